This design comes from an exercise in tuning for small area, a short achievable clock period and few clock cycles per item on the open sky130 flow, not from production work. Where RTL was checked, it was by simulation tests only, not by an equivalence proof against the original. Order is by start time. A run may have started before the one above it ended, and the first run may already hold edits. Not every run is shown, and edits may drop behaviour that the tests do not exercise. No functional check of the RTL was part of runs 8, 10, 30 to 33, 40, 54 to 56, 60 to 62 and 74 to 77. The clock cells of runs 36 to 79 come from the design's own scripts or RTL, not from TritonCTS. The clock input has no modelled driver; a real chip could not lean on it and would need a root buffer or a full tree. Power figures rest on the tool's default switching activity, not on a simulated workload.

## flow/design.v

```verilog
module Log2(
  input clk,
  input reset,
  input h,
  output reg flag,
  input [7:0] in,
  output reg [7:0] out  
);
  reg [2:0] parteI;
  reg [3:0] estado;
  reg [4:0] z;
  reg [15:0] mantissa, aux;
  parameter idle = 0;
  parameter estado1 = 1;
  parameter estado2 = 2;
  parameter estado3 = 3;
  parameter estado4 = 4;
  parameter estado5 = 5;
  parameter estado6 = 6;
  parameter estado7 = 7;
  parameter estado8 = 8;
  parameter estado9 = 9;
  parameter estado10 = 10;
  parameter estado11 = 11;
	always_comb begin  
if (in[7])
  parteI <= 3'd7;
else if (in[6])
  parteI <= 3'd6;
else if (in[5])
  parteI <= 3'd5;
else if (in[4])
  parteI <= 3'd4;
else if (in[3])
  parteI <= 3'd3;
else if (in[2])
  parteI <= 3'd2;
else if (in[1])
  parteI <= 3'd1;
else if (in[0])
  parteI <= 3'd0;
      else parteI <= 3'd0;
    end
  always@(posedge clk or posedge reset) begin  
    if(reset)
      begin
        z <= 0;
        estado <= idle;
        flag <=0;
        out <= 0;
        mantissa <=0;
      end
    else begin
      if(estado == idle) begin  
        mantissa <= in;
        z <= 0;
        if (h) begin
          flag <=0;
          estado = estado1;
        end
      end
      else if (estado == estado1) begin
        {mantissa,aux} <= {mantissa << (3'd7 - parteI), 8'd0}*{mantissa << (3'd7 - parteI), 8'd0}; 
         estado <= estado2;
       end
      else if (estado == estado2) begin
        if(mantissa[15]) begin
          z++;
        end else  mantissa <= mantissa << 1;
         estado <= estado3;
      end
        else if(estado == estado3) begin
          {mantissa,aux} <= mantissa *mantissa;
          z = z << 1;
          estado <= estado4;
        end
      else if(estado == estado4) begin
  			if(mantissa[15]) begin
          z++;
        end else mantissa <= mantissa << 1; 
          estado <= estado5;
        end
      else if(estado == estado5) begin
  			{mantissa,aux} <= mantissa *mantissa;
          z = z << 1;  
          estado <= estado6;
        end
      else if(estado == estado6) begin
  			if(mantissa[15]) begin
          z++;  
        end else mantissa <= mantissa << 1; 
          estado <= estado7;
        end
      else if(estado == estado7) begin
  			{mantissa,aux} <= mantissa *mantissa;
          z = z << 1;  
          estado <= estado8;
        end
      else if(estado == estado8) begin
  			if(mantissa[15]) begin
          z++;  
        end else mantissa <= mantissa << 1; 
          estado <= estado9;
        end
      else if(estado == estado9) begin
  			{mantissa,aux} <= mantissa *mantissa;
          z = z << 1;  
          estado <= estado10;
        end
      else if(estado == estado10) begin
  			if(mantissa[15]) begin
          z++;  
        end else mantissa <= mantissa << 1; 
          estado <= estado11;
        end
      else if(estado == estado11) begin
        out <= {parteI,z};
        flag <= 1;  
        estado = idle;
        end
      end
    end
endmodule
```

## flow/run.sh

```bash
#!/bin/bash
# synth_recipe.tcl (not shown) runs the flow's synth.tcl, then flattens the netlist and writes it again
# the make line also repeats each setting of config.mk as NAME=value (left out here)
make -C /OpenROAD-flow-scripts/flow DESIGN_CONFIG=/design/flow/config.mk WORK_HOME=/design/flow/orfs CLKGATE_MAP_FILE= SYNTH_SCRIPT=/design/flow/synth_recipe.tcl finish
```

## flow/config.mk

```make
export PLATFORM = sky130hd
export DESIGN_NAME = Log2
export DESIGN_NICKNAME = Log2
export VERILOG_FILES = /design/flow/design.v
export SDC_FILE = /design/flow/constraint.sdc
export NUM_CORES = 4
export LEC_CHECK = 0
export CAP_MARGIN = 20
export CORE_MARGIN = 2
export CORE_UTILIZATION = 40
export SLEW_MARGIN = 20
```

## flow/constraint.sdc

```tcl
create_clock -name core_clock -period 10.0 [get_ports {clk}]
set_input_delay 2.0000 -clock core_clock [delete_from_list [all_inputs] [get_ports {clk}]]
set_output_delay 2.0000 -clock core_clock [all_outputs]
set_load 0.01 [all_outputs]
```

==> results of run 1 <==
## cells by family (layout without fill, tap and decap cells)
group | after synthesis | after routing | synth area share
AO/OA/AOI/OAI | 186 | 186 | 0.09994
other | 0 | 1 | 0
XOR/XNOR | 46 | 46 | 0.03241
AND/OR/NAND/NOR | 358 | 358 | 0.1321
multiplexers | 24 | 24 | 0.02335
flip-flops | 34 | 34 | 0.06844
buffers and inverters | 427 | 412 | 0.1304
adder cells (fa/ha/maj) | 372 | 372 | 0.5133
## worst paths after layout
check                      depth (start not counted)                  endpoint
max                                               26  mantissa[14]$_DFFE_PP0P_
min                                                2        out[7]$_DFFE_PP0P_
max reg2reg                                       22  mantissa[12]$_DFFE_PP0P_
min reg2reg                                        2        out[7]$_DFFE_PP0P_
max in group asynchronous                          3   mantissa[3]$_DFFE_PP0P_
min in group asynchronous                          3        out[7]$_DFFE_PP0P_
## cell type report
cell class	count	area [um2]	share of cell area
antenna	1	2.502	0.0001902
clock buffer	6	138.9	0.01055
inverter	371	1393	0.1058
multi-input combinational	986	9968	0.7575
sequential	34	850.8	0.06466
tap	396	495.5	0.03765
timing repair buffer	35	310.3	0.02358
## cell usage after synthesis, types with 3 or more instances
| cell type | number | area [um2] |
|---|---|---|
| nand2_1 | 154 | 578.1 |
| o211ai_1 | 5 | 37.54 |
| a211oi_1 | 9 | 67.56 |
| inv_1 | 367 | 1378 |
| a21oi_1 | 51 | 255.2 |
| a31o_2 | 4 | 35.03 |
| o22ai_1 | 4 | 25.02 |
| a21boi_0 | 3 | 22.52 |
| nor2b_1 | 8 | 50.05 |
| and2_1 | 42 | 262.8 |
| fa_1 | 230 | 4604 |
| nand4_1 | 6 | 37.54 |
| and3_1 | 8 | 50.05 |
| xnor2_1 | 31 | 271.5 |
| nor3_1 | 13 | 65.06 |
| mux2i_1 | 11 | 110.1 |
| o31ai_1 | 4 | 30.03 |
| or2_2 | 3 | 18.77 |
| a21o_1 | 14 | 105.1 |
| xor2_1 | 15 | 131.4 |
| a31oi_1 | 11 | 68.82 |
| or3_1 | 4 | 25.02 |
| a311oi_1 | 3 | 26.28 |
| a211o_1 | 3 | 26.28 |
| dfrtp_1 | 34 | 850.8 |
| nand3_1 | 18 | 90.09 |
| clkinv_1 | 4 | 15.01 |
| o21a_1 | 3 | 22.52 |
| ha_1 | 142 | 1777 |
| o21ai_0 | 38 | 190.2 |
| o21ai_1 | 9 | 45.04 |
| mux4_2 | 3 | 67.56 |
| nand2b_1 | 7 | 43.79 |
| nor2_1 | 85 | 319.1 |
| clkbuf_1 | 47 | 176.4 |
| mux2_2 | 10 | 112.6 |
| buf_2 | 6 | 30.03 |
## registers in the layout (all words and copies together), names as in the netlist
register / cells
z: 5
mantissa: 16
out: 8
estado: 4
flag: 1
## worst min-delay path, cell delays in order, from the launching register on
cell	delay, ps
dfrtp_1	350
nand2_1	50
o21ai_0	60
## cell usage in the layout (no fill, tap or decap), drive strengths merged, types with 13 or more instances in the layout
cell | synthesis | layout
a21o | 15 | 15
a21oi | 51 | 51
and2 | 42 | 42
buf | 9 | 16
clkdlybuf4s50 | 0 | 19
dfrtp | 34 | 34
fa | 230 | 230
ha | 142 | 142
inv | 367 | 367
nand2 | 154 | 154
nand3 | 18 | 18
nor2 | 85 | 85
nor3 | 13 | 13
o21ai | 48 | 48
xnor2 | 31 | 31
xor2 | 15 | 15
## stage by stage
stage | cell area [um2] | worst slack [ps] | instances | utilization | hold slack (ps)
final | 13160 | 772.2 | 1829 | 0.4302 | 489.3
after global routing | 13160 | 248.7 | 1828 | 0.4301 | 527.7
after CTS | 13160 | 834.2 | 1828 | 0.4301 | 492.2
after detailed placement | 13020 | 583.9 | 1822 | 0.4256 | 475.4
after global placement | 13020 | 667.8 | 1822 | 0.4256 | 476.4
after floorplan | 12430 | 1889 | 1447 | - | 489.1
## layer usage
layer | wire [um] | vias up | global-route usage
met5 | 0 | - | 0
met4 | 414 | 0 | 0.03032
met3 | 1133 | 29 | 0.01455
met2 | 14750 | 195 | 0.3356
met1 | 13150 | 4625 | 0.2637
li1 | - | 4419 | -
==> run summary, run 1 <==
TritonRoute pass-1 iters = 7
Setup TNS = 0 ps
Hold Violations, Final = 0
slowest stage delay, CP = 600 ps
final layout net count = 1816
Slew Limit Fails = 0
skew final = 5.411 ps
initial antenna violation count = 1
average size of a mapped cell = 8.592 um2
routability congestion estimate = 0.9200
status = complete, no violations
Max-Cap Viols = 0
minimum clock period = 9228 ps
Die ar. = 32510 um2
Die Wd = 180.3 um
Worst Path Required = 10150 ps
# DRC = 0
HPWL after DPL = 24290 um
worst slew pin tran = 1071 ps
Fmax = 108.4 MHz
Tot GR Track Use = 0.1913
RSZ-0062 raised after global routing = no
largest net degree at the start of global routing = 35
CTS Buf Count = 5
period utilization = 0.9228
Die H = 180.3 um
Post-Synthesis Cells = 1447
Core Rows = 64
CTS tree = built
total grt overflow = 0
Max clock buf depth = 2
PostCTS Resize Cnt = 0
worst hold start = out[7]$_DFFE_PP0P_
CTS sink cnt = 34
DR vias/cell = 5.067
Worst slew margin = 0.2863
ys async rst share = 1.000
r2r startpoint = mantissa[12]$_DFFE_PP0P_
syn_nets = 1830
critical path data arrival time = 9380 ps
CTS clock-pin slew for the worst setup and hold paths = 50 ps
CP Capture Type = flip-flop
Post-synth top flop = dfrtp_1
first-pass GRT wire length = 50920 um
number of global-route vias before repair = 9919
Final setup viols = 0
Core Area = 30590 um2
Post-CTS Hold Buffers = 0
worst-path cell with the longest stage delay = or4_1
crit path launch = in[2]
total wire length = 29450 um
synth unique cells = 70
Worst Hold Class = flip-flop to flip-flop
share of layout cells above drive strength 1 = 0.04050
area grow syn2layout = 5.848%
Starting Density = 0.4064
Clk Latency, worst-skew pair = 280 ps
Critical Path Start Type = input pin
Vias = 9268
setup slack, reg-to-reg = 2700 ps
most used cell along the critical path = fa_1
# IOs = 20
wire per inst = 16.10 um
Root Driver = clkbuf_16
CP delay by family, top = adder cells
Final ANT Viol Nets = 0
post-synthesis sequential area ratio = 0.06844
EDFF count, synth = 0
Fill cells = 3089
CP Max Fanout = 11
IO Port Bufs = 19
H-tree depth = 2
Syn Std Cell Area = 12430 um2
Post-CTS Setup Repair Bufs = 0
Iteration-0 DRC Markers = 631
CP Class = input pin to flip-flop
worst path buffer plus inverter count = 6
Ys Warns = 1
Seq cells post-synth = 34
Testbench counts, summed over its fixed seeds: cycles 49,152, conversions 4,096.
Power of run 1 is not shown: default switching activity piles up to over one toggle a cycle in this logic, so the estimate is an artifact.
==> run 2: changes to the inputs <==
==> flow/design.v (replaced) <==
module Log2(
  input clk,
  input reset,
  input h,
  output reg flag,
  input [7:0] in,
  output reg [7:0] out
);
  reg busy;
  wire [7:0] lut;
  always @(posedge clk or posedge reset) begin
    if (reset) begin
      busy <= 1'b0;
      flag <= 1'b0;
    end else begin
      busy <= h;
      flag <= busy | (flag & ~h);
    end
  end
  always @(posedge clk) begin
    if (h)
      out <= in;
    else if (busy)
      out <= lut;
  end
  wire new_n17, new_n18, new_n19, new_n20, new_n21, new_n22, new_n23,     new_n24, new_n25, new_n26, new_n27, new_n28, new_n29, new_n30, new_n31,     new_n32, new_n33, new_n34, new_n35, new_n36, new_n37, new_n38, new_n39,     new_n40, new_n41, new_n43, new_n44, new_n45, new_n46, new_n47, new_n48,     new_n49, new_n50, new_n51, new_n52, new_n53, new_n55, new_n56, new_n57,     new_n58, new_n59, new_n60, new_n61, new_n62, new_n63, new_n64, new_n65,     new_n66, new_n67, new_n68, new_n69, new_n70, new_n71, new_n72, new_n73,     new_n74, new_n75, new_n76, new_n77, new_n78, new_n79, new_n80, new_n81,     new_n82, new_n83, new_n84, new_n85, new_n86, new_n87, new_n88, new_n89,     new_n90, new_n91, new_n92, new_n93, new_n94, new_n95, new_n96, new_n97,     new_n98, new_n99, new_n100, new_n101, new_n102, new_n103, new_n104,     new_n105, new_n106, new_n107, new_n108, new_n109, new_n110, new_n111,     new_n112, new_n113, new_n114, new_n115, new_n116, new_n117, new_n119,     new_n120, new_n121, new_n122, new_n123, new_n124, new_n125, new_n126,     new_n127, new_n128, new_n129, new_n130, new_n132, new_n133, new_n134,     new_n135, new_n136, new_n138, new_n139;
  assign new_n17 = ~out[5] & ~out[7];
  assign new_n18 = out[1] & ~out[4];
  assign new_n19 = ~out[3] & ~new_n18;
  assign new_n20 = ~out[6] & ~new_n19;
  assign new_n21 = new_n17 & ~new_n20;
  assign new_n22 = out[4] & ~out[7];
  assign new_n23 = ~out[6] & ~new_n22;
  assign new_n24 = out[0] & ~out[3];
  assign new_n25 = ~out[2] & ~new_n24;
  assign new_n26 = new_n17 & ~new_n25;
  assign new_n27 = new_n23 & ~new_n26;
  assign new_n28 = ~new_n21 & ~new_n27;
  assign new_n29 = out[6] & ~out[7];
  assign new_n30 = ~new_n17 & ~new_n29;
  assign new_n31 = ~out[6] & ~out[7];
  assign new_n32 = out[0] & new_n31;
  assign new_n33 = out[2] & ~new_n31;
  assign new_n34 = ~new_n32 & ~new_n33;
  assign new_n35 = new_n30 & ~new_n34;
  assign new_n36 = out[1] & ~out[7];
  assign new_n37 = out[6] & new_n36;
  assign new_n38 = ~new_n35 & ~new_n37;
  assign new_n39 = ~out[2] & ~out[3];
  assign new_n40 = ~out[4] & ~out[5];
  assign new_n41 = ~new_n39 & new_n40;
  assign lut[6] = ~new_n31 | new_n41;
  assign new_n43 = out[3] & lut[6];
  assign new_n44 = out[1] & ~lut[6];
  assign new_n45 = ~new_n43 & ~new_n44;
  assign new_n46 = ~new_n30 & new_n45;
  assign new_n47 = ~new_n23 & ~new_n30;
  assign new_n48 = ~out[2] & ~lut[6];
  assign new_n49 = ~out[4] & ~new_n32;
  assign new_n50 = lut[6] & new_n49;
  assign new_n51 = ~new_n48 & ~new_n50;
  assign new_n52 = ~new_n47 & ~new_n51;
  assign new_n53 = ~new_n46 & ~new_n52;
  assign lut[5] = ~new_n46 & ~new_n47;
  assign new_n55 = ~new_n51 & ~lut[5];
  assign new_n56 = ~out[3] & ~out[7];
  assign new_n57 = ~out[5] & ~new_n36;
  assign new_n58 = ~new_n56 & ~new_n57;
  assign new_n59 = lut[5] & ~new_n58;
  assign new_n60 = ~new_n55 & ~new_n59;
  assign new_n61 = new_n30 & ~new_n45;
  assign new_n62 = ~new_n34 & new_n47;
  assign new_n63 = ~new_n61 & ~new_n62;
  assign new_n64 = out[0] & out[7];
  assign new_n65 = new_n63 & new_n64;
  assign new_n66 = ~new_n60 & ~new_n65;
  assign new_n67 = ~new_n63 & ~new_n64;
  assign new_n68 = ~new_n66 & ~new_n67;
  assign new_n69 = new_n53 & ~new_n68;
  assign new_n70 = out[1] & out[7];
  assign new_n71 = out[0] & new_n29;
  assign new_n72 = ~new_n70 & ~new_n71;
  assign new_n73 = ~new_n60 & new_n72;
  assign new_n74 = ~new_n69 & ~new_n73;
  assign new_n75 = new_n38 & ~new_n74;
  assign new_n76 = ~new_n38 & ~new_n72;
  assign new_n77 = new_n63 & ~new_n76;
  assign new_n78 = new_n60 & ~new_n77;
  assign new_n79 = new_n53 & new_n78;
  assign new_n80 = ~new_n38 & ~new_n63;
  assign new_n81 = new_n38 & ~new_n72;
  assign new_n82 = ~new_n80 & ~new_n81;
  assign new_n83 = new_n79 & new_n82;
  assign new_n84 = ~new_n75 & ~new_n83;
  assign new_n85 = new_n28 & ~new_n84;
  assign new_n86 = ~new_n38 & new_n72;
  assign new_n87 = new_n64 & ~new_n86;
  assign new_n88 = ~new_n63 & new_n87;
  assign new_n89 = ~new_n81 & ~new_n86;
  assign new_n90 = ~new_n80 & ~new_n89;
  assign new_n91 = ~new_n88 & ~new_n90;
  assign new_n92 = new_n53 & ~new_n91;
  assign new_n93 = ~new_n28 & ~new_n60;
  assign new_n94 = ~new_n92 & new_n93;
  assign new_n95 = new_n38 & new_n60;
  assign new_n96 = ~new_n91 & new_n95;
  assign new_n97 = ~new_n94 & ~new_n96;
  assign new_n98 = new_n38 & ~new_n65;
  assign new_n99 = new_n63 & new_n98;
  assign new_n100 = new_n90 & ~new_n99;
  assign new_n101 = ~out[5] & new_n88;
  assign new_n102 = ~new_n53 & ~new_n101;
  assign new_n103 = ~new_n100 & new_n102;
  assign new_n104 = ~new_n97 & ~new_n103;
  assign new_n105 = ~new_n66 & new_n86;
  assign new_n106 = ~new_n28 & ~new_n105;
  assign new_n107 = ~new_n104 & new_n106;
  assign new_n108 = new_n60 & ~new_n98;
  assign new_n109 = new_n38 & ~new_n60;
  assign new_n110 = ~new_n67 & ~new_n72;
  assign new_n111 = ~new_n109 & new_n110;
  assign new_n112 = ~new_n108 & ~new_n111;
  assign new_n113 = new_n63 & new_n78;
  assign new_n114 = new_n28 & ~new_n53;
  assign new_n115 = ~new_n113 & new_n114;
  assign new_n116 = ~new_n112 & new_n115;
  assign new_n117 = ~new_n107 & ~new_n116;
  assign lut[0] = ~new_n85 & new_n117;
  assign new_n119 = ~new_n94 & ~new_n116;
  assign new_n120 = ~new_n28 & new_n80;
  assign new_n121 = ~new_n63 & new_n76;
  assign new_n122 = ~new_n28 & ~new_n77;
  assign new_n123 = ~new_n121 & new_n122;
  assign new_n124 = ~new_n60 & new_n63;
  assign new_n125 = new_n28 & ~new_n78;
  assign new_n126 = ~new_n124 & new_n125;
  assign new_n127 = ~new_n123 & ~new_n126;
  assign new_n128 = ~new_n120 & ~new_n127;
  assign new_n129 = ~new_n119 & ~new_n128;
  assign new_n130 = new_n119 & ~new_n127;
  assign lut[1] = ~new_n129 & ~new_n130;
  assign new_n132 = ~new_n77 & ~lut[1];
  assign new_n133 = ~new_n120 & ~new_n132;
  assign new_n134 = new_n53 & ~new_n133;
  assign new_n135 = ~new_n53 & ~new_n80;
  assign new_n136 = ~new_n132 & new_n135;
  assign lut[2] = ~new_n134 & ~new_n136;
  assign new_n138 = ~new_n60 & new_n134;
  assign new_n139 = new_n60 & ~new_n134;
  assign lut[3] = new_n138 | new_n139;
  assign lut[4] = new_n28 | new_n79;
  assign lut[7] = ~new_n31 | ~new_n40;
endmodule
==> run 2 against run 1 <==
Against the previous run:
- still clean
- worst setup slack better by 5600 ps
- fmax rose to 2.5 times the previous value
- global-route usage up 1.9 points
- final cell count down 88%
- synthesized cell count down 89%
- clock skew down 1.0 ps
- wire length down 88%
- sequential cell count down 24
==> run summary, run 2 <==
critical path data arrival time = 1640 ps
Clk Latency, worst-skew pair = 270 ps
average size of a mapped cell = 7.942 um2
Top reg by flops = out
Ys Warns = 1
final layout net count = 189
worst-path cell with the longest stage delay = edfxtp_1
Slew Limit Fails = 0
Die ar. = 3665 um2
busiest grt layer = met2
Synth top cells by count = nand2_1 (19), inv_1 (11), nor2_1 (10), o21ai_0 (10), a21oi_1 (9)
Fill cells = 327
Worst slew margin = 0.5184
Die H = 60.54 um
Max clock buf depth = 2
first-pass GRT wire length = 5878 um
Die Wd = 60.54 um
Final ANT Viol Nets = 0
Yosys top cell area share = 0.1879
# DRC = 0
DR vias/cell = 5.922
Root Driver = clkbuf_4
most frequent cell after synthesis = nand2_1
post-synthesis sequential area ratio = 0.2270
crit path launch = out[7]$_DFFE_PP_
Core Rows = 20
slowest stage delay, CP = 730 ps
leading area contributor after synthesis = edfxtp_1
commonest cells after routing, fill and taps aside = nand2_1 (19), clkdlybuf4s50_1 (19), inv_1 (11)
H-tree depth = 1
CTS sink cnt = 10
Vias = 1297
Worst Hold Class = flip-flop to flip-flop
Placed Cells incl. Taps = 215
worst path buffer plus inverter count = 1
number of global-route vias before repair = 1227
status = complete, no violations
Post-Synthesis Cells = 161
TritonRoute pass-1 iters = 4
Top Layer Used = met4
total wire length = 3455 um
PostCTS Resize Cnt = 0
Worst Path Required = 8000 ps
Fmax = 274.8 MHz
# IOs = 20
CP Class = flip-flop to output pin
ys async rst share = 0.2000
CP delay by family, top = flip-flops
IO Port Bufs = 19
met3 WL post-DR = 189 um
worst slew pin tran = 722.4 ps
Max-Cap Viols = 0
minimum clock period = 3639 ps
final instance area = 1489 um2
period utilization = 0.3639
Non-Filler Instances = 219
antenna cells = 0
Finished Core Util = 0.4877
Place WS = 6185 ps
Area contributors post-synth = edfxtp_1 (19%), nand2_1 (5.6%), dfrtp_1 (3.9%)
CP Capture Type = output pin
Starting Density = 0.4189
GR Util met1 = 0.2977
Setup TNS = 0 ps
number of flip-flops in the largest register = 8
area grow syn2layout = 16.44%
total grt overflow = 0
CP Max Fanout = 18
Cell Area, Placed = 1463 um2
Hold Violations, Final = 0
setup slack, reg-to-reg = 6600 ps
## run 2: changes by cell type after synthesis, moves of 14 or more
cell      before  now
nor2_1        85   10
inv_1        367   11
and2_1        42    0
clkbuf_1      47    1
a21oi_1       51    9
o21ai_0       38   10
xnor2_1       31    0
ha_1         142    2
dfrtp_1       34    2
nand2_1      154   19
nand3_1       18    4
fa_1         230    0
xor2_1        15    0
## run 2: power breakdown
part	internal, uW	total (uW)	switching, uW
combinational	69.2	166	96.7
clock	15.4	30.0	14.6
sequential	54.2	71.3	17.1
total	139	267	128
## run 2: cell type report
class / count / area, um2 / share of cell area
repair buffers: 19 / 190.2 / 0.1277
well taps: 44 / 55.05 / 0.03697
clock buffers: 4 / 26.28 / 0.01765
inverters: 11 / 41.29 / 0.02773
multi-input cells: 131 / 885.9 / 0.5950
flip-flops and latches: 10 / 290.3 / 0.1950
## run 2: cell families after synthesis
group                      Yosys count  share of synthesized area
DFF                                 10                     0.2270
muxes                                3                    0.03033
buffers and inverters               20                    0.08023
AOI/OAI and AO/OA                   61                     0.3611
adders and majority gates            2                    0.01957
and+or+nand+nor                     65                     0.2818
## run 2: path summary, 6_finish.rpt
check	endpoint	cells past startpoint
max	out[7]	1
min	flag$_DFF_PP0_	1
max reg2reg	out[3]$_DFFE_PP_	11
min reg2reg	flag$_DFF_PP0_	1
max in group asynchronous	flag$_DFF_PP0_	2
min in group asynchronous	busy$_DFF_PP0_	2
Testbench counts for the RTL of run 2, summed over its fixed seeds: cycles 8,192, conversions 4,096.
==> run 3: changes to the inputs <==
==> flow/flow/run.sh (new file) <==
#!/bin/bash
# Standard ORFS layout with two changes:
#  - synthesis maps the logic with an area-oriented ABC script (flow/abc_area.script);
#  - port buffers are sky130_fd_sc_hd__buf_2 instead of the default delay buffer.
set -euo pipefail
rm -rf myscripts
cp -r "$FLOW_HOME/scripts" myscripts
cp flow/abc_area.script myscripts/abc_area.script
bash standard.sh synth ABC_AREA=1 SCRIPTS_DIR="$PWD/myscripts" > synth.log 2>&1
bash standard.sh finish "BUFFER_PORTS_ARGS=-buffer_cell sky130_fd_sc_hd__buf_2" > layout.log 2>&1
==> flow/flow/abc_area.script (new file) <==
strash
dch
amap
topo
==> flow/standard.sh (new file) <==
#!/bin/bash
# synth_recipe.tcl (not shown) runs the flow's synth.tcl, then flattens the netlist and writes it again
# the make line also repeats each setting of config.mk as NAME=value (left out here)
make -C /OpenROAD-flow-scripts/flow DESIGN_CONFIG=/design/flow/config.mk WORK_HOME=/design/flow/orfs CLKGATE_MAP_FILE= SYNTH_SCRIPT=/design/flow/synth_recipe.tcl "${@:-finish}"
removed: flow/run.sh
==> run 3 against run 2 <==
Against the previous run:
- hold slack lost 2.5 ps
- wire length shrank 39%
- critical endpoint is now out[3]$_DFFE_PP_
- largest power group unchanged
- final cell count shrank 25%
- combinational power shrank 38%
- register-to-register slack lost 870 ps
- sequential cell count is the same
- fmax shrank 15%
- critical path depth grew 14
- still clean on timing, DRC and antenna
- synthesized cell count shrank 29%
==> run summary, run 3 <==
total wire length = 2092 um
Slew Limit Fails = 0
DR vias/cell = 5.585
wire per inst = 12.76 um
routability congestion estimate = 0.9715
Post-Synthesis Cells = 114
number of flip-flops in the largest register = 8
average size of a mapped cell = 7.266 um2
period utilization = 0.4272
CTS sink cnt = 10
Die ar. = 2451 um2
antenna cells = 0
Cell Area, Placed = 957.2 um2
Worst slew margin = 0.5402
commonest cells after routing, fill and taps aside = nor2_1 (22), clkinv_1 (19), buf_2 (19)
final instance area = 993.5 um2
setup slack, reg-to-reg = 5730 ps
Finished Core Util = 0.5064
Yosys top cell area share = 0.2900
Final setup viols = 0
CP Capture Type = flip-flop
HPWL after DPL = 1675 um
EDFF count, synth = 8
minimum clock period = 4272 ps
most frequent cell after synthesis = nor2_1
Root Driver = clkbuf_4
Core Rows = 16
# IOs = 20
hold path endpoint = flag$_DFF_PP0_
Post-CTS Setup Repair Bufs = 0
Die H = 49.51 um
Syn Std Cell Area = 828.3 um2
Max-Cap Viols = 0
worst-path cell with the longest stage delay = a32oi_1
CP Capture Point = out[3]$_DFFE_PP_
post-synthesis sequential area ratio = 0.3505
Ys Warns = 1
CP Class = flip-flop to flip-flop
CTS clock-pin slew for the worst setup and hold paths = 70 ps
Area contributors post-synth = edfxtp_1 (29%), nor2_1 (10%), clkinv_1 (8.6%)
slowest stage delay, CP = 610 ps
CP Max Fanout = 8
worst slew pin tran = 689.6 ps
CP delay by family, top = compound AO/OA/AOI/OAI gates
share of layout cells above drive strength 1 = 0.1679
RSZ-0062 raised after global routing = no
skew final = 5.437 ps
Multi-input gate area = 466.7 um2
ys async rst share = 0.2000
status = complete, no violations
largest net degree at the start of global routing = 17
Worst Path Required = 10000 ps
reg-to-reg endpoint = out[3]$_DFFE_PP_
most used cell along the critical path = o21ai_0
initial antenna violation count = 0
Placed Cells incl. Taps = 160
CTS tree = built
worst path buffer plus inverter count = 2
register area = 290.3 um2
Iteration-0 DRC Markers = 44
crit path launch = out[5]$_DFFE_PP_
worst hold start = busy$_DFF_PP0_
Worst R2R Path Depth = 15
IO Port Bufs = 19
Post-CTS Hold Buffers = 0
Critical Path Start Type = flip-flop
synth unique cells = 23
Setup TNS = 0 ps
Post-synth top flop = edfxtp_1
final layout net count = 151
commonest non-fill, non-tap cell in the layout = nor2_1
-- run 3: changes by cell type in the layout (fill, tap and decap cells not counted), moves of 4 or more --
cell / change
inv_1: -11
nor3_1: -5
clkdlybuf4s50_1: -19
o32a_1: +4
or2_2: -4
buf_2: +19
nand3_1: -4
clkinv_1: +19
nor2_1: +12
nand2_1: -7
-- run 3: metrics by stage --
stage | hold slack (ps) | power, uW
final | 447.4 | 200.9
after global routing | 471.1 | 216.7
after CTS | 453.9 | 200.2
after detailed placement | 438.8 | 162.8
after global placement | 427.5 | 162.3
after floorplan | 420.5 | 136.0
-- run 3: layer usage --
metal / up-vias / share of wire / track usage / wire (um)
li1: 461 / - / - / -
met1: 416 / 0.48 / 0.2438 / 1008
met2: 39 / 0.45 / 0.2995 / 951
met3: 0 / 0.063 / 0.05455 / 131
met4: 0 / 0 / 0.04167 / 0
met5: - / 0 / 0 / 0
-- run 3: power by group --
part	leakage [uW]	internal, uW	switching (uW)
registers	0.000102	53.8	7.39
clock network	0.0000210	22.1	14.3
logic	0.000272	37.8	65.5
total	0.000395	114	87.2
-- run 3: cell type report --
cell class	count	share of cell area
sequential	10	0.2922
timing repair buffer	19	0.09572
tap	27	0.03401
clock buffer	4	0.03652
inverter	19	0.07179
multi-input combinational	85	0.4698
-- run 3: cells by family after synthesis --
family          synth area share
simple gates              0.2100
fa+ha+maj                0.03021
compound gates            0.3233
flops                     0.3505
buf+inv                  0.08610
==> run 4: changes to the inputs <==
--- a/flow/flow/run.sh
+++ b/flow/flow/run.sh
@@ -8,3 +8,3 @@
 cp flow/abc_area.script myscripts/abc_area.script
 bash standard.sh synth ABC_AREA=1 SCRIPTS_DIR="$PWD/myscripts" > synth.log 2>&1
-bash standard.sh finish "BUFFER_PORTS_ARGS=-buffer_cell sky130_fd_sc_hd__buf_2" > layout.log 2>&1
+bash standard.sh finish SETUP_SLACK_MARGIN=7.3 "BUFFER_PORTS_ARGS=-buffer_cell sky130_fd_sc_hd__buf_2" > layout.log 2>&1
==> run 4 against run 3 <==
Against the previous run:
- critical path depth rose by 3
- design area increased by 51%
- final cell count up 21%
- register-to-register slack gained 1000 ps
- sequential share of layout area shrank 9.9 points
- clock power is 1% higher
- wire length up 48%
- die area did not move
- synthesized cell count is the same
- worst setup slack improved by 1000 ps
- area after synthesis unchanged
- hold slack better by 12 ps
- critical path type unchanged
- critical endpoint is now out[0]$_DFFE_PP_
==> run summary, run 4 <==
share of layout cells above drive strength 1 = 0.5731
comb pwr = 225 uW
Root Driver = clkbuf_4
skew final = 2.892 ps
mux share of post-synthesis cell area = 0
Max clock buf depth = 2
CTS Buf Count = 3
Worst R2R Path Depth = 18
CP Capture Type = flip-flop
CP Max Fanout = 3
Tot GR Track Use = 0.2521
Vias = 1078
Iteration-0 DRC Markers = 38
Worst Setup Slack, final = 6724 ps
met3 WL post-DR = 157 um
Finished Core Util = 0.7640
Yosys top cell area share = 0.2900
Critical Path Start Type = flip-flop
critical path data arrival time = 3290 ps
routability congestion estimate = 1.035
H-tree depth = 1
Post-CTS Hold Buffers = 0
CP Class = flip-flop to flip-flop
antenna cells = 0
CTS clock-pin slew for the worst setup and hold paths = 70 ps
routed length on met2 = 1576 um
largest net degree at the start of global routing = 17
most frequent cell after synthesis = nor2_1
Seq. pwr = 58.7 uW
Syn Std Cell Area = 828.3 um2
CTS sink cnt = 10
TritonRoute pass-1 iters = 4
Largest regs = out: 8 flops, busy: 1 flops, flag: 1 flops
EDFF count, synth = 8
average size of a mapped cell = 7.266 um2
commonest non-fill, non-tap cell in the layout = buf_4
Seq cells post-synth = 10
Clock buf/inv share = 0.02421
Placed Cells incl. Taps = 160
Die Wd = 49.51 um
seq_cells = 10
Worst Hold Class = flip-flop to flip-flop
Synth Area in Compound Gates = 0.3233
final instance area = 1499 um2
Place WS = 6252 ps
post-synthesis sequential area ratio = 0.3505
Top reg by flops = out
Die H = 49.51 um
Setup TNS = 0 ps
status = complete, no violations
post-synthesis adder-cell area fraction = 0.03021
Max-Cap Viols = 0
Fmax = 305.2 MHz
Die ar. = 2451 um2
Worst slew margin = 0.7537
Clk. pwr = 36.9 uW
r2r startpoint = out[5]$_DFFE_PP_
minimum clock period = 3276 ps
Final ANT Viol Nets = 0
Post-Synthesis Cells = 114
ys async rst share = 0.2000
top cell category = multi-input gates
wire per inst = 15.59 um
final layout net count = 185
Starting Density = 0.4222
Post-synth top flop = edfxtp_1
Synth top cells by count = nor2_1 (22), clkinv_1 (19), nand2_1 (12)
Tap Count = 27
worst hold margin = 459.8 ps
CTS tree = built
clock network power share = 0.115
## run 4: how the worst min path moves through the flow
stage | from | end | slack [ps] | depth (start not counted)
floorplan | busy$_DFF_PP0_ | flag$_DFF_PP0_ | 420 | 1
global placement | busy$_DFF_PP0_ | flag$_DFF_PP0_ | 430 | 1
detailed placement | busy$_DFF_PP0_ | flag$_DFF_PP0_ | 450 | 1
CTS | busy$_DFF_PP0_ | flag$_DFF_PP0_ | 470 | 1
global route | busy$_DFF_PP0_ | flag$_DFF_PP0_ | 490 | 1
finish | busy$_DFF_PP0_ | flag$_DFF_PP0_ | 460 | 1
## run 4: worst max-delay path: stages (launching register included)
cell and delay (ps):
edfxtp_1 390, buf_4 160, or2_4 260, nand2_2 100
nor2_1 70, a21oi_2 150, clkinv_2 80, ha_1 300
nor2b_2 220, a21oi_2 70, nor2_2 120, nor2_2 50
buf_4 120, buf_4 120, buf_4 120, buf_4 120
o32a_1 180, a211oi_2 260, o41ai_2 130
## run 4: layer usage
| layer | up-vias | global-route usage |
|---|---|---|
| li1 | 522 | - |
| met1 | 510 | 0.3136 |
| met2 | 42 | 0.4572 |
| met3 | 4 | 0.04848 |
| met4 | 0 | 0.04167 |
| met5 | - | 0 |
## run 4: what timing repair did
item	4_1_cts	5_1_grt
setup buffers	30	4
hold endpoints to repair	0	0
setup endpoints to repair	21	23
resized for setup	26	24
pin swaps	16	10
==> run 5: changes to the inputs <==
==> flow/flow/abc_area.script (replaced) <==
strash
dch
map -D 2000
topo
buffer -p
upsize -D 2000
dnsize -D 2000
==> run 5 against run 4 <==
Against the previous run:
- largest cell class unchanged
- still clean on timing, DRC and antenna
- critical path type is now flip-flop to output pin
- largest power group unchanged
- critical endpoint is now out[1]
- hold slack gained 32 ps
- non-clock buffer count decreased by 4
- sequential share of layout area about the same
- via count is 4.4% higher
- highest routed layer unchanged
- sequential cell count unchanged
==> run summary, run 5 <==
status = complete, no violations
Worst slew margin = 0.7314
Iteration-0 DRC Markers = 19
commonest cells after routing, fill and taps aside = buf_4 (23), nand2_1 (21), buf_2 (18)
initial antenna violation count = 0
Root Driver = clkbuf_4
Setup TNS = 0 ps
Final setup viols = 0
Sw Ratio = 0.4395
area grow syn2layout = 62.42%
share of layout cells above drive strength 1 = 0.5249
Critical Path Start Type = flip-flop
CP Class = flip-flop to output pin
Post-CTS Setup Repair Bufs = 23
number of flip-flops in the largest register = 8
H-tree depth = 1
EDFF count, synth = 8
Clk. pwr = 28.5 uW
GRT met3 Usage = 0.05172
IO Port Bufs = 19
Fill cells = 184
total wire length = 2910 um
Post-synth top flop = edfxtp_1
Final ANT Viol Nets = 0
CTS Buf Count = 3
final layout net count = 195
Die H = 52.02 um
CP delay by family, top = flip-flops
slowest stage delay, CP = 430 ps
synth unique cells = 32
CTS tree = built
Tot GR Track Use = 0.2290
largest power group = combinational cells
Worst Setup Slack, final = 7051 ps
Synth Area in Compound Gates = 0.3107
Synth Area in XOR/XNOR = 0.009498
PostCTS Resize Cnt = 23
Max clock buf depth = 2
mux share of post-synthesis cell area = 0
Seq. pwr = 58.9 uW
ys async rst share = 0.2000
average size of a mapped cell = 7.148 um2
Post-CTS Hold Buffers = 0
Largest regs = out: 8 flops, busy: 1 flops, flag: 1 flops
busiest grt layer = met2
CP Capture Type = output pin
combinational share of power = 0.652
worst slew pin tran = 398.7 ps
Slew Limit Fails = 0
Place WS = 7014 ps
Syn Std Cell Area = 922.1 um2
minimum clock period = 2949 ps
period utilization = 0.2949
first-pass GRT wire length = 4636 um
leading area contributor after synthesis = edfxtp_1
routability congestion estimate = 0.8242
Post-Synthesis Cells = 129
Metal-1 WL = 1219 um
Synth Area in Simple Gates = 0.2483
HPWL after DPL = 1748 um
reg-to-reg endpoint = out[3]$_DFFE_PP_
worst hold margin = 492.0 ps
Worst R2R Path Depth = 18
TritonRoute pass-1 iters = 5
clock network power share = 0.114
skew final = 4.823 ps
DR vias/cell = 5.383
Vias = 1125
Cell Int Power = 140.7 uW
post-synthesis adder-cell area fraction = 0.02714
comb pwr = 164 uW
-- run 5: cell types whose count changed after synthesis, sizes merged, moves of 2 or more --
cell / before / now
a211oi: 3 / 0
nor2: 22 / 16
o211ai: 0 / 3
o31ai: 2 / 0
o32a: 4 / 0
nand2: 12 / 27
inv: 0 / 20
o21ai: 8 / 19
nand3: 0 / 4
nor3: 3 / 1
clkinv: 19 / 1
a21o: 2 / 0
-- run 5: stage by stage --
stage          power, uW  cells    util  cell area [um2]
2_1_floorplan      139.0    129       -            949.7
3_3_place_gp       162.0    175  0.4894             1072
3_5_place_dp       163.7    175  0.4894             1072
4_1_cts            231.7    202  0.6305             1381
5_1_grt            271.6    209  0.6836             1498
6_report           251.0    209  0.6836             1498
-- run 5: worst register-to-register path: cells and delay by family (launching register included) --
family                    cells  cell delay (ps)
AOI/OAI and AO/OA            10             1250
and+or+nand+nor               5              600
DFF                           1              380
buffers and inverters         2              270
xor gates and xnor gates      1              160
-- run 5: cell type report --
cell class | instances | area (um2) | area share
Tap cell | 28 | 35.03 | 0.02339
Multi-Input combinational cell | 97 | 698.2 | 0.4662
Inverter | 21 | 86.33 | 0.05764
Sequential cell | 10 | 290.3 | 0.1938
Clock inverter | 1 | 3.754 | 0.002506
Timing Repair Buffer | 49 | 361.6 | 0.2414
Clock buffer | 3 | 22.52 | 0.01504
==> run 6: changes to the inputs <==
--- a/flow/flow/run.sh
+++ b/flow/flow/run.sh
@@ -8,3 +8,3 @@
 cp flow/abc_area.script myscripts/abc_area.script
 bash standard.sh synth ABC_AREA=1 SCRIPTS_DIR="$PWD/myscripts" > synth.log 2>&1
-bash standard.sh finish SETUP_SLACK_MARGIN=7.3 "BUFFER_PORTS_ARGS=-buffer_cell sky130_fd_sc_hd__buf_2" > layout.log 2>&1
+bash standard.sh finish SETUP_SLACK_MARGIN=6.8 "BUFFER_PORTS_ARGS=-buffer_cell sky130_fd_sc_hd__buf_2" > layout.log 2>&1
==> flow/flow/abc_area.script (replaced) <==
strash
dch
amap
topo
==> run 6 against run 5 <==
Against the previous run:
- still clean
- design area down 10%
- utilization increased by 0.20 points
- sequential power increased by 6.5%
- total power rose by 8.1%
- hold slack worse by 42 ps
- critical endpoint is now out[3]$_DFFE_PP_
- largest cell class unchanged
==> run summary, run 6 <==
Root Driver = clkbuf_4
first-pass GRT wire length = 4312 um
HPWL after DPL = 1701 um
busiest grt layer = met2
routed length on met2 = 1564 um
Fmax = 300.6 MHz
Iteration-0 DRC Markers = 31
post-synthesis sequential area ratio = 0.3505
commonest cells after routing, fill and taps aside = buf_4 (22), buf_2 (19), nor2_1 (15)
slowest stage delay, CP = 470 ps
setup slack, reg-to-reg = 6670 ps
worst path buffer plus inverter count = 4
CP delay by family, top = compound AO/OA/AOI/OAI gates
Max-Cap Viols = 0
TritonRoute pass-1 iters = 5
EDFF count, synth = 8
worst hold start = busy$_DFF_PP0_
average size of a mapped cell = 7.266 um2
largest net degree at the start of global routing = 17
Worst Path Required = 10010 ps
Finished Core Util = 0.6856
Die H = 49.51 um
Core Rows = 16
H-tree depth = 1
number of flip-flops in the largest register = 8
Placed Cells incl. Taps = 160
number of global-route vias before repair = 963
Vias = 1080
CTS clock-pin slew for the worst setup and hold paths = 70 ps
Ys Warns = 1
# DRC = 0
status = complete, no violations
commonest non-fill, non-tap cell in the layout = buf_4
CP Class = flip-flop to flip-flop
Post-synth top flop = edfxtp_1
area grow syn2layout = 62.39%
total grt overflow = 0
synth unique cells = 23
Post-Synthesis Cells = 114
reg-to-reg endpoint = out[3]$_DFFE_PP_
total wire length = 2969 um
period utilization = 0.3327
critical path depth = 18
Top reg by flops = out
share of layout cells above drive strength 1 = 0.4875
Core Area = 1962 um2
Place WS = 6320 ps
Worst Setup Slack, final = 6673 ps
ys async rst share = 0.2000
Syn Std Cell Area = 828.3 um2
most frequent cell after synthesis = nor2_1
Die Wd = 49.51 um
Cell Area, Placed = 1022 um2
Synth top cells by count = nor2_1 (22), clkinv_1 (19), nand2_1 (12)
Setup TNS = 0 ps
Non-Filler Instances = 187
Max clock buf depth = 2
Yosys top cell area share = 0.2900
CP Capture Type = flip-flop
wire per inst = 15.88 um
antenna cells = 0
minimum clock period = 3327 ps
Area contributors post-synth = edfxtp_1 (29%), nor2_1 (10%), clkinv_1 (8.6%)
Top Layer Used = met4
syn_nets = 127
CTS tree = built
worst hold margin = 449.8 ps
Final setup viols = 0
hold path endpoint = flag$_DFF_PP0_
r2r startpoint = out[7]$_DFFE_PP_
Tot GR Track Use = 0.2336
## run 6: cell types whose count changed after synthesis, moves of 3 or more
cell | previous run | this run
inv_2 | 3 | 0
a211oi_1 | 0 | 3
o32a_1 | 0 | 4
inv_1 | 17 | 0
clkinv_1 | 1 | 19
nand3_1 | 4 | 0
nand2_2 | 4 | 0
o21ai_1 | 4 | 0
o21ai_2 | 5 | 0
nor2_1 | 12 | 22
nand2_1 | 23 | 12
or2_0 | 0 | 3
## run 6: cell families (layout without fill, tap and decap cells)
logic type	Yosys count	in the layout	share of synthesized area
and+or+nand+nor	42	42	0.2100
AOI/OAI and AO/OA	41	41	0.3233
buffers and inverters	19	65	0.08610
DFF	10	10	0.3505
adders and majority gates	2	2	0.03021
## run 6: power by group
group	total, uW	switching (uW)	leakage (uW)	internal (uW)
Sequential	62.7	8.85	0.000102	53.9
Combinational	180	101	0.000430	78.6
Clock	28.8	13.4	0.0000150	15.4
## run 6: repair_timing
item | CTS | global route
hold buffers | 0 | 0
endpoints found under the setup margin | 2 | 3
resized for setup | 17 | 17
pin swaps | 9 | 12
gates cloned | 0 | 0
setup buffers | 16 | 7
## run 6: final cells by class
| class | count | area (um2) |
|---|---|---|
| clock buffers | 4 | 26.28 |
| fillers | 169 | 616.8 |
| inverters | 19 | 81.33 |
| multi-input cells | 85 | 641.9 |
| flip-flops and latches | 10 | 290.3 |
| well taps | 27 | 33.78 |
| repair buffers | 42 | 271.5 |
==> run 7: changes to the inputs <==
--- a/flow/flow/run.sh
+++ b/flow/flow/run.sh
@@ -8,3 +8,3 @@
 cp flow/abc_area.script myscripts/abc_area.script
 bash standard.sh synth ABC_AREA=1 SCRIPTS_DIR="$PWD/myscripts" > synth.log 2>&1
-bash standard.sh finish SETUP_SLACK_MARGIN=6.8 "BUFFER_PORTS_ARGS=-buffer_cell sky130_fd_sc_hd__buf_2" > layout.log 2>&1
+bash standard.sh finish "BUFFER_PORTS_ARGS=-buffer_cell sky130_fd_sc_hd__buf_2" > layout.log 2>&1
==> flow/flow/abc_area.script (replaced) <==
strash
dch
map -D 2000
topo
buffer -p
upsize -D 2000
dnsize -D 2000
==> run 7 against run 6 <==
Against the previous run:
- first-iteration DRC count fell by 32%
- synthesized cell count rose by 13%
- critical path depth fell by 3
- clock power fell by 2%
- largest cell class unchanged
- still clean
- critical path type unchanged
==> run summary, run 7 <==
Post-CTS Setup Repair Bufs = 0
post-synthesis adder-cell area fraction = 0.02714
routability congestion estimate = 0.7645
post-synthesis sequential area ratio = 0.3148
share of layout cells above drive strength 1 = 0.2848
Iteration-0 DRC Markers = 21
PostCTS Resize Cnt = 0
largest net degree at the start of global routing = 11
wire per inst = 12.94 um
Syn Std Cell Area = 922.1 um2
synth unique cells = 32
Sw Ratio = 0.4496
largest power group = combinational cells
Area contributors post-synth = edfxtp_1 (26%), nand2_1 (9.4%), inv_1 (6.9%)
EDFF count, synth = 8
CP Class = flip-flop to flip-flop
Post-CTS Hold Buffers = 0
clock network power share = 0.149
Final setup viols = 0
Worst Hold Class = flip-flop to flip-flop
worst path buffer plus inverter count = 2
DR vias/cell = 5.453
number of global-route vias before repair = 1000
Fill cells = 239
antenna cells = 0
worst hold margin = 465.1 ps
H-tree depth = 1
ys async rst share = 0.2000
Seq. pwr = 61.0 uW
Top reg by flops = out
comb pwr = 100 uW
Tot GR Track Use = 0.2078
M2 GR Usage = 0.3797
Slew Limit Fails = 0
Worst slew margin = 0.6206
status = complete, no violations
Critical Path Start Type = flip-flop
crit path cell chain = nor2_4 -> nand2_2 -> o21ai_0 -> inv_1 -> o21ai_2 -> inv_2 -> a21oi_1 -> o2111ai_1 -> o21ai_2 -> o21ai_2 -> o21ai_2 -> nand2_2 -> a21oi_2 -> xor2_1 -> o21ai_1
leading area contributor after synthesis = edfxtp_1
Clk Latency, worst-skew pair = 260 ps
Post-Synthesis Cells = 129
first-pass GRT wire length = 4236 um
Seq cells post-synth = 10
commonest cells after routing, fill and taps aside = nand2_1 (23), buf_2 (19), inv_1 (17)
initial antenna violation count = 0
skew final = 4.721 ps
Starting Density = 0.4209
Setup TNS = 0 ps
mux share of post-synthesis cell area = 0
number of flip-flops in the largest register = 8
CP delay by family, top = compound AO/OA/AOI/OAI gates
total grt overflow = 0
most used cell along the critical path = o21ai_2
Synth Area in Simple Gates = 0.2483
# DRC = 0
period utilization = 0.3103
Worst Setup Slack, final = 6897 ps
register area = 290.3 um2
Vias = 976
Yosys top cell area share = 0.2605
P_sw = 85.31 uW
combinational share of power = 0.529
Max-Cap Viols = 0
average size of a mapped cell = 7.148 um2
Fmax = 322.3 MHz
total power = 189.7 uW
Die H = 52.02 um
CP Max Fanout = 9
final layout net count = 165
Synth Area in XOR/XNOR = 0.009498
Core Rows = 17
[run 7: path summary, 6_finish.rpt]
check / startpoint / to / slack (ps) / cells after the start
max: out[7]$_DFFE_PP_ / out[3]$_DFFE_PP_ / 6900 / 15
min: busy$_DFF_PP0_ / flag$_DFF_PP0_ / 470 / 2
max reg2reg: out[7]$_DFFE_PP_ / out[3]$_DFFE_PP_ / 6900 / 15
min reg2reg: busy$_DFF_PP0_ / flag$_DFF_PP0_ / 470 / 2
max in group asynchronous: reset / busy$_DFF_PP0_ / 8310 / 2
min in group asynchronous: reset / flag$_DFF_PP0_ / 1580 / 2
[run 7: tightest hold or removal path, cell delays in order (launching register included)]
cell and delay [ps]:
dfrtp_1 330, inv_1 50, nand2_1 60
[run 7: layer usage]
layer | vias to the layer above | share of wire
li1 | 494 | -
met1 | 457 | 0.45
met2 | 23 | 0.50
met3 | 2 | 0.037
met4 | 0 | 0.0082
met5 | - | 0
[run 7: metrics by stage]
step	instances	util	area [um2]
2_1_floorplan	129	-	922.1
5_1_grt	179	0.4906	1075
3_5_place_dp	175	0.4786	1049
4_1_cts	179	0.4906	1075
3_3_place_gp	175	0.4786	1049
6_report	179	0.4906	1075
[run 7: final cells by class]
type	count	share of cell area
Multi-Input combinational cell	97	0.5111
Sequential cell	10	0.2701
Timing Repair Buffer	19	0.08848
Inverter	21	0.07334
Tap cell	28	0.03260
Clock buffer	4	0.02445
==> run 8: changes to the inputs <==
==> flow/design.v (replaced) <==
module Log2(
  input clk,
  input reset,
  input h,
  output reg flag,
  input [7:0] in,
  output reg [7:0] out  
);
  reg busy;
  always @(posedge clk or posedge reset) begin
    if (reset) begin
      busy <= 1'b0;
      flag <= 1'b0;
    end else begin
      busy <= h;
      flag <= busy | (flag & ~h);
    end
  end
  wire [2:0] p;
  assign p[2] = |out[7:4];
  wire [7:0] s1 = p[2] ? out : {out[3:0], 4'b0};
  assign p[1] = |s1[7:6];
  wire [7:0] s2 = p[1] ? s1 : {s1[5:0], 2'b0};
  assign p[0] = s2[7];
  wire [6:0] n = p[0] ? s2[6:0] : {s2[5:0], 1'b0};
  localparam [127:0] DTAB = 128'h0124456788899aaaabaaaaa997765321;
  wire [3:0] d = DTAB[{n[6:2], 2'b00} +: 4];
  wire [7:0] sum = {1'b0, n} + {4'b0, d};
  wire [7:0] lg = {p, sum[6:2]};
  always @(posedge clk) begin
    if (h)
      out <= in;
    else if (busy)
      out <= lg;
  end
endmodule
==> flow/flow/run.sh (replaced) <==
#!/bin/bash
# Standard ORFS layout with these changes:
#  - synthesis maps the logic with the ABC script in flow/abc_area.script;
#  - port buffers are sky130_fd_sc_hd__buf_2 instead of the default delay buffer;
#  - extra make settings: SETUP_SLACK_MARGIN=7.1 SETUP_MOVE_SEQUENCE=sizeup,swap
set -euo pipefail
rm -rf myscripts
cp -r "$FLOW_HOME/scripts" myscripts
cp flow/abc_area.script myscripts/abc_area.script
bash standard.sh synth ABC_AREA=1 SCRIPTS_DIR="$PWD/myscripts" > synth.log 2>&1
bash standard.sh finish SETUP_SLACK_MARGIN=7.1 SETUP_MOVE_SEQUENCE=sizeup,swap "BUFFER_PORTS_ARGS=-buffer_cell sky130_fd_sc_hd__buf_2" > layout.log 2>&1
==> flow/flow/abc_area.script (replaced) <==
strash
dch
map -D 2000
topo
==> run 8 against run 7 <==
Against the previous run:
- non-clock buffer count stayed put
- synthesized cell count grew 3.9%
- utilization increased by 7.5 points
- still clean on timing, DRC and antenna
- critical path type unchanged
- sequential cell count unchanged
- combinational power up 47%
- highest routed layer unchanged
- first-iteration DRC count is 38% lower
==> run summary, run 8 <==
status = complete, no violations
IO Port Bufs = 19
Cell Area, Placed = 1122 um2
Place WS = 5925 ps
Worst slew margin = 0.6366
Worst Setup Slack, final = 6053 ps
CP Max Fanout = 9
Max-Cap Viols = 0
Core Rows = 17
slowest stage delay, CP = 530 ps
Root Driver = clkbuf_4
DR vias/cell = 5.281
Syn Std Cell Area = 917.1 um2
EDFF count, synth = 8
TritonRoute pass-1 iters = 4
Synth Area in Simple Gates = 0.2674
area grow syn2layout = 35.20%
CP delay by family, top = simple AND/OR/NAND/NOR gates
post-synthesis sequential area ratio = 0.3165
Synth top cells by count = nand2_1 (37), o21ai_0 (20), clkinv_1 (18)
post-synthesis adder-cell area fraction = 0.1228
Die ar. = 2692 um2
GR Util met1 = 0.2270
Max clock buf depth = 2
Top reg by flops = out
Slew Limit Fails = 0
Fill cells = 201
Synth Area in Compound Gates = 0.2196
Worst R2R Path Depth = 19
Die Wd = 51.89 um
Top Layer Used = met4
Post-Synthesis Cells = 134
H-tree depth = 1
routability congestion estimate = 0.8508
Fmax = 253.3 MHz
CTS sink cnt = 10
total wire length = 2218 um
hold depth = 2
Final ANT Viol Nets = 0
reg-to-reg endpoint = out[4]$_DFFE_PP_
wire per inst = 11.99 um
Post-synth top flop = edfxtp_1
Die H = 51.89 um
r2r startpoint = out[5]$_DFFE_PP_
worst path buffer plus inverter count = 2
met3 WL post-DR = 90 um
# DRC = 0
Critical Path Start Type = flip-flop
average size of a mapped cell = 6.844 um2
CP Capture Point = out[4]$_DFFE_PP_
Clk Latency, worst-skew pair = 260 ps
largest family of logic cells by synthesized area = simple AND/OR/NAND/NOR gates
crit path launch = out[5]$_DFFE_PP_
M2 GR Usage = 0.3312
largest net degree at the start of global routing = 13
Worst Path Required = 10020 ps
CTS clock-pin slew for the worst setup and hold paths = 70 ps
critical path depth = 19
Ys Warns = 1
final layout net count = 178
Post-CTS Hold Buffers = 0
total grt overflow = 0
crit path cell chain = nor4_4 -> a21oi_2 -> o21ai_4 -> clkinv_4 -> or2_4 -> o21ai_4 -> ha_4 -> o21ai_1 -> nor2_1 -> nor3_1 -> a211oi_1 -> ha_1 -> a31o_4 -> nand3_2 -> and2_4 -> nor2_4 -> inv_4 -> o21ai_1 -> a31oi_1
Final setup viols = 0
Area contributors post-synth = edfxtp_1 (26%), nand2_1 (15%), ha_1 (12%)
most frequent cell after synthesis = nand2_1
number of flip-flops in the largest register = 8
commonest non-fill, non-tap cell in the layout = nand2_1
worst hold start = flag$_DFF_PP0_
worst slew pin tran = 539.4 ps
Tot GR Track Use = 0.1846
[run 8: cell count changes after synthesis, sizes merged, moves of 2 or more]
cell	delta
o21a	-2
ha	+7
nand2	+10
a21oi	-3
inv	-20
o22ai	-4
clkinv	+17
o211ai	-3
[run 8: stage by stage]
stage,util,std cells,hold WS [ps],power [uW]
2_1_floorplan,-,134,457.2,162.1
3_3_place_gp,0.5123,181,451.7,191.1
3_5_place_dp,0.5123,181,456.2,191.6
4_1_cts,0.5425,185,471.7,225.7
5_1_grt,0.5660,185,508.9,258.2
6_report,0.5660,185,464.4,237.5
[run 8: layout make-up]
cell class | count | share of cell area
clock buffers | 4 | 0.02119
inverters | 18 | 0.06458
multi-input cells | 106 | 0.5752
flip-flops and latches | 10 | 0.2341
well taps | 28 | 0.02825
repair buffers | 19 | 0.07669
[run 8: kinds of logic after synthesis]
kind of cell	after synthesis
AO/OA/AOI/OAI	36
adder cells (fa/ha/maj)	9
buffers and inverters	18
flip-flops	10
AND/OR/NAND/NOR	61
[run 8: timing repair]
action,CTS,global route
pin swaps,1,10
setup endpoints to repair,8,18
gates cloned,0,0
gates resized for setup,9,11
[run 8: worst min-delay path, delay by kind of cell, from the launching register on]
family / cells / cell delay, ps
flip-flops: 1 / 330
AND/OR/NAND/NOR: 2 / 100
[run 8: report_power, final]
group / internal, uW / switching, uW
clock network: 15.4 / 13.4
registers: 54.6 / 7.22
logic: 57.4 / 89.4
==> run 9: changes to the inputs <==
==> flow/design.v: back to that of run 2 <==
==> flow/flow/abc_area.script (replaced) <==
strash
dch
map -D 2000
topo
buffer -p
upsize -D 2000
dnsize -D 2000
==> run 9 against run 8 <==
Against the previous run:
- via count is 0.31% lower
- clock-buffer cell count unchanged
- final cell count down 3.2%
- area after synthesis increased by 0.55%
- sequential cell count is the same
- register-to-register slack better by 960 ps
- global-route usage increased by 0.20 points
- wire length increased by 8.9%
- first-iteration DRC count is 140% higher
- critical path depth shrank 18
- non-clock buffer count stayed put
- die area rose by 0.50%
- critical path type is now flip-flop to output pin
- highest routed layer unchanged
==> run summary, run 9 <==
Multi-input gate area = 645.6 um2
Worst Hold Class = flip-flop to flip-flop
Top reg by flops = out
EDFF count, synth = 8
top cell category = multi-input gates
Core Rows = 17
setup slack, reg-to-reg = 7010 ps
number of global-route vias before repair = 852
Signal buf overhead = 0.08042
slowest stage delay, CP = 600 ps
Die Wd = 52.02 um
Max clock buf depth = 2
Core Area = 2191 um2
Final ANT Viol Nets = 0
Max-Cap Viols = 0
Non-clk invs = 21
Worst Path Required = 8000 ps
Post-CTS Hold Buffers = 0
Top Layer Used = met4
Vias = 974
CTS sink cnt = 10
most frequent cell after synthesis = nand2_1
commonest non-fill, non-tap cell in the layout = nand2_1
RSZ-0062 raised after global routing = yes
Yosys top cell area share = 0.2605
CTS clock-pin slew for the worst setup and hold paths = 70 ps
Fmax = 324.9 MHz
fraction of area in registers = 0.2455
status = complete, no violations
final layout net count = 165
worst path buffer plus inverter count = 1
register area = 290.3 um2
IO Port Bufs = 19
Largest regs = out: 8 flops, busy: 1 flops, flag: 1 flops
Buffers excl. clock = 19
HPWL after DPL = 1786 um
final instance area = 1182 um2
total wire length = 2416 um
worst hold start = busy$_DFF_PP0_
r2r startpoint = out[7]$_DFFE_PP_
first-pass GRT wire length = 3691 um
TritonRoute pass-1 iters = 4
Post-CTS Setup Repair Bufs = 0
hold path endpoint = flag$_DFF_PP0_
Clock buf/inv share = 0.03069
area grow syn2layout = 28.22%
total grt overflow = 0
Starting Density = 0.4209
Tot GR Track Use = 0.1866
skew final = 3.710 ps
fraction of area in multi-input gates = 0.5460
Fill cells = 210
share of layout cells above drive strength 1 = 0.3907
crit path cell chain = buf_2
Die ar. = 2706 um2
CP Max Fanout = 9
Clk Latency, worst-skew pair = 270 ps
Multi-In Gates = 97
CP delay by family, top = flip-flops
worst slew pin tran = 497.1 ps
number of flip-flops in the largest register = 8
CP Capture Type = output pin
Die H = 52.02 um
H-tree depth = 1
Area contributors post-synth = edfxtp_1 (26%), nand2_1 (9.4%), inv_1 (6.9%)
Placed Cells incl. Taps = 175
worst hold margin = 464.9 ps
critical path data arrival time = 1080 ps
Slew Limit Fails = 0
DR vias/cell = 5.441
reg-to-reg endpoint = out[3]$_DFFE_PP_
## run 9: how the worst max path moves through the flow
stage | start | end | slack (ps) | depth (start not counted)
after floorplan | h | out[0]$_DFFE_PP_ | 7110 | 3
after global routing | out[7]$_DFFE_PP_ | out[3]$_DFFE_PP_ | 6810 | 15
final | out[7]$_DFFE_PP_ | out[7] | 6920 | 1
after global placement | out[7]$_DFFE_PP_ | out[3]$_DFFE_PP_ | 7040 | 15
after CTS | out[7]$_DFFE_PP_ | out[7] | 6970 | 1
after detailed placement | out[7]$_DFFE_PP_ | out[3]$_DFFE_PP_ | 6990 | 15
## run 9: kinds of logic after synthesis
family,count (synthesis),synth area share
fa+ha+maj,2,0.02713
compound gates,44,0.3107
xor+xnor,1,0.009500
simple gates,50,0.2483
flops,10,0.3148
buf+inv,22,0.08954
## run 9: power breakdown
group	internal, uW	switching, uW	leakage, uW
combinational	42.7	72.4	0.000381
sequential	53.2	8.68	0.000103
clock	22.1	15.0	0.0000210
total	118	96.0	0.000504
## run 9: tightest hold or removal path: stages (launching register included)
cell and delay [ps]:
dfrtp_1 330, inv_1 50, nand2_1 60
## run 9: timing repair
action	CTS	global route
resized for setup	1	17
pin swaps	0	8
endpoints found under the hold margin	0	0
setup endpoints to repair	7	7
## run 9: per-layer routing
layer  GRT usage  up-vias
met4     0.05263        0
met2      0.3101       32
met3     0.04310        2
met1      0.2397      451
li1            -      489
met5           0        -
Testbench counts for the RTL of run 9, summed over its fixed seeds: cycles 8,192, conversions 4,096.
==> run 10: changes to the inputs <==
==> flow/design.v (replaced) <==
module Log2(
  input clk,
  input reset,
  input h,
  output reg flag,
  input [7:0] in,
  output reg [7:0] out  
);
  reg busy;
  always @(posedge clk or posedge reset) begin
    if (reset) begin
      busy <= 1'b0;
      flag <= 1'b0;
    end else begin
      busy <= h;
      flag <= busy | (flag & ~h);
    end
  end
  wire [2:0] p;
  assign p[2] = |out[7:4];
  wire [7:0] s1 = p[2] ? out : {out[3:0], 4'b0};
  assign p[1] = |s1[7:6];
  wire [7:0] s2 = p[1] ? s1 : {s1[5:0], 2'b0};
  assign p[0] = s2[7];
  wire [6:0] n = p[0] ? s2[6:0] : {s2[5:0], 1'b0};
  localparam [127:0] DTAB = 128'h0124456788899aaaabaaaaa997765321;
  wire [3:0] d = DTAB[{n[6:2], 2'b00} +: 4];
  wire [7:0] sum = {1'b0, n} + {4'b0, d};
  wire [7:0] lg = {p, sum[6:2]};
  always @(posedge clk) begin
    if (h)
      out <= in;
    else if (busy)
      out <= lg;
  end
endmodule
==> flow/flow/run.sh (replaced) <==
#!/bin/bash
# Standard ORFS layout with these changes:
#  - synthesis maps the logic with the ABC script in flow/abc_area.script
#    (same synthesis script otherwise, so registers keep their names and types);
#  - port buffers are sky130_fd_sc_hd__buf_2 instead of the default delay buffer;
#  - extra make settings: 
set -euo pipefail
rm -rf myscripts
cp -r "$FLOW_HOME/scripts" myscripts
cp flow/abc_area.script myscripts/abc_area.script
bash standard.sh synth ABC_AREA=1 SCRIPTS_DIR="$PWD/myscripts" > synth.log 2>&1
bash standard.sh finish  "BUFFER_PORTS_ARGS=-buffer_cell sky130_fd_sc_hd__buf_2" > layout.log 2>&1
==> flow/flow/abc_area.script (replaced) <==
strash
dch
map -D 2000
topo
upsize -D 2000
dnsize -D 2000
==> run 10 against run 9 <==
Against the previous run:
- global-route usage down 2.1 points
- sequential share of layout area up 0.37 points
- utilization down 6.1 points
- area after synthesis up 9.1%
- synthesized cell count up 3.9%
- die area up 8.4%
- clock-buffer cell count down 1
- non-clock buffer count unchanged
==> run summary, run 10 <==
Max-Cap Viols = 0
met3 WL post-DR = 114 um
area grow syn2layout = 15.80%
Fill cells = 251
Core Rows = 18
Yosys top cell area share = 0.2388
# IOs = 20
commonest cells after routing, fill and taps aside = nand2_1 (35), buf_2 (19), nor2_1 (14), o21ai_0 (14), clkinv_1 (12)
Die H = 54.15 um
Setup TNS = 0 ps
skew final = 4.177 ps
Vias = 957
Post-Synthesis Cells = 134
GR Util met1 = 0.2177
# DRC = 0
setup slack, reg-to-reg = 5610 ps
worst-path cell with the longest stage delay = o21ai_0
Post-synth top flop = edfxtp_1
CP Capture Point = out[4]$_DFFE_PP_
Die ar. = 2932 um2
antenna cells = 0
Placed Cells incl. Taps = 183
RSZ-0062 raised after global routing = no
Place WS = 5562 ps
busiest grt layer = met2
CP delay by family, top = compound AO/OA/AOI/OAI gates
Die Wd = 54.15 um
period utilization = 0.4391
CTS sink cnt = 10
CTS clock-pin slew for the worst setup and hold paths = 60 ps
Root Driver = clkbuf_4
worst path buffer plus inverter count = 3
critical path depth = 19
number of flip-flops in the largest register = 8
M2 GR Usage = 0.2751
wire per inst = 11.23 um
final layout net count = 178
Max clock buf depth = 2
Post-CTS Setup Repair Bufs = 0
Final ANT Viol Nets = 0
routed length on met2 = 1000 um
average size of a mapped cell = 7.507 um2
DR vias/cell = 5.118
Worst Hold Class = flip-flop to flip-flop
Clk Latency, worst-skew pair = 260 ps
total wire length = 2100 um
CP Capture Type = flip-flop
total power = 219.3 uW
post-synthesis sequential area ratio = 0.2886
Worst Setup Slack, final = 5609 ps
crit path launch = out[4]$_DFFE_PP_
PostCTS Resize Cnt = 0
GRT met3 Usage = 0.03333
Starting Density = 0.4136
Finished Core Util = 0.4789
reg-to-reg endpoint = out[4]$_DFFE_PP_
hold path endpoint = flag$_DFF_PP0_
Core Area = 2432 um2
Metal-1 WL = 975 um
Top Layer Used = met4
Worst R2R Path Depth = 19
Worst Path Required = 10010 ps
Hold Violations, Final = 0
largest net degree at the start of global routing = 13
worst hold start = flag$_DFF_PP0_
status = complete, no violations
slowest stage delay, CP = 530 ps
leading area contributor after synthesis = edfxtp_1
Ys Warns = 1
worst hold margin = 475.7 ps
Cell Area, Placed = 1139 um2
## run 10: cell types whose count changed in the layout (fill, tap and decap cells not counted), moves of 3 or more
cell,delta
nor2_2,-4
ha_1,+9
clkinv_1,+12
nand2_2,-6
nor2_4,-3
o21ai_0,+4
inv_1,-14
a21oi_1,-4
nor2_1,+5
nand2_1,+14
## run 10: logic make-up after synthesis
| logic type | after synthesis | share of synthesized area |
|---|---|---|
| DFF | 10 | 0.2886 |
| adders and majority gates | 9 | 0.1119 |
| and+or+nand+nor | 61 | 0.2960 |
| AOI/OAI and AO/OA | 36 | 0.2314 |
| buffers and inverters | 18 | 0.07214 |
## run 10: tightest hold or removal path: cells and delay by family, from the launching register on
family | cells | cell delay, ps
flip-flops | 1 | 350
AND/OR/NAND/NOR | 2 | 100
## run 10: layout make-up
type,count,area [um2],share of cell area
tap,30,37.54,0.03222
clock inverter,1,3.754,0.003222
sequential,10,290.3,0.2492
multi-input combinational,106,643.1,0.5521
timing repair buffer,19,95.09,0.08163
clock buffer,3,22.52,0.01933
inverter,18,72.57,0.06230
## run 10: where the power goes
group | switching, uW | internal [uW]
logic | 80.6 | 49.5
clock network | 12.9 | 14.4
registers | 7.21 | 54.7
total | 101 | 119
==> run 11: changes to the inputs <==
==> flow/design.v: back to that of run 2 <==
==> run 11 against run 10 <==
Against the previous run:
- clock power grew 2%
- synthesized cell count decreased by 4.5%
- highest routed layer is now met3
- critical path type unchanged
- worst setup slack improved by 1200 ps
- via count up 0.84%
- die area fell by 7.4%
- fmax rose by 40%
- global-route usage rose by 2.0 points
- hold slack got worse by 2.4 ps
- design area shrank 7.1%
- sequential share of layout area increased by 1.9 points
- still clean on timing, DRC and antenna
- critical endpoint is now out[3]$_DFFE_PP_
- largest power group unchanged
- sequential power decreased by 2%
- wire length grew 4.6%
==> run summary, run 11 <==
status = complete, no violations
r2r startpoint = out[7]$_DFFE_PP_
Synth Area in Compound Gates = 0.3095
Place WS = 6889 ps
Slew Limit Fails = 0
Top reg by flops = out
Ys Warns = 1
CTS tree = built
commonest non-fill, non-tap cell in the layout = nand2_1
Post-Synthesis Cells = 128
critical path depth = 15
skew final = 7.518 ps
number of global-route vias before repair = 910
Yosys top cell area share = 0.2595
Iteration-0 DRC Markers = 20
Core Area = 2191 um2
worst slew pin tran = 609.7 ps
RSZ-0062 raised after global routing = no
largest power group = combinational cells
post-synthesis sequential area ratio = 0.3135
Clk. pwr = 27.9 uW
CTS clock-pin slew for the worst setup and hold paths = 70 ps
Worst Path Required = 10010 ps
Seq cells post-synth = 10
worst-path cell with the longest stage delay = edfxtp_1
commonest cells after routing, fill and taps aside = nand2_1 (23), buf_2 (19), clkinv_1 (15)
comb pwr = 102 uW
Finished Core Util = 0.4940
M2 GR Usage = 0.3312
Max-Cap Viols = 0
CTS sink cnt = 10
hold path endpoint = flag$_DFF_PP0_
first-pass GRT wire length = 3753 um
Vias = 965
post-synthesis adder-cell area fraction = 0.02703
Post-CTS Setup Repair Bufs = 0
worst hold margin = 473.2 ps
most used cell along the critical path = clkinv_1
final instance area = 1082 um2
ys async rst share = 0.2000
critical path data arrival time = 3160 ps
GR Util met1 = 0.2254
Final setup viols = 0
Synth Area in XOR/XNOR = 0.009459
share of layout cells above drive strength 1 = 0.2848
Die ar. = 2715 um2
average size of a mapped cell = 7.234 um2
PostCTS Resize Cnt = 0
P_sw = 87.06 uW
[run 11: cell types whose count changed after synthesis, sizes merged, moves of 2 or more]
| cell | previous run | this run |
|---|---|---|
| o21a | 0 | 2 |
| ha | 9 | 2 |
| o211ai | 0 | 3 |
| nand2 | 37 | 27 |
| o22ai | 0 | 4 |
| a21oi | 8 | 11 |
| clkinv | 11 | 14 |
[run 11: logic make-up after synthesis]
| group | count (synthesis) |
|---|---|
| flops | 10 |
| xor+xnor | 1 |
| fa+ha+maj | 2 |
| buf+inv | 21 |
| simple gates | 50 |
| compound gates | 44 |
[run 11: worst max path at each step]
stage,end,slack (ps)
floorplan,out[3]$_DFFE_PP_,7260
global placement,out[0]$_DFFE_PP_,6930
detailed placement,out[1]$_DFFE_PP_,6890
CTS,out[3]$_DFFE_PP_,6900
global route,out[3]$_DFFE_PP_,6630
finish,out[3]$_DFFE_PP_,6850
[run 11: cell type report]
type | count | area (um2)
Fill cell | 236 | 1109
Clock buffer | 3 | 22.52
Inverter | 21 | 81.33
Multi-Input combinational cell | 97 | 554.3
Clock inverter | 1 | 3.754
Timing Repair Buffer | 19 | 95.09
Tap cell | 28 | 35.03
Sequential cell | 10 | 290.3
[run 11: metal layers]
metal / up-vias / share of wire
li1: 492 / -
met1: 447 / 0.47
met2: 26 / 0.49
met3: 0 / 0.043
met4: 0 / 0
met5: - / 0
Testbench counts for the RTL of run 11, summed over its fixed seeds: cycles 8,192, conversions 4,096.
==> run 12: changes to the inputs <==
--- a/flow/design.v
+++ b/flow/design.v
@@ -19,8 +19,8 @@
   end
   always @(posedge clk) begin
-    if (h)
+    if (busy)
+      out <= lut;
+    else if (h | ~flag)
       out <= in;
-    else if (busy)
-      out <= lut;
   end
   wire new_n17, new_n18, new_n19, new_n20, new_n21, new_n22, new_n23,     new_n24, new_n25, new_n26, new_n27, new_n28, new_n29, new_n30, new_n31,     new_n32, new_n33, new_n34, new_n35, new_n36, new_n37, new_n38, new_n39,     new_n40, new_n41, new_n43, new_n44, new_n45, new_n46, new_n47, new_n48,     new_n49, new_n50, new_n51, new_n52, new_n53, new_n55, new_n56, new_n57,     new_n58, new_n59, new_n60, new_n61, new_n62, new_n63, new_n64, new_n65,     new_n66, new_n67, new_n68, new_n69, new_n70, new_n71, new_n72, new_n73,     new_n74, new_n75, new_n76, new_n77, new_n78, new_n79, new_n80, new_n81,     new_n82, new_n83, new_n84, new_n85, new_n86, new_n87, new_n88, new_n89,     new_n90, new_n91, new_n92, new_n93, new_n94, new_n95, new_n96, new_n97,     new_n98, new_n99, new_n100, new_n101, new_n102, new_n103, new_n104,     new_n105, new_n106, new_n107, new_n108, new_n109, new_n110, new_n111,     new_n112, new_n113, new_n114, new_n115, new_n116, new_n117, new_n119,     new_n120, new_n121, new_n122, new_n123, new_n124, new_n125, new_n126,     new_n127, new_n128, new_n129, new_n130, new_n132, new_n133, new_n134,     new_n135, new_n136, new_n138, new_n139;
==> flow/flow/abc_area.script (replaced) <==
strash
dch
map -D 1600
topo
buffer -p
upsize -D 1600
dnsize -D 1600
==> run 12 against run 11 <==
Against the previous run:
- still clean on timing, DRC and antenna
- combinational power grew about 20%
- utilization shrank 1.6 points
- first-iteration DRC count shrank 10%
- sequential power grew 3.6%
- critical path type is now flip-flop to output pin
- largest power group unchanged
==> run summary, run 12 <==
# IOs = 20
Worst slew margin = 0.6853
Vias = 986
final layout net count = 173
Place WS = 7112 ps
share of layout cells above drive strength 1 = 0.3019
antenna cells = 0
Die Wd = 53.90 um
Placed Cells incl. Taps = 185
Core Rows = 18
Post-CTS Setup Repair Bufs = 0
# DRC = 0
Cell Int Power = 112.4 uW
leading area contributor after synthesis = edfxtp_1
combinational share of power = 0.574
initial antenna violation count = 0
setup slack, reg-to-reg = 7080 ps
commonest non-fill, non-tap cell in the layout = nand2_1
Non-Filler Instances = 189
total grt overflow = 0
CTS sink cnt = 10
worst slew pin tran = 467.2 ps
Yosys top cell area share = 0.2412
worst-path cell with the longest stage delay = edfxtp_1
CP Capture Type = output pin
crit path launch = out[7]$_DFFE_PP_
Root Driver = clkbuf_4
Post-synth top flop = edfxtp_1
average size of a mapped cell = 7.270 um2
skew final = 2.655 ps
Cell Area, Placed = 1125 um2
CP Capture Point = out[7]
worst hold start = flag$_DFF_PP0_
Largest regs = out: 8 flops, busy: 1 flops, flag: 1 flops
worst path buffer plus inverter count = 1
Max clock buf depth = 2
status = complete, no violations
post-synthesis sequential area ratio = 0.2915
Die ar. = 2905 um2
DR vias/cell = 5.217
Worst R2R Path Depth = 17
HPWL after DPL = 1907 um
Setup TNS = 0 ps
P_sw = 100.8 uW
RSZ-0062 raised after global routing = no
Worst Setup Slack, final = 7043 ps
most frequent cell after synthesis = nand2_1
Clk Latency, worst-skew pair = 260 ps
PostCTS Resize Cnt = 0
Final setup viols = 0
Area contributors post-synth = edfxtp_1 (24%), nand2_1 (9.0%), nor2_1 (6.4%)
Critical Path Start Type = flip-flop
IO Port Bufs = 19
Iteration-0 DRC Markers = 18
Seq cells post-synth = 10
syn_nets = 150
Post-CTS Hold Buffers = 0
Max-Cap Viols = 0
H-tree depth = 1
wire per inst = 12.37 um
ys async rst share = 0.2000
minimum clock period = 2957 ps
CP delay by family, top = flip-flops
hold path endpoint = flag$_DFF_PP0_
clock network power share = 0.131
Fmax = 338.1 MHz
area grow syn2layout = 15.58%
CTS clock-pin slew for the worst setup and hold paths = 60 ps
Synth top cells by count = nand2_1 (24), nor2_1 (17), inv_1 (16)
period utilization = 0.2957
r2r startpoint = out[7]$_DFFE_PP_
[run 12: through the flow]
| stage | hold WS [ps] | power, uW |
|---|---|---|
| 2_1_floorplan | 540.4 | 155.7 |
| 3_3_place_gp | 537.1 | 184.0 |
| 3_5_place_dp | 546.2 | 184.6 |
| 4_1_cts | 558.1 | 213.5 |
| 5_1_grt | 587.2 | 234.8 |
| 6_report | 550.0 | 213.3 |
[run 12: layer usage]
layer | share of wire | up-vias | global-route usage
li1 | - | 515 | -
met1 | 0.48 | 453 | 0.2547
met2 | 0.49 | 18 | 0.3171
met3 | 0.030 | 0 | 0.01667
met4 | 0 | 0 | 0.02564
met5 | 0 | - | 0
[run 12: layout make-up]
class                   instances  area (um2)
clock buffers                   4       26.28
fillers                       253        1259
inverters                      19       71.32
multi-input cells             107       630.6
flip-flops and latches         10       290.3
well taps                      30       37.54
repair buffers                 19       95.09
[run 12: cells by family (layout without fill, tap and decap cells)]
family                     after synthesis  count (layout)  synth area share
adders and majority gates                2               2           0.02512
AOI/OAI and AO/OA                       43              43            0.3141
DFF                                     10              10            0.2915
and+or+nand+nor                         62              62            0.2940
buffers and inverters                   20              42           0.07537
[run 12: power by group through the flow]
stage                     clock [uW]  sequential [uW]  combinational (uW)
final                           28.0             63.0                 122
after floorplan                    0             64.5                91.2
after CTS                       29.0             63.1                 121
after global routing            32.1             64.4                 138
after global placement             0             63.9                 120
after detailed placement           0             64.0                 121
Testbench counts for the RTL of run 12, summed over its fixed seeds: cycles 8,192, conversions 4,096.
==> run 13: changes to the inputs <==
==> flow/flow/run.sh (replaced) <==
#!/bin/bash
# Standard ORFS layout with these changes:
#  - synthesis maps the logic with the ABC script in flow/abc_area.script
#    (same synthesis script otherwise, so registers keep their names and types);
#  - port buffers are sky130_fd_sc_hd__buf_1 instead of the default delay buffer;
#  - extra make settings: 
set -euo pipefail
rm -rf myscripts
cp -r "$FLOW_HOME/scripts" myscripts
cp flow/abc_area.script myscripts/abc_area.script
bash standard.sh synth ABC_AREA=1 SCRIPTS_DIR="$PWD/myscripts" > synth.log 2>&1
bash standard.sh finish  "BUFFER_PORTS_ARGS=-buffer_cell sky130_fd_sc_hd__buf_1" > layout.log 2>&1
==> flow/flow/abc_area.script (replaced) <==
strash
dch
map -D 2000
topo
buffer -p
upsize -D 2000
dnsize -D 2000
==> run 13 against run 12 <==
Against the previous run:
- via count fell by 2.1%
- global-route usage rose by 0.23 points
- largest cell class unchanged
- largest power group unchanged
- register-to-register slack got worse by 130 ps
- utilization rose by 1.2 points
- sequential cell count stayed put
- fmax down 3.0%
- non-clock buffer count stayed put
- clock skew barely moved
==> run summary, run 13 <==
antenna cells = 0
Max clock buf depth = 2
Setup TNS = 0 ps
Ys Warns = 1
Root Driver = clkbuf_4
PostCTS Resize Cnt = 0
r2r startpoint = out[7]$_DFFE_PP_
Syn Std Cell Area = 944.7 um2
Slew Limit Fails = 0
Seq cells post-synth = 10
Placed Cells incl. Taps = 175
clock network power share = 0.169
# DRC = 0
total wire length = 2205 um
first-pass GRT wire length = 3781 um
synth unique cells = 33
Core Rows = 17
EDFF count, synth = 8
Place WS = 6955 ps
hold path endpoint = flag$_DFF_PP0_
worst slew pin tran = 650.0 ps
status = complete, no violations
minimum clock period = 3050 ps
worst hold margin = 552.9 ps
Fmax = 327.9 MHz
skew final = 2.205 ps
wire per inst = 12.32 um
slowest stage delay, CP = 560 ps
most used cell along the critical path = o21ai_2
HPWL after DPL = 1757 um
total grt overflow = 0
Worst R2R Path Depth = 14
Iteration-0 DRC Markers = 19
commonest non-fill, non-tap cell in the layout = nand2_1
Tot GR Track Use = 0.1866
IO Port Bufs = 19
Hold Violations, Final = 0
Synth top cells by count = nand2_1 (21), inv_1 (17), nor2_1 (11), o21ai_0 (11), a21oi_1 (10)
P_sw = 99.42 uW
Worst Hold Class = flip-flop to flip-flop
final layout net count = 165
Worst slew margin = 0.5667
worst-path cell with the longest stage delay = edfxtp_1
largest power group = combinational cells
CTS sink cnt = 10
Vias = 965
register area = 290.3 um2
crit path cell chain = nor2_4 -> nand2_4 -> o21ai_0 -> o21ai_0 -> o22ai_1 -> a21oi_1 -> or2_1 -> o21ai_2 -> o21ai_2 -> o21ai_2 -> nand2_2 -> a21oi_2 -> xor2_1 -> o21ai_1
post-synthesis sequential area ratio = 0.3073
syn_nets = 142
setup slack, reg-to-reg = 6950 ps
Core Area = 2212 um2
largest net degree at the start of global routing = 11
CTS clock-pin slew for the worst setup and hold paths = 70 ps
Worst Setup Slack, final = 6950 ps
CTS tree = built
final instance area = 1084 um2
Worst Path Required = 10020 ps
Largest regs = out: 8 flops, busy: 1 flops, flag: 1 flops
ys async rst share = 0.2000
CP Max Fanout = 9
DR vias/cell = 5.391
total power = 216.3 uW
Die ar. = 2766 um2
CP Capture Type = flip-flop
commonest cells after routing, fill and taps aside = nand2_1 (21), buf_1 (19), inv_1 (17)
leading area contributor after synthesis = edfxtp_1
combinational share of power = 0.532
Post-synth top flop = edfxtp_1
routability congestion estimate = 0.7833
Clk Latency, worst-skew pair = 270 ps
==> run 13: cell count changes in the layout (fill, tap and decap cells not counted), sizes merged, moves of 2 or more <==
cell,change
a21oi,+3
a22oi,-2
a31oi,-4
nand2,-7
nor2,-6
o21a,+2
o21ai,+2
o22ai,+3
o31ai,-2
or2,+2
==> run 13: cells by family after synthesis <==
logic type	share of synthesized area
flip-flops	0.3073
XOR/XNOR	0.009273
AND/OR/NAND/NOR	0.2543
buffers and inverters	0.08741
adder cells (fa/ha/maj)	0.02649
AO/OA/AOI/OAI	0.3152
==> run 13: critical path: cells and delay by family, from the launching register on <==
| kind | cells | cell delay [ps] |
|---|---|---|
| flip-flops | 1 | 560 |
| AND/OR/NAND/NOR | 4 | 700 |
| AO/OA/AOI/OAI | 9 | 1370 |
| XOR/XNOR | 1 | 170 |
==> run 13: metal layers <==
metal,vias up,GRT usage,share of wire
met4,0,0.05556,0.010
met1,434,0.2261,0.47
met3,4,0.05143,0.059
li1,494,-,-
met2,33,0.3188,0.46
met5,-,0,0
==> run 13: area by class of cell <==
type / instances / share of cell area
flip-flops and latches: 10 / 0.2679
repair buffers: 19 / 0.06582
clock buffers: 4 / 0.03349
multi-input cells: 97 / 0.5277
well taps: 28 / 0.03233
inverters: 21 / 0.07275
==> run 14: changes to the inputs <==
==> flow/flow/run.sh (replaced) <==
#!/bin/bash
# Standard ORFS layout with these changes:
#  - synthesis maps the logic with the ABC script in flow/abc_area.script
#    (same synthesis script otherwise, so registers keep their names and types);
#  - port buffers are sky130_fd_sc_hd__buf_2 instead of the default delay buffer;
#  - extra make settings: 
set -euo pipefail
rm -rf myscripts
cp -r "$FLOW_HOME/scripts" myscripts
cp flow/abc_area.script myscripts/abc_area.script
bash standard.sh synth ABC_AREA=1 SCRIPTS_DIR="$PWD/myscripts" > synth.log 2>&1
bash standard.sh finish  "BUFFER_PORTS_ARGS=-buffer_cell sky130_fd_sc_hd__buf_2" > layout.log 2>&1
==> flow/flow/abc_area.script (replaced) <==
strash
dch
map -D 1600
topo
==> run 14 against run 13 <==
Against the previous run:
- clock power about the same
- global-route usage up 0.65 points
- sequential power down 3.7%
- total power down 5.9%
- area after synthesis down 6.6%
- clock skew up 1.8 ps
- via count up 6.0%
- first-iteration DRC count up 16%
- critical path type unchanged
- critical endpoint unchanged
- largest power group unchanged
==> run summary, run 14 <==
status = complete, no violations
share of layout cells above drive strength 1 = 0.1509
TritonRoute pass-1 iters = 4
Tot GR Track Use = 0.1931
Multi-input gate area = 520.5 um2
Area contributors post-synth = edfxtp_1 (27%), nand2_1 (14%), o21ai_0 (10%)
Synth top cells by count = nand2_1 (32), nor2_1 (23), clkinv_1 (19)
DR vias/cell = 5.471
HPWL after DPL = 1788 um
area grow syn2layout = 18.87%
Die ar. = 2597 um2
antenna cells = 0
average size of a mapped cell = 6.486 um2
reg-to-reg endpoint = out[3]$_DFFE_PP_
number of global-route vias before repair = 882
Die Wd = 50.96 um
CTS tree = built
slowest stage delay, CP = 620 ps
CP Capture Point = out[3]$_DFFE_PP_
critical path data arrival time = 3330 ps
Fill cells = 238
Syn Std Cell Area = 882.1 um2
ys async rst share = 0.2000
hold depth = 2
Largest regs = out: 8 flops, busy: 1 flops, flag: 1 flops
Worst R2R Path Depth = 14
synth unique cells = 20
commonest cells after routing, fill and taps aside = nand2_1 (32), nor2_1 (23), clkinv_1 (19), buf_2 (19), o21ai_0 (18)
syn_nets = 149
PostCTS Resize Cnt = 0
Fmax = 300.5 MHz
Worst slew margin = 0.5062
total grt overflow = 0
first-pass GRT wire length = 3801 um
commonest non-fill, non-tap cell in the layout = nand2_1
Die H = 50.96 um
# DRC = 0
Core Area = 2148 um2
largest net degree at the start of global routing = 14
total wire length = 2295 um
final layout net count = 173
setup slack, reg-to-reg = 6670 ps
Post-CTS Setup Repair Bufs = 0
Finished Core Util = 0.4881
worst-path cell with the longest stage delay = o21ai_0
routability congestion estimate = 0.8548
Clk Latency, worst-skew pair = 270 ps
IO Port Bufs = 19
CP Capture Type = flip-flop
crit path cell chain = nor2_1 -> nand2_1 -> nand2_1 -> o21ai_0 -> nor2_1 -> nor2_1 -> o21ai_0 -> nand2_1 -> a32oi_1 -> o211ai_1 -> a31oi_1 -> nor2_1 -> nand2_1 -> a31oi_1
Worst Setup Slack, final = 6672 ps
H-tree depth = 1
CP Max Fanout = 6
wire per inst = 12.27 um
Post-synth top flop = edfxtp_1
Worst Hold Class = flip-flop to flip-flop
minimum clock period = 3328 ps
Worst Path Required = 10010 ps
Core Rows = 17
Ys Warns = 1
CTS clock-pin slew for the worst setup and hold paths = 70 ps
Post-CTS Hold Buffers = 0
Seq cells post-synth = 10
initial antenna violation count = 0
CP delay by family, top = compound AO/OA/AOI/OAI gates
CTS Buf Count = 3
Max-Cap Viols = 0
post-synthesis sequential area ratio = 0.3291
RSZ-0062 raised after global routing = no
leading area contributor after synthesis = edfxtp_1
hold path endpoint = flag$_DFF_PP0_
==> run 14: area by class of cell <==
class | instances | area share
repair buffers | 19 | 0.09069
flip-flops and latches | 10 | 0.2768
multi-input cells | 107 | 0.4964
well taps | 28 | 0.03341
inverters | 19 | 0.06802
clock buffers | 4 | 0.03461
==> run 14: stage by stage <==
step | cell area [um2] | cells | hold slack, ps
floorplan | 882.1 | 136 | 560.9
global placement | 1012 | 183 | 517.9
detailed placement | 1012 | 183 | 528.8
CTS | 1049 | 187 | 539.9
global route | 1049 | 187 | 592.9
finish | 1049 | 187 | 534.6
==> run 14: worst register-to-register path: cells and delay by family, from the launching register on <==
kind	cells	cell delay, ps
DFF	1	460
and+or+nand+nor	8	1100
AOI/OAI and AO/OA	6	1510
==> run 14: report_power, final <==
group          internal (uW)  leakage [uW]  switching, uW
sequential              54.0      0.000103           8.21
clock                   22.1     0.0000210           14.6
combinational           35.7      0.000308           69.0
==> run 14: metal layers <==
layer	GRT usage	vias to the layer above	share of wire
li1	-	518	-
met1	0.2573	460	0.47
met2	0.3074	39	0.45
met3	0.04386	6	0.061
met4	0.06306	0	0.016
met5	0	-	0
==> run 14: logic make-up after synthesis <==
family	Yosys count	synth area share
compound gates	43	0.2865
fa+ha+maj	2	0.02836
buf+inv	19	0.08085
flops	10	0.3291
simple gates	62	0.2752
==> run 15: changes to the inputs <==
==> flow/flow/run.sh (replaced) <==
#!/bin/bash
# Standard ORFS layout with these changes:
#  - synthesis maps the logic with the ABC script in flow/abc_area.script
#    (same synthesis script otherwise, so registers keep their names and types);
#  - port buffers are sky130_fd_sc_hd__buf_1 instead of the default delay buffer;
#  - extra make settings: 
set -euo pipefail
rm -rf myscripts
cp -r "$FLOW_HOME/scripts" myscripts
cp flow/abc_area.script myscripts/abc_area.script
bash standard.sh synth ABC_AREA=1 SCRIPTS_DIR="$PWD/myscripts" > synth.log 2>&1
bash standard.sh finish  "BUFFER_PORTS_ARGS=-buffer_cell sky130_fd_sc_hd__buf_1" > layout.log 2>&1
==> run 15 against run 14 <==
Against the previous run:
- via count shrank 5.8%
- critical endpoint unchanged
- utilization decreased by 1.1 points
- wire length decreased by 3.0%
- first-iteration DRC count is 9.1% higher
- final cell count stayed put
- largest power group unchanged
- sequential cell count is the same
- fmax decreased by 0.35%
- critical path depth unchanged
- worst setup slack got worse by 12 ps
==> run summary, run 15 <==
# DRC = 0
Worst Hold Class = flip-flop to flip-flop
Top reg by flops = out
leading area contributor after synthesis = edfxtp_1
CTS Buf Count = 3
Post-CTS Setup Repair Bufs = 0
ys async rst share = 0.2000
worst path buffer plus inverter count = 0
CTS sink cnt = 10
Area contributors post-synth = edfxtp_1 (27%), nand2_1 (14%), o21ai_0 (10%)
Die ar. = 2597 um2
Tot GR Track Use = 0.1874
PostCTS Resize Cnt = 0
Hold Violations, Final = 0
wire per inst = 11.90 um
Die H = 50.96 um
clock network power share = 0.179
Cell Int Power = 109.6 uW
Vias = 964
Max clock buf depth = 2
status = complete, no violations
Worst slew margin = 0.4912
Finished Core Util = 0.4770
syn_nets = 149
commonest cells after routing, fill and taps aside = nand2_1 (32), nor2_1 (23), clkinv_1 (19), buf_1 (19), o21ai_0 (18)
Post-Synthesis Cells = 136
period utilization = 0.3339
worst-path cell with the longest stage delay = o21ai_0
TritonRoute pass-1 iters = 4
GRT met3 Usage = 0.02632
total grt overflow = 0
post-synthesis sequential area ratio = 0.3291
Fill cells = 229
antenna cells = 0
routability congestion estimate = 0.8651
Place WS = 6738 ps
Seq. pwr = 61.8 uW
CP Max Fanout = 6
Root Driver = clkbuf_4
most frequent cell after synthesis = nand2_1
Starting Density = 0.4106
Clk Latency, worst-skew pair = 260 ps
final layout net count = 173
CP Capture Type = flip-flop
total wire length = 2226 um
Seq cells post-synth = 10
Synth top cells by count = nand2_1 (32), nor2_1 (23), clkinv_1 (19)
Core Area = 2148 um2
# IOs = 20
largest power group = combinational cells
Critical Path Start Type = flip-flop
Sequential Power Share = 0.310
Fmax = 299.5 MHz
CP delay by family, top = compound AO/OA/AOI/OAI gates
P_sw = 89.90 uW
critical path data arrival time = 3340 ps
number of flip-flops in the largest register = 8
busiest grt layer = met2
average size of a mapped cell = 6.486 um2
total power = 199.5 uW
area grow syn2layout = 16.17%
Setup TNS = 0 ps
CP Class = flip-flop to flip-flop
HPWL after DPL = 1804 um
M2 GR Usage = 0.3117
Slew Limit Fails = 0
Post-CTS Hold Buffers = 0
final instance area = 1025 um2
combinational share of power = 0.511
commonest non-fill, non-tap cell in the layout = nand2_1
Post-synth top flop = edfxtp_1
[run 15: worst paths after layout]
path                                  start               end  slack (ps)  depth (start not counted)
max                        out[7]$_DFFE_PP_  out[3]$_DFFE_PP_        6660                         14
min                          flag$_DFF_PP0_    flag$_DFF_PP0_         550                          2
max reg2reg                out[7]$_DFFE_PP_  out[3]$_DFFE_PP_        6660                         14
min reg2reg                  flag$_DFF_PP0_    flag$_DFF_PP0_         550                          2
max in group asynchronous             reset    busy$_DFF_PP0_        8370                          2
min in group asynchronous             reset    flag$_DFF_PP0_        1540                          2
[run 15: logic make-up after synthesis]
| group | after synthesis | share of synthesized area |
|---|---|---|
| buffers and inverters | 19 | 0.08085 |
| adder cells (fa/ha/maj) | 2 | 0.02836 |
| flip-flops | 10 | 0.3291 |
| AND/OR/NAND/NOR | 62 | 0.2752 |
| AO/OA/AOI/OAI | 43 | 0.2865 |
[run 15: final cells by class]
type / instances / area, um2 / share of cell area
Clock buffer: 4 / 36.28 / 0.03541
Inverter: 19 / 71.32 / 0.06960
Multi-Input combinational cell: 107 / 520.5 / 0.5079
Sequential cell: 10 / 290.3 / 0.2833
Tap cell: 28 / 35.03 / 0.03419
Timing Repair Buffer: 19 / 71.32 / 0.06960
[run 15: metal layers]
layer / vias to the layer above / share of wire
met3: 0 / 0.063
li1: 516 / -
met5: - / 0
met1: 416 / 0.49
met2: 32 / 0.45
met4: 0 / 0
==> run 16: changes to the inputs <==
==> flow/flow/run.sh (replaced) <==
#!/bin/bash
# Standard ORFS layout with these changes:
#  - synthesis maps the logic with the ABC script in flow/abc_area.script
#    (same synthesis script otherwise, so registers keep their names and types);
#  - port buffers are sky130_fd_sc_hd__buf_1 instead of the default delay buffer;
#  - extra make settings: SETUP_SLACK_MARGIN=7.0 SETUP_MOVE_SEQUENCE=sizeup,swap
set -euo pipefail
rm -rf myscripts
cp -r "$FLOW_HOME/scripts" myscripts
cp flow/abc_area.script myscripts/abc_area.script
bash standard.sh synth ABC_AREA=1 SCRIPTS_DIR="$PWD/myscripts" > synth.log 2>&1
bash standard.sh finish SETUP_SLACK_MARGIN=7.0 SETUP_MOVE_SEQUENCE=sizeup,swap "BUFFER_PORTS_ARGS=-buffer_cell sky130_fd_sc_hd__buf_1" > layout.log 2>&1
--- a/flow/config.mk
+++ b/flow/config.mk
@@ -7,5 +7,5 @@
 export LEC_CHECK = 0
 export CAP_MARGIN = 20
-export CORE_MARGIN = 2
-export CORE_UTILIZATION = 40
+export CORE_AREA = 2.5 2.5 61.5 61.5
+export DIE_AREA = 0 0 64 64
 export SLEW_MARGIN = 20
==> run 16 against run 15 <==
Against the previous run:
- synthesized cell count did not move
- total power rose by 16%
- sequential power rose by 2%
- utilization fell by 12 points
- register-to-register slack improved by 510 ps
- design area rose by 17%
- critical path depth fell by 13
- sequential share of layout area fell by 4.1 points
- fmax rose by 12%
- clock-buffer cell count did not move
- combinational power rose by about 30%
- critical endpoint is now out[7]
==> run summary, run 16 <==
status = complete, no violations
total power = 231.9 uW
post-synthesis sequential area ratio = 0.3291
CTS Buf Count = 3
Worst R2R Path Depth = 13
CTS tree = built
total grt overflow = 0
reg-to-reg endpoint = out[2]$_DFFE_PP_
worst slew pin tran = 390.2 ps
number of flip-flops in the largest register = 8
syn_nets = 149
minimum clock period = 2973 ps
DR vias/cell = 5.049
Slew Limit Fails = 0
Core Area = 3337 um2
EDFF count, synth = 8
Worst Hold Class = flip-flop to flip-flop
Root Driver = clkbuf_4
CTS sink cnt = 10
Post-synth top flop = edfxtp_1
crit path launch = out[7]$_DFFE_PP_
Tot GR Track Use = 0.1191
Worst slew margin = 0.7399
antenna cells = 0
Place WS = 6778 ps
leading area contributor after synthesis = edfxtp_1
Placed Cells incl. Taps = 201
Cell Area, Placed = 1011 um2
Final ANT Viol Nets = 0
crit path cell chain = clkbuf_2
slowest stage delay, CP = 510 ps
IO Port Bufs = 19
period utilization = 0.2973
Setup TNS = 0 ps
HPWL after DPL = 1800 um
final instance area = 1196 um2
first-pass GRT wire length = 3891 um
share of layout cells above drive strength 1 = 0.1950
Iteration-0 DRC Markers = 14
Worst Path Required = 8000 ps
Top reg by flops = out
hold path endpoint = flag$_DFF_PP0_
critical path depth = 1
# DRC = 0
CP Capture Type = output pin
most frequent cell after synthesis = nand2_1
final layout net count = 173
routability congestion estimate = 0.9092
Die Wd = 64 um
worst-path cell with the longest stage delay = edfxtp_1
critical path data arrival time = 970 ps
synth unique cells = 20
wire per inst = 12.59 um
Post-Synthesis Cells = 136
worst hold margin = 533.9 ps
# IOs = 20
initial antenna violation count = 0
Starting Density = 0.2643
CP Capture Point = out[7]
Die H = 64 um
ys async rst share = 0.2000
Finished Core Util = 0.3585
CTS clock-pin slew for the worst setup and hold paths = 70 ps
largest net degree at the start of global routing = 14
TritonRoute pass-1 iters = 4
Hold Violations, Final = 0
area grow syn2layout = 35.60%
setup slack, reg-to-reg = 7170 ps
Syn Std Cell Area = 882.1 um2
Die ar. = 4096 um2
worst path buffer plus inverter count = 1
==> run 16: timing repair <==
action	CTS	global route
pin swaps	0	7
setup buffers	0	0
gates resized for setup	5	36
hold buffers	0	0
endpoints found under the setup margin	2	4
==> run 16: logic make-up after synthesis <==
family / count (synthesis) / synth area share
compound gates: 43 / 0.2865
fa+ha+maj: 2 / 0.02836
buf+inv: 19 / 0.08085
flops: 10 / 0.3291
simple gates: 62 / 0.2752
==> run 16: layout make-up <==
type,instances,area [um2],area share
sequential,10,290.3,0.2427
timing repair buffer,19,72.57,0.06067
tap,46,57.56,0.04812
multi-input combinational,107,665.6,0.5565
clock buffer,4,36.28,0.03033
inverter,19,73.82,0.06172
==> run 16: power by group <==
group,internal (uW),switching [uW]
Combinational,45.4,87.2
Sequential,54.0,8.88
Clock,22.1,14.3
Total,122,110
==> run 16: metal layers <==
metal  up-vias  track usage  wire, um
met3         4      0.02289       158
met1       467       0.1707      1160
li1        527            -         -
met4         0      0.05163        26
met2        37       0.1719      1235
met5         -            0         0
==> run 17: changes to the inputs <==
==> flow/flow/run.sh (replaced) <==
#!/bin/bash
# Standard ORFS layout with these changes:
#  - synthesis maps the logic with the ABC script in flow/abc_area.script
#    (same synthesis script otherwise, so registers keep their names and types);
#  - port buffers are sky130_fd_sc_hd__buf_1 instead of the default delay buffer;
#  - extra make settings: 
set -euo pipefail
rm -rf myscripts
cp -r "$FLOW_HOME/scripts" myscripts
cp flow/abc_area.script myscripts/abc_area.script
bash standard.sh synth ABC_AREA=1 SCRIPTS_DIR="$PWD/myscripts" > synth.log 2>&1
bash standard.sh finish  "BUFFER_PORTS_ARGS=-buffer_cell sky130_fd_sc_hd__buf_1" > layout.log 2>&1
==> flow/flow/abc_area.script (replaced) <==
strash
dch
map -D 2000
topo
buffer -p
upsize -D 2000
dnsize -D 2000
==> run 17 against run 16 <==
Against the previous run:
- still clean on timing, DRC and antenna
- design area decreased by 7.5%
- sequential share of layout area increased by 2.0 points
- wire length decreased by 17%
- global-route usage decreased by 0.88 points
- final cell count decreased by 3.9%
- clock-buffer cell count unchanged
- utilization decreased by 2.7 points
- fmax decreased by 2.7%
==> run summary, run 17 <==
Post-CTS Hold Buffers = 0
first-pass GRT wire length = 3663 um
CP delay by family, top = compound AO/OA/AOI/OAI gates
Post-CTS Setup Repair Bufs = 0
crit path cell chain = nor2_4 -> nand2_1 -> o21ai_1 -> o22ai_2 -> ha_1 -> nand2_1 -> a21oi_1 -> or2_1 -> o21ai_2 -> o21ai_2 -> o21ai_2 -> nand2_2 -> a21oi_2 -> xor2_1 -> o21ai_1
Sw Ratio = 0.4575
register area = 290.3 um2
GR Util met1 = 0.1569
CTS sink cnt = 10
setup slack, reg-to-reg = 6940 ps
status = complete, no violations
worst-path cell with the longest stage delay = edfxtp_1
commonest cells after routing, fill and taps aside = nand2_1 (21), buf_1 (19), inv_1 (17)
wire per inst = 10.84 um
Root Driver = clkbuf_4
DR vias/cell = 4.787
Final setup viols = 0
Vias = 943
antenna cells = 0
area grow syn2layout = 17.09%
Worst R2R Path Depth = 15
Post-Synthesis Cells = 129
Hold Violations, Final = 0
Yosys top cell area share = 0.2543
most used cell along the critical path = o21ai_2
period utilization = 0.3056
GRT met3 Usage = 0.02641
Critical Path Start Type = flip-flop
average size of a mapped cell = 7.323 um2
CTS Buf Count = 3
leading area contributor after synthesis = edfxtp_1
slowest stage delay, CP = 560 ps
Top reg by flops = out
Ys Warns = 1
Clk. pwr = 35.2 uW
M2 GR Usage = 0.1680
Cell Int Power = 116.8 uW
Tot GR Track Use = 0.1102
Fill cells = 370
largest family of logic cells by synthesized area = compound AO/OA/AOI/OAI gates
# DRC = 0
Core Area = 3337 um2
most frequent cell after synthesis = nand2_1
number of flip-flops in the largest register = 8
TritonRoute pass-1 iters = 4
Top Layer Used = met4
Setup TNS = 0 ps
RSZ-0062 raised after global routing = no
Max-Cap Viols = 0
total grt overflow = 0
crit path launch = out[7]$_DFFE_PP_
Die ar. = 4096 um2
Core Rows = 21
Worst Setup Slack, final = 6944 ps
syn_nets = 142
busiest grt layer = met2
Synth Area in Compound Gates = 0.3152
initial antenna violation count = 0
number of global-route vias before repair = 817
worst slew pin tran = 605.0 ps
reg-to-reg endpoint = out[3]$_DFFE_PP_
CP Max Fanout = 9
largest net degree at the start of global routing = 11
largest power group = combinational cells
Area contributors post-synth = edfxtp_1 (25%), nand2_1 (8.3%), inv_1 (6.8%)
Multi-input gate area = 571.8 um2
Synth Area in Simple Gates = 0.2543
Syn Std Cell Area = 944.7 um2
r2r startpoint = out[7]$_DFFE_PP_
CP Capture Point = out[3]$_DFFE_PP_
Synth Area in XOR/XNOR = 0.009272
[run 17: cell types whose count changed after synthesis, sizes merged, moves of 3 or more]
cell,before,now
o22ai,1,4
clkinv,19,1
a31oi,6,2
nand2,32,25
nor2,23,17
a21oi,8,11
inv,0,20
[run 17: worst min path at each step]
| stage | start | end | cells after the start |
|---|---|---|---|
| 2_1_floorplan | flag$_DFF_PP0_ | flag$_DFF_PP0_ | 2 |
| 3_5_place_dp | flag$_DFF_PP0_ | flag$_DFF_PP0_ | 2 |
| 5_1_grt | flag$_DFF_PP0_ | flag$_DFF_PP0_ | 2 |
| 6_report | flag$_DFF_PP0_ | flag$_DFF_PP0_ | 2 |
| 4_1_cts | flag$_DFF_PP0_ | flag$_DFF_PP0_ | 2 |
| 3_3_place_gp | flag$_DFF_PP0_ | flag$_DFF_PP0_ | 2 |
[run 17: layout make-up]
type	count	share of cell area
Timing Repair Buffer	19	0.06448
Clock buffer	4	0.03281
Multi-Input combinational cell	97	0.5170
Sequential cell	10	0.2624
Inverter	21	0.07127
Tap cell	46	0.05204
[run 17: stage by stage]
step	instances	util	hold WS [ps]	total power [uW]	instance area, um2
2_1_floorplan	129	-	571.1	153.4	944.7
3_3_place_gp	193	0.3206	537.3	180.8	1070
3_5_place_dp	193	0.3206	536.3	179.3	1070
5_1_grt	197	0.3315	628.8	235.7	1106
6_report	197	0.3315	538.7	215.3	1106
4_1_cts	197	0.3315	547.1	214.7	1106
==> run 18: changes to the inputs <==
==> flow/design.v (replaced) <==
module Log2(
  input clk,
  input reset,
  input h,
  output reg flag,
  input [7:0] in,
  output reg [7:0] out
);
  reg busy;
  wire [7:0] lut;
  always @(posedge clk or posedge reset) begin
    if (reset) begin
      busy <= 1'b0;
      flag <= 1'b0;
    end else begin
      busy <= h;
      flag <= busy | (flag & ~h);
    end
  end
  always @(posedge clk) begin
    if (busy)
      out <= lut;
    else if (h | ~flag)
      out <= in;
  end
  log2_lut u_lut (.x(out), .y(lut));
endmodule
module log2_lut(input [7:0] x, output [7:0] y);
  wire new_n17, new_n18, new_n19, new_n20, new_n21, new_n22, new_n23,
    new_n24, new_n25, new_n26, new_n27, new_n28, new_n29, new_n30, new_n31,
    new_n32, new_n33, new_n34, new_n35, new_n36, new_n37, new_n38, new_n39,
    new_n40, new_n41, new_n43, new_n44, new_n45, new_n46, new_n47, new_n48,
    new_n49, new_n50, new_n51, new_n52, new_n53, new_n55, new_n56, new_n57,
    new_n58, new_n59, new_n60, new_n61, new_n62, new_n63, new_n64, new_n65,
    new_n66, new_n67, new_n68, new_n69, new_n70, new_n71, new_n72, new_n73,
    new_n74, new_n75, new_n76, new_n77, new_n78, new_n79, new_n80, new_n81,
    new_n82, new_n83, new_n84, new_n85, new_n86, new_n87, new_n88, new_n89,
    new_n90, new_n91, new_n92, new_n93, new_n94, new_n95, new_n96, new_n97,
    new_n98, new_n99, new_n100, new_n101, new_n102, new_n103, new_n104,
    new_n105, new_n106, new_n107, new_n108, new_n109, new_n110, new_n111,
    new_n112, new_n113, new_n114, new_n115, new_n116, new_n117, new_n119,
    new_n120, new_n121, new_n122, new_n123, new_n124, new_n125, new_n126,
    new_n127, new_n128, new_n129, new_n130, new_n132, new_n133, new_n134,
    new_n135, new_n136, new_n138, new_n139;
  assign new_n17 = ~x[5] & ~x[7];
  assign new_n18 = x[1] & ~x[4];
  assign new_n19 = ~x[3] & ~new_n18;
  assign new_n20 = ~x[6] & ~new_n19;
  assign new_n21 = new_n17 & ~new_n20;
  assign new_n22 = x[4] & ~x[7];
  assign new_n23 = ~x[6] & ~new_n22;
  assign new_n24 = x[0] & ~x[3];
  assign new_n25 = ~x[2] & ~new_n24;
  assign new_n26 = new_n17 & ~new_n25;
  assign new_n27 = new_n23 & ~new_n26;
  assign new_n28 = ~new_n21 & ~new_n27;
  assign new_n29 = x[6] & ~x[7];
  assign new_n30 = ~new_n17 & ~new_n29;
  assign new_n31 = ~x[6] & ~x[7];
  assign new_n32 = x[0] & new_n31;
  assign new_n33 = x[2] & ~new_n31;
  assign new_n34 = ~new_n32 & ~new_n33;
  assign new_n35 = new_n30 & ~new_n34;
  assign new_n36 = x[1] & ~x[7];
  assign new_n37 = x[6] & new_n36;
  assign new_n38 = ~new_n35 & ~new_n37;
  assign new_n39 = ~x[2] & ~x[3];
  assign new_n40 = ~x[4] & ~x[5];
  assign new_n41 = ~new_n39 & new_n40;
  assign y[6] = ~new_n31 | new_n41;
  assign new_n43 = x[3] & y[6];
  assign new_n44 = x[1] & ~y[6];
  assign new_n45 = ~new_n43 & ~new_n44;
  assign new_n46 = ~new_n30 & new_n45;
  assign new_n47 = ~new_n23 & ~new_n30;
  assign new_n48 = ~x[2] & ~y[6];
  assign new_n49 = ~x[4] & ~new_n32;
  assign new_n50 = y[6] & new_n49;
  assign new_n51 = ~new_n48 & ~new_n50;
  assign new_n52 = ~new_n47 & ~new_n51;
  assign new_n53 = ~new_n46 & ~new_n52;
  assign y[5] = ~new_n46 & ~new_n47;
  assign new_n55 = ~new_n51 & ~y[5];
  assign new_n56 = ~x[3] & ~x[7];
  assign new_n57 = ~x[5] & ~new_n36;
  assign new_n58 = ~new_n56 & ~new_n57;
  assign new_n59 = y[5] & ~new_n58;
  assign new_n60 = ~new_n55 & ~new_n59;
  assign new_n61 = new_n30 & ~new_n45;
  assign new_n62 = ~new_n34 & new_n47;
  assign new_n63 = ~new_n61 & ~new_n62;
  assign new_n64 = x[0] & x[7];
  assign new_n65 = new_n63 & new_n64;
  assign new_n66 = ~new_n60 & ~new_n65;
  assign new_n67 = ~new_n63 & ~new_n64;
  assign new_n68 = ~new_n66 & ~new_n67;
  assign new_n69 = new_n53 & ~new_n68;
  assign new_n70 = x[1] & x[7];
  assign new_n71 = x[0] & new_n29;
  assign new_n72 = ~new_n70 & ~new_n71;
  assign new_n73 = ~new_n60 & new_n72;
  assign new_n74 = ~new_n69 & ~new_n73;
  assign new_n75 = new_n38 & ~new_n74;
  assign new_n76 = ~new_n38 & ~new_n72;
  assign new_n77 = new_n63 & ~new_n76;
  assign new_n78 = new_n60 & ~new_n77;
  assign new_n79 = new_n53 & new_n78;
  assign new_n80 = ~new_n38 & ~new_n63;
  assign new_n81 = new_n38 & ~new_n72;
  assign new_n82 = ~new_n80 & ~new_n81;
  assign new_n83 = new_n79 & new_n82;
  assign new_n84 = ~new_n75 & ~new_n83;
  assign new_n85 = new_n28 & ~new_n84;
  assign new_n86 = ~new_n38 & new_n72;
  assign new_n87 = new_n64 & ~new_n86;
  assign new_n88 = ~new_n63 & new_n87;
  assign new_n89 = ~new_n81 & ~new_n86;
  assign new_n90 = ~new_n80 & ~new_n89;
  assign new_n91 = ~new_n88 & ~new_n90;
  assign new_n92 = new_n53 & ~new_n91;
  assign new_n93 = ~new_n28 & ~new_n60;
  assign new_n94 = ~new_n92 & new_n93;
  assign new_n95 = new_n38 & new_n60;
  assign new_n96 = ~new_n91 & new_n95;
  assign new_n97 = ~new_n94 & ~new_n96;
  assign new_n98 = new_n38 & ~new_n65;
  assign new_n99 = new_n63 & new_n98;
  assign new_n100 = new_n90 & ~new_n99;
  assign new_n101 = ~x[5] & new_n88;
  assign new_n102 = ~new_n53 & ~new_n101;
  assign new_n103 = ~new_n100 & new_n102;
  assign new_n104 = ~new_n97 & ~new_n103;
  assign new_n105 = ~new_n66 & new_n86;
  assign new_n106 = ~new_n28 & ~new_n105;
  assign new_n107 = ~new_n104 & new_n106;
  assign new_n108 = new_n60 & ~new_n98;
  assign new_n109 = new_n38 & ~new_n60;
  assign new_n110 = ~new_n67 & ~new_n72;
  assign new_n111 = ~new_n109 & new_n110;
  assign new_n112 = ~new_n108 & ~new_n111;
  assign new_n113 = new_n63 & new_n78;
  assign new_n114 = new_n28 & ~new_n53;
  assign new_n115 = ~new_n113 & new_n114;
  assign new_n116 = ~new_n112 & new_n115;
  assign new_n117 = ~new_n107 & ~new_n116;
  assign y[0] = ~new_n85 & new_n117;
  assign new_n119 = ~new_n94 & ~new_n116;
  assign new_n120 = ~new_n28 & new_n80;
  assign new_n121 = ~new_n63 & new_n76;
  assign new_n122 = ~new_n28 & ~new_n77;
  assign new_n123 = ~new_n121 & new_n122;
  assign new_n124 = ~new_n60 & new_n63;
  assign new_n125 = new_n28 & ~new_n78;
  assign new_n126 = ~new_n124 & new_n125;
  assign new_n127 = ~new_n123 & ~new_n126;
  assign new_n128 = ~new_n120 & ~new_n127;
  assign new_n129 = ~new_n119 & ~new_n128;
  assign new_n130 = new_n119 & ~new_n127;
  assign y[1] = ~new_n129 & ~new_n130;
  assign new_n132 = ~new_n77 & ~y[1];
  assign new_n133 = ~new_n120 & ~new_n132;
  assign new_n134 = new_n53 & ~new_n133;
  assign new_n135 = ~new_n53 & ~new_n80;
  assign new_n136 = ~new_n132 & new_n135;
  assign y[2] = ~new_n134 & ~new_n136;
  assign new_n138 = ~new_n60 & new_n134;
  assign new_n139 = new_n60 & ~new_n134;
  assign y[3] = new_n138 | new_n139;
  assign y[4] = new_n28 | new_n79;
  assign y[7] = ~new_n31 | ~new_n40;
endmodule
==> flow/flow/abc_area.script (replaced) <==
strash
dch
map -D 1800
topo
buffer -p
upsize -D 1800
dnsize -D 1800
==> run 18 against run 17 <==
Against the previous run:
- still clean on timing, DRC and antenna
- clock-buffer cell count unchanged
- combinational power shrank 12%
- wire length up 11%
- final cell count grew 1.5%
- hold slack improved by 27 ps
- first-iteration DRC count decreased by 16%
==> run summary, run 18 <==
status = complete, no violations
Critical Path Start Type = flip-flop
DR vias/cell = 4.735
total wire length = 2364 um
Core Rows = 21
Die Wd = 64 um
crit path cell chain = buf_1
Starting Density = 0.2778
skew final = 5.880 ps
setup slack, reg-to-reg = 7050 ps
H-tree depth = 1
largest net degree at the start of global routing = 14
syn_nets = 145
ys async rst share = 0.2000
Max-Cap Viols = 0
area grow syn2layout = 17.41%
IO Port Bufs = 19
Area contributors post-synth = edfxtp_1 (26%), nand2_1 (8.9%), inv_1 (8.5%)
Iteration-0 DRC Markers = 57
first-pass GRT wire length = 4105 um
CTS tree = built
Final setup viols = 0
Non-Filler Instances = 200
most frequent cell after synthesis = nand2_1
final instance area = 1089 um2
critical path data arrival time = 990 ps
# IOs = 20
Post-synth top flop = edfxtp_1
RSZ-0062 raised after global routing = no
Tot GR Track Use = 0.1274
antenna cells = 0
Clk Latency, worst-skew pair = 260 ps
Cell Area, Placed = 1052 um2
# DRC = 0
share of layout cells above drive strength 1 = 0.1234
period utilization = 0.2995
Syn Std Cell Area = 927.1 um2
Worst Path Required = 8000 ps
CP Max Fanout = 9
minimum clock period = 2995 ps
routability congestion estimate = 0.8926
worst hold start = flag$_DFF_PP0_
leading area contributor after synthesis = edfxtp_1
slowest stage delay, CP = 540 ps
commonest non-fill, non-tap cell in the layout = nand2_1
crit path launch = out[7]$_DFFE_PP_
Synth top cells by count = nand2_1 (22), inv_1 (21), nor2_1 (16)
worst path buffer plus inverter count = 1
CP Capture Type = output pin
total power = 199.5 uW
worst-path cell with the longest stage delay = edfxtp_1
Worst R2R Path Depth = 14
Max clock buf depth = 2
synth unique cells = 29
average size of a mapped cell = 7.024 um2
Hold Violations, Final = 0
worst slew pin tran = 643.4 ps
number of global-route vias before repair = 953
TritonRoute pass-1 iters = 4
r2r startpoint = out[7]$_DFFE_PP_
Place WS = 7099 ps
Top reg by flops = out
worst hold margin = 566.1 ps
hold depth = 2
critical path depth = 1
CP Capture Point = out[7]
Vias = 947
reg-to-reg endpoint = out[3]$_DFFE_PP_
Post-CTS Setup Repair Bufs = 0
Post-CTS Hold Buffers = 0
Seq cells post-synth = 10
run 18: cell count changes after synthesis, moves of 2 or more:
cell      previous run  this run
inv_1               17        21
nor2_4               3         1
o21ai_0             11        13
nor2_2               3         0
o211ai_1             2         5
inv_2                3         1
o21ai_1              4         2
nor2_1              11        16
a31oi_1              2         4
run 18: tightest hold or removal path, stage by stage (launching register included):
cell and delay, ps:
dfrtp_1 390, inv_1 70, o21ai_0 70
run 18: cells by family after synthesis:
logic type | synth area share
flops | 0.3131
fa+ha+maj | 0.02699
buf+inv | 0.09987
simple gates | 0.2429
compound gates | 0.3171
run 18: area by class of cell:
type,count,area (um2)
clock buffers,4,36.28
inverters,23,88.84
repair buffers,19,71.32
well taps,46,57.56
flip-flops and latches,10,290.3
fillers,386,2248
multi-input cells,98,544.3
run 18: routing by layer:
| layer | part of all wire | vias to the layer above | global-route usage |
|---|---|---|---|
| li1 | - | 503 | - |
| met1 | 0.49 | 417 | 0.1605 |
| met2 | 0.45 | 23 | 0.2083 |
| met3 | 0.044 | 4 | 0.02641 |
| met4 | 0.013 | 0 | 0.05707 |
| met5 | 0 | - | 0 |
run 18: report_power, final:
part,switching (uW),leakage [uW],internal (uW)
registers,9.21,0.000103,53.6
clock network,13.7,0.0000210,22.1
logic,66.9,0.000324,33.9
total,89.8,0.000448,110
Testbench counts for the RTL of run 18, summed over its fixed seeds: cycles 8,192, conversions 4,096.
==> run 19: changes to the inputs <==
==> flow/flow/abc_area.script (replaced) <==
strash
dch
map -D 1800
topo
upsize -D 1800
dnsize -D 1800
==> run 19 against run 18 <==
Against the previous run:
- clock skew increased by 2.1 ps
- total power decreased by 5.3%
- fmax decreased by 0.33%
- clock power decreased by 23%
- global-route usage decreased by 0.83 points
- sequential cell count unchanged
- worst setup slack got worse by 9.8 ps
- register-to-register slack got worse by 50 ps
- hold slack got worse by 34 ps
- still clean on timing, DRC and antenna
- die area unchanged
- first-iteration DRC count increased by 60%
- area after synthesis decreased by 2.6%
==> run summary, run 19 <==
status = complete, no violations
critical path depth = 1
Final ANT Viol Nets = 0
hold depth = 2
routability congestion estimate = 0.9252
worst hold margin = 532.5 ps
DR vias/cell = 4.870
Iteration-0 DRC Markers = 91
CP Class = flip-flop to output pin
ys async rst share = 0.2000
HPWL after DPL = 1838 um
Fill cells = 372
Top reg by flops = out
Core Area = 3337 um2
worst hold start = flag$_DFF_PP0_
hold path endpoint = flag$_DFF_PP0_
slowest stage delay, CP = 550 ps
Slew Limit Fails = 0
CTS sink cnt = 10
final layout net count = 168
Yosys top cell area share = 0.2659
first-pass GRT wire length = 3884 um
Hold Violations, Final = 0
Post-CTS Setup Repair Bufs = 0
register area = 290.3 um2
Ys Warns = 1
largest net degree at the start of global routing = 14
r2r startpoint = out[7]$_DFFE_PP_
TritonRoute pass-1 iters = 4
CTS Buf Count = 3
Non-Filler Instances = 200
Clk Latency, worst-skew pair = 260 ps
Worst R2R Path Depth = 15
Critical Path Start Type = flip-flop
busiest grt layer = met2
M2 GR Usage = 0.1979
Starting Density = 0.2707
total power = 188.9 uW
H-tree depth = 1
Post-synth top flop = edfxtp_1
Multi-input gate area = 526.8 um2
reg-to-reg endpoint = out[3]$_DFFE_PP_
total wire length = 2263 um
Area contributors post-synth = edfxtp_1 (27%), nand2_1 (10%), clkinv_1 (7.5%)
leading area contributor after synthesis = edfxtp_1
CTS tree = built
Worst slew margin = 0.5121
IO Port Bufs = 19
crit path launch = out[7]$_DFFE_PP_
Place WS = 7031 ps
crit path cell chain = buf_1
Seq cells post-synth = 10
synth unique cells = 26
Tot GR Track Use = 0.1191
Finished Core Util = 0.3172
final instance area = 1059 um2
Setup TNS = 0 ps
Syn Std Cell Area = 903.4 um2
Root Driver = clkbuf_4
setup slack, reg-to-reg = 7000 ps
GR Util met1 = 0.1513
post-synthesis sequential area ratio = 0.3213
number of global-route vias before repair = 946
period utilization = 0.3005
worst path buffer plus inverter count = 1
worst slew pin tran = 724.2 ps
PostCTS Resize Cnt = 0
Placed Cells incl. Taps = 196
EDFF count, synth = 8
Post-Synthesis Cells = 131
total grt overflow = 0
-- run 19: cell types whose count changed in the layout (fill, tap and decap cells not counted), moves of 2 or more --
cell | previous run | this run
clkinv_1 | 0 | 18
inv_1 | 21 | 2
inv_2 | 1 | 3
nand2_1 | 22 | 25
nand2_2 | 3 | 1
o21ai_0 | 13 | 11
o21ai_1 | 2 | 4
-- run 19: report_power, final --
group          switching (uW)  total [uW]  internal (uW)
Clock                    12.3        27.6           15.3
Sequential               9.91        63.6           53.7
Combinational            64.6        97.7           33.1
Total                    86.7         189            102
-- run 19: cell type report --
class / count / share of cell area
well taps: 46 / 0.05437
multi-input cells: 98 / 0.4976
flip-flops and latches: 10 / 0.2742
clock buffers: 4 / 0.02482
repair buffers: 19 / 0.06738
inverters: 23 / 0.08156
-- run 19: kinds of logic (layout without fill, tap and decap cells) --
| kind of cell | count (synthesis) | in the layout | synth area share |
|---|---|---|---|
| simple gates | 50 | 50 | 0.2299 |
| flops | 10 | 10 | 0.3213 |
| compound gates | 46 | 46 | 0.3255 |
| fa+ha+maj | 2 | 2 | 0.02770 |
| buf+inv | 23 | 46 | 0.09556 |
-- run 19: per-layer routing --
layer | up-vias | routed length (um)
li1 | 503 | -
met5 | - | 0
met1 | 434 | 1057
met2 | 37 | 1045
met4 | 0 | 0
met3 | 0 | 160
==> run 20: changes to the inputs <==
==> flow/design.v (replaced) <==
module Log2(
  input clk,
  input reset,
  input h,
  output reg flag,
  input [7:0] in,
  output reg [7:0] out
);
  reg busy;
  wire [7:0] lut;
  always @(posedge clk or posedge reset) begin
    if (reset) begin
      busy <= 1'b0;
      flag <= 1'b0;
    end else begin
      busy <= h;
      flag <= busy | (flag & ~h);
    end
  end
  always @(posedge clk) begin
    if (busy)
      out <= lut;
    else if (h | ~flag)
      out <= in;
  end
  log2_lut u_lut (.x(out), .y(lut));
endmodule
module log2_lut(input [7:0] x, output [7:0] y);
  wire new_n17, new_n18, new_n19, new_n20, new_n21, new_n22, new_n23,
    new_n24, new_n25, new_n26, new_n28, new_n29, new_n30, new_n31, new_n32,
    new_n33, new_n35, new_n36, new_n37, new_n38, new_n39, new_n40, new_n41,
    new_n42, new_n43, new_n44, new_n46, new_n47, new_n48, new_n49, new_n50,
    new_n51, new_n52, new_n53, new_n54, new_n55, new_n56, new_n57, new_n58,
    new_n59, new_n60, new_n61, new_n62, new_n63, new_n64, new_n65, new_n66,
    new_n67, new_n68, new_n69, new_n70, new_n71, new_n72, new_n73, new_n74,
    new_n75, new_n76, new_n77, new_n78, new_n79, new_n80, new_n81, new_n82,
    new_n83, new_n84, new_n85, new_n86, new_n87, new_n88, new_n89, new_n90,
    new_n91, new_n92, new_n93, new_n94, new_n95, new_n96, new_n97, new_n98,
    new_n99, new_n100, new_n101, new_n102, new_n103, new_n104, new_n105,
    new_n106, new_n107, new_n108, new_n109, new_n110, new_n111, new_n112,
    new_n113, new_n115, new_n116, new_n117, new_n118, new_n119, new_n120,
    new_n121, new_n122, new_n123, new_n125, new_n126, new_n127, new_n129,
    new_n130;
  assign new_n17 = x[0] & ~x[3];
  assign new_n18 = ~x[2] & ~new_n17;
  assign new_n19 = ~x[5] & ~new_n18;
  assign new_n20 = ~x[4] & ~new_n19;
  assign new_n21 = ~x[7] & ~new_n20;
  assign new_n22 = ~x[6] & ~new_n21;
  assign new_n23 = x[3] & ~x[6];
  assign new_n24 = ~x[7] & ~new_n23;
  assign new_n25 = ~x[6] & ~x[7];
  assign new_n26 = ~x[4] & ~x[5];
  assign y[7] = ~new_n25 | ~new_n26;
  assign new_n28 = x[1] & ~y[7];
  assign new_n29 = ~x[5] & ~new_n28;
  assign new_n30 = new_n24 & new_n29;
  assign new_n31 = ~new_n22 & ~new_n30;
  assign new_n32 = ~x[2] & ~x[3];
  assign new_n33 = new_n26 & ~new_n32;
  assign y[6] = ~new_n25 | new_n33;
  assign new_n35 = ~x[2] & ~y[6];
  assign new_n36 = ~x[0] & ~x[5];
  assign new_n37 = new_n25 & ~new_n36;
  assign new_n38 = ~x[4] & ~new_n37;
  assign new_n39 = ~new_n35 & ~new_n38;
  assign new_n40 = x[1] & ~x[2];
  assign new_n41 = ~x[3] & ~new_n40;
  assign new_n42 = ~x[4] & ~new_n41;
  assign new_n43 = ~x[5] & ~new_n42;
  assign new_n44 = ~x[6] & ~new_n43;
  assign y[5] = x[7] | new_n44;
  assign new_n46 = new_n39 & ~y[5];
  assign new_n47 = ~new_n24 & ~new_n29;
  assign new_n48 = ~new_n46 & ~new_n47;
  assign new_n49 = new_n31 & ~new_n48;
  assign new_n50 = ~x[0] & new_n25;
  assign new_n51 = ~x[2] & ~new_n25;
  assign new_n52 = y[7] & ~new_n51;
  assign new_n53 = ~new_n50 & new_n52;
  assign new_n54 = y[5] & new_n53;
  assign new_n55 = x[1] & x[6];
  assign new_n56 = ~y[5] & new_n55;
  assign new_n57 = ~new_n54 & ~new_n56;
  assign new_n58 = x[1] & x[7];
  assign new_n59 = x[0] & new_n58;
  assign new_n60 = new_n57 & ~new_n59;
  assign new_n61 = x[3] & ~new_n25;
  assign new_n62 = x[1] & new_n25;
  assign new_n63 = ~new_n26 & new_n62;
  assign new_n64 = ~new_n61 & ~new_n63;
  assign new_n65 = y[5] & ~new_n64;
  assign new_n66 = ~y[5] & new_n53;
  assign new_n67 = ~new_n65 & ~new_n66;
  assign new_n68 = x[0] & ~new_n25;
  assign new_n69 = ~new_n58 & ~new_n68;
  assign new_n70 = new_n67 & ~new_n69;
  assign new_n71 = ~new_n31 & new_n69;
  assign new_n72 = ~new_n70 & ~new_n71;
  assign new_n73 = new_n60 & new_n72;
  assign new_n74 = x[1] & ~new_n57;
  assign new_n75 = new_n70 & new_n74;
  assign new_n76 = ~y[5] & ~new_n64;
  assign new_n77 = new_n39 & y[5];
  assign new_n78 = ~new_n76 & ~new_n77;
  assign new_n79 = ~new_n75 & new_n78;
  assign new_n80 = ~new_n73 & new_n79;
  assign new_n81 = new_n49 & ~new_n80;
  assign new_n82 = ~new_n59 & ~new_n67;
  assign new_n83 = new_n57 & ~new_n82;
  assign new_n84 = ~new_n57 & ~new_n67;
  assign new_n85 = ~new_n78 & ~new_n84;
  assign new_n86 = ~new_n83 & new_n85;
  assign new_n87 = new_n81 & ~new_n86;
  assign new_n88 = ~x[1] & x[7];
  assign new_n89 = ~new_n86 & new_n88;
  assign new_n90 = ~new_n69 & ~new_n89;
  assign new_n91 = new_n57 & ~new_n90;
  assign new_n92 = ~new_n78 & ~new_n91;
  assign new_n93 = ~new_n70 & ~new_n82;
  assign new_n94 = ~new_n57 & ~new_n93;
  assign new_n95 = ~new_n31 & new_n48;
  assign new_n96 = ~new_n94 & new_n95;
  assign new_n97 = ~new_n92 & new_n96;
  assign new_n98 = new_n78 & ~new_n82;
  assign new_n99 = new_n48 & ~new_n98;
  assign new_n100 = ~new_n69 & new_n74;
  assign new_n101 = ~new_n99 & new_n100;
  assign new_n102 = ~new_n96 & ~new_n101;
  assign new_n103 = ~new_n91 & new_n102;
  assign new_n104 = ~new_n97 & ~new_n103;
  assign new_n105 = ~new_n17 & new_n31;
  assign new_n106 = new_n57 & new_n105;
  assign new_n107 = ~new_n78 & new_n106;
  assign new_n108 = ~new_n60 & ~new_n99;
  assign new_n109 = ~new_n31 & ~new_n108;
  assign new_n110 = ~new_n49 & ~new_n109;
  assign new_n111 = new_n80 & ~new_n110;
  assign new_n112 = ~new_n107 & ~new_n111;
  assign new_n113 = ~new_n104 & new_n112;
  assign y[0] = new_n87 | new_n113;
  assign new_n115 = ~new_n49 & new_n84;
  assign new_n116 = new_n104 & new_n115;
  assign new_n117 = ~new_n92 & new_n95;
  assign new_n118 = ~new_n81 & ~new_n117;
  assign new_n119 = new_n67 & ~new_n101;
  assign new_n120 = new_n118 & ~new_n119;
  assign new_n121 = ~new_n116 & new_n120;
  assign new_n122 = ~new_n115 & ~new_n119;
  assign new_n123 = ~new_n118 & ~new_n122;
  assign y[1] = ~new_n121 & ~new_n123;
  assign new_n125 = ~new_n115 & ~new_n120;
  assign new_n126 = ~new_n78 & ~new_n125;
  assign new_n127 = new_n78 & new_n125;
  assign y[2] = ~new_n126 & ~new_n127;
  assign new_n129 = ~new_n48 & new_n126;
  assign new_n130 = new_n48 & ~new_n126;
  assign y[3] = ~new_n129 & ~new_n130;
  assign y[4] = new_n31 | new_n129;
endmodule
==> flow/flow/abc_area.script (replaced) <==
strash
dch
map -D 1400
topo
buffer -p
upsize -D 1400
dnsize -D 1400
==> run 20 against run 19 <==
Against the previous run:
- register-to-register slack gained 70 ps
- non-clock buffer count stayed put
- area after synthesis grew 2.6%
- die area unchanged
- critical path depth is the same
- hold slack improved by 26 ps
- global-route usage fell by 0.71 points
- utilization up 0.79 points
- final cell count shrank 1.0%
==> run summary, run 20 <==
crit path cell chain = buf_1
worst hold start = flag$_DFF_PP0_
Die H = 64 um
area grow syn2layout = 17.00%
EDFF count, synth = 8
CP Class = flip-flop to output pin
CP Capture Type = output pin
average size of a mapped cell = 7.132 um2
Starting Density = 0.2778
CTS sink cnt = 10
worst hold margin = 558.8 ps
initial antenna violation count = 0
post-synthesis sequential area ratio = 0.3131
# DRC = 0
Cell Area, Placed = 1049 um2
Yosys top cell area share = 0.2591
CP delay by family, top = flip-flops
Non-Filler Instances = 198
period utilization = 0.2996
IO Port Bufs = 19
Worst slew margin = 0.6957
CTS clock-pin slew for the worst setup and hold paths = 70 ps
Multi-input gate area = 550.5 um2
Area contributors post-synth = edfxtp_1 (26%), nand2_1 (11%), a21oi_1 (8.1%)
Worst Setup Slack, final = 7004 ps
ys async rst share = 0.2000
Final ANT Viol Nets = 0
register area = 290.3 um2
Slew Limit Fails = 0
H-tree depth = 1
Post-CTS Setup Repair Bufs = 0
Core Area = 3337 um2
wire per inst = 10.71 um
worst slew pin tran = 456.5 ps
routability congestion estimate = 0.7970
Post-synth top flop = edfxtp_1
CTS tree = built
Max clock buf depth = 2
critical path data arrival time = 1000 ps
share of layout cells above drive strength 1 = 0.1250
r2r startpoint = out[7]$_DFFE_PP_
hold path endpoint = flag$_DFF_PP0_
Core Rows = 21
RSZ-0062 raised after global routing = no
total grt overflow = 0
final instance area = 1085 um2
Vias = 956
Seq cells post-synth = 10
skew final = 1.264 ps
status = complete, no violations
Post-CTS Hold Buffers = 0
Syn Std Cell Area = 927.1 um2
Iteration-0 DRC Markers = 47
Ys Warns = 1
first-pass GRT wire length = 3726 um
syn_nets = 143
number of flip-flops in the largest register = 8
CTS Buf Count = 3
number of global-route vias before repair = 857
CP Max Fanout = 7
most frequent cell after synthesis = nand2_1
Final setup viols = 0
Root Driver = clkbuf_4
hold depth = 2
Largest regs = out: 8 flops, busy: 1 flops, flag: 1 flops
Setup TNS = 0 ps
Tot GR Track Use = 0.1120
HPWL after DPL = 1747 um
total wire length = 2120 um
Die ar. = 4096 um2
# IOs = 20
[run 20: cell count changes after synthesis, sizes merged, moves of 2 or more]
cell and change:
o21ai -3, clkinv -17, a21oi +6, o22ai +2, o31ai +2, nor2 -2
inv +15, a31oi -3, o211ai -4
[run 20: report_power, final]
group	switching, uW	internal (uW)	total [uW]	leakage, uW
sequential	9.98	54.4	64.4	0.000103
clock	14.5	22.1	36.6	0.0000210
combinational	68.7	39.4	108	0.000334
[run 20: kinds of logic after synthesis]
logic type                 Yosys count  synth area share
DFF                                 10            0.3131
AOI/OAI and AO/OA                   47            0.3360
and+or+nand+nor                     49            0.2308
buffers and inverters               22           0.09311
adders and majority gates            2           0.02699
[run 20: area by class of cell]
class	instances	area share
multi-input combinational	98	0.5075
sequential	10	0.2676
inverter	21	0.07266
timing repair buffer	19	0.06574
tap	46	0.05306
clock buffer	4	0.03345
[run 20: per-layer routing]
layer	wire, um	vias up	part of all wire	track usage
met5	0	-	0	0
met4	25	0	0.012	0.04891
met3	100	4	0.047	0.005282
met2	976	34	0.46	0.1875
met1	1017	426	0.48	0.1488
li1	-	492	-	-
Testbench counts for the RTL of run 20, summed over its fixed seeds: cycles 8,192, conversions 4,096.
==> run 21: changes to the inputs <==
==> flow/flow/abc_area.script (replaced) <==
strash
dch
map -D 1600
topo
upsize -D 1600
dnsize -D 1600
==> run 21 against run 20 <==
Against the previous run:
- still clean on timing, DRC and antenna
- total power fell by 5.1%
- critical path depth rose by 15
- sequential share of layout area rose by 1.8 points
- sequential cell count did not move
- register-to-register slack got worse by 280 ps
- utilization fell by 2.1 points
- synthesized cell count fell by 11%
- wire length fell by 5.0%
- die area did not move
- final cell count fell by 6.6%
- hold slack got worse by 15 ps
- critical path type is now flip-flop to flip-flop
- critical endpoint is now out[4]$_DFFE_PP_
- largest cell class unchanged
- highest routed layer unchanged
==> run summary, run 21 <==
CP Class = flip-flop to flip-flop
final instance area = 1016 um2
RSZ-0062 raised after global routing = no
# IOs = 20
Signal buf overhead = 0.07020
Post-CTS Hold Buffers = 0
initial antenna violation count = 0
wire per inst = 10.89 um
Top reg by flops = out
total grt overflow = 0
Yosys top cell area share = 0.2824
seq_cells = 10
minimum clock period = 3212 ps
PostCTS Resize Cnt = 0
DR vias/cell = 4.735
synth unique cells = 27
Cell Area, Placed = 979.7 um2
Worst R2R Path Depth = 16
r2r startpoint = out[7]$_DFFE_PP_
Setup TNS = 0 ps
Synth Area in Compound Gates = 0.3103
Worst Hold Class = flip-flop to flip-flop
TritonRoute pass-1 iters = 4
CP Capture Point = out[4]$_DFFE_PP_
Largest regs = out: 8 flops, busy: 1 flops, flag: 1 flops
crit path cell chain = nor2_4 -> o21ai_2 -> o22ai_1 -> nand2_1 -> o21ai_1 -> nand2_1 -> o211ai_2 -> a31oi_1 -> o21ai_0 -> a21oi_1 -> o21ai_1 -> o21ai_0 -> ha_1 -> ha_1 -> nor2_1 -> a21oi_1
Seq cells post-synth = 10
crit path launch = out[7]$_DFFE_PP_
average size of a mapped cell = 7.335 um2
reg-to-reg endpoint = out[4]$_DFFE_PP_
CTS clock-pin slew for the worst setup and hold paths = 60 ps
Max-Cap Viols = 0
total wire length = 2014 um
status = complete, no violations
Multi-input gate area = 504.2 um2
largest net degree at the start of global routing = 12
period utilization = 0.3212
critical path depth = 16
syn_nets = 129
Multi-In Gates = 91
CTS sink cnt = 10
Die ar. = 4096 um2
mux share of post-synthesis cell area = 0.02647
first-pass GRT wire length = 3484 um
CP Capture Type = flip-flop
Tap Count = 46
routability congestion estimate = 0.8882
Worst slew margin = 0.6581
post-synthesis adder-cell area fraction = 0.02941
## run 21: changes by cell type after synthesis, sizes merged, moves of 5 or more
cell    change
nor2        +6
o21ai       +5
clkinv     +11
nand2       -6
a21oi       -6
inv        -17
nand3       -5
## run 21: where the power goes
part / leakage, uW / internal, uW / switching, uW
clock: 0.0000210 / 22.1 / 14.1
combinational: 0.000237 / 36.2 / 60.9
sequential: 0.000103 / 54.6 / 10.5
## run 21: metal layers
metal / track usage / share of wire / up-vias
met1: 0.1261 / 0.46 / 388
met5: 0 / 0 / -
li1: - / - / 450
met3: 0.01937 / 0.048 / 2
met2: 0.1875 / 0.48 / 36
met4: 0.03533 / 0.0094 / 0
## run 21: worst min-delay path by stage
| stage | start | to | cells after the start |
|---|---|---|---|
| CTS | flag$_DFF_PP0_ | flag$_DFF_PP0_ | 2 |
| global route | flag$_DFF_PP0_ | flag$_DFF_PP0_ | 2 |
| floorplan | flag$_DFF_PP0_ | flag$_DFF_PP0_ | 2 |
| detailed placement | flag$_DFF_PP0_ | flag$_DFF_PP0_ | 2 |
| global placement | flag$_DFF_PP0_ | flag$_DFF_PP0_ | 2 |
| finish | flag$_DFF_PP0_ | flag$_DFF_PP0_ | 2 |
## run 21: stage by stage
stage               power (uW)  hold slack [ps]
floorplan                137.9            560.9
global placement         163.7            527.8
detailed placement       161.9            541.4
CTS                      198.6            549.8
global route             214.5            592.6
finish                   198.4            543.5
==> run 22: changes to the inputs <==
==> flow/design.v: back to that of run 18 <==
--- a/flow/flow/run.sh
+++ b/flow/flow/run.sh
@@ -10,3 +10,3 @@
 cp flow/abc_area.script myscripts/abc_area.script
 bash standard.sh synth ABC_AREA=1 SCRIPTS_DIR="$PWD/myscripts" > synth.log 2>&1
-bash standard.sh finish  "BUFFER_PORTS_ARGS=-buffer_cell sky130_fd_sc_hd__buf_1" > layout.log 2>&1
+bash standard.sh finish "CTS_ARGS=-root_buf sky130_fd_sc_hd__clkbuf_8 -buf_list sky130_fd_sc_hd__clkbuf_8 -dont_use_dummy_load -repair_clock_nets"  "BUFFER_PORTS_ARGS=-buffer_cell sky130_fd_sc_hd__buf_1" > layout.log 2>&1
==> flow/flow/abc_area.script (replaced) <==
strash
dch
map -D 1800
topo
upsize -D 1800
dnsize -D 1800
==> run 22 against run 21 <==
Against the previous run:
- still clean
- die area stayed put
- sequential power is 2% lower
- via count is 12% higher
- clock-buffer cell count is 1 lower
- first-iteration DRC count grew to 2.8 times the previous value
- register-to-register slack better by 210 ps
- final cell count is 7.6% higher
- worst setup slack better by 210 ps
- critical path type unchanged
- largest cell class unchanged
==> run summary, run 22 <==
r2r startpoint = out[7]$_DFFE_PP_
Slew Limit Fails = 0
CTS tree = built
worst hold margin = 529.2 ps
final layout net count = 168
reg-to-reg endpoint = out[3]$_DFFE_PP_
CP Max Fanout = 9
M2 GR Usage = 0.1979
critical path data arrival time = 2960 ps
status = complete, no violations
CTS Buf Count = 3
Post-Synthesis Cells = 131
leading area contributor after synthesis = edfxtp_1
Final ANT Viol Nets = 0
area grow syn2layout = 18.84%
HPWL after DPL = 1838 um
Hold Violations, Final = 0
CTS clock-pin slew for the worst setup and hold paths = 40 ps
Top Layer Used = met4
clock network power share = 0.198
# IOs = 20
Area contributors post-synth = edfxtp_1 (27%), nand2_1 (10%), clkinv_1 (7.5%)
first-pass GRT wire length = 3919 um
Final setup viols = 0
average size of a mapped cell = 6.896 um2
Die H = 64 um
GRT met3 Usage = 0.03345
largest net degree at the start of global routing = 14
final instance area = 1074 um2
H-tree depth = 1
# DRC = 0
most used cell along the critical path = o21ai_2
IO Port Bufs = 19
Seq cells post-synth = 10
RSZ-0062 raised after global routing = no
initial antenna violation count = 0
met3 WL post-DR = 155 um
Max clock buf depth = 2
commonest cells after routing, fill and taps aside = nand2_1 (25), buf_1 (19), clkinv_1 (18)
wire per inst = 11.57 um
total wire length = 2302 um
Iteration-0 DRC Markers = 86
routed length on met2 = 1042 um
minimum clock period = 3002 ps
CP Class = flip-flop to flip-flop
skew final = 3.057 ps
EDFF count, synth = 8
Sw Ratio = 0.4381
Starting Density = 0.2707
P_sw = 88.24 uW
setup slack, reg-to-reg = 7000 ps
Worst Path Required = 9960 ps
CP Capture Type = flip-flop
hold depth = 2
crit path launch = out[7]$_DFFE_PP_
busiest grt layer = met2
worst hold start = flag$_DFF_PP0_
TritonRoute pass-1 iters = 4
Critical Path Start Type = flip-flop
Metal-1 WL = 1085 um
Vias = 985
slowest stage delay, CP = 530 ps
Die Wd = 64 um
combinational share of power = 0.485
Top reg by flops = out
Core Rows = 21
Synth top cells by count = nand2_1 (25), clkinv_1 (18), nor2_1 (16)
worst slew pin tran = 725.3 ps
Root Driver = clkbuf_8
Worst R2R Path Depth = 15
Clk Latency, worst-skew pair = 230 ps
run 22: worst reg2reg max path, stage by stage, from the launching register on:
cell and delay, ps:
edfxtp_1 530, nor2_4 230, nand2_2 100, nand2_1 80
o21ai_2 80, o21ai_2 200, o221ai_1 160, o21ai_2 170
inv_2 130, nor2_1 120, o2111ai_1 210, o211ai_1 190
nand3_1 120, a21oi_1 210, or2_1 130, a31oi_1 60
run 22: area by class of cell:
type / count / area [um2]
Sequential cell: 10 / 290.3
Inverter: 23 / 86.33
Timing Repair Buffer: 19 / 71.32
Tap cell: 46 / 57.56
Fill cell: 372 / 2263
Clock buffer: 3 / 41.29
Multi-Input combinational cell: 98 / 526.8
run 22: power by group through the flow:
stage / Clock, uW / Sequential [uW] / Combinational, uW
final: 39.9 / 63.8 / 97.8
after floorplan: 0 / 64.4 / 72.2
after detailed placement: 0 / 64.4 / 96.8
after global routing: 44.0 / 64.9 / 111
after CTS: 40.3 / 63.8 / 97.4
after global placement: 0 / 64.4 / 98.1
run 22: cells by family after synthesis:
kind of cell	after synthesis	share of synthesized area
fa+ha+maj	2	0.02770
buf+inv	23	0.09556
compound gates	46	0.3255
simple gates	50	0.2299
flops	10	0.3213
run 22: stage by stage:
step	setup slack, ps	util	instances
after floorplan	7372	-	131
after global placement	7047	0.3093	196
after global routing	6683	0.3217	199
after CTS	7009	0.3217	199
final	6998	0.3217	199
after detailed placement	7031	0.3093	196
Testbench counts for the RTL of run 22, summed over its fixed seeds: cycles 8,192, conversions 4,096.
==> run 23: changes to the inputs <==
--- a/flow/flow/run.sh
+++ b/flow/flow/run.sh
@@ -10,3 +10,3 @@
 cp flow/abc_area.script myscripts/abc_area.script
 bash standard.sh synth ABC_AREA=1 SCRIPTS_DIR="$PWD/myscripts" > synth.log 2>&1
-bash standard.sh finish "CTS_ARGS=-root_buf sky130_fd_sc_hd__clkbuf_8 -buf_list sky130_fd_sc_hd__clkbuf_8 -dont_use_dummy_load -repair_clock_nets"  "BUFFER_PORTS_ARGS=-buffer_cell sky130_fd_sc_hd__buf_1" > layout.log 2>&1
+bash standard.sh finish "CTS_ARGS=-sink_clustering_enable -sink_clustering_size 20 -sink_clustering_max_diameter 200 -dont_use_dummy_load -repair_clock_nets"  "BUFFER_PORTS_ARGS=-buffer_cell sky130_fd_sc_hd__buf_1" > layout.log 2>&1
==> run 23 against run 22 <==
Against the previous run:
- utilization decreased by 0.56 points
- total power fell by 7.2%
- die area stayed put
- first-iteration DRC count grew 1.2%
- combinational power hardly changed
- via count down 0.51%
- critical endpoint unchanged
- critical path type unchanged
- synthesized cell count unchanged
- clock-buffer cell count is the same
- area after synthesis unchanged
- register-to-register slack hardly changed
==> run summary, run 23 <==
CP delay by family, top = compound AO/OA/AOI/OAI gates
Clk Latency, worst-skew pair = 260 ps
Seq cells post-synth = 10
worst-path cell with the longest stage delay = o21ai_0
P_sw = 86.31 uW
register area = 290.3 um2
number of flip-flops in the largest register = 8
largest family of logic cells by synthesized area = compound AO/OA/AOI/OAI gates
commonest cells after routing, fill and taps aside = nand2_1 (25), buf_1 (19), clkinv_1 (18)
Core Rows = 21
mux share of post-synthesis cell area = 0
# IOs = 20
Worst Hold Class = flip-flop to flip-flop
Tap Count = 46
Placed Cells incl. Taps = 196
most used cell along the critical path = o21ai_0
Post-synth top flop = edfxtp_1
ys async rst share = 0.2000
Area contributors post-synth = edfxtp_1 (27%), nand2_1 (10%), clkinv_1 (7.5%)
worst path buffer plus inverter count = 0
Core Area = 3337 um2
worst slew pin tran = 731.9 ps
Synth Area in XOR/XNOR = 0
Sequential Power Share = 0.340
synth unique cells = 26
DR vias/cell = 4.925
Starting Density = 0.2707
routability congestion estimate = 0.9252
share of layout cells above drive strength 1 = 0.09804
worst hold margin = 532.5 ps
largest net degree at the start of global routing = 14
leading area contributor after synthesis = edfxtp_1
status = complete, no violations
IO Port Bufs = 19
CP Capture Type = flip-flop
post-synthesis adder-cell area fraction = 0.02770
area grow syn2layout = 16.76%
Die H = 64 um
Syn Std Cell Area = 903.4 um2
skew final = 3.924 ps
Die Wd = 64 um
Tot GR Track Use = 0.1191
clock network power share = 0.137
Cell Area, Placed = 1032 um2
HPWL after DPL = 1838 um
total power = 186.9 uW
Fill cells = 374
Synth Area in Simple Gates = 0.2299
Fmax = 333.8 MHz
initial antenna violation count = 0
combinational share of power = 0.523
Largest regs = out: 8 flops, busy: 1 flops, flag: 1 flops
commonest non-fill, non-tap cell in the layout = nand2_1
total grt overflow = 0
Root Driver = clkbuf_4
final layout net count = 168
Non-Filler Instances = 199
Vias = 980
CP Max Fanout = 9
CLK BUF = 3
Post-CTS Hold Buffers = 0
Final ANT Viol Nets = 0
Synth top cells by count = nand2_1 (25), clkinv_1 (18), nor2_1 (16)
TritonRoute pass-1 iters = 4
seq_cells = 10
top cell category = multi-input gates
CTS tree = built
fraction of area in registers = 0.2752
Multi-input gate area = 526.8 um2
number of global-route vias before repair = 946
final instance area = 1055 um2
-- run 23: changes by cell type in the layout (fill, tap and decap cells not counted) --
cell	before	now
clkbuf_4	0	3
clkbuf_8	3	0
-- run 23: power groups by stage --
stage               Combinational [uW]  Clock (uW)  Sequential (uW)
floorplan                         72.2           0             64.4
global placement                  98.1           0             64.4
detailed placement                96.8           0             64.4
CTS                               97.4        25.9             63.6
global route                       111        29.6             64.8
finish                            97.8        25.6             63.6
-- run 23: final timing paths --
check	start	slack [ps]	to	depth (start not counted)
max	out[7]$_DFFE_PP_	7000	out[3]$_DFFE_PP_	11
min	flag$_DFF_PP0_	530	flag$_DFF_PP0_	2
max reg2reg	out[7]$_DFFE_PP_	7000	out[3]$_DFFE_PP_	11
min reg2reg	flag$_DFF_PP0_	530	flag$_DFF_PP0_	2
max in group asynchronous	reset	8360	busy$_DFF_PP0_	2
min in group asynchronous	reset	1550	flag$_DFF_PP0_	2
-- run 23: worst min-delay path: stages, from the launching register on --
cell and delay, ps:
dfrtp_1 380, clkinv_1 50, o21ai_0 60
-- run 23: per-layer routing --
metal	track usage	routed length, um	vias to the layer above
met5	0	0	-
met4	0.02989	0	0
met3	0.03345	163	0
met2	0.1979	1034	42
met1	0.1513	1063	435
li1	-	-	503
==> run 24: changes to the inputs <==
--- a/flow/config.mk
+++ b/flow/config.mk
@@ -9,3 +9,3 @@
 export CORE_AREA = 2.5 2.5 61.5 61.5
 export DIE_AREA = 0 0 64 64
-export SLEW_MARGIN = 20
+export SLEW_MARGIN = 80
==> run 24 against run 23 <==
Against the previous run:
- worst setup slack got worse by 180 ps
- first-iteration DRC count fell by 31%
- fmax fell by 5.7%
- non-clock buffer count is 1 higher
- still clean
- largest cell class unchanged
- final cell count rose by 0.50%
==> run summary, run 24 <==
status = complete, no violations
antenna cells = 0
Worst Path Required = 8000 ps
first-pass GRT wire length = 4188 um
commonest cells after routing, fill and taps aside = nand2_1 (24), buf_1 (19), clkinv_1 (18)
wire per inst = 11.81 um
Post-Synthesis Cells = 131
Worst Setup Slack, final = 6824 ps
commonest non-fill, non-tap cell in the layout = nand2_1
Largest regs = out: 8 flops, busy: 1 flops, flag: 1 flops
clock network power share = 0.130
post-synthesis sequential area ratio = 0.3213
TritonRoute pass-1 iters = 4
Vias = 997
CP Class = flip-flop to output pin
worst slew pin tran = 268.6 ps
Yosys top cell area share = 0.2659
routability congestion estimate = 0.9252
Sw Ratio = 0.4681
Ys Warns = 1
CP Capture Point = out[7]
total grt overflow = 0
Post-CTS Setup Repair Bufs = 0
CTS tree = built
Syn Std Cell Area = 903.4 um2
CTS sink cnt = 10
DR vias/cell = 4.985
crit path cell chain = clkdlybuf4s15_2 -> buf_1
Fill cells = 379
final layout net count = 169
comb pwr = 110 uW
Clk. pwr = 25.9 uW
Area contributors post-synth = edfxtp_1 (27%), nand2_1 (10%), clkinv_1 (7.5%)
Cell Area, Placed = 1092 um2
Hold Violations, Final = 0
HPWL after DPL = 1917 um
# IOs = 20
Max-Cap Viols = 0
Core Area = 3337 um2
P_sw = 93.21 uW
Worst R2R Path Depth = 15
leading area contributor after synthesis = edfxtp_1
Tot GR Track Use = 0.1272
Non-Filler Instances = 200
area grow syn2layout = 25.76%
worst-path cell with the longest stage delay = edfxtp_1
CP Max Fanout = 7
most frequent cell after synthesis = nand2_1
ys async rst share = 0.2000
Worst Hold Class = flip-flop to flip-flop
Slew Limit Fails = 0
CTS clock-pin slew for the worst setup and hold paths = 60 ps
Top Layer Used = met4
total power = 199.1 uW
total wire length = 2362 um
Metal-1 WL = 1156 um
Sequential Power Share = 0.318
EDFF count, synth = 8
average size of a mapped cell = 6.896 um2
Final setup viols = 0
crit path launch = out[7]$_DFFE_PP_
skew final = 10.41 ps
Fmax = 314.9 MHz
share of layout cells above drive strength 1 = 0.1688
Post-CTS Hold Buffers = 0
critical path depth = 2
RSZ-0062 raised after global routing = no
minimum clock period = 3176 ps
syn_nets = 144
r2r startpoint = out[7]$_DFFE_PP_
Cell Int Power = 105.9 uW
-- run 24: cell count changes in the layout (fill, tap and decap cells not counted), sizes merged --
cell / previous run / this run
clkdlybuf4s15: 0 / 1
-- run 24: worst min path at each step --
stage,start,cells past startpoint,endpoint,slack (ps)
2_1_floorplan,flag$_DFF_PP0_,2,flag$_DFF_PP0_,560
3_3_place_gp,flag$_DFF_PP0_,2,flag$_DFF_PP0_,520
3_5_place_dp,flag$_DFF_PP0_,2,flag$_DFF_PP0_,530
4_1_cts,flag$_DFF_PP0_,2,flag$_DFF_PP0_,540
5_1_grt,flag$_DFF_PP0_,2,flag$_DFF_PP0_,600
6_report,flag$_DFF_PP0_,2,flag$_DFF_PP0_,530
-- run 24: final cells by class --
cell class	instances	area, um2	area share
multi-input combinational	98	595.6	0.5242
sequential	10	291.5	0.2566
inverter	23	86.33	0.07599
timing repair buffer	20	82.58	0.07269
tap	46	57.56	0.05066
clock buffer	3	22.52	0.01982
-- run 24: cell families after synthesis --
| group | share of synthesized area |
|---|---|
| compound gates | 0.3255 |
| fa+ha+maj | 0.02770 |
| buf+inv | 0.09556 |
| flops | 0.3213 |
| simple gates | 0.2299 |
-- run 24: routing by layer --
layer  up-vias  global-route usage
li1        510                   -
met5         -                   0
met4         0             0.03261
met3         2             0.03169
met1       456              0.1640
met2        29              0.2109
==> run 25: changes to the inputs <==
--- a/flow/flow/run.sh
+++ b/flow/flow/run.sh
@@ -10,3 +10,3 @@
 cp flow/abc_area.script myscripts/abc_area.script
 bash standard.sh synth ABC_AREA=1 SCRIPTS_DIR="$PWD/myscripts" > synth.log 2>&1
-bash standard.sh finish "CTS_ARGS=-sink_clustering_enable -sink_clustering_size 20 -sink_clustering_max_diameter 200 -dont_use_dummy_load -repair_clock_nets"  "BUFFER_PORTS_ARGS=-buffer_cell sky130_fd_sc_hd__buf_1" > layout.log 2>&1
+bash standard.sh finish SETUP_SLACK_MARGIN=6.95 SETUP_MOVE_SEQUENCE=sizeup,swap "CTS_ARGS=-sink_clustering_enable -sink_clustering_size 20 -sink_clustering_max_diameter 200 -dont_use_dummy_load -repair_clock_nets"  "BUFFER_PORTS_ARGS=-buffer_cell sky130_fd_sc_hd__buf_1" > layout.log 2>&1
--- a/flow/config.mk
+++ b/flow/config.mk
@@ -9,3 +9,3 @@
 export CORE_AREA = 2.5 2.5 61.5 61.5
 export DIE_AREA = 0 0 64 64
-export SLEW_MARGIN = 80
+export SLEW_MARGIN = 20
==> run 25 against run 24 <==
Against the previous run:
- sequential share of layout area is 0.20 points higher
- highest routed layer is now met3
- wire length is 3.0% higher
- synthesized cell count stayed put
- critical path depth is 1 lower
- register-to-register slack better by 120 ps
- first-iteration DRC count is 20% higher
- global-route usage is 0.81 points lower
- clock skew is 4.1 ps lower
- area after synthesis stayed put
- sequential cell count stayed put
- clock power is 2% lower
==> run summary, run 25 <==
Clk. pwr = 25.3 uW
critical path depth = 1
average size of a mapped cell = 6.896 um2
crit path launch = out[7]$_DFFE_PP_
leading area contributor after synthesis = edfxtp_1
# IOs = 20
critical path data arrival time = 1060 ps
Worst R2R Path Depth = 15
Root Driver = clkbuf_4
HPWL after DPL = 1838 um
worst-path cell with the longest stage delay = edfxtp_1
EDFF count, synth = 8
Vias = 992
CP Capture Type = output pin
Seq cells post-synth = 10
Hold Violations, Final = 0
total wire length = 2433 um
Finished Core Util = 0.3363
worst path buffer plus inverter count = 1
Core Rows = 21
largest power group = combinational cells
synth unique cells = 26
total grt overflow = 0
slowest stage delay, CP = 590 ps
Placed Cells incl. Taps = 196
CTS Buf Count = 3
commonest non-fill, non-tap cell in the layout = nand2_1
Worst slew margin = 0.6364
first-pass GRT wire length = 3884 um
period utilization = 0.3059
routability congestion estimate = 0.9252
routed length on met2 = 1180 um
skew final = 6.272 ps
comb pwr = 110 uW
# DRC = 0
r2r startpoint = out[7]$_DFFE_PP_
Non-Filler Instances = 199
largest net degree at the start of global routing = 14
worst slew pin tran = 541.8 ps
Die H = 64 um
Metal-1 WL = 1121 um
most frequent cell after synthesis = nand2_1
initial antenna violation count = 0
Tot GR Track Use = 0.1191
share of layout cells above drive strength 1 = 0.1569
CTS tree = built
Sequential Power Share = 0.321
Ys Warns = 1
CTS clock-pin slew for the worst setup and hold paths = 60 ps
reg-to-reg endpoint = out[3]$_DFFE_PP_
status = complete, no violations
minimum clock period = 3059 ps
worst hold margin = 531.8 ps
Syn Std Cell Area = 903.4 um2
Die Wd = 64 um
setup slack, reg-to-reg = 7030 ps
total power = 199.0 uW
TritonRoute pass-1 iters = 4
Worst Setup Slack, final = 6941 ps
final layout net count = 168
Yosys top cell area share = 0.2659
H-tree depth = 1
IO Port Bufs = 19
Starting Density = 0.2707
Slew Limit Fails = 0
commonest cells after routing, fill and taps aside = nand2_1 (24), clkinv_1 (18), buf_1 (18)
Post-CTS Setup Repair Bufs = 0
Post-synth top flop = edfxtp_1
Max clock buf depth = 2
Fmax = 327.0 MHz
Top reg by flops = out
-- run 25: cell type report --
class	count	area [um2]
Fill cell	372	2215
Multi-Input combinational cell	98	590.6
Sequential cell	10	290.3
Inverter	23	88.84
Timing Repair Buffer	19	72.57
Tap cell	46	57.56
Clock buffer	3	22.52
-- run 25: how the worst min path moves through the flow --
stage	startpoint	endpoint	slack, ps	cells past startpoint
after floorplan	flag$_DFF_PP0_	flag$_DFF_PP0_	560	2
after global placement	flag$_DFF_PP0_	flag$_DFF_PP0_	520	2
after detailed placement	flag$_DFF_PP0_	flag$_DFF_PP0_	530	2
after CTS	flag$_DFF_PP0_	flag$_DFF_PP0_	540	2
after global routing	flag$_DFF_PP0_	flag$_DFF_PP0_	600	2
final	flag$_DFF_PP0_	flag$_DFF_PP0_	530	2
-- run 25: logic make-up (layout without fill, tap and decap cells) --
kind of cell | after synthesis | after routing | share of synthesized area
AND/OR/NAND/NOR | 50 | 50 | 0.2299
AO/OA/AOI/OAI | 46 | 46 | 0.3255
buffers and inverters | 23 | 45 | 0.09556
flip-flops | 10 | 10 | 0.3213
adder cells (fa/ha/maj) | 2 | 2 | 0.02770
-- run 25: routing by layer --
metal | up-vias | track usage
li1 | 501 | -
met1 | 457 | 0.1513
met2 | 34 | 0.1979
met3 | 0 | 0.03345
met4 | 0 | 0.02989
met5 | - | 0
==> run 26: changes to the inputs <==
--- a/flow/flow/run.sh
+++ b/flow/flow/run.sh
@@ -10,3 +10,3 @@
 cp flow/abc_area.script myscripts/abc_area.script
 bash standard.sh synth ABC_AREA=1 SCRIPTS_DIR="$PWD/myscripts" > synth.log 2>&1
-bash standard.sh finish SETUP_SLACK_MARGIN=6.95 SETUP_MOVE_SEQUENCE=sizeup,swap "CTS_ARGS=-sink_clustering_enable -sink_clustering_size 20 -sink_clustering_max_diameter 200 -dont_use_dummy_load -repair_clock_nets"  "BUFFER_PORTS_ARGS=-buffer_cell sky130_fd_sc_hd__buf_1" > layout.log 2>&1
+bash standard.sh finish "CTS_ARGS=-sink_clustering_enable -sink_clustering_size 20 -sink_clustering_max_diameter 200 -dont_use_dummy_load -repair_clock_nets"  "BUFFER_PORTS_ARGS=-buffer_cell sky130_fd_sc_hd__buf_1" > layout.log 2>&1
==> flow/flow/abc_area.script (replaced) <==
strash
dch
map -D 1700
topo
upsize -D 1700
dnsize -D 1700
==> run 26 against run 25 <==
Against the previous run:
- still clean
- wire length decreased by 6.2%
- register-to-register slack got worse by 60 ps
- clock-buffer cell count unchanged
- hold slack improved by 5.7 ps
- utilization decreased by 1.8 points
- critical endpoint is now out[3]$_DFFE_PP_
- highest routed layer is now met4
==> run summary, run 26 <==
Area contributors post-synth = edfxtp_1 (26%), nand2_1 (9.5%), clkinv_1 (7.4%)
worst-path cell with the longest stage delay = edfxtp_1
Worst Hold Class = flip-flop to flip-flop
status = complete, no violations
RSZ-0062 raised after global routing = no
CLK BUF = 3
Worst slew margin = 0.6106
Synth top cells by count = nand2_1 (23), clkinv_1 (18), nor2_1 (14)
Fill cells = 396
CP delay by family, top = simple AND/OR/NAND/NOR gates
worst slew pin tran = 577.9 ps
Worst Path Required = 10000 ps
routability congestion estimate = 0.9085
ys async rst share = 0.2000
Core Area = 3337 um2
total power = 183.2 uW
CTS clock-pin slew for the worst setup and hold paths = 60 ps
worst path buffer plus inverter count = 1
final layout net count = 165
Buffers excl. clock = 19
H-tree depth = 1
Slew Limit Fails = 0
Post-Synthesis Cells = 128
Multi-input gate area = 543.0 um2
Tot GR Track Use = 0.1225
Die ar. = 4096 um2
Seq cells post-synth = 10
Post-synth top flop = edfxtp_1
CP Max Fanout = 9
TritonRoute pass-1 iters = 5
Starting Density = 0.2733
area grow syn2layout = 16.60%
skew final = 6.322 ps
period utilization = 0.3031
EDFF count, synth = 8
Vias = 959
Clock buf/inv share = 0.02118
Clk Latency, worst-skew pair = 260 ps
Hold Violations, Final = 0
# DRC = 0
Iteration-0 DRC Markers = 64
setup slack, reg-to-reg = 6970 ps
seq_cells = 10
PostCTS Resize Cnt = 0
Non-clk invs = 21
Place WS = 7003 ps
Max clock buf depth = 2
CP Class = flip-flop to flip-flop
Tap Count = 46
top cell category = multi-input gates
DR vias/cell = 4.893
HPWL after DPL = 1855 um
leading area contributor after synthesis = edfxtp_1
antenna cells = 0
register area = 290.3 um2
fraction of area in registers = 0.2729
minimum clock period = 3031 ps
Signal buf overhead = 0.06706
# IOs = 20
wire per inst = 11.65 um
CTS Buf Count = 3
Max-Cap Viols = 0
share of layout cells above drive strength 1 = 0.1200
commonest cells after routing, fill and taps aside = nand2_1 (23), buf_1 (19), clkinv_1 (18)
number of global-route vias before repair = 872
Placed Cells incl. Taps = 193
Final ANT Viol Nets = 0
commonest non-fill, non-tap cell in the layout = nand2_1
Final setup viols = 0
CTS sink cnt = 10
total wire length = 2283 um
[run 26: routing by layer]
layer,up-vias,wire [um],track usage
met4,0,12,0.02717
li1,495,-,-
met1,426,1086,0.1754
met2,36,1016,0.1823
met5,-,0,0
met3,2,168,0.03345
[run 26: final timing paths]
path / from / cells past startpoint / to
worst min-delay path: flag$_DFF_PP0_ / 2 / flag$_DFF_PP0_
min in group asynchronous: reset / 2 / flag$_DFF_PP0_
worst min register to register: flag$_DFF_PP0_ / 2 / flag$_DFF_PP0_
worst max-delay path: out[7]$_DFFE_PP_ / 14 / out[3]$_DFFE_PP_
worst max register to register: out[7]$_DFFE_PP_ / 14 / out[3]$_DFFE_PP_
max in group asynchronous: reset / 2 / busy$_DFF_PP0_
[run 26: cells by family (layout without fill, tap and decap cells)]
logic type,after synthesis,in the layout,share of synthesized area
AO/OA/AOI/OAI,48,48,0.3402
adder cells (fa/ha/maj),2,2,0.02743
buffers and inverters,21,43,0.08641
flip-flops,10,10,0.3182
AND/OR/NAND/NOR,47,47,0.2277
[run 26: report_power, final]
part           total [uW]  switching [uW]  internal [uW]
Clock                25.7            11.9           13.8
Sequential           63.1            9.66           53.5
Combinational        94.4            62.1           32.4
Total                 183            83.6           99.6
[run 26: per-stage QoR]
step / util / instance area, um2
floorplan: - / 912.1
global placement: 0.3120 / 1041
detailed placement: 0.3120 / 1041
CTS: 0.3187 / 1064
global route: 0.3187 / 1064
finish: 0.3187 / 1064
==> run 27: changes to the inputs <==
==> flow/design.v: back to that of run 20 <==
==> flow/flow/abc_area.script (replaced) <==
strash
dch
map -D 1400
topo
buffer -p
upsize -D 1400
dnsize -D 1400
==> run 27 against run 26 <==
Against the previous run:
- still clean
- non-clock buffer count stayed put
- register-to-register slack improved by 100 ps
- critical path depth fell by 13
- highest routed layer unchanged
- hold slack gained 21 ps
- sequential cell count unchanged
==> run summary, run 27 <==
Multi-In Gates = 98
Largest regs = out: 8 flops, busy: 1 flops, flag: 1 flops
Setup TNS = 0 ps
Post-CTS Setup Repair Bufs = 0
ys async rst share = 0.2000
Starting Density = 0.2778
Root Driver = clkbuf_4
Cell Area, Placed = 1049 um2
CTS clock-pin slew for the worst setup and hold paths = 70 ps
HPWL after DPL = 1747 um
area grow syn2layout = 15.52%
average size of a mapped cell = 7.132 um2
Die Wd = 64 um
initial antenna violation count = 0
Final ANT Viol Nets = 0
Worst Hold Class = flip-flop to flip-flop
seq_cells = 10
Finished Core Util = 0.3210
Worst R2R Path Depth = 16
status = complete, no violations
commonest cells after routing, fill and taps aside = nand2_1 (26), buf_1 (19), inv_1 (17)
H-tree depth = 1
Core Rows = 21
worst hold start = flag$_DFF_PP0_
r2r startpoint = out[7]$_DFFE_PP_
# IOs = 20
Worst Setup Slack, final = 7001 ps
final layout net count = 166
worst path buffer plus inverter count = 1
most frequent cell after synthesis = nand2_1
PostCTS Resize Cnt = 0
Final setup viols = 0
Post-synth top flop = edfxtp_1
Post-CTS Hold Buffers = 0
wire per inst = 10.75 um
Max-Cap Viols = 0
CTS tree = built
Place WS = 7106 ps
routability congestion estimate = 0.7970
CLK BUF = 3
top cell category = multi-input gates
Fill cells = 376
antenna cells = 0
setup slack, reg-to-reg = 7070 ps
CTS Buf Count = 3
fraction of area in multi-input gates = 0.5140
Placed Cells incl. Taps = 194
worst-path cell with the longest stage delay = edfxtp_1
Clock buf/inv share = 0.02103
hold path endpoint = flag$_DFF_PP0_
EDFF count, synth = 8
critical path data arrival time = 1000 ps
share of layout cells above drive strength 1 = 0.1192
skew final = 11.78 ps
Tap Count = 46
Seq cells post-synth = 10
slowest stage delay, CP = 540 ps
Tot GR Track Use = 0.1116
DR vias/cell = 4.838
RSZ-0062 raised after global routing = no
final instance area = 1071 um2
post-synthesis sequential area ratio = 0.3131
CP delay by family, top = flip-flops
Worst Path Required = 8000 ps
first-pass GRT wire length = 3712 um
crit path cell chain = buf_1
CP Capture Type = output pin
number of global-route vias before repair = 855
CP Class = flip-flop to output pin
CP Max Fanout = 7
Area contributors post-synth = edfxtp_1 (26%), nand2_1 (11%), a21oi_1 (8.1%)
run 27: changes by cell type after synthesis, sizes merged, moves of 2 or more:
cell and change:
inv +17, o22ai +3, a21oi +7, a31oi -2, clkinv -17, o221ai -2
nand3 +4, o21ai -7
run 27: per-layer routing:
layer	track usage	part of all wire	vias up
met5	0	0	-
li1	-	-	492
met1	0.1488	0.47	425
met2	0.1862	0.46	32
met3	0.005282	0.053	4
met4	0.04891	0.012	0
run 27: worst max path at each step:
stage	start	endpoint	slack (ps)	cells after the start
3_5_place_dp	out[7]$_DFFE_PP_	out[4]$_DFFE_PP_	7110	16
6_report	out[7]$_DFFE_PP_	out[7]	7000	1
4_1_cts	out[7]$_DFFE_PP_	out[7]	6990	1
3_3_place_gp	out[7]$_DFFE_PP_	out[4]$_DFFE_PP_	7110	16
2_1_floorplan	out[7]$_DFFE_PP_	out[3]$_DFFE_PP_	7360	16
5_1_grt	out[7]$_DFFE_PP_	out[3]$_DFFE_PP_	6780	16
run 27: cells by family after synthesis:
family | synth area share
buffers and inverters | 0.09311
AO/OA/AOI/OAI | 0.3360
AND/OR/NAND/NOR | 0.2308
flip-flops | 0.3131
adder cells (fa/ha/maj) | 0.02699
run 27: power breakdown:
group	internal (uW)	switching, uW	total, uW
logic	39.4	68.6	108
clock network	13.9	13.2	27.1
registers	54.5	10.1	64.5
Testbench counts for the RTL of run 27, summed over its fixed seeds: cycles 8,192, conversions 4,096.
==> run 28: changes to the inputs <==
==> flow/design.v: back to that of run 18 <==
==> flow/flow/abc_area.script (replaced) <==
strash
dch
map -D 1800
topo
upsize -D 1500
dnsize -D 1500
==> run 28 against run 27 <==
Against the previous run:
- clock-buffer cell count is the same
- critical path type is now flip-flop to flip-flop
- utilization is 0.49 points lower
- fmax up 0.12%
- via count up 2.8%
- critical endpoint is now out[3]$_DFFE_PP_
- wire length is 6.8% higher
- total power is 6.4% lower
- largest cell class unchanged
- die area did not move
- critical path depth grew 10
- design area decreased by 1.5%
==> run summary, run 28 <==
Hold Violations, Final = 0
Final setup viols = 0
Ys Warns = 1
Non-clk invs = 23
routability congestion estimate = 0.9252
total wire length = 2260 um
Setup TNS = 0 ps
commonest non-fill, non-tap cell in the layout = nand2_1
CTS Buf Count = 3
Largest regs = out: 8 flops, busy: 1 flops, flag: 1 flops
# IOs = 20
Area contributors post-synth = edfxtp_1 (27%), nand2_1 (10%), clkinv_1 (7.5%)
Iteration-0 DRC Markers = 87
status = complete, no violations
Post-Synthesis Cells = 131
TritonRoute pass-1 iters = 4
worst path buffer plus inverter count = 0
Worst slew margin = 0.5069
slowest stage delay, CP = 610 ps
fraction of area in registers = 0.2752
Synth top cells by count = nand2_1 (25), clkinv_1 (18), nor2_1 (16)
final instance area = 1055 um2
initial antenna violation count = 0
Fill cells = 374
IO Port Bufs = 19
critical path data arrival time = 2980 ps
skew final = 3.924 ps
Clk Latency, worst-skew pair = 260 ps
minimum clock period = 2996 ps
Signal buf overhead = 0.06762
Worst Hold Class = flip-flop to flip-flop
Cell Area, Placed = 1032 um2
Die ar. = 4096 um2
synth unique cells = 26
Syn Std Cell Area = 903.4 um2
CTS clock-pin slew for the worst setup and hold paths = 60 ps
Tap Count = 46
DR vias/cell = 4.925
EDFF count, synth = 8
commonest cells after routing, fill and taps aside = nand2_1 (25), buf_1 (19), clkinv_1 (18)
Die Wd = 64 um
Multi-In Gates = 98
HPWL after DPL = 1838 um
Critical Path Start Type = flip-flop
RSZ-0062 raised after global routing = no
leading area contributor after synthesis = edfxtp_1
Max clock buf depth = 2
Fmax = 333.8 MHz
worst-path cell with the longest stage delay = o21ai_0
crit path cell chain = nor2_4 -> nand2_2 -> o21ai_0 -> o21ai_1 -> o21ai_0 -> o2111ai_1 -> o211ai_1 -> nand3_1 -> a21oi_1 -> or2_1 -> a31oi_1
Post-CTS Hold Buffers = 0
worst slew pin tran = 731.9 ps
Tot GR Track Use = 0.1191
Multi-input gate area = 526.8 um2
worst hold margin = 532.5 ps
H-tree depth = 1
Post-CTS Setup Repair Bufs = 0
Post-synth top flop = edfxtp_1
Root Driver = clkbuf_4
average size of a mapped cell = 6.896 um2
Core Area = 3337 um2
CP delay by family, top = compound AO/OA/AOI/OAI gates
Buffers excl. clock = 19
syn_nets = 144
number of global-route vias before repair = 946
antenna cells = 0
wire per inst = 11.36 um
CP Class = flip-flop to flip-flop
total grt overflow = 0
PostCTS Resize Cnt = 0
Clock buf/inv share = 0.02135
[run 28: changes by cell type after synthesis, sizes merged, moves of 3 or more]
cell	previous run	this run
inv	20	5
o21ai	16	19
o211ai	1	5
a21oi	17	11
clkinv	1	18
a31oi	1	4
[run 28: layer usage]
metal	track usage	wire (um)	up-vias
met2	0.1979	1034	42
li1	-	-	503
met4	0.02989	0	0
met5	0	0	-
met1	0.1513	1063	435
met3	0.03345	163	0
[run 28: power breakdown]
group / leakage, uW / switching, uW / internal, uW
combinational: 0.000262 / 64.6 / 33.1
clock: 0.0000138 / 11.8 / 13.8
sequential: 0.000103 / 9.92 / 53.7
total: 0.000378 / 86.3 / 101
[run 28: final timing paths]
kind | from | endpoint | cells past startpoint
worst min register to register | flag$_DFF_PP0_ | flag$_DFF_PP0_ | 2
worst min-delay path | flag$_DFF_PP0_ | flag$_DFF_PP0_ | 2
worst max register to register | out[7]$_DFFE_PP_ | out[3]$_DFFE_PP_ | 11
min in group asynchronous | reset | flag$_DFF_PP0_ | 2
max in group asynchronous | reset | busy$_DFF_PP0_ | 2
worst max-delay path | out[7]$_DFFE_PP_ | out[3]$_DFFE_PP_ | 11
[run 28: cells by family (layout without fill, tap and decap cells)]
kind of cell             Yosys count  after routing  synth area share
AO/OA/AOI/OAI                     46             46            0.3255
adder cells (fa/ha/maj)            2              2           0.02770
buffers and inverters             23             45           0.09556
flip-flops                        10             10            0.3213
AND/OR/NAND/NOR                   50             50            0.2299
Testbench counts for the RTL of run 28, summed over its fixed seeds: cycles 8,192, conversions 4,096.
==> run 29: changes to the inputs <==
==> flow/flow/abc_area.script (replaced) <==
strash
dch
map -D 1900
topo
upsize -D 1900
dnsize -D 1900
==> run 29 against run 28 <==
Against the previous run:
- sequential share of layout area fell by 0.85 points
- hold slack improved by 3.7 ps
- register-to-register slack barely moved
- sequential cell count did not move
- combinational power rose by 15%
- die area did not move
- clock skew fell by 3.5 ps
- synthesized cell count fell by 1.5%
==> run summary, run 29 <==
Iteration-0 DRC Markers = 76
Cell Area, Placed = 1066 um2
first-pass GRT wire length = 3732 um
worst-path cell with the longest stage delay = edfxtp_1
crit path launch = out[7]$_DFFE_PP_
Setup TNS = 0 ps
Yosys top cell area share = 0.2563
worst slew pin tran = 599.3 ps
Critical Path Start Type = flip-flop
final instance area = 1089 um2
period utilization = 0.3023
CTS tree = built
DR vias/cell = 4.929
Slew Limit Fails = 0
critical path depth = 1
Die ar. = 4096 um2
worst hold start = flag$_DFF_PP0_
CTS sink cnt = 10
minimum clock period = 3023 ps
total wire length = 2202 um
Place WS = 7022 ps
share of layout cells above drive strength 1 = 0.1656
crit path cell chain = buf_1
Area contributors post-synth = edfxtp_1 (26%), nand2_1 (8.4%), clkinv_1 (5.6%)
hold depth = 2
Top reg by flops = out
Final setup viols = 0
number of global-route vias before repair = 854
syn_nets = 142
reg-to-reg endpoint = out[3]$_DFFE_PP_
CP Max Fanout = 9
IO Port Bufs = 19
Worst Path Required = 8000 ps
Largest regs = out: 8 flops, busy: 1 flops, flag: 1 flops
hold path endpoint = flag$_DFF_PP0_
# DRC = 0
Max clock buf depth = 2
setup slack, reg-to-reg = 7010 ps
Worst Hold Class = flip-flop to flip-flop
total grt overflow = 0
Starting Density = 0.2808
register area = 290.3 um2
Ys Warns = 1
CTS clock-pin slew for the worst setup and hold paths = 60 ps
Tot GR Track Use = 0.1138
Post-synth top flop = edfxtp_1
# IOs = 20
routability congestion estimate = 0.8552
RSZ-0062 raised after global routing = no
status = complete, no violations
r2r startpoint = out[7]$_DFFE_PP_
CTS Buf Count = 3
Die Wd = 64 um
post-synthesis sequential area ratio = 0.3097
Finished Core Util = 0.3262
commonest non-fill, non-tap cell in the layout = nand2_1
PostCTS Resize Cnt = 0
CP Capture Type = output pin
average size of a mapped cell = 7.265 um2
final layout net count = 166
Final ANT Viol Nets = 0
antenna cells = 0
number of flip-flops in the largest register = 8
CP delay by family, top = flip-flops
Syn Std Cell Area = 937.1 um2
synth unique cells = 30
Hold Violations, Final = 0
Worst R2R Path Depth = 16
TritonRoute pass-1 iters = 4
CP Class = flip-flop to output pin
Clk Latency, worst-skew pair = 260 ps
## run 29: changes by cell type in the layout (fill, tap and decap cells not counted), moves of 2 or more
cell and change:
nor2_1 -3, clkinv_1 -4, nand2_1 -4, o211ai_1 -3
nand2_2 +3, inv_1 +2, nor2_2 +3
## run 29: cells by family after synthesis
group,synth area share
fa+ha+maj,0.02670
compound gates,0.3231
buf+inv,0.08678
simple gates,0.2537
flops,0.3097
## run 29: worst max path at each step
| stage | slack (ps) | endpoint |
|---|---|---|
| CTS | 6970 | out[7] |
| floorplan | 7270 | out[3]$_DFFE_PP_ |
| finish | 6980 | out[7] |
| detailed placement | 7020 | out[3]$_DFFE_PP_ |
| global placement | 7060 | out[3]$_DFFE_PP_ |
| global route | 6770 | out[3]$_DFFE_PP_ |
## run 29: metal layers
layer  track usage  routed length [um]
met5             0                   0
met4       0.04348                  34
met3       0.02993                 155
met2        0.1719                 966
met1        0.1542                1046
## run 29: power by group
part	internal (uW)	total (uW)	switching (uW)
logic	39.6	112	72.8
registers	54.1	63.6	9.47
clock network	13.9	27.2	13.3
## run 29: final cells by class
class | count | area share
Multi-Input combinational cell | 98 | 0.5195
Timing Repair Buffer | 19 | 0.06552
Sequential cell | 10 | 0.2667
Tap cell | 46 | 0.05287
Clock buffer | 3 | 0.02069
Inverter | 21 | 0.07471
==> run 30: changes to the inputs <==
==> flow/design.v (replaced) <==
module Log2(
  input clk,
  input reset,
  input h,
  output reg flag,
  input [7:0] in,
  output reg [7:0] out
);
  reg busy;
  wire [7:0] lut;
  always @(posedge clk or posedge reset) begin
    if (reset) begin
      busy <= 1'b0;
      flag <= 1'b0;
    end else begin
      busy <= h;
      flag <= busy | (flag & ~h);
    end
  end
  always @(posedge clk) begin
    if (busy)
      out <= lut;
    else if (h | ~flag)
      out <= in;
  end
  log2_lut u_lut (.x(out), .y(lut));
endmodule
module log2_lut(input [7:0] x, output [7:0] y);
  wire [7:0] oh;
  assign oh[7] = x[7];
  assign oh[6] = ~x[7] & x[6];
  assign oh[5] = ~|x[7:6] & x[5];
  assign oh[4] = ~|x[7:5] & x[4];
  assign oh[3] = ~|x[7:4] & x[3];
  assign oh[2] = ~|x[7:3] & x[2];
  assign oh[1] = ~|x[7:2] & x[1];
  assign oh[0] = ~|x[7:1];
  wire [2:0] p = {|oh[7:4], |{oh[7:6],oh[3:2]}, |{oh[7],oh[5],oh[3],oh[1]}};
  wire [13:0] xe = {x[6:0], 7'b0};
  wire [6:0] n = ({7{oh[7]}} & x[6:0]) | ({7{oh[6]}} & {x[5:0],1'b0}) | ({7{oh[5]}} & {x[4:0],2'b0})
               | ({7{oh[4]}} & {x[3:0],3'b0}) | ({7{oh[3]}} & {x[2:0],4'b0}) | ({7{oh[2]}} & {x[1:0],5'b0})
               | ({7{oh[1]}} & {x[0],6'b0});
  reg [4:0] g;
  always @* case (n)
    7'd0: g = 5'd0;
    7'd1: g = 5'd0;
    7'd2: g = 5'd0;
    7'd3: g = 5'd1;
    7'd4: g = 5'd1;
    7'd5: g = 5'd1;
    7'd6: g = 5'd2;
    7'd7: g = 5'd2;
    7'd8: g = 5'd2;
    7'd9: g = 5'd3;
    7'd10: g = 5'd3;
    7'd11: g = 5'd3;
    7'd12: g = 5'd4;
    7'd13: g = 5'd4;
    7'd14: g = 5'd4;
    7'd15: g = 5'd5;
    7'd16: g = 5'd5;
    7'd17: g = 5'd5;
    7'd18: g = 5'd6;
    7'd19: g = 5'd6;
    7'd20: g = 5'd6;
    7'd21: g = 5'd7;
    7'd22: g = 5'd7;
    7'd23: g = 5'd7;
    7'd24: g = 5'd7;
    7'd25: g = 5'd8;
    7'd26: g = 5'd8;
    7'd27: g = 5'd8;
    7'd28: g = 5'd9;
    7'd29: g = 5'd9;
    7'd30: g = 5'd9;
    7'd31: g = 5'd10;
    7'd32: g = 5'd10;
    7'd33: g = 5'd10;
    7'd34: g = 5'd10;
    7'd35: g = 5'd11;
    7'd36: g = 5'd11;
    7'd37: g = 5'd11;
    7'd38: g = 5'd12;
    7'd39: g = 5'd12;
    7'd40: g = 5'd12;
    7'd41: g = 5'd12;
    7'd42: g = 5'd13;
    7'd43: g = 5'd13;
    7'd44: g = 5'd13;
    7'd45: g = 5'd13;
    7'd46: g = 5'd14;
    7'd47: g = 5'd14;
    7'd48: g = 5'd14;
    7'd49: g = 5'd14;
    7'd50: g = 5'd15;
    7'd51: g = 5'd15;
    7'd52: g = 5'd15;
    7'd53: g = 5'd15;
    7'd54: g = 5'd16;
    7'd55: g = 5'd16;
    7'd56: g = 5'd16;
    7'd57: g = 5'd17;
    7'd58: g = 5'd17;
    7'd59: g = 5'd17;
    7'd60: g = 5'd17;
    7'd61: g = 5'd17;
    7'd62: g = 5'd18;
    7'd63: g = 5'd18;
    7'd64: g = 5'd18;
    7'd65: g = 5'd18;
    7'd66: g = 5'd19;
    7'd67: g = 5'd19;
    7'd68: g = 5'd19;
    7'd69: g = 5'd19;
    7'd70: g = 5'd20;
    7'd71: g = 5'd20;
    7'd72: g = 5'd20;
    7'd73: g = 5'd20;
    7'd74: g = 5'd21;
    7'd75: g = 5'd21;
    7'd76: g = 5'd21;
    7'd77: g = 5'd21;
    7'd78: g = 5'd21;
    7'd79: g = 5'd22;
    7'd80: g = 5'd22;
    7'd81: g = 5'd22;
    7'd82: g = 5'd22;
    7'd83: g = 5'd23;
    7'd84: g = 5'd23;
    7'd85: g = 5'd23;
    7'd86: g = 5'd23;
    7'd87: g = 5'd23;
    7'd88: g = 5'd24;
    7'd89: g = 5'd24;
    7'd90: g = 5'd24;
    7'd91: g = 5'd24;
    7'd92: g = 5'd25;
    7'd93: g = 5'd25;
    7'd94: g = 5'd25;
    7'd95: g = 5'd25;
    7'd96: g = 5'd25;
    7'd97: g = 5'd26;
    7'd98: g = 5'd26;
    7'd99: g = 5'd26;
    7'd100: g = 5'd26;
    7'd101: g = 5'd26;
    7'd102: g = 5'd27;
    7'd103: g = 5'd27;
    7'd104: g = 5'd27;
    7'd105: g = 5'd27;
    7'd106: g = 5'd27;
    7'd107: g = 5'd28;
    7'd108: g = 5'd28;
    7'd109: g = 5'd28;
    7'd110: g = 5'd28;
    7'd111: g = 5'd28;
    7'd112: g = 5'd29;
    7'd113: g = 5'd29;
    7'd114: g = 5'd29;
    7'd115: g = 5'd29;
    7'd116: g = 5'd29;
    7'd117: g = 5'd29;
    7'd118: g = 5'd30;
    7'd119: g = 5'd30;
    7'd120: g = 5'd30;
    7'd121: g = 5'd30;
    7'd122: g = 5'd30;
    7'd123: g = 5'd31;
    7'd124: g = 5'd31;
    7'd125: g = 5'd31;
    7'd126: g = 5'd31;
    7'd127: g = 5'd31;
    default: g = 0;
  endcase
  assign y = {p, g};
endmodule
==> flow/flow/abc_area.script (replaced) <==
strash
dch
map -D 1600
topo
upsize -D 1600
dnsize -D 1600
==> run 30 against run 29 <==
Against the previous run:
- total power shrank 12%
- clock-buffer cell count is the same
- area after synthesis grew 6.9%
- critical path depth is the same
- first-iteration DRC count grew 14%
- utilization grew 1.9 points
- synthesized cell count grew 21%
- clock skew grew 14 ps
- non-clock buffer count is the same
- critical path type unchanged
==> run summary, run 30 <==
Tot GR Track Use = 0.1308
Finished Core Util = 0.3457
CTS Buf Count = 3
Worst Path Required = 8000 ps
H-tree depth = 1
Hold Violations, Final = 0
CP Capture Type = output pin
Slew Limit Fails = 0
crit path cell chain = buf_1
share of layout cells above drive strength 1 = 0.1067
Worst Hold Class = flip-flop to flip-flop
Worst slew margin = 0.7139
PostCTS Resize Cnt = 0
Max-Cap Viols = 0
commonest cells after routing, fill and taps aside = nand2_1 (28), nor2_1 (26), buf_1 (19)
number of global-route vias before repair = 980
antenna cells = 0
area grow syn2layout = 15.11%
skew final = 14.30 ps
Final setup viols = 0
critical path data arrival time = 930 ps
Top reg by flops = out
Fill cells = 373
syn_nets = 169
commonest non-fill, non-tap cell in the layout = nand2_1
final instance area = 1154 um2
total power = 178.5 uW
slowest stage delay, CP = 500 ps
Max clock buf depth = 2
RSZ-0062 raised after global routing = no
CP delay by family, top = flip-flops
comb pwr = 93.0 uW
Core Area = 3337 um2
HPWL after DPL = 2018 um
largest power group = combinational cells
P_sw = 81.55 uW
Post-CTS Hold Buffers = 0
Post-synth top flop = edfxtp_1
Clk Latency, worst-skew pair = 260 ps
leading area contributor after synthesis = edfxtp_1
routability congestion estimate = 0.8145
# DRC = 0
number of flip-flops in the largest register = 8
Fmax = 341.2 MHz
Cell Area, Placed = 1131 um2
ys async rst share = 0.2000
IO Port Bufs = 19
Syn Std Cell Area = 1002 um2
Starting Density = 0.3003
clock network power share = 0.142
synth unique cells = 27
TritonRoute pass-1 iters = 4
setup slack, reg-to-reg = 7570 ps
Post-Synthesis Cells = 156
Post-CTS Setup Repair Bufs = 0
CTS tree = built
Iteration-0 DRC Markers = 87
largest net degree at the start of global routing = 13
EDFF count, synth = 8
Vias = 1095
Core Rows = 21
worst hold margin = 534.2 ps
Sequential Power Share = 0.337
CTS sink cnt = 10
Final ANT Viol Nets = 0
Die H = 64 um
Critical Path Start Type = flip-flop
CP Class = flip-flop to output pin
status = complete, no violations
Seq cells post-synth = 10
Area contributors post-synth = edfxtp_1 (24%), nand2_1 (10%), nor2_1 (9.7%)
==> run 30: layout make-up <==
class                      instances  area, um2  area share
multi-input combinational        118      606.8      0.5260
tap                               46      57.56     0.04989
clock buffer                       3      22.52     0.01952
sequential                        10      290.3      0.2516
inverter                          28      105.1     0.09111
timing repair buffer              19      71.32     0.06182
==> run 30: metrics by stage <==
step / setup slack [ps] / std cells
final: 7069 / 224
after CTS: 7063 / 224
after global routing: 7018 / 224
after detailed placement: 7222 / 221
after global placement: 7233 / 221
after floorplan: 7453 / 156
==> run 30: final timing paths <==
kind / startpoint / endpoint / cells after the start
max: out[7]$_DFFE_PP_ / out[7] / 1
min: flag$_DFF_PP0_ / flag$_DFF_PP0_ / 2
max reg2reg: out[7]$_DFFE_PP_ / out[2]$_DFFE_PP_ / 12
min reg2reg: flag$_DFF_PP0_ / flag$_DFF_PP0_ / 2
max in group asynchronous: reset / flag$_DFF_PP0_ / 2
min in group asynchronous: reset / busy$_DFF_PP0_ / 2
==> run 30: logic make-up after synthesis <==
| kind of cell | synth area share |
|---|---|
| AO/OA/AOI/OAI | 0.3259 |
| adder cells (fa/ha/maj) | 0.02496 |
| buffers and inverters | 0.1049 |
| flip-flops | 0.2896 |
| AND/OR/NAND/NOR | 0.2547 |
==> run 30: metal layers <==
metal	routed length (um)	GRT usage	up-vias
met2	1131	0.2083	23
li1	-	-	587
met3	87	0.01056	2
met1	1193	0.1833	483
met5	0	0	-
met4	19	0.04891	0
==> run 31: changes to the inputs <==
==> flow/flow/abc_area.script (replaced) <==
strash
dch
map -D 1800
topo
upsize -D 1800
dnsize -D 1800
==> run 31 against run 30 <==
Against the previous run:
- sequential power barely moved
- synthesized cell count did not move
- hold slack got worse by 2.0 ps
- clock power barely moved
- utilization fell by 0.56 points
- critical path depth did not move
- fmax fell by 1.1%
- clock-buffer cell count did not move
- die area did not move
- wire length rose by 0.37%
- register-to-register slack got worse by 300 ps
- critical endpoint unchanged
- highest routed layer unchanged
==> run summary, run 31 <==
status = complete, no violations
CTS tree = built
routability congestion estimate = 0.8230
hold path endpoint = flag$_DFF_PP0_
worst-path cell with the longest stage delay = edfxtp_1
antenna cells = 0
Area contributors post-synth = edfxtp_1 (24%), nor2_1 (13%), clkinv_1 (11%)
worst slew pin tran = 484.9 ps
# DRC = 0
worst path buffer plus inverter count = 1
Worst Setup Slack, final = 7035 ps
DR vias/cell = 4.942
average size of a mapped cell = 6.304 um2
total power = 175.0 uW
Tot GR Track Use = 0.1221
GR Util met1 = 0.1721
RSZ-0062 raised after global routing = no
Placed Cells incl. Taps = 221
commonest non-fill, non-tap cell in the layout = nor2_1
Clk. pwr = 25.3 uW
wire per inst = 10.89 um
post-synthesis sequential area ratio = 0.2952
reg-to-reg endpoint = out[1]$_DFFE_PP_
area grow syn2layout = 15.39%
Max clock buf depth = 2
first-pass GRT wire length = 4077 um
Fill cells = 390
setup slack, reg-to-reg = 7270 ps
busiest grt layer = met2
CP delay by family, top = flip-flops
Synth top cells by count = nor2_1 (35), clkinv_1 (28), nand2_1 (24)
Die Wd = 64 um
post-synthesis adder-cell area fraction = 0.02545
Metal-1 WL = 1226 um
initial antenna violation count = 0
EDFF count, synth = 8
Core Rows = 21
CTS Buf Count = 3
Starting Density = 0.2947
commonest cells after routing, fill and taps aside = nor2_1 (35), clkinv_1 (28), nand2_1 (24)
Top reg by flops = out
IO Port Bufs = 19
Synth Area in Simple Gates = 0.2519
syn_nets = 169
GRT met3 Usage = 0.01232
Critical Path Start Type = flip-flop
Die ar. = 4096 um2
most frequent cell after synthesis = nor2_1
skew final = 12.63 ps
Post-Synthesis Cells = 156
largest net degree at the start of global routing = 13
Sw Ratio = 0.4521
Non-Filler Instances = 224
combinational share of power = 0.512
Core Area = 3337 um2
CTS sink cnt = 10
total grt overflow = 0
worst hold margin = 532.2 ps
ys async rst share = 0.2000
CP Class = flip-flop to output pin
PostCTS Resize Cnt = 0
largest power group = combinational cells
Synth Area in Compound Gates = 0.3130
minimum clock period = 2965 ps
Worst Path Required = 8000 ps
period utilization = 0.2965
Clk Latency, worst-skew pair = 260 ps
number of flip-flops in the largest register = 8
Slew Limit Fails = 0
comb pwr = 89.6 uW
largest family of logic cells by synthesized area = compound AO/OA/AOI/OAI gates
-- run 31: changes by cell type after synthesis, moves of 2 or more --
cell      before  now
o211ai_2       0    2
nor2_1        26   35
clkinv_1      18   28
o21ai_1        4    0
a21oi_2        2    0
a21oi_1       18   14
o21ai_0       14   16
inv_2         10    2
nand2_1       28   24
a211oi_1       0    2
-- run 31: kinds of logic after synthesis --
family	Yosys count
AO/OA/AOI/OAI	50
adder cells (fa/ha/maj)	2
buffers and inverters	30
flip-flops	10
AND/OR/NAND/NOR	64
-- run 31: cell type report --
type | instances | area [um2] | share of cell area
Clock buffer | 3 | 22.52 | 0.01985
Timing Repair Buffer | 19 | 71.32 | 0.06284
Multi-Input combinational cell | 116 | 580.6 | 0.5116
Inverter | 30 | 112.6 | 0.09923
Tap cell | 46 | 57.56 | 0.05072
Sequential cell | 10 | 290.3 | 0.2558
-- run 31: worst max path at each step --
| stage | cells after the start | startpoint | end | slack [ps] |
|---|---|---|---|---|
| after global placement | 14 | out[7]$_DFFE_PP_ | out[1]$_DFFE_PP_ | 7240 |
| after floorplan | 2 | h | out[0]$_DFFE_PP_ | 7450 |
| after CTS | 1 | out[7]$_DFFE_PP_ | out[7] | 7030 |
| after global routing | 14 | out[7]$_DFFE_PP_ | out[1]$_DFFE_PP_ | 6880 |
| after detailed placement | 3 | h | out[1]$_DFFE_PP_ | 7250 |
| final | 1 | out[7]$_DFFE_PP_ | out[7] | 7030 |
==> run 32: changes to the inputs <==
==> flow/flow/abc_area.script (replaced) <==
strash
dch
map -D 2000
topo
==> run 32 against run 31 <==
Against the previous run:
- combinational power hardly changed
- wire length grew 2.7%
- clock skew decreased by 7.1 ps
- critical path depth is 13 higher
- worst setup slack worse by 77 ps
- clock-buffer cell count is the same
- sequential power is essentially flat
- utilization fell by 0.15 points
- total power up 0.50%
- fmax down 2.5%
- sequential cell count unchanged
- die area unchanged
- critical endpoint is now out[1]$_DFFE_PP_
==> run summary, run 32 <==
status = complete, no violations
Final setup viols = 0
Critical Path Start Type = flip-flop
setup slack, reg-to-reg = 6960 ps
final instance area = 1130 um2
Max-Cap Viols = 0
Ys Warns = 2
Area contributors post-synth = edfxtp_1 (25%), nor2_1 (14%), clkinv_1 (12%)
crit path launch = out[7]$_DFFE_PP_
Worst R2R Path Depth = 14
CP Class = flip-flop to flip-flop
minimum clock period = 3042 ps
Vias = 1125
CTS tree = built
Root Driver = clkbuf_4
TritonRoute pass-1 iters = 4
critical path depth = 14
total power = 175.9 uW
Place WS = 7004 ps
initial antenna violation count = 0
Post-Synthesis Cells = 159
Fill cells = 377
Worst Hold Class = flip-flop to flip-flop
Worst Setup Slack, final = 6958 ps
total wire length = 2506 um
Starting Density = 0.2932
number of global-route vias before repair = 968
Die Wd = 64 um
total grt overflow = 0
Largest regs = out: 8 flops, busy: 1 flops, flag: 1 flops
Finished Core Util = 0.3386
Final ANT Viol Nets = 0
fraction of area in registers = 0.2569
ys async rst share = 0.2000
Die ar. = 4096 um2
CP Capture Type = flip-flop
register area = 290.3 um2
final layout net count = 196
Top reg by flops = out
CP Capture Point = out[1]$_DFFE_PP_
average size of a mapped cell = 6.154 um2
Max clock buf depth = 2
Placed Cells incl. Taps = 224
Slew Limit Fails = 0
CTS clock-pin slew for the worst setup and hold paths = 70 ps
H-tree depth = 1
DR vias/cell = 4.956
Fmax = 328.7 MHz
# IOs = 20
worst slew pin tran = 612.6 ps
routability congestion estimate = 0.8629
Die H = 64 um
synth unique cells = 19
commonest cells after routing, fill and taps aside = nor2_1 (36), clkinv_1 (30), nand2_1 (27)
syn_nets = 172
Core Rows = 21
Tap Count = 46
Syn Std Cell Area = 978.4 um2
IO Port Bufs = 19
Cell Area, Placed = 1107 um2
Signal buf overhead = 0.06312
Multi-In Gates = 119
# DRC = 0
critical path data arrival time = 3040 ps
CP Max Fanout = 9
crit path cell chain = nor2_1 -> nand2_1 -> nor2_1 -> clkinv_1 -> nor2_1 -> clkinv_1 -> o211ai_1 -> clkinv_1 -> o21ai_0 -> a21oi_1 -> o21ai_0 -> nand2_1 -> nand2_1 -> a31oi_1
slowest stage delay, CP = 500 ps
Iteration-0 DRC Markers = 42
most frequent cell after synthesis = nor2_1
CP delay by family, top = compound AO/OA/AOI/OAI gates
worst hold start = flag$_DFF_PP0_
==> run 32: where the power goes <==
| part | internal, uW | switching [uW] | total, uW |
|---|---|---|---|
| Sequential | 52.1 | 7.71 | 59.8 |
| Combinational | 29.0 | 60.3 | 89.3 |
| Clock | 13.8 | 13.0 | 26.8 |
| Total | 95.0 | 81.0 | 176 |
==> run 32: layer usage <==
metal | share of wire | up-vias | global-route usage
met3 | 0.059 | 2 | 0.02641
met2 | 0.46 | 37 | 0.2135
li1 | - | 588 | -
met1 | 0.48 | 498 | 0.1683
met4 | 0.0052 | 0 | 0.01902
met5 | 0 | - | 0
==> run 32: logic make-up (layout without fill, tap and decap cells) <==
family                   count (synthesis)  in the layout  share of synthesized area
AND/OR/NAND/NOR                         68             68                     0.2685
AO/OA/AOI/OAI                           49             49                     0.2941
buffers and inverters                   30             52                     0.1151
flip-flops                              10             10                     0.2967
adder cells (fa/ha/maj)                  2              2                    0.02557
==> run 32: how the worst min path moves through the flow <==
stage / slack, ps / depth (start not counted) / to
6_report: 550 / 2 / flag$_DFF_PP0_
5_1_grt: 610 / 2 / flag$_DFF_PP0_
4_1_cts: 560 / 2 / flag$_DFF_PP0_
3_5_place_dp: 550 / 2 / flag$_DFF_PP0_
3_3_place_gp: 540 / 2 / flag$_DFF_PP0_
2_1_floorplan: 560 / 2 / flag$_DFF_PP0_
==> run 33: changes to the inputs <==
==> flow/flow/abc_area.script (replaced) <==
strash
dch
map -D 2200
topo
upsize -D 2200
dnsize -D 2200
==> run 33 against run 32 <==
Against the previous run:
- still clean on timing, DRC and antenna
- clock skew unchanged
- synthesized cell count unchanged
- combinational power about the same
- clock power about the same
- via count unchanged
- wire length unchanged
- sequential cell count unchanged
- hold slack unchanged
- first-iteration DRC count unchanged
- final cell count unchanged
- critical path depth unchanged
- fmax unchanged
- critical path type unchanged
- largest power group unchanged
==> run summary, run 33 <==
Seq. pwr = 59.8 uW
Critical Path Start Type = flip-flop
Final ANT Viol Nets = 0
r2r startpoint = out[7]$_DFFE_PP_
initial antenna violation count = 0
worst path buffer plus inverter count = 3
routability congestion estimate = 0.8629
Cell Int Power = 94.97 uW
leading area contributor after synthesis = edfxtp_1
TritonRoute pass-1 iters = 4
Worst R2R Path Depth = 14
Ys Warns = 2
Die Wd = 64 um
Die H = 64 um
critical path depth = 14
Fill cells = 377
# IOs = 20
Clk. pwr = 26.8 uW
largest power group = combinational cells
H-tree depth = 1
number of global-route vias before repair = 968
post-synthesis sequential area ratio = 0.2967
final layout net count = 196
Placed Cells incl. Taps = 224
total power = 175.9 uW
Sw Ratio = 0.4602
CTS tree = built
ys async rst share = 0.2000
Area contributors post-synth = edfxtp_1 (25%), nor2_1 (14%), clkinv_1 (12%)
synth unique cells = 19
Root Driver = clkbuf_4
DR vias/cell = 4.956
critical path data arrival time = 3040 ps
Fmax = 328.7 MHz
antenna cells = 0
Core Area = 3337 um2
status = complete, no violations
Yosys top cell area share = 0.2455
Final setup viols = 0
Top reg by flops = out
CP Max Fanout = 9
CTS clock-pin slew for the worst setup and hold paths = 70 ps
Finished Core Util = 0.3386
Max-Cap Viols = 0
minimum clock period = 3042 ps
worst slew pin tran = 612.6 ps
CTS Buf Count = 3
Post-CTS Setup Repair Bufs = 0
Worst Hold Class = flip-flop to flip-flop
final instance area = 1130 um2
Post-synth top flop = edfxtp_1
combinational share of power = 0.508
Worst Path Required = 10000 ps
Non-Filler Instances = 227
Hold Violations, Final = 0
share of layout cells above drive strength 1 = 0.01657
Setup TNS = 0 ps
number of flip-flops in the largest register = 8
CP Capture Type = flip-flop
P_sw = 80.96 uW
skew final = 5.559 ps
slowest stage delay, CP = 500 ps
Die ar. = 4096 um2
reg-to-reg endpoint = out[1]$_DFFE_PP_
Multi-input gate area = 575.6 um2
worst-path cell with the longest stage delay = edfxtp_1
worst hold margin = 549.1 ps
Place WS = 7004 ps
Cell Area, Placed = 1107 um2
Largest regs = out: 8 flops, busy: 1 flops, flag: 1 flops
hold path endpoint = flag$_DFF_PP0_
==> run 33: worst max-delay path by stage <==
stage                  endpoint        startpoint
6_report       out[1]$_DFFE_PP_  out[7]$_DFFE_PP_
4_1_cts        out[1]$_DFFE_PP_  out[7]$_DFFE_PP_
3_5_place_dp   out[1]$_DFFE_PP_  out[7]$_DFFE_PP_
3_3_place_gp   out[1]$_DFFE_PP_  out[7]$_DFFE_PP_
2_1_floorplan  out[1]$_DFFE_PP_  out[7]$_DFFE_PP_
5_1_grt        out[1]$_DFFE_PP_  out[7]$_DFFE_PP_
==> run 33: layer usage <==
layer  global-route usage  vias up  share of wire
li1                     -      588              -
met1               0.1683      498           0.48
met2               0.2135       37           0.46
met3              0.02641        2          0.059
met4              0.01902        0         0.0052
met5                    0        -              0
==> run 33: final cells by class <==
cell class                      count  area share
Inverter                           30     0.09967
Sequential cell                    10      0.2569
Multi-Input combinational cell    119      0.5094
Tap cell                           46     0.05094
Clock buffer                        3     0.01993
Timing Repair Buffer               19     0.06312
==> run 33: cell families (layout without fill, tap and decap cells) <==
logic type,after synthesis,count (layout),synth area share
buffers and inverters,30,52,0.1151
adder cells (fa/ha/maj),2,2,0.02557
flip-flops,10,10,0.2967
AO/OA/AOI/OAI,49,49,0.2941
AND/OR/NAND/NOR,68,68,0.2685
==> run 34: changes to the inputs <==
==> flow/design.v: back to that of run 18 <==
--- a/flow/flow/run.sh
+++ b/flow/flow/run.sh
@@ -9,4 +9,4 @@
 cp -r "$FLOW_HOME/scripts" myscripts
 cp flow/abc_area.script myscripts/abc_area.script
-bash standard.sh synth ABC_AREA=1 SCRIPTS_DIR="$PWD/myscripts" > synth.log 2>&1
+bash standard.sh synth ABC_AREA=1 ABC_LOAD_IN_FF=12 SCRIPTS_DIR="$PWD/myscripts" > synth.log 2>&1
 bash standard.sh finish "CTS_ARGS=-sink_clustering_enable -sink_clustering_size 20 -sink_clustering_max_diameter 200 -dont_use_dummy_load -repair_clock_nets"  "BUFFER_PORTS_ARGS=-buffer_cell sky130_fd_sc_hd__buf_1" > layout.log 2>&1
==> flow/flow/abc_area.script (replaced) <==
strash
dch
map -D 1800
topo
upsize -D 1800
dnsize -D 1800
==> run 34 against run 33 <==
Against the previous run:
- fmax grew 0.20%
- synthesized cell count shrank 18%
- worst setup slack gained 6.2 ps
- combinational power grew 12%
- critical path type is now flip-flop to output pin
- largest cell class unchanged
==> run summary, run 34 <==
status = complete, no violations
CP Class = flip-flop to output pin
IO Port Bufs = 19
Die H = 64 um
Root Driver = clkbuf_4
Worst slew margin = 0.5716
CP Max Fanout = 9
CTS clock-pin slew for the worst setup and hold paths = 70 ps
Hold Violations, Final = 0
Core Area = 3337 um2
critical path depth = 1
Worst Hold Class = flip-flop to flip-flop
Core Rows = 21
CP delay by family, top = flip-flops
hold depth = 2
Iteration-0 DRC Markers = 46
Post-synth top flop = edfxtp_1
Starting Density = 0.2775
reg-to-reg endpoint = out[3]$_DFFE_PP_
total wire length = 2252 um
Synth top cells by count = nand2_1 (22), clkinv_1 (18), nor2_1 (16)
Worst R2R Path Depth = 13
skew final = 18.32 ps
CP Capture Type = output pin
Fmax = 329.4 MHz
synth unique cells = 28
Metal-1 WL = 1063 um
Post-CTS Hold Buffers = 0
CTS sink cnt = 10
final layout net count = 168
first-pass GRT wire length = 3801 um
slowest stage delay, CP = 570 ps
HPWL after DPL = 1850 um
Final ANT Viol Nets = 0
worst-path cell with the longest stage delay = edfxtp_1
antenna cells = 0
period utilization = 0.3036
largest net degree at the start of global routing = 14
r2r startpoint = out[7]$_DFFE_PP_
routability congestion estimate = 0.8549
post-synthesis sequential area ratio = 0.3135
number of global-route vias before repair = 878
DR vias/cell = 4.879
crit path cell chain = buf_1
Final setup viols = 0
commonest non-fill, non-tap cell in the layout = nand2_1
critical path data arrival time = 1040 ps
Critical Path Start Type = flip-flop
Max clock buf depth = 2
total grt overflow = 0
routed length on met2 = 969 um
H-tree depth = 1
area grow syn2layout = 16.35%
wire per inst = 11.32 um
TritonRoute pass-1 iters = 4
Setup TNS = 0 ps
setup slack, reg-to-reg = 7030 ps
crit path launch = out[7]$_DFFE_PP_
share of layout cells above drive strength 1 = 0.1373
initial antenna violation count = 0
# IOs = 20
Post-CTS Setup Repair Bufs = 0
worst hold start = flag$_DFF_PP0_
syn_nets = 144
Die ar. = 4096 um2
Post-Synthesis Cells = 131
commonest cells after routing, fill and taps aside = nand2_1 (22), buf_1 (19), clkinv_1 (18)
RSZ-0062 raised after global routing = no
Yosys top cell area share = 0.2595
ys async rst share = 0.2000
# DRC = 0
[run 34: layer usage]
metal / global-route usage / up-vias
li1: - / 500
met1: 0.1596 / 429
met2: 0.1758 / 40
met3: 0.04225 / 2
met4: 0.01630 / 0
met5: 0 / -
[run 34: cell families (layout without fill, tap and decap cells)]
logic type / after synthesis / after routing / synth area share
and+or+nand+nor: 50 / 50 / 0.2378
AOI/OAI and AO/OA: 46 / 46 / 0.3284
buffers and inverters: 23 / 45 / 0.09323
DFF: 10 / 10 / 0.3135
adders and majority gates: 2 / 2 / 0.02702
[run 34: report_power, final]
part / internal [uW] / leakage [uW] / switching (uW)
clock network: 13.8 / 0.0000138 / 12.0
logic: 34.1 / 0.000266 / 66.2
registers: 53.7 / 0.000103 / 9.61
total: 102 / 0.000382 / 87.8
[run 34: cell type report]
| type | instances | area (um2) |
|---|---|---|
| fill | 373 | 2260 |
| sequential | 10 | 290.3 |
| clock buffer | 3 | 22.52 |
| tap | 46 | 57.56 |
| multi-input combinational | 98 | 549.3 |
| timing repair buffer | 19 | 71.32 |
| inverter | 23 | 86.33 |
[run 34: through the flow]
stage	std cells	utilization	setup WS [ps]	power (uW)	instance area, um2
final	199	0.3228	6964	189.4	1077
after global routing	199	0.3228	6744	206.7	1077
after CTS	199	0.3228	6964	189.7	1077
after detailed placement	196	0.3161	7073	163.0	1055
after global placement	196	0.3161	7039	165.3	1055
after floorplan	131	-	7338	139.3	925.9
Testbench counts for the RTL of run 34, summed over its fixed seeds: cycles 8,192, conversions 4,096.
==> run 35: changes to the inputs <==
==> flow/design.v: back to that of run 20 <==
==> flow/flow/abc_area.script (replaced) <==
strash
dch
map -D 1400
topo
buffer -p
upsize -D 1400
dnsize -D 1400
==> run 35 against run 34 <==
Against the previous run:
- worst setup slack worse by 2.0 ps
- largest cell class unchanged
- design area is 0.70% higher
- critical path depth is 15 higher
- global-route usage is 0.087 points lower
- total power is 6.4% higher
- critical endpoint is now out[3]$_DFFE_PP_
- non-clock buffer count stayed put
- clock-buffer cell count stayed put
- sequential power is 1% higher
- sequential share of layout area is 0.19 points lower
- register-to-register slack worse by 70 ps
- combinational power is 11% higher
- critical path type is now flip-flop to flip-flop
==> run summary, run 35 <==
Cell Int Power = 108.9 uW
Sw Ratio = 0.4597
# IOs = 20
Setup TNS = 0 ps
Worst R2R Path Depth = 16
mux share of post-synthesis cell area = 0
syn_nets = 143
final layout net count = 166
Seq. pwr = 64.2 uW
met3 WL post-DR = 102 um
Max clock buf depth = 2
Ys Warns = 1
ys async rst share = 0.2000
Worst Path Required = 10010 ps
CTS tree = built
slowest stage delay, CP = 540 ps
Post-Synthesis Cells = 130
initial antenna violation count = 0
GR Util met1 = 0.1580
minimum clock period = 3038 ps
Die Wd = 64 um
Synth Area in XOR/XNOR = 0
crit path cell chain = nor2_4 -> o21ai_2 -> o22ai_2 -> inv_2 -> o21bai_4 -> nand3_1 -> nand3_2 -> a21oi_2 -> o21ai_2 -> nand2_1 -> nand3_1 -> o21ai_0 -> ha_1 -> ha_1 -> nand2_1 -> nand2_1
Core Area = 3337 um2
area grow syn2layout = 15.60%
Sequential Power Share = 0.319
comb pwr = 111 uW
busiest grt layer = met2
Fill cells = 381
Starting Density = 0.2812
setup slack, reg-to-reg = 6960 ps
Iteration-0 DRC Markers = 34
CP Max Fanout = 7
Seq cells post-synth = 10
Fmax = 329.1 MHz
worst path buffer plus inverter count = 1
CP Class = flip-flop to flip-flop
worst-path cell with the longest stage delay = edfxtp_1
Hold Violations, Final = 0
first-pass GRT wire length = 3808 um
status = complete, no violations
leading area contributor after synthesis = edfxtp_1
Post-CTS Setup Repair Bufs = 0
CTS sink cnt = 10
Slew Limit Fails = 0
hold depth = 2
number of flip-flops in the largest register = 8
Vias = 937
combinational share of power = 0.551
TritonRoute pass-1 iters = 4
Die ar. = 4096 um2
Non-Filler Instances = 197
average size of a mapped cell = 7.218 um2
most frequent cell after synthesis = nand2_1
total power = 201.5 uW
CTS Buf Count = 3
worst slew pin tran = 445.0 ps
EDFF count, synth = 8
Largest regs = out: 8 flops, busy: 1 flops, flag: 1 flops
HPWL after DPL = 1812 um
Worst slew margin = 0.7033
largest power group = combinational cells
synth unique cells = 29
IO Port Bufs = 19
Area contributors post-synth = edfxtp_1 (26%), nand2_1 (10%), a21oi_1 (7.5%)
CP delay by family, top = simple AND/OR/NAND/NOR gates
Post-synth top flop = edfxtp_1
total wire length = 2205 um
critical path depth = 16
Metal-1 WL = 1089 um
RSZ-0062 raised after global routing = no
run 35: path summary, 6_finish.rpt:
path,from,endpoint
min,flag$_DFF_PP0_,flag$_DFF_PP0_
max,out[7]$_DFFE_PP_,out[3]$_DFFE_PP_
min reg2reg,flag$_DFF_PP0_,flag$_DFF_PP0_
min in group asynchronous,reset,flag$_DFF_PP0_
max reg2reg,out[7]$_DFFE_PP_,out[3]$_DFFE_PP_
max in group asynchronous,reset,busy$_DFF_PP0_
run 35: layout make-up:
| type | count | area [um2] | area share |
|---|---|---|---|
| clock buffers | 3 | 22.52 | 0.02076 |
| inverters | 21 | 78.83 | 0.07266 |
| multi-input cells | 98 | 564.3 | 0.5202 |
| flip-flops and latches | 10 | 290.3 | 0.2676 |
| well taps | 46 | 57.56 | 0.05306 |
| repair buffers | 19 | 71.32 | 0.06574 |
run 35: metrics by stage:
stage	hold WS [ps]	utilization	setup WS (ps)	area, um2
global placement	535.1	0.3183	6954	1062
detailed placement	555.0	0.3183	6992	1062
finish	557.3	0.3251	6962	1085
CTS	562.7	0.3251	6959	1085
floorplan	571.1	-	7305	938.4
global route	617.8	0.3251	6734	1085
run 35: cells by family (layout without fill, tap and decap cells):
family          after synthesis  after routing
fa+ha+maj                     2              2
flops                        10             10
buf+inv                      22             43
compound gates               47             47
simple gates                 49             49
Testbench counts for the RTL of run 35, summed over its fixed seeds: cycles 8,192, conversions 4,096.
==> run 36: changes to the inputs <==
==> flow/flow/run.sh (replaced) <==
#!/bin/bash
# Standard ORFS layout with these changes:
#  - synthesis maps the logic with the ABC script in flow/abc_area.script
#    (same synthesis script otherwise, so registers keep their names and types);
#  - port buffers are sky130_fd_sc_hd__buf_1 instead of the default delay buffer;
#  - the clock tree is a single clkbuf_4 between the clock port and the ten
#    registers (all registers get the same clock arrival), instead of an H-tree.
set -euo pipefail
rm -rf myscripts
cp -r "$FLOW_HOME/scripts" myscripts
cp flow/abc_area.script myscripts/abc_area.script
python3 - <<'PY'
p = 'myscripts/cts.tcl'
s = open(p).read()
old = 'log_cmd clock_tree_synthesis {*}$cts_args'
assert old in s
new = '''set clk_loads {}
foreach pin [get_pins -of_objects [get_nets clk] -filter "direction == input"] { lappend clk_loads $pin }
log_cmd insert_buffer -buffer_cell sky130_fd_sc_hd__clkbuf_4 -net [get_nets clk] -buffer_name clkbuf_root -net_name clk_root
set_propagated_clock [all_clocks]'''
open(p, 'w').write(s.replace(old, new))
PY
bash standard.sh synth ABC_AREA=1 SCRIPTS_DIR="$PWD/myscripts" > synth.log 2>&1
bash standard.sh finish SCRIPTS_DIR="$PWD/myscripts" "BUFFER_PORTS_ARGS=-buffer_cell sky130_fd_sc_hd__buf_1" > layout.log 2>&1
==> run 36 against run 35 <==
Against the previous run:
- first-iteration DRC count did not move
- hold slack improved by 6.3 ps
- worst setup slack better by 110 ps
- via count decreased by 0.85%
- combinational power about the same
- sequential power about the same
- clock skew down 10 ps
- die area did not move
- sequential cell count unchanged
- total power is 6.9% lower
- final cell count shrank 1.0%
- area after synthesis down 1.2%
==> run summary, run 36 <==
Placed Cells incl. Taps = 194
Vias = 929
Post-synth top flop = edfxtp_1
average size of a mapped cell = 7.132 um2
CP delay by family, top = simple AND/OR/NAND/NOR gates
worst hold margin = 563.7 ps
area grow syn2layout = 13.90%
Sequential Power Share = 0.343
TritonRoute pass-1 iters = 4
PostCTS Resize Cnt = 0
status = complete, no violations
Clk Latency, worst-skew pair = 170 ps
Multi-input gate area = 550.5 um2
largest power group = combinational cells
RSZ-0062 raised after global routing = no
Final ANT Viol Nets = 0
Iteration-0 DRC Markers = 34
leading area contributor after synthesis = edfxtp_1
most used cell along the critical path = nand2_1
CTS clock-pin slew for the worst setup and hold paths = 110 ps
total power = 187.6 uW
Starting Density = 0.2778
share of layout cells above drive strength 1 = 0.1074
Die H = 64 um
Largest regs = out: 8 flops, busy: 1 flops, flag: 1 flops
Worst slew margin = 0.6932
final instance area = 1056 um2
Critical Path Start Type = flip-flop
Die ar. = 4096 um2
wire per inst = 10.62 um
worst-path cell with the longest stage delay = edfxtp_1
Worst Path Required = 9940 ps
commonest non-fill, non-tap cell in the layout = nand2_1
post-synthesis sequential area ratio = 0.3131
Core Area = 3337 um2
Core Rows = 21
Clk. pwr = 15.4 uW
Finished Core Util = 0.3165
routed length on met2 = 962 um
GRT met3 Usage = 0
Ys Warns = 1
Post-Synthesis Cells = 130
total grt overflow = 0
Setup TNS = 0 ps
Final setup viols = 0
minimum clock period = 2924 ps
Non-Filler Instances = 195
period utilization = 0.2924
routability congestion estimate = 0.7970
busiest grt layer = met2
number of global-route vias before repair = 821
Seq cells post-synth = 10
Area contributors post-synth = edfxtp_1 (26%), nand2_1 (11%), a21oi_1 (8.1%)
Worst Setup Slack, final = 7076 ps
Tot GR Track Use = 0.1046
Seq. pwr = 64.4 uW
Post-CTS Setup Repair Bufs = 0
CP Max Fanout = 7
clock network power share = 0.082
Top Layer Used = met3
Die Wd = 64 um
Sw Ratio = 0.4747
syn_nets = 143
hold depth = 2
worst slew pin tran = 460.2 ps
slowest stage delay, CP = 550 ps
combinational share of power = 0.575
EDFF count, synth = 8
skew final = 0.9374 ps
Yosys top cell area share = 0.2591
comb pwr = 108 uW
run 36: cell count changes after synthesis:
| cell | delta |
|---|---|
| a21oi_1 | +1 |
| a21oi_2 | -1 |
| buf_2 | -1 |
| buf_4 | +1 |
| nand3_1 | -1 |
| nand3_2 | +1 |
| nor2_1 | -1 |
| nor2_2 | +1 |
| o21ai_0 | -1 |
| o21ai_1 | +2 |
| o21ai_4 | -1 |
| o22ai_1 | +1 |
| o22ai_2 | -1 |
run 36: area by class of cell, without the clock buffers:
type                    instances  share of cell area
inverters                      21             0.07464
multi-input cells              98              0.5213
flip-flops and latches         10              0.2749
well taps                      46             0.05450
repair buffers                 19             0.06754
run 36: cell families after synthesis:
family                     synth area share
adders and majority gates           0.02699
buffers and inverters               0.09311
DFF                                  0.3131
AOI/OAI and AO/OA                    0.3360
and+or+nand+nor                      0.2308
run 36: worst paths after layout:
check,start,to,slack (ps)
setup / recovery,out[7]$_DFFE_PP_,out[3]$_DFFE_PP_,7080
hold / removal,flag$_DFF_PP0_,flag$_DFF_PP0_,560
setup reg to reg,out[7]$_DFFE_PP_,out[3]$_DFFE_PP_,7080
hold reg to reg,flag$_DFF_PP0_,flag$_DFF_PP0_,560
max in group asynchronous,reset,busy$_DFF_PP0_,8270
min in group asynchronous,reset,flag$_DFF_PP0_,1630
==> run 37: changes to the inputs <==
--- a/flow/flow/run.sh
+++ b/flow/flow/run.sh
@@ -15,7 +15,19 @@
 old = 'log_cmd clock_tree_synthesis {*}$cts_args'
 assert old in s
-new = '''set clk_loads {}
-foreach pin [get_pins -of_objects [get_nets clk] -filter "direction == input"] { lappend clk_loads $pin }
-log_cmd insert_buffer -buffer_cell sky130_fd_sc_hd__clkbuf_4 -net [get_nets clk] -buffer_name clkbuf_root -net_name clk_root
+new = '''# place the one clock buffer at the centre of the registers it drives
+set clk_net [[ord::get_db_block] findNet clk]
+set sx 0
+set sy 0
+set sn 0
+foreach iterm [$clk_net getITerms] {
+  lassign [[$iterm getInst] getLocation] ix iy
+  set sx [expr {$sx + $ix}]
+  set sy [expr {$sy + $iy}]
+  incr sn
+}
+set cx [ord::dbu_to_microns [expr {$sx / $sn}]]
+set cy [ord::dbu_to_microns [expr {$sy / $sn}]]
+puts "clock buffer at $cx $cy for $sn registers"
+log_cmd insert_buffer -buffer_cell sky130_fd_sc_hd__clkbuf_4 -net [get_nets clk] -location [list $cx $cy] -buffer_name clkbuf_root -net_name clk_root
 set_propagated_clock [all_clocks]'''
 open(p, 'w').write(s.replace(old, new))
==> run 37 against run 36 <==
Against the previous run:
- still clean on timing, DRC and antenna
- area after synthesis stayed put
- utilization is the same
- total power is essentially flat
- hold slack about the same
- clock power shrank 3%
- design area stayed put
- sequential share of layout area stayed put
- via count is 1.3% higher
- combinational power is essentially flat
==> run summary, run 37 <==
Ys Warns = 1
Seq. pwr = 64.3 uW
syn_nets = 143
HPWL after DPL = 1747 um
Worst Path Required = 9930 ps
CP Capture Type = flip-flop
P_sw = 88.91 uW
initial antenna violation count = 0
Die Wd = 64 um
Setup TNS = 0 ps
area grow syn2layout = 13.90%
Core Area = 3337 um2
worst hold start = flag$_DFF_PP0_
commonest cells after routing, fill and taps aside = nand2_1 (26), buf_1 (19), inv_1 (17)
post-synthesis sequential area ratio = 0.3131
period utilization = 0.2921
Area contributors post-synth = edfxtp_1 (26%), nand2_1 (11%), a21oi_1 (8.1%)
synth unique cells = 29
share of layout cells above drive strength 1 = 0.1074
RSZ-0062 raised after global routing = no
combinational share of power = 0.577
Sw Ratio = 0.4743
Post-Synthesis Cells = 130
commonest non-fill, non-tap cell in the layout = nand2_1
worst slew pin tran = 447.6 ps
hold depth = 2
crit path cell chain = nor2_4 -> o21ai_2 -> o22ai_2 -> inv_2 -> o21bai_4 -> nand3_2 -> nand3_2 -> a21oi_2 -> o21ai_2 -> nand2_1 -> nand3_1 -> o21ai_0 -> ha_1 -> ha_1 -> nand2_1 -> nand2_1
Clk Latency, worst-skew pair = 160 ps
Core Rows = 21
Seq cells post-synth = 10
largest power group = combinational cells
Post-CTS Hold Buffers = 0
Cell Int Power = 98.56 uW
Tot GR Track Use = 0.1053
PostCTS Resize Cnt = 0
largest net degree at the start of global routing = 11
Final setup viols = 0
antenna cells = 0
Die ar. = 4096 um2
Syn Std Cell Area = 927.1 um2
final layout net count = 164
final instance area = 1056 um2
slowest stage delay, CP = 550 ps
average size of a mapped cell = 7.132 um2
Multi-input gate area = 550.5 um2
Fill cells = 373
crit path launch = out[7]$_DFFE_PP_
Clk. pwr = 15.0 uW
Critical Path Start Type = flip-flop
Worst Hold Class = flip-flop to flip-flop
Final ANT Viol Nets = 0
total wire length = 2073 um
register area = 290.3 um2
leading area contributor after synthesis = edfxtp_1
DR vias/cell = 4.826
critical path data arrival time = 2860 ps
Starting Density = 0.2778
hold path endpoint = flag$_DFF_PP0_
# IOs = 20
skew final = 0.8074 ps
Slew Limit Fails = 0
status = complete, no violations
Max-Cap Viols = 0
ys async rst share = 0.2000
CP Class = flip-flop to flip-flop
wire per inst = 10.63 um
Post-synth top flop = edfxtp_1
Worst R2R Path Depth = 16
Fmax = 342.3 MHz
setup slack, reg-to-reg = 7080 ps
IO Port Bufs = 19
## run 37: critical path, delay by kind of cell (launching register included)
family | cells | cell delay, ps
simple gates | 7 | 820
compound gates | 6 | 800
flops | 1 | 550
fa+ha+maj | 2 | 460
buf+inv | 1 | 70
## run 37: layer usage
layer / global-route usage / vias to the layer above / routed length [um]
li1: - / 486 / -
met1: 0.1498 / 429 / 1029
met2: 0.1862 / 24 / 949
met3: 0.001761 / 2 / 86
met4: 0.005435 / 0 / 8
met5: 0 / - / 0
## run 37: area by class of cell, without the clock buffers
class                           instances  area share
Tap cell                               46     0.05450
Multi-Input combinational cell         98      0.5213
Sequential cell                        10      0.2749
Timing Repair Buffer                   19     0.06754
Inverter                               21     0.07464
## run 37: cell families after synthesis
kind of cell               Yosys count  synth area share
AOI/OAI and AO/OA                   47            0.3360
DFF                                 10            0.3131
buffers and inverters               22           0.09311
adders and majority gates            2           0.02699
and+or+nand+nor                     49            0.2308
## run 37: per-stage QoR
stage,setup WS (ps),total power [uW],utilization,std cells
2_1_floorplan,7359,148.3,-,130
3_3_place_gp,7107,175.0,0.3142,194
3_5_place_dp,7106,172.8,0.3142,194
4_1_cts,7082,187.7,0.3165,195
5_1_grt,6792,205.7,0.3165,195
6_report,7079,187.5,0.3165,195
==> run 38: changes to the inputs <==
--- a/flow/flow/run.sh
+++ b/flow/flow/run.sh
@@ -4,5 +4,5 @@
 #    (same synthesis script otherwise, so registers keep their names and types);
 #  - port buffers are sky130_fd_sc_hd__buf_1 instead of the default delay buffer;
-#  - the clock tree is a single clkbuf_4 between the clock port and the ten
+#  - the clock tree is a single clkbuf_8 between the clock port and the ten
 #    registers (all registers get the same clock arrival), instead of an H-tree.
 set -euo pipefail
@@ -29,5 +29,5 @@
 set cy [ord::dbu_to_microns [expr {$sy / $sn}]]
 puts "clock buffer at $cx $cy for $sn registers"
-log_cmd insert_buffer -buffer_cell sky130_fd_sc_hd__clkbuf_4 -net [get_nets clk] -location [list $cx $cy] -buffer_name clkbuf_root -net_name clk_root
+log_cmd insert_buffer -buffer_cell sky130_fd_sc_hd__clkbuf_8 -net [get_nets clk] -location [list $cx $cy] -buffer_name clkbuf_root -net_name clk_root
 set_propagated_clock [all_clocks]'''
 open(p, 'w').write(s.replace(old, new))
==> run 38 against run 37 <==
Against the previous run:
- utilization rose by 0.19 points
- sequential power barely moved
- first-iteration DRC count fell by 7.5%
- design area rose by 0.59%
- sequential cell count did not move
- critical path depth did not move
- clock skew barely moved
- combinational power barely moved
- critical path type unchanged
- critical endpoint unchanged
- largest power group unchanged
==> run summary, run 38 <==
Yosys top cell area share = 0.2591
Iteration-0 DRC Markers = 37
Sw Ratio = 0.4640
GR Util met1 = 0.1498
Setup TNS = 0 ps
share of layout cells above drive strength 1 = 0.1074
Sequential Power Share = 0.336
TritonRoute pass-1 iters = 4
largest power group = combinational cells
ys async rst share = 0.2000
commonest non-fill, non-tap cell in the layout = nand2_1
Starting Density = 0.2778
Syn Std Cell Area = 927.1 um2
Cell Area, Placed = 1049 um2
Post-CTS Hold Buffers = 0
most used cell along the critical path = nand2_1
worst-path cell with the longest stage delay = edfxtp_1
Hold Violations, Final = 0
Tap Count = 46
busiest grt layer = met2
skew final = 0.6914 ps
# IOs = 20
Worst slew margin = 0.6913
Top Layer Used = met4
Non-clk invs = 21
Post-CTS Setup Repair Bufs = 0
Fill cells = 374
register area = 290.3 um2
M2 GR Usage = 0.1875
number of global-route vias before repair = 837
P_sw = 89.10 uW
total power = 192.0 uW
Area contributors post-synth = edfxtp_1 (26%), nand2_1 (11%), a21oi_1 (8.1%)
commonest cells after routing, fill and taps aside = nand2_1 (26), buf_1 (19), inv_1 (17)
hold path endpoint = flag$_DFF_PP0_
antenna cells = 0
Synth top cells by count = nand2_1 (26), inv_1 (17), a21oi_1 (15)
Worst R2R Path Depth = 16
final layout net count = 164
PostCTS Resize Cnt = 0
post-synthesis sequential area ratio = 0.3131
Final ANT Viol Nets = 0
Cell Int Power = 102.9 uW
Multi-input gate area = 550.5 um2
Metal-1 WL = 1027 um
DR vias/cell = 4.831
Non-Filler Instances = 195
routability congestion estimate = 0.7970
Finished Core Util = 0.3183
# DRC = 0
status = complete, no violations
Placed Cells incl. Taps = 194
total wire length = 2090 um
Seq. pwr = 64.4 uW
final instance area = 1062 um2
reg-to-reg endpoint = out[3]$_DFFE_PP_
Slew Limit Fails = 0
comb pwr = 108 uW
worst hold margin = 558.0 ps
Worst Hold Class = flip-flop to flip-flop
routed length on met2 = 956 um
Tot GR Track Use = 0.1057
CP Max Fanout = 7
minimum clock period = 2922 ps
Seq cells post-synth = 10
EDFF count, synth = 8
leading area contributor after synthesis = edfxtp_1
largest net degree at the start of global routing = 11
Post-synth top flop = edfxtp_1
top cell category = multi-input gates
hold depth = 2
## run 38: changes by cell type in the layout (fill, tap and decap cells not counted)
cell | before | now
clkbuf_4 | 1 | 0
clkbuf_8 | 0 | 1
## run 38: worst min-delay path, delay by kind of cell (launching register included)
kind,cells,cell delay [ps]
buffers and inverters,1,70
AO/OA/AOI/OAI,1,70
flip-flops,1,380
## run 38: cells by family (layout without fill, tap and decap cells)
| family | count (synthesis) | in the layout | share of synthesized area |
|---|---|---|---|
| buffers and inverters | 22 | 41 | 0.09311 |
| adders and majority gates | 2 | 2 | 0.02699 |
| and+or+nand+nor | 49 | 49 | 0.2308 |
| AOI/OAI and AO/OA | 47 | 47 | 0.3360 |
| DFF | 10 | 10 | 0.3131 |
## run 38: how the worst max path moves through the flow
stage                                  end  slack (ps)        startpoint  cells after the start
after floorplan           out[3]$_DFFE_PP_        7360  out[7]$_DFFE_PP_                     16
after global placement    out[4]$_DFFE_PP_        7110  out[7]$_DFFE_PP_                     16
after detailed placement  out[4]$_DFFE_PP_        7110  out[7]$_DFFE_PP_                     16
after CTS                 out[4]$_DFFE_PP_        7090  out[7]$_DFFE_PP_                     16
after global routing      out[4]$_DFFE_PP_        6800  out[7]$_DFFE_PP_                     16
final                     out[3]$_DFFE_PP_        7080  out[7]$_DFFE_PP_                     16
==> run 39: changes to the inputs <==
==> flow/design.v: back to that of run 18 <==
==> flow/flow/abc_area.script (replaced) <==
strash
dch
map -D 1800
topo
upsize -D 1800
dnsize -D 1800
==> run 39 against run 38 <==
Against the previous run:
- combinational power down 9%
- sequential power down 1%
- wire length up 7.1%
- utilization down 0.49 points
- total power down 6.5%
- area after synthesis down 2.6%
- hold slack worse by 26 ps
- sequential cell count unchanged
- final cell count up 1.0%
- die area unchanged
- clock skew about the same
- first-iteration DRC count up 150%
==> run summary, run 39 <==
Worst slew margin = 0.5077
period utilization = 0.2996
Final ANT Viol Nets = 0
Tap Count = 46
Starting Density = 0.2707
total grt overflow = 0
Sw Ratio = 0.4662
# IOs = 20
Post-CTS Hold Buffers = 0
Sequential Power Share = 0.354
commonest cells after routing, fill and taps aside = nand2_1 (25), buf_1 (19), clkinv_1 (18)
Syn Std Cell Area = 903.4 um2
crit path cell chain = nor2_4 -> nand2_2 -> o21ai_0 -> o21ai_1 -> o21ai_0 -> o2111ai_1 -> o211ai_1 -> nand3_1 -> a21oi_1 -> or2_1 -> a31oi_1
HPWL after DPL = 1838 um
fraction of area in registers = 0.2775
Top reg by flops = out
TritonRoute pass-1 iters = 4
Max-Cap Viols = 0
Yosys top cell area share = 0.2659
fraction of area in multi-input gates = 0.5036
Worst Path Required = 9870 ps
Seq cells post-synth = 10
critical path data arrival time = 2860 ps
share of layout cells above drive strength 1 = 0.08609
Top Layer Used = met4
PostCTS Resize Cnt = 0
Die H = 64 um
minimum clock period = 2996 ps
routed length on met2 = 1035 um
number of flip-flops in the largest register = 8
CP Capture Type = flip-flop
largest power group = combinational cells
Non-clk invs = 23
initial antenna violation count = 0
Largest regs = out: 8 flops, busy: 1 flops, flag: 1 flops
Die Wd = 64 um
worst slew pin tran = 730.7 ps
worst-path cell with the longest stage delay = o21ai_0
slowest stage delay, CP = 610 ps
clock network power share = 0.101
Multi-In Gates = 98
seq_cells = 10
Core Area = 3337 um2
Metal-1 WL = 1078 um
status = complete, no violations
final layout net count = 166
commonest non-fill, non-tap cell in the layout = nand2_1
Die ar. = 4096 um2
top cell category = multi-input gates
CP Max Fanout = 9
Post-CTS Setup Repair Bufs = 0
RSZ-0062 raised after global routing = no
Fill cells = 371
EDFF count, synth = 8
ys async rst share = 0.2000
most frequent cell after synthesis = nand2_1
Multi-input gate area = 526.8 um2
most used cell along the critical path = o21ai_0
first-pass GRT wire length = 3829 um
IO Port Bufs = 19
Clk. pwr = 18.2 uW
area grow syn2layout = 15.79%
post-synthesis sequential area ratio = 0.3213
busiest grt layer = met2
synth unique cells = 26
Final setup viols = 0
syn_nets = 144
DR vias/cell = 4.898
Post-Synthesis Cells = 131
Area contributors post-synth = edfxtp_1 (27%), nand2_1 (10%), clkinv_1 (7.5%)
# DRC = 0
-- run 39: per-stage QoR --
stage / utilization / hold WS, ps / instances / power (uW) / setup slack [ps]
after global routing: 0.3135 / 599.3 / 197 / 196.2 / 6683
after CTS: 0.3135 / 536.6 / 197 / 179.0 / 7010
final: 0.3135 / 532.4 / 197 / 179.6 / 7004
after detailed placement: 0.3093 / 526.6 / 196 / 161.3 / 7031
after floorplan: - / 560.9 / 131 / 136.5 / 7372
after global placement: 0.3093 / 523.2 / 196 / 162.5 / 7047
-- run 39: logic make-up (layout without fill, tap and decap cells) --
family	count (synthesis)	count (layout)	share of synthesized area
simple gates	50	50	0.2299
buf+inv	23	43	0.09556
compound gates	46	46	0.3255
fa+ha+maj	2	2	0.02770
flops	10	10	0.3213
-- run 39: worst max-delay path, delay by kind of cell (launching register included) --
family,cells,cell delay (ps)
compound gates,7,1600
flops,1,540
simple gates,4,580
-- run 39: path summary, 6_finish.rpt --
kind                                  start  cells past startpoint                to  slack, ps
max                        out[7]$_DFFE_PP_                     11  out[3]$_DFFE_PP_       7000
min                          flag$_DFF_PP0_                      2    flag$_DFF_PP0_        530
max reg2reg                out[7]$_DFFE_PP_                     11  out[3]$_DFFE_PP_       7000
min reg2reg                  flag$_DFF_PP0_                      2    flag$_DFF_PP0_        530
max in group asynchronous             reset                      2    busy$_DFF_PP0_       8230
min in group asynchronous             reset                      2    flag$_DFF_PP0_       1670
Testbench counts for the RTL of run 39, summed over its fixed seeds: cycles 8,192, conversions 4,096.
==> run 40: changes to the inputs <==
==> flow/design.v: back to that of run 30 <==
==> run 40 against run 39 <==
Against the previous run:
- clock skew hardly changed
- total power is 6.9% lower
- utilization is 2.4 points higher
- die area stayed put
- worst setup slack better by 170 ps
- final cell count is 13% higher
- hold slack better by 2.1 ps
- sequential cell count stayed put
- clock power is 5% lower
==> run summary, run 40 <==
Non-Filler Instances = 222
Clk Latency, worst-skew pair = 120 ps
Hold Violations, Final = 0
ys async rst share = 0.2000
commonest non-fill, non-tap cell in the layout = nor2_1
Largest regs = out: 8 flops, busy: 1 flops, flag: 1 flops
Multi-input gate area = 580.6 um2
wire per inst = 10.94 um
TritonRoute pass-1 iters = 4
Starting Density = 0.2947
# DRC = 0
Worst Setup Slack, final = 7170 ps
Fmax = 353.4 MHz
Post-Synthesis Cells = 156
Placed Cells incl. Taps = 221
Final setup viols = 0
CP Capture Type = output pin
worst slew pin tran = 484.7 ps
fraction of area in registers = 0.2578
worst path buffer plus inverter count = 1
Metal-1 WL = 1215 um
Setup TNS = 0 ps
met3 WL post-DR = 92 um
number of global-route vias before repair = 936
total power = 167.3 uW
synth unique cells = 22
Die H = 64 um
IO Port Bufs = 19
Top reg by flops = out
leading area contributor after synthesis = edfxtp_1
Slew Limit Fails = 0
minimum clock period = 2830 ps
Vias = 1100
Core Rows = 21
PostCTS Resize Cnt = 0
Cell Area, Placed = 1112 um2
Post-synth top flop = edfxtp_1
CP delay by family, top = flip-flops
Die ar. = 4096 um2
CP Class = flip-flop to output pin
Synth top cells by count = nor2_1 (35), clkinv_1 (28), nand2_1 (24)
Seq cells post-synth = 10
Worst Hold Class = flip-flop to flip-flop
DR vias/cell = 4.955
Fill cells = 388
Post-CTS Hold Buffers = 0
Yosys top cell area share = 0.2443
status = complete, no violations
Top Layer Used = met4
crit path cell chain = buf_1
Place WS = 7249 ps
commonest cells after routing, fill and taps aside = nor2_1 (35), clkinv_1 (28), nand2_1 (24)
skew final = 0.5107 ps
worst hold margin = 534.5 ps
final instance area = 1126 um2
Worst Path Required = 8000 ps
Max-Cap Viols = 0
average size of a mapped cell = 6.304 um2
Tap Count = 46
Iteration-0 DRC Markers = 88
Final ANT Viol Nets = 0
CP Max Fanout = 9
most frequent cell after synthesis = nor2_1
total wire length = 2428 um
Syn Std Cell Area = 983.4 um2
routability congestion estimate = 0.8230
Core Area = 3337 um2
share of layout cells above drive strength 1 = 0.02841
Tot GR Track Use = 0.1166
Area contributors post-synth = edfxtp_1 (24%), nor2_1 (13%), clkinv_1 (11%)
critical path data arrival time = 830 ps
## run 40: changes by cell type after synthesis, sizes merged, moves of 2 or more
cell	delta
a211oi	+2
a21oi	+3
clkinv	+10
inv	-3
nand2	-2
nand3	-3
nor2	+18
o21ai	-3
o311ai	+2
## run 40: kinds of logic after synthesis
logic type / synth area share
adder cells (fa/ha/maj): 0.02544
AND/OR/NAND/NOR: 0.2519
buffers and inverters: 0.1145
flip-flops: 0.2952
AO/OA/AOI/OAI: 0.3130
## run 40: routing by layer
metal  GRT usage  vias up
li1            -      581
met1      0.1721      485
met2      0.1940       32
met3    0.005282        2
met4     0.01087        0
met5           0        -
## run 40: final timing paths
| path | from | endpoint | slack, ps | depth (start not counted) |
|---|---|---|---|---|
| hold / removal | flag$_DFF_PP0_ | flag$_DFF_PP0_ | 530 | 2 |
| hold reg to reg | flag$_DFF_PP0_ | flag$_DFF_PP0_ | 530 | 2 |
| setup reg to reg | out[7]$_DFFE_PP_ | out[1]$_DFFE_PP_ | 7260 | 14 |
| min in group asynchronous | reset | busy$_DFF_PP0_ | 1680 | 2 |
| setup / recovery | out[7]$_DFFE_PP_ | out[7] | 7170 | 1 |
| max in group asynchronous | reset | flag$_DFF_PP0_ | 8230 | 2 |
## run 40: report_power, final
group	switching, uW	total (uW)	internal [uW]	leakage, uW
Clock	8.27	17.3	9.05	0.00000719
Sequential	7.93	60.1	52.2	0.000103
Combinational	59.9	89.9	30.0	0.000279
==> run 41: changes to the inputs <==
==> flow/design.v (replaced) <==
module Log2(
  input clk,
  input reset,
  input h,
  output reg flag,
  input [7:0] in,
  output reg [7:0] out
);
  reg busy;
  wire [7:0] lut;
  always @(posedge clk or posedge reset) begin
    if (reset) begin
      busy <= 1'b0;
      flag <= 1'b0;
    end else begin
      busy <= h;
      flag <= busy | (flag & ~h);
    end
  end
  always @(posedge clk) begin
    if (busy)
      out <= lut;
    else if (h | ~flag)
      out <= in;
  end
  log2_lut u_lut (.x(out), .y(lut));
endmodule
module log2_lut(input [7:0] x, output [7:0] y);
  wire [7:0] oh;
  assign oh[7] = x[7];
  assign oh[6] = ~x[7] & x[6];
  assign oh[5] = ~|x[7:6] & x[5];
  assign oh[4] = ~|x[7:5] & x[4];
  assign oh[3] = ~|x[7:4] & x[3];
  assign oh[2] = ~|x[7:3] & x[2];
  assign oh[1] = ~|x[7:2] & x[1];
  assign oh[0] = ~|x[7:1];
  wire [2:0] p = {|oh[7:4], |{oh[7:6],oh[3:2]}, |{oh[7],oh[5],oh[3],oh[1]}};
  wire [13:0] xe = {x[6:0], 7'b0};
  wire [6:0] n = ({7{oh[7]}} & x[6:0]) | ({7{oh[6]}} & {x[5:0],1'b0}) | ({7{oh[5]}} & {x[4:0],2'b0})
               | ({7{oh[4]}} & {x[3:0],3'b0}) | ({7{oh[3]}} & {x[2:0],4'b0}) | ({7{oh[2]}} & {x[1:0],5'b0})
               | ({7{oh[1]}} & {x[0],6'b0});
  wire [4:0] g;
  g7 u_g (.n(n), .g(g));
  assign y = {p, g};
endmodule
module g7(input [6:0] n, output [4:0] g);
  wire new_n13, new_n14, new_n15, new_n16, new_n17, new_n19, new_n20,
    new_n21, new_n22, new_n23, new_n24, new_n25, new_n26, new_n27, new_n28,
    new_n29, new_n30, new_n31, new_n32, new_n33, new_n34, new_n35, new_n36,
    new_n37, new_n38, new_n39, new_n40, new_n41, new_n42, new_n43, new_n44,
    new_n45, new_n46, new_n47, new_n48, new_n49, new_n50, new_n51, new_n52,
    new_n53, new_n54, new_n55, new_n56, new_n57, new_n58, new_n59, new_n60,
    new_n61, new_n62, new_n63, new_n64, new_n65, new_n66, new_n68, new_n69,
    new_n70, new_n72, new_n73, new_n74, new_n75, new_n76, new_n77, new_n78,
    new_n80, new_n81, new_n82, new_n83, new_n84;
  assign new_n13 = n[2] & n[1];
  assign new_n14 = ~n[3] & ~new_n13;
  assign new_n15 = ~n[6] & n[5];
  assign new_n16 = n[4] & new_n15;
  assign new_n17 = ~new_n14 & new_n16;
  assign g[4] = n[6] | new_n17;
  assign new_n19 = n[4] & n[3];
  assign new_n20 = n[6] & n[5];
  assign new_n21 = ~n[6] & ~n[5];
  assign new_n22 = ~n[2] & new_n21;
  assign new_n23 = ~new_n20 & ~new_n22;
  assign new_n24 = n[3] & n[2];
  assign new_n25 = ~n[0] & ~new_n15;
  assign new_n26 = new_n24 & new_n25;
  assign new_n27 = n[6] & new_n19;
  assign new_n28 = n[1] & ~new_n27;
  assign new_n29 = ~new_n26 & new_n28;
  assign new_n30 = ~new_n19 & ~new_n21;
  assign new_n31 = n[0] & ~new_n30;
  assign new_n32 = n[4] & new_n21;
  assign new_n33 = ~new_n20 & ~new_n32;
  assign new_n34 = ~new_n31 & new_n33;
  assign new_n35 = ~n[2] & ~new_n34;
  assign new_n36 = ~new_n29 & ~new_n35;
  assign new_n37 = n[1] & n[0];
  assign new_n38 = n[6] & ~n[5];
  assign new_n39 = ~n[4] & ~n[3];
  assign new_n40 = ~n[1] & ~n[0];
  assign new_n41 = new_n39 & ~new_n40;
  assign new_n42 = ~new_n38 & new_n41;
  assign new_n43 = ~new_n27 & ~new_n42;
  assign new_n44 = ~new_n37 & ~new_n43;
  assign new_n45 = ~n[3] & n[0];
  assign new_n46 = ~n[6] & n[1];
  assign new_n47 = new_n45 & ~new_n46;
  assign new_n48 = ~n[5] & n[4];
  assign new_n49 = ~new_n40 & new_n48;
  assign new_n50 = ~new_n47 & new_n49;
  assign new_n51 = ~new_n44 & ~new_n50;
  assign new_n52 = ~new_n36 & new_n51;
  assign new_n53 = ~new_n19 & new_n21;
  assign new_n54 = ~new_n39 & ~new_n45;
  assign new_n55 = new_n53 & new_n54;
  assign new_n56 = ~n[4] & new_n20;
  assign new_n57 = n[2] & ~new_n56;
  assign new_n58 = ~new_n55 & new_n57;
  assign new_n59 = ~new_n52 & ~new_n58;
  assign new_n60 = new_n37 & new_n56;
  assign new_n61 = new_n29 & new_n58;
  assign new_n62 = ~new_n60 & ~new_n61;
  assign new_n63 = ~new_n59 & new_n62;
  assign new_n64 = ~new_n48 & ~new_n56;
  assign new_n65 = ~n[3] & new_n13;
  assign new_n66 = ~new_n64 & new_n65;
  assign g[0] = new_n63 | new_n66;
  assign new_n68 = ~new_n23 & g[0];
  assign new_n69 = new_n19 & ~new_n68;
  assign new_n70 = ~n[5] & ~new_n69;
  assign g[3] = ~new_n17 & ~new_n70;
  assign new_n72 = ~n[5] & new_n69;
  assign new_n73 = ~new_n17 & ~new_n72;
  assign new_n74 = ~n[4] & new_n21;
  assign new_n75 = ~new_n24 & new_n74;
  assign new_n76 = ~new_n68 & ~new_n75;
  assign new_n77 = ~new_n14 & new_n76;
  assign new_n78 = ~n[4] & ~new_n77;
  assign g[2] = new_n73 & ~new_n78;
  assign new_n80 = new_n14 & ~new_n76;
  assign new_n81 = n[4] & new_n73;
  assign new_n82 = n[3] & new_n61;
  assign new_n83 = new_n77 & ~new_n82;
  assign new_n84 = ~new_n81 & new_n83;
  assign g[1] = ~new_n80 & ~new_n84;
endmodule
==> run 41 against run 40 <==
Against the previous run:
- still clean on timing, DRC and antenna
- worst setup slack worse by 16 ps
- wire length down 0.25%
- sequential cell count unchanged
- register-to-register slack worse by 90 ps
- fmax down 0.57%
- global-route usage up 0.16 points
- synthesized cell count down 13%
- largest power group unchanged
==> run summary, run 41 <==
status = complete, no violations
Seq cells post-synth = 10
Iteration-0 DRC Markers = 30
Worst R2R Path Depth = 15
commonest cells after routing, fill and taps aside = nand2_1 (31), buf_1 (19), nor2_1 (16)
Final ANT Viol Nets = 0
crit path launch = out[3]$_DFFE_PP_
CP Max Fanout = 6
IO Port Bufs = 19
skew final = 0.7170 ps
hold depth = 2
most frequent cell after synthesis = nand2_1
CTS clock-pin slew for the worst setup and hold paths = 70 ps
register area = 290.3 um2
CP Capture Point = out[3]
share of layout cells above drive strength 1 = 0.1548
largest net degree at the start of global routing = 13
number of flip-flops in the largest register = 8
Finished Core Util = 0.3345
setup slack, reg-to-reg = 7170 ps
Cell Area, Placed = 1102 um2
hold path endpoint = flag$_DFF_PP0_
Core Rows = 21
Critical Path Start Type = flip-flop
Setup TNS = 0 ps
HPWL after DPL = 1943 um
commonest non-fill, non-tap cell in the layout = nand2_1
Core Area = 3337 um2
PostCTS Resize Cnt = 0
worst-path cell with the longest stage delay = edfxtp_1
Post-Synthesis Cells = 135
Max-Cap Viols = 0
leading area contributor after synthesis = edfxtp_1
antenna cells = 0
Yosys top cell area share = 0.2468
Area contributors post-synth = edfxtp_1 (25%), nand2_1 (12%), nor2_1 (6.2%)
CP Capture Type = output pin
CP delay by family, top = flip-flops
Tap Count = 46
Place WS = 7194 ps
Largest regs = out: 8 flops, busy: 1 flops, flag: 1 flops
period utilization = 0.2846
Worst Setup Slack, final = 7154 ps
wire per inst = 12.05 um
Clk Latency, worst-skew pair = 130 ps
Post-CTS Hold Buffers = 0
RSZ-0062 raised after global routing = no
Post-synth top flop = edfxtp_1
Top reg by flops = out
worst path buffer plus inverter count = 1
EDFF count, synth = 8
Ys Warns = 1
number of global-route vias before repair = 894
Tot GR Track Use = 0.1181
routability congestion estimate = 0.9741
post-synthesis sequential area ratio = 0.2982
Worst Path Required = 8000 ps
Fmax = 351.4 MHz
worst hold start = flag$_DFF_PP0_
crit path cell chain = buf_1
Multi-In Gates = 101
Starting Density = 0.2917
Multi-input gate area = 591.8 um2
Worst Hold Class = flip-flop to flip-flop
first-pass GRT wire length = 4064 um
Hold Violations, Final = 0
Die ar. = 4096 um2
Worst slew margin = 0.7407
r2r startpoint = out[7]$_DFFE_PP_
# IOs = 20
synth unique cells = 36
## run 41: cell count changes after synthesis, sizes merged, moves of 3 or more
| cell | delta |
|---|---|
| clkinv | -18 |
| a21oi | -8 |
| inv | +12 |
| a31oi | -3 |
| nor2 | -14 |
| nand3 | +4 |
| o21ai | -7 |
| nand2 | +10 |
## run 41: cells by family (layout without fill, tap and decap cells)
group           after synthesis  in the layout  share of synthesized area
buf+inv                      24             44                    0.09382
simple gates                 67             67                     0.3509
flops                        10             10                     0.2982
compound gates               34             34                     0.2571
## run 41: worst min-delay path: stages (launching register included)
cell and delay (ps):
dfrtp_1 390, clkinv_1 60, o21ai_0 60
## run 41: routing by layer
metal | global-route usage | wire, um | vias up
li1 | - | - | 511
met1 | 0.1714 | 1175 | 457
met2 | 0.2031 | 1137 | 25
met3 | 0.003521 | 100 | 2
met4 | 0.008152 | 8 | 0
met5 | 0 | 0 | -
## run 41: power by group
group	leakage (uW)	internal [uW]	switching, uW	total [uW]
clock	0.00000719	9.10	9.87	19.0
combinational	0.000348	28.2	59.0	87.2
sequential	0.000104	52.8	9.28	62.1
total	0.000459	90.1	78.2	168
## run 41: through the flow
| step | total power (uW) | std cells |
|---|---|---|
| floorplan | 127.1 | 135 |
| global placement | 151.6 | 200 |
| detailed placement | 149.0 | 200 |
| CTS | 168.1 | 201 |
| global route | 183.6 | 201 |
| finish | 168.2 | 201 |
Testbench counts for the RTL of run 41, summed over its fixed seeds: cycles 8,192, conversions 4,096.
==> run 42: changes to the inputs <==
==> flow/flow/abc_area.script (replaced) <==
strash
dch
map -D 1600
topo
==> run 42 against run 41 <==
Against the previous run:
- still clean
- via count up 2.9%
- highest routed layer unchanged
- synthesized cell count up 2.2%
- sequential cell count unchanged
==> run summary, run 42 <==
routability congestion estimate = 0.9742
skew final = 0.7511 ps
CP Max Fanout = 9
final layout net count = 171
initial antenna violation count = 0
status = complete, no violations
Largest regs = out: 8 flops, busy: 1 flops, flag: 1 flops
Starting Density = 0.2643
Max-Cap Viols = 0
Non-Filler Instances = 204
number of flip-flops in the largest register = 8
slowest stage delay, CP = 510 ps
commonest non-fill, non-tap cell in the layout = nand2_1
# IOs = 20
RSZ-0062 raised after global routing = no
Die Wd = 64 um
Fmax = 320.6 MHz
Fill cells = 372
Tot GR Track Use = 0.1148
met3 WL post-DR = 184 um
Clk Latency, worst-skew pair = 130 ps
Metal-1 WL = 1131 um
ys async rst share = 0.2000
leading area contributor after synthesis = edfxtp_1
CP Capture Type = flip-flop
TritonRoute pass-1 iters = 4
Core Rows = 21
Vias = 1024
period utilization = 0.3119
Post-CTS Hold Buffers = 0
Post-Synthesis Cells = 138
worst path buffer plus inverter count = 0
crit path cell chain = nor2_1 -> nand2_1 -> o21ai_0 -> nand2_1 -> nor2_1 -> nor2_1 -> nand2_1 -> o32ai_1 -> o21ai_0 -> a21boi_0 -> o21ai_0 -> o21ai_0
Die H = 64 um
Cell Area, Placed = 1011 um2
Ys Warns = 1
Setup TNS = 0 ps
worst slew pin tran = 588.8 ps
worst-path cell with the longest stage delay = edfxtp_1
number of global-route vias before repair = 929
synth unique cells = 21
Worst Path Required = 9890 ps
antenna cells = 0
commonest cells after routing, fill and taps aside = nand2_1 (32), nor2_1 (23), clkinv_1 (21)
most used cell along the critical path = o21ai_0
GR Util met1 = 0.1613
Multi-input gate area = 513.0 um2
Synth top cells by count = nand2_1 (32), nor2_1 (23), clkinv_1 (21)
Place WS = 6982 ps
Final setup viols = 0
share of layout cells above drive strength 1 = 0.01266
Iteration-0 DRC Markers = 66
CP Class = flip-flop to flip-flop
# DRC = 0
CTS clock-pin slew for the worst setup and hold paths = 70 ps
Yosys top cell area share = 0.2723
critical path data arrival time = 3000 ps
Post-CTS Setup Repair Bufs = 0
largest net degree at the start of global routing = 13
wire per inst = 11.66 um
routed length on met2 = 1022 um
DR vias/cell = 5.020
register area = 290.3 um2
EDFF count, synth = 8
minimum clock period = 3119 ps
Area contributors post-synth = edfxtp_1 (27%), nand2_1 (14%), nor2_1 (9.8%)
Final ANT Viol Nets = 0
Worst Setup Slack, final = 6881 ps
Critical Path Start Type = flip-flop
PostCTS Resize Cnt = 0
CP delay by family, top = compound AO/OA/AOI/OAI gates
==> run 42: metrics by stage <==
stage / hold slack [ps] / power [uW]
after floorplan: 560.9 / 116.3
after global placement: 524.1 / 140.1
after detailed placement: 531.0 / 137.3
after CTS: 542.5 / 156.8
after global routing: 588.2 / 170.9
final: 542.6 / 158.0
==> run 42: cell type report, without the clock buffers <==
type                       count  share of cell area
sequential                    10              0.2833
timing repair buffer          19             0.06960
inverter                      21             0.07692
multi-input combinational    107              0.5006
tap                           46             0.05617
==> run 42: path summary, 6_finish.rpt <==
path	startpoint	endpoint	slack, ps	cells after the start
hold reg to reg	flag$_DFF_PP0_	flag$_DFF_PP0_	540	2
hold / removal	flag$_DFF_PP0_	flag$_DFF_PP0_	540	2
setup / recovery	out[7]$_DFFE_PP_	out[1]$_DFFE_PP_	6880	12
setup reg to reg	out[7]$_DFFE_PP_	out[1]$_DFFE_PP_	6880	12
max in group asynchronous	reset	flag$_DFF_PP0_	8240	2
min in group asynchronous	reset	busy$_DFF_PP0_	1670	2
==> run 42: kinds of logic after synthesis <==
logic type / count (synthesis) / share of synthesized area
AND/OR/NAND/NOR: 69 / 0.3234
AO/OA/AOI/OAI: 38 / 0.2582
buffers and inverters: 21 / 0.08937
flip-flops: 10 / 0.3291
==> run 42: power by group <==
group / switching [uW] / internal [uW] / total, uW
Clock: 10.7 / 9.13 / 19.9
Combinational: 51.7 / 24.2 / 75.9
Sequential: 9.48 / 52.7 / 62.2
==> run 43: changes to the inputs <==
--- a/flow/flow/run.sh
+++ b/flow/flow/run.sh
@@ -34,3 +34,3 @@
 PY
 bash standard.sh synth ABC_AREA=1 SCRIPTS_DIR="$PWD/myscripts" > synth.log 2>&1
-bash standard.sh finish SCRIPTS_DIR="$PWD/myscripts" "BUFFER_PORTS_ARGS=-buffer_cell sky130_fd_sc_hd__buf_1" > layout.log 2>&1
+bash standard.sh finish SETUP_SLACK_MARGIN=7.05 SETUP_MOVE_SEQUENCE=sizeup SCRIPTS_DIR="$PWD/myscripts" "BUFFER_PORTS_ARGS=-buffer_cell sky130_fd_sc_hd__buf_1" > layout.log 2>&1
==> run 43 against run 42 <==
Against the previous run:
- utilization is 2.7 points higher
- largest power group unchanged
- register-to-register slack improved by 330 ps
- critical path depth is 11 lower
- highest routed layer unchanged
==> run summary, run 43 <==
critical path depth = 1
initial antenna violation count = 0
CP Max Fanout = 9
Die H = 64 um
Tot GR Track Use = 0.1156
critical path data arrival time = 890 ps
area grow syn2layout = 26.52%
largest net degree at the start of global routing = 13
syn_nets = 149
crit path cell chain = buf_1
most frequent cell after synthesis = nand2_1
Place WS = 6982 ps
Starting Density = 0.2643
total grt overflow = 0
Seq cells post-synth = 10
CP Class = flip-flop to output pin
Hold Violations, Final = 0
setup slack, reg-to-reg = 7210 ps
Finished Core Util = 0.3345
Vias = 1063
status = complete, no violations
worst path buffer plus inverter count = 1
Synth top cells by count = nand2_1 (32), nor2_1 (23), clkinv_1 (21)
commonest cells after routing, fill and taps aside = nand2_1 (27), buf_1 (19), nor2_1 (18), clkinv_1 (18), o21ai_0 (10)
minimum clock period = 2893 ps
hold depth = 2
leading area contributor after synthesis = edfxtp_1
TritonRoute pass-1 iters = 5
Worst Path Required = 8000 ps
Non-Filler Instances = 204
Slew Limit Fails = 0
Fmax = 345.7 MHz
# IOs = 20
hold path endpoint = flag$_DFF_PP0_
ys async rst share = 0.2000
total wire length = 2562 um
Clk Latency, worst-skew pair = 130 ps
Area contributors post-synth = edfxtp_1 (27%), nand2_1 (14%), nor2_1 (9.8%)
# DRC = 0
Post-CTS Setup Repair Bufs = 0
average size of a mapped cell = 6.392 um2
Post-synth top flop = edfxtp_1
Worst slew margin = 0.7138
reg-to-reg endpoint = out[1]$_DFFE_PP_
Iteration-0 DRC Markers = 54
Die Wd = 64 um
skew final = 0.6940 ps
Core Area = 3337 um2
post-synthesis sequential area ratio = 0.3291
Worst Setup Slack, final = 7107 ps
Max-Cap Viols = 0
first-pass GRT wire length = 4064 um
commonest non-fill, non-tap cell in the layout = nand2_1
Final setup viols = 0
Post-Synthesis Cells = 138
EDFF count, synth = 8
Die ar. = 4096 um2
Placed Cells incl. Taps = 203
Syn Std Cell Area = 882.1 um2
Worst Hold Class = flip-flop to flip-flop
HPWL after DPL = 1913 um
Yosys top cell area share = 0.2723
CP Capture Point = out[7]
CP delay by family, top = flip-flops
number of global-route vias before repair = 934
Worst R2R Path Depth = 16
CP Capture Type = output pin
r2r startpoint = out[7]$_DFFE_PP_
Largest regs = out: 8 flops, busy: 1 flops, flag: 1 flops
routability congestion estimate = 0.9742
synth unique cells = 21
==> run 43: kinds of logic (layout without fill, tap and decap cells) <==
family	Yosys count	in the layout	synth area share
AND/OR/NAND/NOR	69	69	0.3234
flip-flops	10	10	0.3291
AO/OA/AOI/OAI	38	38	0.2582
buffers and inverters	21	41	0.08937
==> run 43: where the power goes <==
group          total, uW  leakage, uW  switching (uW)  internal [uW]
clock               19.5   0.00000719            10.4           9.12
sequential          63.2     0.000104            10.4           52.8
combinational       87.6     0.000272            59.2           28.4
==> run 43: cell type report, without the clock buffers <==
type	count	area, um2
Fill cell	366	2221
Inverter	21	78.83
Multi-Input combinational cell	107	604.3
Sequential cell	10	290.3
Tap cell	46	57.56
Timing Repair Buffer	19	71.32
==> run 43: timing repair <==
item | in CTS | in global routing
setup endpoints to repair | 3 | 3
hold buffers | 0 | 0
cloned | 0 | 0
resized for setup | 2 | 29
pin swaps | 0 | 0
==> run 43: metrics by stage <==
step | hold slack (ps) | cell area [um2] | power, uW
after floorplan | 560.9 | 882.1 | 116.3
final | 543.8 | 1116 | 170.2
after global placement | 524.1 | 1011 | 140.1
after global routing | 588.2 | 1116 | 183.2
after detailed placement | 531.0 | 1011 | 137.3
after CTS | 542.5 | 1027 | 157.1
==> run 43: per-layer routing <==
metal	track usage	wire length (um)	up-vias
li1	-	-	524
met2	0.1953	1171	46
met5	0	0	-
met1	0.1623	1195	485
met3	0.008803	144	8
met4	0.01902	50	0
==> run 44: changes to the inputs <==
==> flow/design.v: back to that of run 20 <==
--- a/flow/flow/run.sh
+++ b/flow/flow/run.sh
@@ -34,3 +34,3 @@
 PY
 bash standard.sh synth ABC_AREA=1 SCRIPTS_DIR="$PWD/myscripts" > synth.log 2>&1
-bash standard.sh finish SETUP_SLACK_MARGIN=7.05 SETUP_MOVE_SEQUENCE=sizeup SCRIPTS_DIR="$PWD/myscripts" "BUFFER_PORTS_ARGS=-buffer_cell sky130_fd_sc_hd__buf_1" > layout.log 2>&1
+bash standard.sh finish SCRIPTS_DIR="$PWD/myscripts" "BUFFER_PORTS_ARGS=-buffer_cell sky130_fd_sc_hd__buf_1" > layout.log 2>&1
==> flow/flow/abc_area.script (replaced) <==
strash
dch
map -D 1300
topo
buffer -p
upsize -D 1300
dnsize -D 1300
==> run 44 against run 43 <==
Against the previous run:
- critical endpoint is now out[3]$_DFFE_PP_
- wire length decreased by 4.3%
- highest routed layer unchanged
- combinational power grew 34%
- register-to-register slack lost 110 ps
- total power up 19%
- largest cell class unchanged
==> run summary, run 44 <==
Fmax = 345.4 MHz
Worst Hold Class = flip-flop to flip-flop
RSZ-0062 raised after global routing = no
Seq. pwr = 67.0 uW
antenna cells = 0
post-synthesis adder-cell area fraction = 0.02466
Critical Path Start Type = flip-flop
CP Capture Type = flip-flop
critical path data arrival time = 2790 ps
first-pass GRT wire length = 4271 um
CP Class = flip-flop to flip-flop
Post-CTS Hold Buffers = 0
Final setup viols = 0
Placed Cells incl. Taps = 204
number of global-route vias before repair = 974
Ys Warns = 1
Fill cells = 367
CP Max Fanout = 8
TritonRoute pass-1 iters = 4
mux share of post-synthesis cell area = 0
Synth top cells by count = nand2_1 (23), nor2_1 (16), a21oi_1 (15), inv_1 (15), o21ai_0 (9)
Area contributors post-synth = edfxtp_1 (24%), nand2_1 (8.5%), a21oi_1 (7.4%)
Non-clk invs = 21
Syn Std Cell Area = 1015 um2
largest power group = combinational cells
Starting Density = 0.3041
area grow syn2layout = 13.69%
Clk. pwr = 19.2 uW
IO Port Bufs = 19
average size of a mapped cell = 7.248 um2
Vias = 1032
share of layout cells above drive strength 1 = 0.1509
Synth Area in Simple Gates = 0.2232
Seq cells post-synth = 10
leading area contributor after synthesis = edfxtp_1
fraction of area in registers = 0.2516
period utilization = 0.2895
largest net degree at the start of global routing = 11
Core Rows = 21
minimum clock period = 2895 ps
worst hold start = flag$_DFF_PP0_
commonest cells after routing, fill and taps aside = nand2_1 (23), buf_1 (19), nor2_1 (16)
most frequent cell after synthesis = nand2_1
Core Area = 3337 um2
crit path cell chain = nor2_2 -> o21ai_2 -> o22ai_1 -> o21bai_2 -> o211ai_2 -> nand2_1 -> o21ai_1 -> a21oi_1 -> o21bai_1 -> nand3_1 -> o21ai_0 -> ha_1 -> ha_1 -> nand2_1 -> nand2_1
Final ANT Viol Nets = 0
Finished Core Util = 0.3457
most used cell along the critical path = nand2_1
Synth Area in Compound Gates = 0.3847
commonest non-fill, non-tap cell in the layout = nand2_1
busiest grt layer = met2
total power = 203.4 uW
Iteration-0 DRC Markers = 15
Place WS = 7132 ps
Clk Latency, worst-skew pair = 130 ps
slowest stage delay, CP = 540 ps
Hold Violations, Final = 0
status = complete, no violations
total wire length = 2452 um
Top reg by flops = out
M2 GR Usage = 0.2096
Sequential Power Share = 0.329
Die H = 64 um
DR vias/cell = 5.034
Max-Cap Viols = 0
Worst slew margin = 0.7079
synth unique cells = 33
Die ar. = 4096 um2
total grt overflow = 0
r2r startpoint = out[7]$_DFFE_PP_
number of flip-flops in the largest register = 8
==> run 44: routing by layer <==
layer	wire length, um	up-vias	part of all wire
met5	0	-	0
met4	34	0	0.014
met3	106	4	0.043
met2	1128	33	0.46
met1	1184	461	0.48
li1	-	534	-
==> run 44: worst max-delay path, delay by kind of cell, from the launching register on <==
kind / cells / cell delay (ps)
AO/OA/AOI/OAI: 8 / 1090
AND/OR/NAND/NOR: 5 / 570
flip-flops: 1 / 540
adder cells (fa/ha/maj): 2 / 450
==> run 44: kinds of logic after synthesis <==
kind of cell,after synthesis
buffers and inverters,22
adders and majority gates,2
DFF,10
and+or+nand+nor,52
AOI/OAI and AO/OA,54
==> run 44: metrics by stage <==
step	hold slack, ps	instance area [um2]
3_3_place_gp	536.5	1140
2_1_floorplan	571.1	1015
6_report	553.1	1154
4_1_cts	556.1	1154
5_1_grt	636.6	1154
3_5_place_dp	547.7	1140
==> run 44: worst paths after layout <==
check                      slack, ps                to  depth (start not counted)
min in group asynchronous       1680    busy$_DFF_PP0_                          2
setup reg to reg                7100  out[3]$_DFFE_PP_                         15
hold / removal                   550    flag$_DFF_PP0_                          2
setup / recovery                7100  out[3]$_DFFE_PP_                         15
hold reg to reg                  550    flag$_DFF_PP0_                          2
max in group asynchronous       8210    flag$_DFF_PP0_                          2
Testbench counts for the RTL of run 44, summed over its fixed seeds: cycles 8,192, conversions 4,096.
==> run 45: changes to the inputs <==
==> flow/flow/abc_area.script (replaced) <==
strash
dch
map -D 1500
topo
buffer -p
upsize -D 1500
dnsize -D 1500
==> run 45 against run 44 <==
Against the previous run:
- hold slack improved by 0.77 ps
- first-iteration DRC count increased by 110%
- sequential power decreased by 2%
- design area decreased by 13%
- area after synthesis decreased by 15%
- worst setup slack got worse by 200 ps
- critical path depth increased by 3
- combinational power decreased by 18%
- fmax decreased by 6.4%
- final cell count decreased by 10%
- critical path type unchanged
- largest cell class unchanged
- sequential share of layout area increased by 3.7 points
- clock skew about the same
==> run summary, run 45 <==
status = complete, no violations
Worst R2R Path Depth = 18
most frequent cell after synthesis = nand2_1
r2r startpoint = out[2]$_DFFE_PP_
DR vias/cell = 4.750
Max-Cap Viols = 0
worst slew pin tran = 389.6 ps
area grow syn2layout = 16.04%
Clk Latency, worst-skew pair = 130 ps
routed length on met2 = 1018 um
Worst Path Required = 9890 ps
total wire length = 2108 um
syn_nets = 132
total grt overflow = 0
CP Capture Type = flip-flop
initial antenna violation count = 0
Seq cells post-synth = 10
Starting Density = 0.2595
slowest stage delay, CP = 460 ps
critical path data arrival time = 2980 ps
Cell Area, Placed = 991.0 um2
M2 GR Usage = 0.1901
# IOs = 20
Core Rows = 21
most used cell along the critical path = nand2_1
Post-synth top flop = edfxtp_1
crit path launch = out[2]$_DFFE_PP_
crit path cell chain = inv_1 -> a21oi_1 -> o21ai_1 -> nand2_1 -> nand2_2 -> nand2_1 -> o21ai_1 -> nand2_1 -> o211ai_2 -> a31oi_1 -> o21ai_1 -> a21oi_1 -> nand2_1 -> o21ai_0 -> ha_1 -> ha_1 -> nand2_1 -> nand2_1
Placed Cells incl. Taps = 183
worst hold margin = 553.9 ps
Largest regs = out: 8 flops, busy: 1 flops, flag: 1 flops
number of global-route vias before repair = 816
final layout net count = 153
Die ar. = 4096 um2
average size of a mapped cell = 7.276 um2
Non-Filler Instances = 184
ys async rst share = 0.2000
met3 WL post-DR = 81 um
Tot GR Track Use = 0.1091
Slew Limit Fails = 0
Vias = 874
hold path endpoint = flag$_DFF_PP0_
Area contributors post-synth = edfxtp_1 (28%), nand2_1 (9.5%), inv_1 (6.9%)
CP delay by family, top = compound AO/OA/AOI/OAI gates
Iteration-0 DRC Markers = 32
Setup TNS = 0 ps
Post-CTS Hold Buffers = 0
Worst slew margin = 0.7385
wire per inst = 11.46 um
Hold Violations, Final = 0
IO Port Bufs = 19
worst-path cell with the longest stage delay = edfxtp_1
Die Wd = 64 um
critical path depth = 18
Core Area = 3337 um2
Critical Path Start Type = flip-flop
number of flip-flops in the largest register = 8
Worst Hold Class = flip-flop to flip-flop
Finished Core Util = 0.3011
Synth top cells by count = nand2_1 (22), inv_1 (16), nor2_1 (15)
# DRC = 0
Post-Synthesis Cells = 119
commonest cells after routing, fill and taps aside = nand2_1 (22), buf_1 (19), inv_1 (16)
GRT met3 Usage = 0.001761
Fmax = 323.1 MHz
CP Class = flip-flop to flip-flop
CP Max Fanout = 5
commonest non-fill, non-tap cell in the layout = nand2_1
Die H = 64 um
first-pass GRT wire length = 3829 um
Ys Warns = 1
run 45: cell count changes after synthesis, moves of 2 or more:
| cell | delta |
|---|---|
| a21oi_1 | -5 |
| inv_2 | -6 |
| nand3_1 | -4 |
| nand3_2 | -2 |
| nand3b_1 | +2 |
| o21a_1 | +2 |
| o21ai_1 | +5 |
| o21bai_1 | -2 |
| o21bai_2 | -2 |
| o22ai_2 | -2 |
run 45: per-stage QoR:
stage / setup slack (ps) / total power, uW
finish: 6905 / 180.7
global route: 6629 / 198.9
CTS: 6963 / 180.5
detailed placement: 6976 / 161.7
global placement: 6936 / 163.0
floorplan: 7278 / 137.1
run 45: cell type report, without the clock buffers:
type / instances / area [um2]
tap: 46 / 57.56
timing repair buffer: 19 / 71.32
multi-input combinational: 92 / 511.7
fill: 391 / 2332
sequential: 10 / 290.3
inverter: 16 / 60.06
run 45: report_power, final:
part           internal (uW)  total [uW]  switching, uW
registers               54.6        65.9           11.4
clock network           9.08        18.4           9.33
logic                   35.2        96.4           61.1
run 45: logic make-up (layout without fill, tap and decap cells):
family                   count (synthesis)  in the layout  synth area share
AO/OA/AOI/OAI                           45             45            0.3381
AND/OR/NAND/NOR                         45             45            0.2240
buffers and inverters                   17             36           0.07370
flip-flops                              10             10            0.3353
adder cells (fa/ha/maj)                  2              2           0.02890
==> run 46: changes to the inputs <==
==> flow/design.v: back to that of run 41 <==
==> flow/flow/abc_area.script (replaced) <==
strash
dch
map -D 1700
topo
upsize -D 1700
dnsize -D 1700
==> run 46 against run 45 <==
Against the previous run:
- utilization rose by 4.0 points
- fmax rose by 9.3%
- largest power group unchanged
- total power fell by 2.3%
- clock power rose by 4%
- clock skew barely moved
==> run summary, run 46 <==
number of global-route vias before repair = 961
CP Class = flip-flop to output pin
# IOs = 20
Ys Warns = 1
post-synthesis adder-cell area fraction = 0
Finished Core Util = 0.3416
critical path depth = 1
Synth Area in Compound Gates = 0.2685
worst-path cell with the longest stage delay = edfxtp_1
Top reg by flops = out
Starting Density = 0.2988
Vias = 1036
Slew Limit Fails = 0
Core Rows = 21
Worst Hold Class = flip-flop to flip-flop
Post-synth top flop = edfxtp_1
Post-Synthesis Cells = 137
area grow syn2layout = 14.30%
worst slew pin tran = 532.3 ps
Worst Path Required = 8000 ps
routability congestion estimate = 0.9047
final instance area = 1140 um2
Die Wd = 64 um
Die ar. = 4096 um2
# DRC = 0
Worst slew margin = 0.6451
commonest cells after routing, fill and taps aside = nand2_1 (29), nor2_1 (21), buf_1 (19)
Clk Latency, worst-skew pair = 130 ps
Non-Filler Instances = 203
commonest non-fill, non-tap cell in the layout = nand2_1
antenna cells = 0
first-pass GRT wire length = 4250 um
largest net degree at the start of global routing = 12
Worst Setup Slack, final = 7169 ps
CP Capture Type = output pin
Seq cells post-synth = 10
hold depth = 2
most frequent cell after synthesis = nand2_1
status = complete, no violations
Tot GR Track Use = 0.1210
synth unique cells = 36
Core Area = 3337 um2
CP Max Fanout = 7
IO Port Bufs = 19
HPWL after DPL = 1942 um
post-synthesis sequential area ratio = 0.2911
final layout net count = 170
average size of a mapped cell = 7.279 um2
Setup TNS = 0 ps
Worst R2R Path Depth = 16
TritonRoute pass-1 iters = 4
mux share of post-synthesis cell area = 0
critical path data arrival time = 830 ps
total wire length = 2296 um
CP delay by family, top = flip-flops
PostCTS Resize Cnt = 0
Final ANT Viol Nets = 0
ys async rst share = 0.2000
Synth top cells by count = nand2_1 (29), nor2_1 (21), clkinv_1 (13)
Fmax = 353.2 MHz
Placed Cells incl. Taps = 202
Iteration-0 DRC Markers = 50
share of layout cells above drive strength 1 = 0.1656
crit path cell chain = buf_1
total grt overflow = 0
setup slack, reg-to-reg = 7230 ps
wire per inst = 11.31 um
DR vias/cell = 5.103
Final setup viols = 0
skew final = 0.6506 ps
period utilization = 0.2831
==> run 46: layout make-up, without the clock buffers <==
type,instances,area [um2],share of cell area
multi-input cells,107,631.9,0.5543
repair buffers,19,71.32,0.06257
flip-flops and latches,10,290.3,0.2547
well taps,46,57.56,0.05049
inverters,20,75.07,0.06586
==> run 46: per-layer routing <==
metal | wire (um) | share of wire | global-route usage
met3 | 204 | 0.089 | 0.01056
met4 | 19 | 0.0083 | 0.01087
met5 | 0 | 0 | 0
met2 | 984 | 0.43 | 0.1849
met1 | 1089 | 0.47 | 0.1893
==> run 46: final timing paths <==
path | startpoint | end
worst max-delay path | out[7]$_DFFE_PP_ | out[7]
worst min-delay path | flag$_DFF_PP0_ | flag$_DFF_PP0_
worst max register to register | out[7]$_DFFE_PP_ | out[3]$_DFFE_PP_
worst min register to register | flag$_DFF_PP0_ | flag$_DFF_PP0_
max in group asynchronous | reset | flag$_DFF_PP0_
min in group asynchronous | reset | busy$_DFF_PP0_
==> run 46: where the power goes <==
group          internal, uW  switching (uW)
clock network          9.10            9.99
logic                  33.2            62.0
registers              52.8            9.36
total                  95.1            81.3
==> run 46: cells by family after synthesis <==
group	count (synthesis)
AO/OA/AOI/OAI	36
AND/OR/NAND/NOR	71
flip-flops	10
buffers and inverters	20
Testbench counts for the RTL of run 46, summed over its fixed seeds: cycles 8,192, conversions 4,096.
==> run 47: changes to the inputs <==
==> flow/flow/abc_area.script (replaced) <==
strash
dch
map -D 1600
topo
upsize -D 2000
dnsize -D 2000
==> run 47 against run 46 <==
Against the previous run:
- still clean on timing, DRC and antenna
- sequential share of layout area grew 2.9 points
- synthesized cell count is 0.73% higher
- combinational power fell by 21%
- hold slack better by 25 ps
- final cell count rose by 0.49%
- area after synthesis is 12% lower
- critical endpoint is now out[1]$_DFFE_PP_
==> run summary, run 47 <==
status = complete, no violations
worst-path cell with the longest stage delay = edfxtp_1
Syn Std Cell Area = 880.8 um2
routability congestion estimate = 0.9232
crit path cell chain = nor2_1 -> nand2_1 -> nor2_1 -> nand2_1 -> o41ai_1 -> nor2_1 -> clkinv_1 -> nand2_1 -> nand4_1 -> nand2_1 -> a21oi_1 -> nor2_1 -> o21ai_1 -> a21boi_0 -> o21ai_0 -> o21ai_0
Ys Warns = 1
IO Port Bufs = 19
combinational share of power = 0.484
EDFF count, synth = 8
P_sw = 69.30 uW
Sw Ratio = 0.4457
Die ar. = 4096 um2
Fmax = 343.1 MHz
period utilization = 0.2914
CP Capture Type = flip-flop
CP Max Fanout = 9
Seq. pwr = 62.0 uW
synth unique cells = 22
initial antenna violation count = 0
Area contributors post-synth = edfxtp_1 (27%), nand2_1 (14%), nor2_1 (9.8%)
hold depth = 2
TritonRoute pass-1 iters = 5
Placed Cells incl. Taps = 203
share of layout cells above drive strength 1 = 0.006329
critical path data arrival time = 2790 ps
reg-to-reg endpoint = out[1]$_DFFE_PP_
PostCTS Resize Cnt = 0
worst slew pin tran = 424.9 ps
GRT met3 Usage = 0.008803
HPWL after DPL = 1843 um
commonest cells after routing, fill and taps aside = nand2_1 (32), nor2_1 (23), clkinv_1 (21)
largest net degree at the start of global routing = 13
comb pwr = 75.3 uW
Worst R2R Path Depth = 16
Worst slew margin = 0.7148
worst hold start = flag$_DFF_PP0_
met3 WL post-DR = 181 um
crit path launch = out[7]$_DFFE_PP_
slowest stage delay, CP = 510 ps
wire per inst = 10.95 um
hold path endpoint = flag$_DFF_PP0_
Sequential Power Share = 0.399
most frequent cell after synthesis = nand2_1
minimum clock period = 2914 ps
Post-CTS Setup Repair Bufs = 0
GR Util met1 = 0.1645
Die H = 64 um
number of flip-flops in the largest register = 8
Final setup viols = 0
Synth top cells by count = nand2_1 (32), nor2_1 (23), clkinv_1 (21)
DR vias/cell = 5.127
Post-synth top flop = edfxtp_1
final layout net count = 171
RSZ-0062 raised after global routing = no
first-pass GRT wire length = 3843 um
CTS clock-pin slew for the worst setup and hold paths = 60 ps
Core Rows = 21
busiest grt layer = met2
commonest non-fill, non-tap cell in the layout = nand2_1
Seq cells post-synth = 10
Setup TNS = 0 ps
Iteration-0 DRC Markers = 60
Clk. pwr = 18.2 uW
Top Layer Used = met4
CP Class = flip-flop to flip-flop
average size of a mapped cell = 6.383 um2
routed length on met2 = 975 um
Yosys top cell area share = 0.2727
M2 GR Usage = 0.1706
# IOs = 20
antenna cells = 0
==> run 47: cell types whose count changed after synthesis, moves of 3 or more <==
cell	change
o21ai_0	+6
inv_1	-3
nand3_2	-4
nand2_1	+3
inv_2	-4
clkinv_1	+8
nand4_1	+3
a22oi_1	+3
==> run 47: cell type report, without the clock buffers <==
cell class / count / area [um2]
Fill cell: 387 / 2313
Inverter: 21 / 78.83
Multi-Input combinational cell: 107 / 511.7
Sequential cell: 10 / 290.3
Tap cell: 46 / 57.56
Timing Repair Buffer: 19 / 71.32
==> run 47: through the flow <==
stage | total power, uW | hold WS, ps | area (um2)
after floorplan | 116.7 | 560.9 | 880.8
after global placement | 139.4 | 522.4 | 1010
after detailed placement | 136.4 | 564.5 | 1010
after CTS | 154.9 | 577.0 | 1023
after global routing | 169.1 | 585.1 | 1023
final | 155.5 | 560.7 | 1023
==> run 47: kinds of logic after synthesis <==
kind of cell | Yosys count | synth area share
AND/OR/NAND/NOR | 69 | 0.3225
AO/OA/AOI/OAI | 38 | 0.2585
buffers and inverters | 21 | 0.08949
flip-flops | 10 | 0.3295
==> run 47: critical path, delay by kind of cell (launching register included) <==
family / cells / cell delay [ps]
and+or+nand+nor: 9 / 1190
buffers and inverters: 1 / 120
DFF: 1 / 510
AOI/OAI and AO/OA: 6 / 850
==> run 48: changes to the inputs <==
==> flow/flow/abc_area.script (replaced) <==
strash
dch
map -D 1500
topo
upsize -D 2000
dnsize -D 2000
==> run 48 against run 47 <==
Against the previous run:
- clock skew about the same
- total power up 8.1%
- synthesized cell count up 2.9%
- sequential share of layout area down 2.1 points
- sequential cell count unchanged
- clock power up 9%
- register-to-register slack about the same
- via count up 4.1%
- design area up 8.2%
- global-route usage up 3.0 points
- fmax up 0.32%
- worst setup slack better by 9.3 ps
- critical endpoint unchanged
==> run summary, run 48 <==
Post-CTS Setup Repair Bufs = 0
Final setup viols = 0
CP Class = flip-flop to flip-flop
Post-Synthesis Cells = 142
Worst Path Required = 9880 ps
Critical Path Start Type = flip-flop
Worst slew margin = 0.6970
Max-Cap Viols = 0
Clk Latency, worst-skew pair = 130 ps
most frequent cell after synthesis = nand2_1
Setup TNS = 0 ps
Metal-1 WL = 1243 um
area grow syn2layout = 14.79%
HPWL after DPL = 2166 um
Core Area = 3337 um2
Slew Limit Fails = 0
skew final = 0.4638 ps
Worst Hold Class = flip-flop to flip-flop
# IOs = 20
total grt overflow = 0
Die Wd = 64 um
GRT met3 Usage = 0.007042
average size of a mapped cell = 6.793 um2
Die ar. = 4096 um2
Seq cells post-synth = 10
RSZ-0062 raised after global routing = no
status = complete, no violations
Sw Ratio = 0.4623
P_sw = 77.67 uW
Synth top cells by count = nand2_1 (24), clkinv_1 (22), nor2_1 (20)
Yosys top cell area share = 0.2490
Post-CTS Hold Buffers = 0
first-pass GRT wire length = 4733 um
CP delay by family, top = simple AND/OR/NAND/NOR gates
post-synthesis sequential area ratio = 0.3009
EDFF count, synth = 8
Fmax = 344.2 MHz
IO Port Bufs = 19
clock network power share = 0.119
Sequential Power Share = 0.379
slowest stage delay, CP = 550 ps
CP Capture Type = flip-flop
Place WS = 7115 ps
DR vias/cell = 5.236
Top Layer Used = met4
Iteration-0 DRC Markers = 164
combinational share of power = 0.503
Post-synth top flop = edfxtp_1
syn_nets = 153
minimum clock period = 2905 ps
Ys Warns = 1
GR Util met1 = 0.1989
critical path data arrival time = 2780 ps
Worst Setup Slack, final = 7095 ps
Tot GR Track Use = 0.1384
leading area contributor after synthesis = edfxtp_1
ys async rst share = 0.2000
met3 WL post-DR = 149 um
routability congestion estimate = 0.9831
# DRC = 0
final layout net count = 175
Die H = 64 um
Final ANT Viol Nets = 0
Hold Violations, Final = 0
Clk. pwr = 19.9 uW
Core Rows = 21
Starting Density = 0.2891
largest power group = combinational cells
period utilization = 0.2905
PostCTS Resize Cnt = 0
worst path buffer plus inverter count = 0
-- run 48: cell families after synthesis --
family                 after synthesis  synth area share
and+or+nand+nor                     65            0.3113
buffers and inverters               23           0.08949
AOI/OAI and AO/OA                   44            0.2983
DFF                                 10            0.3009
-- run 48: stage by stage --
stage | cells | utilization | cell area, um2 | total power (uW)
4_1_cts | 208 | 0.3318 | 1107 | 166.3
3_3_place_gp | 207 | 0.3277 | 1094 | 149.8
2_1_floorplan | 142 | - | 964.7 | 125.0
3_5_place_dp | 207 | 0.3277 | 1094 | 147.6
5_1_grt | 208 | 0.3318 | 1107 | 184.5
6_report | 208 | 0.3318 | 1107 | 168.0
-- run 48: worst paths after layout --
| kind | from | to | cells after the start |
|---|---|---|---|
| worst max-delay path | out[7]$_DFFE_PP_ | out[1]$_DFFE_PP_ | 13 |
| min in group asynchronous | reset | busy$_DFF_PP0_ | 2 |
| worst min-delay path | flag$_DFF_PP0_ | flag$_DFF_PP0_ | 2 |
| worst min register to register | flag$_DFF_PP0_ | flag$_DFF_PP0_ | 2 |
| worst max register to register | out[7]$_DFFE_PP_ | out[1]$_DFFE_PP_ | 13 |
| max in group asynchronous | reset | flag$_DFF_PP0_ | 2 |
-- run 48: layout make-up, without the clock buffers --
class / count / area (um2)
Tap cell: 46 / 57.56
Sequential cell: 10 / 290.3
Timing Repair Buffer: 19 / 71.32
Fill cell: 381 / 2230
Multi-Input combinational cell: 109 / 588.1
Inverter: 23 / 86.33
==> run 49: changes to the inputs <==
==> flow/flow/abc_area.script (replaced) <==
strash
dch
map -D 1600
topo
upsize -D 1800
dnsize -D 1800
==> run 49 against run 48 <==
Against the previous run:
- hold slack worse by 54 ps
- still clean
- utilization down 0.11 points
- total power is 1.1% lower
- combinational power grew 0.7%
==> run summary, run 49 <==
antenna cells = 0
Metal-1 WL = 1153 um
wire per inst = 11.54 um
Synth Area in Simple Gates = 0.3568
worst hold start = flag$_DFF_PP0_
Ys Warns = 1
total power = 166.2 uW
Post-Synthesis Cells = 138
Worst R2R Path Depth = 14
leading area contributor after synthesis = edfxtp_1
Largest regs = out: 8 flops, busy: 1 flops, flag: 1 flops
synth unique cells = 31
Starting Density = 0.2880
Core Area = 3337 um2
CP Max Fanout = 9
commonest cells after routing, fill and taps aside = nand2_1 (28), nor2_1 (20), buf_1 (19)
Multi-input gate area = 591.8 um2
largest net degree at the start of global routing = 13
Die Wd = 64 um
Synth Area in Compound Gates = 0.2591
Fill cells = 383
Area contributors post-synth = edfxtp_1 (25%), nand2_1 (11%), nor2_1 (7.8%)
Top Layer Used = met4
Final setup viols = 0
crit path cell chain = buf_1
worst-path cell with the longest stage delay = edfxtp_1
DR vias/cell = 4.990
average size of a mapped cell = 6.963 um2
Tot GR Track Use = 0.1206
post-synthesis adder-cell area fraction = 0
Iteration-0 DRC Markers = 25
Core Rows = 21
status = complete, no violations
Yosys top cell area share = 0.2500
Top reg by flops = out
area grow syn2layout = 14.84%
EDFF count, synth = 8
final layout net count = 171
commonest non-fill, non-tap cell in the layout = nand2_1
worst slew pin tran = 416.3 ps
Worst slew margin = 0.7194
Die ar. = 4096 um2
CP Class = flip-flop to output pin
CTS clock-pin slew for the worst setup and hold paths = 60 ps
total wire length = 2355 um
number of flip-flops in the largest register = 8
initial antenna violation count = 0
IO Port Bufs = 19
first-pass GRT wire length = 4140 um
Final ANT Viol Nets = 0
met3 WL post-DR = 72 um
CP Capture Type = output pin
routed length on met2 = 1119 um
Hold Violations, Final = 0
slowest stage delay, CP = 560 ps
Vias = 1018
critical path data arrival time = 880 ps
worst path buffer plus inverter count = 1
RSZ-0062 raised after global routing = no
minimum clock period = 2877 ps
Seq cells post-synth = 10
setup slack, reg-to-reg = 7290 ps
Post-synth top flop = edfxtp_1
total grt overflow = 0
routability congestion estimate = 0.8346
Worst Hold Class = flip-flop to flip-flop
largest family of logic cells by synthesized area = simple AND/OR/NAND/NOR gates
Post-CTS Hold Buffers = 0
Die H = 64 um
hold path endpoint = flag$_DFF_PP0_
Synth Area in XOR/XNOR = 0
run 49: logic make-up after synthesis:
group	count (synthesis)
buffers and inverters	21
AO/OA/AOI/OAI	38
flip-flops	10
AND/OR/NAND/NOR	69
run 49: where the power goes:
group | switching (uW) | total, uW | internal, uW
logic | 56.9 | 85.1 | 28.2
clock network | 9.11 | 18.2 | 9.08
registers | 10.1 | 62.9 | 52.8
run 49: worst reg2reg max path: cells and delay by family (launching register included):
| family | cells | cell delay (ps) |
|---|---|---|
| compound gates | 7 | 890 |
| flops | 1 | 540 |
| simple gates | 7 | 1010 |
run 49: through the flow:
stage,area [um2],utilization,cells,setup slack [ps]
CTS,1104,0.3307,204,7122
floorplan,960.9,-,138,7452
detailed placement,1090,0.3266,203,7245
global route,1104,0.3307,204,6987
finish,1104,0.3307,204,7123
global placement,1090,0.3266,203,7253
run 49: worst max-delay path by stage:
stage | to | from | cells after the start | slack [ps]
4_1_cts | out[7] | out[7]$_DFFE_PP_ | 1 | 7120
6_report | out[7] | out[7]$_DFFE_PP_ | 1 | 7120
2_1_floorplan | out[0]$_DFFE_PP_ | h | 2 | 7450
5_1_grt | out[3]$_DFFE_PP_ | out[7]$_DFFE_PP_ | 14 | 6990
3_5_place_dp | out[3]$_DFFE_PP_ | h | 3 | 7250
3_3_place_gp | out[1]$_DFFE_PP_ | h | 3 | 7250
==> run 50: changes to the inputs <==
==> flow/flow/abc_area.script (replaced) <==
strash
dch
map -D 1400
topo
upsize -D 2000
dnsize -D 2000
==> run 50 against run 49 <==
Against the previous run:
- synthesized cell count rose by 7.2%
- critical path type is now flip-flop to flip-flop
- total power fell by 2.3%
- via count rose by 15%
- first-iteration DRC count rose to 4.2 times the previous value
- hold slack improved by 27 ps
- wire length rose by 13%
- fmax fell by 9.5%
- worst setup slack got worse by 300 ps
- clock skew barely moved
==> run summary, run 50 <==
slowest stage delay, CP = 550 ps
worst hold margin = 566.6 ps
setup slack, reg-to-reg = 6820 ps
Largest regs = out: 8 flops, busy: 1 flops, flag: 1 flops
combinational share of power = 0.482
total wire length = 2669 um
antenna cells = 0
Fmax = 314.8 MHz
routability congestion estimate = 0.9641
Metal-1 WL = 1298 um
Placed Cells incl. Taps = 213
Iteration-0 DRC Markers = 106
CP delay by family, top = compound AO/OA/AOI/OAI gates
IO Port Bufs = 19
number of global-route vias before repair = 1035
register area = 290.3 um2
Worst Hold Class = flip-flop to flip-flop
leading area contributor after synthesis = edfxtp_1
skew final = 0.8590 ps
DR vias/cell = 5.449
Place WS = 6861 ps
GRT met3 Usage = 0.007042
Syn Std Cell Area = 1011 um2
minimum clock period = 3177 ps
number of flip-flops in the largest register = 8
Setup TNS = 0 ps
Worst Path Required = 9870 ps
Hold Violations, Final = 0
TritonRoute pass-1 iters = 4
Sw Ratio = 0.4498
Top Layer Used = met4
GR Util met1 = 0.2061
ys async rst share = 0.2000
total power = 162.4 uW
Area contributors post-synth = edfxtp_1 (24%), nand2_1 (8.5%), nor2_1 (8.2%)
M2 GR Usage = 0.2096
commonest cells after routing, fill and taps aside = nand2_1 (23), nor2_1 (22), clkinv_1 (19), buf_1 (19), nand4_1 (13)
crit path cell chain = nor2_2 -> nand2_1 -> o221ai_1 -> clkinv_1 -> a31oi_1 -> nand2_1 -> o22ai_1 -> o21bai_1 -> o2bb2ai_1 -> nand3_1 -> a21oi_1 -> o22ai_1
period utilization = 0.3177
Sequential Power Share = 0.403
comb pwr = 78.3 uW
# IOs = 20
wire per inst = 12.47 um
RSZ-0062 raised after global routing = no
critical path data arrival time = 3050 ps
post-synthesis sequential area ratio = 0.2871
most frequent cell after synthesis = nand2_1
Tot GR Track Use = 0.1338
Cell Int Power = 89.36 uW
area grow syn2layout = 14.11%
Seq cells post-synth = 10
Vias = 1166
largest net degree at the start of global routing = 19
Die ar. = 4096 um2
critical path depth = 12
Die H = 64 um
# DRC = 0
commonest non-fill, non-tap cell in the layout = nand2_1
Final setup viols = 0
Synth top cells by count = nand2_1 (23), nor2_1 (22), clkinv_1 (19)
EDFF count, synth = 8
clock network power share = 0.115
Yosys top cell area share = 0.2376
Post-Synthesis Cells = 148
Top reg by flops = out
Worst slew margin = 0.5969
Worst Setup Slack, final = 6823 ps
status = complete, no violations
Post-CTS Hold Buffers = 0
CP Capture Type = flip-flop
r2r startpoint = out[7]$_DFFE_PP_
==> run 50: cell types whose count changed in the layout (fill, tap and decap cells not counted), moves of 3 or more <==
| cell | previous run | this run |
|---|---|---|
| a22oi_1 | 5 | 0 |
| o21ai_1 | 5 | 1 |
| inv_2 | 4 | 0 |
| nand2_1 | 28 | 23 |
| nand4_1 | 3 | 13 |
| nand2_2 | 3 | 0 |
| o21a_1 | 0 | 3 |
| nand3_1 | 5 | 12 |
==> run 50: layout make-up, without the clock buffers <==
cell class	count	area share
Timing Repair Buffer	19	0.06182
Multi-Input combinational cell	119	0.5629
Sequential cell	10	0.2516
Inverter	19	0.06182
Tap cell	46	0.04989
==> run 50: worst max-delay path by stage <==
stage	from	end	slack (ps)
floorplan	out[7]$_DFFE_PP_	out[1]$_DFFE_PP_	7320
global placement	out[7]$_DFFE_PP_	out[1]$_DFFE_PP_	6870
detailed placement	out[7]$_DFFE_PP_	out[1]$_DFFE_PP_	6860
CTS	out[7]$_DFFE_PP_	out[1]$_DFFE_PP_	6840
global route	out[7]$_DFFE_PP_	out[1]$_DFFE_PP_	6450
finish	out[7]$_DFFE_PP_	out[1]$_DFFE_PP_	6820
==> run 50: cell families after synthesis <==
group | synth area share
simple gates | 0.3379
flops | 0.2871
compound gates | 0.3044
buf+inv | 0.07055
==> run 50: worst min-delay path: stages, from the launching register on <==
cell and delay, ps:
dfrtp_1 390, clkinv_1 60, o21ai_0 80
==> run 51: changes to the inputs <==
==> flow/flow/abc_area.script (replaced) <==
strash
dch
map -D 1600
topo
upsize -D 1900
dnsize -D 1900
==> run 51 against run 50 <==
Against the previous run:
- design area fell by 9.7%
- first-iteration DRC count fell by 49%
- clock power rose by 5%
- largest cell class unchanged
- utilization fell by 3.3 points
- register-to-register slack improved by 400 ps
- sequential power fell by 5.2%
- sequential cell count did not move
- hold slack got worse by 27 ps
- still clean
- critical path depth fell by 11
==> run summary, run 51 <==
M2 GR Usage = 0.1771
CTS clock-pin slew for the worst setup and hold paths = 70 ps
number of global-route vias before repair = 924
Worst Hold Class = flip-flop to flip-flop
GRT met3 Usage = 0.008803
minimum clock period = 2845 ps
ys async rst share = 0.2000
worst path buffer plus inverter count = 1
slowest stage delay, CP = 510 ps
# DRC = 0
post-synthesis adder-cell area fraction = 0
Core Rows = 21
Tap Count = 46
worst slew pin tran = 472.9 ps
mux share of post-synthesis cell area = 0
average size of a mapped cell = 6.519 um2
wire per inst = 11.22 um
Post-CTS Setup Repair Bufs = 0
Synth Area in Simple Gates = 0.3282
Clk Latency, worst-skew pair = 130 ps
Worst Setup Slack, final = 7155 ps
Top reg by flops = out
Synth top cells by count = nand2_1 (32), nor2_1 (21), clkinv_1 (20)
met3 WL post-DR = 170 um
Multi-input gate area = 530.5 um2
antenna cells = 0
total wire length = 2288 um
skew final = 1.063 ps
Iteration-0 DRC Markers = 54
syn_nets = 149
Synth Area in XOR/XNOR = 0
Ys Warns = 1
Core Area = 3337 um2
post-synthesis sequential area ratio = 0.3227
Vias = 1020
Yosys top cell area share = 0.2670
Largest regs = out: 8 flops, busy: 1 flops, flag: 1 flops
CP Class = flip-flop to output pin
final layout net count = 171
Place WS = 7208 ps
routability congestion estimate = 0.8770
leading area contributor after synthesis = edfxtp_1
Starting Density = 0.2696
EDFF count, synth = 8
fraction of area in multi-input gates = 0.5090
Setup TNS = 0 ps
Seq cells post-synth = 10
register area = 290.3 um2
initial antenna violation count = 0
Top Layer Used = met4
Syn Std Cell Area = 899.6 um2
top cell category = multi-input gates
critical path data arrival time = 840 ps
largest family of logic cells by synthesized area = simple AND/OR/NAND/NOR gates
status = complete, no violations
DR vias/cell = 5.000
busiest grt layer = met2
number of flip-flops in the largest register = 8
TritonRoute pass-1 iters = 4
HPWL after DPL = 1883 um
Worst slew margin = 0.6806
Slew Limit Fails = 0
Finished Core Util = 0.3123
Post-CTS Hold Buffers = 0
Fmax = 351.5 MHz
Max-Cap Viols = 0
RSZ-0062 raised after global routing = no
Die Wd = 64 um
most frequent cell after synthesis = nand2_1
Post-Synthesis Cells = 138
CP Capture Type = output pin
run 51: cell count changes in the layout (fill, tap and decap cells not counted), sizes merged, moves of 5 or more:
cell,before,now
nand2,23,32
nand3,12,6
a22oi,0,5
o21ai,9,14
nand4,13,4
run 51: through the flow:
| step | instances | power, uW | hold slack [ps] | instance area, um2 |
|---|---|---|---|---|
| 2_1_floorplan | 138 | 120.1 | 560.9 | 899.6 |
| 3_3_place_gp | 203 | 142.8 | 523.1 | 1028 |
| 3_5_place_dp | 203 | 140.8 | 533.4 | 1028 |
| 4_1_cts | 204 | 159.9 | 542.8 | 1042 |
| 5_1_grt | 204 | 174.2 | 614.4 | 1042 |
| 6_report | 204 | 160.6 | 539.9 | 1042 |
run 51: final timing paths:
check / endpoint / from / depth (start not counted)
max in group asynchronous: busy$_DFF_PP0_ / reset / 2
hold / removal: flag$_DFF_PP0_ / flag$_DFF_PP0_ / 2
setup reg to reg: out[1]$_DFFE_PP_ / out[7]$_DFFE_PP_ / 16
min in group asynchronous: flag$_DFF_PP0_ / reset / 2
hold reg to reg: flag$_DFF_PP0_ / flag$_DFF_PP0_ / 2
setup / recovery: out[7] / out[7]$_DFFE_PP_ / 1
run 51: where the power goes:
group	leakage (uW)	internal (uW)	switching, uW
Combinational	0.000251	26.0	53.1
Sequential	0.000104	52.7	9.27
Clock	0.00000719	9.12	10.5
Total	0.000362	87.8	72.8
==> run 52: changes to the inputs <==
==> flow/flow/abc_area.script (replaced) <==
strash
dch
map -D 1700
topo
upsize -D 1900
dnsize -D 1900
==> run 52 against run 51 <==
Against the previous run:
- hold slack barely moved
- utilization is 0.64 points higher
- register-to-register slack got worse by 80 ps
- sequential cell count stayed put
- fmax decreased by 0.39%
- area after synthesis grew 2.4%
- sequential power is 0.8% lower
- worst setup slack got worse by 11 ps
- design area up 2.0%
- sequential share of layout area fell by 0.56 points
- final cell count fell by 0.49%
==> run summary, run 52 <==
status = complete, no violations
Synth Area in Simple Gates = 0.3451
setup slack, reg-to-reg = 7140 ps
largest power group = combinational cells
Die H = 64 um
final layout net count = 170
Non-clk invs = 20
Max-Cap Viols = 0
ys async rst share = 0.2000
largest net degree at the start of global routing = 12
most used cell along the critical path = nand2_1
Final setup viols = 0
Worst slew margin = 0.6722
commonest non-fill, non-tap cell in the layout = nand2_1
Sequential Power Share = 0.376
Worst Path Required = 9880 ps
first-pass GRT wire length = 3939 um
final instance area = 1064 um2
Slew Limit Fails = 0
worst path buffer plus inverter count = 1
Post-synth top flop = edfxtp_1
# IOs = 20
Die Wd = 64 um
leading area contributor after synthesis = edfxtp_1
register area = 290.3 um2
slowest stage delay, CP = 510 ps
total grt overflow = 0
PostCTS Resize Cnt = 0
Cell Int Power = 89.97 uW
CP Max Fanout = 7
Fill cells = 375
Tap Count = 46
total wire length = 2349 um
worst slew pin tran = 491.7 ps
post-synthesis adder-cell area fraction = 0
r2r startpoint = out[7]$_DFFE_PP_
Cell Area, Placed = 1050 um2
mux share of post-synthesis cell area = 0
Critical Path Start Type = flip-flop
TritonRoute pass-1 iters = 4
hold path endpoint = flag$_DFF_PP0_
Syn Std Cell Area = 920.9 um2
period utilization = 0.2856
Post-Synthesis Cells = 137
comb pwr = 83.7 uW
Iteration-0 DRC Markers = 52
Yosys top cell area share = 0.2609
routability congestion estimate = 0.9186
Area contributors post-synth = edfxtp_1 (26%), nand2_1 (13%), nor2_1 (9.0%)
# DRC = 0
Sw Ratio = 0.4501
skew final = 1.019 ps
worst-path cell with the longest stage delay = edfxtp_1
seq_cells = 10
Multi-In Gates = 107
Worst R2R Path Depth = 18
Worst Hold Class = flip-flop to flip-flop
fraction of area in multi-input gates = 0.5224
Die ar. = 4096 um2
hold depth = 2
commonest cells after routing, fill and taps aside = nand2_1 (31), nor2_1 (22), buf_1 (19)
Placed Cells incl. Taps = 202
Largest regs = out: 8 flops, busy: 1 flops, flag: 1 flops
Ys Warns = 1
Starting Density = 0.2760
IO Port Bufs = 19
Vias = 1019
critical path data arrival time = 2740 ps
Synth Area in Compound Gates = 0.2582
Synth top cells by count = nand2_1 (31), nor2_1 (22), clkinv_1 (14)
combinational share of power = 0.512
==> run 52: cell types whose count changed after synthesis, moves of 2 or more <==
cell	previous run	this run
clkinv_1	20	14
inv_2	1	5
a22oi_1	5	2
o21ai_0	11	8
nand4_1	3	1
o22ai_1	2	4
==> run 52: through the flow <==
stage	hold WS (ps)	total power, uW	setup WS, ps
2_1_floorplan	560.9	124.0	7453
3_3_place_gp	533.0	146.9	7197
3_5_place_dp	538.6	145.3	7209
4_1_cts	548.7	163.1	7168
5_1_grt	587.2	178.1	6855
6_report	540.1	163.6	7144
==> run 52: how the worst max path moves through the flow <==
stage / slack (ps) / cells after the start / endpoint
after floorplan: 7450 / 2 / out[0]$_DFFE_PP_
after global placement: 7200 / 16 / out[1]$_DFFE_PP_
after detailed placement: 7210 / 18 / out[1]$_DFFE_PP_
after CTS: 7170 / 1 / out[7]
after global routing: 6860 / 17 / out[1]$_DFFE_PP_
final: 7140 / 18 / out[1]$_DFFE_PP_
==> run 52: routing by layer <==
layer	track usage	share of wire	vias to the layer above
met4	0.01630	0.0051	0
met5	0	0	-
met3	0.01408	0.066	2
met2	0.1797	0.42	34
met1	0.1678	0.51	451
li1	-	-	532
==> run 52: logic make-up after synthesis <==
group	count (synthesis)
and+or+nand+nor	71
AOI/OAI and AO/OA	36
buffers and inverters	20
DFF	10
==> run 53: changes to the inputs <==
==> flow/flow/abc_area.script (replaced) <==
strash
dch
map -D 1600
topo
upsize -D 1850
dnsize -D 1850
==> run 53 against run 52 <==
Against the previous run:
- critical path depth down 17
- fmax down 0.92%
- total power down 1.5%
- critical endpoint is now out[7]
- still clean
- combinational power down 4.5%
- largest power group unchanged
- critical path type is now flip-flop to output pin
- first-iteration DRC count up 42%
- utilization down 0.34 points
- largest cell class unchanged
- area after synthesis down 1.2%
- via count down 2.2%
- sequential share of layout area up 0.29 points
==> run summary, run 53 <==
CP Class = flip-flop to output pin
Post-Synthesis Cells = 138
final layout net count = 171
total power = 161.1 uW
Top reg by flops = out
seq_cells = 10
Starting Density = 0.2726
CP Max Fanout = 9
largest net degree at the start of global routing = 13
IO Port Bufs = 19
worst path buffer plus inverter count = 1
Largest regs = out: 8 flops, busy: 1 flops, flag: 1 flops
mux share of post-synthesis cell area = 0
# IOs = 20
Post-CTS Setup Repair Bufs = 0
Tot GR Track Use = 0.1116
Final setup viols = 0
total wire length = 2284 um
Synth Area in Simple Gates = 0.3356
Fmax = 346.9 MHz
commonest cells after routing, fill and taps aside = nand2_1 (31), nor2_1 (20), buf_1 (19)
crit path cell chain = buf_1
fraction of area in registers = 0.2759
wire per inst = 11.20 um
Seq cells post-synth = 10
Vias = 997
number of flip-flops in the largest register = 8
commonest non-fill, non-tap cell in the layout = nand2_1
routability congestion estimate = 0.8842
slowest stage delay, CP = 550 ps
top cell category = multi-input gates
Synth top cells by count = nand2_1 (31), nor2_1 (20), clkinv_1 (18)
Core Rows = 21
Non-Filler Instances = 204
CP delay by family, top = flip-flops
Hold Violations, Final = 0
CTS clock-pin slew for the worst setup and hold paths = 70 ps
Critical Path Start Type = flip-flop
Max-Cap Viols = 0
leading area contributor after synthesis = edfxtp_1
total grt overflow = 0
Die H = 64 um
PostCTS Resize Cnt = 0
Cell Area, Placed = 1039 um2
largest family of logic cells by synthesized area = simple AND/OR/NAND/NOR gates
Worst Setup Slack, final = 7117 ps
Multi-In Gates = 107
Setup TNS = 0 ps
TritonRoute pass-1 iters = 4
status = complete, no violations
antenna cells = 0
Post-CTS Hold Buffers = 0
Yosys top cell area share = 0.2641
period utilization = 0.2883
DR vias/cell = 4.887
fraction of area in multi-input gates = 0.5137
worst-path cell with the longest stage delay = edfxtp_1
HPWL after DPL = 1877 um
average size of a mapped cell = 6.591 um2
critical path data arrival time = 880 ps
Area contributors post-synth = edfxtp_1 (26%), nand2_1 (13%), nor2_1 (8.3%)
Post-synth top flop = edfxtp_1
Final ANT Viol Nets = 0
skew final = 0.7768 ps
post-synthesis sequential area ratio = 0.3191
Clk Latency, worst-skew pair = 130 ps
# DRC = 0
initial antenna violation count = 0
Die Wd = 64 um
Die ar. = 4096 um2
Slew Limit Fails = 0
-- run 53: metal layers --
| layer | GRT usage | routed length [um] |
|---|---|---|
| met3 | 0.007042 | 165 |
| met1 | 0.1564 | 1053 |
| met2 | 0.1940 | 1038 |
| met5 | 0 | 0 |
| met4 | 0.01087 | 27 |
-- run 53: kinds of logic after synthesis --
group / Yosys count
flip-flops: 10
AND/OR/NAND/NOR: 69
buffers and inverters: 21
AO/OA/AOI/OAI: 38
-- run 53: power breakdown --
part           internal (uW)  switching [uW]  leakage, uW
Combinational           26.4            53.5     0.000259
Sequential              52.8            9.70     0.000104
Clock                   9.09            9.65   0.00000719
Total                   88.3            72.8     0.000369
-- run 53: final timing paths --
kind | startpoint | depth (start not counted) | endpoint | slack, ps
worst max-delay path | out[7]$_DFFE_PP_ | 1 | out[7] | 7120
worst min-delay path | flag$_DFF_PP0_ | 2 | flag$_DFF_PP0_ | 530
worst max register to register | out[7]$_DFFE_PP_ | 14 | out[1]$_DFFE_PP_ | 7260
worst min register to register | flag$_DFF_PP0_ | 2 | flag$_DFF_PP0_ | 530
max in group asynchronous | reset | 2 | flag$_DFF_PP0_ | 8240
min in group asynchronous | reset | 2 | busy$_DFF_PP0_ | 1670
==> run 54: changes to the inputs <==
--- a/flow/design.v
+++ b/flow/design.v
@@ -22,7 +22,7 @@
       out <= lut;
     else if (h | ~flag)
-      out <= in;
+      out <= ~in;
   end
-  log2_lut u_lut (.x(out), .y(lut));
+  log2_lut u_lut (.x(~out), .y(lut));
 endmodule
 module log2_lut(input [7:0] x, output [7:0] y);
==> flow/flow/abc_area.script (replaced) <==
strash
dch
map -D 1600
topo
upsize -D 1900
dnsize -D 1900
==> run 54 against run 53 <==
Against the previous run:
- still clean on timing, DRC and antenna
- clock skew hardly changed
- via count rose by 0.80%
- clock power grew 7%
- sequential share of layout area rose by 0.33 points
- sequential cell count did not move
- utilization shrank 0.38 points
- first-iteration DRC count is 11% lower
- global-route usage about the same
- area after synthesis shrank 1.4%
- largest power group unchanged
==> run summary, run 54 <==
Vias = 1005
largest power group = combinational cells
Seq cells post-synth = 10
Critical Path Start Type = flip-flop
Die ar. = 4096 um2
Clk. pwr = 20.1 uW
CP Capture Point = out[1]$_DFFE_PP_
Setup TNS = 0 ps
leading area contributor after synthesis = edfxtp_1
CP Class = flip-flop to flip-flop
Final ANT Viol Nets = 0
Cell Int Power = 102.0 uW
period utilization = 0.2863
Clk Latency, worst-skew pair = 140 ps
HPWL after DPL = 1913 um
initial antenna violation count = 0
Area contributors post-synth = edfxtp_1 (27%), nand2_1 (11%), clkinv_1 (7.1%)
status = complete, no violations
Worst Hold Class = flip-flop to flip-flop
Tot GR Track Use = 0.1116
Non-Filler Instances = 198
Sequential Power Share = 0.332
Iteration-0 DRC Markers = 66
Die Wd = 64 um
Seq. pwr = 66.4 uW
Core Rows = 21
total wire length = 2321 um
most used cell along the critical path = nand2_1
Starting Density = 0.2688
critical path data arrival time = 2750 ps
total power = 199.8 uW
worst hold margin = 550.0 ps
Syn Std Cell Area = 897.1 um2
Post-Synthesis Cells = 132
commonest cells after routing, fill and taps aside = nand2_1 (26), buf_1 (19), clkinv_1 (17)
Yosys top cell area share = 0.2678
routability congestion estimate = 0.8331
Post-synth top flop = edfxtp_1
Core Area = 3337 um2
Hold Violations, Final = 0
combinational share of power = 0.567
# IOs = 20
commonest non-fill, non-tap cell in the layout = nand2_1
RSZ-0062 raised after global routing = no
syn_nets = 143
number of global-route vias before repair = 911
TritonRoute pass-1 iters = 4
Post-CTS Setup Repair Bufs = 0
CP Max Fanout = 8
clock network power share = 0.101
total grt overflow = 0
Worst Setup Slack, final = 7137 ps
EDFF count, synth = 8
Slew Limit Fails = 0
reg-to-reg endpoint = out[1]$_DFFE_PP_
P_sw = 97.82 uW
share of layout cells above drive strength 1 = 0.06579
area grow syn2layout = 15.90%
Placed Cells incl. Taps = 197
PostCTS Resize Cnt = 0
Fmax = 349.3 MHz
worst slew pin tran = 350.0 ps
crit path cell chain = nand2_1 -> nor2_1 -> nand2_1 -> o221ai_1 -> a21oi_1 -> nand3_2 -> nor2_1 -> nand3_1 -> nand3_1 -> a21boi_0 -> o21bai_1 -> nand2_1 -> nand3b_1 -> a21oi_1 -> o22ai_1
comb pwr = 113 uW
DR vias/cell = 5.076
largest net degree at the start of global routing = 11
post-synthesis sequential area ratio = 0.3236
first-pass GRT wire length = 3939 um
synth unique cells = 25
average size of a mapped cell = 6.796 um2
Max-Cap Viols = 0
[run 54: changes by cell type in the layout (fill, tap and decap cells not counted), moves of 2 or more]
cell / previous run / this run
a21oi_1: 8 / 10
a31oi_1: 3 / 0
nand2_1: 31 / 26
nand3_1: 6 / 8
nand3_2: 0 / 3
nor2_1: 20 / 16
o21ai_1: 2 / 0
o21ai_2: 2 / 0
o22ai_1: 2 / 5
[run 54: kinds of logic after synthesis]
| family | count (synthesis) | synth area share |
|---|---|---|
| flip-flops | 10 | 0.3236 |
| buffers and inverters | 21 | 0.08786 |
| AO/OA/AOI/OAI | 40 | 0.2803 |
| AND/OR/NAND/NOR | 61 | 0.3082 |
[run 54: cell type report, without the clock buffers]
class | instances | area [um2]
Sequential cell | 10 | 290.3
Tap cell | 46 | 57.56
Fill cell | 391 | 2297
Timing Repair Buffer | 19 | 71.32
Inverter | 21 | 78.83
Multi-Input combinational cell | 101 | 528.0
[run 54: critical path, delay by kind of cell (launching register included)]
family,cells,cell delay [ps]
simple gates,9,1230
compound gates,6,870
flops,1,510
[run 54: layer usage]
layer	track usage	vias up	share of wire
li1	-	510	-
met1	0.1576	462	0.49
met2	0.1901	31	0.44
met3	0.01056	2	0.057
met4	0.01087	0	0.012
met5	0	-	0
[run 54: stage by stage]
step	utilization	cell area, um2
floorplan	-	897.1
global placement	0.3075	1026
detailed placement	0.3075	1026
CTS	0.3116	1040
global route	0.3116	1040
finish	0.3116	1040
==> run 55: changes to the inputs <==
==> flow/design.v (replaced) <==
module Log2(
  input clk,
  input reset,
  input h,
  output reg flag,
  input [7:0] in,
  output reg [7:0] out
);
  reg busy;
  wire [7:0] lut;
  always @(posedge clk or posedge reset) begin
    if (reset) begin
      busy <= 1'b0;
      flag <= 1'b0;
    end else begin
      busy <= h;
      flag <= busy | (flag & ~h);
    end
  end
  always @(posedge clk) begin
    if (busy)
      out <= lut;
    else if (h | ~flag)
      out <= in;
  end
  log2_lut u_lut (.x(out), .y(lut));
endmodule
module log2_lut(input [7:0] x, output [7:0] y);
  wire [7:0] oh;
  assign oh[7] = x[7];
  assign oh[6] = ~x[7] & x[6];
  assign oh[5] = ~|x[7:6] & x[5];
  assign oh[4] = ~|x[7:5] & x[4];
  assign oh[3] = ~|x[7:4] & x[3];
  assign oh[2] = ~|x[7:3] & x[2];
  assign oh[1] = ~|x[7:2] & x[1];
  assign oh[0] = ~|x[7:1];
  wire [2:0] p = {|oh[7:4], |{oh[7:6],oh[3:2]}, |{oh[7],oh[5],oh[3],oh[1]}};
  wire [13:0] xe = {x[6:0], 7'b0};
  wire [6:0] n = ({7{oh[7]}} & x[6:0]) | ({7{oh[6]}} & {x[5:0],1'b0}) | ({7{oh[5]}} & {x[4:0],2'b0})
               | ({7{oh[4]}} & {x[3:0],3'b0}) | ({7{oh[3]}} & {x[2:0],4'b0}) | ({7{oh[2]}} & {x[1:0],5'b0})
               | ({7{oh[1]}} & {x[0],6'b0});
  wire [4:0] g;
  g7 u_g (.n(n), .g(g));
  assign y = {p, g};
endmodule
module g7(input [6:0] n, output [4:0] g);
  wire new_n13, new_n14, new_n15, new_n16, new_n17, new_n18, new_n19,
    new_n20, new_n21, new_n22, new_n23, new_n24, new_n25, new_n26, new_n27,
    new_n28, new_n29, new_n30, new_n31, new_n32, new_n33, new_n34, new_n35,
    new_n36, new_n37, new_n38, new_n39, new_n40, new_n41, new_n42, new_n43,
    new_n44, new_n45, new_n46, new_n47, new_n48, new_n49, new_n50, new_n51,
    new_n52, new_n53, new_n54, new_n55, new_n56, new_n58, new_n60, new_n62,
    new_n63, new_n64, new_n65, new_n66, new_n67, new_n68, new_n70, new_n71,
    new_n72, new_n73, new_n74, new_n75, new_n76, new_n77, new_n78;
  assign new_n13 = n[6] & n[5];
  assign new_n14 = ~n[4] & new_n13;
  assign new_n15 = ~n[5] & n[4];
  assign new_n16 = ~new_n14 & ~new_n15;
  assign new_n17 = n[4] & n[3];
  assign new_n18 = n[6] & new_n17;
  assign new_n19 = n[1] & ~new_n18;
  assign new_n20 = ~new_n15 & new_n19;
  assign new_n21 = n[6] & ~n[5];
  assign new_n22 = ~n[4] & ~n[3];
  assign new_n23 = ~n[0] & new_n22;
  assign new_n24 = ~new_n21 & new_n23;
  assign new_n25 = new_n20 & ~new_n24;
  assign new_n26 = ~n[6] & ~n[5];
  assign new_n27 = ~n[4] & new_n26;
  assign new_n28 = ~new_n13 & ~new_n26;
  assign new_n29 = ~n[1] & ~new_n28;
  assign new_n30 = ~new_n27 & new_n29;
  assign new_n31 = ~n[5] & n[3];
  assign new_n32 = ~n[6] & ~new_n17;
  assign new_n33 = ~new_n31 & new_n32;
  assign new_n34 = n[0] & ~new_n33;
  assign new_n35 = ~new_n30 & ~new_n34;
  assign new_n36 = ~new_n25 & new_n35;
  assign new_n37 = n[3] & ~n[1];
  assign new_n38 = new_n14 & ~new_n37;
  assign new_n39 = ~n[5] & new_n17;
  assign new_n40 = ~new_n38 & ~new_n39;
  assign new_n41 = n[0] & ~new_n40;
  assign new_n42 = ~n[2] & ~new_n41;
  assign new_n43 = ~new_n36 & new_n42;
  assign new_n44 = ~new_n16 & ~new_n43;
  assign new_n45 = n[3] & new_n27;
  assign new_n46 = ~n[3] & ~new_n16;
  assign new_n47 = ~new_n45 & ~new_n46;
  assign new_n48 = n[2] & ~new_n47;
  assign new_n49 = ~new_n28 & ~new_n48;
  assign new_n50 = ~new_n44 & new_n49;
  assign new_n51 = n[2] & ~new_n14;
  assign new_n52 = new_n20 & new_n51;
  assign new_n53 = ~n[3] & ~new_n52;
  assign new_n54 = ~new_n50 & ~new_n53;
  assign new_n55 = n[4] & new_n54;
  assign new_n56 = n[5] & new_n55;
  assign g[4] = n[6] | new_n56;
  assign new_n58 = ~n[5] & ~new_n55;
  assign g[3] = ~new_n56 & ~new_n58;
  assign new_n60 = ~n[4] & ~new_n54;
  assign g[2] = ~new_n55 & ~new_n60;
  assign new_n62 = new_n50 & new_n53;
  assign new_n63 = ~new_n54 & ~new_n62;
  assign new_n64 = ~n[0] & new_n31;
  assign new_n65 = new_n19 & ~new_n64;
  assign new_n66 = ~new_n45 & new_n51;
  assign new_n67 = n[3] & new_n66;
  assign new_n68 = new_n65 & new_n67;
  assign g[1] = new_n63 | new_n68;
  assign new_n70 = ~new_n18 & ~new_n21;
  assign new_n71 = ~n[1] & ~new_n70;
  assign new_n72 = new_n43 & ~new_n71;
  assign new_n73 = ~n[6] & ~n[0];
  assign new_n74 = new_n48 & new_n73;
  assign new_n75 = ~new_n65 & new_n66;
  assign new_n76 = ~new_n74 & new_n75;
  assign new_n77 = new_n48 & new_n65;
  assign new_n78 = ~new_n76 & ~new_n77;
  assign g[0] = new_n72 | ~new_n78;
endmodule
==> run 55 against run 54 <==
Against the previous run:
- still clean on timing, DRC and antenna
- clock skew down 0.71 ps
- register-to-register slack worse by 440 ps
- design area down 1.1%
- sequential cell count unchanged
- sequential power down 4.2%
- wire length down 13%
- global-route usage down 1.1 points
- via count down 9.6%
- critical path depth up 3
- largest cell class unchanged
- highest routed layer is now met3
==> run summary, run 55 <==
status = complete, no violations
antenna cells = 0
Slew Limit Fails = 0
worst slew pin tran = 454.0 ps
Fmax = 303.1 MHz
Worst R2R Path Depth = 18
critical path data arrival time = 3190 ps
TritonRoute pass-1 iters = 4
Finished Core Util = 0.3082
period utilization = 0.3300
total power = 167.2 uW
Synth top cells by count = nand2_1 (31), clkinv_1 (24), nor2_1 (18)
Placed Cells incl. Taps = 195
PostCTS Resize Cnt = 0
first-pass GRT wire length = 3574 um
final layout net count = 169
Post-CTS Hold Buffers = 0
r2r startpoint = out[7]$_DFFE_PP_
Setup TNS = 0 ps
slowest stage delay, CP = 470 ps
Ys Warns = 1
CP Class = flip-flop to flip-flop
Core Area = 3337 um2
Core Rows = 21
most frequent cell after synthesis = nand2_1
worst-path cell with the longest stage delay = edfxtp_1
CP Max Fanout = 7
Post-CTS Setup Repair Bufs = 0
Place WS = 6743 ps
Hold Violations, Final = 0
synth unique cells = 20
Die ar. = 4096 um2
Fill cells = 381
critical path depth = 18
post-synthesis sequential area ratio = 0.3277
EDFF count, synth = 8
CP Capture Point = out[3]$_DFFE_PP_
M2 GR Usage = 0.1667
Seq cells post-synth = 10
commonest non-fill, non-tap cell in the layout = nand2_1
Critical Path Start Type = flip-flop
GRT met3 Usage = 0.001761
post-synthesis adder-cell area fraction = 0.08475
GR Util met1 = 0.1536
Tot GR Track Use = 0.1010
# DRC = 0
Largest regs = out: 8 flops, busy: 1 flops, flag: 1 flops
largest net degree at the start of global routing = 14
routability congestion estimate = 0.8525
Worst Path Required = 9890 ps
Final ANT Viol Nets = 0
IO Port Bufs = 19
Area contributors post-synth = edfxtp_1 (27%), nand2_1 (13%), clkinv_1 (10%)
Synth Area in Simple Gates = 0.2613
Vias = 909
syn_nets = 147
# IOs = 20
worst path buffer plus inverter count = 1
area grow syn2layout = 16.10%
Max-Cap Viols = 0
CTS clock-pin slew for the worst setup and hold paths = 70 ps
number of global-route vias before repair = 840
ys async rst share = 0.2000
skew final = 0.2467 ps
Non-Filler Instances = 196
reg-to-reg endpoint = out[3]$_DFFE_PP_
Synth Area in Compound Gates = 0.2203
Iteration-0 DRC Markers = 18
register area = 290.3 um2
largest family of logic cells by synthesized area = simple AND/OR/NAND/NOR gates
Yosys top cell area share = 0.2712
-- run 55: worst min path at each step --
stage                   startpoint              to  slack [ps]  depth (start not counted)
global route        flag$_DFF_PP0_  flag$_DFF_PP0_         600                          2
finish              flag$_DFF_PP0_  flag$_DFF_PP0_         540                          2
CTS                 flag$_DFF_PP0_  flag$_DFF_PP0_         540                          2
global placement    flag$_DFF_PP0_  flag$_DFF_PP0_         520                          2
detailed placement  flag$_DFF_PP0_  flag$_DFF_PP0_         530                          2
floorplan           flag$_DFF_PP0_  flag$_DFF_PP0_         560                          2
-- run 55: final cells by class, without the clock buffers --
cell class                 instances  share of cell area
multi-input combinational         95              0.4878
tap                               46             0.05596
timing repair buffer              19             0.06934
sequential                        10              0.2822
inverter                          25             0.09124
-- run 55: cell families after synthesis --
logic type | after synthesis
buffers and inverters | 25
DFF | 10
and+or+nand+nor | 58
adders and majority gates | 6
AOI/OAI and AO/OA | 31
-- run 55: power breakdown --
group | internal, uW | total (uW) | switching (uW)
Sequential | 54.1 | 63.6 | 9.50
Clock | 9.12 | 19.6 | 10.5
Combinational | 30.4 | 84.0 | 53.6
Total | 93.6 | 167 | 73.5
-- run 55: metal layers --
layer,wire length [um],vias to the layer above
met4,0,0
met1,1020,401
li1,-,486
met3,72,0
met5,0,-
met2,929,22
==> run 56: changes to the inputs <==
==> flow/design.v (replaced) <==
module Log2(
  input clk,
  input reset,
  input h,
  output reg flag,
  input [7:0] in,
  output reg [7:0] out
);
  reg busy;
  wire [7:0] lut;
  always @(posedge clk or posedge reset) begin
    if (reset) begin
      busy <= 1'b0;
      flag <= 1'b0;
    end else begin
      busy <= h;
      flag <= busy | (flag & ~h);
    end
  end
  always @(posedge clk) begin
    if (busy)
      out <= lut;
    else if (h | ~flag)
      out <= in;
  end
  log2_lut u_lut (.x(out), .y(lut));
endmodule
module log2_lut(input [7:0] x, output [7:0] y);
  wire [7:0] oh;
  assign oh[7] = x[7];
  assign oh[6] = ~x[7] & x[6];
  assign oh[5] = ~|x[7:6] & x[5];
  assign oh[4] = ~|x[7:5] & x[4];
  assign oh[3] = ~|x[7:4] & x[3];
  assign oh[2] = ~|x[7:3] & x[2];
  assign oh[1] = ~|x[7:2] & x[1];
  assign oh[0] = ~|x[7:1];
  wire [2:0] p = {|oh[7:4], |{oh[7:6],oh[3:2]}, |{oh[7],oh[5],oh[3],oh[1]}};
  wire [13:0] xe = {x[6:0], 7'b0};
  wire [6:0] n = ({7{oh[7]}} & x[6:0]) | ({7{oh[6]}} & {x[5:0],1'b0}) | ({7{oh[5]}} & {x[4:0],2'b0})
               | ({7{oh[4]}} & {x[3:0],3'b0}) | ({7{oh[3]}} & {x[2:0],4'b0}) | ({7{oh[2]}} & {x[1:0],5'b0})
               | ({7{oh[1]}} & {x[0],6'b0});
  wire [4:0] g;
  g7 u_g (.n(n), .g(g));
  assign y = {p, g};
endmodule
module g7(input [6:0] n, output [4:0] g);
  wire new_n13, new_n14, new_n15, new_n16, new_n17, new_n18, new_n19,
    new_n20, new_n21, new_n22, new_n23, new_n24, new_n25, new_n26, new_n27,
    new_n28, new_n29, new_n30, new_n31, new_n32, new_n33, new_n34, new_n35,
    new_n36, new_n37, new_n38, new_n39, new_n40, new_n41, new_n42, new_n43,
    new_n44, new_n45, new_n46, new_n47, new_n48, new_n49, new_n50, new_n51,
    new_n52, new_n53, new_n54, new_n55, new_n56, new_n57, new_n58, new_n59,
    new_n60, new_n62, new_n63, new_n64, new_n65, new_n66, new_n67, new_n69,
    new_n71, new_n73, new_n74, new_n75, new_n76, new_n77, new_n78, new_n79;
  assign new_n13 = n[6] & n[5];
  assign new_n14 = ~n[2] & ~n[1];
  assign new_n15 = ~n[3] & n[0];
  assign new_n16 = new_n13 & ~new_n15;
  assign new_n17 = new_n14 & new_n16;
  assign new_n18 = n[3] & ~n[0];
  assign new_n19 = ~n[2] & n[1];
  assign new_n20 = new_n18 & new_n19;
  assign new_n21 = ~n[4] & ~new_n20;
  assign new_n22 = ~new_n17 & new_n21;
  assign new_n23 = new_n13 & ~new_n22;
  assign new_n24 = n[1] & n[0];
  assign new_n25 = n[6] & ~new_n24;
  assign new_n26 = n[3] & n[0];
  assign new_n27 = ~n[6] & n[1];
  assign new_n28 = ~new_n26 & ~new_n27;
  assign new_n29 = ~new_n25 & new_n28;
  assign new_n30 = ~n[5] & ~new_n29;
  assign new_n31 = n[3] & new_n25;
  assign new_n32 = ~new_n30 & ~new_n31;
  assign new_n33 = ~n[2] & ~new_n32;
  assign new_n34 = ~n[5] & ~new_n26;
  assign new_n35 = n[2] & n[1];
  assign new_n36 = n[6] & n[3];
  assign new_n37 = new_n35 & ~new_n36;
  assign new_n38 = new_n14 & new_n29;
  assign new_n39 = ~new_n37 & ~new_n38;
  assign new_n40 = ~new_n34 & ~new_n39;
  assign new_n41 = ~new_n33 & ~new_n40;
  assign new_n42 = ~n[6] & ~n[5];
  assign new_n43 = n[3] & new_n42;
  assign new_n44 = ~new_n13 & ~new_n43;
  assign new_n45 = ~new_n18 & new_n35;
  assign new_n46 = ~n[0] & new_n27;
  assign new_n47 = ~new_n14 & ~new_n46;
  assign new_n48 = ~new_n45 & new_n47;
  assign new_n49 = new_n44 & new_n48;
  assign new_n50 = ~n[0] & new_n42;
  assign new_n51 = new_n49 & new_n50;
  assign new_n52 = new_n41 & ~new_n51;
  assign new_n53 = n[4] & ~new_n52;
  assign new_n54 = ~n[2] & new_n42;
  assign new_n55 = ~new_n53 & new_n54;
  assign new_n56 = ~new_n23 & ~new_n55;
  assign new_n57 = n[3] & new_n56;
  assign new_n58 = ~new_n41 & ~new_n44;
  assign new_n59 = new_n22 & ~new_n49;
  assign new_n60 = ~new_n58 & new_n59;
  assign g[0] = ~new_n53 & ~new_n60;
  assign new_n62 = n[2] & ~g[0];
  assign new_n63 = ~new_n13 & new_n62;
  assign new_n64 = ~new_n42 & new_n63;
  assign new_n65 = ~new_n57 & ~new_n64;
  assign new_n66 = n[4] & ~new_n65;
  assign new_n67 = n[5] & new_n66;
  assign g[4] = n[6] | new_n67;
  assign new_n69 = ~n[5] & ~new_n66;
  assign g[3] = ~new_n67 & ~new_n69;
  assign new_n71 = ~n[4] & new_n65;
  assign g[2] = ~new_n66 & ~new_n71;
  assign new_n73 = ~n[4] & new_n42;
  assign new_n74 = new_n63 & ~new_n73;
  assign new_n75 = new_n57 & ~new_n74;
  assign new_n76 = new_n56 & ~new_n73;
  assign new_n77 = ~new_n62 & ~new_n76;
  assign new_n78 = ~new_n64 & ~new_n77;
  assign new_n79 = ~n[3] & ~new_n78;
  assign g[1] = ~new_n75 & ~new_n79;
endmodule
==> run 56 against run 55 <==
Against the previous run:
- design area increased by 3.3%
- sequential share of layout area decreased by 0.90 points
- still clean
- utilization increased by 1.0 points
- total power increased by 4.0%
- largest power group unchanged
- global-route usage increased by 0.99 points
- combinational power increased by 9.2%
- area after synthesis increased by 3.8%
- final cell count unchanged
- clock skew about the same
- highest routed layer is now met4
- die area unchanged
- sequential power decreased by 0.8%
==> run summary, run 56 <==
status = complete, no violations
CP Max Fanout = 7
number of global-route vias before repair = 919
final layout net count = 165
fraction of area in registers = 0.2733
most used cell along the critical path = nand2_1
period utilization = 0.3413
worst-path cell with the longest stage delay = edfxtp_1
setup slack, reg-to-reg = 6590 ps
Syn Std Cell Area = 919.6 um2
Hold Violations, Final = 0
worst hold start = flag$_DFF_PP0_
Post-Synthesis Cells = 130
syn_nets = 143
CTS clock-pin slew for the worst setup and hold paths = 70 ps
GRT met3 Usage = 0.008803
HPWL after DPL = 1809 um
r2r startpoint = out[7]$_DFFE_PP_
hold path endpoint = flag$_DFF_PP0_
Non-clk invs = 23
Cell Area, Placed = 1049 um2
Ys Warns = 1
Largest regs = out: 8 flops, busy: 1 flops, flag: 1 flops
Die Wd = 64 um
mux share of post-synthesis cell area = 0
Tap Count = 46
register area = 290.3 um2
Post-synth top flop = edfxtp_1
Worst Path Required = 9880 ps
seq_cells = 10
Final ANT Viol Nets = 0
busiest grt layer = met2
Sequential Power Share = 0.363
Seq cells post-synth = 10
Die ar. = 4096 um2
Yosys top cell area share = 0.2612
comb pwr = 91.7 uW
minimum clock period = 3413 ps
Top Layer Used = met4
crit path cell chain = inv_2 -> nand2_1 -> nor3_1 -> nand2_1 -> o2111ai_2 -> nand2_1 -> nand2_1 -> nor2_1 -> o22ai_1 -> nand2_1 -> a21oi_1 -> o21ai_2 -> nand4_1 -> o21ai_0 -> ha_1 -> ha_1 -> o21ai_0 -> nand2_1
Seq. pwr = 63.1 uW
Setup TNS = 0 ps
commonest non-fill, non-tap cell in the layout = nand2_1
Synth Area in Simple Gates = 0.2844
skew final = 0.4747 ps
ys async rst share = 0.2000
initial antenna violation count = 0
Worst R2R Path Depth = 18
Fill cells = 381
-- run 56: cell count changes after synthesis, moves of 4 or more --
cell,previous run,this run
ha_1,6,2
nor2_2,0,4
nor2_1,18,11
a21oi_1,9,3
inv_2,1,5
clkinv_1,24,17
o21ai_1,0,4
-- run 56: worst max-delay path by stage --
stage                     start          endpoint  slack [ps]  cells past startpoint
2_1_floorplan  out[7]$_DFFE_PP_  out[4]$_DFFE_PP_        7070                     17
3_3_place_gp   out[7]$_DFFE_PP_  out[3]$_DFFE_PP_        6720                     17
3_5_place_dp   out[7]$_DFFE_PP_  out[4]$_DFFE_PP_        6640                     17
4_1_cts        out[7]$_DFFE_PP_  out[4]$_DFFE_PP_        6620                     17
5_1_grt        out[7]$_DFFE_PP_  out[4]$_DFFE_PP_        6280                     15
6_report       out[7]$_DFFE_PP_  out[4]$_DFFE_PP_        6590                     18
-- run 56: logic make-up (layout without fill, tap and decap cells) --
group           count (synthesis)  count (layout)
simple gates                   60              60
compound gates                 35              35
buf+inv                        23              43
flops                          10              10
fa+ha+maj                       2               2
-- run 56: stage by stage --
| stage | hold WS [ps] | setup slack (ps) |
|---|---|---|
| 2_1_floorplan | 560.9 | 7070 |
| 3_3_place_gp | 534.4 | 6724 |
| 3_5_place_dp | 550.5 | 6643 |
| 4_1_cts | 558.4 | 6621 |
| 5_1_grt | 589.9 | 6277 |
| 6_report | 550.2 | 6587 |
==> run 57: changes to the inputs <==
==> flow/design.v: back to that of run 41 <==
==> flow/flow/abc_area.script (replaced) <==
strash
dch
map -D 1500
topo
upsize -D 1900
dnsize -D 1900
==> run 57 against run 56 <==
Against the previous run:
- global-route usage grew 1.6 points
- fmax grew 18%
- sequential cell count is the same
- synthesized cell count grew 9.2%
- wire length grew 13%
- final cell count grew 6.1%
- register-to-register slack gained 580 ps
- total power shrank 2.9%
==> run summary, run 57 <==
CP Class = flip-flop to output pin
# IOs = 20
worst hold margin = 564.8 ps
Finished Core Util = 0.3371
minimum clock period = 2896 ps
busiest grt layer = met2
Worst slew margin = 0.7422
number of global-route vias before repair = 1045
Max-Cap Viols = 0
area grow syn2layout = 14.52%
critical path data arrival time = 900 ps
CP Capture Type = output pin
Iteration-0 DRC Markers = 82
Largest regs = out: 8 flops, busy: 1 flops, flag: 1 flops
Ys Warns = 1
TritonRoute pass-1 iters = 4
status = complete, no violations
number of flip-flops in the largest register = 8
Die Wd = 64 um
commonest non-fill, non-tap cell in the layout = nand2_1
Final setup viols = 0
Syn Std Cell Area = 982.2 um2
CTS clock-pin slew for the worst setup and hold paths = 60 ps
first-pass GRT wire length = 4478 um
Non-Filler Instances = 208
Yosys top cell area share = 0.2446
Post-Synthesis Cells = 142
Post-synth top flop = edfxtp_1
RSZ-0062 raised after global routing = no
routed length on met2 = 1145 um
Post-CTS Setup Repair Bufs = 0
HPWL after DPL = 2080 um
most frequent cell after synthesis = nand2_1
Cell Area, Placed = 1111 um2
Metal-1 WL = 1187 um
wire per inst = 11.96 um
CP Max Fanout = 10
Synth top cells by count = nand2_1 (23), clkinv_1 (22), nor2_1 (20)
Die ar. = 4096 um2
Hold Violations, Final = 0
Worst Path Required = 8000 ps
Clk Latency, worst-skew pair = 130 ps
Post-CTS Hold Buffers = 0
crit path cell chain = buf_1
antenna cells = 0
GR Util met1 = 0.1837
final layout net count = 175
Starting Density = 0.2943
Top Layer Used = met4
DR vias/cell = 5.231
Critical Path Start Type = flip-flop
average size of a mapped cell = 6.917 um2
# DRC = 0
syn_nets = 153
final instance area = 1125 um2
period utilization = 0.2896
total power = 168.8 uW
Tot GR Track Use = 0.1269
skew final = 0.3288 ps
Slew Limit Fails = 0
total wire length = 2488 um
Worst Hold Class = flip-flop to flip-flop
routability congestion estimate = 0.9186
worst path buffer plus inverter count = 1
Worst Setup Slack, final = 7104 ps
Core Rows = 21
synth unique cells = 32
met3 WL post-DR = 134 um
share of layout cells above drive strength 1 = 0.06790
Area contributors post-synth = edfxtp_1 (24%), nand2_1 (8.8%), clkinv_1 (8.4%)
Final ANT Viol Nets = 0
==> run 57: cell types whose count changed in the layout (fill, tap and decap cells not counted), sizes merged, moves of 3 or more <==
cell and change:
a21oi +7, o21ai -3, nor2 +6, inv -5
nand2 -9, nand3 +3, clkinv +5
==> run 57: final cells by class, without the clock buffers <==
class	count	area [um2]	share of cell area
inverters	23	86.33	0.07675
flip-flops and latches	10	290.3	0.2581
repair buffers	19	71.32	0.06340
well taps	46	57.56	0.05117
multi-input cells	109	605.6	0.5384
==> run 57: power breakdown <==
part	switching [uW]	total [uW]	internal [uW]
registers	10.4	63.2	52.8
logic	57.2	87.4	30.2
clock network	9.17	18.2	9.08
==> run 57: cells by family after synthesis <==
| logic type | after synthesis | share of synthesized area |
|---|---|---|
| AND/OR/NAND/NOR | 65 | 0.3134 |
| AO/OA/AOI/OAI | 44 | 0.3032 |
| buffers and inverters | 23 | 0.08790 |
| flip-flops | 10 | 0.2955 |
==> run 57: worst paths after layout <==
check                                  from          endpoint  slack (ps)  depth (start not counted)
min reg2reg                  flag$_DFF_PP0_    flag$_DFF_PP0_         560                          2
min in group asynchronous             reset    busy$_DFF_PP0_        1680                          2
min                          flag$_DFF_PP0_    flag$_DFF_PP0_         560                          2
max                        out[7]$_DFFE_PP_            out[7]        7100                          1
max in group asynchronous             reset    flag$_DFF_PP0_        8230                          2
max reg2reg                out[7]$_DFFE_PP_  out[1]$_DFFE_PP_        7170                         13
Testbench counts for the RTL of run 57, summed over its fixed seeds: cycles 8,192, conversions 4,096.
==> run 58: changes to the inputs <==
==> flow/flow/abc_area.script (replaced) <==
strash
dch
map -D 1600
topo
upsize -D 1950
dnsize -D 1950
==> run 58 against run 57 <==
Against the previous run:
- hold slack worse by 29 ps
- total power is 6.6% lower
- synthesized cell count down 2.8%
- critical path type is now flip-flop to flip-flop
- worst setup slack worse by 4.6 ps
==> run summary, run 58 <==
status = complete, no violations
IO Port Bufs = 19
Metal-1 WL = 1097 um
Max-Cap Viols = 0
busiest grt layer = met2
Synth Area in XOR/XNOR = 0
total wire length = 2265 um
Worst Path Required = 9870 ps
RSZ-0062 raised after global routing = no
number of flip-flops in the largest register = 8
hold depth = 2
period utilization = 0.2901
Die Wd = 64 um
critical path data arrival time = 2780 ps
HPWL after DPL = 1864 um
DR vias/cell = 5.020
area grow syn2layout = 16.06%
most frequent cell after synthesis = nand2_1
Sw Ratio = 0.4480
Top reg by flops = out
Area contributors post-synth = edfxtp_1 (27%), nand2_1 (14%), nor2_1 (9.7%)
crit path cell chain = nor2_1 -> nand2_1 -> o41ai_1 -> nor2_1 -> nand2_1 -> o21ai_0 -> o21ai_0 -> a21oi_1 -> nor2_1 -> o21ai_2 -> nand2_1 -> nand3_1 -> a21oi_1 -> o21ai_0
Vias = 1024
first-pass GRT wire length = 4057 um
Sequential Power Share = 0.392
antenna cells = 0
Syn Std Cell Area = 888.4 um2
GRT met3 Usage = 0.01585
Top Layer Used = met4
CP Capture Type = flip-flop
Core Area = 3337 um2
Fmax = 344.7 MHz
Synth Area in Compound Gates = 0.2648
final layout net count = 171
M2 GR Usage = 0.1849
TritonRoute pass-1 iters = 4
reg-to-reg endpoint = out[1]$_DFFE_PP_
total grt overflow = 0
Post-CTS Setup Repair Bufs = 0
met3 WL post-DR = 129 um
hold path endpoint = flag$_DFF_PP0_
Starting Density = 0.2662
Ys Warns = 1
minimum clock period = 2901 ps
r2r startpoint = out[7]$_DFFE_PP_
routability congestion estimate = 0.8896
post-synthesis sequential area ratio = 0.3268
EDFF count, synth = 8
Synth top cells by count = nand2_1 (32), nor2_1 (23), clkinv_1 (20)
# IOs = 20
Iteration-0 DRC Markers = 56
post-synthesis adder-cell area fraction = 0
number of global-route vias before repair = 944
setup slack, reg-to-reg = 7100 ps
Yosys top cell area share = 0.2704
Core Rows = 21
worst hold start = flag$_DFF_PP0_
Worst R2R Path Depth = 14
skew final = 0.2668 ps
GR Util met1 = 0.1616
synth unique cells = 23
slowest stage delay, CP = 520 ps
Post-synth top flop = edfxtp_1
Hold Violations, Final = 0
crit path launch = out[7]$_DFFE_PP_
Worst slew margin = 0.7175
worst-path cell with the longest stage delay = edfxtp_1
CP Capture Point = out[1]$_DFFE_PP_
CP Max Fanout = 9
share of layout cells above drive strength 1 = 0.02532
Worst Hold Class = flip-flop to flip-flop
==> run 58: per-stage QoR <==
stage               power, uW  instances  hold WS (ps)  worst slack [ps]  cell area (um2)
global route            173.1        204         604.6              6795             1031
detailed placement      139.0        203         532.1              7142             1017
finish                  157.7        204         535.7              7099             1031
CTS                     158.2        204         540.3              7127             1031
floorplan               118.6        138         560.9              7452            888.4
global placement        140.5        203         522.6              7118             1017
==> run 58: power by group through the flow <==
| stage | Combinational (uW) | Clock, uW | Sequential, uW |
|---|---|---|---|
| after floorplan | 55.5 | 0 | 63.1 |
| after global placement | 77.7 | 0 | 62.8 |
| after detailed placement | 76.3 | 0 | 62.6 |
| after CTS | 77.0 | 19.5 | 61.7 |
| after global routing | 88.8 | 21.1 | 63.3 |
| final | 77.0 | 18.8 | 61.9 |
==> run 58: area by class of cell, without the clock buffers <==
type	instances	area (um2)
fillers	392	2306
multi-input cells	107	519.2
flip-flops and latches	10	290.3
inverters	21	78.83
repair buffers	19	71.32
well taps	46	57.56
==> run 58: worst reg2reg max path: stages, from the launching register on <==
cell      delay, ps
edfxtp_1        520
nor2_1          260
nand2_1         140
o41ai_1         370
nor2_1          190
nand2_1         160
o21ai_0          90
o21ai_0         190
a21oi_1          90
nor2_1          120
o21ai_2          80
nand2_1         100
nand3_1         100
a21oi_1         140
o21ai_0          90
==> run 59: changes to the inputs <==
==> flow/flow/abc_area.script (replaced) <==
strash
dch
map -D 1650
topo
upsize -D 1900
dnsize -D 1900
==> run 59 against run 58 <==
Against the previous run:
- hold slack improved by 13 ps
- utilization rose by 0.94 points
- global-route usage fell by 0.20 points
- first-iteration DRC count rose by 100%
- total power rose by 1.6%
- sequential share of layout area fell by 0.83 points
- design area rose by 3.0%
- final cell count did not move
- synthesized cell count did not move
- combinational power rose by 4.9%
- worst setup slack got worse by 11 ps
- wire length fell by 0.71%
- highest routed layer unchanged
==> run summary, run 59 <==
status = complete, no violations
Non-clk invs = 19
total wire length = 2249 um
Multi-In Gates = 109
CP Max Fanout = 7
fraction of area in multi-input gates = 0.5253
Ys Warns = 1
wire per inst = 11.02 um
Iteration-0 DRC Markers = 113
Post-CTS Hold Buffers = 0
Final setup viols = 0
EDFF count, synth = 8
Worst Hold Class = flip-flop to flip-flop
Post-synth top flop = edfxtp_1
RSZ-0062 raised after global routing = no
post-synthesis sequential area ratio = 0.3156
first-pass GRT wire length = 3891 um
Clk Latency, worst-skew pair = 130 ps
CP Capture Type = flip-flop
ys async rst share = 0.2000
CTS clock-pin slew for the worst setup and hold paths = 60 ps
most frequent cell after synthesis = nand2_1
skew final = 0.3789 ps
Fill cells = 384
total power = 160.3 uW
Tap Count = 46
Yosys top cell area share = 0.2612
IO Port Bufs = 19
CP Class = flip-flop to flip-flop
fraction of area in registers = 0.2733
final instance area = 1062 um2
commonest non-fill, non-tap cell in the layout = nand2_1
synth unique cells = 28
Top reg by flops = out
worst slew pin tran = 446.3 ps
Worst slew margin = 0.7025
Die Wd = 64 um
Final ANT Viol Nets = 0
minimum clock period = 2912 ps
# IOs = 20
Core Rows = 21
M2 GR Usage = 0.1745
Post-CTS Setup Repair Bufs = 0
HPWL after DPL = 1877 um
critical path data arrival time = 2790 ps
# DRC = 0
Worst Path Required = 9880 ps
Seq cells post-synth = 10
Synth top cells by count = nand2_1 (33), nor2_1 (23), clkinv_1 (17)
total grt overflow = 0
Cell Area, Placed = 1049 um2
Multi-input gate area = 558.0 um2
Post-Synthesis Cells = 138
GR Util met1 = 0.1594
Area contributors post-synth = edfxtp_1 (26%), nand2_1 (13%), nor2_1 (9.4%)
seq_cells = 10
top cell category = multi-input gates
Tot GR Track Use = 0.1118
Hold Violations, Final = 0
worst path buffer plus inverter count = 1
Vias = 1036
Fmax = 343.4 MHz
GRT met3 Usage = 0.008803
Starting Density = 0.2756
number of flip-flops in the largest register = 8
busiest grt layer = met2
Place WS = 7150 ps
leading area contributor after synthesis = edfxtp_1
DR vias/cell = 5.078
routability congestion estimate = 0.8651
most used cell along the critical path = nor2_1
## run 59: cell types whose count changed after synthesis, sizes merged, moves of 2 or more
cell,before,now
a22oi,5,3
clkinv,20,17
nand2,32,34
nor2,23,25
o21ai,14,10
## run 59: routing by layer
layer  wire (um)  share of wire  up-vias
li1            -              -      528
met1        1080           0.48      464
met2         969           0.43       40
met3         158          0.070        4
met4          41          0.018        0
met5           0              0        -
## run 59: where the power goes
group / switching, uW / internal (uW)
clock network: 8.71 / 9.07
registers: 8.90 / 52.8
logic: 53.7 / 27.1
## run 59: path summary, 6_finish.rpt
path / from / to / slack [ps] / depth (start not counted)
max: out[7]$_DFFE_PP_ / out[1]$_DFFE_PP_ / 7090 / 18
min: flag$_DFF_PP0_ / flag$_DFF_PP0_ / 550 / 2
max reg2reg: out[7]$_DFFE_PP_ / out[1]$_DFFE_PP_ / 7090 / 18
min reg2reg: flag$_DFF_PP0_ / flag$_DFF_PP0_ / 550 / 2
max in group asynchronous: reset / busy$_DFF_PP0_ / 8230 / 2
min in group asynchronous: reset / flag$_DFF_PP0_ / 1670 / 2
## run 59: cell families after synthesis
kind of cell	after synthesis	synth area share
flops	10	0.3156
simple gates	73	0.3510
buf+inv	19	0.07755
compound gates	36	0.2558
## run 59: worst min-delay path, stage by stage, from the launching register on
cell      delay [ps]
dfrtp_1          390
clkinv_1          60
o21ai_0           60
==> run 60: changes to the inputs <==
==> flow/design.v (replaced) <==
module Log2(
  input clk,
  input reset,
  input h,
  output reg flag,
  input [7:0] in,
  output reg [7:0] out
);
  reg busy;
  wire [7:0] lut;
  always @(posedge clk or posedge reset) begin
    if (reset) begin
      busy <= 1'b0;
      flag <= 1'b0;
    end else begin
      busy <= h;
      flag <= busy | (flag & ~h);
    end
  end
  always @(posedge clk) begin
    if (busy)
      out <= lut;
    else if (h | ~flag)
      out <= in;
  end
  log2_lut u_lut (.x(out), .y(lut));
endmodule
module log2_lut(input [7:0] x, output [7:0] y);
  wire [7:0] oh;
  assign oh[7] = x[7];
  assign oh[6] = ~x[7] & x[6];
  assign oh[5] = ~|x[7:6] & x[5];
  assign oh[4] = ~|x[7:5] & x[4];
  assign oh[3] = ~|x[7:4] & x[3];
  assign oh[2] = ~|x[7:3] & x[2];
  assign oh[1] = ~|x[7:2] & x[1];
  assign oh[0] = ~|x[7:1];
  wire [2:0] p = {|oh[7:4], |{oh[7:6],oh[3:2]}, |{oh[7],oh[5],oh[3],oh[1]}};
  wire [13:0] xe = {x[6:0], 7'b0};
  wire [6:0] n = ({7{oh[7]}} & x[6:0]) | ({7{oh[6]}} & {x[5:0],1'b0}) | ({7{oh[5]}} & {x[4:0],2'b0})
               | ({7{oh[4]}} & {x[3:0],3'b0}) | ({7{oh[3]}} & {x[2:0],4'b0}) | ({7{oh[2]}} & {x[1:0],5'b0})
               | ({7{oh[1]}} & {x[0],6'b0});
  wire [4:0] g;
  g7 u_g (.n(n), .g(g));
  assign y = {p, g};
endmodule
module g7(input [6:0] n, output [4:0] g);
  wire new_n13, new_n14, new_n15, new_n16, new_n17, new_n18, new_n19,
    new_n20, new_n21, new_n22, new_n23, new_n24, new_n25, new_n26, new_n27,
    new_n28, new_n29, new_n30, new_n31, new_n32, new_n33, new_n34, new_n35,
    new_n36, new_n37, new_n38, new_n39, new_n40, new_n41, new_n42, new_n43,
    new_n44, new_n45, new_n46, new_n47, new_n48, new_n49, new_n50, new_n51,
    new_n52, new_n53, new_n54, new_n55, new_n56, new_n57, new_n58, new_n59,
    new_n60, new_n61, new_n62, new_n63, new_n64, new_n65, new_n66, new_n67,
    new_n69, new_n71, new_n72, new_n73, new_n74, new_n76, new_n77, new_n78,
    new_n79, new_n81, new_n82, new_n83;
  assign new_n13 = n[5] & n[0];
  assign new_n14 = ~n[1] & ~new_n13;
  assign new_n15 = n[6] & n[4];
  assign new_n16 = ~new_n14 & ~new_n15;
  assign new_n17 = n[3] & ~new_n16;
  assign new_n18 = ~n[6] & ~n[1];
  assign new_n19 = n[4] & ~new_n18;
  assign new_n20 = ~n[3] & ~new_n19;
  assign new_n21 = ~new_n17 & ~new_n20;
  assign new_n22 = n[6] & ~n[5];
  assign new_n23 = ~n[0] & ~new_n22;
  assign new_n24 = n[1] & ~new_n23;
  assign new_n25 = n[5] & ~n[4];
  assign new_n26 = n[6] & new_n25;
  assign new_n27 = new_n14 & new_n26;
  assign new_n28 = ~new_n24 & ~new_n27;
  assign new_n29 = ~new_n21 & new_n28;
  assign new_n30 = n[6] & n[0];
  assign new_n31 = ~n[2] & ~new_n30;
  assign new_n32 = n[1] & ~new_n31;
  assign new_n33 = ~new_n18 & ~new_n32;
  assign new_n34 = new_n25 & ~new_n33;
  assign new_n35 = ~n[5] & n[4];
  assign new_n36 = ~n[2] & ~new_n35;
  assign new_n37 = ~new_n34 & new_n36;
  assign new_n38 = ~new_n29 & new_n37;
  assign new_n39 = n[2] & new_n26;
  assign new_n40 = ~n[6] & n[5];
  assign new_n41 = n[3] & ~new_n40;
  assign new_n42 = ~new_n35 & ~new_n41;
  assign new_n43 = ~new_n39 & new_n42;
  assign new_n44 = ~new_n33 & ~new_n43;
  assign new_n45 = ~n[4] & new_n23;
  assign new_n46 = n[4] & n[0];
  assign new_n47 = ~new_n30 & ~new_n46;
  assign new_n48 = ~new_n45 & new_n47;
  assign new_n49 = n[2] & new_n15;
  assign new_n50 = n[3] & ~new_n49;
  assign new_n51 = ~new_n48 & new_n50;
  assign new_n52 = new_n44 & ~new_n51;
  assign new_n53 = ~new_n38 & ~new_n52;
  assign new_n54 = n[2] & ~n[1];
  assign new_n55 = ~new_n26 & new_n54;
  assign new_n56 = new_n53 & ~new_n55;
  assign new_n57 = n[2] & ~new_n26;
  assign new_n58 = new_n56 & new_n57;
  assign new_n59 = ~n[3] & ~new_n58;
  assign new_n60 = ~new_n25 & ~new_n35;
  assign new_n61 = ~n[2] & ~new_n53;
  assign new_n62 = ~new_n60 & ~new_n61;
  assign new_n63 = ~new_n22 & ~new_n40;
  assign new_n64 = ~new_n62 & new_n63;
  assign new_n65 = ~new_n59 & ~new_n64;
  assign new_n66 = n[4] & new_n65;
  assign new_n67 = n[5] & new_n66;
  assign g[4] = n[6] | new_n67;
  assign new_n69 = ~n[5] & ~new_n66;
  assign g[3] = ~new_n67 & ~new_n69;
  assign new_n71 = ~n[4] & n[3];
  assign new_n72 = n[2] & new_n71;
  assign new_n73 = ~n[4] & ~new_n65;
  assign new_n74 = ~new_n66 & ~new_n73;
  assign g[2] = new_n72 | new_n74;
  assign new_n76 = ~new_n59 & ~new_n72;
  assign new_n77 = new_n64 & ~new_n76;
  assign new_n78 = n[3] & new_n58;
  assign new_n79 = new_n65 & ~new_n78;
  assign g[1] = ~new_n77 & ~new_n79;
  assign new_n81 = ~new_n46 & new_n54;
  assign new_n82 = new_n44 & new_n81;
  assign new_n83 = ~new_n65 & new_n82;
  assign g[0] = ~new_n56 & ~new_n83;
endmodule
==> flow/flow/abc_area.script (replaced) <==
strash
dch
map -D 1600
topo
upsize -D 1900
dnsize -D 1900
==> run 60 against run 59 <==
Against the previous run:
- still clean on timing, DRC and antenna
- design area is 4.8% higher
- critical path depth is 1 higher
- clock power is 5% higher
- global-route usage is 0.42 points higher
- wire length is 7.4% higher
- via count is 2.5% higher
- worst setup slack worse by 650 ps
- final cell count is 0.98% higher
- utilization is 1.5 points higher
- combinational power is 19% higher
- sequential power is 4.4% higher
- largest power group unchanged
- highest routed layer unchanged
==> run summary, run 60 <==
Largest regs = out: 8 flops, busy: 1 flops, flag: 1 flops
largest net degree at the start of global routing = 11
final layout net count = 179
hold path endpoint = flag$_DFF_PP0_
Post-synth top flop = edfxtp_1
M2 GR Usage = 0.1914
Synth top cells by count = nand2_1 (37), clkinv_1 (19), nor2_1 (13)
status = complete, no violations
worst slew pin tran = 702.6 ps
combinational share of power = 0.537
crit path launch = out[7]$_DFFE_PP_
routed length on met2 = 1105 um
CTS clock-pin slew for the worst setup and hold paths = 70 ps
Area contributors post-synth = edfxtp_1 (25%), nand2_1 (14%), ha_1 (7.7%)
largest family of logic cells by synthesized area = simple AND/OR/NAND/NOR gates
hold depth = 2
GR Util met1 = 0.1616
GRT met3 Usage = 0.01232
first-pass GRT wire length = 4022 um
Setup TNS = 0 ps
skew final = 0.2019 ps
Top Layer Used = met4
r2r startpoint = out[7]$_DFFE_PP_
RSZ-0062 raised after global routing = no
busiest grt layer = met2
critical path data arrival time = 3460 ps
routability congestion estimate = 0.9026
synth unique cells = 27
Post-Synthesis Cells = 140
leading area contributor after synthesis = edfxtp_1
total grt overflow = 0
average size of a mapped cell = 6.935 um2
period utilization = 0.3566
Core Rows = 21
Fill cells = 359
slowest stage delay, CP = 460 ps
Starting Density = 0.2910
Metal-1 WL = 1129 um
Sw Ratio = 0.4646
Core Area = 3337 um2
Sequential Power Share = 0.359
reg-to-reg endpoint = out[3]$_DFFE_PP_
Critical Path Start Type = flip-flop
total wire length = 2416 um
post-synthesis adder-cell area fraction = 0.07732
EDFF count, synth = 8
most frequent cell after synthesis = nand2_1
Max-Cap Viols = 0
post-synthesis sequential area ratio = 0.2990
Post-CTS Setup Repair Bufs = 0
Hold Violations, Final = 0
DR vias/cell = 5.155
number of global-route vias before repair = 937
Syn Std Cell Area = 970.9 um2
P_sw = 83.23 uW
minimum clock period = 3566 ps
Tot GR Track Use = 0.1160
Yosys top cell area share = 0.2474
setup slack, reg-to-reg = 6430 ps
HPWL after DPL = 1950 um
antenna cells = 0
critical path depth = 19
most used cell along the critical path = nand2_1
CP Max Fanout = 5
Worst slew margin = 0.5316
# DRC = 0
worst-path cell with the longest stage delay = edfxtp_1
mux share of post-synthesis cell area = 0
CP Capture Point = out[3]$_DFFE_PP_
PostCTS Resize Cnt = 0
# IOs = 20
==> run 60: stage by stage <==
step | hold WS, ps | utilization | instances | setup slack, ps | power (uW)
floorplan | 560.9 | - | 140 | 6865 | 134.8
global placement | 531.0 | 0.3296 | 205 | 6517 | 160.6
detailed placement | 544.5 | 0.3296 | 205 | 6454 | 159.7
CTS | 556.2 | 0.3337 | 206 | 6434 | 178.2
global route | 592.0 | 0.3337 | 206 | 6070 | 194.2
finish | 551.2 | 0.3337 | 206 | 6434 | 179.2
==> run 60: kinds of logic (layout without fill, tap and decap cells) <==
| family | count (synthesis) | in the layout |
|---|---|---|
| adder cells (fa/ha/maj) | 6 | 6 |
| flip-flops | 10 | 10 |
| buffers and inverters | 21 | 41 |
| AND/OR/NAND/NOR | 70 | 70 |
| AO/OA/AOI/OAI | 33 | 33 |
==> run 60: layout make-up, without the clock buffers <==
cell class / count / area [um2] / area share
multi-input combinational: 109 / 601.8 / 0.5404
tap: 46 / 57.56 / 0.05169
inverter: 21 / 78.83 / 0.07079
timing repair buffer: 19 / 71.32 / 0.06404
sequential: 10 / 290.3 / 0.2607
==> run 60: power by group through the flow <==
stage	Combinational [uW]	Clock [uW]	Sequential, uW
floorplan	69.3	0	65.6
global placement	95.4	0	65.2
detailed placement	94.8	0	64.9
CTS	95.4	18.7	64.1
finish	96.1	18.7	64.4
global route	109	19.8	65.4
==> run 61: changes to the inputs <==
==> flow/design.v (replaced) <==
module Log2(
  input clk,
  input reset,
  input h,
  output reg flag,
  input [7:0] in,
  output reg [7:0] out
);
  reg busy;
  wire [7:0] lut;
  always @(posedge clk or posedge reset) begin
    if (reset) begin
      busy <= 1'b0;
      flag <= 1'b0;
    end else begin
      busy <= h;
      flag <= busy | (flag & ~h);
    end
  end
  always @(posedge clk) begin
    if (busy)
      out <= lut;
    else if (h | ~flag)
      out <= in;
  end
  log2_lut u_lut (.x(out), .y(lut));
endmodule
module log2_lut(input [7:0] x, output [7:0] y);
  wire [7:0] oh;
  assign oh[7] = x[7];
  assign oh[6] = ~x[7] & x[6];
  assign oh[5] = ~|x[7:6] & x[5];
  assign oh[4] = ~|x[7:5] & x[4];
  assign oh[3] = ~|x[7:4] & x[3];
  assign oh[2] = ~|x[7:3] & x[2];
  assign oh[1] = ~|x[7:2] & x[1];
  assign oh[0] = ~|x[7:1];
  wire [2:0] p = {|oh[7:4], |{oh[7:6],oh[3:2]}, |{oh[7],oh[5],oh[3],oh[1]}};
  wire [13:0] xe = {x[6:0], 7'b0};
  wire [6:0] n = ({7{oh[7]}} & x[6:0]) | ({7{oh[6]}} & {x[5:0],1'b0}) | ({7{oh[5]}} & {x[4:0],2'b0})
               | ({7{oh[4]}} & {x[3:0],3'b0}) | ({7{oh[3]}} & {x[2:0],4'b0}) | ({7{oh[2]}} & {x[1:0],5'b0})
               | ({7{oh[1]}} & {x[0],6'b0});
  wire [4:0] g;
  g7 u_g (.n(n), .g(g));
  assign y = {p, g};
endmodule
module g7(input [6:0] n, output [4:0] g);
  wire new_n13, new_n14, new_n15, new_n16, new_n17, new_n18, new_n19,
    new_n20, new_n21, new_n22, new_n23, new_n24, new_n25, new_n26, new_n27,
    new_n28, new_n29, new_n30, new_n31, new_n32, new_n33, new_n34, new_n35,
    new_n36, new_n37, new_n38, new_n39, new_n40, new_n41, new_n42, new_n43,
    new_n44, new_n45, new_n46, new_n47, new_n48, new_n49, new_n50, new_n51,
    new_n52, new_n53, new_n54, new_n55, new_n56, new_n57, new_n58, new_n59,
    new_n60, new_n61, new_n62, new_n63, new_n64, new_n65, new_n66, new_n68,
    new_n70, new_n72, new_n73, new_n74, new_n75, new_n76, new_n77, new_n78,
    new_n79, new_n80, new_n81, new_n82, new_n83, new_n84, new_n85, new_n87,
    new_n88, new_n89, new_n90, new_n91;
  assign new_n13 = n[6] & n[5];
  assign new_n14 = ~n[6] & ~n[5];
  assign new_n15 = ~new_n13 & ~new_n14;
  assign new_n16 = ~n[3] & ~new_n15;
  assign new_n17 = ~n[5] & n[3];
  assign new_n18 = ~n[3] & n[1];
  assign new_n19 = n[1] & n[0];
  assign new_n20 = ~new_n18 & ~new_n19;
  assign new_n21 = n[5] & ~new_n20;
  assign new_n22 = ~n[6] & ~n[0];
  assign new_n23 = ~n[2] & ~new_n22;
  assign new_n24 = ~new_n21 & new_n23;
  assign new_n25 = ~n[3] & n[2];
  assign new_n26 = n[1] & new_n25;
  assign new_n27 = new_n13 & ~new_n26;
  assign new_n28 = ~new_n13 & new_n18;
  assign new_n29 = ~n[6] & ~n[1];
  assign new_n30 = new_n17 & new_n29;
  assign new_n31 = ~new_n28 & ~new_n30;
  assign new_n32 = ~new_n27 & new_n31;
  assign new_n33 = ~n[4] & ~new_n32;
  assign new_n34 = ~new_n24 & new_n33;
  assign new_n35 = ~new_n17 & ~new_n34;
  assign new_n36 = n[4] & n[1];
  assign new_n37 = ~n[6] & ~n[2];
  assign new_n38 = ~new_n36 & new_n37;
  assign new_n39 = ~new_n35 & ~new_n38;
  assign new_n40 = ~n[6] & n[3];
  assign new_n41 = n[4] & n[0];
  assign new_n42 = n[5] & ~new_n41;
  assign new_n43 = new_n40 & ~new_n42;
  assign new_n44 = n[6] & n[4];
  assign new_n45 = n[1] & ~new_n44;
  assign new_n46 = ~new_n43 & ~new_n45;
  assign new_n47 = ~n[5] & n[4];
  assign new_n48 = ~new_n46 & ~new_n47;
  assign new_n49 = n[6] & ~n[4];
  assign new_n50 = n[0] & new_n49;
  assign new_n51 = ~n[6] & ~n[4];
  assign new_n52 = ~new_n50 & ~new_n51;
  assign new_n53 = new_n16 & new_n52;
  assign new_n54 = new_n46 & new_n53;
  assign new_n55 = ~new_n48 & ~new_n54;
  assign new_n56 = n[2] & ~new_n55;
  assign new_n57 = new_n17 & new_n50;
  assign new_n58 = ~n[5] & ~new_n41;
  assign new_n59 = new_n40 & ~new_n58;
  assign new_n60 = ~new_n16 & ~new_n59;
  assign new_n61 = ~new_n57 & new_n60;
  assign new_n62 = ~new_n56 & new_n61;
  assign new_n63 = ~new_n39 & new_n62;
  assign new_n64 = ~new_n16 & ~new_n63;
  assign new_n65 = n[4] & new_n64;
  assign new_n66 = n[5] & new_n65;
  assign g[4] = n[6] | new_n66;
  assign new_n68 = ~n[5] & ~new_n65;
  assign g[3] = ~new_n66 & ~new_n68;
  assign new_n70 = ~n[4] & ~new_n64;
  assign g[2] = ~new_n65 & ~new_n70;
  assign new_n72 = ~new_n22 & ~new_n36;
  assign new_n73 = new_n56 & ~new_n72;
  assign new_n74 = ~n[2] & new_n55;
  assign new_n75 = ~new_n34 & ~new_n74;
  assign new_n76 = ~new_n73 & new_n75;
  assign new_n77 = ~n[1] & new_n76;
  assign new_n78 = n[2] & ~new_n61;
  assign new_n79 = ~new_n44 & ~new_n51;
  assign new_n80 = ~n[3] & ~n[2];
  assign new_n81 = new_n79 & new_n80;
  assign new_n82 = ~new_n78 & ~new_n81;
  assign new_n83 = ~new_n77 & ~new_n82;
  assign new_n84 = new_n25 & new_n47;
  assign new_n85 = ~new_n63 & ~new_n84;
  assign g[1] = new_n83 | ~new_n85;
  assign new_n87 = new_n64 & g[1];
  assign new_n88 = ~new_n19 & ~new_n79;
  assign new_n89 = new_n82 & ~new_n88;
  assign new_n90 = ~new_n64 & new_n89;
  assign new_n91 = ~new_n76 & ~new_n90;
  assign g[0] = ~new_n87 & ~new_n91;
endmodule
==> run 61 against run 60 <==
Against the previous run:
- still clean
- register-to-register slack better by 98 ps
- critical path depth is 2 lower
- synthesized cell count is 4.3% lower
- fmax is 2.8% higher
- first-iteration DRC count is 26% lower
- design area is 0.79% lower
- sequential cell count stayed put
- combinational power is 16% higher
- wire length is 7.3% lower
- critical path type unchanged
- highest routed layer unchanged
==> run summary, run 61 <==
routed length on met2 = 1027 um
Worst Hold Class = flip-flop to flip-flop
Core Area = 3337 um2
Worst Path Required = 9880 ps
post-synthesis adder-cell area fraction = 0.07802
slowest stage delay, CP = 560 ps
DR vias/cell = 4.950
Placed Cells incl. Taps = 199
CP Capture Type = flip-flop
average size of a mapped cell = 7.180 um2
Post-CTS Setup Repair Bufs = 0
worst hold margin = 538.2 ps
number of global-route vias before repair = 911
first-pass GRT wire length = 3795 um
area grow syn2layout = 14.82%
Tap Count = 46
final layout net count = 173
M2 GR Usage = 0.1901
Die Wd = 64 um
# IOs = 20
Post-CTS Hold Buffers = 0
Starting Density = 0.2883
ys async rst share = 0.2000
Multi-input gate area = 596.8 um2
Synth Area in Simple Gates = 0.2913
Place WS = 6569 ps
largest net degree at the start of global routing = 12
Synth Area in XOR/XNOR = 0
GRT met3 Usage = 0.003521
worst path buffer plus inverter count = 1
initial antenna violation count = 0
Synth top cells by count = nand2_1 (33), clkinv_1 (17), o21ai_0 (13)
Seq cells post-synth = 10
Multi-In Gates = 104
TritonRoute pass-1 iters = 4
fraction of area in multi-input gates = 0.5402
Top Layer Used = met4
wire per inst = 11.20 um
antenna cells = 0
Largest regs = out: 8 flops, busy: 1 flops, flag: 1 flops
Die ar. = 4096 um2
top cell category = multi-input gates
Slew Limit Fails = 0
largest family of logic cells by synthesized area = simple AND/OR/NAND/NOR gates
PostCTS Resize Cnt = 0
mux share of post-synthesis cell area = 0
commonest cells after routing, fill and taps aside = nand2_1 (33), buf_1 (19), clkinv_1 (17)
Core Rows = 21
fraction of area in registers = 0.2627
status = complete, no violations
most frequent cell after synthesis = nand2_1
minimum clock period = 3468 ps
register area = 290.3 um2
Critical Path Start Type = flip-flop
period utilization = 0.3468
IO Port Bufs = 19
CP Max Fanout = 10
CTS clock-pin slew for the worst setup and hold paths = 60 ps
busiest grt layer = met2
synth unique cells = 28
Die H = 64 um
met3 WL post-DR = 76 um
Finished Core Util = 0.3311
commonest non-fill, non-tap cell in the layout = nand2_1
Area contributors post-synth = edfxtp_1 (25%), nand2_1 (13%), ha_1 (7.8%)
Metal-1 WL = 1125 um
Cell Int Power = 104.0 uW
number of flip-flops in the largest register = 8
Fill cells = 367
routability congestion estimate = 0.8624
Final ANT Viol Nets = 0
-- run 61: power groups by stage --
stage / sequential (uW) / clock (uW) / combinational [uW]
5_1_grt: 73.7 / 20.7 / 129
2_1_floorplan: 72.2 / 0 / 80.4
3_5_place_dp: 72.6 / 0 / 111
3_3_place_gp: 73.3 / 0 / 111
4_1_cts: 71.8 / 18.3 / 111
6_report: 72.3 / 17.9 / 111
-- run 61: cells by family (layout without fill, tap and decap cells) --
family          count (synthesis)  count (layout)
compound gates                 36              36
buf+inv                        20              40
simple gates                   62              62
flops                          10              10
fa+ha+maj                       6               6
-- run 61: worst reg2reg max path, delay by kind of cell (launching register included) --
family	cells	cell delay (ps)
and+or+nand+nor	10	1290
DFF	1	560
adders and majority gates	3	660
AOI/OAI and AO/OA	3	460
buffers and inverters	1	250
-- run 61: worst paths after layout --
path | startpoint | cells after the start | endpoint | slack, ps
max in group asynchronous | reset | 2 | flag$_DFF_PP0_ | 8230
max | out[7]$_DFFE_PP_ | 17 | out[3]$_DFFE_PP_ | 6530
min | flag$_DFF_PP0_ | 2 | flag$_DFF_PP0_ | 540
min in group asynchronous | reset | 2 | busy$_DFF_PP0_ | 1680
min reg2reg | flag$_DFF_PP0_ | 2 | flag$_DFF_PP0_ | 540
max reg2reg | out[7]$_DFFE_PP_ | 17 | out[3]$_DFFE_PP_ | 6530
==> run 62: changes to the inputs <==
==> flow/design.v: back to that of run 55 <==
==> flow/flow/abc_area.script (replaced) <==
strash
dch
map -D 1400
topo
upsize -D 1800
dnsize -D 1800
==> run 62 against run 61 <==
Against the previous run:
- synthesized cell count is 5.2% lower
- total power down 17%
- critical endpoint unchanged
- critical path depth stayed put
- first-iteration DRC count grew 28%
- area after synthesis fell by 9.2%
- hold slack improved by 0.56 ps
- global-route usage grew 0.36 points
- sequential power is 11% lower
- die area unchanged
- worst setup slack worse by 68 ps
- highest routed layer unchanged
==> run summary, run 62 <==
status = complete, no violations
commonest non-fill, non-tap cell in the layout = nand2_1
Worst Hold Class = flip-flop to flip-flop
GR Util met1 = 0.1574
Top Layer Used = met4
total wire length = 2259 um
# IOs = 20
PostCTS Resize Cnt = 0
Post-CTS Hold Buffers = 0
largest net degree at the start of global routing = 13
synth unique cells = 20
Slew Limit Fails = 0
period utilization = 0.3536
Final setup viols = 0
share of layout cells above drive strength 1 = 0.006803
Synth top cells by count = nand2_1 (26), clkinv_1 (21), nor2_1 (20)
Final ANT Viol Nets = 0
TritonRoute pass-1 iters = 4
total grt overflow = 0
Worst slew margin = 0.5691
Post-synth top flop = edfxtp_1
Multi-In Gates = 96
Syn Std Cell Area = 873.3 um2
number of global-route vias before repair = 869
Place WS = 6465 ps
M2 GR Usage = 0.1888
Core Rows = 21
minimum clock period = 3536 ps
Tot GR Track Use = 0.1123
Setup TNS = 0 ps
Die Wd = 64 um
post-synthesis adder-cell area fraction = 0.08596
busiest grt layer = met2
antenna cells = 0
fraction of area in multi-input gates = 0.4963
skew final = 0.5602 ps
CP Capture Type = flip-flop
Fill cells = 376
Finished Core Util = 0.3045
Largest regs = out: 8 flops, busy: 1 flops, flag: 1 flops
total power = 166.2 uW
Max-Cap Viols = 0
wire per inst = 11.70 um
post-synthesis sequential area ratio = 0.3324
GRT met3 Usage = 0.01056
Post-CTS Setup Repair Bufs = 0
CP Class = flip-flop to flip-flop
routability congestion estimate = 0.9056
Synth Area in Compound Gates = 0.2321
ys async rst share = 0.2000
Area contributors post-synth = edfxtp_1 (28%), nand2_1 (11%), clkinv_1 (9.0%)
worst hold margin = 538.7 ps
Starting Density = 0.2617
HPWL after DPL = 1835 um
CP Max Fanout = 8
RSZ-0062 raised after global routing = no
Tap Count = 46
average size of a mapped cell = 6.877 um2
final layout net count = 166
fraction of area in registers = 0.2857
met3 WL post-DR = 119 um
Fmax = 282.8 MHz
leading area contributor after synthesis = edfxtp_1
Critical Path Start Type = flip-flop
IO Port Bufs = 19
Metal-1 WL = 1025 um
Worst Setup Slack, final = 6464 ps
Seq cells post-synth = 10
Vias = 958
register area = 290.3 um2
area grow syn2layout = 16.33%
==> run 62: cell types whose count changed after synthesis, sizes merged, moves of 2 or more <==
cell | before | now
nand2 | 33 | 26
a22oi | 3 | 1
nand3 | 10 | 4
nor3 | 1 | 3
inv | 3 | 0
clkinv | 17 | 21
o221ai | 0 | 3
nor2 | 14 | 20
a21oi | 5 | 9
o31ai | 2 | 0
nor4 | 3 | 1
==> run 62: final timing paths <==
path,start,endpoint,slack [ps],cells after the start
worst max-delay path,out[7]$_DFFE_PP_,out[3]$_DFFE_PP_,6460,17
worst min-delay path,flag$_DFF_PP0_,flag$_DFF_PP0_,540,2
worst max register to register,out[7]$_DFFE_PP_,out[3]$_DFFE_PP_,6460,17
worst min register to register,flag$_DFF_PP0_,flag$_DFF_PP0_,540,2
max in group asynchronous,reset,busy$_DFF_PP0_,8240,2
min in group asynchronous,reset,flag$_DFF_PP0_,1670,2
==> run 62: report_power, final <==
part,internal (uW),switching [uW]
Clock,9.13,10.8
Combinational,28.2,54.0
Sequential,54.1,9.95
==> run 62: critical path: stages (launching register included) <==
cell	delay, ps
edfxtp_1	440
clkinv_1	230
a21oi_1	170
o21ai_0	90
nor3_1	450
clkinv_1	240
ha_1	260
nand2_1	100
o22ai_1	80
a21oi_1	200
a21oi_1	90
nor2_1	100
nand2_1	60
ha_1	210
ha_1	180
ha_1	270
nand2_1	70
nand2_1	50
==> run 63: changes to the inputs <==
==> flow/design.v: back to that of run 41 <==
--- a/flow/flow/run.sh
+++ b/flow/flow/run.sh
@@ -34,3 +34,3 @@
 PY
 bash standard.sh synth ABC_AREA=1 SCRIPTS_DIR="$PWD/myscripts" > synth.log 2>&1
-bash standard.sh finish SCRIPTS_DIR="$PWD/myscripts" "BUFFER_PORTS_ARGS=-buffer_cell sky130_fd_sc_hd__buf_1" > layout.log 2>&1
+bash standard.sh finish RECOVER_POWER=100 SETUP_SLACK_MARGIN=7.1 SETUP_MOVE_SEQUENCE=sizeup SCRIPTS_DIR="$PWD/myscripts" "BUFFER_PORTS_ARGS=-buffer_cell sky130_fd_sc_hd__buf_1" > layout.log 2>&1
==> flow/flow/abc_area.script (replaced) <==
strash
dch
map -D 1600
topo
upsize -D 1900
dnsize -D 1900
==> run 63 against run 62 <==
Against the previous run:
- fmax is 17% higher
- sequential cell count did not move
- sequential share of layout area down 1.5 points
- clock skew rose by 0.53 ps
- global-route usage down 0.099 points
- critical path depth stayed put
- final cell count increased by 5.7%
- first-iteration DRC count is 100% higher
- utilization rose by 1.7 points
- die area did not move
- wire length up 7.2%
- register-to-register slack better by 520 ps
- critical path type unchanged
==> run summary, run 63 <==
Slew Limit Fails = 0
Post-CTS Hold Buffers = 0
Seq cells post-synth = 10
M2 GR Usage = 0.1771
status = complete, no violations
first-pass GRT wire length = 3877 um
skew final = 1.088 ps
critical path data arrival time = 3000 ps
Die Wd = 64 um
met3 WL post-DR = 152 um
Cell Area, Placed = 1028 um2
Worst slew margin = 0.7347
worst path buffer plus inverter count = 1
r2r startpoint = out[7]$_DFFE_PP_
HPWL after DPL = 1883 um
ys async rst share = 0.2000
area grow syn2layout = 19.33%
Ys Warns = 1
antenna cells = 0
Worst R2R Path Depth = 17
commonest non-fill, non-tap cell in the layout = nand2_1
EDFF count, synth = 8
crit path cell chain = nor2_1 -> nand2_1 -> nor2_1 -> nand2_1 -> o41ai_2 -> nor2_1 -> inv_2 -> nand2_1 -> nand4_1 -> nand2_1 -> a21oi_1 -> nor2_1 -> o21ai_0 -> nand2_1 -> nand3_1 -> nand2_1 -> o21ai_0
GR Util met1 = 0.1634
Fill cells = 363
routability congestion estimate = 0.8770
routed length on met2 = 1079 um
number of flip-flops in the largest register = 8
CP delay by family, top = simple AND/OR/NAND/NOR gates
CP Max Fanout = 9
# DRC = 0
Area contributors post-synth = edfxtp_1 (27%), nand2_1 (13%), nor2_1 (8.8%)
Top reg by flops = out
Post-synth top flop = edfxtp_1
minimum clock period = 3021 ps
Worst Setup Slack, final = 6979 ps
Non-Filler Instances = 204
RSZ-0062 raised after global routing = yes
Hold Violations, Final = 0
initial antenna violation count = 0
CP Capture Type = flip-flop
combinational share of power = 0.496
hold path endpoint = flag$_DFF_PP0_
worst slew pin tran = 397.9 ps
wire per inst = 11.87 um
Syn Std Cell Area = 899.6 um2
syn_nets = 149
period utilization = 0.3021
reg-to-reg endpoint = out[2]$_DFFE_PP_
## run 63: layout make-up, without the clock buffers
cell class / count / area share
Sequential cell: 10 / 0.2704
Timing Repair Buffer: 19 / 0.06643
Tap cell: 46 / 0.05361
Multi-Input combinational cell: 107 / 0.5233
Inverter: 21 / 0.07343
## run 63: kinds of logic after synthesis
group / Yosys count / synth area share
DFF: 10 / 0.3227
and+or+nand+nor: 69 / 0.3283
buffers and inverters: 21 / 0.08762
AOI/OAI and AO/OA: 38 / 0.2615
## run 63: power groups by stage
stage               combinational, uW  sequential, uW  clock [uW]
floorplan                        56.8            63.3           0
global placement                 79.7            63.0           0
CTS                              78.6            61.8        19.5
detailed placement               78.1            62.7           0
finish                           80.9            62.4        19.8
global route                     91.4            63.6        20.9
## run 63: timing repair
item / in CTS / in global routing
resized for setup: 0 / 14
setup endpoints to repair: 0 / 3
buffers inserted: 0 / 0
## run 63: through the flow
step                      power [uW]  hold slack [ps]
after floorplan                120.1            560.9
after global placement         142.8            523.1
after detailed placement       140.8            533.4
after CTS                      159.9            542.8
after global routing           175.9            614.4
final                          163.1            540.1
## run 63: worst reg2reg max path, cell delays in order, from the launching register on
cell and delay [ps]:
edfxtp_1 520, nor2_1 270, nand2_1 180, nor2_1 220
nand2_1 100, o41ai_2 70, nor2_1 170, inv_2 110
nand2_1 70, nand4_1 90, nand2_1 80, a21oi_1 150
nor2_1 50, o21ai_0 270, nand2_1 150, nand3_1 120
nand2_1 60, o21ai_0 170
Testbench counts for the RTL of run 63, summed over its fixed seeds: cycles 8,192, conversions 4,096.
==> run 64: changes to the inputs <==
--- a/flow/flow/run.sh
+++ b/flow/flow/run.sh
@@ -34,3 +34,3 @@
 PY
 bash standard.sh synth ABC_AREA=1 SCRIPTS_DIR="$PWD/myscripts" > synth.log 2>&1
-bash standard.sh finish RECOVER_POWER=100 SETUP_SLACK_MARGIN=7.1 SETUP_MOVE_SEQUENCE=sizeup SCRIPTS_DIR="$PWD/myscripts" "BUFFER_PORTS_ARGS=-buffer_cell sky130_fd_sc_hd__buf_1" > layout.log 2>&1
+bash standard.sh finish RECOVER_POWER=100 SCRIPTS_DIR="$PWD/myscripts" "BUFFER_PORTS_ARGS=-buffer_cell sky130_fd_sc_hd__buf_1" > layout.log 2>&1
==> run 64 against run 63 <==
Against the previous run:
- still clean
- combinational power down 4.7%
- wire length is 5.0% lower
- utilization down 1.3 points
- sequential cell count stayed put
- worst setup slack got worse by 11 ps
- largest power group unchanged
==> run summary, run 64 <==
status = complete, no violations
slowest stage delay, CP = 510 ps
wire per inst = 11.28 um
Top reg by flops = out
Die ar. = 4096 um2
Iteration-0 DRC Markers = 64
hold path endpoint = flag$_DFF_PP0_
RSZ-0062 raised after global routing = no
Post-CTS Setup Repair Bufs = 0
Final setup viols = 0
commonest non-fill, non-tap cell in the layout = nand2_1
worst slew pin tran = 465.6 ps
Fill cells = 364
synth unique cells = 26
Post-Synthesis Cells = 138
worst-path cell with the longest stage delay = edfxtp_1
most used cell along the critical path = nand2_1
reg-to-reg endpoint = out[2]$_DFFE_PP_
number of flip-flops in the largest register = 8
Core Area = 3337 um2
CP Capture Point = out[2]$_DFFE_PP_
Core Rows = 21
# IOs = 20
# DRC = 0
worst hold start = flag$_DFF_PP0_
total grt overflow = 0
Vias = 1021
Worst Path Required = 9970 ps
routability congestion estimate = 0.8770
Worst R2R Path Depth = 15
Final ANT Viol Nets = 0
Yosys top cell area share = 0.2670
total power = 158.6 uW
skew final = 0.9600 ps
first-pass GRT wire length = 3877 um
minimum clock period = 3032 ps
Synth top cells by count = nand2_1 (32), nor2_1 (21), clkinv_1 (20)
Max-Cap Viols = 0
leading area contributor after synthesis = edfxtp_1
Area contributors post-synth = edfxtp_1 (27%), nand2_1 (13%), nor2_1 (8.8%)
Worst slew margin = 0.6855
Place WS = 7208 ps
crit path cell chain = nor2_1 -> nand2_1 -> nor2_1 -> nand2_1 -> nand4_1 -> nand2_1 -> nor2_1 -> nor2_1 -> nand2_1 -> o32ai_1 -> o21ai_0 -> nand2_1 -> nand3_1 -> nand2_1 -> o21ai_0
CTS clock-pin slew for the worst setup and hold paths = 70 ps
ys async rst share = 0.2000
r2r startpoint = out[7]$_DFFE_PP_
antenna cells = 0
HPWL after DPL = 1883 um
DR vias/cell = 5.005
Fmax = 329.8 MHz
critical path data arrival time = 3010 ps
initial antenna violation count = 0
Critical Path Start Type = flip-flop
setup slack, reg-to-reg = 6970 ps
share of layout cells above drive strength 1 = 0.02532
worst path buffer plus inverter count = 0
CP Class = flip-flop to flip-flop
Worst Hold Class = flip-flop to flip-flop
crit path launch = out[7]$_DFFE_PP_
hold depth = 2
Hold Violations, Final = 0
CP delay by family, top = simple AND/OR/NAND/NOR gates
Slew Limit Fails = 0
syn_nets = 149
Largest regs = out: 8 flops, busy: 1 flops, flag: 1 flops
most frequent cell after synthesis = nand2_1
post-synthesis sequential area ratio = 0.3227
Post-CTS Hold Buffers = 0
area grow syn2layout = 14.46%
CP Capture Type = flip-flop
largest net degree at the start of global routing = 13
[run 64: cell counts after synthesis]
Identical to the previous run, type by type.
[run 64: area by class of cell, without the clock buffers]
class | count | area [um2] | share of cell area
Inverter | 21 | 78.83 | 0.07655
Tap cell | 46 | 57.56 | 0.05589
Timing Repair Buffer | 19 | 71.32 | 0.06926
Sequential cell | 10 | 290.3 | 0.2819
Multi-Input combinational cell | 107 | 518.0 | 0.5030
[run 64: cell families after synthesis]
family	after synthesis	share of synthesized area
AO/OA/AOI/OAI	38	0.2615
AND/OR/NAND/NOR	69	0.3283
flip-flops	10	0.3227
buffers and inverters	21	0.08762
[run 64: metal layers]
| metal | GRT usage | part of all wire | vias to the layer above |
|---|---|---|---|
| li1 | - | - | 523 |
| met1 | 0.1634 | 0.49 | 451 |
| met2 | 0.1771 | 0.43 | 43 |
| met3 | 0.008803 | 0.068 | 4 |
| met4 | 0.02446 | 0.015 | 0 |
| met5 | 0 | 0 | - |
[run 64: metrics by stage]
stage / util / instances / area, um2
floorplan: - / 138 / 899.6
global placement: 0.3082 / 203 / 1028
detailed placement: 0.3082 / 203 / 1028
CTS: 0.3123 / 204 / 1042
global route: 0.3086 / 204 / 1030
finish: 0.3086 / 204 / 1030
[run 64: power by group]
part	internal [uW]	switching, uW
Sequential	52.7	9.22
Clock	9.12	10.4
Combinational	24.8	52.3
Total	86.6	72.0
==> run 65: changes to the inputs <==
--- a/flow/flow/run.sh
+++ b/flow/flow/run.sh
@@ -4,5 +4,5 @@
 #    (same synthesis script otherwise, so registers keep their names and types);
 #  - port buffers are sky130_fd_sc_hd__buf_1 instead of the default delay buffer;
-#  - the clock tree is a single clkbuf_8 between the clock port and the ten
+#  - the clock tree is a single clkbuf_4 between the clock port and the ten
 #    registers (all registers get the same clock arrival), instead of an H-tree.
 set -euo pipefail
@@ -29,8 +29,8 @@
 set cy [ord::dbu_to_microns [expr {$sy / $sn}]]
 puts "clock buffer at $cx $cy for $sn registers"
-log_cmd insert_buffer -buffer_cell sky130_fd_sc_hd__clkbuf_8 -net [get_nets clk] -location [list $cx $cy] -buffer_name clkbuf_root -net_name clk_root
+log_cmd insert_buffer -buffer_cell sky130_fd_sc_hd__clkbuf_4 -net [get_nets clk] -location [list $cx $cy] -buffer_name clkbuf_root -net_name clk_root
 set_propagated_clock [all_clocks]'''
 open(p, 'w').write(s.replace(old, new))
 PY
 bash standard.sh synth ABC_AREA=1 SCRIPTS_DIR="$PWD/myscripts" > synth.log 2>&1
-bash standard.sh finish RECOVER_POWER=100 SCRIPTS_DIR="$PWD/myscripts" "BUFFER_PORTS_ARGS=-buffer_cell sky130_fd_sc_hd__buf_1" > layout.log 2>&1
+bash standard.sh finish SCRIPTS_DIR="$PWD/myscripts" "BUFFER_PORTS_ARGS=-buffer_cell sky130_fd_sc_hd__buf_1" > layout.log 2>&1
==> run 65 against run 64 <==
Against the previous run:
- still clean on timing, DRC and antenna
- clock power down 24%
- combinational power grew 2%
- area after synthesis is the same
- first-iteration DRC count is 16% lower
- wire length shrank 1.7%
- critical path type is now flip-flop to output pin
==> run summary, run 65 <==
status = complete, no violations
routability congestion estimate = 0.8770
Post-CTS Setup Repair Bufs = 0
worst hold margin = 547.0 ps
Multi-In Gates = 107
Die H = 64 um
fraction of area in registers = 0.2802
final layout net count = 171
leading area contributor after synthesis = edfxtp_1
Non-clk invs = 21
ys async rst share = 0.2000
Worst Setup Slack, final = 7113 ps
skew final = 0.4927 ps
Fmax = 346.4 MHz
final instance area = 1036 um2
number of flip-flops in the largest register = 8
Starting Density = 0.2696
worst slew pin tran = 470.7 ps
DR vias/cell = 5.000
number of global-route vias before repair = 922
Place WS = 7208 ps
most frequent cell after synthesis = nand2_1
critical path data arrival time = 890 ps
period utilization = 0.2887
total power = 155.8 uW
Tot GR Track Use = 0.1110
largest net degree at the start of global routing = 13
EDFF count, synth = 8
Synth top cells by count = nand2_1 (32), nor2_1 (21), clkinv_1 (20)
syn_nets = 149
worst-path cell with the longest stage delay = edfxtp_1
Post-CTS Hold Buffers = 0
first-pass GRT wire length = 3877 um
average size of a mapped cell = 6.519 um2
CP delay by family, top = flip-flops
commonest non-fill, non-tap cell in the layout = nand2_1
Finished Core Util = 0.3105
Clk Latency, worst-skew pair = 160 ps
synth unique cells = 26
Max-Cap Viols = 0
Non-Filler Instances = 204
Worst Path Required = 8000 ps
Critical Path Start Type = flip-flop
TritonRoute pass-1 iters = 4
worst path buffer plus inverter count = 1
Iteration-0 DRC Markers = 54
Seq cells post-synth = 10
total grt overflow = 0
# IOs = 20
Hold Violations, Final = 0
Largest regs = out: 8 flops, busy: 1 flops, flag: 1 flops
RSZ-0062 raised after global routing = no
share of layout cells above drive strength 1 = 0.04430
top cell category = multi-input gates
Die ar. = 4096 um2
CP Class = flip-flop to output pin
Yosys top cell area share = 0.2670
antenna cells = 0
Top reg by flops = out
minimum clock period = 2887 ps
CP Capture Type = output pin
busiest grt layer = met2
initial antenna violation count = 0
PostCTS Resize Cnt = 0
Post-Synthesis Cells = 138
Die Wd = 64 um
post-synthesis sequential area ratio = 0.3227
Slew Limit Fails = 0
Tap Count = 46
Core Area = 3337 um2
Worst slew margin = 0.6821
==> run 65: cell types whose count changed in the layout (fill, tap and decap cells not counted) <==
cell      before  now
o21ai_0       12   11
nor2_1        22   21
clkbuf_8       1    0
nand4_2        0    1
clkbuf_4       0    1
nand4_1        4    3
o21ai_2        1    2
nor2_2         1    2
==> run 65: logic make-up after synthesis <==
kind of cell / synth area share
compound gates: 0.2615
simple gates: 0.3283
flops: 0.3227
buf+inv: 0.08762
==> run 65: path summary, 6_finish.rpt <==
kind / cells past startpoint / slack (ps) / startpoint / end
max in group asynchronous: 2 / 8280 / reset / busy$_DFF_PP0_
worst min-delay path: 2 / 550 / flag$_DFF_PP0_ / flag$_DFF_PP0_
worst min register to register: 2 / 550 / flag$_DFF_PP0_ / flag$_DFF_PP0_
worst max register to register: 16 / 7210 / out[7]$_DFFE_PP_ / out[1]$_DFFE_PP_
worst max-delay path: 1 / 7110 / out[7]$_DFFE_PP_ / out[7]
min in group asynchronous: 2 / 1620 / reset / flag$_DFF_PP0_
==> run 65: report_power, final <==
group | internal, uW | total, uW | switching, uW
clock network | 4.80 | 14.9 | 10.1
registers | 52.7 | 61.9 | 9.25
logic | 26.0 | 79.0 | 53.0
==> run 65: layer usage <==
layer / routed length (um) / part of all wire
met4: 27 / 0.012
met2: 961 / 0.42
met1: 1097 / 0.48
met5: 0 / 0
met3: 177 / 0.078
==> run 66: changes to the inputs <==
--- a/flow/flow/run.sh
+++ b/flow/flow/run.sh
@@ -4,5 +4,5 @@
 #    (same synthesis script otherwise, so registers keep their names and types);
 #  - port buffers are sky130_fd_sc_hd__buf_1 instead of the default delay buffer;
-#  - the clock tree is a single clkbuf_4 between the clock port and the ten
+#  - the clock tree is a single clkbuf_8 between the clock port and the ten
 #    registers (all registers get the same clock arrival), instead of an H-tree.
 set -euo pipefail
@@ -29,5 +29,5 @@
 set cy [ord::dbu_to_microns [expr {$sy / $sn}]]
 puts "clock buffer at $cx $cy for $sn registers"
-log_cmd insert_buffer -buffer_cell sky130_fd_sc_hd__clkbuf_4 -net [get_nets clk] -location [list $cx $cy] -buffer_name clkbuf_root -net_name clk_root
+log_cmd insert_buffer -buffer_cell sky130_fd_sc_hd__clkbuf_8 -net [get_nets clk] -location [list $cx $cy] -buffer_name clkbuf_root -net_name clk_root
 set_propagated_clock [all_clocks]'''
 open(p, 'w').write(s.replace(old, new))
==> flow/flow/abc_area.script (replaced) <==
strash
dch
map -D 1550
topo
upsize -D 1900
dnsize -D 1900
==> run 66 against run 65 <==
Against the previous run:
- still clean on timing, DRC and antenna
- area after synthesis grew 10%
- total power grew 12%
- worst setup slack lost 53 ps
- hold slack gained 14 ps
- synthesized cell count grew 5.8%
- clock power grew about 30%
- combinational power grew 15%
- sequential power grew 3.9%
- global-route usage grew 1.5 points
- critical path type is now flip-flop to flip-flop
- largest power group unchanged
==> run summary, run 66 <==
leading area contributor after synthesis = edfxtp_1
total wire length = 2548 um
worst hold margin = 560.6 ps
Final ANT Viol Nets = 0
Tot GR Track Use = 0.1257
largest power group = combinational cells
CP Class = flip-flop to flip-flop
Top Layer Used = met4
antenna cells = 0
Seq cells post-synth = 10
GRT met3 Usage = 0.008803
final layout net count = 179
Worst Hold Class = flip-flop to flip-flop
Area contributors post-synth = edfxtp_1 (24%), nand2_1 (10%), nor2_1 (8.3%)
worst slew pin tran = 545.1 ps
share of layout cells above drive strength 1 = 0.1024
skew final = 0.3457 ps
Starting Density = 0.2977
Post-CTS Setup Repair Bufs = 0
initial antenna violation count = 0
Synth top cells by count = nand2_1 (27), nor2_1 (22), clkinv_1 (14)
Die H = 64 um
worst-path cell with the longest stage delay = edfxtp_1
period utilization = 0.2940
TritonRoute pass-1 iters = 4
Worst slew margin = 0.6344
wire per inst = 12.02 um
Ys Warns = 1
busiest grt layer = met1
Max-Cap Viols = 0
routability congestion estimate = 0.9530
clock network power share = 0.111
EDFF count, synth = 8
Syn Std Cell Area = 993.5 um2
Largest regs = out: 8 flops, busy: 1 flops, flag: 1 flops
GR Util met1 = 0.1989
Final setup viols = 0
crit path cell chain = inv_2 -> nand2_1 -> nor2_2 -> inv_2 -> o21ai_0 -> clkinv_1 -> nor2_1 -> nand2_1 -> o21ai_0 -> o21bai_2 -> o2bb2ai_2 -> nand3_1 -> a21oi_1 -> o21ai_1
Core Rows = 21
CP delay by family, top = compound AO/OA/AOI/OAI gates
commonest cells after routing, fill and taps aside = nand2_1 (27), nor2_1 (22), buf_1 (19)
Setup TNS = 0 ps
Clk Latency, worst-skew pair = 130 ps
commonest non-fill, non-tap cell in the layout = nand2_1
RSZ-0062 raised after global routing = no
HPWL after DPL = 2097 um
Critical Path Start Type = flip-flop
Fmax = 340.2 MHz
Yosys top cell area share = 0.2418
number of flip-flops in the largest register = 8
IO Port Bufs = 19
largest net degree at the start of global routing = 11
Post-Synthesis Cells = 146
CP Capture Type = flip-flop
Slew Limit Fails = 0
status = complete, no violations
Sequential Power Share = 0.368
Iteration-0 DRC Markers = 142
most frequent cell after synthesis = nand2_1
synth unique cells = 34
CP Max Fanout = 10
post-synthesis sequential area ratio = 0.2922
first-pass GRT wire length = 4374 um
# DRC = 0
Die Wd = 64 um
crit path launch = out[7]$_DFFE_PP_
DR vias/cell = 5.278
Seq. pwr = 64.3 uW
P_sw = 81.63 uW
Worst Path Required = 9890 ps
# IOs = 20
-- run 66: kinds of logic (layout without fill, tap and decap cells) --
family / Yosys count / after routing / synth area share
flip-flops: 10 / 10 / 0.2922
buffers and inverters: 20 / 40 / 0.07556
AO/OA/AOI/OAI: 44 / 44 / 0.2960
AND/OR/NAND/NOR: 72 / 72 / 0.3363
-- run 66: cell type report, without the clock buffers --
cell class	count	area, um2	area share
Multi-Input combinational cell	116	628.1	0.5529
Timing Repair Buffer	19	71.32	0.06278
Inverter	20	75.07	0.06608
Tap cell	46	57.56	0.05066
Sequential cell	10	290.3	0.2555
-- run 66: worst paths after layout --
kind                               endpoint  slack, ps  cells past startpoint
max                        out[1]$_DFFE_PP_       7060                     14
min                          flag$_DFF_PP0_        560                      2
max reg2reg                out[1]$_DFFE_PP_       7060                     14
min reg2reg                  flag$_DFF_PP0_        560                      2
max in group asynchronous    flag$_DFF_PP0_       8230                      2
min in group asynchronous    busy$_DFF_PP0_       1680                      2
-- run 66: metrics by stage --
step	total power, uW	cells	utilization	cell area [um2]	worst slack [ps]
6_report	174.8	212	0.3405	1136	7060
5_1_grt	190.8	212	0.3405	1136	6709
3_3_place_gp	157.0	211	0.3363	1122	7146
2_1_floorplan	131.6	146	-	993.5	7453
4_1_cts	173.7	212	0.3405	1136	7106
3_5_place_dp	154.9	211	0.3363	1122	7149
==> run 67: changes to the inputs <==
==> flow/flow/abc_area.script (replaced) <==
strash
dch
map -D 1600
topo
upsize -D 2000
dnsize -D 1900
==> run 67 against run 66 <==
Against the previous run:
- sequential cell count is the same
- hold slack lost 21 ps
- highest routed layer unchanged
- total power decreased by 9.3%
- global-route usage down 1.3 points
- utilization shrank 3.3 points
- via count fell by 9.7%
- critical path depth grew 2
- register-to-register slack is essentially flat
- die area unchanged
- worst setup slack got worse by 9.0 ps
- clock skew about the same
==> run summary, run 67 <==
r2r startpoint = out[7]$_DFFE_PP_
reg-to-reg endpoint = out[1]$_DFFE_PP_
combinational share of power = 0.489
Yosys top cell area share = 0.2716
Fill cells = 381
Die ar. = 4096 um2
Sw Ratio = 0.4548
Placed Cells incl. Taps = 203
CP Capture Type = flip-flop
ys async rst share = 0.2000
comb pwr = 77.4 uW
Worst Setup Slack, final = 7051 ps
Ys Warns = 1
Clk Latency, worst-skew pair = 130 ps
Fmax = 339.1 MHz
worst hold margin = 539.3 ps
CP Class = flip-flop to flip-flop
commonest non-fill, non-tap cell in the layout = nand2_1
critical path depth = 16
TritonRoute pass-1 iters = 4
Worst slew margin = 0.7043
Final setup viols = 0
Post-synth top flop = edfxtp_1
Syn Std Cell Area = 884.6 um2
Tot GR Track Use = 0.1123
Worst Hold Class = flip-flop to flip-flop
worst slew pin tran = 443.6 ps
Finished Core Util = 0.3078
final layout net count = 171
number of flip-flops in the largest register = 8
commonest cells after routing, fill and taps aside = nand2_1 (32), nor2_1 (23), clkinv_1 (21)
PostCTS Resize Cnt = 0
first-pass GRT wire length = 3946 um
Largest regs = out: 8 flops, busy: 1 flops, flag: 1 flops
routability congestion estimate = 0.8995
# IOs = 20
Starting Density = 0.2651
Hold Violations, Final = 0
Place WS = 7135 ps
# DRC = 0
Seq. pwr = 62.1 uW
Core Rows = 21
leading area contributor after synthesis = edfxtp_1
Core Area = 3337 um2
clock network power share = 0.119
largest power group = combinational cells
Worst Path Required = 9880 ps
slowest stage delay, CP = 510 ps
synth unique cells = 23
Clk. pwr = 18.9 uW
Die H = 64 um
number of global-route vias before repair = 953
crit path launch = out[7]$_DFFE_PP_
Non-Filler Instances = 204
HPWL after DPL = 1912 um
Final ANT Viol Nets = 0
Critical Path Start Type = flip-flop
EDFF count, synth = 8
final instance area = 1027 um2
status = complete, no violations
wire per inst = 11.76 um
Slew Limit Fails = 0
worst-path cell with the longest stage delay = edfxtp_1
Sequential Power Share = 0.392
period utilization = 0.2949
Synth top cells by count = nand2_1 (32), nor2_1 (23), clkinv_1 (21)
Iteration-0 DRC Markers = 58
IO Port Bufs = 19
initial antenna violation count = 0
DR vias/cell = 4.956
syn_nets = 149
==> run 67: changes by cell type after synthesis, moves of 2 or more <==
cell      before  now
clkinv_1      14   21
inv_2          5    0
nand2_1       27   32
a22oi_1        3    5
nor2_2         2    0
o22ai_1        4    2
==> run 67: how the worst min path moves through the flow <==
stage,endpoint,startpoint,cells after the start,slack (ps)
detailed placement,flag$_DFF_PP0_,flag$_DFF_PP0_,2,530
floorplan,flag$_DFF_PP0_,flag$_DFF_PP0_,2,560
finish,flag$_DFF_PP0_,flag$_DFF_PP0_,2,540
global placement,flag$_DFF_PP0_,flag$_DFF_PP0_,2,520
CTS,flag$_DFF_PP0_,flag$_DFF_PP0_,2,540
global route,flag$_DFF_PP0_,flag$_DFF_PP0_,2,600
==> run 67: kinds of logic after synthesis <==
kind of cell	share of synthesized area
AND/OR/NAND/NOR	0.3211
AO/OA/AOI/OAI	0.2617
buffers and inverters	0.08911
flip-flops	0.3281
==> run 67: cell type report, without the clock buffers <==
class,instances,share of cell area
inverters,21,0.07674
well taps,46,0.05603
repair buffers,19,0.06943
flip-flops and latches,10,0.2826
multi-input cells,107,0.5018
==> run 67: per-layer routing <==
| layer | GRT usage | vias to the layer above | wire length (um) |
|---|---|---|---|
| li1 | - | 523 | - |
| met1 | 0.1692 | 453 | 1239 |
| met2 | 0.1706 | 31 | 1012 |
| met3 | 0.01585 | 4 | 123 |
| met4 | 0.01902 | 0 | 24 |
| met5 | 0 | - | 0 |
==> run 68: changes to the inputs <==
==> flow/flow/abc_area.script (replaced) <==
strash
dch
map -D 1600
topo
upsize -D 1900
dnsize -D 2000
==> run 68 against run 67 <==
Against the previous run:
- total power down 0.85%
- critical path depth did not move
- still clean
- final cell count unchanged
- sequential share of layout area rose by 0.10 points
- synthesized cell count unchanged
- sequential power down 0.6%
- die area is the same
- largest power group unchanged
- via count is 2.2% lower
- combinational power decreased by 1%
- worst setup slack improved by 1.9 ps
- largest cell class unchanged
- sequential cell count is the same
- utilization fell by 0.11 points
==> run summary, run 68 <==
Clk. pwr = 18.8 uW
Fill cells = 398
Non-Filler Instances = 204
largest power group = combinational cells
Syn Std Cell Area = 880.8 um2
CTS clock-pin slew for the worst setup and hold paths = 70 ps
status = complete, no violations
IO Port Bufs = 19
P_sw = 70.66 uW
Top Layer Used = met3
clock network power share = 0.120
minimum clock period = 2947 ps
EDFF count, synth = 8
Area contributors post-synth = edfxtp_1 (27%), nand2_1 (14%), nor2_1 (9.8%)
Final setup viols = 0
Fmax = 339.3 MHz
crit path launch = out[7]$_DFFE_PP_
routed length on met2 = 1003 um
Post-CTS Hold Buffers = 0
most frequent cell after synthesis = nand2_1
syn_nets = 149
Seq cells post-synth = 10
CP Class = flip-flop to flip-flop
HPWL after DPL = 1831 um
ys async rst share = 0.2000
Worst Hold Class = flip-flop to flip-flop
average size of a mapped cell = 6.383 um2
# DRC = 0
comb pwr = 76.6 uW
slowest stage delay, CP = 500 ps
share of layout cells above drive strength 1 = 0.01266
period utilization = 0.2947
Max-Cap Viols = 0
M2 GR Usage = 0.1862
critical path data arrival time = 2830 ps
Die H = 64 um
Final ANT Viol Nets = 0
final layout net count = 171
Vias = 989
Sequential Power Share = 0.392
combinational share of power = 0.488
wire per inst = 11.02 um
# IOs = 20
initial antenna violation count = 0
Placed Cells incl. Taps = 203
PostCTS Resize Cnt = 0
Post-synth top flop = edfxtp_1
RSZ-0062 raised after global routing = no
DR vias/cell = 4.848
[run 68: kinds of logic after synthesis]
family | synth area share
AND/OR/NAND/NOR | 0.3225
AO/OA/AOI/OAI | 0.2585
flip-flops | 0.3295
buffers and inverters | 0.08948
[run 68: final cells by class, without the clock buffers]
class                           instances  area (um2)  share of cell area
Timing Repair Buffer                   19       71.32             0.06968
Multi-Input combinational cell        107       511.7              0.5000
Tap cell                               46       57.56             0.05623
Inverter                               21       78.83             0.07702
Sequential cell                        10       290.3              0.2836
[run 68: worst min-delay path, delay by kind of cell, from the launching register on]
kind                   cells  cell delay, ps
flip-flops                 1             380
AO/OA/AOI/OAI              1              60
buffers and inverters      1              60
[run 68: worst paths after layout]
kind,end,slack [ps],depth (start not counted)
max,out[1]$_DFFE_PP_,7050,16
min,flag$_DFF_PP0_,540,2
max reg2reg,out[1]$_DFFE_PP_,7050,16
min reg2reg,flag$_DFF_PP0_,540,2
max in group asynchronous,busy$_DFF_PP0_,8230,2
min in group asynchronous,flag$_DFF_PP0_,1670,2
[run 68: per-stage QoR]
step	utilization	hold WS (ps)	setup slack (ps)	power [uW]	cell area, um2
floorplan	-	560.9	7452	117.4	880.8
global placement	0.3026	525.2	7082	140.1	1010
detailed placement	0.3026	535.4	7126	137.8	1010
CTS	0.3067	547.0	7085	156.9	1023
global route	0.3067	582.2	6704	172.4	1023
finish	0.3067	544.7	7053	157.1	1023
==> run 69: changes to the inputs <==
==> flow/flow/abc_area.script (replaced) <==
strash
dch
map -D 1600
topo
buffer -p
upsize -D 1900
dnsize -D 1900
==> run 69 against run 68 <==
Against the previous run:
- via count rose by 1.5%
- synthesized cell count rose by 0.72%
- largest cell class unchanged
- design area rose by 0.37%
- largest power group unchanged
- first-iteration DRC count rose by 59%
- global-route usage fell by 0.85 points
- die area did not move
- fmax rose by 3.0%
- clock skew barely moved
- final cell count did not move
- area after synthesis rose by 0.85%
- sequential cell count did not move
- still clean
- wire length fell by 1.2%
==> run summary, run 69 <==
status = complete, no violations
crit path cell chain = nor2_1 -> nand3_1 -> nor2_1 -> nor2_1 -> o21ai_1 -> nand2_1 -> nor2_1 -> nor2_1 -> nand2_1 -> a21oi_1 -> nor2_1 -> o21ai_2 -> nand2_1 -> nand3_1 -> a21oi_1 -> o21ai_1
CP Max Fanout = 9
Area contributors post-synth = edfxtp_1 (27%), nand2_1 (14%), nor2_1 (9.7%)
busiest grt layer = met2
HPWL after DPL = 1815 um
Synth top cells by count = nand2_1 (32), nor2_1 (23), inv_1 (21)
hold depth = 2
crit path launch = out[7]$_DFFE_PP_
RSZ-0062 raised after global routing = no
Slew Limit Fails = 0
CP Capture Point = out[1]$_DFFE_PP_
GR Util met1 = 0.1500
Final ANT Viol Nets = 0
final layout net count = 171
CP delay by family, top = simple AND/OR/NAND/NOR gates
post-synthesis sequential area ratio = 0.3268
Vias = 1004
Post-Synthesis Cells = 139
Synth Area in XOR/XNOR = 0
worst-path cell with the longest stage delay = edfxtp_1
commonest cells after routing, fill and taps aside = nand2_1 (32), nor2_1 (23), inv_1 (21)
worst hold start = flag$_DFF_PP0_
Top Layer Used = met4
met3 WL post-DR = 124 um
most used cell along the critical path = nor2_1
largest net degree at the start of global routing = 13
Worst R2R Path Depth = 16
minimum clock period = 2862 ps
DR vias/cell = 4.922
commonest non-fill, non-tap cell in the layout = nand2_1
CP Class = flip-flop to flip-flop
Largest regs = out: 8 flops, busy: 1 flops, flag: 1 flops
r2r startpoint = out[7]$_DFFE_PP_
syn_nets = 150
initial antenna violation count = 0
antenna cells = 0
Clk Latency, worst-skew pair = 130 ps
mux share of post-synthesis cell area = 0
Worst slew margin = 0.7130
reg-to-reg endpoint = out[1]$_DFFE_PP_
GRT met3 Usage = 0.007042
Synth Area in Compound Gates = 0.2606
slowest stage delay, CP = 510 ps
Starting Density = 0.2662
M2 GR Usage = 0.1758
EDFF count, synth = 8
Fill cells = 372
number of flip-flops in the largest register = 8
[run 69: report_power, final]
| part | internal, uW | total, uW | switching [uW] | leakage (uW) |
|---|---|---|---|---|
| Combinational | 24.8 | 75.9 | 51.1 | 0.000338 |
| Clock | 9.10 | 19.1 | 9.95 | 0.00000719 |
| Sequential | 52.7 | 61.4 | 8.65 | 0.000104 |
| Total | 86.7 | 156 | 69.7 | 0.000449 |
[run 69: metrics by stage]
step / std cells / util / worst slack [ps] / hold slack [ps] / instance area [um2]
after floorplan: 139 / - / 7453 / 571.1 / 888.4
after global placement: 203 / 0.3037 / 7194 / 539.7 / 1013
after detailed placement: 203 / 0.3037 / 7194 / 544.7 / 1013
after CTS: 204 / 0.3078 / 7177 / 555.2 / 1027
after global routing: 204 / 0.3078 / 6815 / 586.8 / 1027
final: 204 / 0.3078 / 7138 / 552.8 / 1027
[run 69: cell families after synthesis]
| logic type | after synthesis |
|---|---|
| buffers and inverters | 22 |
| DFF | 10 |
| AOI/OAI and AO/OA | 38 |
| and+or+nand+nor | 69 |
[run 69: cell type report, without the clock buffers]
class / instances / area, um2 / area share
Tap cell: 46 / 57.56 / 0.05603
Sequential cell: 10 / 290.3 / 0.2826
Multi-Input combinational cell: 107 / 515.5 / 0.5018
Timing Repair Buffer: 19 / 71.32 / 0.06943
Inverter: 21 / 78.83 / 0.07674
==> run 70: changes to the inputs <==
==> flow/flow/abc_area.script (replaced) <==
strash
dch
map -D 1700
topo
upsize -D 2000
dnsize -D 2000
==> run 70 against run 69 <==
Against the previous run:
- clock power is 5% lower
- global-route usage is 1.6 points higher
- critical path depth stayed put
- sequential share of layout area is 0.20 points lower
- combinational power is 7.6% higher
- sequential cell count stayed put
- die area stayed put
- design area is 0.73% higher
- fmax is 3.1% lower
- area after synthesis is 0.42% higher
- via count is 2.4% higher
==> run summary, run 70 <==
final instance area = 1035 um2
critical path depth = 16
Worst Path Required = 9880 ps
CTS clock-pin slew for the worst setup and hold paths = 60 ps
commonest cells after routing, fill and taps aside = nand2_1 (32), nor2_1 (23), buf_1 (19)
TritonRoute pass-1 iters = 4
wire per inst = 11.61 um
critical path data arrival time = 2840 ps
most frequent cell after synthesis = nand2_1
reg-to-reg endpoint = out[1]$_DFFE_PP_
Synth Area in Compound Gates = 0.2553
busiest grt layer = met1
Iteration-0 DRC Markers = 53
Seq cells post-synth = 10
Seq. pwr = 60.9 uW
Top Layer Used = met4
crit path cell chain = nor2_2 -> nand3_1 -> clkinv_1 -> a221oi_1 -> and3_2 -> nand2_1 -> nand4_1 -> o211ai_1 -> nor2_1 -> a31oi_1 -> o21ai_1 -> nand2_1 -> a22oi_2 -> nand3_1 -> a21oi_1 -> o21ai_1
CP Capture Type = flip-flop
Area contributors post-synth = edfxtp_1 (27%), nand2_1 (13%), nor2_1 (9.7%)
Largest regs = out: 8 flops, busy: 1 flops, flag: 1 flops
number of global-route vias before repair = 876
CP delay by family, top = simple AND/OR/NAND/NOR gates
worst path buffer plus inverter count = 1
CP Class = flip-flop to flip-flop
largest family of logic cells by synthesized area = simple AND/OR/NAND/NOR gates
P_sw = 72.18 uW
Starting Density = 0.2673
worst hold margin = 546.4 ps
Core Rows = 21
synth unique cells = 27
worst-path cell with the longest stage delay = edfxtp_1
Finished Core Util = 0.3101
combinational share of power = 0.508
CP Max Fanout = 7
DR vias/cell = 5.064
Die H = 64 um
EDFF count, synth = 8
GR Util met1 = 0.1932
Die ar. = 4096 um2
largest power group = combinational cells
Synth Area in Simple Gates = 0.3352
clock network power share = 0.113
Hold Violations, Final = 0
worst slew pin tran = 528.4 ps
IO Port Bufs = 19
# IOs = 20
Synth top cells by count = nand2_1 (32), nor2_1 (23), clkinv_1 (16)
routed length on met2 = 1058 um
Yosys top cell area share = 0.2693
skew final = 0.5822 ps
total power = 160.8 uW
average size of a mapped cell = 6.512 um2
share of layout cells above drive strength 1 = 0.06369
Clk Latency, worst-skew pair = 130 ps
HPWL after DPL = 1926 um
Setup TNS = 0 ps
Top reg by flops = out
slowest stage delay, CP = 500 ps
syn_nets = 148
leading area contributor after synthesis = edfxtp_1
Post-Synthesis Cells = 137
Sw Ratio = 0.4488
Clk. pwr = 18.2 uW
Critical Path Start Type = flip-flop
Worst slew margin = 0.6477
Vias = 1028
status = complete, no violations
hold path endpoint = flag$_DFF_PP0_
Cell Int Power = 88.65 uW
number of flip-flops in the largest register = 8
largest net degree at the start of global routing = 12
-- run 70: changes by cell type in the layout (fill, tap and decap cells not counted), sizes merged, moves of 2 or more --
cell    change
inv        -17
nand3       +2
clkinv     +16
o21ai       -3
o22ai       +2
nand4       -3
a22oi       -2
-- run 70: final cells by class, without the clock buffers --
| class | count | area, um2 |
|---|---|---|
| fill | 378 | 2302 |
| inverter | 20 | 75.07 |
| timing repair buffer | 19 | 71.32 |
| tap | 46 | 57.56 |
| sequential | 10 | 290.3 |
| multi-input combinational | 107 | 526.8 |
-- run 70: worst max-delay path by stage --
stage	startpoint	endpoint	slack (ps)
2_1_floorplan	out[7]$_DFFE_PP_	out[1]$_DFFE_PP_	7430
3_3_place_gp	out[7]$_DFFE_PP_	out[1]$_DFFE_PP_	7160
3_5_place_dp	out[7]$_DFFE_PP_	out[1]$_DFFE_PP_	7130
4_1_cts	out[7]$_DFFE_PP_	out[1]$_DFFE_PP_	7100
5_1_grt	out[7]$_DFFE_PP_	out[1]$_DFFE_PP_	6710
6_report	out[7]$_DFFE_PP_	out[1]$_DFFE_PP_	7050
-- run 70: metrics by stage --
stage | std cells | worst slack, ps
3_5_place_dp | 202 | 7130
6_report | 203 | 7046
4_1_cts | 203 | 7098
5_1_grt | 203 | 6706
3_3_place_gp | 202 | 7155
2_1_floorplan | 137 | 7433
==> run 71: changes to the inputs <==
==> flow/flow/abc_area.script (replaced) <==
strash
dch
map -D 1800
topo
upsize -D 2000
dnsize -D 2000
==> run 71 against run 70 <==
Against the previous run:
- critical path depth fell by 1
- total power increased by 0.39%
- design area rose by 1.6%
- first-iteration DRC count grew 120%
- global-route usage decreased by 0.32 points
- fmax is 4.0% lower
- critical endpoint is now out[2]$_DFFE_PP_
- final cell count fell by 0.99%
- clock power rose by 3%
- register-to-register slack got worse by 120 ps
- synthesized cell count shrank 1.5%
- area after synthesis up 1.8%
- highest routed layer unchanged
- die area did not move
==> run summary, run 71 <==
# IOs = 20
Metal-1 WL = 1128 um
IO Port Bufs = 19
average size of a mapped cell = 6.729 um2
Finished Core Util = 0.3150
Cell Area, Placed = 1037 um2
first-pass GRT wire length = 4057 um
Sw Ratio = 0.4523
commonest cells after routing, fill and taps aside = nand2_1 (33), clkinv_1 (21), buf_1 (19)
HPWL after DPL = 1909 um
antenna cells = 0
total grt overflow = 0
worst hold start = flag$_DFF_PP0_
final layout net count = 168
Yosys top cell area share = 0.2645
ys async rst share = 0.2000
final instance area = 1051 um2
initial antenna violation count = 0
slowest stage delay, CP = 490 ps
CP Class = flip-flop to flip-flop
synth unique cells = 31
Top Layer Used = met4
Final setup viols = 0
routed length on met2 = 1033 um
# DRC = 0
wire per inst = 11.58 um
setup slack, reg-to-reg = 6920 ps
clock network power share = 0.116
Core Area = 3337 um2
Non-Filler Instances = 201
number of flip-flops in the largest register = 8
most used cell along the critical path = nor2_1
minimum clock period = 3079 ps
Placed Cells incl. Taps = 200
largest net degree at the start of global routing = 13
worst-path cell with the longest stage delay = edfxtp_1
Die Wd = 64 um
Cell Int Power = 88.43 uW
TritonRoute pass-1 iters = 4
Seq cells post-synth = 10
CP Capture Type = flip-flop
Worst Setup Slack, final = 6921 ps
number of global-route vias before repair = 882
Top reg by flops = out
area grow syn2layout = 15.70%
worst slew pin tran = 433.2 ps
PostCTS Resize Cnt = 0
Vias = 1011
total wire length = 2328 um
GR Util met1 = 0.1716
EDFF count, synth = 8
Slew Limit Fails = 0
Sequential Power Share = 0.378
Tot GR Track Use = 0.1168
Area contributors post-synth = edfxtp_1 (26%), nand2_1 (14%), clkinv_1 (8.7%)
leading area contributor after synthesis = edfxtp_1
Iteration-0 DRC Markers = 117
Starting Density = 0.2722
crit path cell chain = nor2_2 -> nand2_1 -> nor2_1 -> nand2_1 -> o211ai_1 -> nor2_2 -> nor2_1 -> nor2_1 -> a31oi_2 -> nand4_1 -> o31ai_1 -> o21ai_2 -> nand2_2 -> nand3_1 -> a32o_1
commonest non-fill, non-tap cell in the layout = nand2_1
Post-CTS Hold Buffers = 0
status = complete, no violations
met3 WL post-DR = 147 um
Ys Warns = 1
P_sw = 73.03 uW
M2 GR Usage = 0.1862
CP Max Fanout = 7
CTS clock-pin slew for the worst setup and hold paths = 70 ps
Worst Hold Class = flip-flop to flip-flop
busiest grt layer = met2
Setup TNS = 0 ps
run 71: cell count changes in the layout (fill, tap and decap cells not counted), moves of 2 or more:
cell and change:
clkinv_1 +5, nor2_1 -5, nand3_1 -3, a31oi_1 -2, inv_2 -2, nor2_2 +2, o21ai_0 -2
run 71: worst paths after layout:
path                       cells after the start                to
max                                           15  out[2]$_DFFE_PP_
min                                            2    flag$_DFF_PP0_
max reg2reg                                   15  out[2]$_DFFE_PP_
min reg2reg                                    2    flag$_DFF_PP0_
max in group asynchronous                      2    busy$_DFF_PP0_
min in group asynchronous                      2    flag$_DFF_PP0_
run 71: power groups by stage:
stage	clock [uW]	sequential, uW	combinational (uW)
2_1_floorplan	0	62.6	59.1
3_3_place_gp	0	61.9	81.9
3_5_place_dp	0	61.8	80.7
4_1_cts	18.9	61.0	81.3
5_1_grt	20.7	62.3	92.4
6_report	18.7	61.0	81.7
run 71: cell families (layout without fill, tap and decap cells):
family / Yosys count / in the layout / synth area share
compound gates: 34 / 34 / 0.2617
buf+inv: 24 / 44 / 0.09918
flops: 10 / 10 / 0.3196
simple gates: 67 / 67 / 0.3196
run 71: cell type report, without the clock buffers:
class | count | area [um2]
fillers | 367 | 2286
repair buffers | 19 | 71.32
inverters | 24 | 90.09
multi-input cells | 101 | 528.0
flip-flops and latches | 10 | 290.3
well taps | 46 | 57.56
==> run 72: changes to the inputs <==
==> flow/flow/abc_area.script (replaced) <==
strash
dch -f
map -D 1600
topo
upsize -D 1900
dnsize -D 1900
==> run 72 against run 71 <==
Against the previous run:
- critical path depth decreased by 3
- area after synthesis increased by 5.4%
- die area unchanged
- utilization increased by 1.5 points
- hold slack improved by 4.8 ps
- sequential cell count unchanged
- global-route usage decreased by 0.13 points
- wire length increased by 1.2%
- clock skew about the same
- sequential share of layout area decreased by 1.2 points
- register-to-register slack improved by 200 ps
- fmax increased by 7.0%
- highest routed layer unchanged
==> run summary, run 72 <==
status = complete, no violations
Cell Int Power = 94.89 uW
number of global-route vias before repair = 967
most used cell along the critical path = nand2_1
critical path data arrival time = 2750 ps
Vias = 1086
minimum clock period = 2877 ps
# DRC = 0
mux share of post-synthesis cell area = 0
CP Class = flip-flop to flip-flop
slowest stage delay, CP = 490 ps
final instance area = 1100 um2
largest net degree at the start of global routing = 15
Critical Path Start Type = flip-flop
Largest regs = out: 8 flops, busy: 1 flops, flag: 1 flops
final layout net count = 183
antenna cells = 0
RSZ-0062 raised after global routing = no
P_sw = 80.03 uW
Max-Cap Viols = 0
leading area contributor after synthesis = edfxtp_1
Finished Core Util = 0.3296
Core Rows = 21
Fmax = 347.6 MHz
TritonRoute pass-1 iters = 4
syn_nets = 161
synth unique cells = 26
EDFF count, synth = 8
first-pass GRT wire length = 4084 um
Synth top cells by count = nand2_1 (41), clkinv_1 (22), nor2_1 (19)
post-synthesis adder-cell area fraction = 0
Post-CTS Hold Buffers = 0
Place WS = 7186 ps
hold path endpoint = flag$_DFF_PP0_
Die Wd = 64 um
Core Area = 3337 um2
Area contributors post-synth = edfxtp_1 (25%), nand2_1 (16%), clkinv_1 (8.6%)
ys async rst share = 0.2000
Worst Hold Class = flip-flop to flip-flop
Die ar. = 4096 um2
Synth Area in XOR/XNOR = 0
Worst Path Required = 9880 ps
CP delay by family, top = compound AO/OA/AOI/OAI gates
Worst slew margin = 0.6973
CTS clock-pin slew for the worst setup and hold paths = 60 ps
Synth Area in Compound Gates = 0.2641
Post-synth top flop = edfxtp_1
worst slew pin tran = 449.4 ps
DR vias/cell = 5.028
Worst R2R Path Depth = 12
worst hold start = flag$_DFF_PP0_
Slew Limit Fails = 0
Final ANT Viol Nets = 0
Sw Ratio = 0.4575
worst path buffer plus inverter count = 0
commonest non-fill, non-tap cell in the layout = nand2_1
worst hold margin = 539.0 ps
Ys Warns = 1
CP Max Fanout = 9
critical path depth = 12
Final setup viols = 0
CP Capture Point = out[1]$_DFFE_PP_
share of layout cells above drive strength 1 = 0.03529
hold depth = 2
commonest cells after routing, fill and taps aside = nand2_1 (41), clkinv_1 (22), nor2_1 (19), buf_1 (19)
Synth Area in Simple Gates = 0.3346
worst-path cell with the longest stage delay = edfxtp_1
Setup TNS = 0 ps
Clk Latency, worst-skew pair = 130 ps
total grt overflow = 0
Tot GR Track Use = 0.1155
==> run 72: cell count changes after synthesis, sizes merged, moves of 2 or more <==
cell | before | now
nand3 | 6 | 3
o21ai | 9 | 12
a21oi | 6 | 10
o2bb2ai | 0 | 2
a31oi | 2 | 0
o221ai | 2 | 0
nor3 | 3 | 6
nand2 | 34 | 41
nor2 | 21 | 19
==> run 72: layer usage <==
layer	GRT usage	part of all wire	vias to the layer above
met5	0	0	-
met4	0.01087	0.0030	0
met3	0.007042	0.056	2
met2	0.1914	0.46	46
met1	0.1701	0.48	477
li1	-	-	561
==> run 72: cell families after synthesis <==
logic type      Yosys count
flops                    10
buf+inv                  25
compound gates           39
simple gates             76
==> run 72: cell type report, without the clock buffers <==
class                           count  area, um2
Fill cell                         374       2237
Multi-Input combinational cell    115      573.1
Sequential cell                    10      290.3
Inverter                           25      93.84
Timing Repair Buffer               19      71.32
Tap cell                           46      57.56
==> run 72: metrics by stage <==
step | std cells | total power [uW]
2_1_floorplan | 150 | 132.9
3_3_place_gp | 215 | 159.0
3_5_place_dp | 215 | 156.8
4_1_cts | 216 | 175.0
5_1_grt | 216 | 191.6
6_report | 216 | 174.9
==> run 72: power by group through the flow <==
stage	combinational, uW	sequential, uW	clock (uW)
6_report	93.9	62.8	18.3
5_1_grt	107	64.0	20.4
4_1_cts	93.9	62.6	18.6
3_5_place_dp	93.3	63.5	0
3_3_place_gp	94.8	64.2	0
2_1_floorplan	68.6	64.3	0
==> run 73: changes to the inputs <==
==> flow/flow/abc_area.script (replaced) <==
strash
map -D 1600
topo
upsize -D 1900
dnsize -D 1900
==> run 73 against run 72 <==
Against the previous run:
- sequential share of layout area fell by 3.4 points
- fmax fell by 3.5%
- sequential power rose by 11%
- critical endpoint unchanged
- total power rose by 17%
- worst setup slack got worse by 100 ps
- synthesized cell count rose by 7.3%
- still clean on timing, DRC and antenna
- global-route usage rose by 1.8 points
- utilization rose by 4.9 points
- largest power group unchanged
- area after synthesis rose by 17%
- highest routed layer is now met3
- die area did not move
- largest cell class unchanged
==> run summary, run 73 <==
number of global-route vias before repair = 1057
syn_nets = 172
Cell Area, Placed = 1251 um2
Starting Density = 0.3363
Post-Synthesis Cells = 161
Fmax = 335.5 MHz
Clk Latency, worst-skew pair = 130 ps
post-synthesis sequential area ratio = 0.2586
r2r startpoint = out[6]$_DFFE_PP_
Sw Ratio = 0.4958
comb pwr = 118 uW
slowest stage delay, CP = 530 ps
CP Capture Type = flip-flop
worst path buffer plus inverter count = 2
final instance area = 1265 um2
reg-to-reg endpoint = out[1]$_DFFE_PP_
PostCTS Resize Cnt = 0
average size of a mapped cell = 6.971 um2
Sequential Power Share = 0.339
Die Wd = 64 um
Setup TNS = 0 ps
Final setup viols = 0
worst-path cell with the longest stage delay = edfxtp_1
P_sw = 101.8 uW
Yosys top cell area share = 0.2140
CP Class = flip-flop to flip-flop
most frequent cell after synthesis = nand2_1
Vias = 1181
crit path launch = out[6]$_DFFE_PP_
initial antenna violation count = 0
Die ar. = 4096 um2
largest power group = combinational cells
critical path depth = 16
CTS clock-pin slew for the worst setup and hold paths = 60 ps
RSZ-0062 raised after global routing = no
Largest regs = out: 8 flops, busy: 1 flops, flag: 1 flops
Hold Violations, Final = 0
Seq cells post-synth = 10
# IOs = 20
setup slack, reg-to-reg = 7020 ps
worst slew pin tran = 438.6 ps
Top reg by flops = out
IO Port Bufs = 19
status = complete, no violations
Fill cells = 375
CP Max Fanout = 8
hold depth = 2
final layout net count = 194
TritonRoute pass-1 iters = 4
Post-CTS Hold Buffers = 0
Worst R2R Path Depth = 16
Cell Int Power = 103.5 uW
Core Area = 3337 um2
Ys Warns = 1
crit path cell chain = nor2_2 -> nand3_1 -> nor3_2 -> clkinv_1 -> nand3b_1 -> nand2_2 -> nor2_1 -> nor2_1 -> o21ai_1 -> inv_1 -> o21bai_1 -> a21oi_1 -> nor4_1 -> nand2_1 -> nand3_1 -> nand2_1
Die H = 64 um
total grt overflow = 0
Worst Path Required = 9890 ps
skew final = 0.8405 ps
Place WS = 7043 ps
area grow syn2layout = 12.71%
routability congestion estimate = 0.8347
Post-synth top flop = edfxtp_1
EDFF count, synth = 8
# DRC = 0
combinational share of power = 0.573
worst hold start = flag$_DFF_PP0_
Tot GR Track Use = 0.1332
largest net degree at the start of global routing = 13
critical path data arrival time = 2870 ps
commonest non-fill, non-tap cell in the layout = nand2_1
==> run 73: per-stage QoR <==
step / total power (uW) / utilization / hold WS [ps] / std cells
floorplan: 158.4 / - / 560.9 / 161
global placement: 189.1 / 0.3750 / 548.2 / 226
detailed placement: 186.8 / 0.3750 / 548.0 / 226
CTS: 205.0 / 0.3791 / 558.2 / 227
global route: 223.0 / 0.3791 / 577.8 / 227
finish: 205.4 / 0.3791 / 560.1 / 227
==> run 73: metal layers <==
metal,global-route usage,share of wire,vias to the layer above
met5,0,0,-
met4,0.01902,0,0
met3,0.005282,0.039,0
met2,0.2292,0.47,28
met1,0.1882,0.50,532
li1,-,-,621
==> run 73: worst min-delay path, cell delays in order (launching register included) <==
cell and delay (ps):
dfrtp_1 390, clkinv_1 60, o21ai_0 70
==> run 73: area by class of cell, without the clock buffers <==
cell class	count	area [um2]	area share
multi-input combinational	127	742.0	0.5865
sequential	10	290.3	0.2295
inverter	24	90.09	0.07122
timing repair buffer	19	71.32	0.05638
tap	46	57.56	0.04550
==> run 73: logic make-up (layout without fill, tap and decap cells) <==
kind of cell | Yosys count | after routing | share of synthesized area
buf+inv | 24 | 44 | 0.08026
compound gates | 39 | 39 | 0.2631
flops | 10 | 10 | 0.2586
simple gates | 88 | 88 | 0.3980
==> run 74: changes to the inputs <==
==> flow/design.v (replaced) <==
module Log2(
  input clk,
  input reset,
  input h,
  output reg flag,
  input [7:0] in,
  output reg [7:0] out
);
  reg busy;
  wire [7:0] lut;
  always @(posedge clk or posedge reset) begin
    if (reset) begin
      busy <= 1'b0;
      flag <= 1'b0;
    end else begin
      busy <= h;
      flag <= busy | (flag & ~h);
    end
  end
  always @(posedge clk) begin
    if (busy)
      out <= lut;
    else if (h | ~flag)
      out <= in;
  end
  log2_lut u_lut (.x(out), .y(lut));
endmodule
module log2_lut(input [7:0] x, output [7:0] y);
  wire new_n17, new_n18, new_n19, new_n20, new_n21, new_n22, new_n23,
    new_n24, new_n26, new_n27, new_n28, new_n29, new_n30, new_n31, new_n32,
    new_n33, new_n34, new_n35, new_n36, new_n37, new_n38, new_n39, new_n40,
    new_n41, new_n42, new_n43, new_n44, new_n45, new_n46, new_n47, new_n48,
    new_n49, new_n50, new_n51, new_n52, new_n53, new_n54, new_n55, new_n56,
    new_n57, new_n58, new_n59, new_n60, new_n61, new_n62, new_n63, new_n64,
    new_n65, new_n66, new_n67, new_n68, new_n69, new_n70, new_n71, new_n72,
    new_n73, new_n74, new_n75, new_n76, new_n77, new_n78, new_n79, new_n80,
    new_n81, new_n82, new_n83, new_n84, new_n85, new_n86, new_n87, new_n88,
    new_n89, new_n90, new_n91, new_n92, new_n93, new_n94, new_n95, new_n96,
    new_n97, new_n98, new_n99, new_n100, new_n101, new_n102, new_n103,
    new_n104, new_n105, new_n106, new_n107, new_n108, new_n109, new_n110,
    new_n111, new_n112, new_n113, new_n114, new_n115, new_n116, new_n117,
    new_n118, new_n119, new_n120, new_n121, new_n123, new_n124, new_n125,
    new_n126, new_n127, new_n128, new_n129, new_n130, new_n131, new_n132,
    new_n133, new_n134, new_n135, new_n136, new_n137, new_n138, new_n139,
    new_n140, new_n141, new_n143, new_n145, new_n148, new_n149, new_n151,
    new_n152;
  assign new_n17 = x[4] & ~x[7];
  assign new_n18 = ~x[6] & ~new_n17;
  assign new_n19 = x[3] & ~x[6];
  assign new_n20 = ~x[7] & ~new_n19;
  assign new_n21 = ~x[5] & new_n20;
  assign new_n22 = ~new_n18 & ~new_n21;
  assign new_n23 = ~x[6] & ~x[7];
  assign new_n24 = ~x[4] & ~x[5];
  assign y[7] = ~new_n23 | ~new_n24;
  assign new_n26 = x[3] & ~y[7];
  assign new_n27 = x[2] & new_n26;
  assign new_n28 = x[1] & ~y[7];
  assign new_n29 = x[0] & ~x[3];
  assign new_n30 = ~x[2] & ~new_n29;
  assign new_n31 = new_n28 & ~new_n30;
  assign new_n32 = ~new_n27 & ~new_n31;
  assign new_n33 = ~new_n22 & new_n32;
  assign new_n34 = x[0] & ~x[5];
  assign new_n35 = new_n23 & ~new_n34;
  assign new_n36 = x[1] & x[5];
  assign new_n37 = new_n35 & ~new_n36;
  assign new_n38 = x[6] & ~x[7];
  assign new_n39 = ~x[2] & new_n38;
  assign new_n40 = ~x[3] & x[7];
  assign new_n41 = y[7] & ~new_n40;
  assign new_n42 = ~new_n39 & new_n41;
  assign new_n43 = ~new_n37 & new_n42;
  assign new_n44 = x[0] & new_n24;
  assign new_n45 = ~x[6] & ~new_n44;
  assign new_n46 = x[3] & ~new_n45;
  assign new_n47 = x[5] & ~x[6];
  assign new_n48 = x[2] & new_n47;
  assign new_n49 = ~new_n46 & ~new_n48;
  assign new_n50 = ~x[7] & ~new_n49;
  assign new_n51 = x[1] & ~x[5];
  assign new_n52 = ~x[6] & new_n51;
  assign new_n53 = ~x[7] & ~new_n52;
  assign new_n54 = x[4] & ~new_n53;
  assign new_n55 = ~new_n50 & ~new_n54;
  assign new_n56 = new_n43 & ~new_n55;
  assign new_n57 = ~new_n33 & new_n56;
  assign new_n58 = ~x[5] & ~new_n28;
  assign new_n59 = ~new_n20 & ~new_n58;
  assign new_n60 = ~x[6] & new_n29;
  assign new_n61 = ~x[4] & ~new_n60;
  assign new_n62 = ~x[7] & ~new_n47;
  assign new_n63 = ~x[2] & ~x[6];
  assign new_n64 = new_n62 & ~new_n63;
  assign new_n65 = ~new_n61 & new_n64;
  assign new_n66 = ~new_n59 & ~new_n65;
  assign new_n67 = new_n33 & ~new_n66;
  assign new_n68 = x[0] & x[7];
  assign new_n69 = x[0] & new_n35;
  assign new_n70 = x[1] & new_n38;
  assign new_n71 = x[2] & x[7];
  assign new_n72 = ~new_n70 & ~new_n71;
  assign new_n73 = ~new_n69 & new_n72;
  assign new_n74 = new_n43 & ~new_n73;
  assign new_n75 = ~new_n68 & new_n74;
  assign new_n76 = ~new_n67 & new_n75;
  assign new_n77 = x[0] & new_n38;
  assign new_n78 = x[1] & x[7];
  assign new_n79 = ~new_n77 & ~new_n78;
  assign new_n80 = ~new_n76 & ~new_n79;
  assign new_n81 = ~new_n57 & new_n80;
  assign new_n82 = ~new_n43 & new_n55;
  assign new_n83 = ~new_n43 & new_n68;
  assign new_n84 = new_n33 & new_n66;
  assign new_n85 = ~new_n83 & new_n84;
  assign new_n86 = ~new_n56 & new_n85;
  assign new_n87 = ~new_n82 & new_n86;
  assign new_n88 = ~new_n33 & ~new_n66;
  assign new_n89 = new_n55 & new_n88;
  assign new_n90 = ~new_n73 & ~new_n89;
  assign new_n91 = ~new_n87 & new_n90;
  assign new_n92 = new_n81 & ~new_n91;
  assign new_n93 = ~x[0] & ~x[1];
  assign new_n94 = ~new_n23 & ~new_n93;
  assign new_n95 = ~new_n83 & new_n94;
  assign new_n96 = new_n55 & ~new_n84;
  assign new_n97 = new_n95 & ~new_n96;
  assign new_n98 = ~new_n55 & new_n84;
  assign new_n99 = ~new_n88 & ~new_n98;
  assign new_n100 = ~new_n97 & new_n99;
  assign new_n101 = new_n73 & ~new_n100;
  assign new_n102 = ~new_n92 & ~new_n101;
  assign new_n103 = x[1] & new_n68;
  assign new_n104 = ~new_n33 & new_n66;
  assign new_n105 = new_n94 & ~new_n104;
  assign new_n106 = new_n82 & new_n105;
  assign new_n107 = ~new_n57 & ~new_n106;
  assign new_n108 = ~new_n103 & ~new_n107;
  assign new_n109 = ~new_n55 & new_n66;
  assign new_n110 = new_n95 & new_n109;
  assign new_n111 = ~new_n89 & ~new_n98;
  assign new_n112 = new_n103 & ~new_n111;
  assign new_n113 = ~new_n110 & ~new_n112;
  assign new_n114 = ~new_n108 & new_n113;
  assign new_n115 = ~new_n102 & new_n114;
  assign new_n116 = ~new_n81 & new_n91;
  assign new_n117 = ~new_n89 & ~new_n109;
  assign new_n118 = ~new_n72 & ~new_n79;
  assign new_n119 = ~new_n43 & new_n118;
  assign new_n120 = ~new_n117 & new_n119;
  assign new_n121 = ~new_n116 & ~new_n120;
  assign y[0] = new_n115 | ~new_n121;
  assign new_n123 = ~new_n43 & ~new_n118;
  assign new_n124 = new_n73 & new_n84;
  assign new_n125 = ~new_n88 & ~new_n124;
  assign new_n126 = y[0] & ~new_n125;
  assign new_n127 = new_n55 & ~new_n74;
  assign new_n128 = new_n84 & new_n127;
  assign new_n129 = ~new_n126 & ~new_n128;
  assign new_n130 = new_n123 & ~new_n129;
  assign new_n131 = new_n56 & ~new_n126;
  assign new_n132 = new_n66 & new_n131;
  assign new_n133 = new_n67 & ~new_n123;
  assign new_n134 = ~new_n55 & new_n133;
  assign new_n135 = ~new_n132 & ~new_n134;
  assign new_n136 = ~new_n55 & new_n135;
  assign new_n137 = new_n43 & new_n81;
  assign new_n138 = new_n91 & new_n137;
  assign new_n139 = ~new_n123 & new_n129;
  assign new_n140 = ~new_n138 & new_n139;
  assign new_n141 = ~new_n136 & new_n140;
  assign y[1] = ~new_n130 & ~new_n141;
  assign new_n143 = new_n55 & ~new_n139;
  assign y[2] = new_n135 & ~new_n143;
  assign new_n145 = new_n66 & ~new_n131;
  assign y[3] = ~new_n134 & ~new_n145;
  assign y[4] = ~new_n33 | new_n134;
  assign new_n148 = ~x[2] & new_n28;
  assign new_n149 = ~new_n26 & new_n62;
  assign y[5] = new_n148 | ~new_n149;
  assign new_n151 = ~x[2] & ~x[3];
  assign new_n152 = new_n24 & ~new_n151;
  assign y[6] = ~new_n23 | new_n152;
endmodule
==> flow/flow/abc_area.script (replaced) <==
strash
dch
map -D 1600
topo
upsize -D 1900
dnsize -D 1900
==> run 74 against run 73 <==
Against the previous run:
- fmax grew 2.1%
- sequential power shrank 13%
- still clean on timing, DRC and antenna
- sequential share of layout area grew 4.7 points
- critical path type unchanged
- critical endpoint is now out[2]$_DFFE_PP_
- worst setup slack gained 63 ps
- sequential cell count is the same
==> run summary, run 74 <==
setup slack, reg-to-reg = 7080 ps
share of layout cells above drive strength 1 = 0.07333
TritonRoute pass-1 iters = 4
Syn Std Cell Area = 908.4 um2
most used cell along the critical path = nand2_1
r2r startpoint = out[5]$_DFFE_PP_
M2 GR Usage = 0.2005
PostCTS Resize Cnt = 0
Die ar. = 4096 um2
CP delay by family, top = simple AND/OR/NAND/NOR gates
Fill cells = 374
largest power group = combinational cells
Die Wd = 64 um
Clk. pwr = 19.3 uW
IO Port Bufs = 19
wire per inst = 12.23 um
DR vias/cell = 5.087
Non-Filler Instances = 196
Worst Hold Class = flip-flop to flip-flop
CP Max Fanout = 6
commonest cells after routing, fill and taps aside = nand2_1 (23), nor2_1 (19), buf_1 (19)
busiest grt layer = met2
first-pass GRT wire length = 4174 um
Synth top cells by count = nand2_1 (23), nor2_1 (19), clkinv_1 (17)
met3 WL post-DR = 168 um
syn_nets = 141
Finished Core Util = 0.3150
Final setup viols = 0
reg-to-reg endpoint = out[2]$_DFFE_PP_
Clk Latency, worst-skew pair = 130 ps
comb pwr = 74.4 uW
hold path endpoint = flag$_DFF_PP0_
total grt overflow = 0
largest family of logic cells by synthesized area = compound AO/OA/AOI/OAI gates
routed length on met2 = 1073 um
Core Area = 3337 um2
GRT met3 Usage = 0.01585
status = complete, no violations
Multi-input gate area = 550.5 um2
worst path buffer plus inverter count = 0
combinational share of power = 0.482
post-synthesis sequential area ratio = 0.3196
clock network power share = 0.125
critical path data arrival time = 2810 ps
Worst Path Required = 9890 ps
Synth Area in Compound Gates = 0.3251
# IOs = 20
leading area contributor after synthesis = edfxtp_1
Max-Cap Viols = 0
HPWL after DPL = 1963 um
commonest non-fill, non-tap cell in the layout = nand2_1
Yosys top cell area share = 0.2645
antenna cells = 0
Sw Ratio = 0.4315
total power = 154.2 uW
Placed Cells incl. Taps = 195
hold depth = 2
skew final = 1.113 ps
synth unique cells = 32
Tot GR Track Use = 0.1202
Die H = 64 um
Seq. pwr = 60.6 uW
Vias = 997
Area contributors post-synth = edfxtp_1 (26%), nand2_1 (9.5%), nor2_1 (7.9%)
Cell Int Power = 87.67 uW
area grow syn2layout = 15.70%
Metal-1 WL = 1145 um
post-synthesis adder-cell area fraction = 0
Iteration-0 DRC Markers = 82
CP Class = flip-flop to flip-flop
P_sw = 66.53 uW
## run 74: cell types whose count changed after synthesis, moves of 3 or more
cell / delta
a21oi_1: +5
a31oi_1: +3
clkinv_1: -3
nand2_1: -11
nand2_2: -3
nand3_1: -6
nand3_2: -3
nand4_1: -6
nor2_1: +3
nor4_1: -3
## run 74: stage by stage
stage          hold WS (ps)  worst slack [ps]
2_1_floorplan         560.9              7432
3_3_place_gp          533.8              7081
3_5_place_dp          539.0              7112
4_1_cts               550.6              7096
5_1_grt               634.0              6825
6_report              538.2              7082
## run 74: how the worst max path moves through the flow
stage,start,endpoint,cells after the start
5_1_grt,out[6]$_DFFE_PP_,out[2]$_DFFE_PP_,13
4_1_cts,out[5]$_DFFE_PP_,out[2]$_DFFE_PP_,13
3_3_place_gp,out[5]$_DFFE_PP_,out[2]$_DFFE_PP_,13
2_1_floorplan,out[7]$_DFFE_PP_,out[2]$_DFFE_PP_,13
3_5_place_dp,out[5]$_DFFE_PP_,out[2]$_DFFE_PP_,13
6_report,out[5]$_DFFE_PP_,out[2]$_DFFE_PP_,13
## run 74: worst min-delay path: stages (launching register included)
cell	delay (ps)
dfrtp_1	380
clkinv_1	50
o21ai_0	70
## run 74: cell type report, without the clock buffers
class,count,area share
Sequential cell,10,0.2762
Tap cell,46,0.05476
Timing Repair Buffer,19,0.06786
Inverter,18,0.06429
Multi-Input combinational cell,102,0.5238
==> run 75: changes to the inputs <==
==> flow/design.v (replaced) <==
module Log2(
  input clk,
  input reset,
  input h,
  output reg flag,
  input [7:0] in,
  output reg [7:0] out
);
  reg busy;
  wire [7:0] lut;
  always @(posedge clk or posedge reset) begin
    if (reset) begin
      busy <= 1'b0;
      flag <= 1'b0;
    end else begin
      busy <= h;
      flag <= busy | (flag & ~h);
    end
  end
  always @(posedge clk) begin
    if (busy)
      out <= lut;
    else if (h | ~flag)
      out <= in;
  end
  log2_lut u_lut (.x(out), .y(lut));
endmodule
module log2_lut(input [7:0] x, output [7:0] y);
  wire new_n17, new_n18, new_n20, new_n21, new_n22, new_n24, new_n25,
    new_n26, new_n27, new_n28, new_n29, new_n30, new_n31, new_n32, new_n33,
    new_n34, new_n35, new_n36, new_n37, new_n38, new_n39, new_n40, new_n41,
    new_n42, new_n43, new_n44, new_n45, new_n46, new_n47, new_n48, new_n49,
    new_n50, new_n51, new_n52, new_n53, new_n54, new_n55, new_n56, new_n57,
    new_n58, new_n59, new_n60, new_n61, new_n62, new_n63, new_n64, new_n65,
    new_n66, new_n67, new_n68, new_n69, new_n70, new_n71, new_n72, new_n73,
    new_n74, new_n75, new_n76, new_n77, new_n78, new_n79, new_n80, new_n81,
    new_n82, new_n83, new_n84, new_n85, new_n86, new_n87, new_n88, new_n89,
    new_n90, new_n91, new_n92, new_n93, new_n94, new_n95, new_n96, new_n97,
    new_n98, new_n99, new_n100, new_n101, new_n102, new_n103, new_n104,
    new_n105, new_n106, new_n107, new_n108, new_n109, new_n110, new_n111,
    new_n112, new_n113, new_n114, new_n115, new_n116, new_n117, new_n118,
    new_n119, new_n120, new_n121, new_n122, new_n124, new_n125, new_n126,
    new_n127, new_n128, new_n129, new_n130, new_n131, new_n132, new_n133,
    new_n134, new_n135, new_n136, new_n137, new_n138, new_n139, new_n140,
    new_n141, new_n143, new_n145, new_n148, new_n149;
  assign new_n17 = ~x[6] & ~x[7];
  assign new_n18 = ~x[5] & new_n17;
  assign y[7] = x[4] | ~new_n18;
  assign new_n20 = x[3] & ~y[7];
  assign new_n21 = x[2] & ~y[7];
  assign new_n22 = new_n17 & ~new_n21;
  assign y[6] = new_n20 | ~new_n22;
  assign new_n24 = x[1] & new_n18;
  assign new_n25 = ~x[4] & new_n24;
  assign new_n26 = ~y[6] & new_n25;
  assign new_n27 = x[0] & new_n26;
  assign new_n28 = x[4] & ~x[7];
  assign new_n29 = ~x[6] & ~new_n28;
  assign new_n30 = x[3] & ~x[6];
  assign new_n31 = ~x[7] & ~new_n30;
  assign new_n32 = ~x[5] & new_n31;
  assign new_n33 = ~new_n29 & ~new_n32;
  assign new_n34 = ~x[1] & ~x[3];
  assign new_n35 = new_n21 & ~new_n34;
  assign new_n36 = ~new_n33 & ~new_n35;
  assign new_n37 = ~new_n27 & new_n36;
  assign new_n38 = x[1] & new_n20;
  assign new_n39 = x[0] & ~x[3];
  assign new_n40 = ~x[4] & ~new_n39;
  assign new_n41 = x[2] & new_n18;
  assign new_n42 = ~new_n40 & new_n41;
  assign new_n43 = x[6] & ~x[7];
  assign new_n44 = x[4] & new_n43;
  assign new_n45 = x[5] & ~new_n31;
  assign new_n46 = ~new_n44 & ~new_n45;
  assign new_n47 = ~new_n42 & new_n46;
  assign new_n48 = ~new_n38 & new_n47;
  assign new_n49 = new_n37 & new_n48;
  assign new_n50 = x[0] & x[4];
  assign new_n51 = new_n18 & new_n50;
  assign new_n52 = x[5] & new_n17;
  assign new_n53 = x[1] & new_n52;
  assign new_n54 = x[2] & new_n43;
  assign new_n55 = x[3] & x[7];
  assign new_n56 = ~new_n54 & ~new_n55;
  assign new_n57 = ~new_n53 & new_n56;
  assign new_n58 = ~new_n51 & new_n57;
  assign new_n59 = x[0] & ~y[7];
  assign new_n60 = ~new_n43 & ~new_n59;
  assign new_n61 = x[3] & ~new_n60;
  assign new_n62 = x[2] & new_n52;
  assign new_n63 = ~x[7] & ~new_n24;
  assign new_n64 = x[4] & ~new_n63;
  assign new_n65 = ~new_n62 & ~new_n64;
  assign new_n66 = ~new_n61 & new_n65;
  assign new_n67 = new_n58 & new_n66;
  assign new_n68 = ~new_n58 & ~new_n66;
  assign new_n69 = x[0] & x[7];
  assign new_n70 = new_n58 & new_n69;
  assign new_n71 = ~new_n68 & ~new_n70;
  assign new_n72 = ~new_n67 & new_n71;
  assign new_n73 = new_n49 & new_n72;
  assign new_n74 = x[0] & new_n52;
  assign new_n75 = x[2] & x[7];
  assign new_n76 = x[1] & new_n43;
  assign new_n77 = ~new_n75 & ~new_n76;
  assign new_n78 = ~new_n74 & new_n77;
  assign new_n79 = ~new_n37 & ~new_n48;
  assign new_n80 = new_n66 & new_n79;
  assign new_n81 = ~new_n78 & ~new_n80;
  assign new_n82 = ~new_n73 & new_n81;
  assign new_n83 = new_n37 & ~new_n48;
  assign new_n84 = ~new_n58 & ~new_n78;
  assign new_n85 = ~new_n69 & new_n84;
  assign new_n86 = ~new_n83 & new_n85;
  assign new_n87 = x[1] & x[7];
  assign new_n88 = x[0] & new_n43;
  assign new_n89 = ~new_n87 & ~new_n88;
  assign new_n90 = ~new_n37 & new_n68;
  assign new_n91 = ~new_n89 & ~new_n90;
  assign new_n92 = ~new_n86 & new_n91;
  assign new_n93 = ~new_n49 & ~new_n68;
  assign new_n94 = new_n69 & ~new_n93;
  assign new_n95 = new_n48 & ~new_n66;
  assign new_n96 = new_n37 & new_n95;
  assign new_n97 = ~new_n79 & ~new_n96;
  assign new_n98 = ~new_n94 & new_n97;
  assign new_n99 = new_n78 & ~new_n98;
  assign new_n100 = ~new_n92 & ~new_n99;
  assign new_n101 = x[1] & new_n69;
  assign new_n102 = ~new_n37 & new_n48;
  assign new_n103 = ~new_n69 & new_n89;
  assign new_n104 = new_n67 & ~new_n103;
  assign new_n105 = ~new_n102 & new_n104;
  assign new_n106 = ~new_n90 & ~new_n105;
  assign new_n107 = ~new_n101 & ~new_n106;
  assign new_n108 = new_n37 & ~new_n89;
  assign new_n109 = new_n70 & ~new_n108;
  assign new_n110 = new_n95 & ~new_n103;
  assign new_n111 = ~new_n109 & new_n110;
  assign new_n112 = ~new_n107 & ~new_n111;
  assign new_n113 = ~new_n100 & new_n112;
  assign new_n114 = ~new_n82 & ~new_n113;
  assign new_n115 = new_n82 & new_n92;
  assign new_n116 = new_n80 & new_n101;
  assign new_n117 = ~new_n115 & ~new_n116;
  assign new_n118 = ~new_n114 & new_n117;
  assign new_n119 = ~new_n80 & ~new_n95;
  assign new_n120 = ~new_n78 & ~new_n89;
  assign new_n121 = new_n58 & new_n120;
  assign new_n122 = ~new_n119 & new_n121;
  assign y[0] = new_n118 | new_n122;
  assign new_n124 = new_n58 & ~new_n120;
  assign new_n125 = new_n49 & new_n78;
  assign new_n126 = ~new_n79 & ~new_n125;
  assign new_n127 = y[0] & ~new_n126;
  assign new_n128 = new_n66 & ~new_n84;
  assign new_n129 = new_n49 & new_n128;
  assign new_n130 = ~new_n127 & ~new_n129;
  assign new_n131 = new_n124 & ~new_n130;
  assign new_n132 = new_n68 & ~new_n127;
  assign new_n133 = new_n48 & new_n132;
  assign new_n134 = ~new_n66 & ~new_n124;
  assign new_n135 = new_n83 & new_n134;
  assign new_n136 = ~new_n133 & ~new_n135;
  assign new_n137 = ~new_n66 & new_n136;
  assign new_n138 = ~new_n124 & new_n130;
  assign new_n139 = ~new_n58 & new_n115;
  assign new_n140 = new_n138 & ~new_n139;
  assign new_n141 = ~new_n137 & new_n140;
  assign y[1] = ~new_n131 & ~new_n141;
  assign new_n143 = new_n66 & ~new_n138;
  assign y[2] = new_n136 & ~new_n143;
  assign new_n145 = new_n48 & ~new_n132;
  assign y[3] = ~new_n135 & ~new_n145;
  assign y[4] = ~new_n37 | new_n135;
  assign new_n148 = ~x[7] & ~new_n52;
  assign new_n149 = ~new_n20 & new_n148;
  assign y[5] = new_n26 | ~new_n149;
endmodule
==> run 75 against run 74 <==
Against the previous run:
- still clean
- final cell count grew 7.1%
- sequential share of layout area shrank 0.45 points
- utilization grew 0.52 points
- wire length shrank 0.54%
- die area stayed put
- global-route usage up 0.12 points
- clock skew down 0.60 ps
- first-iteration DRC count rose by 8.5%
- critical endpoint is now out[1]$_DFFE_PP_
- largest cell class unchanged
- largest power group unchanged
==> run summary, run 75 <==
commonest cells after routing, fill and taps aside = nand2_1 (37), buf_1 (19), nor2_1 (17)
HPWL after DPL = 1986 um
average size of a mapped cell = 6.430 um2
Worst Hold Class = flip-flop to flip-flop
skew final = 0.5166 ps
largest power group = combinational cells
first-pass GRT wire length = 4278 um
Placed Cells incl. Taps = 209
TritonRoute pass-1 iters = 4
final instance area = 1069 um2
worst hold margin = 538.1 ps
EDFF count, synth = 8
most frequent cell after synthesis = nand2_1
PostCTS Resize Cnt = 0
worst slew pin tran = 592.9 ps
ys async rst share = 0.2000
number of global-route vias before repair = 976
Place WS = 7101 ps
worst hold start = flag$_DFF_PP0_
Final setup viols = 0
Worst Setup Slack, final = 7015 ps
synth unique cells = 26
# IOs = 20
Worst R2R Path Depth = 15
Seq. pwr = 62.7 uW
CP Capture Type = flip-flop
slowest stage delay, CP = 510 ps
Syn Std Cell Area = 925.9 um2
Iteration-0 DRC Markers = 89
Clk. pwr = 18.3 uW
hold path endpoint = flag$_DFF_PP0_
worst path buffer plus inverter count = 1
reg-to-reg endpoint = out[1]$_DFFE_PP_
Core Rows = 21
period utilization = 0.2985
Vias = 1088
Finished Core Util = 0.3202
Sequential Power Share = 0.393
total grt overflow = 0
CP Max Fanout = 8
Die ar. = 4096 um2
IO Port Bufs = 19
Sw Ratio = 0.4484
Core Area = 3337 um2
Die H = 64 um
Final ANT Viol Nets = 0
status = complete, no violations
Post-CTS Setup Repair Bufs = 0
RSZ-0062 raised after global routing = no
area grow syn2layout = 15.40%
Fill cells = 386
commonest non-fill, non-tap cell in the layout = nand2_1
critical path data arrival time = 2860 ps
Yosys top cell area share = 0.2595
r2r startpoint = out[7]$_DFFE_PP_
CTS clock-pin slew for the worst setup and hold paths = 60 ps
number of flip-flops in the largest register = 8
routability congestion estimate = 0.9731
Non-Filler Instances = 210
Ys Warns = 1
share of layout cells above drive strength 1 = 0.05488
Fmax = 335.0 MHz
crit path cell chain = nor2_1 -> nand2_1 -> nor3_1 -> a211o_2 -> clkinv_1 -> nor2_1 -> nand2_1 -> nand3_1 -> o21ai_0 -> a21boi_1 -> o32ai_1 -> nand2_1 -> nand3_1 -> a21oi_1 -> o22ai_1
setup slack, reg-to-reg = 7020 ps
syn_nets = 155
Tot GR Track Use = 0.1214
Post-synth top flop = edfxtp_1
Area contributors post-synth = edfxtp_1 (26%), nand2_1 (15%), a21oi_1 (7.6%)
Slew Limit Fails = 0
worst-path cell with the longest stage delay = edfxtp_1
Cell Area, Placed = 1055 um2
run 75: kinds of logic after synthesis:
| family | after synthesis | share of synthesized area |
|---|---|---|
| DFF | 10 | 0.3135 |
| buffers and inverters | 20 | 0.08108 |
| AOI/OAI and AO/OA | 41 | 0.2635 |
| and+or+nand+nor | 73 | 0.3419 |
run 75: worst max-delay path by stage:
stage,from,slack (ps),depth (start not counted),endpoint
CTS,out[7]$_DFFE_PP_,7090,14,out[1]$_DFFE_PP_
detailed placement,out[7]$_DFFE_PP_,7100,14,out[1]$_DFFE_PP_
global route,out[7]$_DFFE_PP_,6720,15,out[1]$_DFFE_PP_
global placement,out[7]$_DFFE_PP_,7120,15,out[1]$_DFFE_PP_
floorplan,h,7450,2,out[0]$_DFFE_PP_
finish,out[7]$_DFFE_PP_,7020,15,out[1]$_DFFE_PP_
run 75: layout make-up, without the clock buffers:
type | count | area [um2] | share of cell area
Sequential cell | 10 | 290.3 | 0.2717
Timing Repair Buffer | 19 | 71.32 | 0.06675
Tap cell | 46 | 57.56 | 0.05386
Inverter | 20 | 75.07 | 0.07026
Multi-Input combinational cell | 114 | 560.5 | 0.5246
run 75: per-layer routing:
layer | track usage | wire (um)
met5 | 0 | 0
met4 | 0.01630 | 16
met3 | 0.01056 | 118
met2 | 0.2044 | 1092
met1 | 0.1721 | 1156
==> run 76: changes to the inputs <==
==> flow/design.v: back to that of run 74 <==
==> flow/flow/abc_area.script (replaced) <==
strash
dch
map -D 1400
topo
upsize -D 1800
dnsize -D 1800
==> run 76 against run 75 <==
Against the previous run:
- area after synthesis rose by 5.9%
- die area did not move
- clock skew barely moved
- still clean
- global-route usage rose by 1.4 points
- first-iteration DRC count rose by 1.1%
- critical path type is now flip-flop to output pin
- hold slack got worse by 8.0 ps
==> run summary, run 76 <==
CTS clock-pin slew for the worst setup and hold paths = 70 ps
CP delay by family, top = flip-flops
worst-path cell with the longest stage delay = edfxtp_1
number of flip-flops in the largest register = 8
Setup TNS = 0 ps
PostCTS Resize Cnt = 0
Worst Path Required = 8000 ps
number of global-route vias before repair = 1084
GRT met3 Usage = 0.007042
Area contributors post-synth = edfxtp_1 (24%), nand2_1 (11%), nor2_1 (7.3%)
# IOs = 20
synth unique cells = 28
wire per inst = 12.74 um
initial antenna violation count = 0
EDFF count, synth = 8
Largest regs = out: 8 flops, busy: 1 flops, flag: 1 flops
commonest non-fill, non-tap cell in the layout = nand2_1
final layout net count = 181
average size of a mapped cell = 6.628 um2
syn_nets = 159
Die Wd = 64 um
commonest cells after routing, fill and taps aside = nand2_1 (30), nor2_1 (19), buf_1 (19)
Ys Warns = 1
worst slew pin tran = 452.9 ps
Core Rows = 21
Iteration-0 DRC Markers = 90
Final setup viols = 0
Place WS = 7201 ps
skew final = 0.4731 ps
Post-CTS Hold Buffers = 0
slowest stage delay, CP = 550 ps
most frequent cell after synthesis = nand2_1
Vias = 1132
period utilization = 0.2874
first-pass GRT wire length = 4761 um
CP Capture Type = output pin
Worst Setup Slack, final = 7126 ps
worst hold margin = 530.0 ps
Finished Core Util = 0.3367
Hold Violations, Final = 0
leading area contributor after synthesis = edfxtp_1
share of layout cells above drive strength 1 = 0.05952
Worst Hold Class = flip-flop to flip-flop
post-synthesis sequential area ratio = 0.2959
Die ar. = 4096 um2
worst path buffer plus inverter count = 1
Fmax = 347.9 MHz
CP Max Fanout = 9
HPWL after DPL = 2178 um
total grt overflow = 0
status = complete, no violations
area grow syn2layout = 14.54%
Non-Filler Instances = 214
Slew Limit Fails = 0
Critical Path Start Type = flip-flop
TritonRoute pass-1 iters = 4
Core Area = 3337 um2
Final ANT Viol Nets = 0
ys async rst share = 0.2000
critical path data arrival time = 870 ps
antenna cells = 0
Syn Std Cell Area = 980.9 um2
Starting Density = 0.2940
minimum clock period = 2874 ps
largest net degree at the start of global routing = 13
routability congestion estimate = 0.8818
total power = 167.5 uW
busiest grt layer = met2
crit path cell chain = buf_1
Yosys top cell area share = 0.2449
IO Port Bufs = 19
==> run 76: tightest hold or removal path, stage by stage, from the launching register on <==
cell	delay, ps
dfrtp_1	380
clkinv_1	50
o21ai_0	60
==> run 76: final timing paths <==
kind,from,to,slack [ps],cells past startpoint
max in group asynchronous,reset,busy$_DFF_PP0_,8240,2
min,flag$_DFF_PP0_,flag$_DFF_PP0_,530,2
max reg2reg,out[7]$_DFFE_PP_,out[3]$_DFFE_PP_,7240,11
min reg2reg,flag$_DFF_PP0_,flag$_DFF_PP0_,530,2
min in group asynchronous,reset,flag$_DFF_PP0_,1670,2
max,out[6]$_DFFE_PP_,out[6],7130,1
==> run 76: final cells by class, without the clock buffers <==
type	instances	area (um2)
fillers	385	2213
inverters	20	75.07
multi-input cells	118	615.6
flip-flops and latches	10	290.3
well taps	46	57.56
repair buffers	19	71.32
==> run 76: layer usage <==
| metal | vias up | wire, um |
|---|---|---|
| met5 | - | 0 |
| met4 | 0 | 0 |
| met3 | 0 | 134 |
| met2 | 33 | 1299 |
| met1 | 526 | 1293 |
| li1 | 573 | - |
==> run 76: power breakdown <==
part | total (uW) | internal [uW] | switching (uW)
registers | 61.7 | 52.1 | 9.58
logic | 86.8 | 29.5 | 57.3
clock network | 19.0 | 9.10 | 9.85
==> run 76: logic make-up after synthesis <==
logic type	Yosys count	share of synthesized area
compound gates	49	0.3227
buf+inv	20	0.07653
simple gates	69	0.3049
flops	10	0.2959
==> run 77: changes to the inputs <==
==> flow/design.v (replaced) <==
module Log2(
  input clk,
  input reset,
  input h,
  output reg flag,
  input [7:0] in,
  output reg [7:0] out
);
  reg busy;
  wire [7:0] lut;
  always @(posedge clk or posedge reset) begin
    if (reset) begin
      busy <= 1'b0;
      flag <= 1'b0;
    end else begin
      busy <= h;
      flag <= busy | (flag & ~h);
    end
  end
  always @(posedge clk) begin
    if (busy)
      out <= lut;
    else if (h | ~flag)
      out <= in;
  end
  log2_lut u_lut (.x(out), .y(lut));
endmodule
module log2_lut(input [7:0] x, output [7:0] y);
  wire new_n17, new_n18, new_n20, new_n21, new_n22, new_n23, new_n25,
    new_n26, new_n27, new_n28, new_n29, new_n30, new_n31, new_n32, new_n33,
    new_n34, new_n35, new_n36, new_n37, new_n38, new_n39, new_n40, new_n41,
    new_n42, new_n43, new_n44, new_n45, new_n46, new_n47, new_n48, new_n49,
    new_n50, new_n51, new_n52, new_n53, new_n54, new_n55, new_n56, new_n57,
    new_n58, new_n59, new_n60, new_n61, new_n62, new_n63, new_n64, new_n65,
    new_n66, new_n67, new_n68, new_n69, new_n70, new_n71, new_n72, new_n73,
    new_n74, new_n75, new_n76, new_n77, new_n78, new_n79, new_n80, new_n81,
    new_n82, new_n83, new_n84, new_n85, new_n86, new_n87, new_n88, new_n89,
    new_n90, new_n91, new_n92, new_n93, new_n94, new_n95, new_n96, new_n97,
    new_n98, new_n99, new_n100, new_n101, new_n102, new_n103, new_n104,
    new_n105, new_n106, new_n107, new_n108, new_n109, new_n110, new_n111,
    new_n112, new_n113, new_n114, new_n115, new_n116, new_n117, new_n118,
    new_n119, new_n120, new_n121, new_n122, new_n123, new_n125, new_n126,
    new_n127, new_n128, new_n129, new_n130, new_n131, new_n132, new_n133,
    new_n134, new_n135, new_n136, new_n137, new_n138, new_n139, new_n140,
    new_n141, new_n142, new_n144, new_n146, new_n149, new_n150;
  assign new_n17 = ~x[6] & ~x[7];
  assign new_n18 = ~x[5] & new_n17;
  assign y[7] = x[4] | ~new_n18;
  assign new_n20 = x[2] & ~y[7];
  assign new_n21 = ~x[3] & new_n20;
  assign new_n22 = x[3] & ~y[7];
  assign new_n23 = new_n17 & ~new_n22;
  assign y[6] = new_n21 | ~new_n23;
  assign new_n25 = x[1] & ~y[7];
  assign new_n26 = ~y[6] & new_n25;
  assign new_n27 = x[0] & new_n26;
  assign new_n28 = x[4] & ~x[7];
  assign new_n29 = ~x[6] & ~new_n28;
  assign new_n30 = x[6] & ~x[7];
  assign new_n31 = ~x[3] & ~x[6];
  assign new_n32 = ~new_n30 & ~new_n31;
  assign new_n33 = ~x[5] & ~new_n32;
  assign new_n34 = ~new_n29 & ~new_n33;
  assign new_n35 = ~x[1] & ~x[3];
  assign new_n36 = new_n20 & ~new_n35;
  assign new_n37 = ~new_n34 & ~new_n36;
  assign new_n38 = ~new_n27 & new_n37;
  assign new_n39 = x[0] & new_n21;
  assign new_n40 = x[1] & new_n22;
  assign new_n41 = ~x[7] & ~new_n32;
  assign new_n42 = x[5] & ~new_n41;
  assign new_n43 = x[4] & new_n30;
  assign new_n44 = x[4] & new_n18;
  assign new_n45 = x[2] & new_n44;
  assign new_n46 = ~new_n43 & ~new_n45;
  assign new_n47 = ~new_n42 & new_n46;
  assign new_n48 = ~new_n40 & new_n47;
  assign new_n49 = ~new_n39 & new_n48;
  assign new_n50 = new_n38 & new_n49;
  assign new_n51 = x[0] & new_n44;
  assign new_n52 = x[5] & new_n17;
  assign new_n53 = x[1] & new_n52;
  assign new_n54 = x[3] & x[7];
  assign new_n55 = x[2] & new_n30;
  assign new_n56 = ~new_n54 & ~new_n55;
  assign new_n57 = ~new_n53 & new_n56;
  assign new_n58 = ~new_n51 & new_n57;
  assign new_n59 = x[0] & new_n22;
  assign new_n60 = x[1] & new_n44;
  assign new_n61 = x[2] & new_n52;
  assign new_n62 = x[4] & x[7];
  assign new_n63 = x[3] & new_n30;
  assign new_n64 = ~new_n62 & ~new_n63;
  assign new_n65 = ~new_n61 & new_n64;
  assign new_n66 = ~new_n60 & new_n65;
  assign new_n67 = ~new_n59 & new_n66;
  assign new_n68 = new_n58 & new_n67;
  assign new_n69 = ~new_n58 & ~new_n67;
  assign new_n70 = x[0] & x[7];
  assign new_n71 = new_n58 & new_n70;
  assign new_n72 = ~new_n69 & ~new_n71;
  assign new_n73 = ~new_n68 & new_n72;
  assign new_n74 = new_n50 & new_n73;
  assign new_n75 = x[0] & new_n52;
  assign new_n76 = x[2] & x[7];
  assign new_n77 = x[1] & new_n30;
  assign new_n78 = ~new_n76 & ~new_n77;
  assign new_n79 = ~new_n75 & new_n78;
  assign new_n80 = ~new_n38 & ~new_n49;
  assign new_n81 = new_n67 & new_n80;
  assign new_n82 = ~new_n79 & ~new_n81;
  assign new_n83 = ~new_n74 & new_n82;
  assign new_n84 = new_n38 & ~new_n49;
  assign new_n85 = ~new_n58 & ~new_n79;
  assign new_n86 = ~new_n70 & new_n85;
  assign new_n87 = ~new_n84 & new_n86;
  assign new_n88 = ~new_n38 & new_n69;
  assign new_n89 = x[0] & new_n30;
  assign new_n90 = x[1] & x[7];
  assign new_n91 = ~new_n89 & ~new_n90;
  assign new_n92 = ~new_n88 & ~new_n91;
  assign new_n93 = ~new_n87 & new_n92;
  assign new_n94 = ~new_n50 & ~new_n69;
  assign new_n95 = new_n70 & ~new_n94;
  assign new_n96 = new_n49 & ~new_n67;
  assign new_n97 = new_n38 & new_n96;
  assign new_n98 = ~new_n80 & ~new_n97;
  assign new_n99 = ~new_n95 & new_n98;
  assign new_n100 = new_n79 & ~new_n99;
  assign new_n101 = ~new_n93 & ~new_n100;
  assign new_n102 = x[1] & new_n70;
  assign new_n103 = ~new_n38 & new_n49;
  assign new_n104 = ~new_n70 & new_n91;
  assign new_n105 = new_n68 & ~new_n104;
  assign new_n106 = ~new_n103 & new_n105;
  assign new_n107 = ~new_n88 & ~new_n106;
  assign new_n108 = ~new_n102 & ~new_n107;
  assign new_n109 = new_n38 & ~new_n91;
  assign new_n110 = new_n71 & ~new_n109;
  assign new_n111 = new_n96 & ~new_n104;
  assign new_n112 = ~new_n110 & new_n111;
  assign new_n113 = ~new_n108 & ~new_n112;
  assign new_n114 = ~new_n101 & new_n113;
  assign new_n115 = ~new_n83 & ~new_n114;
  assign new_n116 = new_n83 & new_n93;
  assign new_n117 = new_n81 & new_n102;
  assign new_n118 = ~new_n116 & ~new_n117;
  assign new_n119 = ~new_n115 & new_n118;
  assign new_n120 = ~new_n81 & ~new_n96;
  assign new_n121 = ~new_n79 & ~new_n91;
  assign new_n122 = new_n58 & new_n121;
  assign new_n123 = ~new_n120 & new_n122;
  assign y[0] = new_n119 | new_n123;
  assign new_n125 = new_n58 & ~new_n121;
  assign new_n126 = new_n50 & new_n79;
  assign new_n127 = ~new_n80 & ~new_n126;
  assign new_n128 = y[0] & ~new_n127;
  assign new_n129 = new_n67 & ~new_n85;
  assign new_n130 = new_n50 & new_n129;
  assign new_n131 = ~new_n128 & ~new_n130;
  assign new_n132 = new_n125 & ~new_n131;
  assign new_n133 = new_n69 & ~new_n128;
  assign new_n134 = new_n49 & new_n133;
  assign new_n135 = ~new_n67 & ~new_n125;
  assign new_n136 = new_n84 & new_n135;
  assign new_n137 = ~new_n134 & ~new_n136;
  assign new_n138 = ~new_n67 & new_n137;
  assign new_n139 = ~new_n58 & new_n116;
  assign new_n140 = ~new_n125 & new_n131;
  assign new_n141 = ~new_n139 & new_n140;
  assign new_n142 = ~new_n138 & new_n141;
  assign y[1] = ~new_n132 & ~new_n142;
  assign new_n144 = new_n67 & ~new_n140;
  assign y[2] = new_n137 & ~new_n144;
  assign new_n146 = new_n49 & ~new_n133;
  assign y[3] = ~new_n136 & ~new_n146;
  assign y[4] = ~new_n38 | new_n136;
  assign new_n149 = ~x[7] & ~new_n52;
  assign new_n150 = ~new_n22 & new_n149;
  assign y[5] = new_n26 | ~new_n150;
endmodule
==> flow/flow/abc_area.script (replaced) <==
strash
dch
map -D 1600
topo
upsize -D 1900
dnsize -D 1900
==> run 77 against run 76 <==
Against the previous run:
- register-to-register slack got worse by 140 ps
- area after synthesis decreased by 3.7%
- critical path depth increased by 13
- critical endpoint is now out[3]$_DFFE_PP_
==> run summary, run 77 <==
status = complete, no violations
GRT met3 Usage = 0.01761
GR Util met1 = 0.1808
Post-CTS Hold Buffers = 0
most frequent cell after synthesis = nand2_1
worst-path cell with the longest stage delay = edfxtp_1
most used cell along the critical path = nand2_1
Synth Area in Simple Gates = 0.3576
Iteration-0 DRC Markers = 122
# IOs = 20
worst slew pin tran = 493.1 ps
Synth Area in Compound Gates = 0.2596
Place WS = 7112 ps
Post-CTS Setup Repair Bufs = 0
busiest grt layer = met1
minimum clock period = 2901 ps
synth unique cells = 27
Finished Core Util = 0.3258
skew final = 0.3197 ps
CP Class = flip-flop to flip-flop
Clk. pwr = 18.6 uW
Die H = 64 um
largest family of logic cells by synthesized area = simple AND/OR/NAND/NOR gates
largest power group = combinational cells
period utilization = 0.2901
Vias = 1058
Core Area = 3337 um2
antenna cells = 0
total grt overflow = 0
Syn Std Cell Area = 944.7 um2
number of flip-flops in the largest register = 8
Placed Cells incl. Taps = 210
Worst Setup Slack, final = 7099 ps
leading area contributor after synthesis = edfxtp_1
Worst Path Required = 9870 ps
Synth Area in XOR/XNOR = 0
Die ar. = 4096 um2
Worst slew margin = 0.6698
total power = 173.6 uW
Ys Warns = 1
Final ANT Viol Nets = 0
IO Port Bufs = 19
combinational share of power = 0.523
worst path buffer plus inverter count = 1
M2 GR Usage = 0.1680
wire per inst = 11.39 um
share of layout cells above drive strength 1 = 0.05455
Seq cells post-synth = 10
first-pass GRT wire length = 4050 um
Core Rows = 21
Fmax = 344.7 MHz
Post-Synthesis Cells = 145
average size of a mapped cell = 6.515 um2
Non-Filler Instances = 211
ys async rst share = 0.2000
commonest cells after routing, fill and taps aside = nand2_1 (40), nor2_1 (19), buf_1 (19)
Starting Density = 0.2831
Slew Limit Fails = 0
initial antenna violation count = 0
worst hold margin = 535.5 ps
Die Wd = 64 um
Max-Cap Viols = 0
routability congestion estimate = 0.9157
Largest regs = out: 8 flops, busy: 1 flops, flag: 1 flops
P_sw = 80.34 uW
Tot GR Track Use = 0.1158
Worst Hold Class = flip-flop to flip-flop
DR vias/cell = 5.014
commonest non-fill, non-tap cell in the layout = nand2_1
mux share of post-synthesis cell area = 0
CP Max Fanout = 8
[run 77: cell types whose count changed in the layout (fill, tap and decap cells not counted), moves of 2 or more]
cell,before,now
a21boi_1,0,2
a21oi_1,10,6
a31oi_1,10,0
clkinv_1,18,16
nand2_1,30,40
nand3b_1,0,2
nor3_1,3,1
o21ai_0,6,16
o21ai_1,7,2
o221ai_1,2,0
o22ai_1,3,0
[run 77: cell type report, without the clock buffers]
| type | count | area, um2 | area share |
|---|---|---|---|
| Inverter | 19 | 71.32 | 0.06559 |
| Multi-Input combinational cell | 116 | 583.1 | 0.5362 |
| Sequential cell | 10 | 290.3 | 0.2670 |
| Tap cell | 46 | 57.56 | 0.05293 |
| Timing Repair Buffer | 19 | 71.32 | 0.06559 |
[run 77: worst paths after layout]
kind                                  start               end  slack (ps)  cells after the start
min in group asynchronous             reset    flag$_DFF_PP0_        1670                      2
min                          flag$_DFF_PP0_    flag$_DFF_PP0_         540                      2
max in group asynchronous             reset    busy$_DFF_PP0_        8230                      2
max                        out[7]$_DFFE_PP_  out[3]$_DFFE_PP_        7100                     14
min reg2reg                  flag$_DFF_PP0_    flag$_DFF_PP0_         540                      2
max reg2reg                out[7]$_DFFE_PP_  out[3]$_DFFE_PP_        7100                     14
[run 77: metal layers]
layer / wire length [um] / vias up
met5: 0 / -
met4: 12 / 0
met3: 217 / 2
met2: 990 / 40
met1: 1182 / 466
li1: - / 550
==> run 78: changes to the inputs <==
==> flow/design.v: back to that of run 41 <==
--- a/flow/flow/run.sh
+++ b/flow/flow/run.sh
@@ -34,3 +34,3 @@
 PY
 bash standard.sh synth ABC_AREA=1 SCRIPTS_DIR="$PWD/myscripts" > synth.log 2>&1
-bash standard.sh finish SCRIPTS_DIR="$PWD/myscripts" "BUFFER_PORTS_ARGS=-buffer_cell sky130_fd_sc_hd__buf_1" > layout.log 2>&1
+bash standard.sh finish SETUP_SLACK_MARGIN=7.25 SETUP_MOVE_SEQUENCE=sizeup SCRIPTS_DIR="$PWD/myscripts" "BUFFER_PORTS_ARGS=-buffer_cell sky130_fd_sc_hd__buf_1" > layout.log 2>&1
==> run 78 against run 77 <==
Against the previous run:
- critical path depth is 13 lower
- still clean on timing, DRC and antenna
- final cell count is 3.3% lower
- area after synthesis is 4.8% lower
- highest routed layer unchanged
- sequential power is 2% lower
- sequential cell count stayed put
- synthesized cell count is 4.8% lower
- sequential share of layout area is 1.3 points lower
- largest power group unchanged
- clock power is 5% higher
- clock skew is 0.64 ps higher
- first-iteration DRC count is 45% lower
- utilization is 1.6 points higher
- design area is 5.1% higher
==> run summary, run 78 <==
setup slack, reg-to-reg = 7380 ps
Cell Int Power = 91.21 uW
Area contributors post-synth = edfxtp_1 (27%), nand2_1 (13%), nor2_1 (8.8%)
register area = 290.3 um2
RSZ-0062 raised after global routing = yes
antenna cells = 0
number of global-route vias before repair = 924
P_sw = 79.73 uW
slowest stage delay, CP = 540 ps
status = complete, no violations
Core Rows = 21
comb pwr = 88.2 uW
Post-synth top flop = edfxtp_1
average size of a mapped cell = 6.519 um2
Yosys top cell area share = 0.2670
Post-CTS Hold Buffers = 0
Largest regs = out: 8 flops, busy: 1 flops, flag: 1 flops
EDFF count, synth = 8
# IOs = 20
ys async rst share = 0.2000
leading area contributor after synthesis = edfxtp_1
Vias = 1057
Slew Limit Fails = 0
worst path buffer plus inverter count = 1
worst-path cell with the longest stage delay = edfxtp_1
critical path data arrival time = 880 ps
largest power group = combinational cells
Fill cells = 368
Die Wd = 64 um
Tot GR Track Use = 0.1114
Final ANT Viol Nets = 0
Iteration-0 DRC Markers = 67
Worst Path Required = 8000 ps
Hold Violations, Final = 0
post-synthesis sequential area ratio = 0.3227
area grow syn2layout = 26.98%
Clk. pwr = 19.5 uW
CP Max Fanout = 9
commonest cells after routing, fill and taps aside = nand2_1 (28), nor2_1 (19), buf_1 (17)
Sequential Power Share = 0.370
Non-Filler Instances = 204
Top reg by flops = out
Seq. pwr = 63.2 uW
Seq cells post-synth = 10
DR vias/cell = 5.181
largest net degree at the start of global routing = 13
crit path cell chain = buf_2
Multi-input gate area = 628.1 um2
synth unique cells = 26
Core Area = 3337 um2
Post-Synthesis Cells = 138
Metal-1 WL = 1159 um
Synth top cells by count = nand2_1 (32), nor2_1 (21), clkinv_1 (20)
met3 WL post-DR = 159 um
TritonRoute pass-1 iters = 4
CP delay by family, top = flip-flops
critical path depth = 1
CTS clock-pin slew for the worst setup and hold paths = 70 ps
Die ar. = 4096 um2
# DRC = 0
Die H = 64 um
hold path endpoint = flag$_DFF_PP0_
IO Port Bufs = 19
Placed Cells incl. Taps = 203
total grt overflow = 0
routed length on met2 = 1111 um
skew final = 0.9582 ps
routability congestion estimate = 0.8770
worst hold start = flag$_DFF_PP0_
Starting Density = 0.2696
Clk Latency, worst-skew pair = 130 ps
[run 78: kinds of logic after synthesis]
kind of cell	synth area share
simple gates	0.3283
compound gates	0.2615
flops	0.3227
buf+inv	0.08762
[run 78: through the flow]
step	area [um2]	setup slack, ps	utilization	total power, uW
global route	1142	7079	0.3423	184.7
detailed placement	1028	7208	0.3082	140.8
floorplan	899.6	7452	-	120.1
global placement	1028	7206	0.3082	142.8
finish	1142	7119	0.3423	170.9
CTS	1042	7161	0.3123	159.9
[run 78: timing repair]
action / in CTS / in global routing
setup endpoints to repair: 6 / 11
gates cloned: 0 / 0
gates resized for setup: 0 / 31
setup buffers: 0 / 0
[run 78: worst max path at each step]
stage / startpoint / endpoint / slack [ps]
after floorplan: h / out[0]$_DFFE_PP_ / 7450
after global placement: h / out[6]$_DFFE_PP_ / 7210
after detailed placement: h / out[5]$_DFFE_PP_ / 7210
after CTS: out[7]$_DFFE_PP_ / out[7] / 7160
after global routing: out[3]$_DFFE_PP_ / out[3] / 7080
final: out[7]$_DFFE_PP_ / out[7] / 7120
[run 78: per-layer routing]
layer,GRT usage,vias up
met2,0.1771,49
met5,0,-
met1,0.1634,478
met4,0.02446,0
met3,0.008803,6
li1,-,524
[run 78: cell type report, without the clock buffers]
type	count	share of cell area
repair buffers	19	0.06462
well taps	46	0.05038
flip-flops and latches	10	0.2541
inverters	21	0.06900
multi-input cells	107	0.5498
Testbench counts for the RTL of run 78, summed over its fixed seeds: cycles 8,192, conversions 4,096.
==> run 79: changes to the inputs <==
--- a/flow/flow/run.sh
+++ b/flow/flow/run.sh
@@ -34,3 +34,3 @@
 PY
 bash standard.sh synth ABC_AREA=1 SCRIPTS_DIR="$PWD/myscripts" > synth.log 2>&1
-bash standard.sh finish SETUP_SLACK_MARGIN=7.25 SETUP_MOVE_SEQUENCE=sizeup SCRIPTS_DIR="$PWD/myscripts" "BUFFER_PORTS_ARGS=-buffer_cell sky130_fd_sc_hd__buf_1" > layout.log 2>&1
+bash standard.sh finish SETUP_SLACK_MARGIN=7.2 SETUP_MOVE_SEQUENCE=sizeup,swap SCRIPTS_DIR="$PWD/myscripts" "BUFFER_PORTS_ARGS=-buffer_cell sky130_fd_sc_hd__buf_1" > layout.log 2>&1
==> run 79 against run 78 <==
Against the previous run:
- worst setup slack improved by 1.4 ps
- clock skew hardly changed
- sequential share of layout area grew 0.11 points
- sequential cell count stayed put
- highest routed layer unchanged
==> run summary, run 79 <==
Cell Area, Placed = 1028 um2
Die H = 64 um
Post-Synthesis Cells = 138
Seq cells post-synth = 10
Worst Setup Slack, final = 7121 ps
worst hold margin = 539.9 ps
Top reg by flops = out
share of layout cells above drive strength 1 = 0.1519
Synth Area in Compound Gates = 0.2615
# DRC = 0
status = complete, no violations
HPWL after DPL = 1883 um
Die ar. = 4096 um2
skew final = 0.9559 ps
mux share of post-synthesis cell area = 0
largest power group = combinational cells
CP Max Fanout = 9
final layout net count = 171
largest net degree at the start of global routing = 13
routability congestion estimate = 0.8770
Tot GR Track Use = 0.1114
Finished Core Util = 0.3408
Hold Violations, Final = 0
Yosys top cell area share = 0.2670
total grt overflow = 0
Post-CTS Hold Buffers = 0
Final setup viols = 0
Fmax = 347.3 MHz
Vias = 1040
post-synthesis sequential area ratio = 0.3227
Clk. pwr = 19.5 uW
antenna cells = 0
Synth Area in Simple Gates = 0.3282
DR vias/cell = 5.098
Ys Warns = 1
worst-path cell with the longest stage delay = edfxtp_1
ys async rst share = 0.2000
CP Class = flip-flop to output pin
Core Area = 3337 um2
commonest non-fill, non-tap cell in the layout = nand2_1
average size of a mapped cell = 6.519 um2
Iteration-0 DRC Markers = 75
Place WS = 7208 ps
first-pass GRT wire length = 3877 um
worst path buffer plus inverter count = 1
comb pwr = 87.0 uW
Sw Ratio = 0.4657
Max-Cap Viols = 0
EDFF count, synth = 8
Slew Limit Fails = 0
Final ANT Viol Nets = 0
Fill cells = 361
CP delay by family, top = flip-flops
clock network power share = 0.115
number of flip-flops in the largest register = 8
post-synthesis adder-cell area fraction = 0
TritonRoute pass-1 iters = 4
most frequent cell after synthesis = nand2_1
Area contributors post-synth = edfxtp_1 (27%), nand2_1 (13%), nor2_1 (8.8%)
synth unique cells = 26
Setup TNS = 0 ps
critical path data arrival time = 880 ps
wire per inst = 11.91 um
RSZ-0062 raised after global routing = yes
IO Port Bufs = 19
total wire length = 2429 um
number of global-route vias before repair = 924
P_sw = 79.00 uW
Placed Cells incl. Taps = 203
Syn Std Cell Area = 899.6 um2
Non-Filler Instances = 204
run 79: cell counts after synthesis:
No cell type changed its count.
run 79: worst paths after layout:
path	startpoint	endpoint	slack (ps)	cells past startpoint
min in group asynchronous	reset	flag$_DFF_PP0_	1660	2
worst min-delay path	flag$_DFF_PP0_	flag$_DFF_PP0_	540	2
worst min register to register	flag$_DFF_PP0_	flag$_DFF_PP0_	540	2
worst max-delay path	out[7]$_DFFE_PP_	out[7]	7120	1
max in group asynchronous	reset	busy$_DFF_PP0_	8240	2
worst max register to register	out[7]$_DFFE_PP_	out[1]$_DFFE_PP_	7380	15
run 79: layout make-up, without the clock buffers:
type / count / area [um2] / share of cell area
Timing Repair Buffer: 19 / 73.82 / 0.06491
Multi-Input combinational cell: 107 / 623.1 / 0.5479
Inverter: 21 / 78.83 / 0.06931
Sequential cell: 10 / 290.3 / 0.2552
Tap cell: 46 / 57.56 / 0.05061
run 79: per-layer routing:
metal / global-route usage / part of all wire / vias up / wire (um)
li1: - / - / 526 / -
met1: 0.1634 / 0.47 / 473 / 1133
met2: 0.1771 / 0.46 / 37 / 1111
met3: 0.008803 / 0.061 / 4 / 149
met4: 0.02446 / 0.014 / 0 / 34
met5: 0 / 0 / - / 0
run 79: kinds of logic (layout without fill, tap and decap cells):
| family | Yosys count | count (layout) |
|---|---|---|
| AOI/OAI and AO/OA | 38 | 38 |
| buffers and inverters | 21 | 41 |
| DFF | 10 | 10 |
| and+or+nand+nor | 69 | 69 |

separate check: timing with driven ports:
No port has a modelled driver above. Below, the same layouts with a new extraction and two added sets of constraints.
Step 1 (the two cells are an assumption about what drives the block):
set clk [get_ports {clk}]
set_driving_cell -lib_cell sky130_fd_sc_hd__clkbuf_16 $clk
set_driving_cell -lib_cell sky130_fd_sc_hd__buf_2 [delete_from_list [all_inputs] $clk]
Step 2 moves the port delays by t, midway between the first and last clock arrival at a register: inputs arrive t later, outputs are due t later. That takes back most of the time a late clock gives input paths.
a / b / c = ideal ports / drivers / drivers and shift; a / b = the first two.
run | t, ns | slack for setup (ns) | hold WS [ns] | worst setup path at the end | cell pins on the clock port's net
run 1 | 0.309 | 0.772 / 0.785 / 0.476 | 0.489 / 0.489 / 0.489 | input to register | 1
run 2 | 0.287 | 6.361 / 6.338 / 6.170 | 0.450 / 0.450 / 0.450 | input to register | 1
run 3 | 0.278 | 5.728 / 5.728 / 5.728 | 0.447 / 0.447 / 0.447 | register to register | 1
run 4 | 0.285 | 6.724 / 6.724 / 6.724 | 0.460 / 0.460 / 0.460 | register to register | 1
run 5 | 0.282 | 7.051 / 7.033 / 7.095 | 0.492 / 0.492 / 0.492 | register to register | 1
run 6 | 0.280 | 6.673 / 6.673 / 6.673 | 0.450 / 0.450 / 0.450 | register to register | 1
run 7 | 0.279 | 6.897 / 6.897 / 6.893 | 0.465 / 0.465 / 0.465 | input to register | 1
run 8 | 0.278 | 6.053 / 6.053 / 6.053 | 0.464 / 0.464 / 0.464 | register to register | 1
run 9 | 0.286 | 6.922 / 6.902 / 7.013 | 0.465 / 0.465 / 0.465 | register to register | 1
run 10 | 0.272 | 5.609 / 5.609 / 5.609 | 0.476 / 0.476 / 0.476 | register to register | 1
run 11 | 0.278 | 6.854 / 6.854 / 6.854 | 0.473 / 0.473 / 0.473 | register to register | 1
run 12 | 0.270 | 7.043 / 7.027 / 7.078 | 0.550 / 0.550 / 0.550 | register to register | 1
run 13 | 0.286 | 6.950 / 6.932 / 6.950 | 0.553 / 0.553 / 0.553 | register to register | 1
run 14 | 0.283 | 6.672 / 6.672 / 6.672 | 0.535 / 0.535 / 0.535 | register to register | 1
run 15 | 0.276 | 6.661 / 6.661 / 6.661 | 0.546 / 0.546 / 0.546 | register to register | 1
run 16 | 0.285 | 7.027 / 7.007 / 7.169 | 0.534 / 0.534 / 0.534 | register to register | 1
run 17 | 0.279 | 6.944 / 6.940 / 6.944 | 0.539 / 0.539 / 0.539 | register to register | 1
run 18 | 0.284 | 7.005 / 6.982 / 7.052 | 0.566 / 0.566 / 0.566 | register to register | 1
run 19 | 0.273 | 6.995 / 6.978 / 6.997 | 0.532 / 0.532 / 0.532 | register to register | 1
run 20 | 0.281 | 7.004 / 6.988 / 7.075 | 0.559 / 0.559 / 0.559 | register to register | 1
run 21 | 0.279 | 6.788 / 6.788 / 6.788 | 0.544 / 0.544 / 0.544 | register to register | 1
run 22 | 0.253 | 6.998 / 6.998 / 6.998 | 0.529 / 0.529 / 0.529 | register to register | 1
run 23 | 0.272 | 7.004 / 6.988 / 7.004 | 0.532 / 0.532 / 0.532 | register to register | 1
run 24 | 0.274 | 6.824 / 6.806 / 6.910 | 0.535 / 0.535 / 0.535 | register to register | 1
run 25 | 0.269 | 6.941 / 6.924 / 7.035 | 0.532 / 0.532 / 0.532 | register to register | 1
run 26 | 0.274 | 6.969 / 6.969 / 6.969 | 0.537 / 0.537 / 0.537 | register to register | 1
run 27 | 0.278 | 7.001 / 6.984 / 7.065 | 0.559 / 0.559 / 0.559 | register to register | 1
run 28 | 0.272 | 7.004 / 6.988 / 7.004 | 0.532 / 0.532 / 0.532 | register to register | 1
run 29 | 0.280 | 6.977 / 6.958 / 7.012 | 0.536 / 0.536 / 0.536 | register to register | 1
run 30 | 0.270 | 7.069 / 7.049 / 7.217 | 0.534 / 0.534 / 0.534 | input to register | 1
run 31 | 0.270 | 7.035 / 7.017 / 7.233 | 0.532 / 0.532 / 0.532 | input to register | 1
run 32 | 0.275 | 6.958 / 6.958 / 6.958 | 0.549 / 0.549 / 0.549 | register to register | 1
run 33 | 0.275 | 6.958 / 6.958 / 6.958 | 0.549 / 0.549 / 0.549 | register to register | 1
run 34 | 0.273 | 6.964 / 6.944 / 7.028 | 0.535 / 0.535 / 0.535 | register to register | 1
run 35 | 0.270 | 6.962 / 6.962 / 6.962 | 0.557 / 0.557 / 0.557 | register to register | 1
run 36 | 0.178 | 7.076 / 7.074 / 7.076 | 0.564 / 0.564 / 0.564 | register to register | 1
run 37 | 0.180 | 7.079 / 7.070 / 7.079 | 0.563 / 0.563 / 0.563 | register to register | 1
run 38 | 0.152 | 7.078 / 7.078 / 7.078 | 0.558 / 0.558 / 0.558 | register to register | 1
run 39 | 0.146 | 7.004 / 7.004 / 7.004 | 0.532 / 0.532 / 0.532 | register to register | 1
run 40 | 0.145 | 7.170 / 7.149 / 7.244 | 0.534 / 0.534 / 0.534 | input to register | 1
run 41 | 0.149 | 7.154 / 7.134 / 7.174 | 0.538 / 0.538 / 0.538 | register to register | 1
run 42 | 0.153 | 6.881 / 6.881 / 6.881 | 0.543 / 0.543 / 0.543 | register to register | 1
run 43 | 0.152 | 7.107 / 7.087 / 7.205 | 0.544 / 0.544 / 0.544 | input to register | 1
run 44 | 0.149 | 7.105 / 7.089 / 7.105 | 0.553 / 0.553 / 0.553 | register to register | 1
run 45 | 0.144 | 6.905 / 6.905 / 6.905 | 0.554 / 0.554 / 0.554 | register to register | 1
run 46 | 0.153 | 7.169 / 7.146 / 7.222 | 0.535 / 0.535 / 0.535 | input to register | 1
run 47 | 0.147 | 7.086 / 7.086 / 7.086 | 0.561 / 0.561 / 0.561 | register to register | 1
run 48 | 0.154 | 7.095 / 7.088 / 7.095 | 0.593 / 0.593 / 0.593 | register to register | 1
run 49 | 0.147 | 7.123 / 7.103 / 7.236 | 0.539 / 0.539 / 0.539 | input to register | 1
run 50 | 0.150 | 6.823 / 6.823 / 6.823 | 0.567 / 0.567 / 0.567 | register to register | 1
run 51 | 0.154 | 7.155 / 7.133 / 7.219 | 0.540 / 0.540 / 0.540 | register to register | 1
run 52 | 0.148 | 7.144 / 7.144 / 7.144 | 0.540 / 0.540 / 0.540 | register to register | 1
run 53 | 0.152 | 7.117 / 7.094 / 7.220 | 0.532 / 0.532 / 0.532 | input to register | 1
run 54 | 0.158 | 7.137 / 7.137 / 7.137 | 0.550 / 0.550 / 0.550 | register to register | 1
run 55 | 0.152 | 6.700 / 6.700 / 6.700 | 0.537 / 0.537 / 0.537 | register to register | 1
run 56 | 0.152 | 6.587 / 6.587 / 6.587 | 0.550 / 0.550 / 0.550 | register to register | 1
run 57 | 0.148 | 7.104 / 7.083 / 7.166 | 0.565 / 0.565 / 0.565 | register to register | 1
run 58 | 0.149 | 7.099 / 7.099 / 7.099 | 0.536 / 0.536 / 0.536 | register to register | 1
run 59 | 0.145 | 7.088 / 7.088 / 7.088 | 0.549 / 0.549 / 0.549 | register to register | 1
run 60 | 0.149 | 6.434 / 6.434 / 6.434 | 0.551 / 0.551 / 0.551 | register to register | 1
run 61 | 0.145 | 6.532 / 6.532 / 6.532 | 0.538 / 0.538 / 0.538 | register to register | 1
run 62 | 0.155 | 6.464 / 6.464 / 6.464 | 0.539 / 0.539 / 0.539 | register to register | 1
run 63 | 0.155 | 6.979 / 6.979 / 6.979 | 0.540 / 0.540 / 0.540 | register to register | 1
run 64 | 0.154 | 6.968 / 6.968 / 6.968 | 0.540 / 0.540 / 0.540 | register to register | 1
run 65 | 0.180 | 7.113 / 7.096 / 7.212 | 0.547 / 0.547 / 0.547 | register to register | 1
run 66 | 0.150 | 7.060 / 7.060 / 7.060 | 0.561 / 0.561 / 0.561 | register to register | 1
run 67 | 0.149 | 7.051 / 7.051 / 7.051 | 0.539 / 0.539 / 0.539 | register to register | 1
run 68 | 0.147 | 7.053 / 7.053 / 7.053 | 0.545 / 0.545 / 0.545 | register to register | 1
run 69 | 0.153 | 7.138 / 7.138 / 7.138 | 0.553 / 0.553 / 0.553 | register to register | 1
run 70 | 0.144 | 7.046 / 7.046 / 7.046 | 0.546 / 0.546 / 0.546 | register to register | 1
run 71 | 0.154 | 6.921 / 6.921 / 6.921 | 0.534 / 0.534 / 0.534 | register to register | 1
run 72 | 0.147 | 7.123 / 7.123 / 7.123 | 0.539 / 0.539 / 0.539 | register to register | 1
run 73 | 0.146 | 7.020 / 7.019 / 7.019 | 0.560 / 0.560 / 0.560 | register to register | 1
run 74 | 0.155 | 7.082 / 7.082 / 7.082 | 0.538 / 0.538 / 0.538 | register to register | 1
run 75 | 0.149 | 7.015 / 7.015 / 7.015 | 0.538 / 0.538 / 0.538 | register to register | 1
run 76 | 0.149 | 7.126 / 7.106 / 7.191 | 0.530 / 0.530 / 0.530 | input to register | 1
run 77 | 0.150 | 7.099 / 7.099 / 7.099 | 0.536 / 0.536 / 0.536 | register to register | 1
run 78 | 0.154 | 7.119 / 7.098 / 7.219 | 0.540 / 0.540 / 0.540 | input to register | 1
run 79 | 0.154 | 7.121 / 7.099 / 7.219 | 0.540 / 0.540 / 0.540 | input to register | 1
After both steps setup and hold are still met in every run listed. The setup slack of run 1, which loses most, moves by +0.013 ns with the drivers and by -0.296 ns with both steps.
